Background: an optimization exercise with open tools, aiming at small area, a short achievable clock period and few clock cycles. Do not read the settings as production practice. RTL that was checked went through simulation tests only; none was proved equivalent to the original. Order is by start time. A run may have started before the one above it ended, and the first run may already hold edits. Not every run is shown, and edits may drop behaviour that the tests do not exercise. No functional check of the RTL was part of runs 2 to 4, 15, 19 to 22, 26 and 27. Power and IR drop assume default switching activity.

--- flow/run.sh ---
#!/bin/bash
# synth_recipe.tcl (not shown) runs the flow's synth.tcl, then flattens the netlist and writes it again
# the make line also repeats each setting of config.mk as NAME=value (left out here)
make -C /OpenROAD-flow-scripts/flow DESIGN_CONFIG=/design/flow/config.mk WORK_HOME=/design/flow/orfs CLKGATE_MAP_FILE= SYNTH_SCRIPT=/design/flow/synth_recipe.tcl finish
--- flow/config.mk ---
export PLATFORM = sky130hd
export DESIGN_NAME = ALU
export DESIGN_NICKNAME = ALU
export VERILOG_FILES = /design/flow/design.v
export SDC_FILE = /design/flow/constraint.sdc
export NUM_CORES = 4
export LEC_CHECK = 0
export ABC_AREA = 1
export CAP_MARGIN = 20
export CORE_MARGIN = 2
export CORE_UTILIZATION = 40
export SLEW_MARGIN = 20
--- flow/constraint.sdc ---
create_clock -name core_clock -period 5.0 [get_ports {clk}]
set_input_delay 1.0000 -clock core_clock [delete_from_list [all_inputs] [get_ports {clk}]]
set_output_delay 1.0000 -clock core_clock [all_outputs]
set_load 0.01 [all_outputs]
--- flow/design.v ---
module CLA4b(
    input wire [3:0] A,           
    input wire [3:0] B,           
    input wire cin,               
    output wire [3:0] sum,        
    output wire cout,             
    output wire PG,               
    output wire GG                
);
    wire [3:0] g, p;
    assign g = A & B;
    assign p = A | B;
    wire [2:0] c;
    assign c[0] = g[0] | (p[0] & cin);
    assign c[1] = g[1] | (p[1] & g[0]) | (p[1] & p[0] & cin);
    assign c[2] = g[2] | (p[2] & g[1]) | (p[2] & p[1] & g[0]) | (p[2] & p[1] & p[0] & cin);
    assign cout = g[3] | (p[3] & g[2]) | (p[3] & p[2] & g[1]) | (p[3] & p[2] & p[1] & g[0]) | (p[3] & p[2] & p[1] & p[0] & cin);
    assign sum = A ^ B ^ {c, cin};  
    assign PG = &p;
    assign GG = g[3] | (p[3] & g[2]) | (p[3] & p[2] & g[1]) | (p[3] & p[2] & p[1] & g[0]);
endmodule
module CLA8b(
    input wire [7:0] A,
    input wire [7:0] B,
    input wire cin,
    output wire [15:0] sum
);
    wire [1:0] PG, GG;
    wire C4;
    assign C4 = GG[0] | (PG[0] & cin);
    wire [7:0] add_result;
    CLA4b iAdd [1:0] (.A(A), .B(B), .cin({C4, cin}),
                      .sum(add_result), .cout(), .PG(PG), .GG(GG));
    wire C8;
    assign C8 = GG[1] | (PG[1] & GG[0]) | (PG[1] & PG[0] & cin);
    assign sum = {7'h00, C8, add_result};
endmodule
module CLA16b(
    input wire [15:0] A,
    input wire [15:0] B,
    input wire cin,
    output wire [15:0] sum
);
    wire [3:0] PG, GG;
    wire [2:0] C;
    assign C[0] = GG[0] | (PG[0] & cin);
    assign C[1] = GG[1] | (PG[1] & GG[0]) | (PG[1] & PG[0] & cin);
    assign C[2] = GG[2] | (PG[2] & GG[1]) | (PG[2] & PG[1] & GG[0]) | (PG[2] & PG[1] & PG[0] & cin);
    CLA4b iAdd [3:0] (.A(A), .B(B), .cin({C, cin}),
                      .sum(sum), .cout(), .PG(PG), .GG(GG));
endmodule
module Multiplier8b(
    input wire clk,
    input wire rst_n,
    input wire start,
    input wire [7:0] A,
    input wire [7:0] B,
    input wire [2:0] opcode,
    output reg done,
    output wire [15:0] result
);
    reg [15:0] mul_A0, mul_A1, mul_A2, mul_A3, mul_A4, mul_A5, mul_A6, mul_A7;
    always_ff @(posedge clk) begin
        if(~rst_n) begin
            mul_A0 <= 16'h0;
            mul_A1 <= 16'h0;
            mul_A2 <= 16'h0;
            mul_A3 <= 16'h0;
            mul_A4 <= 16'h0;
            mul_A5 <= 16'h0;
            mul_A6 <= 16'h0;
            mul_A7 <= 16'h0;
        end
        else begin
            mul_A0 <= (B[0]) ? {8'h00, A} : 16'h0;
            mul_A1 <= (B[1]) ? {7'h00, A, 1'h0} : 16'h0;
            mul_A2 <= (B[2]) ? {6'h00, A, 2'h0} : 16'h0;
            mul_A3 <= (B[3]) ? {5'h00, A, 3'h0} : 16'h0;
            mul_A4 <= (B[4]) ? {4'h0, A, 4'h0} : 16'h0;
            mul_A5 <= (B[5]) ? {3'h0, A, 5'h00} : 16'h0;
            mul_A6 <= (B[6]) ? {2'h0, A, 6'h00} : 16'h0;
            mul_A7 <= (B[7]) ? {1'h0, A, 7'h00} : 16'h0;
        end
    end
    wire [15:0] sum_bit01, sum_bit23, sum_bit45, sum_bit67;
    CLA16b iAdd_bit01(.A(mul_A0), .B(mul_A1), .cin(1'b0), .sum(sum_bit01));
    CLA16b iAdd_bit23(.A(mul_A2), .B(mul_A3), .cin(1'b0), .sum(sum_bit23));
    CLA16b iAdd_bit45(.A(mul_A4), .B(mul_A5), .cin(1'b0), .sum(sum_bit45));
    CLA16b iAdd_bit67(.A(mul_A6), .B(mul_A7), .cin(1'b0), .sum(sum_bit67));
    reg [15:0] sum_reg_bit01, sum_reg_bit23, sum_reg_bit45, sum_reg_bit67;
    always_ff @(posedge clk) begin
        if(~rst_n) begin
            sum_reg_bit01 <= 16'h0;
            sum_reg_bit23 <= 16'h0;
            sum_reg_bit45 <= 16'h0;
            sum_reg_bit67 <= 16'h0;
        end
        else begin
            sum_reg_bit01 <= sum_bit01;
            sum_reg_bit23 <= sum_bit23;
            sum_reg_bit45 <= sum_bit45;
            sum_reg_bit67 <= sum_bit67;
        end
    end
    wire [15:0] sum_bit0123, sum_bit4567;
    CLA16b iAdd_bit0123(.A(sum_reg_bit01), .B(sum_reg_bit23), .cin(1'b0), .sum(sum_bit0123));
    CLA16b iAdd_bit4567(.A(sum_reg_bit45), .B(sum_reg_bit67), .cin(1'b0), .sum(sum_bit4567));
    reg [15:0] sum_reg_bit0123, sum_reg_bit4567;
    always_ff @(posedge clk) begin
        if(~rst_n) begin
            sum_reg_bit0123 <= 16'h0;
            sum_reg_bit4567 <= 16'h0;
        end
        else begin
            sum_reg_bit0123 <= sum_bit0123;
            sum_reg_bit4567 <= sum_bit4567;
        end
    end
    CLA16b iAdd_result(.A(sum_reg_bit0123), .B(sum_reg_bit4567), .cin(1'b0), .sum(result));
    reg done3, done2, done1;
    always_ff @(posedge clk) begin
        if(~rst_n) begin
            done3 <= 1'b0;
            done2 <= 1'b0;
            done1 <= 1'b0;
            done <= 1'b0;
        end
        else begin
            done3 <= start & ~done & (opcode == 3'b100);
            done2 <= done3 & ~done;
            done1 <= done2 & ~done;
            done <= done1 & ~done;
        end
    end
endmodule
module ALU(
    input wire clk,
    input wire rst_n,
    input wire [7:0] A,
    input wire [7:0] B,
    input wire start,
    input wire [2:0] opcode,
    output wire [15:0] result,
    output wire done
);
    wire [15:0] add_result, mul_result;
    reg single_cycle_done, multi_cycle_done;
    always_ff @(posedge clk) begin
        if(~rst_n)
            single_cycle_done <= 1'b0;
        else
            single_cycle_done <= (start & (|opcode));
    end
    CLA8b iAdder(.A(A), .B(B), .cin(1'b0), .sum(add_result));
    Multiplier8b iMul(.clk(clk), .rst_n(rst_n), .start(start), .A(A), .B(B), .opcode(opcode),
                      .done(multi_cycle_done), .result(mul_result));
    assign result = opcode[2] ? mul_result : 
                    (opcode[1:0] == 2'b01) ? add_result :
                    (opcode[1:0] == 2'b10) ? {8'h00, A & B} :
                    (opcode[1:0] == 2'b11) ? {8'h00, A ^ B} : 16'h0;
    assign done = opcode[2] ? multi_cycle_done : single_cycle_done;
endmodule
==> results of run 1 <==
-- metrics by stage --
step           power (µW)  cells  hold WS, ns  setup slack [ns]
6_report             2634   1197       0.4078            0.4655
5_1_grt              2764   1197       0.4305            0.2741
4_1_cts              2664   1197       0.4093            0.4702
3_5_place_dp         1454   1165       0.3982            0.4829
3_3_place_gp         1451   1165       0.3935            0.5122
2_1_floorplan        1347    906       0.3905             1.621
-- cell families (layout without fill, tap and decap cells) --
| family | count (synthesis) | after routing | share of synthesized area [%] |
|---|---|---|---|
| flip-flops | 134 | 134 | 36.78 |
| XOR/XNOR | 19 | 19 | 2.282 |
| adder cells (fa/ha/maj) | 131 | 131 | 24.43 |
| AO/OA/AOI/OAI | 81 | 81 | 6.365 |
| AND/OR/NAND/NOR | 325 | 325 | 18.75 |
| buffers and inverters | 216 | 278 | 11.39 |
-- where the power goes --
group / internal [µW] / switching (µW) / total, µW
registers: 1120 / 29.3 / 1140
logic: 117 / 167 / 285
clock network: 757 / 448 / 1200
total: 1990 / 644 / 2630
-- worst max-delay path by stage --
stage          start        end  slack [ns]  cells after the start
2_1_floorplan   A[2]  result[5]        1.62                     11
5_1_grt         A[2]  result[4]        0.27                     12
6_report        A[3]  result[4]        0.47                     10
4_1_cts         A[1]  result[4]        0.47                     10
3_5_place_dp    A[2]  result[4]        0.48                     12
3_3_place_gp    A[2]  result[4]        0.51                     12
-- sequential cells by signal (all words and copies together) (netlist names), 10 cells and up --
name / cells
iMul.sum_reg_bit01: 10
iMul.sum_reg_bit0123: 13
iMul.sum_reg_bit23: 10
iMul.sum_reg_bit45: 10
iMul.sum_reg_bit4567: 12
iMul.sum_reg_bit67: 10
-- worst register-to-register path: cells and delay by family (launching register included) --
kind | cells | cell delay [ns]
buffers and inverters | 1 | 0.08
and+or+nand+nor | 3 | 0.27
adders and majority gates | 3 | 1.07
xor gates and xnor gates | 1 | 0.15
AOI/OAI and AO/OA | 1 | 0.19
DFF | 1 | 0.30
-- area by class of cell --
class | instances | area [µm²]
tap | 229 | 286.5
sequential | 134 | 2683
inverter | 205 | 769.5
timing repair buffer | 41 | 397.9
clock buffer | 20 | 456.7
clock inverter | 12 | 127.6
fill | 1749 | 9402
multi-input combinational | 556 | 3780
-- Yosys cell counts (all sizes together), types with 3 or more instances --
cell type    n  area [µm²]
inv        196       735.7
nor2       147       566.8
dfxtp      134        2683
nand2      121       491.7
ha         112        1401
a21oi       47       242.7
nand3       39       200.2
fa          19       380.4
o21ai       17       85.08
xnor2       12       105.1
buf          9       53.80
clkinv       9       33.78
nand4        7       43.79
xor2         7       61.31
nor3         5       25.02
a21boi       3       22.52
a41oi        3       26.28
or2          3       18.77
-- metal layers --
metal / part of all wire, % / vias up / track usage [%]
met2: 45 / 96 / 25.69
met5: 0 / - / 0
met3: 3.7 / 26 / 3.867
met1: 49 / 2337 / 20.06
li1: - / 2841 / -
met4: 2.2 / 0 / 5.901
==> metrics.csv, run 1 <==
metric,value,unit
die_area,0.01933,mm²
io_pins,39,
netlist_instances,906,
antenna_found_initial,0,
postCtsHoldBufs,0,
synth_nets,1059,
r2r_start,iMul.sum_reg_bit01[2]$_SDFF_PN0_,
hold_depth,2,
r2r_end,iMul.sum_reg_bit0123[9]$_SDFF_PN0_,
crit_chain,clkdlybuf4s50_1 > clkinv_1 > ha_1 > nor2_1 > nand3_1 > nand2_2 > fa_1 > a21oi_1 > o21ai_0 > clkdlybuf4s50_1,
p_leak,0.004293,µW
htreeDepth,4,
grt_overflow,0,
report.final.slew_viol_count,0,
critPathSlowestCell,clkdlybuf4s50_1,
die_width,139.0,µm
post-route-period-util,90.69,%
clkSinkCount,134,
cts_made_buffers,17,
min_to,iMul.done1$_SDFF_PN0_,
num_antenna_cells,0,
required,4.00,ns
worstSkewPairLatency,0.41,ns
postRouteAntennaNets,0,
post-route-min-period,4.534,ns
routed_wirelength,14450,µm
post_dp_cell_area,0.007916,mm²
wl_per_cell,12.07,µm
critPathCaptureType,output pin,
cts_buffer_depth,2,
yosysWarnings,2,
vias,5300,
cp-start-kind,input pin,
rows,49,
drtIter0Drc,229,
drive_above_1_share,6.095,%
final_util,47.48,%
synth_seq_area_share,36.78,%
reg2regPathDepth,9,
grt_pass1_vias,5042,
synth_seq_cells,134,
drc,0,
root_buffer,clkbuf_16,
powerDensity,309.9,mW/mm²
fin_area,0.008501,mm²
nets,1108,
cts_setup_buffers,0,
grt_first_pass_wirelength,23940,µm
finalSetupViolCount,0,
hpwl,11290,µm
status,no timing/DRC/antenna violations,
mostFrequentLayoutCells,"inv_1 (193), nor2_1 (143), dfxtp_1 (134)",
area_delta_synth_final,16.56,%
clk_pin_slew,0.05,ns
synth_cell_type_count,40,
die_h,139.0,µm
maxCapViolCount,0,
holdCritStartpoint,iMul.done2$_SDFF_PN0_,
tightest_slew,0.7922,ns
synth_top_flop_cell,dfxtp_1,
hold_path_class,reg2reg,
syn_avg_cell_area,8.050,µm²
coreArea,0.01790,mm²
synth-async-reset-ratio,0,%
port_buffers,38,
cp_slowest_stage_delay,0.50,ns
globalplace.congestion,0.8794,
start_util,40.74,%
critical_path.top_delay_family,buffers and inverters,
grt_max_degree,58,
ff2ff_setup_slack,2.83,ns
relSlewSlack,46.86,%
netlist_area,0.007293,mm²
cts-resized-gates,0,
grt_setup_unrepaired,no,
cp.buffers_inverters,3,
tns,0,ns
layout.cells.most_common,inv_1,
vias_per_cell,4.428,
path_max_fanout,9,
fin_skew,0.003935,ns
fmax,220.5,MHz
cts_tree,yes,
hold_viol_final,0,
grt_usage,15.69,%
synth_edf_count,0,
cpMostUsedCell,clkdlybuf4s50_1,
crit_type,in2out,
cp.arrival,3.53,ns
drt_first_pass_iters,4,
irDropWorstVdd,246.5,µV
Testbench counts, summed over its fixed seeds: cycles 18,025.
==> run 2, diff against run 1 <==
==> flow/design.v (replaced) <==
module ALU(
    input wire clk,
    input wire rst_n,
    input wire [7:0] A,
    input wire [7:0] B,
    input wire start,
    input wire [2:0] opcode,
    output wire [15:0] result,
    output wire done
);
    reg [15:0] P;        
    reg        busy;     
    reg        done_r;
    reg [2:0]  cnt;
    wire mul  = opcode[2];
    wire zero = ~(|A) | ~(|B);
    wire [7:0] X = busy ? P[15:8] : (mul ? {1'b0, A[7:1] & {7{B[0]}}} : B);
    wire       ysel = busy ? P[0] : (~mul | B[1]);
    wire [7:0] Y = A & {8{ysel}};
    wire [8:0] S = {1'b0, X} + {1'b0, Y};
    always @(posedge clk) begin
        if (busy)
            P <= {S, P[7:1]};
        else if (mul)
            P <= zero ? 16'h0000 : {S, A[0] & B[0], B[7:2]};
        else case (opcode[1:0])
            2'b01:   P <= {7'h00, S};
            2'b10:   P <= {8'h00, X & Y};
            2'b11:   P <= {8'h00, X ^ Y};
            default: P <= 16'h0000;
        endcase
    end
    always @(posedge clk) begin
        if (~rst_n) begin
            busy   <= 1'b0;
            done_r <= 1'b0;
        end else begin
            busy   <= start;
            done_r <= start & (busy ? (mul & (cnt == 3'd5)) : (~mul | zero));
        end
        cnt <= busy ? cnt + 3'd1 : 3'd0;
    end
    assign result = P;
    assign done   = done_r;
endmodule
==> run 2 against run 1 <==
Synthesized area decreased by 79%. Sequential power down 82%. Combinational power down about 20%. Hold slack gained 0.048 ns. Cell count down 72%. Non-clock buffer count shrank 2. Critical path depth rose by 2. Maximum frequency up 46%. Clock skew increased by 0.0015 ns. Routed wire length fell by 70%. Setup slack improved by 1.4 ns. Sequential share of layout area down 11 points. Largest power group is now combinational cells.
==> metrics.csv, run 2 <==
metric,value,unit,change
start_util,42.19,%,was 40.74%
netlist_instances,250,,was 906
cp.arrival,3.27,ns,was 3.53 ns
r2r_start,busy$_SDFF_PN0_,,was iMul.sum_reg_bit01[2]$_SDFF_PN0_
synthSimpleGateAreaFrac,35.91,%,was 18.75%
synth-adder-area-share,9.258,%,was 24.43%
drt_first_pass_iters,4,,unchanged
postCtsHoldBufs,0,,unchanged
dpl.cell_count,333,,was 1165
grt_first_pass_wirelength,7521,µm,was 23940 µm
syn_avg_cell_area,6.271,µm²,was 8.050 µm²
r2r_end,P[4]$_DFF_P_,,was iMul.sum_reg_bit0123[9]$_SDFF_PN0_
irDropWorstVdd,110.8,µV,was 246.5 µV
post-route-min-period,3.106,ns,was 4.534 ns
tns,0,ns,unchanged
mostFrequentLayoutCells,"nand2_1 (69), inv_1 (39), clkdlybuf4s50_1 (38)",,"was inv_1 (193), nor2_1 (143), dfxtp_1 (134)"
status,no timing/DRC/antenna violations,,unchanged
coreArea,0.003716,mm²,was 0.01790 mm²
post-route-period-util,62.13,%,was 90.69%
top_regs,"P (16), cnt (3)",,"was iMul.sum_reg_bit0123 (13), iMul.sum_reg_bit4567 (12)"
finalSetupViolCount,0,,unchanged
ff2ff_setup_slack,2.52,ns,was 2.83 ns
port_buffers,38,,unchanged
required,5.16,ns,was 4.00 ns
synth_common_cells,"nand2_1 (69), inv_1 (39), nand3_1 (27), nor2_1 (23), dfxtp_1 (21)",,"was inv_1 (193), nor2_1 (143), dfxtp_1 (134), ha_1 (112), nand2_1 (110)"
grt_setup_unrepaired,no,,unchanged
synth_xor_area_share,1.676,%,was 2.282%
hold_depth,1,,was 2
grt_usage,22.39,%,was 15.69%
hold_ws,0.4553,ns,was 0.4078 ns
wl_met3,182,µm,was 541 µm
routed_wirelength,4377,µm,was 14450 µm
wl_per_cell,12.99,µm,was 12.07 µm
vias_per_cell,4.810,,was 4.428
grt_max_degree,20,,was 58
vias,1621,,was 5300
path_max_fanout,5,,was 9
die_h,66.61,µm,was 139.0 µm
holdCritStartpoint,cnt[0]$_SDFF_PN0_,,was iMul.done2$_SDFF_PN0_
grt_overflow,0,,unchanged
die_area,0.004436,mm²,was 0.01933 mm²
netlist_area,0.001568,mm²,was 0.007293 mm²
rows,22,,was 49
hold_viol_final,0,,unchanged
reg2regPathDepth,14,,was 9
fin_area,0.002036,mm²,was 0.008501 mm²
clk_pin_slew,0.08,ns,was 0.05 ns
area_delta_synth_final,29.85,%,was 16.56%
synth_top_flop_cell,dfxtp_1,,unchanged
synth_cell_type_count,31,,was 40
worstSkewPairLatency,0.26,ns,was 0.41 ns
cts_made_buffers,3,,was 17
ys_top_cells_by_area,"dfxtp_1 (27%), nand2_1 (17%), inv_1 (9.3%), nand3_1 (8.6%), ha_1 (8.0%)",,"was dfxtp_1 (37%), ha_1 (19%), inv_1 (9.9%), nor2_1 (7.4%), nand2_1 (5.7%)"
synth_seq_area_share,26.82,%,was 36.78%
post_dp_cell_area,0.001991,mm²,was 0.007916 mm²
p_leak,0.001005,µW,was 0.004293 µW
crit_type,in2reg,,was in2out
postRouteAntennaNets,0,,unchanged
report.final.slew_viol_count,0,,unchanged
muxShareOfSynthArea,0,%,unchanged
min_to,cnt[0]$_SDFF_PN0_,,was iMul.done1$_SDFF_PN0_
layout.cells.most_common,nand2_1,,was inv_1
tightest_slew,0.4276,ns,was 0.7922 ns
hold_path_class,reg2reg,,unchanged
drive_above_1_share,7.266,%,was 6.095%
yosysWarnings,1,,was 2
drc,0,,unchanged
io_pins,39,,unchanged
cts-resized-gates,0,,unchanged
relSlewSlack,71.13,%,was 46.86%
powerDensity,267.4,mW/mm²,was 309.9 mW/mm²
clkSinkCount,21,,was 134
yosysMostFrequentCell,nand2_1,,was inv_1
nets,323,,was 1108
synth_seq_cells,21,,was 134
synthDominantCellAreaShare,26.82,%,was 36.78%
hpwl,3625,µm,was 11290 µm
cts_buffer_depth,2,,unchanged
cts_tree,yes,,unchanged
highest_layer,met4,,unchanged
maxCapViolCount,0,,unchanged
root_buffer,clkbuf_8,,was clkbuf_16
fillers,391,,was 1749
globalplace.congestion,0.8843,,was 0.8794
cts_setup_buffers,0,,unchanged
largest_register_ffs,16,,was 13
die_width,66.61,µm,was 139.0 µm
drtIter0Drc,160,,was 229
met1_length,2269,µm,was 7117 µm
synth-async-reset-ratio,0,%,unchanged
synth_nets,283,,was 1059
synth_edf_count,0,,unchanged
antenna_found_initial,0,,unchanged
largest_register,P,,was iMul.sum_reg_bit0123
final_cells,337,,was 1197
fin_skew,0.005478,ns,was 0.003935 ns
fmax,321.9,MHz,was 220.5 MHz
synth_compound_area_share,13.41,%,was 6.365%
synth_top_family_by_area,simple AND/OR/NAND/NOR gates,,was adder cells
routed-wl-met2,1891,µm,was 6469 µm
num_antenna_cells,0,,unchanged
grt_pass1_vias,1611,,was 5042
htreeDepth,1,,was 4
critPathCaptureType,flip-flop,,was output pin
cp-start-kind,input pin,,unchanged
synth_top_cell_by_area,dfxtp_1,,unchanged
run 2: cell types whose count changed after synthesis, sizes merged, moves of 18 or more:
cell / before / now
inv: 196 / 46
dfxtp: 134 / 21
nand2: 121 / 72
a21oi: 47 / 7
ha: 112 / 10
nor2: 147 / 27
fa: 19 / 1
run 2: worst max path at each step:
stage | from | end | slack, ns | cells after the start
global placement | opcode[2] | P[2]$_DFF_P_ | 1.68 | 10
global route | opcode[2] | P[4]$_DFF_P_ | 1.61 | 13
floorplan | B[1] | P[2]$_DFF_P_ | 2.43 | 10
CTS | opcode[2] | P[2]$_DFF_P_ | 1.90 | 10
detailed placement | opcode[2] | P[2]$_DFF_P_ | 1.63 | 10
finish | opcode[2] | P[7]$_DFF_P_ | 1.89 | 12
run 2: cell families after synthesis:
family          Yosys count
fa+ha+maj                11
flops                    21
xor+xnor                  3
simple gates            131
buf+inv                  51
compound gates           33
run 2: power breakdown:
group          leakage [µW]  internal, µW  total (µW)  switching, µW
clock             0.0000228          56.8         113           55.7
combinational      0.000808           105         228            123
sequential         0.000175           192         204           12.2
run 2: worst max-delay path, stage by stage:
cell and delay [ns]:
clkdlybuf4s50_1 0.64, nand2_1 0.11, o311ai_0 0.40, ha_1 0.37, nand2_1 0.11, inv_1 0.04, a21oi_1 0.19, nand3_1 0.12
nand3_1 0.10, nand2_1 0.06, nand2_1 0.05, nand2_1 0.05
run 2: stage by stage:
stage / setup WS, ns / util (%) / power, µW
final: 1.894 / 54.78 / 544.4
after global routing: 1.609 / 54.78 / 589.1
after CTS: 1.903 / 54.78 / 547.9
after detailed placement: 1.635 / 53.57 / 435.1
after global placement: 1.678 / 53.57 / 437.8
after floorplan: 2.429 / - / 339.0
run 2: per-layer routing:
layer | track usage (%) | vias up
met4 | 4.592 | 0
met3 | 2.872 | 2
li1 | - | 876
met5 | 0 | -
met1 | 31.82 | 710
met2 | 36.13 | 33
run 2: final cells by class:
type	count	area (µm²)	area share, %
multi-input combinational	178	944.7	46.40
tap	48	60.06	2.950
sequential	21	420.4	20.65
inverter	47	177.7	8.728
clock buffer	4	45.04	2.213
timing repair buffer	39	387.9	19.05
==> run 3, diff against run 2 <==
--- a/flow/config.mk
+++ b/flow/config.mk
@@ -9,4 +9,5 @@
 export CAP_MARGIN = 20
 export CORE_MARGIN = 2
 export CORE_UTILIZATION = 40
+export SETUP_SLACK_MARGIN = 2.5
 export SLEW_MARGIN = 20
==> run 3 against run 2 <==
Still clean on timing, DRC and antenna. Clock power about the same. Clock skew down 0.0026 ns. Sequential power increased by 2%.
==> metrics.csv, run 3 <==
metric,value,unit,change
antenna_found_initial,0,,unchanged
finalSetupViolCount,0,,unchanged
worstSkewPairLatency,0.27,ns,was 0.26 ns
syn_avg_cell_area,6.271,µm²,unchanged
hold_path_class,reg2reg,,unchanged
vias,1772,,was 1621
yosysWarnings,1,,unchanged
die_area,0.004436,mm²,unchanged
io_pins,39,,unchanged
relSlewSlack,76.12,%,was 71.13%
wl_per_cell,14.13,µm,was 12.99 µm
port_buffers,38,,unchanged
grt_usage,24.10,%,was 22.39%
clk_pin_slew,0.08,ns,about the same
synth_top_cell_by_area,dfxtp_1,,unchanged
synth_common_cells,"nand2_1 (69), inv_1 (39), nand3_1 (27), nor2_1 (23), dfxtp_1 (21)",,unchanged
fin_area,0.002298,mm²,was 0.002036 mm²
synth_seq_area_share,26.82,%,unchanged
post-route-min-period,2.450,ns,was 3.106 ns
routed_wirelength,4973,µm,was 4377 µm
drtIter0Drc,151,,was 160
grt_pass1_vias,1676,,was 1611
grt_max_degree,20,,unchanged
top_regs,"P (16), cnt (3)",,unchanged
cp_slowest_stage_delay,0.44,ns,was 0.64 ns
synth_top_flop_cell,dfxtp_1,,unchanged
synth_edf_count,0,,unchanged
irDropWorstVdd,164.3,µV,was 110.8 µV
netlist_area,0.001568,mm²,unchanged
htreeDepth,1,,unchanged
largest_register,P,,unchanged
start_util,42.19,%,unchanged
critical_path.top_delay_family,adder cells,,was buffers and inverters
p_leak,0.001126,µW,was 0.001005 µW
hpwl,3775,µm,was 3625 µm
grt_setup_unrepaired,no,,unchanged
critPathCaptureType,flip-flop,,unchanged
yosysMostFrequentCell,nand2_1,,unchanged
tightest_slew,0.3571,ns,was 0.4276 ns
nets,338,,was 323
cts_buffer_depth,2,,unchanged
synth_nets,283,,unchanged
mostFrequentLayoutCells,"nand2_1 (58), inv_1 (31), nand3_1 (24)",,"was nand2_1 (69), inv_1 (39), clkdlybuf4s50_1 (38)"
report.final.slew_viol_count,0,,unchanged
powerDensity,267.3,mW/mm²,was 267.4 mW/mm²
drive_above_1_share,25.66,%,was 7.266%
num_antenna_cells,0,,unchanged
netlist_instances,250,,unchanged
fin_skew,0.002849,ns,was 0.005478 ns
required,5.21,ns,was 5.16 ns
vias_per_cell,5.034,,was 4.810
crit_chain,buf_12 > inv_4 > o21ai_2 > o21ai_1 > ha_2 > fa_2 > nand2_2 > nand2_2 > nand2_2 > nand2_2 > o21bai_1 > nand2_1 > nand3_1,,was clkdlybuf4s50_1 > nand2_1 > o311ai_0 > ha_1 > nand2_1 > inv_1 > a21oi_1 > nand3_1 > nand3_1 > nand2_1 > nand2_1 > nand2_1
grt_first_pass_wirelength,7976,µm,was 7521 µm
die_width,66.61,µm,unchanged
synthDominantCellAreaShare,26.82,%,unchanged
grt_overflow,0,,unchanged
area_delta_synth_final,46.61,%,was 29.85%
status,no timing/DRC/antenna violations,,unchanged
maxCapViolCount,0,,unchanged
clkSinkCount,21,,unchanged
drc,0,,unchanged
postRouteAntennaNets,0,,unchanged
tns,0,ns,unchanged
globalplace.congestion,0.8661,,was 0.8843
root_buffer,clkbuf_8,,unchanged
cts_tree,yes,,unchanged
fmax,408.2,MHz,was 321.9 MHz
synth_cell_type_count,31,,unchanged
post_dp_cell_area,0.001986,mm²,was 0.001991 mm²
cp.arrival,2.66,ns,was 3.27 ns
path_max_fanout,5,,unchanged
die_h,66.61,µm,unchanged
hold_viol_final,0,,unchanged
post-route-period-util,48.99,%,was 62.13%
cts_made_buffers,3,,unchanged
synth_seq_cells,21,,unchanged
ys_top_cells_by_area,"dfxtp_1 (27%), nand2_1 (17%), inv_1 (9.3%), nand3_1 (8.6%), ha_1 (8.0%)",,unchanged
layout.cells.most_common,nand2_1,,unchanged
synth-async-reset-ratio,0,%,unchanged
cp.buffers_inverters,2,,unchanged
cp-start-kind,input pin,,unchanged
coreArea,0.003716,mm²,unchanged
critPathSlowestCell,fa_2,,was clkdlybuf4s50_1
drt_first_pass_iters,4,,unchanged
largest_register_ffs,16,,unchanged
rows,22,,unchanged
crit_type,in2reg,,unchanged
cpMostUsedCell,nand2_2,,was nand2_1
==> run 3: layer usage <==
metal | vias up | GRT usage [%] | share of wire (%)
li1 | 902 | - | -
met1 | 797 | 32.65 | 45
met2 | 65 | 40.38 | 47
met3 | 8 | 3.378 | 6.4
met4 | 0 | 5.357 | 1.4
met5 | - | 0 | 0
==> run 3: where the power goes <==
part,switching [µW],internal (µW),total (µW)
Sequential,16.6,191,208
Combinational,146,144,291
Clock,58.7,57.0,116
==> run 3: timing repair <==
item,in CTS,in global routing
setup buffers,11,5
gates resized for setup,53,33
endpoints found under the setup margin,16,12
hold buffers,0,0
pin swaps,30,29
==> run 3: layout make-up <==
| type | count | area [µm²] |
|---|---|---|
| sequential | 21 | 424.2 |
| clock buffer | 4 | 45.04 |
| timing repair buffer | 54 | 503.0 |
| inverter | 47 | 187.7 |
| fill | 368 | 1418 |
| tap | 48 | 60.06 |
| multi-input combinational | 178 | 1079 |
==> run 3: worst paths after layout <==
path,from,endpoint,slack [ns],cells past startpoint
setup / recovery,opcode[2],P[4]$_DFF_P_,2.55,13
hold / removal,cnt[0]$_SDFF_PN0_,cnt[0]$_SDFF_PN0_,0.46,1
setup reg to reg,busy$_SDFF_PN0_,P[4]$_DFF_P_,2.72,13
hold reg to reg,cnt[0]$_SDFF_PN0_,cnt[0]$_SDFF_PN0_,0.46,1
==> run 3: cell families (layout without fill, tap and decap cells) <==
logic type	after synthesis	after routing	share of synthesized area [%]
AND/OR/NAND/NOR	131	131	35.91
buffers and inverters	51	105	12.93
AO/OA/AOI/OAI	33	33	13.41
flip-flops	21	21	26.82
adder cells (fa/ha/maj)	11	11	9.258
XOR/XNOR	3	3	1.676
==> run 3: through the flow <==
stage | total power, µW | setup slack [ns] | hold WS [ns] | std cells | utilization, %
6_report | 614.4 | 2.550 | 0.4598 | 352 | 61.85
2_1_floorplan | 339.5 | 2.506 | 0.4215 | 250 | -
4_1_cts | 578.7 | 2.517 | 0.4629 | 347 | 58.48
5_1_grt | 655.5 | 2.488 | 0.4735 | 352 | 61.85
3_5_place_dp | 437.1 | 1.604 | 0.4480 | 332 | 53.43
3_3_place_gp | 438.7 | 1.604 | 0.4375 | 332 | 53.43
==> run 4, diff against run 3 <==
--- a/flow/config.mk
+++ b/flow/config.mk
@@ -9,5 +9,5 @@
 export CAP_MARGIN = 20
 export CORE_MARGIN = 2
 export CORE_UTILIZATION = 40
-export SETUP_SLACK_MARGIN = 2.5
+export SETUP_SLACK_MARGIN = 3.0
 export SLEW_MARGIN = 20
==> run 4 against run 3 <==
Critical path type unchanged. Global-route usage up 0.72 points. Setup slack lost 0.042 ns. Final area grew 0.11%. Cell count up 0.57%. Register-to-register slack worse by 0.11 ns. Synthesized cell count is the same.
==> metrics.csv, run 4 <==
metric,value,unit,change
mostFrequentLayoutCells,"nand2_1 (58), inv_1 (32), dlygate4sd2_1 (30)",,"was nand2_1 (58), inv_1 (31), nand3_1 (24)"
yosysWarnings,1,,unchanged
synth_xor_area_share,1.676,%,unchanged
synth_edf_count,0,,unchanged
root_buffer,clkbuf_8,,unchanged
drive_above_1_share,25.49,%,was 25.66%
maxCapViolCount,0,,unchanged
synth_top_flop_cell,dfxtp_1,,unchanged
fillers,372,,was 368
htreeDepth,1,,unchanged
worst_slack,2.508,ns,was 2.550 ns
post-route-period-util,49.84,%,was 48.99%
rows,22,,unchanged
tightest_slew,0.3685,ns,was 0.3571 ns
reg2regPathDepth,11,,was 13
globalplace.congestion,0.9160,,was 0.8661
synth_top_family_by_area,simple AND/OR/NAND/NOR gates,,unchanged
cp.buffers_inverters,3,,was 2
fmax,401.3,MHz,was 408.2 MHz
fin_area,0.002301,mm²,was 0.002298 mm²
post_dp_cell_area,0.002041,mm²,was 0.001986 mm²
p_int,368.7,µW,was 392.8 µW
cp-start-kind,input pin,,unchanged
drt_first_pass_iters,4,,unchanged
routed_wirelength,5248,µm,was 4973 µm
largest_register_ffs,16,,unchanged
wl_per_cell,14.82,µm,was 14.13 µm
dpl_worst_slack,1.622,ns,was 1.604 ns
port_buffers,38,,unchanged
critPathSlowestCell,fa_2,,unchanged
synth_cell_type_count,31,,unchanged
nets,340,,was 338
top_regs,"P (16), cnt (3)",,unchanged
synth_compound_area_share,13.41,%,unchanged
required,5.21,ns,about the same
pwr-share-seq,34.1,%,was 33.9%
grt_usage,24.82,%,was 24.10%
cpMostUsedCell,o21ai_1,,was nand2_2
drtIter0Drc,95,,was 151
cp_slowest_stage_delay,0.42,ns,was 0.44 ns
r2r_end,P[2]$_DFF_P_,,was P[4]$_DFF_P_
yosysMostFrequentCell,nand2_1,,unchanged
post-route-min-period,2.492,ns,was 2.450 ns
tns,0,ns,unchanged
p_leak,0.001210,µW,was 0.001126 µW
synth-adder-area-share,9.258,%,unchanged
start_util,42.19,%,unchanged
die_h,66.61,µm,unchanged
clkSinkCount,21,,unchanged
ff2ff_setup_slack,2.61,ns,was 2.72 ns
vias_per_cell,5.147,,was 5.034
hold_viol_final,0,,unchanged
synthSimpleGateAreaFrac,35.91,%,unchanged
synth_common_cells,"nand2_1 (69), inv_1 (39), nand3_1 (27), nor2_1 (23), dfxtp_1 (21)",,unchanged
path_max_fanout,5,,unchanged
drc,0,,unchanged
grt_overflow,0,,unchanged
crit_chain,buf_12 > inv_2 > o21ai_2 > o21ai_1 > ha_2 > fa_2 > buf_6 > xnor2_2 > o211ai_1 > a21boi_1 > o21ai_1,,was buf_12 > inv_4 > o21ai_2 > o21ai_1 > ha_2 > fa_2 > nand2_2 > nand2_2 > nand2_2 > nand2_2 > o21bai_1 > nand2_1 > nand3_1
holdCritStartpoint,cnt[0]$_SDFF_PN0_,,unchanged
relSlewSlack,75.43,%,was 76.12%
r2r_start,busy$_SDFF_PN0_,,unchanged
power_frac_clock,19.9,%,was 18.8%
hold_ws,0.4601,ns,was 0.4598 ns
synthDominantCellAreaShare,26.82,%,unchanged
num_antenna_cells,0,,unchanged
syn_avg_cell_area,6.271,µm²,unchanged
area_delta_synth_final,46.77,%,was 46.61%
netlist_instances,250,,unchanged
multi_input_area,0.001075,mm²,was 0.001079 mm²
irDropWorstVdd,148.7,µV,was 164.3 µV
netlist_area,0.001568,mm²,unchanged
min_to,cnt[0]$_SDFF_PN0_,,unchanged
grt_first_pass_wirelength,8252,µm,was 7976 µm
synth_nets,283,,unchanged
synth_top_cell_by_area,dfxtp_1,,unchanged
grt_pass1_vias,1744,,was 1676
cts_made_buffers,3,,unchanged
antenna_found_initial,0,,unchanged
grt_setup_unrepaired,yes,,was no
largest_register,P,,unchanged
powerDensity,259.5,mW/mm²,was 267.3 mW/mm²
hold_path_class,reg2reg,,unchanged
synth_seq_area_share,26.82,%,unchanged
p_switching,228.5,µW,was 221.6 µW
finalSetupViolCount,0,,unchanged
layout.cells.most_common,nand2_1,,unchanged
report.final.slew_viol_count,0,,unchanged
cp.arrival,2.70,ns,was 2.66 ns
postRouteAntennaNets,0,,unchanged
muxShareOfSynthArea,0,%,unchanged
critical_path.top_delay_family,compound AO/OA/AOI/OAI gates,,was adder cells
grt_max_degree,20,,unchanged
netSwitchingFraction,38.26,%,was 36.07%
postCtsHoldBufs,0,,unchanged
hpwl,3923,µm,was 3775 µm
status,no timing/DRC/antenna violations,,unchanged
ys_top_cells_by_area,"dfxtp_1 (27%), nand2_1 (17%), inv_1 (9.3%), nand3_1 (8.6%), ha_1 (8.0%)",,unchanged
io_pins,39,,unchanged
fin_skew,0.003153,ns,was 0.002849 ns
worstSkewPairLatency,0.27,ns,about the same
vias,1822,,was 1772
die_area,0.004436,mm²,unchanged
cts_buffer_depth,2,,unchanged
clk_pin_slew,0.09,ns,was 0.08 ns
die_width,66.61,µm,unchanged
cts_tree,yes,,unchanged
synth_seq_cells,21,,unchanged
critPathLaunch,opcode[2],,unchanged
final-seq-area,420.4,µm²,was 424.2 µm²
synth-async-reset-ratio,0,%,unchanged
hold_depth,1,,unchanged
coreArea,0.003716,mm²,unchanged
pwr-share-comb,46.0,%,was 47.3%
critPathCaptureType,flip-flop,,unchanged
crit_type,in2reg,,unchanged
[run 4: cell families (layout without fill, tap and decap cells)]
logic type      count (synthesis)  count (layout)
fa+ha+maj                      11              11
buf+inv                        51             107
xor+xnor                        3               3
simple gates                  131             131
flops                          21              21
compound gates                 33              33
[run 4: how the worst max path moves through the flow]
stage	to	slack, ns	cells after the start
after floorplan	P[4]$_DFF_P_	2.59	13
after global placement	P[4]$_DFF_P_	1.60	13
after detailed placement	P[4]$_DFF_P_	1.62	13
after CTS	P[4]$_DFF_P_	2.59	14
after global routing	P[7]$_DFF_P_	2.43	14
final	P[2]$_DFF_P_	2.51	11
[run 4: cell type report]
class	count	area share, %
clock inverter	1	0.2175
inverter	47	8.483
tap	48	2.610
clock buffer	3	1.794
multi-input combinational	178	46.71
sequential	21	18.27
timing repair buffer	56	21.91
[run 4: routing by layer]
layer | vias to the layer above | GRT usage [%] | routed length [µm]
li1 | 909 | - | -
met1 | 843 | 31.48 | 2299
met2 | 62 | 43.38 | 2547
met3 | 8 | 3.716 | 304
met4 | 0 | 6.888 | 95
met5 | - | 0 | 0
[run 4: power groups by stage]
| stage | sequential [µW] | combinational (µW) | clock, µW |
|---|---|---|---|
| final | 204 | 275 | 119 |
| after global routing | 206 | 300 | 127 |
| after CTS | 204 | 250 | 120 |
| after detailed placement | 209 | 237 | 0 |
| after global placement | 209 | 239 | 0 |
| after floorplan | 218 | 126 | 0 |
[run 4: worst reg2reg max path, delay by kind of cell, from the launching register on]
family	cells	cell delay, ns
XOR/XNOR	1	0.12
flip-flops	1	0.32
adder cells (fa/ha/maj)	2	0.62
AND/OR/NAND/NOR	1	0.07
buffers and inverters	3	0.56
AO/OA/AOI/OAI	4	0.65
[run 4: timing repair]
action,CTS,global route
pin swaps,42,22
resized for setup,81,21
setup endpoints to repair,34,16
setup buffers,13,4
cloned,0,0
[run 4: metrics by stage]
stage | total power (µW) | util, % | cells
global route | 634.3 | 61.92 | 354
global placement | 447.8 | 54.92 | 333
CTS | 574.7 | 59.49 | 350
finish | 597.1 | 61.92 | 354
floorplan | 344.8 | - | 250
detailed placement | 445.3 | 54.92 | 333
==> run 5, diff against run 4 <==
--- a/flow/design.v
+++ b/flow/design.v
@@ -14,15 +14,17 @@
     reg [2:0]  cnt;
     wire mul  = opcode[2];
     wire zero = ~(|A) | ~(|B);
-    wire [7:0] X = busy ? P[15:8] : (mul ? {1'b0, A[7:1] & {7{B[0]}}} : B);
-    wire       ysel = busy ? P[0] : (~mul | B[1]);
-    wire [7:0] Y = A & {8{ysel}};
+    wire ones = (&A) | (&B);
+    wire [7:0] X = busy ? P[15:8] : B;
+    wire [7:0] Y = A & {8{~busy | P[0]}};
     wire [8:0] S = {1'b0, X} + {1'b0, Y};
     always @(posedge clk) begin
         if (busy)
             P <= {S, P[7:1]};
         else if (mul)
-            P <= zero ? 16'h0000 : {S, A[0] & B[0], B[7:2]};
+            P <= zero ? 16'h0000 :
+                 ones ? {S[7:0], ~S[7:0]} :
+                        {1'b0, A & {8{B[0]}}, B[7:1]};
         else case (opcode[1:0])
             2'b01:   P <= {7'h00, S};
             2'b10:   P <= {8'h00, X & Y};
@@ -36,7 +38,7 @@
             done_r <= 1'b0;
         end else begin
             busy   <= start;
-            done_r <= start & (busy ? (mul & (cnt == 3'd5)) : (~mul | zero));
+            done_r <= start & (busy ? (mul & (cnt == 3'd6)) : (~mul | zero | ones));
         end
         cnt <= busy ? cnt + 3'd1 : 3'd0;
     end
--- a/flow/config.mk
+++ b/flow/config.mk
@@ -9,5 +9,5 @@
 export CAP_MARGIN = 20
 export CORE_MARGIN = 2
 export CORE_UTILIZATION = 40
-export SETUP_SLACK_MARGIN = 3.0
+export SETUP_SLACK_MARGIN = 2.5
 export SLEW_MARGIN = 20
==> run 5 against run 4 <==
Setup slack better by 0.092 ns. Largest power group unchanged. Sequential power shrank 4%. Core utilization is 3.8 points lower. Sequential share of layout area is 1.4 points lower. Register-to-register slack gained 0.05 ns. Highest routed layer unchanged. Largest cell class unchanged. Non-clock buffer count is 3 higher. Routed wire length rose by 16%. Via count up 17%. Clock power about the same. Count of clock-buffer cells in the layout stayed put. Combinational power decreased by 6%.
==> metrics.csv, run 5 <==
metric,value,unit,change
critPathSlowestCell,fa_2,,unchanged
area_delta_synth_final,42.91,%,was 46.77%
post-route-min-period,2.400,ns,was 2.492 ns
worst-path-stages,13,,was 11
critPathLaunch,B[0],,was opcode[2]
final_cells,400,,was 354
r2r_start,busy$_SDFF_PN0_,,unchanged
top_regs,"P (16), cnt (3)",,unchanged
cts_buffer_depth,2,,unchanged
status,no timing/DRC/antenna violations,,unchanged
tightest_slew,0.3360,ns,was 0.3685 ns
vias,2125,,was 1822
tns,0,ns,unchanged
grt_pass1_vias,2047,,was 1744
grt_overflow,0,,unchanged
report.final.slew_viol_count,0,,unchanged
vias_per_cell,5.313,,was 5.147
grt_setup_unrepaired,yes,,unchanged
maxCapViolCount,0,,unchanged
fmax,416.7,MHz,was 401.3 MHz
postRouteAntennaNets,0,,unchanged
synth_edf_count,0,,unchanged
fin_skew,0.01267,ns,was 0.003153 ns
hold_viol_final,0,,unchanged
drive_above_1_share,24.43,%,was 25.49%
cp.arrival,2.56,ns,was 2.70 ns
yosysMostFrequentCell,nand2_1,,unchanged
layout.cells.most_common,nand2_1,,unchanged
drtIter0Drc,178,,was 95
synth_cell_type_count,33,,was 31
synth_top_flop_cell,dfxtp_1,,unchanged
synth-async-reset-ratio,0,%,unchanged
routed_wirelength,6101,µm,was 5248 µm
irDropWorstVdd,94.42,µV,was 148.7 µV
path_max_fanout,4,,was 5
yosysWarnings,1,,unchanged
hpwl,4339,µm,was 3923 µm
critical_path.top_delay_family,simple AND/OR/NAND/NOR gates,,was compound AO/OA/AOI/OAI gates
htreeDepth,1,,unchanged
post-route-period-util,47.99,%,was 49.84%
die_area,0.004911,mm²,was 0.004436 mm²
wl_per_cell,15.25,µm,was 14.82 µm
finalSetupViolCount,0,,unchanged
r2r_end,P[7]$_DFF_P_,,was P[2]$_DFF_P_
clkSinkCount,21,,unchanged
ys_top_cells_by_area,"dfxtp_1 (24%), nand2_1 (19%), nor2_1 (9.0%), inv_1 (8.2%), ha_1 (7.2%)",,"was dfxtp_1 (27%), nand2_1 (17%), inv_1 (9.3%), nand3_1 (8.6%), ha_1 (8.0%)"
nets,382,,was 340
cts_tree,yes,,unchanged
syn_avg_cell_area,6.002,µm²,was 6.271 µm²
post_dp_cell_area,0.002178,mm²,was 0.002041 mm²
ff2ff_setup_slack,2.66,ns,was 2.61 ns
cp-start-kind,input pin,,unchanged
cp.buffers_inverters,2,,was 3
coreArea,0.004294,mm²,was 0.003716 mm²
start_util,40.68,%,was 42.19%
drt_first_pass_iters,5,,was 4
largest_register,P,,unchanged
synthDominantCellAreaShare,24.07,%,was 26.82%
mostFrequentLayoutCells,"nand2_1 (80), nor2_1 (36), inv_1 (35)",,"was nand2_1 (58), inv_1 (32), dlygate4sd2_1 (30)"
synth_seq_area_share,24.07,%,was 26.82%
relSlewSlack,77.57,%,was 75.43%
worstSkewPairLatency,0.27,ns,about the same
netlist_area,0.001747,mm²,was 0.001568 mm²
dpl.cell_count,377,,was 333
critPathCaptureType,flip-flop,,unchanged
clk_pin_slew,0.08,ns,was 0.09 ns
grt_usage,25.57,%,was 24.82%
rows,24,,was 22
synth_common_cells,"nand2_1 (89), nor2_1 (42), inv_1 (38), dfxtp_1 (21), nand3_1 (20)",,"was nand2_1 (69), inv_1 (39), nand3_1 (27), nor2_1 (23), dfxtp_1 (21)"
reg2regPathDepth,14,,was 11
grt_max_degree,29,,was 20
num_antenna_cells,0,,unchanged
die_width,70.08,µm,was 66.61 µm
globalplace.congestion,0.9011,,was 0.9160
crit_type,in2reg,,unchanged
hold_path_class,reg2reg,,unchanged
worstSetupEndpoint,P[6]$_DFF_P_,,was P[2]$_DFF_P_
largest_register_ffs,16,,unchanged
synth_seq_cells,21,,unchanged
powerDensity,230.2,mW/mm²,was 259.5 mW/mm²
synth_nets,324,,was 283
antenna_found_initial,0,,unchanged
p_leak,0.001198,µW,was 0.001210 µW
cp_slowest_stage_delay,0.36,ns,was 0.42 ns
fillers,440,,was 372
synth_top_cell_by_area,dfxtp_1,,unchanged
io_pins,39,,unchanged
crit_chain,buf_2 > inv_2 > o21ai_1 > ha_2 > fa_2 > nand2_2 > nand3_2 > nand3b_1 > nand2_1 > nand2_2 > nand3_2 > a21oi_2 > a21oi_2,,was buf_12 > inv_2 > o21ai_2 > o21ai_1 > ha_2 > fa_2 > buf_6 > xnor2_2 > o211ai_1 > a21boi_1 > o21ai_1
grt_first_pass_wirelength,9894,µm,was 8252 µm
fin_area,0.002496,mm²,was 0.002301 mm²
die_h,70.08,µm,was 66.61 µm
cts_made_buffers,3,,unchanged
root_buffer,clkbuf_8,,unchanged
drc,0,,unchanged
netlist_instances,291,,was 250
required,5.16,ns,was 5.21 ns
port_buffers,38,,unchanged
-- run 5: changes by cell type in the layout (fill, tap and decap cells not counted), moves of 5 or more --
cell	before	now
o21ai_0	3	11
clkbuf_2	0	7
nor2_1	20	36
dlygate4sd2_1	30	4
buf_4	13	20
nand2_1	58	80
nand3_1	23	14
buf_6	5	0
clkdlybuf4s50_1	2	24
inv_2	11	5
a21oi_1	3	10
-- run 5: kinds of logic (layout without fill, tap and decap cells) --
kind of cell,after synthesis,count (layout),share of synthesized area [%]
AO/OA/AOI/OAI,45,45,14.61
buffers and inverters,46,103,10.53
adder cells (fa/ha/maj),11,11,8.310
flip-flops,21,21,24.07
XOR/XNOR,4,4,2.006
AND/OR/NAND/NOR,164,164,40.47
-- run 5: worst min-delay path by stage --
stage	from	endpoint	slack, ns	cells after the start
3_3_place_gp	cnt[0]$_SDFF_PN0_	cnt[0]$_SDFF_PN0_	0.43	1
2_1_floorplan	cnt[0]$_SDFF_PN0_	cnt[0]$_SDFF_PN0_	0.42	1
5_1_grt	cnt[0]$_SDFF_PN0_	cnt[0]$_SDFF_PN0_	0.48	1
6_report	cnt[0]$_SDFF_PN0_	cnt[0]$_SDFF_PN0_	0.45	1
3_5_place_dp	cnt[0]$_SDFF_PN0_	cnt[0]$_SDFF_PN0_	0.44	1
4_1_cts	cnt[0]$_SDFF_PN0_	cnt[0]$_SDFF_PN0_	0.46	1
-- run 5: what timing repair did --
action	CTS	global route
gates resized for setup	42	34
hold endpoints to repair	0	0
pin swaps	17	11
endpoints found under the setup margin	15	13
setup buffers	16	3
hold buffers	0	0
-- run 5: metal layers --
metal | global-route usage, % | part of all wire, % | vias to the layer above
met5 | 0 | 0 | -
met4 | 7.479 | 2.0 | 0
met3 | 5.195 | 6.6 | 15
met2 | 43.28 | 49 | 89
met1 | 32.83 | 43 | 980
li1 | - | - | 1041
-- run 5: final cells by class --
class / instances / area (µm²) / area share (%)
multi-input combinational: 224 / 1314 / 52.63
timing repair buffer: 59 / 500.5 / 20.05
sequential: 21 / 420.4 / 16.84
inverter: 40 / 150.1 / 6.015
tap: 52 / 65.06 / 2.607
clock buffer: 3 / 41.29 / 1.654
clock inverter: 1 / 5.005 / 0.2005
-- run 5: metrics by stage --
| step | setup slack [ns] | util [%] | total power (µW) | hold WS (ns) |
|---|---|---|---|---|
| after floorplan | 2.547 | - | 320.7 | 0.4173 |
| after global placement | 1.671 | 50.73 | 410.5 | 0.4349 |
| after detailed placement | 1.701 | 50.73 | 409.1 | 0.4416 |
| after CTS | 2.496 | 56.06 | 555.7 | 0.4611 |
| after global routing | 2.487 | 58.13 | 614.2 | 0.4796 |
| final | 2.600 | 58.13 | 574.5 | 0.4516 |
-- run 5: worst register-to-register path, delay by kind of cell (launching register included) --
family / cells / cell delay, ns
flip-flops: 1 / 0.35
buffers and inverters: 3 / 0.58
adder cells (fa/ha/maj): 1 / 0.32
AO/OA/AOI/OAI: 3 / 0.40
AND/OR/NAND/NOR: 7 / 0.59
-- run 5: power by group --
group | internal [µW] | switching, µW
Clock | 55.7 | 64.7
Sequential | 185 | 9.85
Combinational | 118 | 141
Total | 359 | 215
Testbench counts for the RTL of run 5, summed over its fixed seeds: cycles 16,520.
==> run 6, diff against run 5 <==
--- a/flow/config.mk
+++ b/flow/config.mk
@@ -9,5 +9,5 @@
 export CAP_MARGIN = 20
 export CORE_MARGIN = 2
 export CORE_UTILIZATION = 40
-export SETUP_SLACK_MARGIN = 2.5
+export SETUP_SLACK_MARGIN = 2.9
 export SLEW_MARGIN = 20
==> run 6 against run 5 <==
Total power is 5.1% higher. Combinational power is 13% higher. Global-route usage is 1.1 points higher. Non-clock buffer count is 6 higher. Routed wire length is 4.3% higher. Critical endpoint is now P[8]$_DFF_P_.
==> metrics.csv, run 6 <==
metric,value,unit,change
power,604.0,µW,was 574.5 µW
relSlewSlack,77.48,%,was 77.57%
coreArea,0.004294,mm²,unchanged
root_buffer,clkbuf_8,,unchanged
rows,24,,unchanged
fin_skew,0.003925,ns,was 0.01267 ns
largest_register_ffs,16,,unchanged
critPathCaptureType,flip-flop,,unchanged
syn_avg_cell_area,6.002,µm²,unchanged
worst_slack,2.584,ns,was 2.600 ns
globalplace.congestion,0.8942,,was 0.9011
netSwitchingFraction,38.30,%,was 37.51%
gr-usage-met2,43.60,%,was 43.28%
ys_top_cells_by_area,"dfxtp_1 (24%), nand2_1 (19%), nor2_1 (9.0%), inv_1 (8.2%), ha_1 (7.2%)",,unchanged
antenna_found_initial,0,,unchanged
holdCritStartpoint,P[5]$_DFF_P_,,was cnt[0]$_SDFF_PN0_
grt_max_degree,15,,was 29
start_util,40.68,%,unchanged
hpwl,4240,µm,was 4339 µm
largest_register,P,,unchanged
nets,389,,was 382
multi_input_area,0.001491,mm²,was 0.001314 mm²
io_pins,39,,unchanged
fillers,386,,was 440
dpl_worst_slack,1.711,ns,was 1.701 ns
synth_edf_count,0,,unchanged
grt_usage,26.71,%,was 25.57%
grt_pass1_vias,2093,,was 2047
top_regs,"P (16), cnt (3)",,unchanged
p_int,372.7,µW,was 359.0 µW
yosysMostFrequentCell,nand2_1,,unchanged
synthDominantCellAreaShare,24.07,%,unchanged
vias,2152,,was 2125
area_delta_synth_final,62.46,%,was 42.91%
synth_common_cells,"nand2_1 (89), nor2_1 (42), inv_1 (38), dfxtp_1 (21), nand3_1 (20)",,unchanged
tightest_slew,0.3366,ns,was 0.3360 ns
post-route-period-util,48.32,%,was 47.99%
drtIter0Drc,148,,was 178
die_h,70.08,µm,unchanged
netlist_instances,291,,unchanged
grt_first_pass_wirelength,10270,µm,was 9894 µm
grt_setup_unrepaired,yes,,unchanged
synth_top_cell_by_area,dfxtp_1,,unchanged
hold_path_class,reg2reg,,unchanged
tns,0,ns,unchanged
yosysWarnings,1,,unchanged
r2r_start,busy$_SDFF_PN0_,,unchanged
r2r_end,P[8]$_DFF_P_,,was P[7]$_DFF_P_
drt_first_pass_iters,4,,was 5
synth-async-reset-ratio,0,%,unchanged
port_buffers,38,,unchanged
num_antenna_cells,0,,unchanged
cp.arrival,2.58,ns,was 2.56 ns
finalSetupViolCount,0,,unchanged
clkSinkCount,21,,unchanged
synth_cell_type_count,33,,unchanged
drive_above_1_share,35.49,%,was 24.43%
grtUsageMet1,35.56,%,was 32.83%
layout.cells.most_common,nand2_1,,unchanged
final_util,66.08,%,was 58.13%
final-seq-area,424.2,µm²,was 420.4 µm²
hold_depth,2,,was 1
hold_viol_final,0,,unchanged
synth_top_flop_cell,dfxtp_1,,unchanged
synth_seq_area_share,24.07,%,unchanged
wl_per_cell,15.64,µm,was 15.25 µm
drc,0,,unchanged
die_width,70.08,µm,unchanged
p_switching,231.3,µW,was 215.5 µW
routed_wirelength,6366,µm,was 6101 µm
power_frac_clock,19.5,%,was 21.0%
htreeDepth,1,,unchanged
mostFrequentLayoutCells,"nand2_1 (72), nor2_1 (32), inv_1 (29)",,"was nand2_1 (80), nor2_1 (36), inv_1 (35)"
maxCapViolCount,0,,unchanged
powerDensity,212.8,mW/mm²,was 230.2 mW/mm²
fmax,413.9,MHz,was 416.7 MHz
netlist_area,0.001747,mm²,unchanged
report.final.slew_viol_count,0,,unchanged
cp-start-kind,input pin,,unchanged
pwr-share-comb,48.3,%,was 45.1%
grt_overflow,0,,unchanged
vias_per_cell,5.287,,was 5.313
path_max_fanout,3,,was 4
post_dp_cell_area,0.002207,mm²,was 0.002178 mm²
clk_pin_slew,0.08,ns,about the same
post-route-min-period,2.416,ns,was 2.400 ns
fin_area,0.002838,mm²,was 0.002496 mm²
worstSkewPairLatency,0.27,ns,about the same
cts_buffer_depth,2,,unchanged
grt_busiest_layer,met2,,unchanged
reg2regPathDepth,14,,unchanged
crit_type,in2reg,,unchanged
p_leak,0.001385,µW,was 0.001198 µW
min_to,P[4]$_DFF_P_,,was cnt[0]$_SDFF_PN0_
required,5.16,ns,about the same
status,no timing/DRC/antenna violations,,unchanged
cts_made_buffers,3,,unchanged
postRouteAntennaNets,0,,unchanged
ff2ff_setup_slack,2.70,ns,was 2.66 ns
synth_nets,324,,unchanged
pwr-share-seq,32.1,%,was 33.9%
die_area,0.004911,mm²,unchanged
irDropWorstVdd,98.89,µV,was 94.42 µV
cts_tree,yes,,unchanged
synth_seq_cells,21,,unchanged
grtUsageMet3,2.597,%,was 5.195%
-- run 6: timing repair --
action,4_1_cts,5_1_grt
endpoints found under the setup margin,34,17
resized for setup,147,18
hold buffers,0,0
gates cloned,3,0
pin swaps,40,17
buffers inserted,20,3
-- run 6: how the worst max path moves through the flow --
stage                               to  depth (start not counted)  from
after global placement    P[2]$_DFF_P_                          9  B[0]
after global routing      P[8]$_DFF_P_                         13  B[0]
after floorplan           P[6]$_DFF_P_                         12  B[0]
final                     P[8]$_DFF_P_                         13  B[0]
after detailed placement  P[6]$_DFF_P_                         13  B[0]
after CTS                 P[6]$_DFF_P_                         14  B[0]
-- run 6: layer usage --
layer,routed length (µm),vias to the layer above
met5,0,-
met4,182,0
met3,479,18
met2,3029,85
met1,2674,993
li1,-,1056
-- run 6: final cells by class --
cell class / count / area share (%)
Clock buffer: 3 / 1.455
Timing Repair Buffer: 65 / 22.66
Tap cell: 52 / 2.293
Clock inverter: 1 / 0.1764
Sequential cell: 21 / 14.95
Multi-Input combinational cell: 225 / 52.56
Inverter: 40 / 5.908
-- run 6: logic make-up after synthesis --
group	count (synthesis)	share of synthesized area, %
AO/OA/AOI/OAI	45	14.61
AND/OR/NAND/NOR	164	40.47
flip-flops	21	24.07
adder cells (fa/ha/maj)	11	8.310
buffers and inverters	46	10.53
XOR/XNOR	4	2.006
-- run 6: metrics by stage --
| stage | instances | hold slack (ns) |
|---|---|---|
| finish | 407 | 0.4549 |
| global route | 407 | 0.4860 |
| CTS | 404 | 0.4579 |
| detailed placement | 377 | 0.4471 |
| global placement | 377 | 0.4317 |
| floorplan | 291 | 0.4173 |
-- run 6: power groups by stage --
stage                     combinational, µW  clock [µW]  sequential, µW
final                                   292         118             194
after global routing                    315         127             197
after CTS                               266         118             194
after detailed placement                214           0             198
after global placement                  214           0             198
after floorplan                         118           0             205
-- run 6: critical path, stage by stage --
cell and delay [ns]:
buf_12 0.11, inv_12 0.04, o21ai_4 0.05, ha_4 0.17
fa_2 0.37, nand2_2 0.07, nand3_2 0.07, nand3b_1 0.16
nand2_2 0.11, a21oi_2 0.17, o21ai_2 0.09, nand2_1 0.07
nand3_1 0.07
==> run 7, diff against run 6 <==
==> flow/flow/run.sh (new file) <==
#!/bin/bash
# The standard layout, with the port buffers made from small buffers
# (sky130_fd_sc_hd__buf_2) instead of the delay buffers buffer_ports picks.
set -euo pipefail
export BUFFER_PORTS_ARGS="-buffer_cell sky130_fd_sc_hd__buf_2"
bash standard.sh > standard.log 2>&1
==> flow/standard.sh (new file) <==
#!/bin/bash
# synth_recipe.tcl (not shown) runs the flow's synth.tcl, then flattens the netlist and writes it again
# the make line also repeats each setting of config.mk as NAME=value (left out here)
make -C /OpenROAD-flow-scripts/flow DESIGN_CONFIG=/design/flow/config.mk WORK_HOME=/design/flow/orfs CLKGATE_MAP_FILE= SYNTH_SCRIPT=/design/flow/synth_recipe.tcl "${@:-finish}"
--- a/flow/config.mk
+++ b/flow/config.mk
@@ -9,5 +9,5 @@
 export CAP_MARGIN = 20
 export CORE_MARGIN = 2
 export CORE_UTILIZATION = 40
-export SETUP_SLACK_MARGIN = 2.9
+export SETUP_SLACK_MARGIN = 2.5
 export SLEW_MARGIN = 20
removed: flow/run.sh
==> run 7 against run 6 <==
Total power is 14% lower. Non-clock buffer count fell by 19. Synthesized area unchanged. Hold slack improved by 0.0023 ns. Final area shrank 22%. Synthesized cell count unchanged. Setup slack got worse by 0.012 ns. Largest cell class unchanged. Highest routed layer unchanged.
==> metrics.csv, run 7 <==
metric,value,unit,change
status,no timing/DRC/antenna violations,,unchanged
root_buffer,clkbuf_8,,unchanged
grt_setup_unrepaired,yes,,unchanged
largest_register,P,,unchanged
drc,0,,unchanged
postRouteAntennaNets,0,,unchanged
hpwl,4304,µm,was 4240 µm
dpl_worst_slack,1.950,ns,was 1.711 ns
synth_cell_type_count,33,,unchanged
report.final.slew_viol_count,0,,unchanged
post_dp_cell_area,0.001981,mm²,was 0.002207 mm²
cts_made_buffers,3,,unchanged
tns,0,ns,unchanged
fin_area,0.002210,mm²,was 0.002838 mm²
synth_edf_count,0,,unchanged
dpl.cell_count,376,,was 377
fmax,411.8,MHz,was 413.9 MHz
drive_above_1_share,25.60,%,was 35.49%
die_width,70.08,µm,unchanged
yosysMostFrequentCell,nand2_1,,unchanged
nets,370,,was 389
syn_avg_cell_area,6.002,µm²,unchanged
drt_first_pass_iters,4,,unchanged
path_max_fanout,3,,unchanged
top_regs,"P (16), cnt (3)",,unchanged
routed_wirelength,5618,µm,was 6366 µm
hold_path_class,reg2reg,,unchanged
start_util,40.68,%,unchanged
cp.arrival,2.59,ns,was 2.58 ns
io_pins,39,,unchanged
largest_register_ffs,16,,unchanged
cp-start-kind,input pin,,unchanged
clk_pin_slew,0.09,ns,was 0.08 ns
die_h,70.08,µm,unchanged
synth_top_flop_cell,dfxtp_1,,unchanged
yosysWarnings,1,,unchanged
fin_skew,0.003030,ns,was 0.003925 ns
cp_slowest_stage_delay,0.38,ns,was 0.37 ns
cpMostUsedCell,nand2_2,,unchanged
post-route-period-util,48.57,%,was 48.32%
vias_per_cell,5.134,,was 5.287
synth_top_cell_by_area,dfxtp_1,,unchanged
clkSinkCount,21,,unchanged
required,5.16,ns,about the same
critPathLaunch,B[0],,unchanged
synth_seq_cells,21,,unchanged
num_antenna_cells,0,,unchanged
htreeDepth,1,,unchanged
synth-async-reset-ratio,0,%,unchanged
globalplace.congestion,0.9564,,was 0.8942
worst_slack,2.571,ns,was 2.584 ns
crit_chain,buf_8 > inv_4 > o21ai_2 > ha_2 > fa_2 > nand2_2 > nand3_2 > nand3b_1 > nand2_2 > nand2_2 > nand3_2 > a21oi_2 > a21oi_2,,was buf_12 > inv_12 > o21ai_4 > ha_4 > fa_2 > nand2_2 > nand3_2 > nand3b_1 > nand2_2 > a21oi_2 > o21ai_2 > nand2_1 > nand3_1
finalSetupViolCount,0,,unchanged
port_buffers,38,,unchanged
grt_pass1_vias,1920,,was 2093
ys_top_cells_by_area,"dfxtp_1 (24%), nand2_1 (19%), nor2_1 (9.0%), inv_1 (8.2%), ha_1 (7.2%)",,unchanged
coreArea,0.004294,mm²,unchanged
area_delta_synth_final,26.50,%,was 62.46%
die_area,0.004911,mm²,unchanged
final_cells,388,,was 407
netlist_instances,291,,unchanged
final_util,51.46,%,was 66.08%
netlist_area,0.001747,mm²,unchanged
vias,1992,,was 2152
drtIter0Drc,125,,was 148
synth_seq_area_share,24.07,%,unchanged
synthDominantCellAreaShare,24.07,%,unchanged
critPathSlowestCell,fa_2,,unchanged
post-route-min-period,2.429,ns,was 2.416 ns
critPathCaptureType,flip-flop,,unchanged
rows,24,,unchanged
hold_viol_final,0,,unchanged
maxCapViolCount,0,,unchanged
tightest_slew,0.4249,ns,was 0.3366 ns
powerDensity,235.5,mW/mm²,was 212.8 mW/mm²
antenna_found_initial,0,,unchanged
relSlewSlack,71.52,%,was 77.48%
cts_tree,yes,,unchanged
wl_per_cell,14.48,µm,was 15.64 µm
layout.cells.most_common,nand2_1,,unchanged
holdCritStartpoint,cnt[0]$_SDFF_PN0_,,was P[5]$_DFF_P_
grt_first_pass_wirelength,9101,µm,was 10270 µm
grt_max_degree,30,,was 15
crit_type,in2reg,,unchanged
r2r_start,busy$_SDFF_PN0_,,unchanged
cts_buffer_depth,2,,unchanged
grt_overflow,0,,unchanged
p_leak,0.001149,µW,was 0.001385 µW
mostFrequentLayoutCells,"nand2_1 (86), nor2_1 (40), buf_2 (36)",,"was nand2_1 (72), nor2_1 (32), inv_1 (29)"
synth_common_cells,"nand2_1 (89), nor2_1 (42), inv_1 (38), dfxtp_1 (21), nand3_1 (20)",,unchanged
synth_nets,324,,unchanged
irDropWorstVdd,109.6,µV,was 98.89 µV
grt_usage,23.18,%,was 26.71%
worstSkewPairLatency,0.26,ns,was 0.27 ns
==> run 7: cell counts after synthesis <==
Identical to the previous run, type by type.
==> run 7: cell type report <==
type / instances / area, µm²
timing repair buffer: 46 / 296.5
tap: 52 / 65.06
inverter: 40 / 156.4
timing repair inverter: 1 / 5.005
multi-input combinational: 224 / 1216
sequential: 21 / 424.2
fill: 449 / 2085
clock buffer: 3 / 41.29
clock inverter: 1 / 5.005
==> run 7: critical path, delay by kind of cell <==
| kind | cells | cell delay (ns) |
|---|---|---|
| compound gates | 3 | 0.28 |
| buf+inv | 2 | 0.14 |
| fa+ha+maj | 2 | 0.59 |
| simple gates | 6 | 0.58 |
==> run 7: worst paths after layout <==
| path | endpoint | slack (ns) | cells past startpoint |
|---|---|---|---|
| min | cnt[0]$_SDFF_PN0_ | 0.46 | 1 |
| max | P[6]$_DFF_P_ | 2.57 | 13 |
| max reg2reg | P[6]$_DFF_P_ | 2.70 | 14 |
| min reg2reg | cnt[0]$_SDFF_PN0_ | 0.46 | 1 |
==> run 7: per-layer routing <==
layer	vias up	GRT usage, %	wire, µm
li1	1018	-	-
met1	892	32.77	2619
met2	72	36.30	2568
met3	10	2.309	332
met4	0	8.974	98
met5	-	0	0
==> run 7: timing repair <==
item / CTS / global route
pin swaps: 2 / 9
endpoints found under the setup margin: 15 / 12
resized for setup: 5 / 29
hold buffers: 0 / 0
gates cloned: 1 / 1
setup buffers: 2 / 4
==> run 7: kinds of logic after synthesis <==
group,count (synthesis),synth area share [%]
buf+inv,46,10.53
simple gates,164,40.47
xor+xnor,4,2.006
fa+ha+maj,11,8.310
compound gates,45,14.61
flops,21,24.07
==> run 7: metrics by stage <==
stage	hold slack, ns	power (µW)
3_5_place_dp	0.4407	383.5
4_1_cts	0.4576	505.1
3_3_place_gp	0.4328	385.2
6_report	0.4572	520.4
2_1_floorplan	0.4173	320.7
5_1_grt	0.4832	558.9
==> run 7: where the power goes <==
group | switching, µW | internal (µW)
clock network | 62.8 | 55.6
logic | 126 | 80.0
registers | 10.5 | 185
==> run 8, diff against run 7 <==
==> flow/run.sh (new file) <==
#!/bin/bash
# synth_recipe.tcl (not shown) runs the flow's synth.tcl, then flattens the netlist and writes it again
# the make line also repeats each setting of config.mk as NAME=value (left out here)
make -C /OpenROAD-flow-scripts/flow DESIGN_CONFIG=/design/flow/config.mk WORK_HOME=/design/flow/orfs CLKGATE_MAP_FILE= SYNTH_SCRIPT=/design/flow/synth_recipe.tcl finish
--- a/flow/config.mk
+++ b/flow/config.mk
@@ -5,7 +5,7 @@
 export SDC_FILE = /design/flow/constraint.sdc
 export NUM_CORES = 4
 export LEC_CHECK = 0
-export ABC_AREA = 1
+export ABC_AREA = 0
 export CAP_MARGIN = 20
 export CORE_MARGIN = 2
 export CORE_UTILIZATION = 40
removed: flow/flow/run.sh
removed: flow/standard.sh
==> run 8 against run 7 <==
Still clean. Die area down 5.7%. Clock power about the same. Final area up 7.3%. Count of clock-buffer cells in the layout unchanged. Synthesized cell count down 31%. Clock skew about the same. Non-clock buffer count up 7. Combinational power up 42%. Largest cell class unchanged. Critical endpoint is now P[12]$_DFF_P_. Critical path depth down 2.
==> metrics.csv, run 8 <==
metric,value,unit,change
status,no timing/DRC/antenna violations,,unchanged
yosysWarnings,1,,unchanged
p_leak,0.0009470,µW,was 0.001149 µW
yosysMostFrequentCell,dfxtp_1,,was nand2_1
irDropWorstVdd,133.8,µV,was 109.6 µV
synth_cell_type_count,44,,was 33
cts_buffer_depth,2,,unchanged
report.final.slew_viol_count,0,,unchanged
io_pins,39,,unchanged
grt_overflow,0,,unchanged
powerDensity,256.1,mW/mm²,was 235.5 mW/mm²
synth_common_cells,"dfxtp_1 (21), nor2_1 (16), a21oi_1 (15)",,"was nand2_1 (89), nor2_1 (42), inv_1 (38), dfxtp_1 (21), nand3_1 (20)"
hold_depth,1,,unchanged
grt_max_degree,24,,was 30
nets,282,,was 370
drt_first_pass_iters,4,,unchanged
cts_tree,yes,,unchanged
drtIter0Drc,209,,was 125
netSwitchingFraction,34.28,%,was 38.39%
netlist_instances,202,,was 291
r2r_start,busy$_SDFF_PN0_,,unchanged
cp-start-kind,input pin,,unchanged
start_util,41.34,%,was 40.68%
hold_ws,0.4799,ns,was 0.4572 ns
p_int,399.1,µW,was 320.6 µW
post-route-period-util,56.16,%,was 48.57%
fmax,356.1,MHz,was 411.8 MHz
relSlewSlack,48.57,%,was 71.52%
clkSinkCount,21,,unchanged
post-route-min-period,2.808,ns,was 2.429 ns
power_frac_clock,19.3,%,was 22.8%
syn_avg_cell_area,8.127,µm²,was 6.002 µm²
maxCapViolCount,0,,unchanged
synth_edf_count,0,,unchanged
vias,1801,,was 1992
r2r_end,P[12]$_DFF_P_,,was P[6]$_DFF_P_
p_switching,208.2,µW,was 199.8 µW
grt_setup_unrepaired,yes,,unchanged
fin_skew,0.002711,ns,was 0.003030 ns
tightest_slew,0.7687,ns,was 0.4249 ns
grt_first_pass_wirelength,8659,µm,was 9101 µm
path_max_fanout,3,,unchanged
reg2regPathDepth,11,,was 14
pwr-share-comb,48.4,%,was 39.7%
globalplace.congestion,0.8939,,was 0.9564
synthDominantCellAreaShare,25.61,%,was 24.07%
netlist_area,0.001642,mm²,was 0.001747 mm²
cp.arrival,2.94,ns,was 2.59 ns
port_buffers,38,,unchanged
critPathCaptureType,flip-flop,,unchanged
ys_top_cells_by_area,"dfxtp_1 (26%), mux2_2 (8.9%), ha_1 (7.6%), a21oi_1 (4.6%), xnor2_1 (4.3%)",,"was dfxtp_1 (24%), nand2_1 (19%), nor2_1 (9.0%), inv_1 (8.2%), ha_1 (7.2%)"
die_width,68.06,µm,was 70.08 µm
antenna_found_initial,0,,unchanged
routed_wirelength,5504,µm,was 5618 µm
hold_path_class,reg2reg,,unchanged
tns,0,ns,unchanged
postRouteAntennaNets,0,,unchanged
power,607.3,µW,was 520.4 µW
layout.cells.most_common,dfxtp_1,,was nand2_1
min_to,cnt[0]$_SDFF_PN0_,,unchanged
rows,23,,was 24
largest_register_ffs,16,,unchanged
num_antenna_cells,0,,unchanged
die_h,68.06,µm,was 70.08 µm
root_buffer,clkbuf_8,,unchanged
mostFrequentLayoutCells,"dfxtp_1 (21), clkdlybuf4s50_1 (20), nor2_1 (15), buf_4 (15), nand2_1 (13)",,"was nand2_1 (86), nor2_1 (40), buf_2 (36)"
die_area,0.004632,mm²,was 0.004911 mm²
wl_per_cell,18.47,µm,was 14.48 µm
worstSkewPairLatency,0.26,ns,about the same
ff2ff_setup_slack,2.28,ns,was 2.70 ns
hpwl,3755,µm,was 4304 µm
vias_per_cell,6.044,,was 5.134
drive_above_1_share,29.44,%,was 25.60%
required,5.13,ns,was 5.16 ns
area_delta_synth_final,44.44,%,was 26.50%
synth_top_flop_cell,dfxtp_1,,unchanged
synth_nets,235,,was 324
clk_pin_slew,0.08,ns,was 0.09 ns
synth_seq_cells,21,,unchanged
cts_made_buffers,3,,unchanged
htreeDepth,1,,unchanged
pwr-share-seq,32.4,%,was 37.6%
largest_register,P,,unchanged
hold_viol_final,0,,unchanged
drc,0,,unchanged
holdCritStartpoint,cnt[0]$_SDFF_PN0_,,unchanged
synth-async-reset-ratio,0,%,unchanged
synth_top_cell_by_area,dfxtp_1,,unchanged
synth_seq_area_share,25.61,%,was 24.07%
finalSetupViolCount,0,,unchanged
grt_usage,25.34,%,was 23.18%
top_regs,"P (16), cnt (3)",,unchanged
coreArea,0.003971,mm²,was 0.004294 mm²
crit_type,in2reg,,unchanged
grt_pass1_vias,1775,,was 1920
postCtsHoldBufs,0,,unchanged
[run 8: cell count changes in the layout (fill, tap and decap cells not counted), moves of 8 or more]
cell             delta
buf_2              -34
nand3_1            -14
dlygate4sd2_1       +9
buf_4               +9
nand2_1            -73
mux2_2              +8
inv_1              -32
clkdlybuf4s50_1    +20
nor2_1             -25
[run 8: routing by layer]
metal	up-vias	track usage [%]	wire length, µm
met5	-	0	0
met4	0	9.250	73
met3	8	3.125	451
met2	94	42.35	2665
met1	850	33.30	2314
li1	849	-	-
[run 8: worst max path at each step]
stage                     to  cells after the start  from
6_report       P[12]$_DFF_P_                     11  B[0]
5_1_grt        P[12]$_DFF_P_                     11  B[0]
4_1_cts         P[8]$_DFF_P_                     10  B[0]
3_5_place_dp    P[8]$_DFF_P_                     10  B[0]
3_3_place_gp    P[8]$_DFF_P_                     10  B[0]
2_1_floorplan   P[8]$_DFF_P_                     10  B[0]
[run 8: area by class of cell]
class | count | area [µm²]
Fill cell | 341 | 1600
Clock buffer | 3 | 41.29
Multi-Input combinational cell | 166 | 1344
Inverter | 4 | 15.01
Timing Repair Buffer | 53 | 483.0
Clock inverter | 1 | 5.005
Sequential cell | 21 | 420.4
Tap cell | 50 | 62.56
[run 8: power by group through the flow]
stage	registers [µW]	logic, µW	clock network, µW
5_1_grt	199	314	128
3_3_place_gp	199	229	0
4_1_cts	197	272	117
3_5_place_dp	200	228	0
6_report	196	294	117
2_1_floorplan	207	135	0
[run 8: repair_timing]
item / in CTS / in global routing
resized for setup: 62 / 13
pin swaps: 24 / 14
setup endpoints to repair: 16 / 13
gates cloned: 0 / 0
buffers inserted: 11 / 3
[run 8: critical path, stage by stage]
cell and delay (ns):
buf_12 0.10, mux2_4 0.27, ha_4 0.17, fa_2 0.33, a21o_1 0.17, a21oi_2 0.19
buf_4 0.15, xor2_2 0.18, nor2_2 0.07, a31oi_1 0.20, o22ai_1 0.10
[run 8: kinds of logic (layout without fill, tap and decap cells)]
kind of cell | after synthesis | after routing | synth area share (%)
buffers and inverters | 15 | 61 | 3.658
adders and majority gates | 11 | 11 | 8.842
xor gates and xnor gates | 11 | 11 | 5.869
muxes | 13 | 13 | 8.918
DFF | 21 | 21 | 25.61
and+or+nand+nor | 71 | 71 | 23.25
AOI/OAI and AO/OA | 60 | 60 | 23.86
[run 8: stage by stage]
step | setup WS (ns) | instances | cell area, µm² | utilization (%)
global placement | 1.227 | 280 | 2082 | 52.43
finish | 2.192 | 298 | 2371 | 59.70
CTS | 2.162 | 295 | 2311 | 58.19
detailed placement | 1.192 | 280 | 2082 | 52.43
global route | 2.128 | 298 | 2371 | 59.70
floorplan | 1.933 | 202 | 1687 | -
==> run 9, diff against run 8 <==
==> flow/flow/run.sh (new file) <==
#!/bin/bash
# The standard layout, with the port buffers made from small buffers
# (sky130_fd_sc_hd__buf_1) instead of the delay buffers buffer_ports picks.
set -euo pipefail
export BUFFER_PORTS_ARGS="-buffer_cell sky130_fd_sc_hd__buf_1"
bash standard.sh > standard.log 2>&1
==> flow/standard.sh (new file) <==
#!/bin/bash
# synth_recipe.tcl (not shown) runs the flow's synth.tcl, then flattens the netlist and writes it again
# the make line also repeats each setting of config.mk as NAME=value (left out here)
make -C /OpenROAD-flow-scripts/flow DESIGN_CONFIG=/design/flow/config.mk WORK_HOME=/design/flow/orfs CLKGATE_MAP_FILE= SYNTH_SCRIPT=/design/flow/synth_recipe.tcl "${@:-finish}"
--- a/flow/config.mk
+++ b/flow/config.mk
@@ -5,7 +5,7 @@
 export SDC_FILE = /design/flow/constraint.sdc
 export NUM_CORES = 4
 export LEC_CHECK = 0
-export ABC_AREA = 0
+export ABC_AREA = 1
 export CAP_MARGIN = 20
 export CORE_MARGIN = 2
 export CORE_UTILIZATION = 40
removed: flow/run.sh
==> run 9 against run 8 <==
Routed wire length increased by 8.9%. Core utilization decreased by 7.2 points. Final area decreased by 4.9%. Via count increased by 15%. Critical path type unchanged. Non-clock buffer count decreased by 5. Clock skew increased by 0.0084 ns. Synthesized cell count increased by 44%. Setup slack improved by 0.37 ns. Synthesized area increased by 6.4%. Flip-flop and latch count unchanged.
==> metrics.csv, run 9 <==
metric,value,unit,change
pwr-share-seq,36.1,%,was 32.4%
drc,0,,unchanged
yosysWarnings,1,,unchanged
synth_edf_count,0,,unchanged
coreArea,0.004294,mm²,was 0.003971 mm²
syn_avg_cell_area,6.002,µm²,was 8.127 µm²
p_switching,217.7,µW,was 208.2 µW
post-route-min-period,2.439,ns,was 2.808 ns
postRouteAntennaNets,0,,unchanged
crit_type,in2reg,,unchanged
power_frac_clock,23.4,%,was 19.3%
fin_area,0.002255,mm²,was 0.002371 mm²
start_util,40.68,%,was 41.34%
p_leak,0.001058,µW,was 0.0009470 µW
grt_first_pass_wirelength,9287,µm,was 8659 µm
root_buffer,clkbuf_8,,unchanged
synth_seq_cells,21,,unchanged
globalplace.congestion,0.9557,,was 0.8939
cp-start-kind,input pin,,unchanged
fmax,410.0,MHz,was 356.1 MHz
fillers,450,,was 341
num_antenna_cells,0,,unchanged
grtUsageMet3,2.165,%,was 3.125%
port_buffers,38,,unchanged
synth_common_cells,"nand2_1 (89), nor2_1 (42), inv_1 (38), dfxtp_1 (21), nand3_1 (20)",,"was dfxtp_1 (21), nor2_1 (16), a21oi_1 (15)"
critPathCaptureType,flip-flop,,unchanged
rows,24,,was 23
cts_tree,yes,,unchanged
hold_ws,0.4573,ns,was 0.4799 ns
power,542.7,µW,was 607.3 µW
grtUsageMet1,32.00,%,was 33.30%
grt_setup_unrepaired,no,,was yes
drt_first_pass_iters,5,,was 4
die_h,70.08,µm,was 68.06 µm
largest_register,P,,unchanged
routed_wirelength,5993,µm,was 5504 µm
ys_top_cells_by_area,"dfxtp_1 (24%), nand2_1 (19%), nor2_1 (9.0%), inv_1 (8.2%), ha_1 (7.2%)",,"was dfxtp_1 (26%), mux2_2 (8.9%), ha_1 (7.6%), a21oi_1 (4.6%), xnor2_1 (4.3%)"
die_width,70.08,µm,was 68.06 µm
clkSinkCount,21,,unchanged
drtIter0Drc,145,,was 209
clk_pin_slew,0.09,ns,was 0.08 ns
synth_nets,324,,was 235
synth_seq_area_share,24.07,%,was 25.61%
dpl_worst_slack,1.957,ns,was 1.192 ns
layout.cells.most_common,nand2_1,,was dfxtp_1
wl_per_cell,15.37,µm,was 18.47 µm
htreeDepth,1,,unchanged
netSwitchingFraction,40.12,%,was 34.28%
report.final.slew_viol_count,0,,unchanged
synthDominantCellAreaShare,24.07,%,was 25.61%
yosysMostFrequentCell,nand2_1,,was dfxtp_1
cp.arrival,2.61,ns,was 2.94 ns
grt_busiest_layer,met2,,unchanged
antenna_found_initial,0,,unchanged
top_regs,"P (16), cnt (3)",,unchanged
io_pins,39,,unchanged
status,no timing/DRC/antenna violations,,unchanged
vias,2075,,was 1801
drive_above_1_share,18.93,%,was 29.44%
synth-async-reset-ratio,0,%,unchanged
synth_top_cell_by_area,dfxtp_1,,unchanged
area_delta_synth_final,29.08,%,was 44.44%
tns,0,ns,unchanged
worstSkewPairLatency,0.28,ns,was 0.26 ns
powerDensity,240.7,mW/mm²,was 256.1 mW/mm²
mostFrequentLayoutCells,"nand2_1 (85), nor2_1 (37), inv_1 (34)",,"was dfxtp_1 (21), clkdlybuf4s50_1 (20), nor2_1 (15), buf_4 (15), nand2_1 (13)"
vias_per_cell,5.321,,was 6.044
post-route-period-util,48.78,%,was 56.16%
grt_usage,23.87,%,was 25.34%
maxCapViolCount,0,,unchanged
gr-usage-met2,39.37,%,was 42.35%
required,5.18,ns,was 5.13 ns
grt_max_degree,30,,was 24
hold_path_class,reg2reg,,unchanged
hpwl,4234,µm,was 3755 µm
post_dp_cell_area,0.001933,mm²,was 0.002082 mm²
worst_slack,2.561,ns,was 2.192 ns
p_int,324.9,µW,was 399.1 µW
fin_skew,0.01113,ns,was 0.002711 ns
relSlewSlack,69.55,%,was 48.57%
synth_cell_type_count,33,,was 44
largest_register_ffs,16,,unchanged
finalSetupViolCount,0,,unchanged
grt_pass1_vias,1947,,was 1775
synth_top_flop_cell,dfxtp_1,,unchanged
die_area,0.004911,mm²,was 0.004632 mm²
cts_buffer_depth,2,,unchanged
nets,372,,was 282
path_max_fanout,4,,was 3
tightest_slew,0.4542,ns,was 0.7687 ns
cts_made_buffers,3,,unchanged
ff2ff_setup_slack,2.59,ns,was 2.28 ns
grt_overflow,0,,unchanged
netlist_area,0.001747,mm²,was 0.001642 mm²
netlist_instances,291,,was 202
irDropWorstVdd,115.8,µV,was 133.8 µV
hold_viol_final,0,,unchanged
pwr-share-comb,40.6,%,was 48.4%
[run 9: cell types whose count changed in the layout (fill, tap and decap cells not counted), moves of 9 or more]
cell | before | now
buf_1 | 0 | 33
clkdlybuf4s50_1 | 20 | 0
dlygate4sd2_1 | 9 | 0
inv_1 | 3 | 34
nand2_1 | 13 | 85
nand3_1 | 3 | 15
nor2_1 | 15 | 37
[run 9: path summary, 6_finish.rpt]
kind                  endpoint  cells past startpoint         startpoint
max               P[6]$_DFF_P_                     13               A[0]
min          cnt[0]$_SDFF_PN0_                      1  cnt[0]$_SDFF_PN0_
max reg2reg       P[6]$_DFF_P_                     14    busy$_SDFF_PN0_
min reg2reg  cnt[0]$_SDFF_PN0_                      1  cnt[0]$_SDFF_PN0_
[run 9: critical path, cell delays in order]
cell,delay [ns]
buf_4,0.13
inv_2,0.05
nor2_2,0.05
ha_4,0.18
fa_2,0.37
nand2_2,0.08
nand3_2,0.08
nand3b_1,0.17
nand2_2,0.09
nand2_2,0.11
nand3_2,0.08
a21oi_2,0.15
a21oi_2,0.06
[run 9: cells by family after synthesis]
| kind of cell | synth area share [%] |
|---|---|
| and+or+nand+nor | 40.47 |
| buffers and inverters | 10.53 |
| AOI/OAI and AO/OA | 14.61 |
| DFF | 24.07 |
| adders and majority gates | 8.310 |
| xor gates and xnor gates | 2.006 |
[run 9: through the flow]
step / instances / utilization, %
2_1_floorplan: 291 / -
3_3_place_gp: 376 / 45.02
3_5_place_dp: 376 / 45.02
4_1_cts: 384 / 47.35
5_1_grt: 390 / 52.51
6_report: 390 / 52.51
[run 9: metal layers]
layer	vias to the layer above	share of wire (%)
li1	1019	-
met1	932	44
met4	0	3.1
met5	-	0
met3	19	7.5
met2	105	46
[run 9: layout make-up]
class	count	area, µm²	share of cell area [%]
clock buffers	3	41.29	1.831
clock inverters	1	5.005	0.2220
inverters	40	156.4	6.937
multi-input cells	224	1295	57.44
flip-flops and latches	21	424.2	18.81
well taps	52	65.06	2.886
repair buffers	48	262.8	11.65
repair inverters	1	5.005	0.2220
[run 9: what timing repair did]
item | 4_1_cts | 5_1_grt
endpoints found under the setup margin | 16 | 14
gates resized for setup | 7 | 44
pin swaps | 0 | 11
setup buffers | 3 | 5
hold buffers | 0 | 0
gates cloned | 1 | 1
[run 9: power groups by stage]
stage          logic, µW  clock network, µW  registers [µW]
2_1_floorplan        116                  0             205
3_3_place_gp         180                  0             198
3_5_place_dp         179                  0             199
4_1_cts              185                125             196
5_1_grt              245                130             198
6_report             220                127             196
==> run 10, diff against run 9 <==
==> flow/flow/run.sh (replaced) <==
#!/bin/bash
# The standard layout, with the port buffers made from small buffers
# (sky130_fd_sc_hd__buf_2) instead of the delay buffers buffer_ports picks.
set -euo pipefail
export BUFFER_PORTS_ARGS="-buffer_cell sky130_fd_sc_hd__buf_2"
bash standard.sh > standard.log 2>&1
--- a/flow/config.mk
+++ b/flow/config.mk
@@ -9,5 +9,6 @@
 export CAP_MARGIN = 20
 export CORE_MARGIN = 2
 export CORE_UTILIZATION = 40
+export CTS_BUF_LIST = sky130_fd_sc_hd__clkbuf_8
 export SETUP_SLACK_MARGIN = 2.5
 export SLEW_MARGIN = 20
==> run 10 against run 9 <==
Setup slack better by 0.010 ns. Critical path depth unchanged. Critical path type unchanged. Routed wire length down 6.3%. First-iteration DRC count down 14%. Count of clock-buffer cells in the layout unchanged. Clock power down 7%.
==> metrics.csv, run 10 <==
metric,value,unit,change
fmax,411.8,MHz,was 410.0 MHz
post-route-min-period,2.429,ns,was 2.439 ns
drive_above_1_share,25.60,%,was 18.93%
worst_slack,2.571,ns,was 2.561 ns
r2r_start,busy$_SDFF_PN0_,,unchanged
netlist_instances,291,,unchanged
coreArea,0.004294,mm²,unchanged
cts_made_buffers,3,,unchanged
reg2regPathDepth,14,,unchanged
grt_setup_unrepaired,yes,,was no
synth_seq_area_share,24.07,%,unchanged
root_buffer,clkbuf_8,,unchanged
hold_depth,1,,unchanged
required,5.16,ns,was 5.18 ns
synth_edf_count,0,,unchanged
hold_ws,0.4572,ns,was 0.4573 ns
drt_first_pass_iters,4,,was 5
htreeDepth,1,,unchanged
synthDominantCellAreaShare,24.07,%,unchanged
worstSkewPairLatency,0.26,ns,was 0.28 ns
drc,0,,unchanged
grt_overflow,0,,unchanged
mostFrequentLayoutCells,"nand2_1 (86), nor2_1 (40), buf_2 (36)",,"was nand2_1 (85), nor2_1 (37), inv_1 (34)"
rows,24,,unchanged
fillers,449,,was 450
grt_usage,23.18,%,was 23.87%
antenna_found_initial,0,,unchanged
nets,370,,was 372
cts_tree,yes,,unchanged
p_leak,0.001149,µW,was 0.001058 µW
synth_top_flop_cell,dfxtp_1,,unchanged
dpl_worst_slack,1.950,ns,was 1.957 ns
cp.arrival,2.59,ns,was 2.61 ns
fin_skew,0.003030,ns,was 0.01113 ns
synth_top_cell_by_area,dfxtp_1,,unchanged
ys_top_cells_by_area,"dfxtp_1 (24%), nand2_1 (19%), nor2_1 (9.0%), inv_1 (8.2%), ha_1 (7.2%)",,unchanged
path_max_fanout,3,,was 4
vias_per_cell,5.134,,was 5.321
tightest_slew,0.4249,ns,was 0.4542 ns
area_delta_synth_final,26.50,%,was 29.08%
largest_register_ffs,16,,unchanged
postRouteAntennaNets,0,,unchanged
grt_first_pass_wirelength,9101,µm,was 9287 µm
io_pins,39,,unchanged
hold_path_class,reg2reg,,unchanged
die_h,70.08,µm,unchanged
hpwl,4304,µm,was 4234 µm
die_width,70.08,µm,unchanged
drtIter0Drc,125,,was 145
crit_type,in2reg,,unchanged
layout.cells.most_common,nand2_1,,unchanged
final-seq-area,424.2,µm²,unchanged
largest_register,P,,unchanged
synth_cell_type_count,33,,unchanged
syn_avg_cell_area,6.002,µm²,unchanged
synth_seq_cells,21,,unchanged
clk_pin_slew,0.09,ns,about the same
r2r_end,P[6]$_DFF_P_,,unchanged
post-route-period-util,48.57,%,was 48.78%
status,no timing/DRC/antenna violations,,unchanged
irDropWorstVdd,109.6,µV,was 115.8 µV
globalplace.congestion,0.9564,,was 0.9557
ff2ff_setup_slack,2.70,ns,was 2.59 ns
finalSetupViolCount,0,,unchanged
cts_buffer_depth,2,,unchanged
die_area,0.004911,mm²,unchanged
yosysWarnings,1,,unchanged
powerDensity,235.5,mW/mm²,was 240.7 mW/mm²
holdCritStartpoint,cnt[0]$_SDFF_PN0_,,unchanged
top_regs,"P (16), cnt (3)",,unchanged
grt_pass1_vias,1920,,was 1947
cp-start-kind,input pin,,unchanged
port_buffers,38,,unchanged
synth_common_cells,"nand2_1 (89), nor2_1 (42), inv_1 (38), dfxtp_1 (21), nand3_1 (20)",,unchanged
grt_max_degree,30,,unchanged
power,520.4,µW,was 542.7 µW
routed_wirelength,5618,µm,was 5993 µm
wl_per_cell,14.48,µm,was 15.37 µm
relSlewSlack,71.52,%,was 69.55%
min_to,cnt[0]$_SDFF_PN0_,,unchanged
multi_input_area,0.001216,mm²,was 0.001295 mm²
yosysMostFrequentCell,nand2_1,,unchanged
report.final.slew_viol_count,0,,unchanged
start_util,40.68,%,unchanged
hold_viol_final,0,,unchanged
clkSinkCount,21,,unchanged
synth-async-reset-ratio,0,%,unchanged
synth_nets,324,,unchanged
maxCapViolCount,0,,unchanged
critPathCaptureType,flip-flop,,unchanged
vias,1992,,was 2075
netlist_area,0.001747,mm²,unchanged
num_antenna_cells,0,,unchanged
tns,0,ns,unchanged
[run 10: cell counts after synthesis]
Identical to the previous run, type by type.
[run 10: what timing repair did]
item	in CTS	in global routing
cloned	1	1
setup endpoints to repair	15	12
pin swaps	2	9
gates resized for setup	5	29
hold buffers	0	0
setup buffers	2	4
[run 10: worst max-delay path by stage]
stage               cells past startpoint             from      endpoint  slack (ns)
finish                                 13             B[0]  P[6]$_DFF_P_        2.57
global route                           13             B[0]  P[6]$_DFF_P_        2.46
CTS                                    13             B[0]  P[6]$_DFF_P_        2.51
detailed placement                     14  busy$_SDFF_PN0_  P[6]$_DFF_P_        1.95
global placement                       13  busy$_SDFF_PN0_  P[3]$_DFF_P_        2.07
floorplan                              12             B[0]  P[6]$_DFF_P_        2.55
[run 10: through the flow]
stage / util (%) / instances / cell area, µm²
CTS: 48.02 / 383 / 2062
detailed placement: 46.12 / 376 / 1981
finish: 51.46 / 388 / 2210
global placement: 46.12 / 376 / 1981
floorplan: - / 291 / 1752
global route: 51.46 / 388 / 2210
[run 10: kinds of logic (layout without fill, tap and decap cells)]
group,Yosys count,in the layout,share of synthesized area [%]
buffers and inverters,46,91,10.53
adder cells (fa/ha/maj),11,11,8.310
XOR/XNOR,4,4,2.006
AO/OA/AOI/OAI,45,45,14.61
flip-flops,21,21,24.07
AND/OR/NAND/NOR,164,164,40.47
[run 10: cell type report]
type	instances	area share (%)
clock buffer	3	1.869
clock inverter	1	0.2265
inverter	40	7.078
multi-input combinational	224	55.04
sequential	21	19.20
tap	52	2.945
timing repair buffer	46	13.42
timing repair inverter	1	0.2265
[run 10: routing by layer]
metal	global-route usage, %	up-vias	part of all wire [%]
met1	32.77	892	47
met2	36.30	72	46
met4	8.974	0	1.7
met5	0	-	0
li1	-	1018	-
met3	2.309	10	5.9
[run 10: power breakdown]
group	total (µW)	switching (µW)	internal (µW)
Combinational	207	126	80.0
Clock	118	62.8	55.6
Sequential	195	10.5	185
Total	520	200	321
[run 10: critical path, cell delays in order]
cell and delay (ns):
buf_8 0.10, inv_4 0.04, o21ai_2 0.06, ha_2 0.21, fa_2 0.38, nand2_2 0.09, nand3_2 0.08, nand3b_1 0.16
nand2_2 0.08, nand2_2 0.09, nand3_2 0.08, a21oi_2 0.16, a21oi_2 0.06
==> run 11, diff against run 10 <==
==> flow/config.mk (replaced) <==
export PLATFORM = sky130hd
export DESIGN_NAME = ALU
export DESIGN_NICKNAME = ALU
export VERILOG_FILES = /design/flow/design.v
export SDC_FILE = /design/flow/constraint.sdc
export NUM_CORES = 4
export LEC_CHECK = 0
export ABC_AREA = 0
export ABC_CLOCK_PERIOD_IN_PS = 1500
export CAP_MARGIN = 20
export CORE_MARGIN = 2
export CORE_UTILIZATION = 40
export SETUP_SLACK_MARGIN = 2.5
export SLEW_MARGIN = 20
==> run 11 against run 10 <==
Core utilization rose by 5.2 points. Critical path depth fell by 2. Combinational power up 37%. Hold slack worse by 0.017 ns. Clock power hardly changed. First-iteration DRC count up 38%. Sequential power about the same. Cell count down 23%. Final area up 1.8%. Count of clock-buffer cells in the layout stayed put. Maximum frequency decreased by 15%. Critical path type unchanged. Largest cell class unchanged.
==> metrics.csv, run 11 <==
metric,value,unit,change
nets,284,,was 370
synthDominantCellAreaShare,25.61,%,was 24.07%
synth_cell_type_count,44,,was 33
grt_max_degree,18,,was 30
wl_per_cell,18.51,µm,was 14.48 µm
grt_setup_unrepaired,yes,,unchanged
drc,0,,unchanged
cts_tree,yes,,unchanged
io_pins,39,,unchanged
synth_top_cell_by_area,dfxtp_1,,unchanged
grt_usage,24.24,%,was 23.18%
post-route-min-period,2.867,ns,was 2.429 ns
die_h,68.06,µm,was 70.08 µm
reg2regPathDepth,8,,was 14
die_width,68.06,µm,was 70.08 µm
synth-async-reset-ratio,0,%,unchanged
netSwitchingFraction,36.30,%,was 38.39%
hold_viol_final,0,,unchanged
tns,0,ns,unchanged
multi_input_area,0.001358,mm²,was 0.001216 mm²
netlist_area,0.001642,mm²,was 0.001747 mm²
largest_register,P,,unchanged
synth_nets,235,,was 324
netlist_instances,202,,was 291
drive_above_1_share,40.00,%,was 25.60%
final-seq-area,424.2,µm²,unchanged
globalplace.congestion,0.9238,,was 0.9564
synth_seq_cells,21,,unchanged
die_area,0.004632,mm²,was 0.004911 mm²
required,5.13,ns,was 5.16 ns
worstSkewPairLatency,0.27,ns,was 0.26 ns
finalSetupViolCount,0,,unchanged
cts_made_buffers,3,,unchanged
yosysWarnings,1,,unchanged
largest_register_ffs,16,,unchanged
cp.arrival,3.00,ns,was 2.59 ns
vias,1786,,was 1992
ys_top_cells_by_area,"dfxtp_1 (26%), mux2_2 (8.9%), ha_1 (7.6%), a21oi_1 (4.6%), xnor2_1 (4.3%)",,"was dfxtp_1 (24%), nand2_1 (19%), nor2_1 (9.0%), inv_1 (8.2%), ha_1 (7.2%)"
synth_top_flop_cell,dfxtp_1,,unchanged
report.final.slew_viol_count,0,,unchanged
pwr-share-comb,47.4,%,was 39.7%
fin_skew,0.001443,ns,was 0.003030 ns
final_cells,300,,was 388
clkSinkCount,21,,unchanged
status,no timing/DRC/antenna violations,,unchanged
maxCapViolCount,0,,unchanged
drt_first_pass_iters,4,,unchanged
p_switching,217.9,µW,was 199.8 µW
start_util,41.34,%,was 40.68%
relSlewSlack,43.61,%,was 71.52%
vias_per_cell,5.953,,was 5.134
coreArea,0.003971,mm²,was 0.004294 mm²
tightest_slew,0.8427,ns,was 0.4249 ns
fmax,348.8,MHz,was 411.8 MHz
dpl.cell_count,280,,was 376
fillers,363,,was 449
rows,23,,was 24
hold_depth,1,,unchanged
cts_buffer_depth,2,,unchanged
area_delta_synth_final,36.97,%,was 26.50%
routed_wirelength,5554,µm,was 5618 µm
powerDensity,267.1,mW/mm²,was 235.5 mW/mm²
synth_common_cells,"dfxtp_1 (21), nor2_1 (16), a21oi_1 (15)",,"was nand2_1 (89), nor2_1 (42), inv_1 (38), dfxtp_1 (21), nand3_1 (20)"
grt_first_pass_wirelength,8259,µm,was 9101 µm
synth_seq_area_share,25.61,%,was 24.07%
top_regs,"P (16), cnt (3)",,unchanged
grt_pass1_vias,1653,,was 1920
yosysMostFrequentCell,dfxtp_1,,was nand2_1
postRouteAntennaNets,0,,unchanged
p_int,382.5,µW,was 320.6 µW
critPathCaptureType,flip-flop,,unchanged
cp-start-kind,input pin,,unchanged
clk_pin_slew,0.08,ns,was 0.09 ns
drtIter0Drc,173,,was 125
port_buffers,38,,unchanged
mostFrequentLayoutCells,"buf_2 (37), dfxtp_1 (20), buf_4 (15)",,"was nand2_1 (86), nor2_1 (40), buf_2 (36)"
path_max_fanout,3,,unchanged
layout.cells.most_common,buf_2,,was nand2_1
pwr-share-seq,32.8,%,was 37.6%
grt_overflow,0,,unchanged
htreeDepth,1,,unchanged
root_buffer,clkbuf_8,,unchanged
p_leak,0.0009439,µW,was 0.001149 µW
irDropWorstVdd,131.3,µV,was 109.6 µV
hold_path_class,reg2reg,,unchanged
syn_avg_cell_area,8.127,µm²,was 6.002 µm²
num_antenna_cells,0,,unchanged
power_frac_clock,19.9,%,was 22.8%
synth_edf_count,0,,unchanged
hpwl,3652,µm,was 4304 µm
antenna_found_initial,0,,unchanged
post-route-period-util,57.34,%,was 48.57%
crit_type,in2reg,,unchanged
-- run 11: cell types whose count changed after synthesis, moves of 6 or more --
cell / before / now
mux2_2: 0 / 13
nand3_1: 20 / 3
xnor2_1: 2 / 8
and2_1: 0 / 11
inv_1: 38 / 4
nand4_1: 1 / 7
nor2_1: 42 / 16
nand2_1: 89 / 13
-- run 11: area by class of cell --
type | instances | area share (%)
repair buffers | 55 | 15.14
clock buffers | 3 | 1.836
inverters | 4 | 0.6678
flip-flops and latches | 21 | 18.86
well taps | 50 | 2.782
clock inverters | 1 | 0.3339
multi-input cells | 166 | 60.38
-- run 11: repair_timing --
action                     4_1_cts  5_1_grt
pin swaps                       17       13
setup buffers                   10        6
resized for setup               16       17
cloned                           0        0
hold buffers                     0        0
setup endpoints to repair       13       12
-- run 11: final timing paths --
path,startpoint,end,slack [ns]
worst max-delay path,B[0],P[12]$_DFF_P_,2.13
worst min-delay path,cnt[0]$_SDFF_PN0_,cnt[0]$_SDFF_PN0_,0.44
worst max register to register,busy$_SDFF_PN0_,P[8]$_DFF_P_,2.34
worst min register to register,cnt[0]$_SDFF_PN0_,cnt[0]$_SDFF_PN0_,0.44
-- run 11: power groups by stage --
stage / combinational, µW / clock [µW] / sequential [µW]
after detailed placement: 203 / 0 / 201
after CTS: 244 / 121 / 197
final: 284 / 119 / 197
after global routing: 307 / 129 / 200
after floorplan: 135 / 0 / 207
after global placement: 203 / 0 / 201
-- run 11: cell families (layout without fill, tap and decap cells) --
family / count (synthesis) / after routing / share of synthesized area [%]
flip-flops: 21 / 21 / 25.61
adder cells (fa/ha/maj): 11 / 11 / 8.842
buffers and inverters: 15 / 63 / 3.658
AO/OA/AOI/OAI: 60 / 60 / 23.86
multiplexers: 13 / 13 / 8.918
AND/OR/NAND/NOR: 71 / 71 / 23.25
XOR/XNOR: 11 / 11 / 5.869
-- run 11: through the flow --
step	hold slack [ns]	utilization, %	setup WS, ns	power [µW]	cell area (µm²)
2_1_floorplan	0.4019	-	1.933	342.5	1687
3_3_place_gp	0.4171	47.64	1.782	404.0	1892
3_5_place_dp	0.4233	47.64	1.740	403.3	1892
4_1_cts	0.4429	53.28	2.191	562.2	2116
5_1_grt	0.4799	56.62	2.031	636.5	2248
6_report	0.4398	56.62	2.133	600.5	2248
-- run 11: critical path, stage by stage --
cell and delay, ns:
buf_12 0.10, mux2_4 0.27, ha_4 0.17, fa_2 0.33, a21o_1 0.19, a21oi_4 0.20
buf_4 0.17, xor2_4 0.18, nor2_4 0.05, a31oi_1 0.20, o22ai_1 0.13
-- run 11: layer usage --
layer  vias up  GRT usage [%]  wire length (µm)
met3        14          2.796               311
met5         -              0                 0
li1        842              -                 -
met1       859          32.97              2357
met2        71          39.68              2753
met4         0          8.000               130
==> run 12, diff against run 11 <==
--- a/flow/flow/run.sh
+++ b/flow/flow/run.sh
@@ -3,4 +3,5 @@
 # (sky130_fd_sc_hd__buf_2) instead of the delay buffers buffer_ports picks.
 set -euo pipefail
 export BUFFER_PORTS_ARGS="-buffer_cell sky130_fd_sc_hd__buf_2"
+export ADDER_MAP_FILE=
 bash standard.sh > standard.log 2>&1
--- a/flow/config.mk
+++ b/flow/config.mk
@@ -6,7 +6,6 @@
 export NUM_CORES = 4
 export LEC_CHECK = 0
 export ABC_AREA = 0
-export ABC_CLOCK_PERIOD_IN_PS = 1500
 export CAP_MARGIN = 20
 export CORE_MARGIN = 2
 export CORE_UTILIZATION = 40
==> run 12 against run 11 <==
Clock skew up 0.012 ns. Global-route usage fell by 0.17 points. Synthesized area up 14%. Cell count grew 17%. First-iteration DRC count is 63% higher. Maximum frequency fell by 12%. Synthesized cell count rose by 24%. Core utilization shrank 0.68 points. Highest routed layer unchanged.
==> metrics.csv, run 12 <==
metric,value,unit,change
die_h,72.50,µm,was 68.06 µm
synth_nets,273,,was 235
grt_max_degree,30,,was 18
synth-async-reset-ratio,0,%,unchanged
cts_buffer_depth,2,,unchanged
critical_path.top_delay_family,simple AND/OR/NAND/NOR gates,,was compound AO/OA/AOI/OAI gates
coreArea,0.004444,mm²,was 0.003971 mm²
drive_above_1_share,34.67,%,was 40.00%
finalSetupViolCount,0,,unchanged
maxCapViolCount,0,,unchanged
hold_depth,2,,was 1
crit_type,in2reg,,unchanged
yosysWarnings,1,,unchanged
p_switching,238.7,µW,was 217.9 µW
synth_common_cells,"nand2_1 (28), nor2_1 (25), dfxtp_1 (21), a21oi_1 (18), clkbuf_1 (14)",,"was dfxtp_1 (21), nor2_1 (16), a21oi_1 (15)"
port_buffers,38,,unchanged
wl_per_cell,18.18,µm,was 18.51 µm
report.final.slew_viol_count,0,,unchanged
status,no timing/DRC/antenna violations,,unchanged
synth_edf_count,0,,unchanged
worstSkewPairLatency,0.28,ns,was 0.27 ns
nets,323,,was 284
ys_top_cells_by_area,"dfxtp_1 (22%), nand2_1 (5.6%), nor2_1 (5.0%), a21oi_1 (4.8%), xor2_1 (4.2%)",,"was dfxtp_1 (26%), mux2_2 (8.9%), ha_1 (7.6%), a21oi_1 (4.6%), xnor2_1 (4.3%)"
pwr-share-comb,47.0,%,was 47.4%
reg2regPathDepth,11,,was 8
routed_wirelength,6399,µm,was 5554 µm
multi_input_area,0.001535,mm²,was 0.001358 mm²
hold_path_class,reg2reg,,unchanged
fmax,308.5,MHz,was 348.8 MHz
yosysMostFrequentCell,nand2_1,,was dfxtp_1
p_leak,0.001026,µW,was 0.0009439 µW
vias_per_cell,6.244,,was 5.953
p_int,376.0,µW,was 382.5 µW
cp.arrival,3.47,ns,was 3.00 ns
fin_skew,0.01328,ns,was 0.001443 ns
grt_setup_unrepaired,yes,,unchanged
start_util,42.23,%,was 41.34%
htreeDepth,1,,unchanged
path_max_fanout,5,,was 3
clkSinkCount,21,,unchanged
grt_first_pass_wirelength,9749,µm,was 8259 µm
irDropWorstVdd,174.3,µV,was 131.3 µV
critPathCaptureType,flip-flop,,unchanged
worst-path-stages,11,,unchanged
io_pins,39,,unchanged
netlist_instances,251,,was 202
cts_made_buffers,3,,unchanged
fillers,417,,was 363
hpwl,4259,µm,was 3652 µm
drt_first_pass_iters,5,,was 4
post-route-period-util,64.84,%,was 57.34%
globalplace.congestion,0.9111,,was 0.9238
antenna_found_initial,0,,unchanged
synth_top_cell_by_area,dfxtp_1,,unchanged
powerDensity,247.3,mW/mm²,was 267.1 mW/mm²
final-seq-area,421.7,µm²,was 424.2 µm²
postRouteAntennaNets,0,,unchanged
grt_pass1_vias,1928,,was 1653
tns,0,ns,unchanged
power_frac_clock,20.2,%,was 19.9%
final_cells,352,,was 300
grt_usage,24.06,%,was 24.24%
layout.cells.most_common,buf_2,,unchanged
largest_register,P,,unchanged
netlist_area,0.001877,mm²,was 0.001642 mm²
synthDominantCellAreaShare,22.40,%,was 25.61%
cp_slowest_stage_delay,0.51,ns,was 0.33 ns
required,5.23,ns,was 5.13 ns
dpl.cell_count,328,,was 280
synth_seq_cells,21,,unchanged
top_regs,"P (16), cnt (3)",,unchanged
pwr-share-seq,32.8,%,about the same
area_delta_synth_final,32.47,%,was 36.97%
rows,24,,was 23
die_width,72.50,µm,was 68.06 µm
vias,2198,,was 1786
post-route-min-period,3.242,ns,was 2.867 ns
crit_chain,buf_12 > nand4_1 > and2_4 > o221ai_2 > o211ai_2 > o41ai_4 > nand3_2 > mux2_4 > or4_1 > a31oi_1 > o31a_1,,was buf_12 > mux2_4 > ha_4 > fa_2 > a21o_1 > a21oi_4 > buf_4 > xor2_4 > nor2_4 > a31oi_1 > o22ai_1
postCtsHoldBufs,0,,unchanged
synth_cell_type_count,55,,was 44
cp-start-kind,input pin,,unchanged
num_antenna_cells,0,,unchanged
die_area,0.005256,mm²,was 0.004632 mm²
hold_viol_final,0,,unchanged
synth_seq_area_share,22.40,%,was 25.61%
grt_overflow,0,,unchanged
clk_pin_slew,0.10,ns,was 0.08 ns
synth_top_flop_cell,dfxtp_1,,unchanged
drtIter0Drc,282,,was 173
root_buffer,clkbuf_8,,unchanged
mostFrequentLayoutCells,"buf_2 (34), nand2_1 (27), buf_4 (22)",,"was buf_2 (37), dfxtp_1 (20), buf_4 (15)"
largest_register_ffs,16,,unchanged
cts_tree,yes,,unchanged
relSlewSlack,67.38,%,was 43.61%
tightest_slew,0.4756,ns,was 0.8427 ns
syn_avg_cell_area,7.477,µm²,was 8.127 µm²
cp.buffers_inverters,1,,was 2
netSwitchingFraction,38.83,%,was 36.30%
drc,0,,unchanged
critPathSlowestCell,or4_1,,was fa_2
## run 12: power by group through the flow
stage               Sequential [µW]  Combinational [µW]  Clock, µW
floorplan                       210                 147          0
global placement                204                 217          0
detailed placement              204                 216          0
CTS                             201                 263        128
global route                    203                 309        134
finish                          201                 289        124
## run 12: cell type report
type	count	area share, %
Clock buffer	3	1.661
Clock inverter	1	0.3020
Inverter	7	1.057
Multi-Input combinational cell	208	61.75
Sequential cell	21	16.96
Tap cell	52	2.617
Timing Repair Buffer	60	15.65
## run 12: final timing paths
check             slack, ns      endpoint       startpoint
setup / recovery       1.76  P[7]$_DFF_P_             A[1]
hold / removal         0.45  P[0]$_DFF_P_     P[1]$_DFF_P_
setup reg to reg       1.83  P[7]$_DFF_P_  busy$_SDFF_PN0_
hold reg to reg        0.45  P[0]$_DFF_P_     P[1]$_DFF_P_
## run 12: timing repair
item | CTS | global route
gates resized for setup | 32 | 15
setup endpoints to repair | 11 | 15
setup buffers | 15 | 5
cloned | 0 | 0
pin swaps | 22 | 20
## run 12: per-layer routing
layer / wire length, µm / track usage, % / share of wire (%) / up-vias
met5: 0 / 0 / 0 / -
met4: 161 / 8.230 / 2.5 / 0
met3: 488 / 4.306 / 7.6 / 24
met2: 2907 / 38.63 / 45 / 138
met1: 2842 / 32.57 / 44 / 1005
li1: - / - / - / 1031
## run 12: logic make-up (layout without fill, tap and decap cells)
group / Yosys count / count (layout) / synth area share, %
flops: 21 / 21 / 22.40
buf+inv: 22 / 71 / 4.800
fa+ha+maj: 1 / 1 / 0.5334
mux: 11 / 11 / 6.600
compound gates: 80 / 80 / 31.73
simple gates: 99 / 99 / 26.00
xor+xnor: 17 / 17 / 7.934
## run 12: through the flow
stage	power (µW)	util (%)	hold WS (ns)	cell area [µm²]	setup slack, ns
final	614.7	55.94	0.4486	2486	1.758
after global routing	646.2	55.94	0.4724	2486	1.635
after CTS	590.6	53.41	0.4572	2374	1.726
after detailed placement	419.9	46.96	0.4424	2087	1.273
after global placement	420.9	46.96	0.4400	2087	1.337
after floorplan	356.8	-	0.4223	1888	1.655
## run 12: worst reg2reg max path: cells and delay by family (launching register included)
| kind | cells | cell delay, ns |
|---|---|---|
| compound gates | 5 | 0.99 |
| buf+inv | 1 | 0.34 |
| flops | 1 | 0.33 |
| mux | 1 | 0.32 |
| simple gates | 4 | 1.15 |
==> run 13, diff against run 12 <==
--- a/flow/config.mk
+++ b/flow/config.mk
@@ -5,7 +5,7 @@
 export SDC_FILE = /design/flow/constraint.sdc
 export NUM_CORES = 4
 export LEC_CHECK = 0
-export ABC_AREA = 0
+export ABC_AREA = 1
 export CAP_MARGIN = 20
 export CORE_MARGIN = 2
 export CORE_UTILIZATION = 40
==> run 13 against run 12 <==
Setup slack better by 0.95 ns. Die area is 0.95% lower. Sequential power is 3% lower. Non-clock buffer count is 21 lower. Clock skew is 0.010 ns lower. Synthesized area is 1.0% lower. First-iteration DRC count is 65% lower. Hold slack better by 0.018 ns. Critical path type unchanged. Critical endpoint is now P[8]$_DFF_P_.
==> metrics.csv, run 13 <==
metric,value,unit,change
status,no timing/DRC/antenna violations,,unchanged
cts_tree,yes,,unchanged
postCtsHoldBufs,0,,unchanged
die_area,0.005206,mm²,was 0.005256 mm²
synth_top_cell_by_area,dfxtp_1,,unchanged
synth_nets,337,,was 273
dpl.cell_count,399,,was 328
postRouteAntennaNets,0,,unchanged
pwr-share-comb,37.8,%,was 47.0%
die_width,72.16,µm,was 72.50 µm
mostFrequentLayoutCells,"nand2_1 (95), inv_1 (42), buf_2 (38)",,"was buf_2 (34), nand2_1 (27), buf_4 (22)"
maxCapViolCount,0,,unchanged
drive_above_1_share,23.65,%,was 34.67%
final_cells,403,,was 352
cts_setup_buffers,0,,was 15
routed_wirelength,5527,µm,was 6399 µm
synth-async-reset-ratio,0,%,unchanged
port_buffers,38,,unchanged
r2r_start,busy$_SDFF_PN0_,,unchanged
worstSetupEndpoint,P[8]$_DFF_P_,,was P[7]$_DFF_P_
synth_top_family_by_area,simple AND/OR/NAND/NOR gates,,was compound AO/OA/AOI/OAI gates
drtIter0Drc,100,,was 282
hold_viol_final,0,,unchanged
multi_input_area,0.001200,mm²,was 0.001535 mm²
critical_path.top_delay_family,simple AND/OR/NAND/NOR gates,,unchanged
grt_setup_unrepaired,no,,was yes
reg2regPathDepth,13,,was 11
synth_edf_count,0,,unchanged
critPathCaptureType,flip-flop,,unchanged
critPathSlowestCell,nor4_1,,was or4_1
report.final.slew_viol_count,0,,unchanged
ys_top_cells_by_area,"dfxtp_1 (23%), nand2_1 (20%), inv_1 (8.5%), o21ai_0 (5.1%), nor2_1 (5.1%)",,"was dfxtp_1 (22%), nand2_1 (5.6%), nor2_1 (5.0%), a21oi_1 (4.8%), xor2_1 (4.2%)"
clk_pin_slew,0.09,ns,was 0.10 ns
cts-resized-gates,0,,was 32
netSwitchingFraction,39.85,%,was 38.83%
synth-adder-area-share,0,%,was 0.5333%
globalplace.congestion,0.8906,,was 0.9111
yosysWarnings,1,,unchanged
wl_per_cell,13.71,µm,was 18.18 µm
grt_max_degree,37,,was 30
fmax,436.5,MHz,was 308.5 MHz
cp_slowest_stage_delay,0.28,ns,was 0.51 ns
required,5.18,ns,was 5.23 ns
hpwl,4158,µm,was 4259 µm
path_max_fanout,12,,was 5
synth_seq_cells,21,,unchanged
antenna_found_initial,0,,unchanged
rows,24,,unchanged
tns,0,ns,unchanged
p_int,307.4,µW,was 376.0 µW
worstSkewPairLatency,0.27,ns,was 0.28 ns
worst-path-stages,10,,was 11
netlist_area,0.001858,mm²,was 0.001877 mm²
relSlewSlack,53.97,%,was 67.38%
root_buffer,clkbuf_8,,unchanged
powerDensity,241.7,mW/mm²,was 247.3 mW/mm²
vias,2092,,was 2198
hold_path_class,reg2reg,,unchanged
r2r_end,P[15]$_DFF_P_,,was P[7]$_DFF_P_
synthDominantCellAreaShare,22.63,%,was 22.40%
grt_pass1_vias,1908,,was 1928
die_h,72.16,µm,was 72.50 µm
largest_register_ffs,16,,unchanged
irDropWorstVdd,133.2,µV,was 174.3 µV
power,511.0,µW,was 614.7 µW
synth_common_cells,"nand2_1 (97), inv_1 (42), nor2_1 (25), dfxtp_1 (21), o21ai_0 (19)",,"was nand2_1 (28), nor2_1 (25), dfxtp_1 (21), a21oi_1 (18), clkbuf_1 (14)"
tightest_slew,0.6879,ns,was 0.4756 ns
netlist_instances,315,,was 251
htreeDepth,1,,unchanged
cp-start-kind,input pin,,unchanged
synthSimpleGateAreaFrac,41.95,%,was 26.00%
layout.cells.most_common,nand2_1,,was buf_2
ff2ff_setup_slack,2.81,ns,was 1.83 ns
clkSinkCount,21,,unchanged
final-seq-area,420.4,µm²,was 421.7 µm²
yosysMostFrequentCell,nand2_1,,unchanged
crit_chain,buf_2 > inv_1 > nor4_1 > nand2_1 > nand2_2 > inv_1 > nand2_2 > o21ai_0 > a21oi_1 > nand2_1,,was buf_12 > nand4_1 > and2_4 > o221ai_2 > o211ai_2 > o41ai_4 > nand3_2 > mux2_4 > or4_1 > a31oi_1 > o31a_1
drt_first_pass_iters,5,,unchanged
muxShareOfSynthArea,0,%,was 6.600%
synth_compound_area_share,20.00,%,was 31.73%
cts_made_buffers,3,,unchanged
post-route-min-period,2.291,ns,was 3.242 ns
start_util,42.09,%,was 42.23%
coreArea,0.004414,mm²,was 0.004444 mm²
synth_top_flop_cell,dfxtp_1,,unchanged
nets,374,,was 323
cp.buffers_inverters,3,,was 1
hold_depth,1,,was 2
num_antenna_cells,0,,unchanged
largest_register,P,,unchanged
finalSetupViolCount,0,,unchanged
p_leak,0.001125,µW,was 0.001026 µW
crit_type,in2reg,,unchanged
synth_cell_type_count,32,,was 55
fin_skew,0.003168,ns,was 0.01328 ns
grt_overflow,0,,unchanged
syn_avg_cell_area,5.899,µm²,was 7.477 µm²
pwr-share-seq,38.1,%,was 32.8%
synth_xor_area_share,2.357,%,was 7.933%
io_pins,39,,unchanged
post-route-period-util,45.82,%,was 64.84%
vias_per_cell,5.191,,was 6.244
power_frac_clock,24.1,%,was 20.2%
cts_buffer_depth,2,,unchanged
fillers,502,,was 417
grt_usage,21.82,%,was 24.06%
grt_first_pass_wirelength,8866,µm,was 9749 µm
critPathLaunch,B[0],,was A[1]
area_delta_synth_final,13.80,%,was 32.47%
synth_seq_area_share,22.63,%,was 22.40%
cp.arrival,2.47,ns,was 3.47 ns
top_regs,"P (16), cnt (3)",,unchanged
p_switching,203.7,µW,was 238.7 µW
drc,0,,unchanged
[run 13: power by group through the flow]
stage / clock, µW / combinational [µW] / sequential [µW]
3_3_place_gp: 0 / 192 / 199
3_5_place_dp: 0 / 192 / 199
4_1_cts: 125 / 192 / 195
5_1_grt: 132 / 217 / 197
6_report: 123 / 193 / 195
2_1_floorplan: 0 / 132 / 206
[run 13: cell families (layout without fill, tap and decap cells)]
group,count (synthesis),after routing
buffers and inverters,55,91
xor gates and xnor gates,5,5
and+or+nand+nor,172,172
DFF,21,21
AOI/OAI and AO/OA,62,62
[run 13: metal layers]
metal / global-route usage, % / up-vias / part of all wire (%) / routed length, µm
li1: - / 1096 / - / -
met3: 2.639 / 9 / 6.6 / 365
met1: 31.01 / 914 / 47 / 2609
met4: 7.338 / 0 / 1.5 / 83
met5: 0 / - / 0 / 0
met2: 34.15 / 73 / 45 / 2468
[run 13: final cells by class]
cell class / count / area share (%)
well taps: 52 / 3.077
inverters: 48 / 8.757
clock inverters: 1 / 0.2367
flip-flops and latches: 21 / 19.88
multi-input cells: 239 / 56.75
clock buffers: 3 / 1.953
repair buffers: 39 / 9.349
[run 13: worst min path at each step]
stage	start	end	slack (ns)
floorplan	cnt[0]$_SDFF_PN0_	cnt[0]$_SDFF_PN0_	0.43
global placement	cnt[0]$_SDFF_PN0_	cnt[0]$_SDFF_PN0_	0.44
detailed placement	cnt[0]$_SDFF_PN0_	cnt[0]$_SDFF_PN0_	0.45
CTS	cnt[0]$_SDFF_PN0_	cnt[0]$_SDFF_PN0_	0.47
global route	cnt[0]$_SDFF_PN0_	cnt[0]$_SDFF_PN0_	0.51
finish	cnt[0]$_SDFF_PN0_	cnt[0]$_SDFF_PN0_	0.47
[run 13: stage by stage]
step | util (%) | worst slack, ns | hold WS [ns] | cell area (µm²)
after floorplan | - | 2.838 | 0.4266 | 1858
after detailed placement | 46.74 | 2.239 | 0.4469 | 2063
after global placement | 46.74 | 2.339 | 0.4398 | 2063
after global routing | 47.90 | 2.535 | 0.5059 | 2115
final | 47.90 | 2.709 | 0.4664 | 2115
after CTS | 47.79 | 2.531 | 0.4719 | 2110
==> run 14, diff against run 13 <==
--- a/flow/config.mk
+++ b/flow/config.mk
@@ -9,5 +9,5 @@
 export CAP_MARGIN = 20
 export CORE_MARGIN = 2
 export CORE_UTILIZATION = 40
-export SETUP_SLACK_MARGIN = 2.5
+export SETUP_SLACK_MARGIN = 2.2
 export SLEW_MARGIN = 20
==> run 14 against run 13 <==
Still clean. Hold slack better by 0.0023 ns. Synthesized area did not move. Critical path depth unchanged.
==> metrics.csv, run 14 <==
metric,value,unit,change
status,no timing/DRC/antenna violations,,unchanged
drtIter0Drc,101,,was 100
cts_tree,yes,,unchanged
r2r_start,busy$_SDFF_PN0_,,unchanged
post-route-min-period,2.507,ns,was 2.291 ns
cp-start-kind,input pin,,unchanged
drt_first_pass_iters,6,,was 5
tns,0,ns,unchanged
synthDominantCellAreaShare,22.63,%,unchanged
crit_chain,buf_2 > inv_1 > nor4_1 > nand2_1 > nand2_1 > inv_1 > nand2_1 > o21ai_0 > a21oi_1 > nand2_1,,was buf_2 > inv_1 > nor4_1 > nand2_1 > nand2_2 > inv_1 > nand2_2 > o21ai_0 > a21oi_1 > nand2_1
ys_top_cells_by_area,"dfxtp_1 (23%), nand2_1 (20%), inv_1 (8.5%), o21ai_0 (5.1%), nor2_1 (5.1%)",,unchanged
irDropWorstVdd,132.7,µV,was 133.2 µV
p_leak,0.001126,µW,was 0.001125 µW
cp_slowest_stage_delay,0.34,ns,was 0.28 ns
fmax,398.8,MHz,was 436.5 MHz
synth_seq_cells,21,,unchanged
syn_avg_cell_area,5.899,µm²,unchanged
routed_wirelength,5527,µm,unchanged
grt_overflow,0,,unchanged
cts_setup_buffers,0,,unchanged
drc,0,,unchanged
netlist_area,0.001858,mm²,unchanged
yosysMostFrequentCell,nand2_1,,unchanged
crit_type,in2reg,,unchanged
hold_ws,0.4687,ns,was 0.4664 ns
synth_top_flop_cell,dfxtp_1,,unchanged
synth_common_cells,"nand2_1 (97), inv_1 (42), nor2_1 (25), dfxtp_1 (21), o21ai_0 (19)",,unchanged
io_pins,39,,unchanged
postCtsHoldBufs,0,,unchanged
rows,24,,unchanged
htreeDepth,1,,unchanged
wl_per_cell,13.71,µm,unchanged
path_max_fanout,12,,unchanged
synth_top_cell_by_area,dfxtp_1,,unchanged
synth-async-reset-ratio,0,%,unchanged
synth_cell_type_count,32,,unchanged
globalplace.congestion,0.8906,,unchanged
postRouteAntennaNets,0,,unchanged
cpMostUsedCell,nand2_1,,
grt_pass1_vias,1908,,unchanged
post-route-period-util,50.15,%,was 45.82%
top_regs,"P (16), cnt (3)",,unchanged
synth_seq_area_share,22.63,%,unchanged
clkSinkCount,21,,unchanged
relSlewSlack,53.33,%,was 53.97%
critPathLaunch,B[0],,unchanged
required,5.17,ns,was 5.18 ns
maxCapViolCount,0,,unchanged
num_antenna_cells,0,,unchanged
tightest_slew,0.6975,ns,was 0.6879 ns
grt_setup_unrepaired,no,,unchanged
largest_register,P,,unchanged
hpwl,4158,µm,unchanged
multi_input_area,0.001195,mm²,was 0.001200 mm²
largest_register_ffs,16,,unchanged
worstSkewPairLatency,0.27,ns,about the same
netlist_instances,315,,unchanged
cts-resized-gates,0,,unchanged
synth_edf_count,0,,unchanged
mostFrequentLayoutCells,"nand2_1 (97), inv_1 (42), buf_2 (38)",,"was nand2_1 (95), inv_1 (42), buf_2 (38)"
die_h,72.16,µm,unchanged
layout.cells.most_common,nand2_1,,unchanged
port_buffers,38,,unchanged
fin_skew,0.002650,ns,was 0.003168 ns
powerDensity,241.9,mW/mm²,was 241.7 mW/mm²
clk_pin_slew,0.09,ns,about the same
fillers,503,,was 502
grt_usage,21.82,%,unchanged
die_width,72.16,µm,unchanged
vias_per_cell,5.236,,was 5.191
coreArea,0.004414,mm²,unchanged
root_buffer,clkbuf_8,,unchanged
finalSetupViolCount,0,,unchanged
cts_made_buffers,3,,unchanged
area_delta_synth_final,13.54,%,was 13.80%
holdCritStartpoint,cnt[0]$_SDFF_PN0_,,unchanged
start_util,42.09,%,unchanged
grt_max_degree,37,,unchanged
vias,2110,,was 2092
grt_first_pass_wirelength,8866,µm,unchanged
cp.arrival,2.68,ns,was 2.47 ns
hold_viol_final,0,,unchanged
yosysWarnings,1,,unchanged
cts_buffer_depth,2,,unchanged
report.final.slew_viol_count,0,,unchanged
drive_above_1_share,23.08,%,was 23.65%
final-seq-area,420.4,µm²,unchanged
critPathSlowestCell,nand2_1,,was nor4_1
hold_path_class,reg2reg,,unchanged
nets,374,,unchanged
die_area,0.005206,mm²,unchanged
antenna_found_initial,0,,unchanged
critPathCaptureType,flip-flop,,unchanged
synth_nets,337,,unchanged
run 14: metrics by stage:
step | utilization [%] | setup slack [ns] | power, µW | cells | instance area (µm²)
6_report | 47.79 | 2.493 | 510.2 | 403 | 2110
5_1_grt | 47.79 | 2.289 | 546.3 | 403 | 2110
4_1_cts | 47.79 | 2.531 | 512.3 | 403 | 2110
3_5_place_dp | 46.74 | 2.239 | 390.1 | 399 | 2063
3_3_place_gp | 46.74 | 2.339 | 391.1 | 399 | 2063
2_1_floorplan | - | 2.838 | 337.4 | 315 | 1858
run 14: cell families after synthesis:
kind of cell              after synthesis  synth area share (%)
AOI/OAI and AO/OA                      62                 20.00
xor gates and xnor gates                5                 2.357
buffers and inverters                  55                 13.06
DFF                                    21                 22.63
and+or+nand+nor                       172                 41.95
run 14: layout make-up:
type,count,share of cell area [%]
clock buffers,3,1.957
well taps,52,3.084
clock inverters,1,0.2372
repair buffers,39,9.371
multi-input cells,239,56.64
flip-flops and latches,21,19.93
inverters,48,8.778
run 14: final timing paths:
kind                                     endpoint  slack (ns)  cells past startpoint
worst max-delay path                 P[8]$_DFF_P_        2.49                     10
worst min-delay path            cnt[0]$_SDFF_PN0_        0.47                      1
worst max register to register      P[15]$_DFF_P_        2.80                     13
worst min register to register  cnt[0]$_SDFF_PN0_        0.47                      1
run 14: power by group:
group | internal, µW | total (µW) | switching (µW)
clock network | 55.9 | 122 | 66.5
logic | 66.9 | 193 | 126
registers | 184 | 195 | 10.4
run 14: metal layers:
layer	vias up	share of wire [%]	GRT usage, %
met3	9	7.6	2.639
met5	-	0	0
met1	919	46	31.01
li1	1097	-	-
met2	85	44	34.15
met4	0	1.5	7.338
run 14: worst max-delay path: cells and delay by family:
| kind | cells | cell delay [ns] |
|---|---|---|
| buffers and inverters | 3 | 0.43 |
| and+or+nand+nor | 5 | 1.00 |
| AOI/OAI and AO/OA | 2 | 0.26 |
==> run 15, diff against run 14 <==
--- a/flow/design.v
+++ b/flow/design.v
@@ -15,6 +15,7 @@
     wire mul  = opcode[2];
     wire zero = ~(|A) | ~(|B);
     wire ones = (&A) | (&B);
+    wire ones_nz = ((&A) & (|B)) | ((&B) & (|A));    
     wire [7:0] X = busy ? P[15:8] : B;
     wire [7:0] Y = A & {8{~busy | P[0]}};
     wire [8:0] S = {1'b0, X} + {1'b0, Y};
@@ -22,9 +23,8 @@
         if (busy)
             P <= {S, P[7:1]};
         else if (mul)
-            P <= zero ? 16'h0000 :
-                 ones ? {S[7:0], ~S[7:0]} :
-                        {1'b0, A & {8{B[0]}}, B[7:1]};
+            P <= ones_nz ? {S[7:0], ~S[7:0]} :
+                           {1'b0, A & {8{B[0]}}, B[7:1] & {7{|A}}};
         else case (opcode[1:0])
             2'b01:   P <= {7'h00, S};
             2'b10:   P <= {8'h00, X & Y};
--- a/flow/config.mk
+++ b/flow/config.mk
@@ -9,5 +9,5 @@
 export CAP_MARGIN = 20
 export CORE_MARGIN = 2
 export CORE_UTILIZATION = 40
-export SETUP_SLACK_MARGIN = 2.2
+export SETUP_SLACK_MARGIN = 2.8
 export SLEW_MARGIN = 20
==> run 15 against run 14 <==
Synthesized cell count up 4.4%. Core utilization increased by 9.9 points. Die area up 3.9%. Maximum frequency is 15% higher.
==> metrics.csv, run 15 <==
metric,value,unit,change
status,no timing/DRC/antenna violations,,unchanged
critPathLaunch,B[3],,was B[0]
post_dp_cell_area,0.002133,mm²,was 0.002063 mm²
root_buffer,clkbuf_8,,unchanged
synth_top_flop_cell,dfxtp_1,,unchanged
crit_type,in2reg,,unchanged
htreeDepth,1,,unchanged
cts_made_buffers,3,,unchanged
maxCapViolCount,0,,unchanged
post-route-period-util,43.79,%,was 50.15%
die_area,0.005408,mm²,was 0.005206 mm²
required,5.15,ns,was 5.17 ns
cp_slowest_stage_delay,0.17,ns,was 0.34 ns
netlist_instances,329,,was 315
cts_buffer_depth,2,,unchanged
vias_per_cell,5.346,,was 5.236
synthDominantCellAreaShare,21.73,%,was 22.63%
irDropWorstVdd,159.2,µV,was 132.7 µV
synth_nets,351,,was 337
drt_first_pass_iters,5,,was 6
rows,25,,was 24
hold_viol_final,0,,unchanged
postRouteAntennaNets,0,,unchanged
die_h,73.54,µm,was 72.16 µm
postCtsHoldBufs,0,,unchanged
die_width,73.54,µm,was 72.16 µm
ff2ff_setup_slack,2.97,ns,was 2.80 ns
hpwl,4766,µm,was 4158 µm
grt_setup_unrepaired,yes,,was no
syn_avg_cell_area,5.879,µm²,was 5.899 µm²
p_leak,0.001325,µW,was 0.001126 µW
r2r_start,busy$_SDFF_PN0_,,unchanged
synth_seq_area_share,21.73,%,was 22.63%
routed_wirelength,6544,µm,was 5527 µm
reg2regPathDepth,14,,was 13
post-route-min-period,2.189,ns,was 2.507 ns
dpl.cell_count,414,,was 399
powerDensity,215.6,mW/mm²,was 241.9 mW/mm²
port_buffers,38,,unchanged
largest_register,P,,unchanged
layout.cells.most_common,nand2_1,,unchanged
relSlewSlack,39.58,%,was 53.33%
cp-start-kind,input pin,,unchanged
synth_common_cells,"nand2_1 (109), inv_1 (36), nor2_1 (25), nand3_1 (22), dfxtp_1 (21)",,"was nand2_1 (97), inv_1 (42), nor2_1 (25), dfxtp_1 (21), o21ai_0 (19)"
nets,405,,was 374
grt_pass1_vias,2134,,was 1908
grt_first_pass_wirelength,9963,µm,was 8866 µm
final_cells,436,,was 403
vias,2331,,was 2110
area_delta_synth_final,39.91,%,was 13.54%
num_antenna_cells,0,,unchanged
critPathSlowestCell,o21ai_4,,was nand2_1
grt_overflow,0,,unchanged
synth_cell_type_count,31,,was 32
holdCritStartpoint,cnt[0]$_SDFF_PN0_,,unchanged
yosysMostFrequentCell,nand2_1,,unchanged
globalplace.congestion,0.9804,,was 0.8906
synth_seq_cells,21,,unchanged
fmax,456.8,MHz,was 398.8 MHz
fin_area,0.002706,mm²,was 0.002110 mm²
critPathCaptureType,flip-flop,,unchanged
clk_pin_slew,0.08,ns,was 0.09 ns
synth_edf_count,0,,unchanged
io_pins,39,,unchanged
largest_register_ffs,16,,unchanged
r2r_end,P[6]$_DFF_P_,,was P[15]$_DFF_P_
tns,0,ns,unchanged
drtIter0Drc,214,,was 101
drc,0,,unchanged
drive_above_1_share,42.41,%,was 23.08%
tightest_slew,0.9030,ns,was 0.6975 ns
cp.buffers_inverters,3,,unchanged
clkSinkCount,21,,unchanged
worstSkewPairLatency,0.26,ns,was 0.27 ns
cp.arrival,2.34,ns,was 2.68 ns
coreArea,0.004692,mm²,was 0.004414 mm²
netlist_area,0.001934,mm²,was 0.001858 mm²
synth_top_cell_by_area,dfxtp_1,,unchanged
ys_top_cells_by_area,"dfxtp_1 (22%), nand2_1 (21%), inv_1 (7.0%), nand2_2 (6.5%), nand3_1 (5.7%)",,"was dfxtp_1 (23%), nand2_1 (20%), inv_1 (8.5%), o21ai_0 (5.1%), nor2_1 (5.1%)"
antenna_found_initial,0,,unchanged
hold_path_class,reg2reg,,unchanged
wl_per_cell,15.01,µm,was 13.71 µm
critical_path.top_delay_family,simple AND/OR/NAND/NOR gates,,unchanged
min_to,cnt[0]$_SDFF_PN0_,,unchanged
grt_max_degree,25,,was 37
grt_usage,23.53,%,was 21.82%
synth-async-reset-ratio,0,%,unchanged
mostFrequentLayoutCells,"nand2_1 (87), buf_2 (30), nand2_2 (29)",,"was nand2_1 (97), inv_1 (42), buf_2 (38)"
top_regs,"P (16), cnt (3)",,unchanged
start_util,41.23,%,was 42.09%
report.final.slew_viol_count,0,,unchanged
fin_skew,0.002386,ns,was 0.002650 ns
yosysWarnings,1,,unchanged
cpMostUsedCell,nand2_2,,was nand2_1
hold_depth,1,,unchanged
cts_tree,yes,,unchanged
path_max_fanout,3,,was 12
crit_chain,buf_6 > inv_4 > o21ai_4 > inv_2 > nand2_4 > nand2_4 > nor2_4 > nand2_2 > nand3_2 > nand2_2 > nand2_2 > nand2_2 > nand2_2 > nand2_2 > nand2_1 > nand3_1,,was buf_2 > inv_1 > nor4_1 > nand2_1 > nand2_1 > inv_1 > nand2_1 > o21ai_0 > a21oi_1 > nand2_1
finalSetupViolCount,0,,unchanged
==> run 15: worst register-to-register path, delay by kind of cell (launching register included) <==
family	cells	cell delay [ns]
AND/OR/NAND/NOR	10	0.96
buffers and inverters	3	0.34
flip-flops	1	0.40
AO/OA/AOI/OAI	1	0.20
==> run 15: stage by stage <==
step,total power [µW],setup slack (ns),hold WS (ns),utilization [%]
detailed placement,404.9,2.256,0.4506,45.47
floorplan,342.8,2.815,0.4266,-
CTS,534.6,2.798,0.4690,49.47
global route,619.0,2.704,0.5113,57.68
global placement,405.1,2.254,0.4415,45.47
finish,583.4,2.811,0.4622,57.68
==> run 15: cell families after synthesis <==
| family | share of synthesized area, % |
|---|---|
| and+or+nand+nor | 48.90 |
| buffers and inverters | 11.32 |
| DFF | 21.73 |
| AOI/OAI and AO/OA | 15.46 |
| xor gates and xnor gates | 2.587 |
==> run 15: metal layers <==
metal	wire [µm]	share of wire, %	vias to the layer above	global-route usage, %
li1	-	-	1175	-
met1	2971	45	1040	33.42
met2	2967	45	100	35.81
met3	467	7.1	16	3.841
met4	138	2.1	0	8.283
met5	0	0	-	0
==> run 15: worst max path at each step <==
stage / end / depth (start not counted)
finish: P[6]$_DFF_P_ / 16
global route: P[6]$_DFF_P_ / 13
CTS: P[7]$_DFF_P_ / 14
detailed placement: P[2]$_DFF_P_ / 10
global placement: P[5]$_DFF_P_ / 10
floorplan: P[4]$_DFF_P_ / 12
==> run 15: cell type report <==
| type | instances | area [µm²] |
|---|---|---|
| Fill cell | 468 | 1986 |
| Multi-Input combinational cell | 260 | 1605 |
| Sequential cell | 21 | 424.2 |
| Timing Repair Buffer | 57 | 400.4 |
| Inverter | 40 | 162.7 |
| Tap cell | 54 | 67.56 |
| Clock buffer | 3 | 41.29 |
| Clock inverter | 1 | 5.005 |
==> run 15: where the power goes <==
group	internal, µW	switching (µW)
Combinational	102	172
Clock	55.6	58.4
Sequential	184	11.1
==> run 15: repair_timing <==
action | in CTS | in global routing
endpoints found under the setup margin | 15 | 14
pin swaps | 18 | 24
gates cloned | 0 | 0
buffers inserted | 5 | 13
gates resized for setup | 35 | 75
==> run 16, diff against run 15 <==
--- a/flow/design.v
+++ b/flow/design.v
@@ -15,7 +15,6 @@
     wire mul  = opcode[2];
     wire zero = ~(|A) | ~(|B);
     wire ones = (&A) | (&B);
-    wire ones_nz = ((&A) & (|B)) | ((&B) & (|A));    
     wire [7:0] X = busy ? P[15:8] : B;
     wire [7:0] Y = A & {8{~busy | P[0]}};
     wire [8:0] S = {1'b0, X} + {1'b0, Y};
@@ -23,8 +22,9 @@
         if (busy)
             P <= {S, P[7:1]};
         else if (mul)
-            P <= ones_nz ? {S[7:0], ~S[7:0]} :
-                           {1'b0, A & {8{B[0]}}, B[7:1] & {7{|A}}};
+            P <= zero ? 16'h0000 :
+                 ones ? {S[7:0], ~S[7:0]} :
+                        {1'b0, A & {8{B[0]}}, B[7:1]};
         else case (opcode[1:0])
             2'b01:   P <= {7'h00, S};
             2'b10:   P <= {8'h00, X & Y};
--- a/flow/config.mk
+++ b/flow/config.mk
@@ -9,5 +9,5 @@
 export CAP_MARGIN = 20
 export CORE_MARGIN = 2
 export CORE_UTILIZATION = 40
-export SETUP_SLACK_MARGIN = 2.8
+export SETUP_SLACK_MARGIN = 3.1
 export SLEW_MARGIN = 20
==> run 16 against run 15 <==
Largest power group unchanged. Synthesized area is 3.9% lower. Flip-flop and latch count stayed put. Hold slack better by 0.0019 ns. Still clean on timing, DRC and antenna. Routed wire length is 13% higher. Sequential power hardly changed. Highest routed layer unchanged. Count of clock-buffer cells in the layout is 1 higher. Critical path type unchanged. Core utilization is 12 points higher. Clock power is 7% higher. Clock skew is 0.013 ns higher. Final area is 14% higher. Cell count is 0.69% lower.
==> metrics.csv, run 16 <==
metric,value,unit,change
status,no timing/DRC/antenna violations,,unchanged
ff2ff_setup_slack,3.04,ns,was 2.97 ns
nets,404,,was 405
path_max_fanout,3,,unchanged
area_delta_synth_final,65.66,%,was 39.91%
clkSinkCount,21,,unchanged
mostFrequentLayoutCells,"nand2_1 (61), nand2_2 (27), buf_4 (26)",,"was nand2_1 (87), buf_2 (30), nand2_2 (29)"
syn_avg_cell_area,5.899,µm²,was 5.879 µm²
synth_top_cell_by_area,dfxtp_1,,unchanged
synth_nets,337,,was 351
synthDominantCellAreaShare,22.63,%,was 21.73%
post-route-min-period,2.114,ns,was 2.189 ns
p_leak,0.001474,µW,was 0.001325 µW
synth_seq_cells,21,,unchanged
hold_viol_final,0,,unchanged
r2r_end,P[2]$_DFF_P_,,was P[6]$_DFF_P_
netSwitchingFraction,42.69,%,was 41.46%
pwr-share-seq,30.8,%,was 33.4%
largest_register_ffs,16,,unchanged
yosysMostFrequentCell,nand2_1,,unchanged
cts_tree,yes,,unchanged
required,5.19,ns,was 5.15 ns
synth_top_flop_cell,dfxtp_1,,unchanged
yosysWarnings,1,,unchanged
irDropWorstVdd,203.0,µV,was 159.2 µV
crit_type,in2reg,,unchanged
final_cells,433,,was 436
drt_first_pass_iters,5,,unchanged
die_h,72.16,µm,was 73.54 µm
vias_per_cell,5.771,,was 5.346
globalplace.congestion,0.8961,,was 0.9804
vias,2499,,was 2331
synth_edf_count,0,,unchanged
finalSetupViolCount,0,,unchanged
grt_first_pass_wirelength,11340,µm,was 9963 µm
synth_seq_area_share,22.63,%,was 21.73%
routed_wirelength,7424,µm,was 6544 µm
synth_common_cells,"nand2_1 (97), inv_1 (42), nor2_1 (25), dfxtp_1 (21), o21ai_0 (19)",,"was nand2_1 (109), inv_1 (36), nor2_1 (25), nand3_1 (22), dfxtp_1 (21)"
port_buffers,38,,unchanged
worstSkewPairLatency,0.28,ns,was 0.26 ns
clk_pin_slew,0.07,ns,was 0.08 ns
synth_cell_type_count,32,,was 31
cts_buffer_depth,2,,unchanged
die_width,72.16,µm,was 73.54 µm
drc,0,,unchanged
post-route-period-util,42.29,%,was 43.79%
p_int,368.4,µW,was 341.5 µW
pwr-share-comb,50.2,%,was 47.0%
postCtsHoldBufs,0,,unchanged
hold_path_class,reg2reg,,unchanged
netlist_area,0.001858,mm²,was 0.001934 mm²
hpwl,4484,µm,was 4766 µm
p_switching,274.4,µW,was 241.9 µW
grt_pass1_vias,2389,,was 2134
root_buffer,clkbuf_8,,unchanged
fmax,473.0,MHz,was 456.8 MHz
dpl.cell_count,399,,was 414
grt_setup_unrepaired,yes,,unchanged
layout.cells.most_common,nand2_1,,unchanged
antenna_found_initial,0,,unchanged
cp.arrival,2.31,ns,was 2.34 ns
critPathCaptureType,flip-flop,,unchanged
rows,24,,was 25
hold_depth,1,,unchanged
cp-start-kind,input pin,,unchanged
powerDensity,208.9,mW/mm²,was 215.6 mW/mm²
postRouteAntennaNets,0,,unchanged
drtIter0Drc,231,,was 214
die_area,0.005206,mm²,was 0.005408 mm²
relSlewSlack,73.34,%,was 39.58%
drive_above_1_share,53.28,%,was 42.41%
r2r_start,busy$_SDFF_PN0_,,unchanged
grt_overflow,0,,unchanged
largest_register,P,,unchanged
maxCapViolCount,0,,unchanged
grt_max_degree,28,,was 25
top_regs,"P (16), cnt (3)",,unchanged
grt_usage,27.57,%,was 23.53%
num_antenna_cells,0,,unchanged
netlist_instances,315,,was 329
cts_made_buffers,3,,unchanged
io_pins,39,,unchanged
min_to,cnt[0]$_SDFF_PN0_,,unchanged
report.final.slew_viol_count,0,,unchanged
fin_skew,0.01521,ns,was 0.002386 ns
tns,0,ns,unchanged
start_util,42.09,%,was 41.23%
tightest_slew,0.3995,ns,was 0.9030 ns
wl_per_cell,17.15,µm,was 15.01 µm
ys_top_cells_by_area,"dfxtp_1 (23%), nand2_1 (20%), inv_1 (8.5%), o21ai_0 (5.1%), nor2_1 (5.1%)",,"was dfxtp_1 (22%), nand2_1 (21%), inv_1 (7.0%), nand2_2 (6.5%), nand3_1 (5.7%)"
holdCritStartpoint,cnt[0]$_SDFF_PN0_,,unchanged
coreArea,0.004414,mm²,was 0.004692 mm²
synth-async-reset-ratio,0,%,unchanged
htreeDepth,1,,unchanged
reg2regPathDepth,10,,was 14
power_frac_clock,19.0,%,was 19.5%
-- run 16: cell count changes after synthesis, sizes merged, moves of 2 or more --
cell / before / now
a21oi: 11 / 19
o21ai: 27 / 25
o211ai: 0 / 4
inv: 40 / 47
nor3: 4 / 0
nand3: 25 / 17
nand2: 132 / 112
o22ai: 9 / 7
-- run 16: worst max-delay path by stage --
stage / endpoint / startpoint / cells past startpoint / slack, ns
finish: P[2]$_DFF_P_ / B[1] / 12 / 2.89
global route: P[6]$_DFF_P_ / B[1] / 14 / 2.77
CTS: P[7]$_DFF_P_ / B[2] / 14 / 3.00
detailed placement: P[8]$_DFF_P_ / B[0] / 10 / 2.29
global placement: P[8]$_DFF_P_ / B[0] / 10 / 2.23
floorplan: P[5]$_DFF_P_ / B[2] / 13 / 2.91
-- run 16: final cells by class --
cell class	instances	area, µm²
clock buffer	4	45.04
fill	337	1336
inverter	48	274.0
multi-input combinational	241	1712
sequential	21	424.2
tap	52	65.06
timing repair buffer	67	558.0
-- run 16: layer usage --
| layer | wire length (µm) | global-route usage [%] | up-vias |
|---|---|---|---|
| met3 | 667 | 3.333 | 24 |
| met2 | 3554 | 45.06 | 159 |
| met4 | 207 | 9.644 | 0 |
| met1 | 2995 | 37.46 | 1162 |
| met5 | 0 | 0 | - |
| li1 | - | - | 1154 |
-- run 16: power groups by stage --
stage               Sequential, µW  Clock, µW  Combinational [µW]
global placement               204          0                 205
detailed placement             203          0                 204
global route                   200        127                 343
floorplan                      206          0                 142
finish                         198        122                 323
CTS                            199        124                 269
-- run 16: logic make-up (layout without fill, tap and decap cells) --
kind of cell | after synthesis | after routing | share of synthesized area [%]
buffers and inverters | 55 | 119 | 13.06
DFF | 21 | 21 | 22.63
AOI/OAI and AO/OA | 62 | 62 | 20.00
and+or+nand+nor | 172 | 174 | 41.95
xor gates and xnor gates | 5 | 5 | 2.357
-- run 16: per-stage QoR --
step / power (µW) / worst slack, ns / cell area [µm²] / utilization, % / hold WS [ns]
3_3_place_gp: 408.9 / 2.234 / 2175 / 49.26 / 0.4416
3_5_place_dp: 407.2 / 2.288 / 2175 / 49.26 / 0.4538
4_1_cts: 591.1 / 3.002 / 2748 / 62.24 / 0.4714
6_report: 642.9 / 2.886 / 3078 / 69.73 / 0.4641
5_1_grt: 669.1 / 2.771 / 3078 / 69.73 / 0.4908
2_1_floorplan: 348.0 / 2.908 / 1979 / - / 0.4266
-- run 16: timing repair --
action                                  4_1_cts  5_1_grt
gates resized for setup                     100       62
endpoints found under the setup margin       17       17
cloned                                        1        2
buffers inserted                             17       10
pin swaps                                    59       42
-- run 16: worst max-delay path: stages --
cell	delay [ns]
buf_8	0.09
inv_6	0.04
nand2_4	0.04
nand2_2	0.05
nand2_2	0.10
inv_2	0.06
o21ai_4	0.18
xor2_2	0.26
inv_1	0.10
nor2_1	0.09
o21ai_0	0.11
a31oi_1	0.17
Testbench counts for the RTL of run 16, summed over its fixed seeds: cycles 16,520.
==> run 17, diff against run 16 <==
--- a/flow/config.mk
+++ b/flow/config.mk
@@ -9,5 +9,5 @@
 export CAP_MARGIN = 20
 export CORE_MARGIN = 2
 export CORE_UTILIZATION = 40
-export SETUP_SLACK_MARGIN = 3.1
+export SETUP_SLACK_MARGIN = 2.8
 export SLEW_MARGIN = 20
==> run 17 against run 16 <==
Synthesized cell count unchanged. Total power shrank 17%. Via count down 14%. Register-to-register slack worse by 0.04 ns. Final area down 27%. Sequential share of layout area up 4.9 points. Highest routed layer unchanged. Synthesized area did not move. Critical path depth increased by 1. Sequential power is essentially flat. Core utilization down 19 points.
==> metrics.csv, run 17 <==
metric,value,unit,change
status,no timing/DRC/antenna violations,,unchanged
worstSkewPairLatency,0.27,ns,was 0.28 ns
ys_top_cells_by_area,"dfxtp_1 (23%), nand2_1 (20%), inv_1 (8.5%), o21ai_0 (5.1%), nor2_1 (5.1%)",,unchanged
yosysWarnings,1,,unchanged
globalplace.congestion,0.8906,,was 0.8961
fillers,506,,was 337
grt_setup_unrepaired,yes,,unchanged
drive_above_1_share,32.02,%,was 53.28%
cp-start-kind,input pin,,unchanged
finalSetupViolCount,0,,unchanged
hold_path_class,reg2reg,,unchanged
irDropWorstVdd,136.6,µV,was 203.0 µV
pwr-share-comb,39.7,%,was 50.2%
netSwitchingFraction,40.42,%,was 42.69%
relSlewSlack,69.62,%,was 73.34%
synth_compound_area_share,20.00,%,unchanged
tns,0,ns,unchanged
antenna_found_initial,0,,unchanged
ff2ff_setup_slack,3.00,ns,was 3.04 ns
post-route-period-util,42.51,%,was 42.29%
p_leak,0.001162,µW,was 0.001474 µW
tightest_slew,0.4541,ns,was 0.3995 ns
report.final.slew_viol_count,0,,unchanged
maxCapViolCount,0,,unchanged
synth_xor_area_share,2.357,%,unchanged
multi_input_area,0.001277,mm²,was 0.001712 mm²
cts_tree,yes,,unchanged
synth_seq_cells,21,,unchanged
synth-adder-area-share,0,%,unchanged
synth_cell_type_count,32,,unchanged
path_max_fanout,4,,was 3
syn_avg_cell_area,5.899,µm²,unchanged
port_buffers,38,,unchanged
final_cells,408,,was 433
largest_register,P,,unchanged
netlist_area,0.001858,mm²,unchanged
top_regs,"P (16), cnt (3)",,unchanged
synth-async-reset-ratio,0,%,unchanged
reg2regPathDepth,13,,was 10
muxShareOfSynthArea,0,%,unchanged
hpwl,4158,µm,was 4484 µm
p_switching,214.4,µW,was 274.4 µW
postRouteAntennaNets,0,,unchanged
root_buffer,clkbuf_8,,unchanged
clkSinkCount,21,,unchanged
grt_overflow,0,,unchanged
final-seq-area,420.4,µm²,was 424.2 µm²
htreeDepth,1,,unchanged
required,5.17,ns,was 5.19 ns
postCtsHoldBufs,0,,unchanged
grt_pass1_vias,1894,,was 2389
coreArea,0.004414,mm²,unchanged
pwr-share-seq,36.8,%,was 30.8%
dpl.cell_count,399,,unchanged
die_width,72.16,µm,unchanged
grt_first_pass_wirelength,8914,µm,was 11340 µm
synth_top_cell_by_area,dfxtp_1,,unchanged
drt_first_pass_iters,4,,was 5
grt_usage,21.91,%,was 27.57%
netlist_instances,315,,unchanged
cts_buffer_depth,2,,unchanged
post-route-min-period,2.125,ns,was 2.114 ns
cp.arrival,2.29,ns,was 2.31 ns
vias_per_cell,5.248,,was 5.771
die_h,72.16,µm,unchanged
routed_wirelength,5683,µm,was 7424 µm
num_antenna_cells,0,,unchanged
synth_common_cells,"nand2_1 (97), inv_1 (42), nor2_1 (25), dfxtp_1 (21), o21ai_0 (19)",,unchanged
dpl_worst_slack,2.239,ns,was 2.288 ns
synthSimpleGateAreaFrac,41.95,%,unchanged
worst_slack,2.875,ns,was 2.886 ns
synth_edf_count,0,,unchanged
fmax,470.5,MHz,was 473.0 MHz
final_util,50.85,%,was 69.73%
cts_made_buffers,3,,unchanged
nets,379,,was 404
synth_nets,337,,unchanged
synth_seq_area_share,22.63,%,unchanged
drtIter0Drc,112,,was 231
mostFrequentLayoutCells,"nand2_1 (88), buf_2 (37), inv_1 (34)",,"was nand2_1 (61), nand2_2 (27), buf_4 (26)"
worstSetupEndpoint,P[7]$_DFF_P_,,was P[2]$_DFF_P_
synth_top_flop_cell,dfxtp_1,,unchanged
area_delta_synth_final,20.81,%,was 65.66%
power_frac_clock,23.5,%,was 19.0%
io_pins,39,,unchanged
powerDensity,236.3,mW/mm²,was 208.9 mW/mm²
drc,0,,unchanged
largest_register_ffs,16,,unchanged
r2r_end,P[6]$_DFF_P_,,was P[2]$_DFF_P_
wl_per_cell,13.93,µm,was 17.15 µm
clk_pin_slew,0.09,ns,was 0.07 ns
fin_skew,0.002461,ns,was 0.01521 ns
hold_viol_final,0,,unchanged
die_area,0.005206,mm²,unchanged
rows,24,,unchanged
crit_type,in2reg,,unchanged
grt_max_degree,37,,was 28
vias,2141,,was 2499
synthDominantCellAreaShare,22.63,%,unchanged
r2r_start,busy$_SDFF_PN0_,,unchanged
p_int,316.0,µW,was 368.4 µW
layout.cells.most_common,nand2_1,,unchanged
yosysMostFrequentCell,nand2_1,,unchanged
synth_top_family_by_area,simple AND/OR/NAND/NOR gates,,unchanged
critPathCaptureType,flip-flop,,unchanged
critPathLaunch,B[3],,was B[1]
start_util,42.09,%,unchanged
[run 17: cell counts after synthesis]
No cell type changed its count.
[run 17: how the worst min path moves through the flow]
stage	startpoint	endpoint	slack [ns]	cells after the start
6_report	cnt[0]$_SDFF_PN0_	cnt[0]$_SDFF_PN0_	0.47	1
5_1_grt	cnt[0]$_SDFF_PN0_	cnt[0]$_SDFF_PN0_	0.51	1
4_1_cts	cnt[0]$_SDFF_PN0_	cnt[0]$_SDFF_PN0_	0.47	1
3_5_place_dp	cnt[0]$_SDFF_PN0_	cnt[0]$_SDFF_PN0_	0.45	1
3_3_place_gp	cnt[0]$_SDFF_PN0_	cnt[0]$_SDFF_PN0_	0.44	1
2_1_floorplan	cnt[0]$_SDFF_PN0_	cnt[0]$_SDFF_PN0_	0.43	1
[run 17: cell type report]
cell class,count,share of cell area (%)
sequential,21,18.73
timing repair buffer,44,11.15
inverter,48,8.250
tap,52,2.899
multi-input combinational,239,56.91
clock buffer,3,1.839
clock inverter,1,0.2230
[run 17: power by group through the flow]
stage | sequential (µW) | clock [µW] | combinational (µW)
4_1_cts | 195 | 125 | 194
5_1_grt | 198 | 132 | 234
3_3_place_gp | 199 | 0 | 192
3_5_place_dp | 199 | 0 | 192
2_1_floorplan | 206 | 0 | 132
6_report | 195 | 125 | 210
[run 17: cells by family (layout without fill, tap and decap cells)]
group | after synthesis | count (layout)
flip-flops | 21 | 21
AND/OR/NAND/NOR | 172 | 172
AO/OA/AOI/OAI | 62 | 62
XOR/XNOR | 5 | 5
buffers and inverters | 55 | 96
[run 17: layer usage]
metal	up-vias	wire, µm	global-route usage [%]
met3	11	304	2.639
met5	-	0	0
met4	0	88	6.709
met1	958	2708	31.52
met2	65	2582	34.15
li1	1107	-	-
[run 17: what timing repair did]
item | 4_1_cts | 5_1_grt
buffers inserted | 0 | 5
pin swaps | 0 | 13
hold endpoints to repair | 0 | 0
setup endpoints to repair | 15 | 14
resized for setup | 6 | 33
[run 17: critical path, stage by stage]
cell	delay, ns
buf_2	0.11
inv_2	0.10
nand2_1	0.08
o21ai_2	0.07
nand2_1	0.07
nand2_1	0.10
nand2_1	0.09
nor2_1	0.13
nand2_2	0.09
nand3_2	0.08
nand3_1	0.11
a21oi_1	0.17
a21oi_1	0.08
[run 17: through the flow]
step	instance area (µm²)	hold slack [ns]	power (µW)
2_1_floorplan	1858	0.4266	337.4
3_3_place_gp	2063	0.4398	391.1
3_5_place_dp	2063	0.4469	390.1
4_1_cts	2125	0.4719	513.5
5_1_grt	2245	0.5059	564.2
6_report	2245	0.4660	530.4
==> run 18, diff against run 17 <==
--- a/flow/config.mk
+++ b/flow/config.mk
@@ -9,5 +9,5 @@
 export CAP_MARGIN = 20
 export CORE_MARGIN = 2
 export CORE_UTILIZATION = 40
-export SETUP_SLACK_MARGIN = 2.8
+export SETUP_SLACK_MARGIN = 2.65
 export SLEW_MARGIN = 20
==> run 18 against run 17 <==
Hold slack hardly changed. Critical path depth is 5 lower. Non-clock buffer count is 3 lower. Cell count is 0.74% lower. Die area stayed put. Synthesized cell count stayed put. Setup slack worse by 0.12 ns. Combinational power is 7% lower. Core utilization is 2.0 points lower. Register-to-register slack worse by 0.08 ns. Via count is 2.0% lower. Synthesized area stayed put. Critical path type unchanged. Highest routed layer unchanged.
==> metrics.csv, run 18 <==
metric,value,unit,change
netlist_instances,315,,unchanged
syn_avg_cell_area,5.899,µm²,unchanged
drtIter0Drc,141,,was 112
rows,24,,unchanged
netlist_area,0.001858,mm²,unchanged
synth_cell_type_count,32,,unchanged
reg2regPathDepth,14,,was 13
hold_viol_final,0,,unchanged
die_h,72.16,µm,unchanged
yosysWarnings,1,,unchanged
num_antenna_cells,0,,unchanged
area_delta_synth_final,16.09,%,was 20.81%
tns,0,ns,unchanged
hpwl,4158,µm,unchanged
cp.arrival,2.42,ns,was 2.29 ns
ff2ff_setup_slack,2.92,ns,was 3.00 ns
final-seq-area,420.4,µm²,unchanged
die_width,72.16,µm,unchanged
critPathLaunch,B[0],,was B[3]
port_buffers,38,,unchanged
finalSetupViolCount,0,,unchanged
io_pins,39,,unchanged
post-route-min-period,2.247,ns,was 2.125 ns
yosysMostFrequentCell,nand2_1,,unchanged
mostFrequentLayoutCells,"nand2_1 (95), inv_1 (41), buf_2 (38)",,"was nand2_1 (88), buf_2 (37), inv_1 (34)"
drive_above_1_share,25.21,%,was 32.02%
root_buffer,clkbuf_8,,unchanged
relSlewSlack,69.49,%,was 69.62%
postCtsHoldBufs,0,,unchanged
coreArea,0.004414,mm²,unchanged
largest_register,P,,unchanged
largest_register_ffs,16,,unchanged
clkSinkCount,21,,unchanged
fin_skew,0.004345,ns,was 0.002461 ns
cts_buffer_depth,2,,unchanged
p_leak,0.001136,µW,was 0.001162 µW
cts_tree,yes,,unchanged
r2r_start,busy$_SDFF_PN0_,,unchanged
wl_per_cell,13.73,µm,was 13.93 µm
synthDominantCellAreaShare,22.63,%,unchanged
grt_setup_unrepaired,yes,,unchanged
drc,0,,unchanged
maxCapViolCount,0,,unchanged
grt_first_pass_wirelength,8866,µm,was 8914 µm
grt_usage,21.82,%,was 21.91%
required,5.17,ns,about the same
worstSkewPairLatency,0.27,ns,about the same
path_max_fanout,12,,was 4
worstSetupEndpoint,done_r$_SDFF_PN0_,,was P[7]$_DFF_P_
postRouteAntennaNets,0,,unchanged
globalplace.congestion,0.8906,,unchanged
grt_max_degree,37,,unchanged
status,no timing/DRC/antenna violations,,unchanged
synth_top_flop_cell,dfxtp_1,,unchanged
nets,376,,was 379
powerDensity,238.5,mW/mm²,was 236.3 mW/mm²
fillers,500,,was 506
crit_type,in2reg,,unchanged
routed_wirelength,5562,µm,was 5683 µm
layout.cells.most_common,nand2_1,,unchanged
synth_common_cells,"nand2_1 (97), inv_1 (42), nor2_1 (25), dfxtp_1 (21), o21ai_0 (19)",,unchanged
start_util,42.09,%,unchanged
top_regs,"P (16), cnt (3)",,unchanged
hold_ws,0.4655,ns,was 0.4660 ns
drt_first_pass_iters,4,,unchanged
vias_per_cell,5.183,,was 5.248
clk_pin_slew,0.09,ns,about the same
fin_area,0.002157,mm²,was 0.002245 mm²
critPathCaptureType,flip-flop,,unchanged
synth_nets,337,,unchanged
ys_top_cells_by_area,"dfxtp_1 (23%), nand2_1 (20%), inv_1 (8.5%), o21ai_0 (5.1%), nor2_1 (5.1%)",,unchanged
report.final.slew_viol_count,0,,unchanged
cp-start-kind,input pin,,unchanged
r2r_end,P[14]$_DFF_P_,,was P[6]$_DFF_P_
cts_made_buffers,3,,unchanged
vias,2099,,was 2141
synth_edf_count,0,,unchanged
multi_input_area,0.001220,mm²,was 0.001277 mm²
post_dp_cell_area,0.002063,mm²,unchanged
synth_top_cell_by_area,dfxtp_1,,unchanged
antenna_found_initial,0,,unchanged
synth_seq_area_share,22.63,%,unchanged
hold_path_class,reg2reg,,unchanged
synth_seq_cells,21,,unchanged
irDropWorstVdd,127.6,µV,was 136.6 µV
grt_pass1_vias,1908,,was 1894
grt_overflow,0,,unchanged
tightest_slew,0.4560,ns,was 0.4541 ns
die_area,0.005206,mm²,unchanged
synth-async-reset-ratio,0,%,unchanged
fmax,445.0,MHz,was 470.5 MHz
htreeDepth,1,,unchanged
post-route-period-util,44.95,%,was 42.51%
## run 18: cell count changes in the layout (fill, tap and decap cells not counted), moves of 2 or more
| cell | previous run | this run |
|---|---|---|
| inv_1 | 34 | 41 |
| a21oi_1 | 15 | 17 |
| inv_2 | 12 | 4 |
| nor2_2 | 10 | 8 |
| nor2_1 | 22 | 24 |
| o21ai_2 | 7 | 5 |
| buf_4 | 6 | 2 |
| nand2_2 | 20 | 14 |
| a21oi_2 | 4 | 2 |
| nand2_1 | 88 | 95 |
| o21ai_0 | 16 | 19 |
## run 18: timing repair
action | in CTS | in global routing
setup endpoints to repair | 6 | 14
buffers inserted | 0 | 2
resized for setup | 1 | 7
pin swaps | 0 | 0
endpoints found under the hold margin | 0 | 0
## run 18: kinds of logic after synthesis
| logic type | synth area share (%) |
|---|---|
| simple gates | 41.95 |
| buf+inv | 13.06 |
| compound gates | 20.00 |
| xor+xnor | 2.357 |
| flops | 22.63 |
## run 18: layout make-up
cell class,instances,area share (%)
timing repair buffer,41,10.03
clock buffer,3,1.914
inverter,48,8.759
multi-input combinational,239,56.55
tap,52,3.016
sequential,21,19.49
clock inverter,1,0.2320
## run 18: critical path, cell delays in order
cell,delay (ns)
buf_2,0.11
inv_1,0.08
nor4_1,0.29
nand2_1,0.13
nand2_4,0.17
clkinvlp_4,0.20
buf_4,0.17
a221oi_1,0.28
## run 18: power by group
group	internal, µW	leakage, µW	switching (µW)	total [µW]
logic	68.1	0.000936	127	195
clock network	55.9	0.0000255	68.6	124
registers	184	0.000175	10.5	195
## run 18: how the worst min path moves through the flow
stage / startpoint / endpoint / depth (start not counted)
6_report: cnt[0]$_SDFF_PN0_ / cnt[0]$_SDFF_PN0_ / 1
5_1_grt: cnt[0]$_SDFF_PN0_ / cnt[0]$_SDFF_PN0_ / 1
4_1_cts: cnt[0]$_SDFF_PN0_ / cnt[0]$_SDFF_PN0_ / 1
3_5_place_dp: cnt[0]$_SDFF_PN0_ / cnt[0]$_SDFF_PN0_ / 1
3_3_place_gp: cnt[0]$_SDFF_PN0_ / cnt[0]$_SDFF_PN0_ / 1
2_1_floorplan: cnt[0]$_SDFF_PN0_ / cnt[0]$_SDFF_PN0_ / 1
## run 18: per-stage QoR
step                instances  power (µW)  worst slack, ns  util, %
floorplan                 315       337.4            2.838        -
global placement          399       391.1            2.339    46.74
detailed placement        399       390.1            2.239    46.74
CTS                       403       512.3            2.681    47.85
global route              405       548.7            2.599    48.87
finish                    405       514.5            2.753    48.87
## run 18: per-layer routing
| layer | part of all wire [%] | up-vias | track usage [%] |
|---|---|---|---|
| li1 | - | 1099 | - |
| met1 | 49 | 937 | 31.01 |
| met2 | 44 | 54 | 34.15 |
| met3 | 5.6 | 9 | 2.639 |
| met4 | 1.5 | 0 | 7.338 |
| met5 | 0 | - | 0 |
==> run 19, diff against run 18 <==
--- a/flow/design.v
+++ b/flow/design.v
@@ -17,7 +17,22 @@
     wire ones = (&A) | (&B);
     wire [7:0] X = busy ? P[15:8] : B;
     wire [7:0] Y = A & {8{~busy | P[0]}};
-    wire [8:0] S = {1'b0, X} + {1'b0, Y};
+    wire [7:0] g = X & Y, p = X ^ Y;
+    wire [7:0] G1, P1, G2, P2, G3;
+    genvar i;
+    generate for (i = 0; i < 8; i = i + 1) begin : l1
+        if (i % 2 == 1) begin assign G1[i] = g[i] | (p[i] & g[i-1]); assign P1[i] = p[i] & p[i-1]; end
+        else begin assign G1[i] = g[i]; assign P1[i] = p[i]; end
+    end endgenerate
+    generate for (i = 0; i < 8; i = i + 1) begin : l2
+        if (i % 4 >= 2) begin assign G2[i] = G1[i] | (P1[i] & G1[(i/4)*4+1]); assign P2[i] = P1[i] & P1[(i/4)*4+1]; end
+        else begin assign G2[i] = G1[i]; assign P2[i] = P1[i]; end
+    end endgenerate
+    generate for (i = 0; i < 8; i = i + 1) begin : l3
+        if (i >= 4) begin assign G3[i] = G2[i] | (P2[i] & G2[3]); end
+        else begin assign G3[i] = G2[i]; end
+    end endgenerate
+    wire [8:0] S = {G3[7], p ^ {G3[6:0], 1'b0}};
     always @(posedge clk) begin
         if (busy)
             P <= {S, P[7:1]};
--- a/flow/config.mk
+++ b/flow/config.mk
@@ -9,5 +9,5 @@
 export CAP_MARGIN = 20
 export CORE_MARGIN = 2
 export CORE_UTILIZATION = 40
-export SETUP_SLACK_MARGIN = 2.65
+export SETUP_SLACK_MARGIN = 2.8
 export SLEW_MARGIN = 20
==> run 19 against run 18 <==
Register-to-register slack gained 0.08 ns. Largest power group is now combinational cells. Final area grew 12%. Synthesized cell count shrank 9.8%.
==> metrics.csv, run 19 <==
metric,value,unit,change
status,no timing/DRC/antenna violations,,unchanged
hold_ws,0.4685,ns,was 0.4655 ns
cts_tree,yes,,unchanged
crit_type,in2reg,,unchanged
hpwl,4128,µm,was 4158 µm
grt_pass1_vias,1784,,was 1908
routed_wirelength,5966,µm,was 5562 µm
synth_edf_count,0,,unchanged
cp.arrival,2.38,ns,was 2.42 ns
synth_nets,306,,was 337
largest_register,P,,unchanged
ys_top_cells_by_area,"dfxtp_1 (25%), nand2_1 (15%), inv_1 (8.1%), a21oi_1 (6.1%), nor2_1 (5.9%)",,"was dfxtp_1 (23%), nand2_1 (20%), inv_1 (8.5%), o21ai_0 (5.1%), nor2_1 (5.1%)"
required,5.16,ns,was 5.17 ns
fmax,450.5,MHz,was 445.0 MHz
powerDensity,225.2,mW/mm²,was 238.5 mW/mm²
critPathCaptureType,flip-flop,,unchanged
clkSinkCount,21,,unchanged
worstSkewPairLatency,0.27,ns,about the same
synth_top_flop_cell,dfxtp_1,,unchanged
drtIter0Drc,165,,was 141
num_antenna_cells,0,,unchanged
synth-async-reset-ratio,0,%,unchanged
tns,0,ns,unchanged
drive_above_1_share,40.71,%,was 25.21%
reg2regPathDepth,15,,was 14
post-route-period-util,44.40,%,was 44.95%
antenna_found_initial,0,,unchanged
synth_top_cell_by_area,dfxtp_1,,unchanged
report.final.slew_viol_count,0,,unchanged
nets,362,,was 376
hold_path_class,reg2reg,,unchanged
io_pins,39,,unchanged
die_h,69.44,µm,was 72.16 µm
fin_skew,0.01097,ns,was 0.004345 ns
die_area,0.004822,mm²,was 0.005206 mm²
tightest_slew,0.4921,ns,was 0.4560 ns
rows,23,,was 24
top_regs,"P (16), cnt (3)",,unchanged
final_cells,389,,was 405
root_buffer,clkbuf_8,,unchanged
netlist_area,0.001713,mm²,was 0.001858 mm²
fin_area,0.002424,mm²,was 0.002157 mm²
finalSetupViolCount,0,,unchanged
vias_per_cell,5.478,,was 5.183
yosysMostFrequentCell,nand2_1,,unchanged
yosysWarnings,1,,unchanged
hold_viol_final,0,,unchanged
cts_made_buffers,3,,unchanged
largest_register_ffs,16,,unchanged
drt_first_pass_iters,4,,unchanged
globalplace.congestion,0.9895,,was 0.8906
hold_depth,1,,unchanged
grt_overflow,0,,unchanged
fillers,381,,was 500
syn_avg_cell_area,6.031,µm²,was 5.899 µm²
postRouteAntennaNets,0,,unchanged
layout.cells.most_common,nand2_1,,unchanged
grt_max_degree,23,,was 37
vias,2131,,was 2099
grt_usage,22.42,%,was 21.82%
wl_per_cell,15.34,µm,was 13.73 µm
htreeDepth,1,,unchanged
coreArea,0.004058,mm²,was 0.004414 mm²
synth_common_cells,"nand2_1 (70), inv_1 (37), nor2_1 (27), a21oi_1 (21), dfxtp_1 (21)",,"was nand2_1 (97), inv_1 (42), nor2_1 (25), dfxtp_1 (21), o21ai_0 (19)"
synth_seq_area_share,24.54,%,was 22.63%
area_delta_synth_final,41.49,%,was 16.09%
clk_pin_slew,0.09,ns,about the same
cp-start-kind,input pin,,unchanged
grt_setup_unrepaired,yes,,unchanged
cts_buffer_depth,2,,unchanged
p_leak,0.001147,µW,was 0.001136 µW
maxCapViolCount,0,,unchanged
die_width,69.44,µm,was 72.16 µm
post-route-min-period,2.220,ns,was 2.247 ns
grt_first_pass_wirelength,8700,µm,was 8866 µm
mostFrequentLayoutCells,"nand2_1 (57), buf_2 (34), inv_1 (28)",,"was nand2_1 (95), inv_1 (41), buf_2 (38)"
path_max_fanout,3,,was 12
start_util,42.21,%,was 42.09%
drc,0,,unchanged
synth_seq_cells,21,,unchanged
netlist_instances,284,,was 315
port_buffers,38,,unchanged
relSlewSlack,67.15,%,was 69.49%
irDropWorstVdd,91.51,µV,was 127.6 µV
synth_cell_type_count,32,,unchanged
synthDominantCellAreaShare,24.54,%,was 22.63%
dpl.cell_count,366,,was 399
post_dp_cell_area,0.001911,mm²,was 0.002063 mm²
==> run 19: cell count changes in the layout (fill, tap and decap cells not counted), moves of 5 or more <==
cell | before | now
nand3_2 | 2 | 8
inv_1 | 41 | 28
buf_4 | 2 | 20
o21ai_1 | 1 | 7
nand2_1 | 95 | 57
nand2_4 | 3 | 10
nand4_1 | 5 | 0
o21ai_0 | 19 | 13
==> run 19: final timing paths <==
kind | start | end | slack [ns]
worst max-delay path | A[1] | P[3]$_DFF_P_ | 2.78
worst min-delay path | cnt[0]$_SDFF_PN0_ | cnt[0]$_SDFF_PN0_ | 0.47
worst max register to register | busy$_SDFF_PN0_ | P[6]$_DFF_P_ | 3.00
worst min register to register | cnt[0]$_SDFF_PN0_ | cnt[0]$_SDFF_PN0_ | 0.47
==> run 19: cell type report <==
class / count / area [µm²] / share of cell area (%)
Clock inverter: 1 / 5.005 / 0.2065
Tap cell: 50 / 62.56 / 2.581
Clock buffer: 3 / 41.29 / 1.704
Inverter: 39 / 165.2 / 6.815
Timing Repair Buffer: 58 / 374.1 / 15.44
Sequential cell: 21 / 424.2 / 17.50
Multi-Input combinational cell: 217 / 1351 / 55.76
==> run 19: stage by stage <==
step                total power, µW  setup WS (ns)  utilization, %
finish                        545.7          2.780           59.73
global route                  579.0          2.725           59.73
CTS                           492.4          2.771           49.55
detailed placement            372.9          2.198           47.09
global placement              373.2          2.301           47.09
floorplan                     321.0          2.805               -
==> run 19: power by group <==
group          switching [µW]  internal (µW)  total, µW  leakage (µW)
Sequential               11.0            184        195      0.000175
Combinational             144           89.2        233      0.000946
Clock                    61.6           55.7        117     0.0000255
Total                     217            329        546       0.00115
==> run 19: cell families (layout without fill, tap and decap cells) <==
kind of cell / count (synthesis) / in the layout / share of synthesized area, %
AND/OR/NAND/NOR: 146 / 146 / 38.20
buffers and inverters: 46 / 101 / 12.34
AO/OA/AOI/OAI: 67 / 67 / 22.86
XOR/XNOR: 4 / 4 / 2.046
flip-flops: 21 / 21 / 24.54
==> run 19: worst max-delay path, cell delays in order <==
cell     delay, ns
buf_2         0.11
inv_2         0.06
a21oi_4       0.21
nor2_4        0.06
o21ai_4       0.17
nand2_1       0.11
nand2_1       0.15
xor2_2        0.18
nor2_1        0.06
o21ai_1       0.18
a21oi_1       0.09
==> run 19: layer usage <==
layer | part of all wire, % | up-vias | track usage, %
met5 | 0 | - | 0
met4 | 2.1 | 0 | 6.100
li1 | - | 1047 | -
met3 | 6.9 | 13 | 2.326
met1 | 43 | 967 | 30.76
met2 | 48 | 104 | 37.29
==> run 19: what timing repair did <==
action / 4_1_cts / 5_1_grt
pin swaps: 0 / 29
hold endpoints to repair: 0 / 0
gates resized for setup: 17 / 70
endpoints found under the setup margin: 16 / 13
hold buffers: 0 / 0
buffers inserted: 0 / 19
==> run 20, diff against run 19 <==
--- a/flow/design.v
+++ b/flow/design.v
@@ -18,21 +18,13 @@
     wire [7:0] X = busy ? P[15:8] : B;
     wire [7:0] Y = A & {8{~busy | P[0]}};
     wire [7:0] g = X & Y, p = X ^ Y;
-    wire [7:0] G1, P1, G2, P2, G3;
+    wire [8:0] c;
+    assign c[0] = 1'b0;
     genvar i;
-    generate for (i = 0; i < 8; i = i + 1) begin : l1
-        if (i % 2 == 1) begin assign G1[i] = g[i] | (p[i] & g[i-1]); assign P1[i] = p[i] & p[i-1]; end
-        else begin assign G1[i] = g[i]; assign P1[i] = p[i]; end
+    generate for (i = 0; i < 8; i = i + 1) begin : rc
+        assign c[i+1] = g[i] | (p[i] & c[i]);
     end endgenerate
-    generate for (i = 0; i < 8; i = i + 1) begin : l2
-        if (i % 4 >= 2) begin assign G2[i] = G1[i] | (P1[i] & G1[(i/4)*4+1]); assign P2[i] = P1[i] & P1[(i/4)*4+1]; end
-        else begin assign G2[i] = G1[i]; assign P2[i] = P1[i]; end
-    end endgenerate
-    generate for (i = 0; i < 8; i = i + 1) begin : l3
-        if (i >= 4) begin assign G3[i] = G2[i] | (P2[i] & G2[3]); end
-        else begin assign G3[i] = G2[i]; end
-    end endgenerate
-    wire [8:0] S = {G3[7], p ^ {G3[6:0], 1'b0}};
+    wire [8:0] S = {c[8], p ^ c[7:0]};
     always @(posedge clk) begin
         if (busy)
             P <= {S, P[7:1]};
==> run 20 against run 19 <==
Non-clock buffer count increased by 2. Core utilization down 1.7 points. Register-to-register slack worse by 0.33 ns. Synthesized area shrank 4.9%. Maximum frequency decreased by 7.1%. Critical path depth grew 7. Largest cell class unchanged. Clock power up 5%. Combinational power down 3%. Count of clock-buffer cells in the layout unchanged.
==> metrics.csv, run 20 <==
metric,value,unit,change
postCtsHoldBufs,0,,unchanged
port_buffers,38,,unchanged
area_delta_synth_final,41.47,%,was 41.49%
grt_overflow,0,,unchanged
drt_first_pass_iters,4,,unchanged
rows,23,,unchanged
critPathCaptureType,flip-flop,,unchanged
grt_first_pass_wirelength,8556,µm,was 8700 µm
netlist_area,0.001629,mm²,was 0.001713 mm²
mostFrequentLayoutCells,"nand2_1 (40), buf_2 (33), inv_1 (23)",,"was nand2_1 (57), buf_2 (34), inv_1 (28)"
die_h,67.82,µm,was 69.44 µm
cts_buffer_depth,2,,unchanged
relSlewSlack,74.38,%,was 67.15%
nets,323,,was 362
htreeDepth,1,,unchanged
syn_avg_cell_area,6.704,µm²,was 6.031 µm²
synth_seq_area_share,25.81,%,was 24.54%
p_leak,0.001097,µW,was 0.001147 µW
cp.arrival,2.56,ns,was 2.38 ns
hold_viol_final,0,,unchanged
synth_nets,265,,was 306
fin_skew,0.007098,ns,was 0.01097 ns
status,no timing/DRC/antenna violations,,unchanged
clk_pin_slew,0.08,ns,was 0.09 ns
die_area,0.004599,mm²,was 0.004822 mm²
hpwl,3628,µm,was 4128 µm
powerDensity,236.2,mW/mm²,was 225.2 mW/mm²
path_max_fanout,4,,was 3
postRouteAntennaNets,0,,unchanged
drtIter0Drc,149,,was 165
antenna_found_initial,0,,unchanged
cts_made_buffers,3,,unchanged
coreArea,0.003971,mm²,was 0.004058 mm²
yosysWarnings,1,,unchanged
irDropWorstVdd,116.3,µV,was 91.51 µV
report.final.slew_viol_count,0,,unchanged
yosysMostFrequentCell,nand2_1,,unchanged
vias_per_cell,5.366,,was 5.478
grt_usage,25.25,%,was 22.42%
wl_per_cell,15.59,µm,was 15.34 µm
grt_pass1_vias,1832,,was 1784
drive_above_1_share,42.67,%,was 40.71%
cts_tree,yes,,unchanged
num_antenna_cells,0,,unchanged
crit_type,in2reg,,unchanged
finalSetupViolCount,0,,unchanged
die_width,67.82,µm,was 69.44 µm
grt_setup_unrepaired,yes,,unchanged
largest_register_ffs,16,,unchanged
synth_edf_count,0,,unchanged
hold_path_class,reg2reg,,unchanged
clkSinkCount,21,,unchanged
post-route-period-util,47.77,%,was 44.40%
ys_top_cells_by_area,"dfxtp_1 (26%), nand2_1 (11%), inv_1 (6.9%), nor2_1 (6.0%), a21oi_1 (5.8%)",,"was dfxtp_1 (25%), nand2_1 (15%), inv_1 (8.1%), a21oi_1 (6.1%), nor2_1 (5.9%)"
maxCapViolCount,0,,unchanged
synth-async-reset-ratio,0,%,unchanged
io_pins,39,,unchanged
routed_wirelength,5458,µm,was 5966 µm
tightest_slew,0.3833,ns,was 0.4921 ns
largest_register,P,,unchanged
synthDominantCellAreaShare,25.81,%,was 24.54%
start_util,41.02,%,was 42.21%
root_buffer,clkbuf_8,,unchanged
vias,1878,,was 2131
synth_cell_type_count,35,,was 32
layout.cells.most_common,nand2_1,,unchanged
post-route-min-period,2.389,ns,was 2.220 ns
synth_common_cells,"nand2_1 (47), inv_1 (30), nor2_1 (26), dfxtp_1 (21), a21oi_1 (19)",,"was nand2_1 (70), inv_1 (37), nor2_1 (27), a21oi_1 (21), dfxtp_1 (21)"
cp-start-kind,input pin,,unchanged
required,5.17,ns,was 5.16 ns
synth_top_flop_cell,dfxtp_1,,unchanged
drc,0,,unchanged
netlist_instances,243,,was 284
grt_max_degree,25,,was 23
synth_top_cell_by_area,dfxtp_1,,unchanged
fmax,418.7,MHz,was 450.5 MHz
tns,0,ns,unchanged
globalplace.congestion,0.8903,,was 0.9895
dpl_worst_slack,2.174,ns,was 2.198 ns
worstSkewPairLatency,0.28,ns,was 0.27 ns
worst_slack,2.611,ns,was 2.780 ns
synth_seq_cells,21,,unchanged
top_regs,"P (16), cnt (3)",,unchanged
[run 20: cell count changes in the layout (fill, tap and decap cells not counted), sizes merged, moves of 4 or more]
cell	previous run	this run
nand3	21	12
inv	38	32
nand2	83	61
xor2	2	8
o32ai	0	4
o21ai	25	17
o221ai	0	5
[run 20: cells by family after synthesis]
| family | synth area share (%) |
|---|---|
| and+or+nand+nor | 34.26 |
| AOI/OAI and AO/OA | 23.96 |
| buffers and inverters | 10.29 |
| DFF | 25.81 |
| xor gates and xnor gates | 5.684 |
[run 20: metal layers]
metal	global-route usage (%)	routed length, µm	vias to the layer above
met5	0	0	-
met4	11.25	86	0
met3	4.934	434	9
met2	41.18	2630	85
met1	32.32	2306	846
li1	-	-	938
[run 20: worst paths after layout]
path	startpoint	to	slack [ns]	cells after the start
setup reg to reg	busy$_SDFF_PN0_	P[7]$_DFF_P_	2.67	18
hold / removal	cnt[0]$_SDFF_PN0_	cnt[0]$_SDFF_PN0_	0.47	1
setup / recovery	A[1]	P[7]$_DFF_P_	2.61	18
hold reg to reg	cnt[0]$_SDFF_PN0_	cnt[0]$_SDFF_PN0_	0.47	1
[run 20: layout make-up]
| class | count | area (µm²) |
|---|---|---|
| clock buffer | 3 | 41.29 |
| clock inverter | 1 | 5.005 |
| fill | 372 | 1667 |
| inverter | 35 | 151.4 |
| multi-input combinational | 180 | 1205 |
| sequential | 21 | 421.7 |
| tap | 50 | 62.56 |
| timing repair buffer | 60 | 417.9 |
[run 20: power by group]
| part | total (µW) | switching [µW] | leakage [µW] | internal (µW) |
|---|---|---|---|---|
| Clock | 123 | 67.0 | 0.0000255 | 55.9 |
| Combinational | 225 | 134 | 0.000897 | 90.9 |
| Sequential | 197 | 11.8 | 0.000175 | 185 |
| Total | 544 | 213 | 0.00110 | 332 |
[run 20: timing repair]
item,in CTS,in global routing
setup buffers,15,6
pin swaps,15,19
endpoints found under the setup margin,17,17
resized for setup,32,32
hold endpoints to repair,0,0
[run 20: stage by stage]
stage | hold slack [ns] | util [%] | area, µm² | total power (µW) | instances
after floorplan | 0.4263 | - | 1649 | 323.9 | 243
after global placement | 0.4416 | 46.91 | 1863 | 375.5 | 325
after detailed placement | 0.4513 | 46.91 | 1863 | 374.3 | 325
after CTS | 0.4717 | 53.81 | 2137 | 519.6 | 344
after global routing | 0.5048 | 58.03 | 2305 | 576.6 | 350
final | 0.4686 | 58.03 | 2305 | 544.3 | 350
[run 20: worst max-delay path, cell delays in order]
cell and delay [ns]:
buf_8 0.09, inv_6 0.03, a21oi_4 0.16, nor2_4 0.05, o21ai_2 0.16, nand2_2 0.10
nand2_2 0.09, nand2_4 0.05, nand2_4 0.06, nand2_4 0.06, nand2_4 0.06, nand2_4 0.06
nand2_4 0.07, nand2_4 0.07, nand3_4 0.09, nand3_2 0.10, a21oi_2 0.16, a21oi_2 0.07
==> run 21, diff against run 20 <==
--- a/flow/design.v
+++ b/flow/design.v
@@ -15,23 +15,16 @@
     wire mul  = opcode[2];
     wire zero = ~(|A) | ~(|B);
     wire ones = (&A) | (&B);
+    wire ones_nz = ((&A) & (|B)) | ((&B) & (|A));    
     wire [7:0] X = busy ? P[15:8] : B;
     wire [7:0] Y = A & {8{~busy | P[0]}};
-    wire [7:0] g = X & Y, p = X ^ Y;
-    wire [8:0] c;
-    assign c[0] = 1'b0;
-    genvar i;
-    generate for (i = 0; i < 8; i = i + 1) begin : rc
-        assign c[i+1] = g[i] | (p[i] & c[i]);
-    end endgenerate
-    wire [8:0] S = {c[8], p ^ c[7:0]};
+    wire [8:0] S = {1'b0, X} + {1'b0, Y};
     always @(posedge clk) begin
         if (busy)
             P <= {S, P[7:1]};
         else if (mul)
-            P <= zero ? 16'h0000 :
-                 ones ? {S[7:0], ~S[7:0]} :
-                        {1'b0, A & {8{B[0]}}, B[7:1]};
+            P <= ones_nz ? {S[7:0], ~S[7:0]} :
+                           {1'b0, A & {8{B[0]}}, B[7:1] & {7{|A}}};
         else case (opcode[1:0])
             2'b01:   P <= {7'h00, S};
             2'b10:   P <= {8'h00, X & Y};
--- a/flow/config.mk
+++ b/flow/config.mk
@@ -9,5 +9,5 @@
 export CAP_MARGIN = 20
 export CORE_MARGIN = 2
 export CORE_UTILIZATION = 40
-export SETUP_SLACK_MARGIN = 2.8
+export SETUP_SLACK_MARGIN = 2.65
 export SLEW_MARGIN = 20
==> run 21 against run 20 <==
Flip-flop and latch count unchanged. Combinational power about the same. Total power down 0.96%. Count of clock-buffer cells in the layout unchanged. Synthesized cell count up 35%. Sequential power about the same. Hold slack worse by 0.0043 ns. Maximum frequency up 4.2%. Routed wire length up 11%. Clock power down 7%. Register-to-register slack better by 0.11 ns. Highest routed layer unchanged.
==> metrics.csv, run 21 <==
metric,value,unit,change
drt_first_pass_iters,4,,unchanged
vias,2250,,was 1878
largest_register_ffs,16,,unchanged
netlist_instances,329,,was 243
met1_length,2848,µm,was 2306 µm
powerDensity,228.4,mW/mm²,was 236.2 mW/mm²
cts_made_buffers,3,,unchanged
wl_per_cell,14.34,µm,was 15.59 µm
synth_top_cell_by_area,dfxtp_1,,unchanged
postRouteAntennaNets,0,,unchanged
netSwitchingFraction,40.88,%,was 39.07%
r2r_start,busy$_SDFF_PN0_,,unchanged
p_switching,220.4,µW,was 212.6 µW
coreArea,0.004692,mm²,was 0.003971 mm²
wl_met3,431,µm,was 434 µm
maxCapViolCount,0,,unchanged
relSlewSlack,47.39,%,was 74.38%
routed_wirelength,6051,µm,was 5458 µm
synth_common_cells,"nand2_1 (109), inv_1 (36), nor2_1 (25), nand3_1 (22), dfxtp_1 (21)",,"was nand2_1 (47), inv_1 (30), nor2_1 (26), dfxtp_1 (21), a21oi_1 (19)"
yosysMostFrequentCell,nand2_1,,unchanged
nets,391,,was 323
cp-start-kind,input pin,,unchanged
synth_seq_area_share,21.73,%,was 25.81%
hold_path_class,reg2reg,,unchanged
die_width,73.54,µm,was 67.82 µm
min_to,cnt[0]$_SDFF_PN0_,,unchanged
hold_viol_final,0,,unchanged
clk_pin_slew,0.08,ns,about the same
die_area,0.005408,mm²,was 0.004599 mm²
yosysWarnings,1,,unchanged
rows,25,,was 23
grt_setup_unrepaired,yes,,unchanged
top_regs,"P (16), cnt (3)",,unchanged
routed-wl-met2,2582,µm,was 2630 µm
p_int,318.7,µW,was 331.6 µW
irDropWorstVdd,165.3,µV,was 116.3 µV
r2r_end,P[4]$_DFF_P_,,was P[7]$_DFF_P_
synth_nets,351,,was 265
drc,0,,unchanged
netlist_area,0.001934,mm²,was 0.001629 mm²
grt_overflow,0,,unchanged
area_delta_synth_final,21.99,%,was 41.47%
grt_pass1_vias,2084,,was 1832
fmax,436.3,MHz,was 418.7 MHz
drive_above_1_share,33.15,%,was 42.67%
holdCritStartpoint,cnt[0]$_SDFF_PN0_,,unchanged
hold_depth,1,,unchanged
crit_type,in2reg,,unchanged
synth_edf_count,0,,unchanged
globalplace.congestion,0.9804,,was 0.8903
pwr-share-comb,42.2,%,was 41.3%
grt_usage,22.91,%,was 25.25%
synth_cell_type_count,31,,was 35
highest_layer,met4,,unchanged
reg2regPathDepth,14,,was 18
report.final.slew_viol_count,0,,unchanged
power_frac_clock,21.4,%,was 22.6%
cts_tree,yes,,unchanged
p_leak,0.001181,µW,was 0.001097 µW
final_util,50.29,%,was 58.03%
post-route-period-util,45.84,%,was 47.77%
syn_avg_cell_area,5.879,µm²,was 6.704 µm²
clkSinkCount,21,,unchanged
synth_seq_cells,21,,unchanged
num_antenna_cells,0,,unchanged
status,no timing/DRC/antenna violations,,unchanged
io_pins,39,,unchanged
critPathCaptureType,flip-flop,,unchanged
tightest_slew,0.7862,ns,was 0.3833 ns
pwr-share-seq,36.4,%,was 36.1%
post-route-min-period,2.292,ns,was 2.389 ns
die_h,73.54,µm,was 67.82 µm
tns,0,ns,unchanged
required,5.21,ns,was 5.17 ns
root_buffer,clkbuf_8,,unchanged
synth_top_flop_cell,dfxtp_1,,unchanged
cp.arrival,2.50,ns,was 2.56 ns
htreeDepth,1,,unchanged
port_buffers,38,,unchanged
postCtsHoldBufs,0,,unchanged
grt_first_pass_wirelength,9694,µm,was 8556 µm
antenna_found_initial,0,,unchanged
worstSkewPairLatency,0.26,ns,was 0.28 ns
dpl.cell_count,414,,was 325
finalSetupViolCount,0,,unchanged
ff2ff_setup_slack,2.78,ns,was 2.67 ns
synth-async-reset-ratio,0,%,unchanged
synthDominantCellAreaShare,21.73,%,was 25.81%
vias_per_cell,5.332,,was 5.366
hpwl,4766,µm,was 3628 µm
largest_register,P,,unchanged
cts_buffer_depth,2,,unchanged
path_max_fanout,3,,was 4
fin_skew,0.005786,ns,was 0.007098 ns
final_cells,422,,was 350
start_util,41.23,%,was 41.02%
ys_top_cells_by_area,"dfxtp_1 (22%), nand2_1 (21%), inv_1 (7.0%), nand2_2 (6.5%), nand3_1 (5.7%)",,"was dfxtp_1 (26%), nand2_1 (11%), inv_1 (6.9%), nor2_1 (6.0%), a21oi_1 (5.8%)"
layout.cells.most_common,nand2_1,,unchanged
drtIter0Drc,155,,was 149
grt_max_degree,25,,unchanged
mostFrequentLayoutCells,"nand2_1 (102), buf_2 (37), inv_1 (31)",,"was nand2_1 (40), buf_2 (33), inv_1 (23)"
==> run 21: changes by cell type after synthesis, moves of 4 or more <==
cell,previous run,this run
a21oi_1,19,9
nand2_4,7,3
o32ai_1,4,0
nand2_2,7,20
nor2_2,0,9
nand2_1,47,109
inv_1,30,36
nand3_1,10,22
o21ai_0,13,18
o221ai_1,4,0
==> run 21: logic make-up (layout without fill, tap and decap cells) <==
group	count (synthesis)	in the layout	share of synthesized area [%]
XOR/XNOR	4	4	2.587
AND/OR/NAND/NOR	205	205	48.90
flip-flops	21	21	21.73
AO/OA/AOI/OAI	51	51	15.46
buffers and inverters	48	87	11.32
==> run 21: how the worst max path moves through the flow <==
stage	startpoint	endpoint	slack, ns	depth (start not counted)
CTS	B[5]	P[2]$_DFF_P_	2.64	10
floorplan	B[2]	P[4]$_DFF_P_	2.82	12
finish	B[3]	P[4]$_DFF_P_	2.71	14
global route	A[3]	P[6]$_DFF_P_	2.63	15
detailed placement	B[5]	P[2]$_DFF_P_	2.26	10
global placement	A[4]	P[5]$_DFF_P_	2.25	10
==> run 21: area by class of cell <==
cell class | instances | area, µm²
Clock buffer | 3 | 41.29
Clock inverter | 1 | 5.005
Fill cell | 501 | 2332
Inverter | 40 | 152.6
Multi-Input combinational cell | 260 | 1435
Sequential cell | 21 | 424.2
Tap cell | 54 | 67.56
Timing Repair Buffer | 43 | 234.0
==> run 21: power by group through the flow <==
stage | clock [µW] | combinational [µW] | sequential [µW]
2_1_floorplan | 0 | 138 | 205
3_3_place_gp | 0 | 205 | 200
3_5_place_dp | 0 | 205 | 200
4_1_cts | 115 | 206 | 197
5_1_grt | 122 | 251 | 198
6_report | 115 | 228 | 196
==> run 21: worst max-delay path, cell delays in order <==
cell     delay [ns]
buf_2          0.13
inv_2          0.07
o21ai_4        0.17
inv_1          0.08
nand2_2        0.09
nand2_4        0.09
nor2_4         0.13
nand2_2        0.07
nand2_2        0.07
xor2_2         0.22
nand2_1        0.10
nand2_1        0.10
nand2_1        0.06
nand3_1        0.11
==> run 21: timing repair <==
item | 4_1_cts | 5_1_grt
pin swaps | 0 | 10
resized for setup | 3 | 38
buffers inserted | 0 | 4
setup endpoints to repair | 14 | 14
==> run 21: layer usage <==
metal / vias up / global-route usage, %
li1: 1142 / -
met1: 995 / 33.17
met2: 94 / 34.03
met3: 19 / 3.429
met4: 0 / 8.687
met5: - / 0
==> run 21: through the flow <==
stage               hold slack (ns)  total power [µW]  setup WS, ns  cell area [µm²]
floorplan                    0.4266             342.8         2.815             1934
global placement             0.4415             405.1         2.254             2133
detailed placement           0.4506             404.9         2.256             2133
CTS                          0.4690             517.7         2.640             2187
global route                 0.5113             571.5         2.632             2360
finish                       0.4642             539.0         2.708             2360
==> run 22, diff against run 21 <==
--- a/flow/design.v
+++ b/flow/design.v
@@ -15,22 +15,26 @@
     wire mul  = opcode[2];
     wire zero = ~(|A) | ~(|B);
     wire ones = (&A) | (&B);
-    wire ones_nz = ((&A) & (|B)) | ((&B) & (|A));    
     wire [7:0] X = busy ? P[15:8] : B;
     wire [7:0] Y = A & {8{~busy | P[0]}};
     wire [8:0] S = {1'b0, X} + {1'b0, Y};
+    wire [7:0] p = X ^ Y;
+    wire [7:0] c = S[7:0] ^ p;               
+    wire m_ones = mul & ~zero & ones;
+    wire m_gen  = mul & ~zero & ~ones;
+    wire is_and = ~mul & (opcode[1:0] == 2'b10);
+    wire use_c  = ~mul & opcode[0] & ~opcode[1] | m_ones;
+    wire [7:0] lo = is_and ? (X & Y) : ((p ^ (c & {8{use_c}})) ^ {8{m_ones}});
+    wire [7:0] hi = m_ones ? S[7:0] : {7'h00, S[8] & ~mul & opcode[0] & ~opcode[1]};
     always @(posedge clk) begin
         if (busy)
             P <= {S, P[7:1]};
-        else if (mul)
-            P <= ones_nz ? {S[7:0], ~S[7:0]} :
-                           {1'b0, A & {8{B[0]}}, B[7:1] & {7{|A}}};
-        else case (opcode[1:0])
-            2'b01:   P <= {7'h00, S};
-            2'b10:   P <= {8'h00, X & Y};
-            2'b11:   P <= {8'h00, X ^ Y};
-            default: P <= 16'h0000;
-        endcase
+        else if (m_gen)
+            P <= {1'b0, A & {8{B[0]}}, B[7:1]};
+        else if (mul & zero)
+            P <= 16'h0000;
+        else
+            P <= {hi, lo};
     end
     always @(posedge clk) begin
         if (~rst_n) begin
--- a/flow/config.mk
+++ b/flow/config.mk
@@ -9,5 +9,5 @@
 export CAP_MARGIN = 20
 export CORE_MARGIN = 2
 export CORE_UTILIZATION = 40
-export SETUP_SLACK_MARGIN = 2.65
+export SETUP_SLACK_MARGIN = 2.8
 export SLEW_MARGIN = 20
==> run 22 against run 21 <==
Combinational power rose by 23%. Largest cell class unchanged. Synthesized area decreased by 0.52%. Setup slack gained 0.054 ns.
==> metrics.csv, run 22 <==
metric,value,unit,change
status,no timing/DRC/antenna violations,,unchanged
drc,0,,unchanged
num_antenna_cells,0,,unchanged
grt_usage,24.53,%,was 22.91%
highest_layer,met4,,unchanged
grt_setup_unrepaired,yes,,unchanged
start_util,41.01,%,was 41.23%
syn_avg_cell_area,5.762,µm²,was 5.879 µm²
synth_top_flop_cell,dfxtp_1,,unchanged
p_int,348.7,µW,was 318.7 µW
synth_top_cell_by_area,nand2_1,,was dfxtp_1
grt_max_degree,26,,was 25
vias_per_cell,5.437,,was 5.332
critPathCaptureType,flip-flop,,unchanged
wl_per_cell,15.10,µm,was 14.34 µm
met1_length,2807,µm,was 2848 µm
maxCapViolCount,0,,unchanged
crit_type,in2reg,,unchanged
rows,25,,unchanged
synthDominantCellAreaShare,23.41,%,was 21.73%
final_util,58.43,%,was 50.29%
hold_viol_final,0,,unchanged
pwr-share-seq,32.9,%,was 36.4%
post-route-min-period,2.238,ns,was 2.292 ns
cp.arrival,2.40,ns,was 2.50 ns
die_area,0.005382,mm²,was 0.005408 mm²
synth_seq_area_share,21.85,%,was 21.73%
antenna_found_initial,0,,unchanged
netlist_instances,334,,was 329
hold_path_class,reg2reg,,unchanged
tightest_slew,0.5190,ns,was 0.7862 ns
p_leak,0.001397,µW,was 0.001181 µW
synth_seq_cells,21,,unchanged
layout.cells.most_common,nand2_1,,unchanged
fin_skew,0.01258,ns,was 0.005786 ns
fmax,446.7,MHz,was 436.3 MHz
yosysWarnings,1,,unchanged
largest_register_ffs,16,,unchanged
report.final.slew_viol_count,0,,unchanged
grt_pass1_vias,2164,,was 2084
clk_pin_slew,0.09,ns,was 0.08 ns
yosysMostFrequentCell,nand2_1,,unchanged
cts_tree,yes,,unchanged
worstSkewPairLatency,0.27,ns,was 0.26 ns
drtIter0Drc,214,,was 155
synth_edf_count,0,,unchanged
drive_above_1_share,42.28,%,was 33.15%
synth_cell_type_count,34,,was 31
grt_overflow,0,,unchanged
clkSinkCount,21,,unchanged
mostFrequentLayoutCells,"nand2_1 (88), inv_1 (37), nand2_2 (33)",,"was nand2_1 (102), buf_2 (37), inv_1 (31)"
post-route-period-util,44.77,%,was 45.84%
synth-async-reset-ratio,0,%,unchanged
htreeDepth,1,,unchanged
vias,2441,,was 2250
required,5.16,ns,was 5.21 ns
powerDensity,217.3,mW/mm²,was 228.4 mW/mm²
globalplace.congestion,0.9741,,was 0.9804
routed-wl-met2,3239,µm,was 2582 µm
finalSetupViolCount,0,,unchanged
port_buffers,38,,unchanged
largest_register,P,,unchanged
grt_first_pass_wirelength,10160,µm,was 9694 µm
die_h,73.36,µm,was 73.54 µm
cts_buffer_depth,2,,unchanged
nets,418,,was 391
coreArea,0.004692,mm²,unchanged
cp-start-kind,input pin,,unchanged
hpwl,4894,µm,was 4766 µm
netSwitchingFraction,41.44,%,was 40.88%
power_frac_clock,19.9,%,was 21.4%
io_pins,39,,unchanged
netlist_area,0.001924,mm²,was 0.001934 mm²
relSlewSlack,65.29,%,was 47.39%
die_width,73.36,µm,was 73.54 µm
synth_common_cells,"nand2_1 (120), inv_1 (50), nand3_1 (36), dfxtp_1 (21), nor2_1 (20)",,"was nand2_1 (109), inv_1 (36), nor2_1 (25), nand3_1 (22), dfxtp_1 (21)"
wl_met3,436,µm,was 431 µm
postRouteAntennaNets,0,,unchanged
routed_wirelength,6778,µm,was 6051 µm
ys_top_cells_by_area,"nand2_1 (23%), dfxtp_1 (22%), inv_1 (9.8%), nand3_1 (9.4%), nor2_1 (3.9%)",,"was dfxtp_1 (22%), nand2_1 (21%), inv_1 (7.0%), nand2_2 (6.5%), nand3_1 (5.7%)"
top_regs,"P (16), cnt (3)",,unchanged
pwr-share-comb,47.2,%,was 42.2%
drt_first_pass_iters,7,,was 4
irDropWorstVdd,106.8,µV,was 165.3 µV
p_switching,246.8,µW,was 220.4 µW
path_max_fanout,4,,was 3
area_delta_synth_final,42.46,%,was 21.99%
synth_nets,356,,was 351
tns,0,ns,unchanged
cts_made_buffers,3,,unchanged
root_buffer,clkbuf_8,,unchanged
-- run 22: cell count changes after synthesis, sizes merged, moves of 5 or more --
cell   before  now
nand3      25   39
nor2       35   27
a21oi      11   19
o22ai       9    2
o21ai      27   14
nor4        5    0
inv        40   52
-- run 22: per-layer routing --
layer	vias up	GRT usage [%]
li1	1194	-
met1	1112	32.67
met2	111	39.24
met3	24	2.469
met4	0	12.53
met5	-	0
-- run 22: cell families after synthesis --
group	share of synthesized area, %
compound gates	15.74
xor+xnor	0.4552
buf+inv	13.59
flops	21.85
simple gates	48.37
-- run 22: area by class of cell --
| class | count | area, µm² |
|---|---|---|
| fill | 485 | 1951 |
| tap | 54 | 67.56 |
| clock inverter | 1 | 5.005 |
| timing repair buffer | 63 | 429.2 |
| inverter | 53 | 231.5 |
| multi-input combinational | 254 | 1543 |
| sequential | 21 | 424.2 |
| clock buffer | 3 | 41.29 |
-- run 22: path summary, 6_finish.rpt --
check | start | endpoint | slack, ns | cells after the start
max | B[1] | P[4]$_DFF_P_ | 2.76 | 16
min | cnt[0]$_SDFF_PN0_ | cnt[0]$_SDFF_PN0_ | 0.47 | 1
min reg2reg | cnt[0]$_SDFF_PN0_ | cnt[0]$_SDFF_PN0_ | 0.47 | 1
max reg2reg | busy$_SDFF_PN0_ | P[4]$_DFF_P_ | 2.91 | 15
-- run 22: power by group through the flow --
stage	clock, µW	sequential [µW]	combinational, µW
global route	129	198	307
detailed placement	0	201	208
CTS	122	197	229
floorplan	0	206	142
finish	119	196	281
global placement	0	200	209
-- run 22: worst max-delay path: stages --
cell and delay [ns]:
buf_12 0.09, inv_12 0.03, nand2_4 0.05, nand2_4 0.06
nand2_2 0.06, inv_2 0.04, nor2_4 0.15, nand2_2 0.09
nand2_4 0.08, nand2_4 0.06, o211ai_1 0.21, nand3_1 0.13
nand3b_1 0.12, nand2_1 0.09, nand2_1 0.08, nand2_1 0.05
-- run 22: metrics by stage --
stage / setup slack (ns) / total power (µW) / cell area, µm² / cells / hold WS (ns)
final: 2.762 / 595.6 / 2741 / 449 / 0.4709
after global routing: 2.706 / 634.1 / 2741 / 449 / 0.4827
after CTS: 2.768 / 547.7 / 2379 / 435 / 0.4747
after detailed placement: 2.285 / 408.6 / 2178 / 421 / 0.4522
after global placement: 2.255 / 409.0 / 2178 / 421 / 0.4421
after floorplan: 2.772 / 347.9 / 1971 / 334 / 0.4257
-- run 22: timing repair --
| action | in CTS | in global routing |
|---|---|---|
| pin swaps | 14 | 54 |
| hold buffers | 0 | 0 |
| resized for setup | 25 | 79 |
| setup buffers | 10 | 14 |
| setup endpoints to repair | 16 | 14 |
==> run 23, diff against run 22 <==
--- a/flow/design.v
+++ b/flow/design.v
@@ -18,23 +18,19 @@
     wire [7:0] X = busy ? P[15:8] : B;
     wire [7:0] Y = A & {8{~busy | P[0]}};
     wire [8:0] S = {1'b0, X} + {1'b0, Y};
-    wire [7:0] p = X ^ Y;
-    wire [7:0] c = S[7:0] ^ p;               
-    wire m_ones = mul & ~zero & ones;
-    wire m_gen  = mul & ~zero & ~ones;
-    wire is_and = ~mul & (opcode[1:0] == 2'b10);
-    wire use_c  = ~mul & opcode[0] & ~opcode[1] | m_ones;
-    wire [7:0] lo = is_and ? (X & Y) : ((p ^ (c & {8{use_c}})) ^ {8{m_ones}});
-    wire [7:0] hi = m_ones ? S[7:0] : {7'h00, S[8] & ~mul & opcode[0] & ~opcode[1]};
     always @(posedge clk) begin
         if (busy)
             P <= {S, P[7:1]};
-        else if (m_gen)
-            P <= {1'b0, A & {8{B[0]}}, B[7:1]};
-        else if (mul & zero)
-            P <= 16'h0000;
-        else
-            P <= {hi, lo};
+        else if (mul)
+            P <= zero ? 16'h0000 :
+                 ones ? {S[7:0], ~S[7:0]} :
+                        {1'b0, A & {8{B[0]}}, B[7:1]};
+        else case (opcode[1:0])
+            2'b01:   P <= {7'h00, S};
+            2'b10:   P <= {8'h00, X & Y};
+            2'b11:   P <= {8'h00, X ^ Y};
+            default: P <= 16'h0000;
+        endcase
     end
     always @(posedge clk) begin
         if (~rst_n) begin
--- a/flow/config.mk
+++ b/flow/config.mk
@@ -9,5 +9,5 @@
 export CAP_MARGIN = 20
 export CORE_MARGIN = 2
 export CORE_UTILIZATION = 40
-export SETUP_SLACK_MARGIN = 2.8
+export SETUP_SLACK_MARGIN = 2.9
 export SLEW_MARGIN = 20
==> run 23 against run 22 <==
Still clean on timing, DRC and antenna. Setup slack gained 0.13 ns. Synthesized area down 3.4%. Routed wire length decreased by 8.4%. Sequential power is essentially flat. Flip-flop and latch count unchanged. Sequential share of layout area is essentially flat. Clock power about the same. First-iteration DRC count fell by 49%. Count of clock-buffer cells in the layout did not move. Die area decreased by 3.3%. Via count decreased by 7.7%. Largest cell class unchanged. Largest power group unchanged. Highest routed layer unchanged.
==> metrics.csv, run 23 <==
metric,value,unit,change
status,no timing/DRC/antenna violations,,unchanged
report.final.slew_viol_count,0,,unchanged
cp.buffers_inverters,3,,unchanged
globalplace.congestion,0.8588,,was 0.9741
fin_skew,0.003777,ns,was 0.01258 ns
crit_chain,buf_6 > inv_4 > nor4_2 > nand2_1 > nand2_4 > clkinvlp_4 > nand2_4 > o21ai_2 > a21oi_1 > nand2_1,,was buf_12 > inv_12 > nand2_4 > nand2_4 > nand2_2 > inv_2 > nor2_4 > nand2_2 > nand2_4 > nand2_4 > o211ai_1 > nand3_1 > nand3b_1 > nand2_1 > nand2_1 > nand2_1
cts_buffer_depth,2,,unchanged
ff2ff_setup_slack,3.00,ns,was 2.91 ns
yosysMostFrequentCell,nand2_1,,unchanged
syn_avg_cell_area,5.899,µm²,was 5.762 µm²
finalSetupViolCount,0,,unchanged
antenna_found_initial,0,,unchanged
synth_seq_cells,21,,unchanged
worst-path-stages,10,,was 16
hold_depth,1,,unchanged
die_area,0.005206,mm²,was 0.005382 mm²
largest_register,P,,unchanged
mostFrequentLayoutCells,"nand2_1 (73), nand2_2 (28), buf_2 (27)",,"was nand2_1 (88), inv_1 (37), nand2_2 (33)"
clkSinkCount,21,,unchanged
powerDensity,217.8,mW/mm²,was 217.3 mW/mm²
wl_per_cell,14.82,µm,was 15.10 µm
cts_made_buffers,3,,unchanged
irDropWorstVdd,169.4,µV,was 106.8 µV
hold_viol_final,0,,unchanged
worst_slack,2.893,ns,was 2.762 ns
grt_max_degree,37,,was 26
netlist_instances,315,,was 334
hold_ws,0.4676,ns,was 0.4709 ns
fillers,426,,was 485
post-route-period-util,42.14,%,was 44.77%
netlist_area,0.001858,mm²,was 0.001924 mm²
hold_path_class,reg2reg,,unchanged
synthDominantCellAreaShare,22.63,%,was 23.41%
drt_first_pass_iters,4,,was 7
crit_type,in2reg,,unchanged
clk_pin_slew,0.09,ns,about the same
grt_first_pass_wirelength,9183,µm,was 10160 µm
synth_cell_type_count,32,,was 34
postRouteAntennaNets,0,,unchanged
fmax,474.6,MHz,was 446.7 MHz
critPathSlowestCell,nor4_2,,was o211ai_1
critPathLaunch,A[0],,was B[1]
min_to,cnt[0]$_SDFF_PN0_,,unchanged
synth_seq_area_share,22.63,%,was 21.85%
routed_wirelength,6208,µm,was 6778 µm
coreArea,0.004414,mm²,was 0.004692 mm²
die_h,72.16,µm,was 73.36 µm
r2r_end,P[5]$_DFF_P_,,was P[4]$_DFF_P_
port_buffers,38,,unchanged
multi_input_area,0.001526,mm²,was 0.001543 mm²
htreeDepth,1,,unchanged
holdCritStartpoint,cnt[0]$_SDFF_PN0_,,unchanged
cts_tree,yes,,unchanged
io_pins,39,,unchanged
grt_setup_unrepaired,yes,,unchanged
critical_path.top_delay_family,simple AND/OR/NAND/NOR gates,,unchanged
drc,0,,unchanged
root_buffer,clkbuf_8,,unchanged
required,5.17,ns,was 5.16 ns
grt_pass1_vias,1908,,was 2164
synth_nets,337,,was 356
ys_top_cells_by_area,"dfxtp_1 (23%), nand2_1 (20%), inv_1 (8.5%), o21ai_0 (5.1%), nor2_1 (5.1%)",,"was nand2_1 (23%), dfxtp_1 (22%), inv_1 (9.8%), nand3_1 (9.4%), nor2_1 (3.9%)"
reg2regPathDepth,14,,was 15
largest_register_ffs,16,,unchanged
critPathCaptureType,flip-flop,,unchanged
p_leak,0.001312,µW,was 0.001397 µW
yosysWarnings,1,,unchanged
grt_usage,22.38,%,was 24.53%
drive_above_1_share,45.78,%,was 42.28%
vias_per_cell,5.375,,was 5.437
synth-async-reset-ratio,0,%,unchanged
final-seq-area,420.4,µm²,was 424.2 µm²
rows,24,,was 25
maxCapViolCount,0,,unchanged
hpwl,4139,µm,was 4894 µm
cp-start-kind,input pin,,unchanged
die_width,72.16,µm,was 73.36 µm
drtIter0Drc,109,,was 214
relSlewSlack,68.57,%,was 65.29%
synth_top_flop_cell,dfxtp_1,,unchanged
top_regs,"P (16), cnt (3)",,unchanged
post-route-min-period,2.107,ns,was 2.238 ns
worstSkewPairLatency,0.27,ns,about the same
tightest_slew,0.4697,ns,was 0.5190 ns
nets,390,,was 418
synth_top_cell_by_area,dfxtp_1,,was nand2_1
dpl_worst_slack,2.265,ns,was 2.285 ns
synth_common_cells,"nand2_1 (97), inv_1 (42), nor2_1 (25), dfxtp_1 (21), o21ai_0 (19)",,"was nand2_1 (120), inv_1 (50), nand3_1 (36), dfxtp_1 (21), nor2_1 (20)"
vias,2252,,was 2441
path_max_fanout,8,,was 4
cp.arrival,2.28,ns,was 2.40 ns
cp_slowest_stage_delay,0.26,ns,was 0.21 ns
start_util,42.09,%,was 41.01%
num_antenna_cells,0,,unchanged
synth_edf_count,0,,unchanged
grt_overflow,0,,unchanged
layout.cells.most_common,nand2_1,,unchanged
tns,0,ns,unchanged
r2r_start,busy$_SDFF_PN0_,,unchanged
area_delta_synth_final,45.86,%,was 42.46%
run 23: cells by family after synthesis:
kind of cell | after synthesis | synth area share (%)
simple gates | 172 | 41.95
xor+xnor | 5 | 2.357
buf+inv | 55 | 13.06
compound gates | 62 | 20.00
flops | 21 | 22.63
run 23: what timing repair did:
item	in CTS	in global routing
hold buffers	0	0
resized for setup	14	117
pin swaps	6	46
buffers inserted	3	13
endpoints found under the setup margin	15	16
run 23: report_power, final:
group / internal (µW) / switching [µW] / total, µW
Sequential: 184 / 11.3 / 196
Combinational: 107 / 165 / 272
Clock: 55.8 / 66.4 / 122
Total: 347 / 243 / 590
run 23: worst max path at each step:
stage                         to  slack (ns)
floorplan           P[7]$_DFF_P_        2.90
global placement    P[8]$_DFF_P_        2.32
detailed placement  P[8]$_DFF_P_        2.26
CTS                 P[6]$_DFF_P_        2.88
global route        P[5]$_DFF_P_        2.84
finish              P[8]$_DFF_P_        2.89
run 23: routing by layer:
layer | up-vias | wire length, µm | track usage (%)
li1 | 1125 | - | -
met1 | 1033 | 2780 | 33.25
met2 | 83 | 2928 | 33.33
met3 | 11 | 403 | 3.472
met4 | 0 | 95 | 6.289
met5 | - | 0 | 0
run 23: layout make-up:
cell class | instances | area share (%)
multi-input cells | 239 | 56.32
inverters | 48 | 8.449
clock inverters | 1 | 0.1847
repair buffers | 55 | 15.60
clock buffers | 3 | 1.524
flip-flops and latches | 21 | 15.51
well taps | 52 | 2.401
run 23: through the flow:
| stage | std cells | power (µW) | util [%] | instance area, µm² |
|---|---|---|---|---|
| 2_1_floorplan | 315 | 340.1 | - | 1878 |
| 3_3_place_gp | 399 | 393.9 | 47.17 | 2082 |
| 3_5_place_dp | 399 | 392.9 | 47.17 | 2082 |
| 4_1_cts | 406 | 519.2 | 49.57 | 2188 |
| 5_1_grt | 419 | 625.3 | 61.39 | 2710 |
| 6_report | 419 | 590.1 | 61.39 | 2710 |
Testbench counts for the RTL of run 23, summed over its fixed seeds: cycles 16,520.
==> run 24, diff against run 23 <==
--- a/flow/config.mk
+++ b/flow/config.mk
@@ -9,5 +9,5 @@
 export CAP_MARGIN = 20
 export CORE_MARGIN = 2
 export CORE_UTILIZATION = 40
-export SETUP_SLACK_MARGIN = 2.9
+export SETUP_SLACK_MARGIN = 2.75
 export SLEW_MARGIN = 20
==> run 24 against run 23 <==
Synthesized area unchanged. Sequential power about the same. Critical path depth increased by 4. Via count decreased by 6.4%. Flip-flop and latch count unchanged. Global-route usage decreased by 0.56 points. Maximum frequency decreased by 1.9%. Die area unchanged. Critical endpoint is now P[7]$_DFF_P_. Largest cell class unchanged.
==> metrics.csv, run 24 <==
metric,value,unit,change
status,no timing/DRC/antenna violations,,unchanged
hold_viol_final,0,,unchanged
routed_wirelength,5618,µm,was 6208 µm
globalplace.congestion,0.8906,,was 0.8588
relSlewSlack,69.07,%,was 68.57%
critPathLaunch,B[2],,was A[0]
postRouteAntennaNets,0,,unchanged
r2r_start,busy$_SDFF_PN0_,,unchanged
powerDensity,238.9,mW/mm²,was 217.8 mW/mm²
root_buffer,clkbuf_8,,unchanged
drtIter0Drc,124,,was 109
cts_tree,yes,,unchanged
die_h,72.16,µm,unchanged
synth_top_flop_cell,dfxtp_1,,unchanged
syn_avg_cell_area,5.899,µm²,unchanged
port_buffers,38,,unchanged
worstSkewPairLatency,0.28,ns,was 0.27 ns
die_width,72.16,µm,unchanged
synth_common_cells,"nand2_1 (97), inv_1 (42), nor2_1 (25), dfxtp_1 (21), o21ai_0 (19)",,unchanged
grtUsageMet1,31.01,%,was 33.25%
report.final.slew_viol_count,0,,unchanged
cts_buffer_depth,2,,unchanged
synth_seq_area_share,22.63,%,unchanged
hold_path_class,reg2reg,,unchanged
synth_nets,337,,unchanged
drt_first_pass_iters,4,,unchanged
fmax,465.4,MHz,was 474.6 MHz
irDropWorstVdd,133.0,µV,was 169.4 µV
grtUsageMet3,2.639,%,was 3.472%
netlist_area,0.001858,mm²,unchanged
tns,0,ns,unchanged
largest_register_ffs,16,,unchanged
post-route-min-period,2.149,ns,was 2.107 ns
layout.cells.most_common,nand2_1,,unchanged
postCtsHoldBufs,0,,unchanged
maxCapViolCount,0,,unchanged
fin_skew,0.005085,ns,was 0.003777 ns
yosysWarnings,1,,unchanged
drc,0,,unchanged
dpl.cell_count,399,,unchanged
final-seq-area,420.4,µm²,unchanged
min_to,cnt[0]$_SDFF_PN0_,,unchanged
grt_usage,21.82,%,was 22.38%
path_max_fanout,4,,was 8
synth-async-reset-ratio,0,%,unchanged
holdCritStartpoint,cnt[0]$_SDFF_PN0_,,unchanged
coreArea,0.004414,mm²,unchanged
fillers,500,,was 426
drive_above_1_share,28.41,%,was 45.78%
synth_cell_type_count,32,,unchanged
multi_input_area,0.001246,mm²,was 0.001526 mm²
hold_depth,1,,unchanged
netlist_instances,315,,unchanged
required,5.17,ns,about the same
critPathCaptureType,flip-flop,,unchanged
start_util,42.09,%,unchanged
grt_first_pass_wirelength,8866,µm,was 9183 µm
grt_max_degree,37,,unchanged
nets,375,,was 390
top_regs,"P (16), cnt (3)",,unchanged
reg2regPathDepth,14,,unchanged
rows,24,,unchanged
num_antenna_cells,0,,unchanged
synth_seq_cells,21,,unchanged
cts_made_buffers,3,,unchanged
ff2ff_setup_slack,2.94,ns,was 3.00 ns
vias,2107,,was 2252
p_leak,0.001136,µW,was 0.001312 µW
area_delta_synth_final,17.10,%,was 45.86%
htreeDepth,1,,unchanged
synthDominantCellAreaShare,22.63,%,unchanged
io_pins,39,,unchanged
crit_type,in2reg,,unchanged
yosysMostFrequentCell,nand2_1,,unchanged
cp.arrival,2.32,ns,was 2.28 ns
antenna_found_initial,0,,unchanged
clk_pin_slew,0.09,ns,about the same
grt_pass1_vias,1908,,unchanged
grt_busiest_layer,met2,,unchanged
vias_per_cell,5.215,,was 5.375
r2r_end,P[7]$_DFF_P_,,was P[5]$_DFF_P_
hpwl,4158,µm,was 4139 µm
synth_edf_count,0,,unchanged
largest_register,P,,unchanged
post-route-period-util,42.98,%,was 42.14%
wl_per_cell,13.91,µm,was 14.82 µm
synth_top_cell_by_area,dfxtp_1,,unchanged
clkSinkCount,21,,unchanged
tightest_slew,0.4623,ns,was 0.4697 ns
final_cells,404,,was 419
gr-usage-met2,34.15,%,was 33.33%
grt_overflow,0,,unchanged
die_area,0.005206,mm²,unchanged
grt_setup_unrepaired,yes,,unchanged
cp-start-kind,input pin,,unchanged
finalSetupViolCount,0,,unchanged
ys_top_cells_by_area,"dfxtp_1 (23%), nand2_1 (20%), inv_1 (8.5%), o21ai_0 (5.1%), nor2_1 (5.1%)",,unchanged
mostFrequentLayoutCells,"nand2_1 (91), buf_2 (38), inv_1 (36)",,"was nand2_1 (73), nand2_2 (28), buf_2 (27)"
==> run 24: where the power goes <==
part	internal, µW	total [µW]	switching, µW
Sequential	184	195	10.6
Combinational	70.6	201	130
Clock	55.9	124	67.9
Total	311	520	209
==> run 24: worst max-delay path by stage <==
stage                          endpoint  slack [ns]  cells past startpoint
after global placement     P[8]$_DFF_P_        2.34                     10
after CTS                  P[6]$_DFF_P_        2.77                     12
after detailed placement   P[8]$_DFF_P_        2.24                     10
after global routing      P[14]$_DFF_P_        2.74                     13
after floorplan            P[5]$_DFF_P_        2.84                      8
final                      P[7]$_DFF_P_        2.85                     14
==> run 24: per-layer routing <==
layer	vias up	part of all wire [%]	routed length, µm
li1	1100	-	-
met1	934	47	2656
met2	64	45	2526
met3	9	6.0	335
met4	0	1.8	100
met5	-	0	0
==> run 24: per-stage QoR <==
stage          total power [µW]  worst slack [ns]  area, µm²  util (%)  hold slack (ns)
6_report                  519.8             2.851       2176     49.29           0.4667
5_1_grt                   554.5             2.735       2176     49.29           0.5059
4_1_cts                   512.7             2.767       2117     47.96           0.4719
3_5_place_dp              390.1             2.239       2063     46.74           0.4469
3_3_place_gp              391.1             2.339       2063     46.74           0.4398
2_1_floorplan             337.4             2.838       1858         -           0.4266
==> run 24: cells by family (layout without fill, tap and decap cells) <==
kind of cell	count (synthesis)	count (layout)	share of synthesized area (%)
DFF	21	21	22.63
and+or+nand+nor	172	172	41.95
AOI/OAI and AO/OA	62	62	20.00
xor gates and xnor gates	5	5	2.357
buffers and inverters	55	92	13.06
==> run 24: worst max-delay path, cell delays in order <==
cell and delay (ns):
buf_2 0.09, inv_1 0.09, o21ai_2 0.14, nand2_2 0.09, nand2_2 0.11, inv_2 0.05, nand2_2 0.08, nand2_4 0.07
nand2_1 0.12, nand2_1 0.08, nand2_2 0.08, nand3_1 0.10, a21oi_1 0.15, a21oi_1 0.07
==> run 24: layout make-up <==
type / count / share of cell area [%]
Tap cell: 52 / 2.990
Inverter: 48 / 8.511
Sequential cell: 21 / 19.32
Multi-Input combinational cell: 239 / 57.27
Clock buffer: 3 / 1.898
Timing Repair Buffer: 40 / 9.776
Clock inverter: 1 / 0.2300
==> run 24: repair_timing <==
item / 4_1_cts / 5_1_grt
pin swaps: 0 / 6
buffers inserted: 0 / 1
setup endpoints to repair: 13 / 13
resized for setup: 4 / 22
==> run 25, diff against run 24 <==
--- a/flow/flow/run.sh
+++ b/flow/flow/run.sh
@@ -4,4 +4,5 @@
 set -euo pipefail
 export BUFFER_PORTS_ARGS="-buffer_cell sky130_fd_sc_hd__buf_2"
 export ADDER_MAP_FILE=
+export RECOVER_POWER=100
 bash standard.sh > standard.log 2>&1
==> run 25 against run 24 <==
Still clean. Critical path depth fell by 2. Via count up 0.76%. Total power down 1.8%. Combinational power fell by 5%. Setup slack got worse by 1.2 ns. Die area is the same. Count of clock-buffer cells in the layout stayed put. Largest cell class unchanged.
==> metrics.csv, run 25 <==
metric,value,unit,change
synth_seq_area_share,22.63,%,unchanged
largest_register,P,,unchanged
fmax,301.1,MHz,was 465.4 MHz
io_pins,39,,unchanged
nets,375,,unchanged
syn_avg_cell_area,5.899,µm²,unchanged
drt_first_pass_iters,4,,unchanged
drive_above_1_share,20.74,%,was 28.41%
status,no timing/DRC/antenna violations,,unchanged
root_buffer,clkbuf_8,,unchanged
final_cells,404,,unchanged
hpwl,4158,µm,unchanged
postCtsHoldBufs,0,,unchanged
required,5.17,ns,about the same
hold_path_class,reg2reg,,unchanged
final-seq-area,420.4,µm²,unchanged
top_regs,"P (16), cnt (3)",,unchanged
multi_input_area,0.001205,mm²,was 0.001246 mm²
cp-start-kind,flip-flop,,was input pin
cp.arrival,3.49,ns,was 2.32 ns
synth-async-reset-ratio,0,%,unchanged
irDropWorstVdd,133.2,µV,was 133.0 µV
fin_skew,0.003115,ns,was 0.005085 ns
grt_usage,21.82,%,unchanged
layout.cells.most_common,nand2_1,,unchanged
clk_pin_slew,0.09,ns,about the same
path_max_fanout,36,,was 4
final_util,47.79,%,was 49.29%
worst_slack,1.679,ns,was 2.851 ns
dpl.cell_count,399,,unchanged
worstSkewPairLatency,0.28,ns,about the same
tns,0,ns,unchanged
die_h,72.16,µm,unchanged
drtIter0Drc,134,,was 124
rows,24,,unchanged
yosysWarnings,1,,unchanged
synth_edf_count,0,,unchanged
coreArea,0.004414,mm²,unchanged
cts_made_buffers,3,,unchanged
start_util,42.09,%,unchanged
grt_first_pass_wirelength,8866,µm,unchanged
grt_overflow,0,,unchanged
synth_seq_cells,21,,unchanged
area_delta_synth_final,13.54,%,was 17.10%
routed_wirelength,5621,µm,was 5618 µm
post-route-min-period,3.321,ns,was 2.149 ns
drc,0,,unchanged
ys_top_cells_by_area,"dfxtp_1 (23%), nand2_1 (20%), inv_1 (8.5%), o21ai_0 (5.1%), nor2_1 (5.1%)",,unchanged
netlist_instances,315,,unchanged
cts_tree,yes,,unchanged
synthDominantCellAreaShare,22.63,%,unchanged
grt_setup_unrepaired,yes,,unchanged
antenna_found_initial,0,,unchanged
netlist_area,0.001858,mm²,unchanged
mostFrequentLayoutCells,"nand2_1 (97), inv_1 (36), nor2_1 (25)",,"was nand2_1 (91), buf_2 (38), inv_1 (36)"
largest_register_ffs,16,,unchanged
num_antenna_cells,0,,unchanged
die_area,0.005206,mm²,unchanged
synth_common_cells,"nand2_1 (97), inv_1 (42), nor2_1 (25), dfxtp_1 (21), o21ai_0 (19)",,unchanged
relSlewSlack,29.74,%,was 69.07%
tightest_slew,1.048,ns,was 0.4623 ns
dpl_worst_slack,2.239,ns,unchanged
yosysMostFrequentCell,nand2_1,,unchanged
crit_type,reg2reg,,was in2reg
globalplace.congestion,0.8906,,unchanged
critPathCaptureType,flip-flop,,unchanged
synth_top_flop_cell,dfxtp_1,,unchanged
post-route-period-util,66.42,%,was 42.98%
die_width,72.16,µm,unchanged
postRouteAntennaNets,0,,unchanged
cts_buffer_depth,2,,unchanged
port_buffers,38,,unchanged
p_leak,0.001068,µW,was 0.001136 µW
report.final.slew_viol_count,0,,unchanged
grtUsageMet1,31.01,%,unchanged
finalSetupViolCount,0,,unchanged
fillers,519,,was 500
hold_viol_final,0,,unchanged
wl_per_cell,13.91,µm,about the same
synth_cell_type_count,32,,unchanged
synth_top_cell_by_area,dfxtp_1,,unchanged
gr-usage-met2,34.15,%,unchanged
grt_busiest_layer,met2,,unchanged
synth_nets,337,,unchanged
grt_max_degree,37,,unchanged
power,510.6,µW,was 519.8 µW
htreeDepth,1,,unchanged
grt_pass1_vias,1908,,unchanged
vias_per_cell,5.255,,was 5.215
vias,2123,,was 2107
powerDensity,242.0,mW/mm²,was 238.9 mW/mm²
clkSinkCount,21,,unchanged
maxCapViolCount,0,,unchanged
grtUsageMet3,2.639,%,unchanged
## run 25: cell counts after synthesis
Identical to the previous run, type by type.
## run 25: final timing paths
path / start / endpoint / slack [ns] / cells after the start
worst max-delay path: busy$_SDFF_PN0_ / P[6]$_DFF_P_ / 1.68 / 12
worst min-delay path: cnt[0]$_SDFF_PN0_ / cnt[0]$_SDFF_PN0_ / 0.47 / 1
worst max register to register: busy$_SDFF_PN0_ / P[6]$_DFF_P_ / 1.68 / 12
worst min register to register: cnt[0]$_SDFF_PN0_ / cnt[0]$_SDFF_PN0_ / 0.47 / 1
## run 25: layout make-up
class / count / area share, %
Inverter: 48 / 8.600
Multi-Input combinational cell: 239 / 57.12
Clock inverter: 1 / 0.2372
Tap cell: 52 / 3.084
Timing Repair Buffer: 40 / 9.075
Sequential cell: 21 / 19.93
Clock buffer: 3 / 1.957
## run 25: metrics by stage
| stage | hold WS, ns | cell area [µm²] |
|---|---|---|
| floorplan | 0.4266 | 1858 |
| global placement | 0.4398 | 2063 |
| detailed placement | 0.4469 | 2063 |
| CTS | 0.4719 | 2117 |
| global route | 0.5059 | 2110 |
| finish | 0.4653 | 2110 |
## run 25: where the power goes
| part | leakage (µW) | internal (µW) | switching [µW] |
|---|---|---|---|
| clock network | 0.0000255 | 56.0 | 69.2 |
| logic | 0.000867 | 63.7 | 127 |
| registers | 0.000175 | 185 | 10.7 |
| total | 0.00107 | 304 | 206 |
## run 25: kinds of logic (layout without fill, tap and decap cells)
kind of cell,count (synthesis),after routing,synth area share (%)
AOI/OAI and AO/OA,62,62,20.00
xor gates and xnor gates,5,5,2.357
buffers and inverters,55,92,13.06
DFF,21,21,22.63
and+or+nand+nor,172,172,41.95
## run 25: critical path, stage by stage, from the launching register on
cell and delay, ns:
dfxtp_1 0.35, buf_8 0.26, clkinvlp_2 0.90, nor2_1 0.49
nor2_1 0.10, nand2_1 0.17, o21ai_0 0.19, nand2_2 0.14
nand2_1 0.11, nand3_1 0.15, nand3_1 0.13, a21oi_1 0.14
a21oi_1 0.07
## run 25: per-layer routing
layer / vias to the layer above / wire (µm)
li1: 1097 / -
met1: 951 / 2716
met2: 66 / 2458
met3: 9 / 358
met4: 0 / 87
met5: - / 0
## run 25: timing repair
item / CTS / global route
endpoints found under the setup margin: 13 / 13
setup buffers: 0 / 1
gates resized for setup: 4 / 22
pin swaps: 0 / 6
==> run 26, diff against run 25 <==
--- a/flow/design.v
+++ b/flow/design.v
@@ -9,9 +9,9 @@
     output wire done
 );
     reg [15:0] P;        
-    reg        busy;     
+    reg [2:0]  st;       
     reg        done_r;
-    reg [2:0]  cnt;
+    wire busy = ~&st;
     wire mul  = opcode[2];
     wire zero = ~(|A) | ~(|B);
     wire ones = (&A) | (&B);
@@ -33,14 +33,14 @@
         endcase
     end
     always @(posedge clk) begin
-        if (~rst_n) begin
-            busy   <= 1'b0;
+        if (~rst_n | ~start)
+            st <= 3'd7;
+        else
+            st <= st + 3'd1;
+        if (~rst_n)
             done_r <= 1'b0;
-        end else begin
-            busy   <= start;
-            done_r <= start & (busy ? (mul & (cnt == 3'd6)) : (~mul | zero | ones));
-        end
-        cnt <= busy ? cnt + 3'd1 : 3'd0;
+        else
+            done_r <= start & (busy ? (st == 3'd6) : (~mul | zero | ones));
     end
     assign result = P;
     assign done   = done_r;
--- a/flow/flow/run.sh
+++ b/flow/flow/run.sh
@@ -4,5 +4,4 @@
 set -euo pipefail
 export BUFFER_PORTS_ARGS="-buffer_cell sky130_fd_sc_hd__buf_2"
 export ADDER_MAP_FILE=
-export RECOVER_POWER=100
 bash standard.sh > standard.log 2>&1
==> run 26 against run 25 <==
Total power grew 53%. Sequential power grew 11%. Largest cell class unchanged. Highest routed layer unchanged. Global-route usage grew 3.7 points.
==> metrics.csv, run 26 <==
metric,value,unit,change
nets,400,,was 375
cp-start-kind,input pin,,was flip-flop
p_int,445.3,µW,was 304.2 µW
ys_top_cells_by_area,"nand2_1 (23%), dfxtp_1 (22%), inv_1 (10%), nand3_1 (6.1%), a21oi_1 (5.6%)",,"was dfxtp_1 (23%), nand2_1 (20%), inv_1 (8.5%), o21ai_0 (5.1%), nor2_1 (5.1%)"
synth_seq_cells,20,,was 21
drtIter0Drc,134,,unchanged
layout.cells.most_common,nand2_1,,unchanged
die_width,71.12,µm,was 72.16 µm
grt_overflow,0,,unchanged
start_util,41.38,%,was 42.09%
final-seq-area,411.6,µm²,was 420.4 µm²
grt_setup_unrepaired,yes,,unchanged
grt_busiest_layer,met2,,unchanged
status,no timing/DRC/antenna violations,,unchanged
htreeDepth,1,,unchanged
grt_usage,25.57,%,was 21.82%
cp.arrival,2.49,ns,was 3.49 ns
power_frac_clock,22.3,%,was 24.5%
cp_slowest_stage_delay,0.33,ns,was 0.90 ns
post-route-period-util,45.45,%,was 66.42%
antenna_found_initial,0,,unchanged
netSwitchingFraction,42.93,%,was 40.43%
post_dp_cell_area,0.002029,mm²,was 0.002063 mm²
routed_wirelength,6329,µm,was 5621 µm
drt_first_pass_iters,5,,was 4
maxCapViolCount,0,,unchanged
ff2ff_setup_slack,2.90,ns,was 1.68 ns
coreArea,0.004354,mm²,was 0.004414 mm²
relSlewSlack,60.36,%,was 29.74%
multi_input_area,0.001359,mm²,was 0.001205 mm²
report.final.slew_viol_count,0,,unchanged
critical_path.top_delay_family,simple AND/OR/NAND/NOR gates,,unchanged
hold_viol_final,0,,unchanged
tightest_slew,0.5924,ns,was 1.048 ns
irDropWorstVdd,194.2,µV,was 133.2 µV
synth_top_cell_by_area,nand2_1,,was dfxtp_1
synth-async-reset-ratio,0,%,unchanged
port_buffers,38,,unchanged
p_leak,0.001294,µW,was 0.001068 µW
mostFrequentLayoutCells,"nand2_1 (98), inv_1 (44), buf_2 (36)",,"was nand2_1 (97), inv_1 (36), nor2_1 (25)"
syn_avg_cell_area,5.613,µm²,was 5.899 µm²
synth_common_cells,"nand2_1 (112), inv_1 (50), nor2_1 (23), nand3_1 (22)",,"was nand2_1 (97), inv_1 (42), nor2_1 (25), dfxtp_1 (21), o21ai_0 (19)"
powerDensity,318.9,mW/mm²,was 242.0 mW/mm²
synth_edf_count,0,,unchanged
die_area,0.005057,mm²,was 0.005206 mm²
num_antenna_cells,0,,unchanged
yosysMostFrequentCell,nand2_1,,unchanged
yosysWarnings,1,,unchanged
die_h,71.12,µm,was 72.16 µm
drc,0,,unchanged
finalSetupViolCount,0,,unchanged
fillers,435,,was 519
fmax,440.0,MHz,was 301.1 MHz
post-route-min-period,2.273,ns,was 3.321 ns
largest_register,P,,unchanged
grt_first_pass_wirelength,10320,µm,was 8866 µm
grt_pass1_vias,2205,,was 1908
root_buffer,clkbuf_8,,unchanged
cts_made_buffers,3,,unchanged
io_pins,39,,unchanged
netlist_instances,321,,was 315
synth_cell_type_count,29,,was 32
synthDominantCellAreaShare,23.33,%,was 22.63%
drive_above_1_share,32.89,%,was 20.74%
tns,0,ns,unchanged
vias_per_cell,5.331,,was 5.255
crit_type,in2reg,,was reg2reg
fin_area,0.002447,mm²,was 0.002110 mm²
wl_per_cell,14.75,µm,was 13.91 µm
gr-usage-met2,40.50,%,was 34.15%
path_max_fanout,6,,was 36
hold_path_class,reg2reg,,unchanged
cts_tree,yes,,unchanged
critPathSlowestCell,nor4_4,,was clkinvlp_2
globalplace.congestion,0.8882,,was 0.8906
vias,2287,,was 2123
pwr-share-seq,27.7,%,was 38.2%
clkSinkCount,20,,was 21
cts_buffer_depth,2,,unchanged
area_delta_synth_final,35.83,%,was 13.54%
required,5.22,ns,was 5.17 ns
cpMostUsedCell,nand2_1,,
critPathCaptureType,flip-flop,,unchanged
grtUsageMet1,35.25,%,was 31.01%
grt_max_degree,19,,was 37
grtUsageMet3,3.419,%,was 2.639%
crit_chain,buf_2 > inv_1 > nor4_4 > nand2_2 > nand2_4 > clkinvlp_4 > buf_4 > a21oi_1 > nand2_1 > nand2_1 > nand2_1 > nand2_1,,was buf_8 > clkinvlp_2 > nor2_1 > nor2_1 > nand2_1 > o21ai_0 > nand2_2 > nand2_1 > nand3_1 > nand3_1 > a21oi_1 > a21oi_1
hpwl,4358,µm,was 4158 µm
rows,24,,unchanged
postRouteAntennaNets,0,,unchanged
synth_seq_area_share,22.22,%,was 22.63%
p_switching,335.1,µW,was 206.4 µW
largest_register_ffs,16,,unchanged
netlist_area,0.001802,mm²,was 0.001858 mm²
synth_nets,343,,was 337
pwr-share-comb,50.0,%,was 37.3%
final_util,56.21,%,was 47.79%
fin_skew,0.004399,ns,was 0.003115 ns
clk_pin_slew,0.09,ns,about the same
synth_top_flop_cell,dfxtp_1,,unchanged
worstSkewPairLatency,0.27,ns,was 0.28 ns
cp.buffers_inverters,4,,was 2
top_regs,"P (16), st (3), done_r (1)",,"was P (16), cnt (3)"
[run 26: changes by cell type in the layout (fill, tap and decap cells not counted), moves of 7 or more]
| cell | change |
|---|---|
| buf_4 | +17 |
| clkbuf_1 | -17 |
| buf_2 | +15 |
| nand2_2 | +10 |
| o21ai_0 | -9 |
| inv_1 | +8 |
| nor2_1 | -7 |
[run 26: logic make-up (layout without fill, tap and decap cells)]
| group | after synthesis | in the layout | share of synthesized area (%) |
|---|---|---|---|
| flip-flops | 20 | 20 | 22.22 |
| XOR/XNOR | 1 | 1 | 0.4862 |
| AO/OA/AOI/OAI | 58 | 58 | 19.31 |
| buffers and inverters | 55 | 110 | 11.94 |
| AND/OR/NAND/NOR | 187 | 188 | 46.04 |
[run 26: final cells by class]
cell class | instances | share of cell area (%)
clock buffers | 3 | 1.687
clock inverters | 1 | 1.227
inverters | 50 | 7.924
multi-input cells | 247 | 55.52
flip-flops and latches | 20 | 16.82
well taps | 52 | 2.658
repair buffers | 56 | 14.16
[run 26: final timing paths]
check / start / endpoint / cells after the start
max: A[0] / P[6]$_DFF_P_ / 12
min: P[7]$_DFF_P_ / P[6]$_DFF_P_ / 2
max reg2reg: st[1]$_SDFF_PP1_ / P[7]$_DFF_P_ / 12
min reg2reg: P[7]$_DFF_P_ / P[6]$_DFF_P_ / 2
[run 26: repair_timing]
| item | in CTS | in global routing |
|---|---|---|
| pin swaps | 5 | 15 |
| gates cloned | 1 | 0 |
| setup endpoints to repair | 16 | 15 |
| resized for setup | 14 | 47 |
| setup buffers | 12 | 6 |
| hold buffers | 0 | 0 |
[run 26: worst register-to-register path, stage by stage (launching register included)]
cell     delay, ns
dfxtp_4       0.43
nand2_1       0.12
nor2_4        0.25
buf_4         0.18
o21ai_0       0.09
or2_2         0.31
nand2_1       0.13
inv_1         0.06
nand2_2       0.09
nand3_1       0.07
nand2_1       0.08
nand2_1       0.05
a21oi_1       0.16
[run 26: metal layers]
layer | up-vias | share of wire [%]
met5 | - | 0
met4 | 0 | 2.4
met3 | 14 | 6.2
met2 | 85 | 46
met1 | 1026 | 45
li1 | 1162 | -
[run 26: per-stage QoR]
| stage | setup WS (ns) | cells | hold WS [ns] | power (µW) |
|---|---|---|---|---|
| 2_1_floorplan | 2.764 | 321 | 0.4468 | 448.8 |
| 3_3_place_gp | 2.219 | 406 | 0.4493 | 544.9 |
| 3_5_place_dp | 2.199 | 406 | 0.4501 | 542.8 |
| 4_1_cts | 2.757 | 423 | 0.4685 | 734.2 |
| 5_1_grt | 2.660 | 429 | 0.4946 | 834.0 |
| 6_report | 2.727 | 429 | 0.4638 | 780.4 |
[run 26: power groups by stage]
| stage | registers, µW | logic [µW] | clock network, µW |
|---|---|---|---|
| after floorplan | 229 | 220 | 0 |
| after global placement | 217 | 328 | 0 |
| after detailed placement | 217 | 326 | 0 |
| after CTS | 215 | 346 | 173 |
| after global routing | 220 | 434 | 180 |
| final | 216 | 390 | 174 |
==> run 27, diff against run 26 <==
--- a/flow/config.mk
+++ b/flow/config.mk
@@ -9,5 +9,5 @@
 export CAP_MARGIN = 20
 export CORE_MARGIN = 2
 export CORE_UTILIZATION = 40
-export SETUP_SLACK_MARGIN = 2.75
+export SETUP_SLACK_MARGIN = 2.6
 export SLEW_MARGIN = 20
==> run 27 against run 26 <==
Still clean on timing, DRC and antenna. Cell count fell by 1.4%. Register-to-register slack got worse by 0.06 ns. Synthesized cell count did not move.
==> metrics.csv, run 27 <==
metric,value,unit,change
root_buffer,clkbuf_8,,unchanged
vias_per_cell,5.305,,was 5.331
syn_avg_cell_area,5.613,µm²,unchanged
p_leak,0.001242,µW,was 0.001294 µW
path_max_fanout,8,,was 6
status,no timing/DRC/antenna violations,,unchanged
start_util,41.38,%,unchanged
power,741.5,µW,was 780.4 µW
netlist_area,0.001802,mm²,unchanged
grt_pass1_vias,2123,,was 2205
cts_buffer_depth,2,,unchanged
r2r_end,P[7]$_DFF_P_,,unchanged
relSlewSlack,60.16,%,was 60.36%
synth-async-reset-ratio,0,%,unchanged
final-seq-area,404.1,µm²,was 411.6 µm²
wl_per_cell,14.43,µm,was 14.75 µm
yosysMostFrequentCell,nand2_1,,unchanged
ys_top_cells_by_area,"nand2_1 (23%), dfxtp_1 (22%), inv_1 (10%), nand3_1 (6.1%), a21oi_1 (5.6%)",,unchanged
post-route-period-util,47.72,%,was 45.45%
post_dp_cell_area,0.002029,mm²,unchanged
irDropWorstVdd,193.9,µV,was 194.2 µV
synth_edf_count,0,,unchanged
required,5.22,ns,about the same
clkSinkCount,20,,unchanged
hold_viol_final,0,,unchanged
synth_cell_type_count,29,,unchanged
multi_input_area,0.001236,mm²,was 0.001359 mm²
cts_tree,yes,,unchanged
htreeDepth,1,,unchanged
globalplace.congestion,0.8882,,unchanged
reg2regPathDepth,15,,was 12
clk_pin_slew,0.09,ns,about the same
area_delta_synth_final,25.35,%,was 35.83%
postRouteAntennaNets,0,,unchanged
netlist_instances,321,,unchanged
r2r_start,st[0]$_SDFF_PP1_,,was st[1]$_SDFF_PP1_
yosysWarnings,1,,unchanged
synth_nets,343,,unchanged
tightest_slew,0.5954,ns,was 0.5924 ns
worstSkewPairLatency,0.27,ns,about the same
num_antenna_cells,0,,unchanged
nets,394,,was 400
dpl_worst_slack,2.199,ns,unchanged
drc,0,,unchanged
synth_seq_cells,20,,unchanged
synth_seq_area_share,22.22,%,unchanged
cts_made_buffers,3,,unchanged
powerDensity,328.3,mW/mm²,was 318.9 mW/mm²
routed_wirelength,6102,µm,was 6329 µm
synth_common_cells,"nand2_1 (112), inv_1 (50), nor2_1 (23), nand3_1 (22)",,unchanged
ff2ff_setup_slack,2.84,ns,was 2.90 ns
synth_top_flop_cell,dfxtp_1,,unchanged
finalSetupViolCount,0,,unchanged
report.final.slew_viol_count,0,,unchanged
drive_above_1_share,23.72,%,was 32.89%
top_regs,"P (16), st (3), done_r (1)",,unchanged
rows,24,,unchanged
grt_first_pass_wirelength,10010,µm,was 10320 µm
drt_first_pass_iters,4,,was 5
vias,2244,,was 2287
fin_skew,0.005409,ns,was 0.004399 ns
largest_register_ffs,16,,unchanged
layout.cells.most_common,nand2_1,,unchanged
maxCapViolCount,0,,unchanged
worstSetupEndpoint,P[6]$_DFF_P_,,unchanged
hold_path_class,reg2reg,,unchanged
cp-start-kind,input pin,,unchanged
postCtsHoldBufs,0,,unchanged
mostFrequentLayoutCells,"nand2_1 (110), inv_1 (48), buf_2 (38)",,"was nand2_1 (98), inv_1 (44), buf_2 (36)"
fin_area,0.002258,mm²,was 0.002447 mm²
antenna_found_initial,0,,unchanged
drtIter0Drc,131,,was 134
worst_slack,2.614,ns,was 2.727 ns
io_pins,39,,unchanged
synth_top_cell_by_area,nand2_1,,unchanged
post-route-min-period,2.386,ns,was 2.273 ns
largest_register,P,,unchanged
die_h,71.12,µm,unchanged
fillers,457,,was 435
final_util,51.87,%,was 56.21%
grt_overflow,0,,unchanged
coreArea,0.004354,mm²,unchanged
critPathLaunch,B[2],,was A[0]
critPathCaptureType,flip-flop,,unchanged
cp.arrival,2.60,ns,was 2.49 ns
die_area,0.005057,mm²,unchanged
fmax,419.1,MHz,was 440.0 MHz
grt_usage,24.80,%,was 25.57%
synthDominantCellAreaShare,23.33,%,unchanged
hpwl,4358,µm,unchanged
tns,0,ns,unchanged
port_buffers,38,,unchanged
grt_setup_unrepaired,yes,,unchanged
die_width,71.12,µm,unchanged
grt_max_degree,19,,unchanged
crit_type,in2reg,,unchanged
-- run 27: cell counts after synthesis --
No cell type changed its count.
-- run 27: worst min-delay path by stage --
stage          cells after the start  slack, ns        startpoint          endpoint
6_report                           2       0.46      P[7]$_DFF_P_      P[6]$_DFF_P_
5_1_grt                            1       0.49      P[3]$_DFF_P_      P[2]$_DFF_P_
4_1_cts                            2       0.47      P[7]$_DFF_P_      P[6]$_DFF_P_
3_5_place_dp                       2       0.45      P[7]$_DFF_P_      P[6]$_DFF_P_
3_3_place_gp                       2       0.45      P[7]$_DFF_P_      P[6]$_DFF_P_
2_1_floorplan                      1       0.45  st[0]$_SDFF_PP1_  st[0]$_SDFF_PP1_
-- run 27: cells by family (layout without fill, tap and decap cells) --
family	after synthesis	count (layout)	share of synthesized area, %
AND/OR/NAND/NOR	187	188	46.04
buffers and inverters	55	104	11.94
XOR/XNOR	1	1	0.4862
AO/OA/AOI/OAI	58	58	19.31
flip-flops	20	20	22.22
-- run 27: layout make-up --
cell class                      count  share of cell area, %
Clock buffer                        3                  1.828
Clock inverter                      1                  1.330
Inverter                           50                  8.476
Multi-Input combinational cell    247                  54.74
Sequential cell                    20                  17.89
Tap cell                           52                  2.881
Timing Repair Buffer               49                  12.63
Timing Repair inverter              1                 0.2216
-- run 27: what timing repair did --
item / in CTS / in global routing
pin swaps: 2 / 1
setup endpoints to repair: 10 / 16
cloned: 1 / 1
buffers inserted: 7 / 4
gates resized for setup: 2 / 14
-- run 27: critical path, cell delays in order --
cell	delay, ns
buf_2	0.14
inv_1	0.10
nor4_2	0.29
nand2_1	0.15
nand2_4	0.17
clkinvlp_4	0.15
buf_4	0.16
a21oi_1	0.18
nand2_1	0.09
nand2_1	0.08
nand2_1	0.05
nand2_1	0.05
-- run 27: routing by layer --
| metal | share of wire, % | up-vias | wire length (µm) | global-route usage (%) |
|---|---|---|---|---|
| li1 | - | 1144 | - | - |
| met1 | 45 | 1002 | 2775 | 34.55 |
| met2 | 45 | 84 | 2755 | 38.73 |
| met3 | 6.7 | 14 | 407 | 3.419 |
| met4 | 2.7 | 0 | 163 | 9.853 |
| met5 | 0 | - | 0 | 0 |
-- run 27: per-stage QoR --
step | std cells | hold slack [ns]
floorplan | 321 | 0.4468
global placement | 406 | 0.4493
detailed placement | 406 | 0.4501
CTS | 418 | 0.4685
global route | 423 | 0.4944
finish | 423 | 0.4632
-- run 27: power breakdown --
part           internal [µW]  leakage [µW]  total, µW  switching (µW)
clock network            107     0.0000357        174            67.3
registers                192      0.000166        216            23.6
logic                    128       0.00104        351             223
==> run 28, diff against run 27 <==
--- a/flow/design.v
+++ b/flow/design.v
@@ -9,9 +9,9 @@
     output wire done
 );
     reg [15:0] P;        
-    reg [2:0]  st;       
+    reg        busy;     
     reg        done_r;
-    wire busy = ~&st;
+    reg [2:0]  cnt;
     wire mul  = opcode[2];
     wire zero = ~(|A) | ~(|B);
     wire ones = (&A) | (&B);
@@ -33,14 +33,14 @@
         endcase
     end
     always @(posedge clk) begin
-        if (~rst_n | ~start)
-            st <= 3'd7;
-        else
-            st <= st + 3'd1;
-        if (~rst_n)
+        if (~rst_n) begin
+            busy   <= 1'b0;
             done_r <= 1'b0;
-        else
-            done_r <= start & (busy ? (st == 3'd6) : (~mul | zero | ones));
+        end else begin
+            busy   <= start;
+            done_r <= start & (busy ? (mul & (cnt == 3'd6)) : (~mul | zero | ones));
+        end
+        cnt <= busy ? cnt + 3'd1 : 3'd0;
     end
     assign result = P;
     assign done   = done_r;
--- a/flow/config.mk
+++ b/flow/config.mk
@@ -9,5 +9,6 @@
 export CAP_MARGIN = 20
 export CORE_MARGIN = 2
 export CORE_UTILIZATION = 40
-export SETUP_SLACK_MARGIN = 2.6
+export PLACE_DENSITY = 0.8
+export SETUP_SLACK_MARGIN = 2.75
 export SLEW_MARGIN = 20
==> run 28 against run 27 <==
Still clean. Count of clock-buffer cells in the layout stayed put. Critical path depth unchanged. Final area is 1.1% lower. Via count fell by 3.1%. Largest cell class unchanged. Largest power group unchanged.
==> metrics.csv, run 28 <==
metric,value,unit,change
status,no timing/DRC/antenna violations,,unchanged
layout.cells.most_common,nand2_1,,unchanged
nets,379,,was 394
crit_chain,buf_2 > inv_1 > o21ai_2 > nand2_2 > o21ai_4 > nand2_2 > nand2_2 > nand2_1 > nand2_2 > nand3_2 > a21oi_2 > a21oi_1,,was buf_2 > inv_1 > nor4_2 > nand2_1 > nand2_4 > clkinvlp_4 > buf_4 > a21oi_1 > nand2_1 > nand2_1 > nand2_1 > nand2_1
die_area,0.005206,mm²,was 0.005057 mm²
fin_area,0.002233,mm²,was 0.002258 mm²
critPathCaptureType,flip-flop,,unchanged
hpwl,4191,µm,was 4358 µm
netlist_instances,315,,was 321
finalSetupViolCount,0,,unchanged
yosysWarnings,1,,unchanged
synth_top_flop_cell,dfxtp_1,,unchanged
root_buffer,clkbuf_8,,unchanged
mostFrequentLayoutCells,"nand2_1 (91), buf_2 (38), inv_1 (36)",,"was nand2_1 (110), inv_1 (48), buf_2 (38)"
grt_max_degree,37,,was 19
htreeDepth,1,,unchanged
cpMostUsedCell,nand2_2,,was nand2_1
cp_slowest_stage_delay,0.19,ns,was 0.29 ns
relSlewSlack,71.01,%,was 60.16%
die_h,72.16,µm,was 71.12 µm
synth_seq_area_share,22.63,%,was 22.22%
hold_path_class,reg2reg,,unchanged
area_delta_synth_final,20.20,%,was 25.35%
num_antenna_cells,0,,unchanged
synth-async-reset-ratio,0,%,unchanged
post_dp_cell_area,0.002063,mm²,was 0.002029 mm²
postCtsHoldBufs,0,,unchanged
worstSkewPairLatency,0.28,ns,was 0.27 ns
netlist_area,0.001858,mm²,was 0.001802 mm²
synth_cell_type_count,32,,was 29
tns,0,ns,unchanged
die_width,72.16,µm,was 71.12 µm
cp.buffers_inverters,2,,was 4
clk_pin_slew,0.09,ns,about the same
clkSinkCount,21,,was 20
crit_type,in2reg,,unchanged
coreArea,0.004414,mm²,was 0.004354 mm²
postRouteAntennaNets,0,,unchanged
p_leak,0.001151,µW,was 0.001242 µW
rows,24,,unchanged
fin_skew,0.007019,ns,was 0.005409 ns
port_buffers,38,,unchanged
powerDensity,236.2,mW/mm²,was 328.3 mW/mm²
drc,0,,unchanged
synth_top_cell_by_area,dfxtp_1,,was nand2_1
syn_avg_cell_area,5.899,µm²,was 5.613 µm²
irDropWorstVdd,141.2,µV,was 193.9 µV
critPathSlowestCell,o21ai_4,,was nor4_2
antenna_found_initial,0,,unchanged
cts_tree,yes,,unchanged
vias_per_cell,5.328,,was 5.305
synth_nets,337,,was 343
yosysMostFrequentCell,nand2_1,,unchanged
globalplace.congestion,0.9097,,was 0.8882
critical_path.top_delay_family,compound AO/OA/AOI/OAI gates,,was simple AND/OR/NAND/NOR gates
vias,2174,,was 2244
hold_viol_final,0,,unchanged
drtIter0Drc,152,,was 131
largest_register_ffs,16,,unchanged
hold_ws,0.4657,ns,was 0.4632 ns
wl_per_cell,13.83,µm,was 14.43 µm
synth_edf_count,0,,unchanged
synth_common_cells,"nand2_1 (97), inv_1 (42), nor2_1 (25), dfxtp_1 (21), o21ai_0 (19)",,"was nand2_1 (112), inv_1 (50), nor2_1 (23), nand3_1 (22)"
drt_first_pass_iters,5,,was 4
report.final.slew_viol_count,0,,unchanged
io_pins,39,,unchanged
cp.arrival,2.38,ns,was 2.60 ns
grt_pass1_vias,2017,,was 2123
tightest_slew,0.4333,ns,was 0.5954 ns
routed_wirelength,5643,µm,was 6102 µm
cts_buffer_depth,2,,unchanged
required,5.17,ns,was 5.22 ns
top_regs,"P (16), cnt (3)",,"was P (16), st (3), done_r (1)"
grt_overflow,0,,unchanged
post-route-period-util,44.29,%,was 47.72%
fmax,451.6,MHz,was 419.1 MHz
synth_seq_cells,21,,was 20
path_max_fanout,4,,was 8
grt_first_pass_wirelength,9177,µm,was 10010 µm
synthDominantCellAreaShare,22.63,%,was 23.33%
grt_usage,22.08,%,was 24.80%
fillers,454,,was 457
largest_register,P,,unchanged
maxCapViolCount,0,,unchanged
ys_top_cells_by_area,"dfxtp_1 (23%), nand2_1 (20%), inv_1 (8.5%), o21ai_0 (5.1%), nor2_1 (5.1%)",,"was nand2_1 (23%), dfxtp_1 (22%), inv_1 (10%), nand3_1 (6.1%), a21oi_1 (5.6%)"
final-seq-area,420.4,µm²,was 404.1 µm²
post-route-min-period,2.214,ns,was 2.386 ns
multi_input_area,0.001269,mm²,was 0.001236 mm²
cp-start-kind,input pin,,unchanged
grt_setup_unrepaired,yes,,unchanged
start_util,42.09,%,was 41.38%
drive_above_1_share,30.34,%,was 23.72%
cts_made_buffers,3,,unchanged
[run 28: final timing paths]
path	from	to	slack, ns	depth (start not counted)
setup / recovery	B[0]	P[6]$_DFF_P_	2.79	12
hold / removal	cnt[0]$_SDFF_PN0_	cnt[0]$_SDFF_PN0_	0.47	1
setup reg to reg	busy$_SDFF_PN0_	P[15]$_DFF_P_	2.86	11
hold reg to reg	cnt[0]$_SDFF_PN0_	cnt[0]$_SDFF_PN0_	0.47	1
[run 28: layout make-up]
cell class                 count  share of cell area, %
tap                           52                  2.913
clock buffer                   3                  1.849
sequential                    21                  18.82
timing repair buffer          44                  10.81
multi-input combinational    239                  56.81
inverter                      48                  8.459
clock inverter                 1                 0.3361
[run 28: kinds of logic after synthesis]
kind of cell | share of synthesized area (%)
xor+xnor | 2.357
compound gates | 20.00
simple gates | 41.95
flops | 22.63
buf+inv | 13.06
[run 28: per-stage QoR]
step	setup slack (ns)	util (%)	instances	total power [µW]
2_1_floorplan	2.838	-	315	337.4
3_3_place_gp	2.260	46.74	399	387.4
3_5_place_dp	2.200	46.74	399	390.2
4_1_cts	2.762	48.47	404	515.3
5_1_grt	2.696	50.60	408	558.3
6_report	2.786	50.60	408	527.6
[run 28: repair_timing]
action / CTS / global route
pin swaps: 1 / 10
endpoints found under the setup margin: 13 / 16
resized for setup: 5 / 22
buffers inserted: 1 / 4
gates cloned: 0 / 0
[run 28: layer usage]
metal | global-route usage, % | share of wire, % | up-vias
met2 | 37.00 | 47 | 87
met4 | 6.709 | 0.76 | 0
met1 | 29.81 | 45 | 979
li1 | - | - | 1102
met3 | 2.361 | 6.8 | 6
met5 | 0 | 0 | -
[run 28: power by group]
| group | internal, µW | switching (µW) |
|---|---|---|
| logic | 73.6 | 134 |
| clock network | 56.7 | 68.1 |
| registers | 184 | 10.6 |
Testbench counts for the RTL of run 28, summed over its fixed seeds: cycles 16,520.
==> run 29, diff against run 28 <==
--- a/flow/config.mk
+++ b/flow/config.mk
@@ -9,6 +9,6 @@
 export CAP_MARGIN = 20
 export CORE_MARGIN = 2
 export CORE_UTILIZATION = 40
-export PLACE_DENSITY = 0.8
+export PLACE_DENSITY = 0.4
 export SETUP_SLACK_MARGIN = 2.75
 export SLEW_MARGIN = 20
==> run 29 against run 28 <==
Non-clock buffer count grew 6. Setup slack gained 0.036 ns. Combinational power grew 9%. Synthesized cell count is the same. Clock power is essentially flat. Die area is the same. Total power grew 4.0%. Clock skew shrank 0.0018 ns. Final area grew 6.6%. Highest routed layer unchanged. Critical path depth is the same. Register-to-register slack gained 0.12 ns. Maximum frequency grew 1.6%. Critical path type unchanged.
==> metrics.csv, run 29 <==
metric,value,unit,change
final_util,53.94,%,was 50.60%
critPathLaunch,B[0],,unchanged
vias_per_cell,5.343,,was 5.328
netlist_area,0.001858,mm²,unchanged
hold_path_class,reg2reg,,unchanged
synth_top_flop_cell,dfxtp_1,,unchanged
drc,0,,unchanged
powerDensity,230.4,mW/mm²,was 236.2 mW/mm²
r2r_start,busy$_SDFF_PN0_,,unchanged
synth_common_cells,"nand2_1 (97), inv_1 (42), nor2_1 (25), dfxtp_1 (21), o21ai_0 (19)",,unchanged
p_leak,0.001214,µW,was 0.001151 µW
relSlewSlack,68.13,%,was 71.01%
cp.arrival,2.35,ns,was 2.38 ns
synth_seq_area_share,22.63,%,unchanged
worstSkewPairLatency,0.28,ns,about the same
root_buffer,clkbuf_8,,unchanged
start_util,42.09,%,unchanged
synth_nets,337,,unchanged
reg2regPathDepth,14,,was 11
maxCapViolCount,0,,unchanged
required,5.17,ns,about the same
die_width,72.16,µm,unchanged
die_h,72.16,µm,unchanged
cts_tree,yes,,unchanged
vias,2212,,was 2174
synth-async-reset-ratio,0,%,unchanged
io_pins,39,,unchanged
critical_path.top_delay_family,compound AO/OA/AOI/OAI gates,,unchanged
report.final.slew_viol_count,0,,unchanged
yosysWarnings,1,,unchanged
grt_overflow,0,,unchanged
multi_input_area,0.001339,mm²,was 0.001269 mm²
synth_seq_cells,21,,unchanged
cp-start-kind,input pin,,unchanged
num_antenna_cells,0,,unchanged
die_area,0.005206,mm²,unchanged
netlist_instances,315,,unchanged
hpwl,4408,µm,was 4191 µm
critPathSlowestCell,o21ai_4,,unchanged
rows,24,,unchanged
yosysMostFrequentCell,nand2_1,,unchanged
cp_slowest_stage_delay,0.19,ns,about the same
cp.buffers_inverters,2,,unchanged
coreArea,0.004414,mm²,unchanged
grt_max_degree,37,,unchanged
finalSetupViolCount,0,,unchanged
largest_register,P,,unchanged
drtIter0Drc,178,,was 152
hold_viol_final,0,,unchanged
routed_wirelength,6315,µm,was 5643 µm
grt_usage,24.63,%,was 22.08%
mostFrequentLayoutCells,"nand2_1 (89), buf_2 (38), inv_1 (33)",,"was nand2_1 (91), buf_2 (38), inv_1 (36)"
synth_edf_count,0,,unchanged
cts_buffer_depth,2,,unchanged
final-seq-area,421.7,µm²,was 420.4 µm²
grt_setup_unrepaired,no,,was yes
r2r_end,P[6]$_DFF_P_,,was P[15]$_DFF_P_
critPathCaptureType,flip-flop,,unchanged
fillers,467,,was 454
wl_per_cell,15.25,µm,was 13.83 µm
tns,0,ns,unchanged
post-route-min-period,2.178,ns,was 2.214 ns
path_max_fanout,4,,unchanged
postRouteAntennaNets,0,,unchanged
synth_top_cell_by_area,dfxtp_1,,unchanged
hold_ws,0.4779,ns,was 0.4657 ns
tightest_slew,0.4764,ns,was 0.4333 ns
htreeDepth,1,,unchanged
fin_skew,0.005231,ns,was 0.007019 ns
clk_pin_slew,0.09,ns,about the same
synth_cell_type_count,32,,unchanged
worst-path-stages,12,,unchanged
ff2ff_setup_slack,2.98,ns,was 2.86 ns
cts_made_buffers,3,,unchanged
status,no timing/DRC/antenna violations,,unchanged
ys_top_cells_by_area,"dfxtp_1 (23%), nand2_1 (20%), inv_1 (8.5%), o21ai_0 (5.1%), nor2_1 (5.1%)",,unchanged
fmax,459.0,MHz,was 451.6 MHz
layout.cells.most_common,nand2_1,,unchanged
port_buffers,38,,unchanged
drt_first_pass_iters,6,,was 5
grt_first_pass_wirelength,9970,µm,was 9177 µm
syn_avg_cell_area,5.899,µm²,unchanged
drive_above_1_share,35.91,%,was 30.34%
largest_register_ffs,16,,unchanged
clkSinkCount,21,,unchanged
antenna_found_initial,0,,unchanged
globalplace.congestion,0.8934,,was 0.9097
postCtsHoldBufs,0,,unchanged
crit_type,in2reg,,unchanged
area_delta_synth_final,28.15,%,was 20.20%
post-route-period-util,43.57,%,was 44.29%
nets,385,,was 379
grt_pass1_vias,2010,,was 2017
worstSetupEndpoint,P[6]$_DFF_P_,,unchanged
irDropWorstVdd,144.0,µV,was 141.2 µV
synthDominantCellAreaShare,22.63,%,unchanged
top_regs,"P (16), cnt (3)",,unchanged
crit_chain,buf_2 > inv_2 > o21ai_2 > nand2_2 > o21ai_4 > nand2_4 > nand2_4 > nand2_1 > nand2_2 > nand3_2 > a21oi_2 > a21oi_2,,was buf_2 > inv_1 > o21ai_2 > nand2_2 > o21ai_4 > nand2_2 > nand2_2 > nand2_1 > nand2_2 > nand3_2 > a21oi_2 > a21oi_1
## run 29: where the power goes
part	switching (µW)	internal [µW]
clock	70.2	56.0
sequential	11.3	185
combinational	144	82.4
## run 29: worst min-delay path by stage
stage	from	endpoint	slack [ns]	cells past startpoint
5_1_grt	cnt[0]$_SDFF_PN0_	cnt[0]$_SDFF_PN0_	0.52	1
4_1_cts	cnt[0]$_SDFF_PN0_	cnt[0]$_SDFF_PN0_	0.48	1
3_3_place_gp	cnt[0]$_SDFF_PN0_	cnt[0]$_SDFF_PN0_	0.45	1
2_1_floorplan	cnt[0]$_SDFF_PN0_	cnt[0]$_SDFF_PN0_	0.43	1
3_5_place_dp	cnt[0]$_SDFF_PN0_	cnt[0]$_SDFF_PN0_	0.46	1
6_report	cnt[0]$_SDFF_PN0_	cnt[0]$_SDFF_PN0_	0.48	1
## run 29: cell type report
class                           count  area share [%]
Clock buffer                        3           1.734
Multi-Input combinational cell    239           56.23
Timing Repair Buffer               50           13.03
Clock inverter                      1          0.2102
Sequential cell                    21           17.71
Inverter                           48           8.355
Tap cell                           52           2.733
## run 29: metrics by stage
stage	instance area (µm²)	setup slack, ns	instances	total power (µW)
CTS	2138	2.753	403	519.5
global route	2381	2.707	414	586.1
detailed placement	2063	2.242	399	393.2
global placement	2063	2.320	399	394.3
floorplan	1858	2.838	315	337.4
finish	2381	2.822	414	548.6
## run 29: logic make-up after synthesis
| kind of cell | synth area share, % |
|---|---|
| simple gates | 41.95 |
| xor+xnor | 2.357 |
| buf+inv | 13.06 |
| compound gates | 20.00 |
| flops | 22.63 |
## run 29: timing repair
item / in CTS / in global routing
endpoints found under the setup margin: 14 / 16
pin swaps: 1 / 12
endpoints found under the hold margin: 0 / 0
gates resized for setup: 7 / 46
cloned: 0 / 1
setup buffers: 0 / 10
## run 29: metal layers
| metal | global-route usage [%] | vias up | part of all wire (%) |
|---|---|---|---|
| met1 | 35.86 | 1010 | 46 |
| met4 | 4.193 | 0 | 1.1 |
| met2 | 39.14 | 86 | 46 |
| met5 | 0 | - | 0 |
| met3 | 3.472 | 9 | 7.2 |
| li1 | - | 1107 | - |
==> run 30, diff against run 29 <==
--- a/flow/design.v
+++ b/flow/design.v
@@ -14,7 +14,6 @@
     reg [2:0]  cnt;
     wire mul  = opcode[2];
     wire zero = ~(|A) | ~(|B);
-    wire ones = (&A) | (&B);
     wire [7:0] X = busy ? P[15:8] : B;
     wire [7:0] Y = A & {8{~busy | P[0]}};
     wire [8:0] S = {1'b0, X} + {1'b0, Y};
@@ -22,9 +21,7 @@
         if (busy)
             P <= {S, P[7:1]};
         else if (mul)
-            P <= zero ? 16'h0000 :
-                 ones ? {S[7:0], ~S[7:0]} :
-                        {1'b0, A & {8{B[0]}}, B[7:1]};
+            P <= zero ? 16'h0000 : {1'b0, A & {8{B[0]}}, B[7:1]};
         else case (opcode[1:0])
             2'b01:   P <= {7'h00, S};
             2'b10:   P <= {8'h00, X & Y};
@@ -38,7 +35,7 @@
             done_r <= 1'b0;
         end else begin
             busy   <= start;
-            done_r <= start & (busy ? (mul & (cnt == 3'd6)) : (~mul | zero | ones));
+            done_r <= start & (busy ? (mul & (cnt == 3'd6)) : (~mul | zero));
         end
         cnt <= busy ? cnt + 3'd1 : 3'd0;
     end
--- a/flow/config.mk
+++ b/flow/config.mk
@@ -9,6 +9,5 @@
 export CAP_MARGIN = 20
 export CORE_MARGIN = 2
 export CORE_UTILIZATION = 40
-export PLACE_DENSITY = 0.4
 export SETUP_SLACK_MARGIN = 2.75
 export SLEW_MARGIN = 20
==> run 30 against run 29 <==
Cell count down 11%. First-iteration DRC count is 35% lower. Flip-flop and latch count stayed put. Highest routed layer unchanged. Non-clock buffer count is 8 lower. Final area is 16% lower. Via count down 15%. Critical path type unchanged.
==> metrics.csv, run 30 <==
metric,value,unit,change
synth-async-reset-ratio,0,%,unchanged
worstSkewPairLatency,0.26,ns,was 0.28 ns
critPathCaptureType,flip-flop,,unchanged
htreeDepth,1,,unchanged
area_delta_synth_final,22.95,%,was 28.15%
mostFrequentLayoutCells,"nand2_1 (92), inv_1 (41), buf_2 (38)",,"was nand2_1 (89), buf_2 (38), inv_1 (33)"
nets,343,,was 385
clk_pin_slew,0.08,ns,was 0.09 ns
largest_register_ffs,16,,unchanged
root_buffer,clkbuf_8,,unchanged
dpl_worst_slack,2.411,ns,was 2.242 ns
routed_wirelength,4900,µm,was 6315 µm
synth_edf_count,0,,unchanged
hold_viol_final,0,,unchanged
irDropWorstVdd,151.1,µV,was 144.0 µV
post_dp_cell_area,0.001838,mm²,was 0.002063 mm²
post-route-min-period,2.124,ns,was 2.178 ns
report.final.slew_viol_count,0,,unchanged
synth_cell_type_count,29,,was 32
synth_seq_area_share,25.97,%,was 22.63%
layout.cells.most_common,nand2_1,,unchanged
drc,0,,unchanged
critPathSlowestCell,a31oi_1,,was o21ai_4
fin_area,0.001991,mm²,was 0.002381 mm²
clkSinkCount,21,,unchanged
die_width,67.62,µm,was 72.16 µm
cpMostUsedCell,nand2_1,,
cp_slowest_stage_delay,0.31,ns,was 0.19 ns
hold_path_class,reg2reg,,unchanged
post-route-period-util,42.49,%,was 43.57%
crit_chain,buf_2 > inv_1 > nand2_1 > nand2_1 > nor2_1 > a21oi_1 > inv_1 > nor2_1 > nand2_1 > a31oi_1 > o211ai_1,,was buf_2 > inv_2 > o21ai_2 > nand2_2 > o21ai_4 > nand2_4 > nand2_4 > nand2_1 > nand2_2 > nand3_2 > a21oi_2 > a21oi_2
yosysMostFrequentCell,nand2_1,,unchanged
cp.buffers_inverters,3,,was 2
start_util,41.07,%,was 42.09%
hpwl,3858,µm,was 4408 µm
synth_top_cell_by_area,dfxtp_1,,unchanged
hold_depth,1,,unchanged
die_h,67.62,µm,was 72.16 µm
finalSetupViolCount,0,,unchanged
cts_buffer_depth,2,,unchanged
powerDensity,254.8,mW/mm²,was 230.4 mW/mm²
netlist_instances,280,,was 315
postRouteAntennaNets,0,,unchanged
cts_tree,yes,,unchanged
cp-start-kind,input pin,,unchanged
vias,1870,,was 2212
power,507.3,µW,was 548.6 µW
grt_first_pass_wirelength,7452,µm,was 9970 µm
drt_first_pass_iters,4,,was 6
rows,23,,was 24
required,5.14,ns,was 5.17 ns
crit_type,in2reg,,unchanged
reg2regPathDepth,11,,was 14
relSlewSlack,53.60,%,was 68.13%
grt_overflow,0,,unchanged
die_area,0.004572,mm²,was 0.005206 mm²
globalplace.congestion,0.9276,,was 0.8934
cts_made_buffers,3,,unchanged
synth_nets,302,,was 337
synthDominantCellAreaShare,25.97,%,was 22.63%
grt_usage,21.74,%,was 24.63%
synth_top_flop_cell,dfxtp_1,,unchanged
fmax,470.7,MHz,was 459.0 MHz
tns,0,ns,unchanged
critical_path.top_delay_family,compound AO/OA/AOI/OAI gates,,unchanged
maxCapViolCount,0,,unchanged
tightest_slew,0.6906,ns,was 0.4764 ns
postCtsHoldBufs,0,,unchanged
synth_common_cells,"nand2_1 (98), inv_1 (41), nor2_1 (22), dfxtp_1 (21), nand3_1 (20)",,"was nand2_1 (97), inv_1 (42), nor2_1 (25), dfxtp_1 (21), o21ai_0 (19)"
synth_seq_cells,21,,unchanged
largest_register,P,,unchanged
wl_per_cell,13.24,µm,was 15.25 µm
coreArea,0.003943,mm²,was 0.004414 mm²
num_antenna_cells,0,,unchanged
grt_max_degree,33,,was 37
worst-path-stages,11,,was 12
drive_above_1_share,25.31,%,was 35.91%
ys_top_cells_by_area,"dfxtp_1 (26%), nand2_1 (23%), inv_1 (9.5%), nand3_1 (6.2%), nor2_1 (5.1%)",,"was dfxtp_1 (23%), nand2_1 (20%), inv_1 (8.5%), o21ai_0 (5.1%), nor2_1 (5.1%)"
final_util,50.49,%,was 53.94%
path_max_fanout,3,,was 4
fin_skew,0.003375,ns,was 0.005231 ns
vias_per_cell,5.054,,was 5.343
status,no timing/DRC/antenna violations,,unchanged
antenna_found_initial,0,,unchanged
io_pins,39,,unchanged
top_regs,"P (16), cnt (3)",,unchanged
syn_avg_cell_area,5.782,µm²,was 5.899 µm²
netlist_area,0.001619,mm²,was 0.001858 mm²
cp.arrival,2.26,ns,was 2.35 ns
port_buffers,38,,unchanged
fillers,441,,was 467
grt_pass1_vias,1636,,was 2010
p_leak,0.001071,µW,was 0.001214 µW
worst_slack,2.876,ns,was 2.822 ns
yosysWarnings,1,,unchanged
drtIter0Drc,115,,was 178
grt_setup_unrepaired,no,,unchanged
[run 30: cell count changes after synthesis, sizes merged, moves of 2 or more]
| cell | change |
|---|---|
| o21ai | -13 |
| a21oi | -8 |
| nor2 | -6 |
| inv | -4 |
| nand2 | -4 |
| nand3 | +3 |
| nand4 | -3 |
| nor3 | +3 |
| nor4 | -3 |
| buf | -2 |
| o32ai | +2 |
| or2 | +2 |
[run 30: worst paths after layout]
| path | endpoint | slack, ns | from |
|---|---|---|---|
| worst min register to register | cnt[0]$_SDFF_PN0_ | 0.47 | cnt[0]$_SDFF_PN0_ |
| worst min-delay path | cnt[0]$_SDFF_PN0_ | 0.47 | cnt[0]$_SDFF_PN0_ |
| worst max-delay path | P[8]$_DFF_P_ | 2.88 | B[4] |
| worst max register to register | P[2]$_DFF_P_ | 2.96 | busy$_SDFF_PN0_ |
[run 30: kinds of logic (layout without fill, tap and decap cells)]
logic type / count (synthesis) / after routing / synth area share [%]
flops: 21 / 21 / 25.97
buf+inv: 49 / 89 / 12.52
simple gates: 164 / 164 / 43.05
xor+xnor: 5 / 5 / 3.169
compound gates: 41 / 41 / 15.30
[run 30: final cells by class]
type                    count  area [µm²]  share of cell area [%]
repair buffers             42       224.0                   11.25
flip-flops and latches     21       420.4                   21.12
clock inverters             1       5.005                  0.2514
inverters                  43       166.4                   8.360
well taps                  50       62.56                   3.143
clock buffers               3       41.29                   2.074
multi-input cells         210        1071                   53.80
[run 30: power breakdown]
group	leakage, µW	total (µW)	internal [µW]	switching [µW]
clock	0.0000255	114	55.6	58.4
sequential	0.000175	194	184	9.71
combinational	0.000871	199	72.7	126
[run 30: worst reg2reg max path: cells and delay by family, from the launching register on]
kind	cells	cell delay [ns]
AND/OR/NAND/NOR	5	0.44
buffers and inverters	2	0.41
AO/OA/AOI/OAI	3	0.53
XOR/XNOR	1	0.21
flip-flops	1	0.33
[run 30: layer usage]
layer  share of wire, %  vias to the layer above  track usage (%)
li1                   -                      964                -
met1                 48                      843            31.00
met2                 45                       57            34.07
met3                4.9                        6            3.667
met4                1.4                        0            4.847
met5                  0                        -                0
[run 30: what timing repair did]
action,CTS,global route
gates resized for setup,3,20
endpoints found under the setup margin,9,13
gates cloned,0,0
setup buffers,1,2
pin swaps,2,4
hold endpoints to repair,0,0
[run 30: metrics by stage]
step                hold WS, ns  instances
finish                   0.4652        370
global route             0.4888        370
CTS                      0.4716        368
detailed placement       0.4537        363
global placement         0.4506        363
floorplan                0.4259        280
Testbench counts for the RTL of run 30, summed over its fixed seeds: cycles 19,103.
==> run 31, diff against run 30 <==
--- a/flow/design.v
+++ b/flow/design.v
@@ -14,6 +14,7 @@
     reg [2:0]  cnt;
     wire mul  = opcode[2];
     wire zero = ~(|A) | ~(|B);
+    wire ones = (&A) | (&B);
     wire [7:0] X = busy ? P[15:8] : B;
     wire [7:0] Y = A & {8{~busy | P[0]}};
     wire [8:0] S = {1'b0, X} + {1'b0, Y};
@@ -21,7 +22,9 @@
         if (busy)
             P <= {S, P[7:1]};
         else if (mul)
-            P <= zero ? 16'h0000 : {1'b0, A & {8{B[0]}}, B[7:1]};
+            P <= zero ? 16'h0000 :
+                 ones ? {S[7:0], ~S[7:0]} :
+                        {1'b0, A & {8{B[0]}}, B[7:1]};
         else case (opcode[1:0])
             2'b01:   P <= {7'h00, S};
             2'b10:   P <= {8'h00, X & Y};
@@ -35,7 +38,7 @@
             done_r <= 1'b0;
         end else begin
             busy   <= start;
-            done_r <= start & (busy ? (mul & (cnt == 3'd6)) : (~mul | zero));
+            done_r <= start & (busy ? (mul & (cnt == 3'd6)) : (~mul | zero | ones));
         end
         cnt <= busy ? cnt + 3'd1 : 3'd0;
     end
--- a/flow/config.mk
+++ b/flow/config.mk
@@ -9,5 +9,6 @@
 export CAP_MARGIN = 20
 export CORE_MARGIN = 2
 export CORE_UTILIZATION = 40
+export GPL_TIMING_DRIVEN = 0
 export SETUP_SLACK_MARGIN = 2.75
 export SLEW_MARGIN = 20
==> run 31 against run 30 <==
Hold slack improved by 0.0034 ns. Maximum frequency decreased by 0.15%. Core utilization is essentially flat. Clock skew up 0.0035 ns. Total power grew 3.9%. Setup slack lost 0.0032 ns. Clock power up 9%. First-iteration DRC count shrank 15%. Critical path type unchanged. Largest power group unchanged.
==> metrics.csv, run 31 <==
metric,value,unit,change
start_util,42.09,%,was 41.07%
p_leak,0.001159,µW,was 0.001071 µW
synth_common_cells,"nand2_1 (97), inv_1 (42), nor2_1 (25), dfxtp_1 (21), o21ai_0 (19)",,"was nand2_1 (98), inv_1 (41), nor2_1 (22), dfxtp_1 (21), nand3_1 (20)"
drc,0,,unchanged
synth_edf_count,0,,unchanged
tns,0,ns,unchanged
synth_cell_type_count,32,,was 29
netlist_area,0.001858,mm²,was 0.001619 mm²
fmax,470.0,MHz,was 470.7 MHz
postCtsHoldBufs,0,,unchanged
r2r_start,busy$_SDFF_PN0_,,unchanged
cts_tree,yes,,unchanged
clkSinkCount,21,,unchanged
powerDensity,236.7,mW/mm²,was 254.8 mW/mm²
relSlewSlack,68.12,%,was 53.60%
vias,2128,,was 1870
globalplace.congestion,0.8858,,was 0.9276
fin_area,0.002227,mm²,was 0.001991 mm²
grt_max_degree,14,,was 33
area_delta_synth_final,19.87,%,was 22.95%
synth_seq_cells,21,,unchanged
drive_above_1_share,29.53,%,was 25.31%
layout.cells.most_common,nand2_1,,unchanged
netlist_instances,315,,was 280
drtIter0Drc,98,,was 115
hold_viol_final,0,,unchanged
grt_first_pass_wirelength,9446,µm,was 7452 µm
status,no timing/DRC/antenna violations,,unchanged
worstSkewPairLatency,0.27,ns,was 0.26 ns
synth-async-reset-ratio,0,%,unchanged
vias_per_cell,5.178,,was 5.054
yosysWarnings,1,,unchanged
largest_register_ffs,16,,unchanged
io_pins,39,,unchanged
path_max_fanout,4,,was 3
tightest_slew,0.4782,ns,was 0.6906 ns
hpwl,4481,µm,was 3858 µm
root_buffer,clkbuf_8,,unchanged
htreeDepth,1,,unchanged
largest_register,P,,unchanged
die_area,0.005206,mm²,was 0.004572 mm²
yosysMostFrequentCell,nand2_1,,unchanged
cts_buffer_depth,2,,unchanged
coreArea,0.004414,mm²,was 0.003943 mm²
hold_path_class,reg2reg,,unchanged
post_dp_cell_area,0.002113,mm²,was 0.001838 mm²
grt_overflow,0,,unchanged
post-route-min-period,2.128,ns,was 2.124 ns
syn_avg_cell_area,5.899,µm²,was 5.782 µm²
grt_pass1_vias,1918,,was 1636
holdCritStartpoint,cnt[0]$_SDFF_PN0_,,unchanged
cp.arrival,2.35,ns,was 2.26 ns
synth_top_cell_by_area,dfxtp_1,,unchanged
routed_wirelength,5934,µm,was 4900 µm
mostFrequentLayoutCells,"nand2_1 (94), buf_2 (39), inv_1 (34)",,"was nand2_1 (92), inv_1 (41), buf_2 (38)"
grt_setup_unrepaired,yes,,was no
wl_per_cell,14.44,µm,was 13.24 µm
cts_made_buffers,3,,unchanged
antenna_found_initial,0,,unchanged
die_h,72.16,µm,was 67.62 µm
report.final.slew_viol_count,0,,unchanged
synth_top_flop_cell,dfxtp_1,,unchanged
grt_usage,23.67,%,was 21.74%
crit_type,in2reg,,unchanged
required,5.22,ns,was 5.14 ns
clk_pin_slew,0.09,ns,was 0.08 ns
port_buffers,38,,unchanged
cp-start-kind,input pin,,unchanged
nets,382,,was 343
postRouteAntennaNets,0,,unchanged
ys_top_cells_by_area,"dfxtp_1 (23%), nand2_1 (20%), inv_1 (8.5%), o21ai_0 (5.1%), nor2_1 (5.1%)",,"was dfxtp_1 (26%), nand2_1 (23%), inv_1 (9.5%), nand3_1 (6.2%), nor2_1 (5.1%)"
irDropWorstVdd,186.1,µV,was 151.1 µV
fin_skew,0.006838,ns,was 0.003375 ns
num_antenna_cells,0,,unchanged
die_width,72.16,µm,was 67.62 µm
top_regs,"P (16), cnt (3)",,unchanged
rows,24,,was 23
finalSetupViolCount,0,,unchanged
drt_first_pass_iters,5,,was 4
critPathCaptureType,flip-flop,,unchanged
synth_seq_area_share,22.63,%,was 25.97%
synth_nets,337,,was 302
maxCapViolCount,0,,unchanged
critPathLaunch,A[0],,was B[4]
post-route-period-util,42.55,%,was 42.49%
synthDominantCellAreaShare,22.63,%,was 25.97%
[run 31: per-stage QoR]
| stage | hold WS, ns | instances | worst slack (ns) | power [µW] | utilization (%) |
|---|---|---|---|---|---|
| floorplan | 0.4266 | 315 | 2.838 | 337.4 | - |
| global placement | 0.4447 | 405 | 2.412 | 395.1 | 47.87 |
| detailed placement | 0.4528 | 405 | 2.425 | 396.0 | 47.87 |
| CTS | 0.4759 | 409 | 2.781 | 520.2 | 49.06 |
| global route | 0.4932 | 411 | 2.737 | 562.2 | 50.45 |
| finish | 0.4686 | 411 | 2.872 | 527.1 | 50.45 |
[run 31: cells by family after synthesis]
logic type	Yosys count	synth area share, %
AOI/OAI and AO/OA	62	20.00
xor gates and xnor gates	5	2.357
DFF	21	22.63
and+or+nand+nor	172	41.95
buffers and inverters	55	13.06
[run 31: repair_timing]
item,CTS,global route
endpoints found under the setup margin,11,14
setup buffers,0,2
resized for setup,2,20
pin swaps,0,3
[run 31: final cells by class]
class                           count  area, µm²
Timing Repair Buffer               40      205.2
Inverter                           48      185.2
Fill cell                         498       2187
Clock buffer                        3      41.29
Clock inverter                      1      7.507
Sequential cell                    21      420.4
Buffer                              7      61.31
Multi-Input combinational cell    239       1241
Tap cell                           52      65.06
[run 31: path summary, 6_finish.rpt]
check	to	cells past startpoint	slack, ns
worst max register to register	P[7]$_DFF_P_	14	3.13
worst max-delay path	P[8]$_DFF_P_	11	2.87
worst min-delay path	cnt[0]$_SDFF_PN0_	1	0.47
worst min register to register	cnt[0]$_SDFF_PN0_	1	0.47
[run 31: where the power goes]
part	leakage [µW]	total, µW	internal [µW]	switching [µW]
combinational	0.000962	208	74.3	134
sequential	0.000175	195	184	10.3
clock	0.0000217	124	56.5	67.9
[run 31: routing by layer]
| metal | track usage [%] | routed length (µm) |
|---|---|---|
| met4 | 4.403 | 75 |
| met2 | 39.35 | 2778 |
| met1 | 32.94 | 2663 |
| met5 | 0 | 0 |
| met3 | 3.194 | 416 |
[run 31: worst max-delay path, cell delays in order]
cell and delay, ns:
buf_2 0.10, inv_1 0.07, nor2_1 0.17, nand2_2 0.13, o21ai_4 0.17, nand2_2 0.10
nand2_2 0.11, nand3_2 0.12, a31oi_2 0.18, nand4_1 0.10, nand2_1 0.08
Testbench counts for the RTL of run 31, summed over its fixed seeds: cycles 16,520.
==> run 32, diff against run 31 <==
--- a/flow/config.mk
+++ b/flow/config.mk
@@ -8,7 +8,6 @@
 export ABC_AREA = 1
 export CAP_MARGIN = 20
 export CORE_MARGIN = 2
-export CORE_UTILIZATION = 40
-export GPL_TIMING_DRIVEN = 0
+export CORE_UTILIZATION = 48
 export SETUP_SLACK_MARGIN = 2.75
 export SLEW_MARGIN = 20
==> run 32 against run 31 <==
Routed wire length fell by 5.4%. Clock skew fell by 0.0048 ns. Cell count fell by 1.7%. Sequential share of layout area fell by 0.26 points. Total power rose by 0.72%. First-iteration DRC count rose by 22%. Clock power barely moved. Maximum frequency fell by 2.5%. Setup slack got worse by 0.056 ns. Critical endpoint is now P[6]$_DFF_P_. Highest routed layer unchanged.
==> metrics.csv, run 32 <==
metric,value,unit,change
critPathCaptureType,flip-flop,,unchanged
synth_nets,337,,unchanged
critPathSlowestCell,a21oi_2,,was a31oi_2
hpwl,4086,µm,was 4481 µm
die_area,0.004384,mm²,was 0.005206 mm²
synth_common_cells,"nand2_1 (97), inv_1 (42), nor2_1 (25), dfxtp_1 (21), o21ai_0 (19)",,unchanged
largest_register_ffs,16,,unchanged
pwr-share-seq,36.7,%,was 37.0%
tightest_slew,0.4634,ns,was 0.4782 ns
cts_made_buffers,3,,unchanged
coreArea,0.003689,mm²,was 0.004414 mm²
synth_seq_area_share,22.63,%,unchanged
synthDominantCellAreaShare,22.63,%,unchanged
synth_top_flop_cell,dfxtp_1,,unchanged
num_antenna_cells,0,,unchanged
post-route-period-util,43.67,%,was 42.55%
start_util,50.37,%,was 42.09%
routed_wirelength,5615,µm,was 5934 µm
hold_viol_final,0,,unchanged
wl_per_cell,13.90,µm,was 14.44 µm
yosysWarnings,1,,unchanged
highest_layer,met4,,unchanged
grt_usage,26.64,%,was 23.67%
netlist_area,0.001858,mm²,unchanged
power_frac_clock,23.1,%,was 23.6%
ys_top_cells_by_area,"dfxtp_1 (23%), nand2_1 (20%), inv_1 (8.5%), o21ai_0 (5.1%), nor2_1 (5.1%)",,unchanged
tns,0,ns,unchanged
port_buffers,38,,unchanged
met1_length,2727,µm,was 2663 µm
drt_first_pass_iters,4,,was 5
hold_ws,0.4759,ns,was 0.4686 ns
grt_overflow,0,,unchanged
wl_met3,281,µm,was 416 µm
postCtsHoldBufs,0,,unchanged
cp_slowest_stage_delay,0.18,ns,about the same
globalplace.congestion,0.9410,,was 0.8858
drtIter0Drc,120,,was 98
synth_edf_count,0,,unchanged
p_switching,215.2,µW,was 211.8 µW
die_h,66.22,µm,was 72.16 µm
antenna_found_initial,0,,unchanged
drc,0,,unchanged
cts_buffer_depth,2,,unchanged
layout.cells.most_common,nand2_1,,unchanged
yosysMostFrequentCell,nand2_1,,unchanged
p_leak,0.001163,µW,was 0.001159 µW
synth-async-reset-ratio,0,%,unchanged
worst_slack,2.817,ns,was 2.872 ns
root_buffer,clkbuf_8,,unchanged
top_regs,"P (16), cnt (3)",,unchanged
htreeDepth,1,,unchanged
postRouteAntennaNets,0,,unchanged
fin_skew,0.002015,ns,was 0.006838 ns
mostFrequentLayoutCells,"nand2_1 (91), buf_2 (37), inv_1 (34)",,"was nand2_1 (94), buf_2 (39), inv_1 (34)"
report.final.slew_viol_count,0,,unchanged
fin_area,0.002258,mm²,was 0.002227 mm²
hold_path_class,reg2reg,,unchanged
cp.arrival,2.36,ns,was 2.35 ns
worstSkewPairLatency,0.27,ns,about the same
finalSetupViolCount,0,,unchanged
vias_per_cell,5.304,,was 5.178
p_int,315.7,µW,was 315.3 µW
synth_top_cell_by_area,dfxtp_1,,unchanged
largest_register,P,,unchanged
required,5.17,ns,was 5.22 ns
die_width,66.22,µm,was 72.16 µm
netSwitchingFraction,40.53,%,was 40.18%
powerDensity,235.1,mW/mm²,was 236.7 mW/mm²
grt_setup_unrepaired,yes,,unchanged
relSlewSlack,68.99,%,was 68.12%
post_dp_cell_area,0.002058,mm²,was 0.002113 mm²
crit_type,in2reg,,unchanged
nets,379,,was 382
grt_max_degree,37,,was 14
clk_pin_slew,0.09,ns,about the same
pwr-share-comb,40.2,%,was 39.4%
routed-wl-met2,2514,µm,was 2778 µm
rows,22,,was 24
crit_chain,buf_2 > inv_2 > o21ai_0 > nand2_1 > nand2_2 > nor2_2 > nand2_4 > nand2_4 > nand2_1 > nand2_2 > nand3_2 > a21oi_2 > a21oi_2,,was buf_2 > inv_1 > nor2_1 > nand2_2 > o21ai_4 > nand2_2 > nand2_2 > nand3_2 > a31oi_2 > nand4_1 > nand2_1
grt_pass1_vias,1868,,was 1918
netlist_instances,315,,unchanged
maxCapViolCount,0,,unchanged
clkSinkCount,21,,unchanged
cts_tree,yes,,unchanged
cp-start-kind,input pin,,unchanged
synth_seq_cells,21,,unchanged
ff2ff_setup_slack,2.91,ns,was 3.13 ns
drive_above_1_share,32.02,%,was 29.53%
irDropWorstVdd,129.6,µV,was 186.1 µV
dpl_worst_slack,2.332,ns,was 2.425 ns
grt_first_pass_wirelength,8907,µm,was 9446 µm
fillers,389,,was 498
path_max_fanout,4,,unchanged
synth_cell_type_count,32,,unchanged
area_delta_synth_final,21.55,%,was 19.87%
power,530.9,µW,was 527.1 µW
vias,2143,,was 2128
io_pins,39,,unchanged
fmax,458.0,MHz,was 470.0 MHz
post-route-min-period,2.183,ns,was 2.128 ns
syn_avg_cell_area,5.899,µm²,unchanged
status,no timing/DRC/antenna violations,,unchanged
## run 32: cell counts after synthesis
No cell type changed its count.
## run 32: through the flow
step | cells | util (%)
2_1_floorplan | 315 | -
6_report | 404 | 61.23
5_1_grt | 404 | 61.23
4_1_cts | 399 | 57.33
3_5_place_dp | 395 | 55.80
3_3_place_gp | 395 | 55.80
## run 32: power groups by stage
stage,logic [µW],registers (µW),clock network (µW)
finish,214,195,122
global route,236,197,128
CTS,194,195,122
detailed placement,192,198,0
global placement,192,198,0
floorplan,132,206,0
## run 32: kinds of logic after synthesis
kind of cell | synth area share (%)
AO/OA/AOI/OAI | 20.00
XOR/XNOR | 2.357
buffers and inverters | 13.06
flip-flops | 22.63
AND/OR/NAND/NOR | 41.95
## run 32: layout make-up
| class | count | area (µm²) | area share, % |
|---|---|---|---|
| multi-input combinational | 239 | 1297 | 57.45 |
| tap | 48 | 60.06 | 2.659 |
| clock buffer | 3 | 41.29 | 1.828 |
| timing repair buffer | 44 | 245.2 | 10.86 |
| inverter | 48 | 188.9 | 8.366 |
| sequential | 21 | 420.4 | 18.61 |
| clock inverter | 1 | 5.005 | 0.2216 |
## run 32: worst paths after layout
check / end / depth (start not counted) / start
setup reg to reg: P[6]$_DFF_P_ / 14 / busy$_SDFF_PN0_
setup / recovery: P[6]$_DFF_P_ / 13 / B[2]
hold / removal: cnt[0]$_SDFF_PN0_ / 1 / cnt[0]$_SDFF_PN0_
hold reg to reg: cnt[0]$_SDFF_PN0_ / 1 / cnt[0]$_SDFF_PN0_
## run 32: critical path, delay by kind of cell
family | cells | cell delay [ns]
and+or+nand+nor | 8 | 0.84
buffers and inverters | 2 | 0.20
AOI/OAI and AO/OA | 3 | 0.33
## run 32: repair_timing
item / 4_1_cts / 5_1_grt
pin swaps: 2 / 12
endpoints found under the setup margin: 13 / 15
cloned: 0 / 0
resized for setup: 3 / 35
buffers inserted: 0 / 5
## run 32: layer usage
metal | vias up | GRT usage [%]
li1 | 1103 | -
met1 | 973 | 38.49
met2 | 58 | 41.88
met3 | 9 | 2.555
met4 | 0 | 7.398
met5 | - | 0
==> run 33, diff against run 32 <==
--- a/flow/config.mk
+++ b/flow/config.mk
@@ -8,6 +8,6 @@
 export ABC_AREA = 1
 export CAP_MARGIN = 20
 export CORE_MARGIN = 2
-export CORE_UTILIZATION = 48
+export CORE_UTILIZATION = 35
 export SETUP_SLACK_MARGIN = 2.75
 export SLEW_MARGIN = 20
==> run 33 against run 32 <==
Register-to-register slack got worse by 0.11 ns. Sequential power barely moved. Clock skew shrank 0.00080 ns. Die area up 35%. Still clean. Cell count up 5.9%. Total power is 0.31% lower. Via count shrank 0.42%. Synthesized area stayed put.
==> metrics.csv, run 33 <==
metric,value,unit,change
cp_slowest_stage_delay,0.26,ns,was 0.18 ns
synth-async-reset-ratio,0,%,unchanged
post-route-period-util,46.29,%,was 43.67%
hold_viol_final,0,,unchanged
final-seq-area,420.4,µm²,unchanged
die_width,76.86,µm,was 66.22 µm
crit_chain,buf_2 > inv_2 > o21ai_2 > nand2_2 > o21ai_4 > nand2_2 > nand2_1 > nand2_1 > nand2_1 > nor2_1 > o21ai_0 > a21oi_1,,was buf_2 > inv_2 > o21ai_0 > nand2_1 > nand2_2 > nor2_2 > nand2_4 > nand2_4 > nand2_1 > nand2_2 > nand3_2 > a21oi_2 > a21oi_2
tns,0,ns,unchanged
hpwl,4368,µm,was 4086 µm
cp.arrival,2.48,ns,was 2.36 ns
worstSkewPairLatency,0.27,ns,about the same
synth_cell_type_count,32,,unchanged
required,5.16,ns,was 5.17 ns
vias_per_cell,4.986,,was 5.304
synth_nets,337,,unchanged
multi_input_area,0.001290,mm²,was 0.001297 mm²
area_delta_synth_final,23.57,%,was 21.55%
postRouteAntennaNets,0,,unchanged
vias,2134,,was 2143
cts_made_buffers,3,,unchanged
die_h,76.86,µm,was 66.22 µm
critPathSlowestCell,o21ai_0,,was a21oi_2
p_leak,0.001175,µW,was 0.001163 µW
root_buffer,clkbuf_8,,unchanged
cpMostUsedCell,nand2_1,,
netlist_instances,315,,unchanged
cts_buffer_depth,2,,unchanged
antenna_found_initial,0,,unchanged
crit_type,in2reg,,unchanged
cp.buffers_inverters,2,,unchanged
synthDominantCellAreaShare,22.63,%,unchanged
clkSinkCount,21,,unchanged
dpl_worst_slack,2.212,ns,was 2.332 ns
netlist_area,0.001858,mm²,unchanged
port_buffers,38,,unchanged
relSlewSlack,67.53,%,was 68.99%
fin_area,0.002296,mm²,was 0.002258 mm²
yosysWarnings,1,,unchanged
nets,381,,was 379
path_max_fanout,4,,unchanged
synth_seq_cells,21,,unchanged
synth_top_cell_by_area,dfxtp_1,,unchanged
grt_usage,19.98,%,was 26.64%
layout.cells.most_common,nand2_1,,unchanged
status,no timing/DRC/antenna violations,,unchanged
post-route-min-period,2.314,ns,was 2.183 ns
maxCapViolCount,0,,unchanged
synth_seq_area_share,22.63,%,unchanged
num_antenna_cells,0,,unchanged
drive_above_1_share,31.56,%,was 32.02%
finalSetupViolCount,0,,unchanged
post_dp_cell_area,0.002086,mm²,was 0.002058 mm²
worst_slack,2.686,ns,was 2.817 ns
coreArea,0.005107,mm²,was 0.003689 mm²
clk_pin_slew,0.09,ns,about the same
drt_first_pass_iters,4,,unchanged
tightest_slew,0.4853,ns,was 0.4634 ns
ys_top_cells_by_area,"dfxtp_1 (23%), nand2_1 (20%), inv_1 (8.5%), o21ai_0 (5.1%), nor2_1 (5.1%)",,unchanged
dpl.cell_count,417,,was 395
fin_skew,0.001211,ns,was 0.002015 ns
rows,26,,was 22
power,529.2,µW,was 530.9 µW
report.final.slew_viol_count,0,,unchanged
globalplace.congestion,0.8974,,was 0.9410
powerDensity,230.5,mW/mm²,was 235.1 mW/mm²
grt_overflow,0,,unchanged
hold_path_class,reg2reg,,unchanged
top_regs,"P (16), cnt (3)",,unchanged
grt_first_pass_wirelength,9653,µm,was 8907 µm
syn_avg_cell_area,5.899,µm²,unchanged
synth_edf_count,0,,unchanged
grt_pass1_vias,1994,,was 1868
critPathCaptureType,flip-flop,,unchanged
critical_path.top_delay_family,compound AO/OA/AOI/OAI gates,,was simple AND/OR/NAND/NOR gates
htreeDepth,1,,unchanged
mostFrequentLayoutCells,"nand2_1 (88), buf_2 (38), inv_1 (37)",,"was nand2_1 (91), buf_2 (37), inv_1 (34)"
grt_max_degree,37,,unchanged
synth_top_flop_cell,dfxtp_1,,unchanged
cts_tree,yes,,unchanged
cp-start-kind,input pin,,unchanged
largest_register,P,,unchanged
die_area,0.005907,mm²,was 0.004384 mm²
start_util,36.38,%,was 50.37%
largest_register_ffs,16,,unchanged
io_pins,39,,unchanged
yosysMostFrequentCell,nand2_1,,unchanged
final_cells,428,,was 404
fillers,566,,was 389
synth_common_cells,"nand2_1 (97), inv_1 (42), nor2_1 (25), dfxtp_1 (21), o21ai_0 (19)",,unchanged
wl_per_cell,13.79,µm,was 13.90 µm
grt_setup_unrepaired,yes,,unchanged
drtIter0Drc,159,,was 120
fmax,432.1,MHz,was 458.0 MHz
irDropWorstVdd,114.1,µV,was 129.6 µV
routed_wirelength,5904,µm,was 5615 µm
drc,0,,unchanged
[run 33: cell counts after synthesis]
Identical to the previous run, type by type.
[run 33: metrics by stage]
stage | util [%] | hold slack (ns)
6_report | 44.95 | 0.4685
5_1_grt | 44.95 | 0.5104
4_1_cts | 41.99 | 0.4758
3_5_place_dp | 40.84 | 0.4555
3_3_place_gp | 40.84 | 0.4458
2_1_floorplan | - | 0.4266
[run 33: kinds of logic (layout without fill, tap and decap cells)]
family,after synthesis,count (layout),share of synthesized area (%)
buf+inv,55,98,13.06
compound gates,62,62,20.00
simple gates,172,172,41.95
flops,21,21,22.63
xor+xnor,5,5,2.357
[run 33: layer usage]
layer	wire [µm]	up-vias	track usage [%]	part of all wire, %
met5	0	-	0	0
met4	65	0	4.545	1.1
met3	303	7	1.529	5.1
met2	2675	71	32.54	45
met1	2860	957	28.57	48
li1	-	1099	-	-
[run 33: layout make-up]
class	count	share of cell area, %
multi-input cells	239	56.19
flip-flops and latches	21	18.31
repair buffers	46	11.44
inverters	48	8.229
well taps	70	3.815
clock buffers	3	1.798
clock inverters	1	0.2180
[run 33: repair_timing]
item                                    in CTS  in global routing
gates resized for setup                      5                 31
pin swaps                                    0                 12
gates cloned                                 0                  0
buffers inserted                             0                  7
endpoints found under the setup margin      13                 16
hold buffers                                 0                  0
[run 33: worst paths after layout]
path | start | to | slack (ns) | depth (start not counted)
min reg2reg | cnt[0]$_SDFF_PN0_ | cnt[0]$_SDFF_PN0_ | 0.47 | 1
max reg2reg | busy$_SDFF_PN0_ | P[4]$_DFF_P_ | 2.80 | 13
min | cnt[0]$_SDFF_PN0_ | cnt[0]$_SDFF_PN0_ | 0.47 | 1
max | B[0] | P[4]$_DFF_P_ | 2.69 | 12
[run 33: report_power, final]
part	switching, µW	internal, µW
combinational	137	73.9
sequential	11.2	184
clock	67.2	55.9
==> run 34, diff against run 33 <==
--- a/flow/config.mk
+++ b/flow/config.mk
@@ -8,6 +8,7 @@
 export ABC_AREA = 1
 export CAP_MARGIN = 20
 export CORE_MARGIN = 2
-export CORE_UTILIZATION = 35
+export CORE_UTILIZATION = 40
 export SETUP_SLACK_MARGIN = 2.75
 export SLEW_MARGIN = 20
+export TNS_END_PERCENT = 5
==> run 34 against run 33 <==
Still clean on timing, DRC and antenna. Core utilization increased by 3.1 points. Synthesized cell count unchanged. Clock skew increased by 0.0018 ns. Synthesized area unchanged. Routed wire length decreased by 6.3%. Flip-flop and latch count unchanged. Global-route usage increased by 1.8 points. Hold slack about the same. Sequential share of layout area increased by 1.5 points. Setup slack improved by 0.081 ns. Largest power group is now registers.
==> metrics.csv, run 34 <==
metric,value,unit,change
status,no timing/DRC/antenna violations,,unchanged
coreArea,0.004414,mm²,was 0.005107 mm²
cp.arrival,2.41,ns,was 2.48 ns
synth_edf_count,0,,unchanged
multi_input_area,0.001202,mm²,was 0.001290 mm²
vias,2119,,was 2134
postRouteAntennaNets,0,,unchanged
netlist_instances,315,,unchanged
postCtsHoldBufs,0,,unchanged
synth_compound_area_share,20.00,%,unchanged
synthDominantCellAreaShare,22.63,%,unchanged
hold_ws,0.4687,ns,was 0.4685 ns
fmax,447.9,MHz,was 432.1 MHz
synth_top_family_by_area,simple AND/OR/NAND/NOR gates,,unchanged
synth_seq_area_share,22.63,%,unchanged
antenna_found_initial,0,,unchanged
root_buffer,clkbuf_8,,unchanged
netlist_area,0.001858,mm²,unchanged
routed_wirelength,5534,µm,was 5904 µm
synth-async-reset-ratio,0,%,unchanged
synth_top_cell_by_area,dfxtp_1,,unchanged
die_area,0.005206,mm²,was 0.005907 mm²
cts_tree,yes,,unchanged
path_max_fanout,4,,unchanged
dpl.cell_count,399,,was 417
powerDensity,241.1,mW/mm²,was 230.5 mW/mm²
fin_skew,0.003003,ns,was 0.001211 ns
irDropWorstVdd,132.6,µV,was 114.1 µV
hold_path_class,reg2reg,,unchanged
post-route-min-period,2.233,ns,was 2.314 ns
synth_cell_type_count,32,,unchanged
yosysWarnings,1,,unchanged
num_antenna_cells,0,,unchanged
rows,24,,was 26
final_cells,403,,was 428
largest_register,P,,unchanged
io_pins,39,,unchanged
cts_setup_buffers,0,,unchanged
required,5.18,ns,was 5.16 ns
fillers,502,,was 566
grt_setup_unrepaired,yes,,unchanged
globalplace.congestion,0.8906,,was 0.8974
hpwl,4158,µm,was 4368 µm
report.final.slew_viol_count,0,,unchanged
worstSkewPairLatency,0.27,ns,about the same
p_leak,0.001126,µW,was 0.001175 µW
grt_max_degree,37,,unchanged
clkSinkCount,21,,unchanged
synth_xor_area_share,2.357,%,unchanged
grt_pass1_vias,1908,,was 1994
drc,0,,unchanged
die_h,72.16,µm,was 76.86 µm
synth_common_cells,"nand2_1 (97), inv_1 (42), nor2_1 (25), dfxtp_1 (21), o21ai_0 (19)",,unchanged
grt_first_pass_wirelength,8866,µm,was 9653 µm
post-route-period-util,44.66,%,was 46.29%
wl_per_cell,13.73,µm,was 13.79 µm
area_delta_synth_final,14.14,%,was 23.57%
die_width,72.16,µm,was 76.86 µm
grt_overflow,0,,unchanged
final-seq-area,420.4,µm²,unchanged
synth_nets,337,,unchanged
grt_usage,21.82,%,was 19.98%
hold_viol_final,0,,unchanged
crit_type,in2reg,,unchanged
muxShareOfSynthArea,0,%,unchanged
cts_buffer_depth,2,,unchanged
mostFrequentLayoutCells,"nand2_1 (95), inv_1 (41), buf_2 (38)",,"was nand2_1 (88), buf_2 (38), inv_1 (37)"
maxCapViolCount,0,,unchanged
tightest_slew,0.4629,ns,was 0.4853 ns
cp-start-kind,input pin,,unchanged
layout.cells.most_common,nand2_1,,unchanged
port_buffers,38,,unchanged
largest_register_ffs,16,,unchanged
drive_above_1_share,24.22,%,was 31.56%
synth_seq_cells,21,,unchanged
yosysMostFrequentCell,nand2_1,,unchanged
drt_first_pass_iters,6,,was 4
vias_per_cell,5.258,,was 4.986
top_regs,"P (16), cnt (3)",,unchanged
critPathCaptureType,flip-flop,,unchanged
start_util,42.09,%,was 36.38%
drtIter0Drc,99,,was 159
tns,0,ns,unchanged
synthSimpleGateAreaFrac,41.95,%,unchanged
synth_top_flop_cell,dfxtp_1,,unchanged
finalSetupViolCount,0,,unchanged
nets,374,,was 381
ys_top_cells_by_area,"dfxtp_1 (23%), nand2_1 (20%), inv_1 (8.5%), o21ai_0 (5.1%), nor2_1 (5.1%)",,unchanged
htreeDepth,1,,unchanged
relSlewSlack,69.02,%,was 67.53%
cts_made_buffers,3,,unchanged
syn_avg_cell_area,5.899,µm²,unchanged
synth-adder-area-share,0,%,unchanged
clk_pin_slew,0.09,ns,about the same
[run 34: cell counts after synthesis]
Identical to the previous run, type by type.
[run 34: kinds of logic (layout without fill, tap and decap cells)]
family                    count (synthesis)  in the layout
AOI/OAI and AO/OA                        62             62
xor gates and xnor gates                  5              5
DFF                                      21             21
buffers and inverters                    55             91
and+or+nand+nor                         172            172
[run 34: final timing paths]
path                     start                end  slack (ns)  depth (start not counted)
max                       B[0]      P[15]$_DFF_P_        2.77                         11
min          cnt[0]$_SDFF_PN0_  cnt[0]$_SDFF_PN0_        0.47                          1
max reg2reg    busy$_SDFF_PN0_      P[15]$_DFF_P_        2.91                         12
min reg2reg  cnt[0]$_SDFF_PN0_  cnt[0]$_SDFF_PN0_        0.47                          1
[run 34: metrics by stage]
step           cell area, µm²  total power [µW]  worst slack, ns  util [%]
6_report                 2121             511.4            2.767     48.04
4_1_cts                  2115             512.5            2.748     47.90
3_5_place_dp             2063             390.1            2.239     46.74
3_3_place_gp             2063             391.1            2.339     46.74
2_1_floorplan            1858             337.4            2.838         -
5_1_grt                  2121             547.1            2.610     48.04
[run 34: report_power, final]
group	switching [µW]	internal [µW]
clock	67.1	55.9
sequential	10.4	184
combinational	126	67.4
[run 34: metal layers]
| metal | global-route usage, % | vias up | part of all wire (%) |
|---|---|---|---|
| li1 | - | 1094 | - |
| met3 | 2.639 | 9 | 5.8 |
| met2 | 34.15 | 77 | 44 |
| met1 | 31.01 | 939 | 48 |
| met4 | 7.338 | 0 | 1.6 |
| met5 | 0 | - | 0 |
[run 34: critical path, cell delays in order]
cell and delay (ns):
buf_2 0.11, inv_1 0.08, o21ai_1 0.19, nand2_2 0.13
o21ai_2 0.21, nand2_2 0.11, nand2_2 0.11, nand3_2 0.10
a31oi_1 0.21, nand2_1 0.08, o31ai_1 0.08
[run 34: final cells by class]
cell class,instances,share of cell area [%]
Clock buffer,3,1.947
Timing Repair Buffer,39,9.499
Sequential cell,21,19.82
Inverter,48,8.732
Clock inverter,1,0.2360
Tap cell,52,3.068
Multi-Input combinational cell,239,56.70
[run 34: repair_timing]
action,4_1_cts,5_1_grt
gates resized for setup,3,2
setup endpoints to repair,13,16
endpoints found under the hold margin,0,0
==> run 35, diff against run 34 <==
--- a/flow/config.mk
+++ b/flow/config.mk
@@ -6,9 +6,8 @@
 export NUM_CORES = 4
 export LEC_CHECK = 0
 export ABC_AREA = 1
-export CAP_MARGIN = 20
+export CAP_MARGIN = 0
 export CORE_MARGIN = 2
 export CORE_UTILIZATION = 40
 export SETUP_SLACK_MARGIN = 2.75
-export SLEW_MARGIN = 20
-export TNS_END_PERCENT = 5
+export SLEW_MARGIN = 0
==> run 35 against run 34 <==
Critical path depth up 3. Core utilization up 1.2 points. Total power rose by 1.6%. Sequential power about the same. Hold slack got worse by 0.0020 ns. Clock skew increased by 0.0021 ns. Flip-flop and latch count unchanged. Synthesized area unchanged. Maximum frequency rose by 3.9%. Count of clock-buffer cells in the layout is the same. Via count decreased by 0.57%. Global-route usage did not move.
==> metrics.csv, run 35 <==
metric,value,unit,change
top_regs,"P (16), cnt (3)",,unchanged
synthDominantCellAreaShare,22.63,%,unchanged
netlist_instances,315,,unchanged
power_frac_clock,23.8,%,was 24.1%
tightest_slew,0.4623,ns,was 0.4629 ns
grt_usage,21.82,%,unchanged
synth_top_flop_cell,dfxtp_1,,unchanged
synth_cell_type_count,32,,unchanged
critPathCaptureType,flip-flop,,unchanged
drtIter0Drc,124,,was 99
p_leak,0.001136,µW,was 0.001126 µW
largest_register_ffs,16,,unchanged
pwr-share-comb,38.7,%,was 37.8%
crit_type,in2reg,,unchanged
pwr-share-seq,37.5,%,was 38.1%
drt_first_pass_iters,4,,was 6
fmax,465.4,MHz,was 447.9 MHz
fin_skew,0.005085,ns,was 0.003003 ns
final_util,49.29,%,was 48.04%
io_pins,39,,unchanged
cts_buffer_depth,2,,unchanged
power,519.8,µW,was 511.4 µW
hold_viol_final,0,,unchanged
maxCapViolCount,0,,unchanged
clk_pin_slew,0.09,ns,about the same
synth_nets,337,,unchanged
p_switching,208.9,µW,was 203.7 µW
ys_top_cells_by_area,"dfxtp_1 (23%), nand2_1 (20%), inv_1 (8.5%), o21ai_0 (5.1%), nor2_1 (5.1%)",,unchanged
cp.arrival,2.32,ns,was 2.41 ns
grt_first_pass_wirelength,8866,µm,unchanged
num_antenna_cells,0,,unchanged
netSwitchingFraction,40.18,%,was 39.83%
nets,375,,was 374
p_int,311.0,µW,was 307.7 µW
clkSinkCount,21,,unchanged
cts_tree,yes,,unchanged
grt_setup_unrepaired,yes,,unchanged
synth_seq_area_share,22.63,%,unchanged
post-route-min-period,2.149,ns,was 2.233 ns
mostFrequentLayoutCells,"nand2_1 (91), buf_2 (38), inv_1 (36)",,"was nand2_1 (95), inv_1 (41), buf_2 (38)"
routed_wirelength,5618,µm,was 5534 µm
rows,24,,unchanged
synth_common_cells,"nand2_1 (97), inv_1 (42), nor2_1 (25), dfxtp_1 (21), o21ai_0 (19)",,unchanged
area_delta_synth_final,17.10,%,was 14.14%
hpwl,4158,µm,unchanged
die_width,72.16,µm,unchanged
layout.cells.most_common,nand2_1,,unchanged
drc,0,,unchanged
hold_path_class,reg2reg,,unchanged
yosysMostFrequentCell,nand2_1,,unchanged
synth_top_cell_by_area,dfxtp_1,,unchanged
grt_pass1_vias,1908,,unchanged
syn_avg_cell_area,5.899,µm²,unchanged
synth-async-reset-ratio,0,%,unchanged
globalplace.congestion,0.8906,,unchanged
vias_per_cell,5.215,,was 5.258
start_util,42.09,%,unchanged
irDropWorstVdd,133.0,µV,was 132.6 µV
htreeDepth,1,,unchanged
postCtsHoldBufs,0,,unchanged
finalSetupViolCount,0,,unchanged
wl_per_cell,13.91,µm,was 13.73 µm
port_buffers,38,,unchanged
coreArea,0.004414,mm²,unchanged
antenna_found_initial,0,,unchanged
status,no timing/DRC/antenna violations,,unchanged
report.final.slew_viol_count,0,,unchanged
post-route-period-util,42.98,%,was 44.66%
postRouteAntennaNets,0,,unchanged
worst_slack,2.851,ns,was 2.767 ns
grt_overflow,0,,unchanged
cts_made_buffers,3,,unchanged
synth_seq_cells,21,,unchanged
worstSkewPairLatency,0.28,ns,was 0.27 ns
yosysWarnings,1,,unchanged
cp-start-kind,input pin,,unchanged
critPathSlowestCell,a21oi_1,,was o21ai_2
required,5.17,ns,was 5.18 ns
netlist_area,0.001858,mm²,unchanged
synth_edf_count,0,,unchanged
tns,0,ns,unchanged
path_max_fanout,4,,unchanged
largest_register,P,,unchanged
dpl_worst_slack,2.239,ns,unchanged
die_area,0.005206,mm²,unchanged
cp_slowest_stage_delay,0.15,ns,was 0.21 ns
grt_max_degree,37,,unchanged
die_h,72.16,µm,unchanged
cpMostUsedCell,nand2_2,,unchanged
powerDensity,238.9,mW/mm²,was 241.1 mW/mm²
root_buffer,clkbuf_8,,unchanged
vias,2107,,was 2119
drive_above_1_share,28.41,%,was 24.22%
crit_chain,buf_2 > inv_1 > o21ai_2 > nand2_2 > nand2_2 > inv_2 > nand2_2 > nand2_4 > nand2_1 > nand2_1 > nand2_2 > nand3_1 > a21oi_1 > a21oi_1,,was buf_2 > inv_1 > o21ai_1 > nand2_2 > o21ai_2 > nand2_2 > nand2_2 > nand3_2 > a31oi_1 > nand2_1 > o31ai_1
relSlewSlack,69.07,%,was 69.02%
[run 35: cell types whose count changed in the layout (fill, tap and decap cells not counted), sizes merged]
cell  delta
buf      +1
[run 35: layout make-up]
class | count | area (µm²)
multi-input cells | 239 | 1246
clock buffers | 3 | 41.29
repair buffers | 40 | 212.7
inverters | 48 | 185.2
flip-flops and latches | 21 | 420.4
clock inverters | 1 | 5.005
fillers | 500 | 2238
well taps | 52 | 65.06
[run 35: power by group through the flow]
| stage | Sequential [µW] | Clock, µW | Combinational [µW] |
|---|---|---|---|
| 2_1_floorplan | 206 | 0 | 132 |
| 3_3_place_gp | 199 | 0 | 192 |
| 3_5_place_dp | 199 | 0 | 192 |
| 4_1_cts | 195 | 125 | 193 |
| 5_1_grt | 198 | 132 | 225 |
| 6_report | 195 | 124 | 201 |
[run 35: layer usage]
layer  GRT usage [%]  vias up  wire length [µm]
met5               0        -                 0
met1           31.01      934              2656
met4           7.338        0               100
met3           2.639        9               335
li1                -     1100                 -
met2           34.15       64              2526
[run 35: worst paths after layout]
kind / endpoint / slack (ns) / startpoint / depth (start not counted)
hold / removal: cnt[0]$_SDFF_PN0_ / 0.47 / cnt[0]$_SDFF_PN0_ / 1
setup reg to reg: P[7]$_DFF_P_ / 2.94 / busy$_SDFF_PN0_ / 14
setup / recovery: P[7]$_DFF_P_ / 2.85 / B[2] / 14
hold reg to reg: cnt[0]$_SDFF_PN0_ / 0.47 / cnt[0]$_SDFF_PN0_ / 1
[run 35: per-stage QoR]
step / instance area [µm²] / hold slack [ns] / std cells
2_1_floorplan: 1858 / 0.4266 / 315
3_5_place_dp: 2063 / 0.4469 / 399
6_report: 2176 / 0.4667 / 404
3_3_place_gp: 2063 / 0.4398 / 399
5_1_grt: 2176 / 0.5059 / 404
4_1_cts: 2117 / 0.4719 / 403
[run 35: repair_timing]
item,4_1_cts,5_1_grt
gates resized for setup,4,22
pin swaps,0,6
buffers inserted,0,1
endpoints found under the setup margin,13,13
cloned,0,0
[run 35: cells by family after synthesis]
group           after synthesis  synth area share [%]
simple gates                172                 41.95
xor+xnor                      5                 2.357
flops                        21                 22.63
buf+inv                      55                 13.06
compound gates               62                 20.00
[run 35: worst max-delay path, delay by kind of cell]
| kind | cells | cell delay [ns] |
|---|---|---|
| AOI/OAI and AO/OA | 3 | 0.36 |
| buffers and inverters | 3 | 0.23 |
| and+or+nand+nor | 8 | 0.73 |

## port drivers added, routing unchanged
In the flow no input, the clock included, has a driving cell. The finished layouts below were timed again as built, in two steps.
Step 1: set_driving_cell puts a clkbuf_16 on clk and a buf_2 on each other input, an assumption about the parent block.
Step 2, shift: input delay + t, output delay - t, t = (earliest + latest rising clock arrival at the registers) / 2. This alone moves slack from input paths to output paths.
Three values: ideal ports, drivers, drivers and shift; two values: the first two.
| run | t, ns | slack for setup (ns) | worst register clock-pin slew, ns | worst data-port slew with drivers (ns) |
|---|---|---|---|---|
| run 1 | 0.450 | 0.466 / 0.439 / 0.439 | 0.06 / 0.06 | 0.04 |
| run 2 | 0.283 | 1.894 / 1.894 / 1.610 | 0.08 / 0.08 | 0.04 |
| run 3 | 0.290 | 2.550 / 2.514 / 2.223 | 0.08 / 0.08 | 0.06 |
| run 4 | 0.293 | 2.508 / 2.463 / 2.170 | 0.09 / 0.09 | 0.07 |
| run 5 | 0.292 | 2.600 / 2.607 / 2.315 | 0.10 / 0.10 | 0.03 |
| run 6 | 0.294 | 2.584 / 2.562 / 2.268 | 0.08 / 0.08 | 0.06 |
| run 7 | 0.289 | 2.571 / 2.559 / 2.269 | 0.09 / 0.09 | 0.05 |
| run 8 | 0.293 | 2.192 / 2.174 / 1.881 | 0.08 / 0.08 | 0.06 |
| run 9 | 0.305 | 2.561 / 2.564 / 2.258 | 0.10 / 0.10 | 0.04 |
| run 10 | 0.289 | 2.571 / 2.559 / 2.269 | 0.09 / 0.09 | 0.05 |
| run 11 | 0.297 | 2.133 / 2.101 / 1.804 | 0.08 / 0.08 | 0.08 |
| run 12 | 0.298 | 1.758 / 1.718 / 1.419 | 0.10 / 0.10 | 0.06 |
| run 13 | 0.299 | 2.709 / 2.713 / 2.414 | 0.09 / 0.09 | 0.03 |
| run 14 | 0.297 | 2.493 / 2.497 / 2.200 | 0.09 / 0.09 | 0.03 |
| run 15 | 0.285 | 2.811 / 2.796 / 2.511 | 0.08 / 0.08 | 0.06 |
| run 16 | 0.295 | 2.886 / 2.847 / 2.552 | 0.09 / 0.09 | 0.06 |
| run 17 | 0.299 | 2.875 / 2.878 / 2.578 | 0.09 / 0.09 | 0.03 |
| run 18 | 0.299 | 2.753 / 2.757 / 2.457 | 0.09 / 0.09 | 0.03 |
| run 19 | 0.293 | 2.780 / 2.785 / 2.492 | 0.09 / 0.09 | 0.05 |
| run 20 | 0.298 | 2.611 / 2.586 / 2.288 | 0.09 / 0.09 | 0.06 |
| run 21 | 0.287 | 2.708 / 2.709 / 2.422 | 0.08 / 0.08 | 0.03 |
| run 22 | 0.293 | 2.762 / 2.721 / 2.428 | 0.09 / 0.09 | 0.07 |
| run 23 | 0.297 | 2.893 / 2.877 / 2.580 | 0.09 / 0.09 | 0.05 |
| run 24 | 0.298 | 2.851 / 2.854 / 2.556 | 0.09 / 0.09 | 0.03 |
| run 25 | 0.300 | 1.679 / 1.679 / 1.679 | 0.09 / 0.09 | 0.03 |
| run 26 | 0.294 | 2.727 / 2.730 / 2.436 | 0.09 / 0.09 | 0.04 |
| run 27 | 0.295 | 2.614 / 2.621 / 2.325 | 0.09 / 0.09 | 0.03 |
| run 28 | 0.301 | 2.786 / 2.784 / 2.483 | 0.09 / 0.09 | 0.03 |
| run 29 | 0.301 | 2.822 / 2.819 / 2.518 | 0.09 / 0.09 | 0.03 |
| run 30 | 0.285 | 2.876 / 2.879 / 2.594 | 0.08 / 0.08 | 0.04 |
| run 31 | 0.300 | 2.872 / 2.881 / 2.581 | 0.09 / 0.09 | 0.03 |
| run 32 | 0.300 | 2.817 / 2.820 / 2.520 | 0.09 / 0.09 | 0.03 |
| run 33 | 0.300 | 2.686 / 2.689 / 2.388 | 0.09 / 0.09 | 0.03 |
| run 34 | 0.297 | 2.767 / 2.771 / 2.474 | 0.09 / 0.09 | 0.03 |
| run 35 | 0.298 | 2.851 / 2.854 / 2.556 | 0.09 / 0.09 | 0.03 |
After both steps every run listed still meets setup and hold. For run 12, which loses most, drivers alone change the setup slack by -0.040 ns; drivers and shift together by -0.339 ns.
